Source: an optimization exercise on an open RTL-to-GDS flow (aim: small area). Production flows keep margins and buffers that such runs may drop.
At most, simulation tests tie the RTL to the original design; equivalence was not proved.
Runs are listed by start time; runs that overlapped did not see each other's results, and the first one shown may already differ from the original design.
Not every run is shown, and edits may drop behaviour that the tests do not exercise.
For runs 3, 4 and 10 to 14, only the layout was checked, not whether the RTL still works.
The flow treats the clock pin as an ideal source, which a real chip does not have.
Power figures rest on the tool's default switching activity, not on a simulated workload.

## run.sh

```bash
#!/bin/bash
# synth_recipe.tcl (not shown) runs the flow's synth.tcl, then flattens the netlist and writes it again
# the make line also repeats each setting of config.mk as NAME=value (left out here)
make -C /OpenROAD-flow-scripts/flow DESIGN_CONFIG=/design/flow/config.mk WORK_HOME=/design/flow/orfs CLKGATE_MAP_FILE= SYNTH_SCRIPT=/design/flow/synth_recipe.tcl finish
```

## config.mk

```make
export PLATFORM = sky130hd
export DESIGN_NAME = CPU
export DESIGN_NICKNAME = CPU
export VERILOG_FILES = /design/flow/design.v
export SDC_FILE = /design/flow/constraint.sdc
export NUM_CORES = 8
export LEC_CHECK = 0
export CAP_MARGIN = 20
export CORE_MARGIN = 2
export CORE_UTILIZATION = 30
export SLEW_MARGIN = 20
```

## constraint.sdc

```tcl
create_clock -name core_clock -period 10.0 [get_ports {clk}]
set_input_delay 2.0000 -clock core_clock [delete_from_list [all_inputs] [get_ports {clk}]]
set_output_delay 2.0000 -clock core_clock [all_outputs]
set_load 0.01 [all_outputs]
```

## design.v

```verilog
module CPU
  ( input             clk
  , input             rst
  , output reg [15:0] addr
  , input      [ 7:0] data_in
  , output reg [ 7:0] data_out
  , output reg        rd_enable
  , output reg        wr_enable
  , input      [7:0]  int_pending
  , output reg [7:0]  int_clear
  );
  reg[15:0] state;
  reg zf;
  reg nf;
  reg hf;
  reg cf;
  reg[15:0] pc;
  reg[15:0] sp;
  reg[7:0] b;
  reg[7:0] c;
  reg[7:0] d;
  reg[7:0] e;
  reg[7:0] h;
  reg[7:0] l;
  reg[7:0] a;
  reg ime;
  reg halted;
  reg [4:0] int_state;
  reg[7:0] alu_lhs;
  reg[7:0] alu_rhs;
  reg[3:0] alu_op;
  reg[7:0] z;
  reg[7:0] w;
  reg[7:0] tmp;
  wire[2:0] state_10_8;
  wire[1:0] state_12_11;
  wire[2:0] state_13_11;
  wire[1:0] state_13_12;
  wire      state_12;
  assign state_10_8  = state[10:8];
  assign state_12_11 = state[12:11];
  assign state_13_11 = state[13:11];
  assign state_13_12 = state[13:12];
  assign state_12    = state[12];
  wire [15:0] addr_p1;
  wire [15:0] addr_m1;
  assign addr_p1 = addr + 16'h0001;
  assign addr_m1 = addr + 16'hffff;
  wire[4:0] half_add;
  wire[4:0] full_add;
  wire[4:0] half_adc;
  wire[4:0] full_adc;
  wire[4:0] half_sub;
  wire[4:0] full_sub;
  wire[4:0] half_sbc;
  wire[4:0] full_sbc;
  wire      alu_zf;
  wire      alu_nf;
  wire      alu_hf;
  wire      alu_cf;
  wire[7:0] alu_r;
  assign half_add = alu_lhs[3:0] + alu_rhs[3:0];
  assign full_add = alu_lhs[7:4] + alu_rhs[7:4] + {3'b000, half_add[4]};
  assign half_adc = alu_lhs[3:0] + alu_rhs[3:0] + {3'b000, cf};
  assign full_adc = alu_lhs[7:4] + alu_rhs[7:4] + {3'b000, half_adc[4]};
  assign half_sub = alu_lhs[3:0] - alu_rhs[3:0];
  assign full_sub = alu_lhs[7:4] - alu_rhs[7:4] - {3'b000, half_sub[4]};
  assign half_sbc = alu_lhs[3:0] - alu_rhs[3:0] - {3'b000, cf};
  assign full_sbc = alu_lhs[7:4] - alu_rhs[7:4] - {3'b000, half_sbc[4]};
  assign alu_zf = !(|alu_r);
  assign alu_nf = 4'b0010 == alu_op || 4'b0011 == alu_op || 4'b0111 == alu_op;
  assign alu_hf =
      4'b0000 == alu_op ? half_add[4] :
      4'b0001 == alu_op ? half_adc[4] :
      4'b0010 == alu_op ? half_sub[4] :
      4'b0011 == alu_op ? half_sbc[4] :
      4'b0100 == alu_op ? 1'b1 :
      4'b0101 == alu_op ? 1'b0 :
      4'b0110 == alu_op ? 1'b0 :
      4'b0111 == alu_op ? half_sub[4] :
      4'b1000 == alu_op ? 1'b0 :
      4'b1001 == alu_op ? 1'b0 :
      4'b1010 == alu_op ? 1'b0 :
      4'b1011 == alu_op ? 1'b0 :
      4'b1100 == alu_op ? 1'b0 :
      4'b1101 == alu_op ? 1'b0 :
      4'b1110 == alu_op ? 1'b0 :
                          1'b0;
  assign alu_cf =
      4'b0000 == alu_op ? full_add[4] :
      4'b0001 == alu_op ? full_adc[4] :
      4'b0010 == alu_op ? full_sub[4] :
      4'b0011 == alu_op ? full_sbc[4] :
      4'b0100 == alu_op ? 1'b0 :
      4'b0101 == alu_op ? 1'b0 :
      4'b0110 == alu_op ? 1'b0 :
      4'b0111 == alu_op ? full_sub[4] :
      4'b1000 == alu_op ? alu_lhs[7] :
      4'b1001 == alu_op ? alu_lhs[0] :
      4'b1010 == alu_op ? alu_lhs[7] :
      4'b1011 == alu_op ? alu_lhs[0] :
      4'b1100 == alu_op ? alu_lhs[7] :
      4'b1101 == alu_op ? alu_lhs[0] :
      4'b1110 == alu_op ? 1'b0 :
                          alu_lhs[0];
  assign alu_r =
      4'b0000 == alu_op ? { full_add[3:0], half_add[3:0] } :
      4'b0001 == alu_op ? { full_adc[3:0], half_adc[3:0] } :
      4'b0010 == alu_op ? { full_sub[3:0], half_sub[3:0] } :
      4'b0011 == alu_op ? { full_sbc[3:0], half_sbc[3:0] } :
      4'b0100 == alu_op ? alu_lhs & alu_rhs :
      4'b0101 == alu_op ? alu_lhs ^ alu_rhs :
      4'b0110 == alu_op ? alu_lhs | alu_rhs :
      4'b0111 == alu_op ? { full_sub[3:0], half_sub[3:0] } :
      4'b1000 == alu_op ? { alu_lhs[6:0], alu_lhs[7] } :
      4'b1001 == alu_op ? { alu_lhs[0], alu_lhs[7:1] } :
      4'b1010 == alu_op ? { alu_lhs[6:0], cf } :
      4'b1011 == alu_op ? { cf, alu_lhs[7:1] } :
      4'b1100 == alu_op ? { alu_lhs[6:0], 1'b0 } :
      4'b1101 == alu_op ? { alu_lhs[7], alu_lhs[7:1] } :
      4'b1110 == alu_op ? { alu_lhs[3:0], alu_lhs[7:4]} :
                          { 1'b0, alu_lhs[7:1] };
  always @(posedge clk) begin
    if (rst) begin
      state     <= 16'h0000;
      zf        <= 1'b0;
      nf        <= 1'b0;
      hf        <= 1'b0;
      cf        <= 1'b0;
      pc        <= 16'h0000;
      sp        <= 16'h0000;
      b         <= 8'h00;
      c         <= 8'h00;
      d         <= 8'h00;
      e         <= 8'h00;
      h         <= 8'h00;
      l         <= 8'h00;
      a         <= 8'h00;
      ime       <= 1'b0;
      halted    <= 1'b0;
      int_clear <= 1'b0;
      int_state <= 1'b0;
      rd_enable <= 1'b0;
      wr_enable <= 1'b0;
    end else begin
      if (halted && |int_pending) begin
        halted <= 1'b0;
      end
      if (int_state || (int_pending && state[7:0] == 8'h00 && ime)) begin
        casez (int_state)
          5'h00: begin
            int_state <= 5'h01;
            ime <= 1'b0;
          end
          5'h01: begin
            int_state <= 5'h02;
          end
          5'h02: begin
            int_state <= 5'h03;
          end
          5'h03: begin
            int_state <= 5'h04;
          end
          5'h04: begin
            int_state <= 5'h05;
          end
          5'h05: begin
            int_state <= 5'h06;
          end
          5'h06: begin
            int_state <= 5'h07;
            sp <= sp + 16'hffff;
          end
          5'h07: begin
            int_state <= 5'h08;
          end
          5'h08: begin
            int_state <= 5'h09;
          end
          5'h09: begin
            int_state <= 5'h0a;
          end
          5'h0a: begin
            int_state <= 5'h0b;
          end
          5'h0b: begin
            int_state <= 5'h0c;
          end
          5'h0c: begin
            int_state <= 5'h0d;
            addr <= sp;
          end
          5'h0d: begin
            int_state <= 5'h0e;
            data_out <= pc[15:8];
            wr_enable <= 1'b1;
          end
          5'h0e: begin
            int_state <= 5'h0f;
            wr_enable <= 1'b0;
            sp <= sp + 16'hffff;
            pc <= { 8'h00, pc[7:0] };
          end
          5'h0f: begin
            int_state <= 5'h10;
          end
          5'h10: begin
            int_state <= 5'h11;
            addr <= sp;
          end
          5'h11: begin
            int_state <= 5'h12;
            data_out <= pc[7:0];
            wr_enable <= 1'b1;
          end
          5'h12: begin
            int_state <= 5'h13;
            wr_enable <= 1'b0;
            if (int_pending & 8'b00000001) begin
              pc <= { pc[15:8], 8'h40 };
              int_clear <= 8'b00000001;
            end else if (int_pending & 8'b00000010) begin
              pc <= { pc[15:8], 8'h48 };
              int_clear <= 8'b00000010;
            end else if (int_pending & 8'b00000100) begin
              pc <= { pc[15:8], 8'h50 };
              int_clear <= 8'b00000100;
            end else if (int_pending & 8'b00001000) begin
              pc <= { pc[15:8], 8'h58 };
              int_clear <= 8'b00001000;
            end else if (int_pending & 8'b00010000) begin
              pc <= { pc[15:8], 8'h60 };
              int_clear <= 8'b00010000;
            end
          end
          5'h13: begin
            int_clear <= 8'h00;
            int_state <= 5'h00;
          end
        endcase
      end else if (!halted) begin
        casez (state)
          16'b????????00000000: begin
            addr <= pc;
            rd_enable <= 1'b1;
            state <= 16'h0001;
          end
          16'b????????00000001: begin
            state <= {data_in, 8'h02};
            rd_enable <= 1'b0;
          end
          16'b00??000100000010: begin
            state <= {state[15:8], 8'h3};
            pc <= pc + 16'd1;
          end
          16'b00??000100000011: begin
            state <= {state[15:8], 8'h4};
          end
          16'b00??000100000100: begin
            state <= {state[15:8], 8'h5};
            addr <= pc;
            rd_enable <= 1'b1;
          end
          16'b00??000100000101: begin
            state <= {state[15:8], 8'h6};
          end
          16'b00??000100000110: begin
            state <= {state[15:8], 8'h7};
          end
          16'b00??000100000111: begin
            state <= {state[15:8], 8'h8};
            rd_enable <= 1'b0;
            pc <= pc + 16'd1;
            casez (state_13_12)
              2'b00: c <= data_in;
              2'b01: e <= data_in;
              2'b10: l <= data_in;
              2'b11: sp <= {sp[15:8], data_in};
            endcase
          end
          16'b00??000100001000: begin
            addr <= pc;
            rd_enable <= 1'b1;
            state <= {state[15:8], 8'h9};
          end
          16'b00??000100001001: begin
            state <= {state[15:8], 8'ha};
          end
          16'b00??000100001010: begin
            state <= {state[15:8], 8'hb};
          end
          16'b00??000100001011: begin
            state <= {state[15:8], 8'h0};
            rd_enable <= 1'b0;
            pc <= pc + 16'd1;
            casez (state_13_12)
              2'b00: b <= data_in;
              2'b01: d <= data_in;
              2'b10: h <= data_in;
              2'b11: sp <= {data_in, sp[7:0]};
            endcase
          end
          16'b001?001000000010: begin
            state <= {state[15:8], 8'h3};
            pc <= pc + 16'd1;
          end
          16'b001?001000000011: begin
            state <= {state[15:8], 8'h4};
          end
          16'b001?001000000100: begin
            state <= {state[15:8], 8'h5};
            addr <= {h, l};
            data_out <= a;
            wr_enable <= 1'b1;
          end
          16'b001?001000000101: begin
            state <= {state[15:8], 8'h6};
            wr_enable <= 1'b0;
          end
          16'b001?001000000110: begin
            state <= {state[15:8], 8'h7};
            addr <= {h, l};
          end
          16'b001?001000000111: begin
            state <= {state[15:8], 8'h0};
            casez (state_12)
              1'b0: begin
                h <= addr_p1[15:8];
                l <= addr_p1[7:0];
              end
              1'b1: begin
                h <= addr_m1[15:8];
                l <= addr_m1[7:0];
              end
            endcase
          end
          16'b001?101000000010: begin
            state <= {state[15:8], 8'h3};
            pc <= pc + 16'd1;
          end
          16'b001?101000000011: begin
            state <= {state[15:8], 8'h4};
          end
          16'b001?101000000100: begin
            state <= {state[15:8], 8'h5};
            addr <= {h, l};
            rd_enable <= 1'b1;
          end
          16'b001?101000000101: begin
            state <= {state[15:8], 8'h6};
            a <= data_in;
            rd_enable <= 1'b0;
          end
          16'b001?101000000110: begin
            state <= {state[15:8], 8'h7};
            addr <= {h, l};
          end
          16'b001?101000000111: begin
            state <= {state[15:8], 8'h0};
            casez (state_12)
              1'b0: begin
                h <= addr_p1[15:8];
                l <= addr_p1[7:0];
              end
              1'b1: begin
                h <= addr_m1[15:8];
                l <= addr_m1[7:0];
              end
            endcase
          end
          16'b10???11000000010: begin
            state <= {state[15:8], 8'h3};
            pc <= pc + 16'd1;
          end
          16'b10??????00000010: begin
            state <= {state[15:8], 8'h3};
            pc <= pc + 16'd1;
            alu_lhs <= a;
            casez (state_10_8)
              3'b000: alu_rhs <= b;
              3'b001: alu_rhs <= c;
              3'b010: alu_rhs <= d;
              3'b011: alu_rhs <= e;
              3'b100: alu_rhs <= h;
              3'b101: alu_rhs <= l;
              3'b111: alu_rhs <= a;
            endcase
            alu_op <= {1'b0, state[13:11]};
          end
          16'b10???11000000011: begin
            state <= {state[15:8], 8'h4};
          end
          16'b10111???00000011: begin
            state <= {state[15:8], 8'h0};
            zf <= alu_zf;
            nf <= alu_nf;
            hf <= alu_hf;
            cf <= alu_cf;
          end
          16'b10??????00000011: begin
            state <= {state[15:8], 8'h0};
            a <= alu_r;
            zf <= alu_zf;
            nf <= alu_nf;
            hf <= alu_hf;
            cf <= alu_cf;
          end
          16'b10???11000000100: begin
            state <= {state[15:8], 8'h5};
            addr <= {h, l};
            rd_enable <= 1'b1;
          end
          16'b10???11000000101: begin
            state <= {state[15:8], 8'h6};
            alu_rhs <= data_in;
            rd_enable <= 1'b0;
          end
          16'b10???11000000110: begin
            state <= {state[15:8], 8'h7};
            alu_lhs <= a;
            alu_op <= state[13:11];
          end
          16'b1011111000000111: begin
            state <= {state[15:8], 8'h0};
            zf <= alu_zf;
            nf <= alu_nf;
            hf <= alu_hf;
            cf <= alu_cf;
          end
          16'b10???11000000111: begin
            state <= {state[15:8], 8'h0};
            a <= alu_r;
            zf <= alu_zf;
            nf <= alu_nf;
            hf <= alu_hf;
            cf <= alu_cf;
          end
          16'b001?001000000010: begin
            state <= {state[15:8], 8'h03};
            pc <= pc + 16'd1;
          end
          16'b001?001000000011: begin
            state <= {state[15:8], 8'h04};
          end
          16'b001?001000000100: begin
            state <= {state[15:8], 8'h05};
            addr <= {h, l};
            wr_enable <= 1'b1;
            data_out <= a;
          end
          16'b001?001000000101: begin
            state <= {state[15:8], 8'h06};
            wr_enable <= 1'b0;
          end
          16'b001?001000000110: begin
            state <= {state[15:8], 8'h07};
            addr <= {h, l};
          end
          16'b001?001000000111: begin
            state <= {state[15:8], 8'h00};
            h <= addr_p1[15:8];
            l <= addr_p1[7:0];
          end
          16'b1100101100000010: begin
            state <= {state[15:8], 8'h03};
            pc <= pc + 16'd1;
          end
          16'b1100101100000011: begin
            state <= {state[15:8], 8'h04};
          end
          16'b1100101100000100: begin
            state <= {state[15:8], 8'h05};
            addr <= pc;
            rd_enable <= 1'b1;
          end
          16'b1100101100000101: begin
            rd_enable <= 1'b0;
            state <= {data_in, 8'h86};
          end
          16'b00???11010000110: begin
            state <= {state[15:8], 8'h87};
            pc <= pc + 16'd1;
          end
          16'b00???11010000111: begin
            state <= {state[15:8], 8'h88};
          end
          16'b00???11010001000: begin
            state <= {state[15:8], 8'h89};
            addr <= {h, l};
            rd_enable <= 1'b1;
          end
          16'b00???11010001001: begin
            state <= {state[15:8], 8'h8a};
            rd_enable <= 1'b0;
            alu_lhs <= data_in;
          end
          16'b00???11010001010: begin
            state <= {state[15:8], 8'h8b};
            alu_rhs <= a;
            alu_op <= {1'b1, state[13:11]};
          end
          16'b00???11010001011: begin
            state <= {state[15:8], 8'h8c};
            z <= alu_r;
            zf <= alu_zf;
            nf <= alu_nf;
            hf <= alu_nf;
            cf <= alu_cf;
          end
          16'b00???11010001100: begin
            state <= {state[15:8], 8'h8d};
            addr <= {h, l};
            data_out <= z;
            wr_enable <= 1'b1;
          end
          16'b00???11010001101: begin
            state <= {state[15:8], 8'h8e};
            wr_enable <= 1'b0;
          end
          16'b00???11010001110: begin
            state <= {state[15:8], 8'h8f};
          end
          16'b00???11010001111: begin
            state <= {state[15:8], 8'h00};
          end
          16'b00??????10000110: begin
            state <= {state[15:8], 8'h87};
            pc <= pc + 16'd1;
            casez (state_10_8)
              3'b000: alu_lhs <= b;
              3'b001: alu_lhs <= c;
              3'b010: alu_lhs <= d;
              3'b011: alu_lhs <= e;
              3'b100: alu_lhs <= h;
              3'b101: alu_lhs <= l;
              3'b111: alu_lhs <= a;
            endcase
            alu_rhs <= 8'h00;
            alu_op <= {1'b1, state[13:11]};
          end
          16'b00??????10000111: begin
            state <= {state[15:8], 8'h00};
            casez (state_10_8)
              3'b000: b <= alu_r;
              3'b001: c <= alu_r;
              3'b010: d <= alu_r;
              3'b011: e <= alu_r;
              3'b100: h <= alu_r;
              3'b101: l <= alu_r;
              3'b111: a <= alu_r;
            endcase
            zf <= alu_zf;
            nf <= alu_nf;
            hf <= alu_hf;
            cf <= alu_cf;
          end
          16'b01???11010000110: begin
            state <= {state[15:8], 8'h87};
            pc <= pc + 16'd1;
          end
          16'b01???11010000111: begin
            state <= {state[15:8], 8'h88};
          end
          16'b01???11010001000: begin
            state <= {state[15:8], 8'h89};
            addr <= {h, l};
            rd_enable <= 1'b1;
          end
          16'b01???11010001001: begin
            state <= {state[15:8], 8'h8a};
            tmp <= data_in;
            rd_enable <= 1'b0;
          end
          16'b01???11010001010: begin
            state <= {state[15:8], 8'h8b};
          end
          16'b01???11010001011: begin
            state <= {state[15:8], 8'h00};
            zf <= (tmp & (8'd1 << state[13:11])) == 8'd0;
            nf <= 1'b0;
            hf <= 1'b1;
          end
          16'b01??????10000110: begin
            state <= {state[15:8], 8'h87};
            pc <= pc + 16'd1;
          end
          16'b01??????10000111: begin
            state <= {state[15:8], 8'h00};
            casez (state_10_8)
              3'b000: zf <= (b & (8'd1 << state[13:11])) == 8'd0;
              3'b001: zf <= (c & (8'd1 << state[13:11])) == 8'd0;
              3'b010: zf <= (d & (8'd1 << state[13:11])) == 8'd0;
              3'b011: zf <= (e & (8'd1 << state[13:11])) == 8'd0;
              3'b100: zf <= (h & (8'd1 << state[13:11])) == 8'd0;
              3'b101: zf <= (l & (8'd1 << state[13:11])) == 8'd0;
              3'b111: zf <= (a & (8'd1 << state[13:11])) == 8'd0;
            endcase
            nf <= 1'b0;
            hf <= 1'b1;
          end
          16'b10???11010000110: begin
            state <= {state[15:8], 8'h87};
            pc <= pc + 16'd1;
          end
          16'b10???11010000111: begin
            state <= {state[15:8], 8'h88};
          end
          16'b10???11010001000: begin
            state <= {state[15:8], 8'h89};
            addr <= {h, l};
            rd_enable <= 1'b1;
          end
          16'b10???11010001001: begin
            state <= {state[15:8], 8'h8a};
            tmp <= data_in;
            rd_enable <= 1'b0;
          end
          16'b10???11010001010: begin
            state <= {state[15:8], 8'h8b};
            tmp <= tmp & ~(8'd1 << state[13:11]);
          end
          16'b10???11010001011: begin
            state <= {state[15:8], 8'h8c};
          end
          16'b10???11010001100: begin
            state <= {state[15:8], 8'h8d};
            addr <= {h, l};
            wr_enable <= 1'b1;
            data_out <= tmp;
          end
          16'b10???11010001101: begin
            state <= {state[15:8], 8'h8e};
            wr_enable <= 1'b0;
          end
          16'b10???11010001110: begin
            state <= {state[15:8], 8'h8f};
          end
          16'b10???11010001111: begin
            state <= {state[15:8], 8'h00};
          end
          16'b10??????10000110: begin
            state <= {state[15:8], 8'h87};
            pc <= pc + 16'd1;
          end
          16'b10??????10000111: begin
            state <= {state[15:8], 8'h00};
            casez (state_10_8)
              3'b000: b <= b & ~(8'd1 << state[13:11]);
              3'b001: c <= c & ~(8'd1 << state[13:11]);
              3'b010: d <= d & ~(8'd1 << state[13:11]);
              3'b011: e <= e & ~(8'd1 << state[13:11]);
              3'b100: h <= h & ~(8'd1 << state[13:11]);
              3'b101: l <= l & ~(8'd1 << state[13:11]);
              3'b111: a <= a & ~(8'd1 << state[13:11]);
            endcase
          end
          16'b11???11010000110: begin
            state <= {state[15:8], 8'h87};
            pc <= pc + 16'd1;
          end
          16'b11???11010000111: begin
            state <= {state[15:8], 8'h88};
          end
          16'b11???11010001000: begin
            state <= {state[15:8], 8'h89};
            addr <= {h, l};
            rd_enable <= 1'b1;
          end
          16'b11???11010001001: begin
            state <= {state[15:8], 8'h8a};
            tmp <= data_in;
            rd_enable <= 1'b0;
          end
          16'b11???11010001010: begin
            state <= {state[15:8], 8'h8b};
            tmp <= tmp | (8'd1 << state[13:11]);
          end
          16'b11???11010001011: begin
            state <= {state[15:8], 8'h8c};
          end
          16'b11???11010001100: begin
            state <= {state[15:8], 8'h8d};
            addr <= {h, l};
            wr_enable <= 1'b1;
            data_out <= tmp;
          end
          16'b11???11010001101: begin
            state <= {state[15:8], 8'h8e};
            wr_enable <= 1'b0;
          end
          16'b11???11010001110: begin
            state <= {state[15:8], 8'h8f};
          end
          16'b11???11010001111: begin
            state <= {state[15:8], 8'h00};
          end
          16'b11??????10000110: begin
            state <= {state[15:8], 8'h87};
            pc <= pc + 16'd1;
          end
          16'b11??????10000111: begin
            state <= {state[15:8], 8'h00};
            casez (state_10_8)
              3'b000: b <= b | (8'd1 << state[13:11]);
              3'b001: c <= c | (8'd1 << state[13:11]);
              3'b010: d <= d | (8'd1 << state[13:11]);
              3'b011: e <= e | (8'd1 << state[13:11]);
              3'b100: h <= h | (8'd1 << state[13:11]);
              3'b101: l <= l | (8'd1 << state[13:11]);
              3'b111: a <= a | (8'd1 << state[13:11]);
            endcase
          end
          16'b0000011100000010: begin
            state <= {state[15:8], 8'h03};
            pc <= pc + 16'd1;
            alu_lhs <= a;
            alu_rhs <= 1'b0;
            alu_op <= 4'b1000;
          end
          16'b0000011100000011: begin
            state <= {state[15:8], 8'h00};
            a <= alu_r;
            zf <= 1'b0;
            nf <= 1'b0;
            hf <= 1'b0;
            cf <= alu_cf;
          end
          16'b0001011100000010: begin
            state <= {state[15:8], 8'h03};
            pc <= pc + 16'd1;
            alu_lhs <= a;
            alu_rhs <= 1'b0;
            alu_op <= 4'b1010;
          end
          16'b0001011100000011: begin
            state <= {state[15:8], 8'h00};
            a <= alu_r;
            zf <= 1'b0;
            nf <= 1'b0;
            hf <= 1'b0;
            cf <= alu_cf;
          end
          16'b0000111100000010: begin
            state <= {state[15:8], 8'h03};
            pc <= pc + 16'd1;
            alu_lhs <= a;
            alu_rhs <= 1'b0;
            alu_op <= 4'b1001;
          end
          16'b0000111100000011: begin
            state <= {state[15:8], 8'h00};
            a <= alu_r;
            zf <= 1'b0;
            nf <= 1'b0;
            hf <= 1'b0;
            cf <= alu_cf;
          end
          16'b0001111100000010: begin
            state <= {state[15:8], 8'h03};
            pc <= pc + 16'd1;
            alu_lhs <= a;
            alu_rhs <= 1'b0;
            alu_op <= 4'b1011;
          end
          16'b0001111100000011: begin
            state <= {state[15:8], 8'h00};
            a <= alu_r;
            zf <= 1'b0;
            nf <= 1'b0;
            hf <= 1'b0;
            cf <= alu_cf;
          end
          16'b001??00000000010: begin
            state <= {state[15:8], 8'h03};
            pc <= pc + 16'd1;
          end
          16'b001??00000000011: begin
            state <= {state[15:8], 8'h04};
          end
          16'b001??00000000100: begin
            state <= {state[15:8], 8'h05};
            addr <= pc;
            rd_enable <= 1'b1;
          end
          16'b001??00000000101: begin
            state <= {state[15:8], 8'h06};
            pc <= pc + 16'd1;
            tmp <= data_in;
            rd_enable <= 1'b0;
          end
          16'b001??00000000110: begin
            state <= {state[15:8], 8'h07};
          end
          16'b001??00000000111: begin
            casez (state_12_11)
              2'b00: begin
                state <= {state[15:8], zf ? 8'h00 : 8'h08};
              end
              2'b01: begin
                state <= {state[15:8], zf ? 8'h08 : 8'h00};
              end
              2'b10: begin
                state <= {state[15:8], cf ? 8'h00 : 8'h08};
              end
              2'b11: begin
                state <= {state[15:8], cf ? 8'h08 : 8'h00};
              end
            endcase
          end
          16'b001??00000001000: begin
            state <= {state[15:8], 8'h09};
          end
          16'b001??00000001001: begin
            state <= {state[15:8], 8'h0a};
          end
          16'b001??00000001010: begin
            state <= {state[15:8], 8'h0b};
          end
          16'b001??00000001011: begin
            state <= {state[15:8], 8'h00};
            if (tmp[7])
              pc <= pc + {8'hff, tmp};
            else
              pc <= pc + {8'h00, tmp};
          end
          16'b0001100000000010: begin
            state <= {state[15:8], 8'h03};
            pc <= pc + 16'd1;
          end
          16'b0001100000000011: begin
            state <= {state[15:8], 8'h04};
          end
          16'b0001100000000100: begin
            state <= {state[15:8], 8'h05};
            addr <= pc;
            rd_enable <= 1'b1;
          end
          16'b0001100000000101: begin
            state <= {state[15:8], 8'h06};
            pc <= pc + 16'd1;
            tmp <= data_in;
            rd_enable <= 1'b0;
          end
          16'b0001100000000110: begin
            state <= {state[15:8], 8'h07};
          end
          16'b0001100000000111: begin
            state <= {state[15:8], 8'h08};
          end
          16'b0001100000001000: begin
            state <= {state[15:8], 8'h09};
          end
          16'b0001100000001001: begin
            state <= {state[15:8], 8'h0a};
          end
          16'b0001100000001010: begin
            state <= {state[15:8], 8'h0b};
          end
          16'b0001100000001011: begin
            state <= {state[15:8], 8'h00};
            if (tmp[7])
              pc <= pc + {8'hff, tmp};
            else
              pc <= pc + {8'h00, tmp};
          end
          16'b0011011000000010: begin
            state <= {state[15:8], 8'h03};
            pc <= pc + 16'd1;
          end
          16'b0011011000000011: begin
            state <= {state[15:8], 8'h04};
          end
          16'b0011011000000100: begin
            state <= {state[15:8], 8'h05};
            addr <= pc;
          end
          16'b0011011000000101: begin
            state <= {state[15:8], 8'h06};
          end
          16'b0011011000000110: begin
            state <= {state[15:8], 8'h07};
            rd_enable <= 1'b1;
          end
          16'b0011011000000111: begin
            state <= {state[15:8], 8'h08};
            pc <= pc + 16'd1;
            tmp <= data_in;
            rd_enable <= 1'b0;
          end
          16'b0011011000001000: begin
            state <= {state[15:8], 8'h09};
            addr <= {h, l};
            data_out <= tmp;
            wr_enable <= 1'b1;
          end
          16'b0011011000001001: begin
            state <= {state[15:8], 8'h0a};
            wr_enable <= 1'b0;
          end
          16'b0011011000001010: begin
            state <= {state[15:8], 8'h0b};
          end
          16'b0011011000001011: begin
            state <= {state[15:8], 8'h00};
          end
          16'b00???11000000010: begin
            state <= {state[15:8], 8'h03};
            pc <= pc + 16'd1;
          end
          16'b00???11000000011: begin
            state <= {state[15:8], 8'h04};
          end
          16'b00???11000000100: begin
            state <= {state[15:8], 8'h05};
            addr <= pc;
            rd_enable <= 1'b1;
          end
          16'b00???11000000101: begin
            casez (state_13_11)
              3'b000: b <= data_in;
              3'b001: c <= data_in;
              3'b010: d <= data_in;
              3'b011: e <= data_in;
              3'b100: h <= data_in;
              3'b101: l <= data_in;
              3'b111: a <= data_in;
            endcase
            rd_enable <= 1'b0;
            state <= {state[15:8], 8'h06};
          end
          16'b00???11000000110: begin
            state <= {state[15:8], 8'h07};
          end
          16'b00???11000000111: begin
            state <= {state[15:8], 8'h00};
            pc <= pc + 16'd1;
          end
          16'b1110001000000010: begin
            pc <= pc + 16'd1;
            state <= {state[15:8], 8'h03};
          end
          16'b1110001000000011: begin
            state <= {state[15:8], 8'h04};
          end
          16'b1110001000000100: begin
            state <= {state[15:8], 8'h05};
            addr <= {8'hff, c};
            data_out <= a;
            wr_enable <= 1'b1;
          end
          16'b1110001000000101: begin
            state <= {state[15:8], 8'h06};
            wr_enable <= 1'b0;
          end
          16'b1110001000000110: begin
            state <= {state[15:8], 8'h07};
          end
          16'b1110001000000111: begin
            state <= {state[15:8], 8'h00};
          end
          16'b1111001000000010: begin
            state <= {state[15:8], 8'h03};
            pc <= pc + 16'd1;
          end
          16'b1111001000000011: begin
            state <= {state[15:8], 8'h04};
          end
          16'b1111001000000100: begin
            state <= {state[15:8], 8'h05};
            addr <= {8'hff, c};
            rd_enable <= 1'b1;
          end
          16'b1111001000000101: begin
            state <= {state[15:8], 8'h06};
            a <= data_in;
            rd_enable <= 1'b0;
          end
          16'b1111001000000110: begin
            state <= {state[15:8], 8'h07};
          end
          16'b1111001000000111: begin
            state <= {state[15:8], 8'h00};
          end
          16'b0011010?00000010: begin
            state <= {state[15:8], 8'h03};
            pc <= pc + 16'd1;
          end
          16'b0011010?00000011: begin
            state <= {state[15:8], 8'h04};
          end
          16'b0011010?00000100: begin
            state <= {state[15:8], 8'h05};
            addr <= {h, l};
            rd_enable <= 1'b1;
          end
          16'b0011010?00000101: begin
            state <= {state[15:8], 8'h06};
            alu_lhs <= data_in;
            rd_enable <= 1'b0;
          end
          16'b0011010?00000110: begin
            state <= {state[15:8], 8'h07};
            alu_rhs <= 8'h01;
            alu_op <= state[8] ? 4'b0010 : 4'b0000;
          end
          16'b0011010?00000111: begin
            state <= {state[15:8], 8'h08};
            z <= alu_r;
            zf <= alu_zf;
            nf <= alu_nf;
            hf <= alu_hf;
          end
          16'b0011010?00001000: begin
            state <= {state[15:8], 8'h09};
            addr <= {h, l};
            data_out <= z;
            wr_enable <= 1'b1;
          end
          16'b0011010?00001001: begin
            state <= {state[15:8], 8'h0a};
            wr_enable <= 1'b0;
          end
          16'b0011010?00001010: begin
            state <= {state[15:8], 8'h0b};
          end
          16'b0011010?00001011: begin
            state <= {state[15:8], 8'h00};
          end
          16'b00???10?00000010: begin
            pc <= pc + 16'd1;
            state <= {state[15:8], 8'h03};
            alu_op <= state[8] ? 4'b0010 : 4'b0000;
            casez (state_13_11)
              3'b000: alu_lhs <= b;
              3'b001: alu_lhs <= c;
              3'b010: alu_lhs <= d;
              3'b011: alu_lhs <= e;
              3'b100: alu_lhs <= h;
              3'b101: alu_lhs <= l;
              3'b111: alu_lhs <= a;
            endcase
            alu_rhs <= 8'h01;
          end
          16'b00???10?00000011: begin
            state <= {state[15:8], 8'h00};
            casez (state_13_11)
              3'b000: b <= alu_r;
              3'b001: c <= alu_r;
              3'b010: d <= alu_r;
              3'b011: e <= alu_r;
              3'b100: h <= alu_r;
              3'b101: l <= alu_r;
              3'b111: a <= alu_r;
            endcase
            zf <= alu_zf;
            nf <= alu_nf;
            hf <= alu_hf;
          end
          16'b0111011000000010: begin
            state <= {state[15:8], 8'h03};
            pc <= pc + 16'd1;
          end
          16'b0111011000000011: begin
            state <= {state[15:8], 8'h00};
            halted <= 1'b1;
          end
          16'b01110???00000010: begin
            state <= {state[15:8], 8'h03};
            pc <= pc + 16'd1;
          end
          16'b01110???00000011: begin
            state <= {state[15:8], 8'h04};
          end
          16'b01110???00000100: begin
            state <= {state[15:8], 8'h05};
            addr <= {h, l};
            casez (state_10_8)
              3'b000: data_out <= b;
              3'b001: data_out <= c;
              3'b010: data_out <= d;
              3'b011: data_out <= e;
              3'b100: data_out <= h;
              3'b101: data_out <= l;
              3'b111: data_out <= a;
            endcase
            wr_enable <= 1'b1;
          end
          16'b01110???00000101: begin
            state <= {state[15:8], 8'h06};
            wr_enable <= 1'b0;
          end
          16'b01110???00000110: begin
            state <= {state[15:8], 8'h07};
          end
          16'b01110???00000111: begin
            state <= {state[15:8], 8'h00};
          end
          16'b01???11000000010: begin
            state <= {state[15:8], 8'h03};
            pc <= pc + 16'd1;
          end
          16'b01???11000000011: begin
            state <= {state[15:8], 8'h04};
          end
          16'b01???11000000100: begin
            state <= {state[15:8], 8'h05};
            addr <= {h, l};
            rd_enable <= 1'b1;
          end
          16'b01???11000000101: begin
            state <= {state[15:8], 8'h06};
            rd_enable <= 1'b0;
            casez (state_13_11)
              3'b000: b <= data_in;
              3'b001: c <= data_in;
              3'b010: d <= data_in;
              3'b011: e <= data_in;
              3'b100: h <= data_in;
              3'b101: l <= data_in;
              3'b111: a <= data_in;
            endcase
          end
          16'b01???11000000110: begin
            state <= {state[15:8], 8'h07};
          end
          16'b01???11000000111: begin
            state <= {state[15:8], 8'h00};
          end
          16'b01??????00000010: begin
            state <= {state[15:8], 8'h03};
            pc <= pc + 16'd1;
            casez (state_10_8)
              3'b000: tmp <= b;
              3'b001: tmp <= c;
              3'b010: tmp <= d;
              3'b011: tmp <= e;
              3'b100: tmp <= h;
              3'b101: tmp <= l;
              3'b111: tmp <= a;
            endcase
          end
          16'b01??????00000011: begin
            state <= {state[15:8], 8'h00};
            casez (state_13_11)
              3'b000: b <= tmp;
              3'b001: c <= tmp;
              3'b010: d <= tmp;
              3'b011: e <= tmp;
              3'b100: h <= tmp;
              3'b101: l <= tmp;
              3'b111: a <= tmp;
            endcase
          end
          16'b1110000000000010: begin
            state <= {state[15:8], 8'h03};
            pc <= pc + 16'd1;
          end
          16'b1110000000000011: begin
            state <= {state[15:8], 8'h04};
          end
          16'b1110000000000100: begin
            state <= {state[15:8], 8'h05};
            addr <= pc;
            rd_enable <= 1'b1;
          end
          16'b1110000000000101: begin
            state <= {state[15:8], 8'h06};
            z <= data_in;
            rd_enable <= 1'b0;
          end
          16'b1110000000000110: begin
            state <= {state[15:8], 8'h07};
          end
          16'b1110000000000111: begin
            state <= {state[15:8], 8'h08};
            pc <= pc + 16'd1;
          end
          16'b1110000000001000: begin
            state <= {state[15:8], 8'h09};
            addr <= {8'hff, z};
            data_out <= a;
            wr_enable <= 1'b1;
          end
          16'b1110000000001001: begin
            state <= {state[15:8], 8'h0a};
            wr_enable <= 1'b0;
          end
          16'b1110000000001010: begin
            state <= {state[15:8], 8'h0b};
          end
          16'b1110000000001011: begin
            state <= {state[15:8], 8'h00};
          end
          16'b000?101000000010: begin
            state <= {state[15:8], 8'h03};
            pc <= pc + 16'd1;
          end
          16'b000?101000000011: begin
            state <= {state[15:8], 8'h04};
          end
          16'b000?101000000100: begin
            state <= {state[15:8], 8'h05};
            casez (state_12)
              1'b0: addr <= {b, c};
              1'b1: addr <= {d, e};
            endcase
            rd_enable <= 1'b1;
          end
          16'b000?101000000101: begin
            state <= {state[15:8], 8'h06};
            a <= data_in;
            rd_enable <= 1'b0;
          end
          16'b000?101000000110: begin
            state <= {state[15:8], 8'h07};
          end
          16'b000?101000000111: begin
            state <= {state[15:8], 8'h00};
          end
          16'b1100110100000010: begin
            state <= {state[15:8], 8'h03};
            pc <= pc + 16'd1;
          end
          16'b1100110100000011: begin
            state <= {state[15:8], 8'h04};
          end
          16'b1100110100000100: begin
            state <= {state[15:8], 8'h05};
            addr <= pc;
            rd_enable <= 1'b1;
          end
          16'b1100110100000101: begin
            state <= {state[15:8], 8'h06};
            z <= data_in;
            rd_enable <= 1'b0;
          end
          16'b1100110100000110: begin
            state <= {state[15:8], 8'h07};
          end
          16'b1100110100000111: begin
            state <= {state[15:8], 8'h08};
            pc <= pc + 16'd1;
          end
          16'b1100110100001000: begin
            state <= {state[15:8], 8'h09};
            addr <= pc;
            rd_enable <= 1'b1;
          end
          16'b1100110100001001: begin
            state <= {state[15:8], 8'h0a};
            w <= data_in;
            rd_enable <= 1'b0;
          end
          16'b1100110100001010: begin
            state <= {state[15:8], 8'h0b};
          end
          16'b1100110100001011: begin
            state <= {state[15:8], 8'h0c};
            pc <= pc + 16'd1;
          end
          16'b110??10000000010: begin
            state <= {state[15:8], 8'h03};
            pc <= pc + 16'd1;
          end
          16'b110??10000000011: begin
            state <= {state[15:8], 8'h04};
          end
          16'b110??10000000100: begin
            state <= {state[15:8], 8'h05};
            addr <= pc;
            rd_enable <= 1'b1;
          end
          16'b110??10000000101: begin
            state <= {state[15:8], 8'h06};
            z <= data_in;
            rd_enable <= 1'b0;
          end
          16'b110??10000000110: begin
            state <= {state[15:8], 8'h07};
          end
          16'b110??10000000111: begin
            state <= {state[15:8], 8'h08};
            pc <= pc + 16'd1;
          end
          16'b110??10000001000: begin
            state <= {state[15:8], 8'h09};
            addr <= pc;
            rd_enable <= 1'b1;
          end
          16'b110??10000001001: begin
            state <= {state[15:8], 8'h0a};
            w <= data_in;
            rd_enable <= 1'b0;
          end
          16'b110??10000001010: begin
            state <= {state[15:8], 8'h0b};
          end
          16'b110??10000001011: begin
            state <= {state[15:8], 8'h0c};
            pc <= pc + 16'd1;
            casez (state_12_11)
              2'b00: begin
                state <= {8'b11001101, zf ? 8'h00 : 8'h0c};
              end
              2'b01: begin
                state <= {8'b11001101, zf ? 8'h0c : 8'h00};
              end
              2'b10: begin
                state <= {8'b11001101, cf ? 8'h00 : 8'h0c};
              end
              2'b11: begin
                state <= {8'b11001101, cf ? 8'h0c : 8'h00};
              end
            endcase
          end
          16'b1100110100001100: begin
            state <= {state[15:8], 8'h0d};
          end
          16'b1100110100001101: begin
            state <= {state[15:8], 8'h0e};
          end
          16'b1100110100001110: begin
            state <= {state[15:8], 8'h0f};
            sp <= sp + 16'hffff;
          end
          16'b1100110100001111: begin
            state <= {state[15:8], 8'h10};
          end
          16'b1100110100010000: begin
            state <= {state[15:8], 8'h11};
            addr <= sp;
            data_out <= pc[15:8];
            wr_enable <= 1'b1;
          end
          16'b1100110100010001: begin
            state <= {state[15:8], 8'h12};
            wr_enable <= 1'b0;
          end
          16'b1100110100010010: begin
            state <= {state[15:8], 8'h13};
            sp <= sp + 16'hffff;
          end
          16'b1100110100010011: begin
            state <= {state[15:8], 8'h14};
            pc <= {w, pc[7:0]};
          end
          16'b1100110100010100: begin
            state <= {state[15:8], 8'h15};
            addr <= sp;
            data_out <= pc[7:0];
            wr_enable <= 1'b1;
          end
          16'b1100110100010101: begin
            state <= {state[15:8], 8'h16};
            wr_enable <= 1'b0;
          end
          16'b1100110100010110: begin
            state <= {state[15:8], 8'h17};
          end
          16'b1100110100010111: begin
            state <= {state[15:8], 8'h00};
            pc <= {pc[15:8], z};
          end
          16'b11??010100000010: begin
            state <= {state[15:8], 8'h03};
            pc <= pc + 16'd1;
          end
          16'b11??010100000011: begin
            state <= {state[15:8], 8'h04};
          end
          16'b11??010100000100: begin
            state <= {state[15:8], 8'h05};
          end
          16'b11??010100000101: begin
            state <= {state[15:8], 8'h06};
          end
          16'b11??010100000110: begin
            state <= {state[15:8], 8'h07};
            sp <= sp + 16'hffff;
          end
          16'b11??010100000111: begin
            state <= {state[15:8], 8'h08};
          end
          16'b11??010100001000: begin
            state <= {state[15:8], 8'h09};
            addr <= sp;
            casez (state_13_12)
              2'b00: data_out <= b;
              2'b01: data_out <= d;
              2'b10: data_out <= h;
              2'b11: data_out <= a;
            endcase
            wr_enable <= 1'b1;
          end
          16'b11??010100001001: begin
            state <= {state[15:8], 8'h0a};
            wr_enable <= 1'b0;
          end
          16'b11??010100001010: begin
            state <= {state[15:8], 8'h0b};
            sp <= sp + 16'hffff;
          end
          16'b11??010100001011: begin
            state <= {state[15:8], 8'h0c};
          end
          16'b11??010100001100: begin
            state <= {state[15:8], 8'h0d};
            addr <= sp;
            casez (state_13_12)
              2'b00: data_out <= c;
              2'b01: data_out <= e;
              2'b10: data_out <= l;
              2'b11: data_out <= { zf, nf, hf, cf, 4'h0 };
            endcase
            wr_enable <= 1'b1;
          end
          16'b11??010100001101: begin
            state <= {state[15:8], 8'h0e};
            wr_enable <= 1'b0;
          end
          16'b11??010100001110: begin
            state <= {state[15:8], 8'h0f};
          end
          16'b11??010100001111: begin
            state <= {state[15:8], 8'h00};
          end
          16'b11??000100000010: begin
            state <= {state[15:8], 8'h03};
            pc <= pc + 16'd1;
          end
          16'b11??000100000011: begin
            state <= {state[15:8], 8'h04};
          end
          16'b11??000100000100: begin
            state <= {state[15:8], 8'h05};
            addr <= sp;
            rd_enable <= 1'b1;
          end
          16'b11??000100000101: begin
            state <= {state[15:8], 8'h06};
            rd_enable <= 1'b0;
            casez (state_13_12)
              2'b00: c <= data_in;
              2'b01: e <= data_in;
              2'b10: l <= data_in;
              2'b11: begin
                zf <= data_in[7];
                nf <= data_in[6];
                hf <= data_in[5];
                cf <= data_in[4];
              end
            endcase
          end
          16'b11??000100000110: begin
            state <= {state[15:8], 8'h07};
            sp <= sp + 1'b1;
          end
          16'b11??000100000111: begin
            state <= {state[15:8], 8'h08};
          end
          16'b11??000100001000: begin
            state <= {state[15:8], 8'h09};
            addr <= sp;
            rd_enable <= 1'b1;
          end
          16'b11??000100001001: begin
            state <= {state[15:8], 8'h0a};
            rd_enable <= 1'b0;
            casez (state_13_12)
              2'b00: b <= data_in;
              2'b01: d <= data_in;
              2'b10: h <= data_in;
              2'b11: a <= data_in;
            endcase
          end
          16'b11??000100001010: begin
            state <= {state[15:8], 8'h0b};
            sp <= sp + 1'b1;
          end
          16'b11??000100001011: begin
            state <= {state[15:8], 8'h00};
          end
          16'b00???01100000010: begin
            state <= {state[15:8], 8'h03};
            pc <= pc + 16'd1;
          end
          16'b00???01100000011: begin
            state <= {state[15:8], 8'h04};
          end
          16'b00???01100000100: begin
            state <= {state[15:8], 8'h05};
          end
          16'b00???01100000101: begin
            state <= {state[15:8], 8'h06};
            casez (state_13_12)
              2'b00: addr <= {b, c};
              2'b01: addr <= {d, e};
              2'b10: addr <= {h, l};
              2'b11: addr <= sp;
            endcase
          end
          16'b00???01100000110: begin
            state <= {state[15:8], 8'h07};
            if (state[11]) begin
              casez (state_13_12)
                2'b00: begin
                  b <= addr_m1[15:8];
                  c <= addr_m1[7:0];
                end
                2'b01: begin
                  d <= addr_m1[15:8];
                  e <= addr_m1[7:0];
                end
                2'b10: begin
                  h <= addr_m1[15:8];
                  l <= addr_m1[7:0];
                end
                2'b11: sp <= addr_m1;
              endcase
            end else begin
              casez (state_13_12)
                2'b00: begin
                  b <= addr_p1[15:8];
                  c <= addr_p1[7:0];
                end
                2'b01: begin
                  d <= addr_p1[15:8];
                  e <= addr_p1[7:0];
                end
                2'b10: begin
                  h <= addr_p1[15:8];
                  l <= addr_p1[7:0];
                end
                2'b11: sp <= addr_p1;
              endcase
            end
          end
          16'b00???01100000111: begin
            state <= {state[15:8], 8'h00};
          end
          16'b110??00000000010: begin
            state <= {state[15:8], 8'h03};
            pc <= pc + 16'd1;
          end
          16'b110??00000000011: begin
            state <= {state[15:8], 8'h04};
          end
          16'b110??00000000100: begin
            state <= {state[15:8], 8'h05};
          end
          16'b110??00000000101: begin
            state <= {state[15:8], 8'h06};
          end
          16'b110??00000000110: begin
            state <= {state[15:8], 8'h07};
          end
          16'b110??00000000111: begin
            casez (state_12_11)
              2'b00: begin
                state <= {8'b11001001, zf ? 8'h00 : 8'h04};
              end
              2'b01: begin
                state <= {8'b11001001, zf ? 8'h04 : 8'h00};
              end
              2'b10: begin
                state <= {8'b11001001, cf ? 8'h00 : 8'h04};
              end
              2'b11: begin
                state <= {8'b11001001, cf ? 8'h04 : 8'h00};
              end
            endcase
          end
          16'b110?100100000010: begin
            state <= {state[15:8], 8'h03};
            pc <= pc + 16'd1;
          end
          16'b110?100100000011: begin
            state <= {state[15:8], 8'h04};
          end
          16'b110?100100000100: begin
            state <= {state[15:8], 8'h05};
            addr <= sp;
            rd_enable <= 1'b1;
          end
          16'b110?100100000101: begin
            state <= {state[15:8], 8'h06};
            z <= data_in;
            rd_enable <= 1'b0;
          end
          16'b110?100100000110: begin
            state <= {state[15:8], 8'h07};
            sp <= sp + 16'h0001;
          end
          16'b110?100100000111: begin
            state <= {state[15:8], 8'h08};
            ime <= state[12] ? 1'b1 : ime;
          end
          16'b110?100100001000: begin
            state <= {state[15:8], 8'h09};
            addr <= sp;
            rd_enable <= 1'b1;
          end
          16'b110?100100001001: begin
            state <= {state[15:8], 8'h0a};
            w <= data_in;
            rd_enable <= 1'b0;
          end
          16'b110?100100001010: begin
            state <= {state[15:8], 8'h0b};
            sp <= sp + 16'h0001;
          end
          16'b110?100100001011: begin
            state <= {state[15:8], 8'h0c};
          end
          16'b110?100100001100: begin
            state <= {state[15:8], 8'h0d};
          end
          16'b110?100100001101: begin
            state <= {state[15:8], 8'h0e};
          end
          16'b110?100100001110: begin
            state <= {state[15:8], 8'h0f};
            pc <= {w, z};
          end
          16'b110?100100001111: begin
            state <= {state[15:8], 8'h00};
          end
          16'b11???11000000010: begin
            state <= {state[15:8], 8'h03};
            pc <= pc + 16'd1;
          end
          16'b11???11000000011: begin
            state <= {state[15:8], 8'h04};
          end
          16'b11???11000000100: begin
            state <= {state[15:8], 8'h05};
            addr <= pc;
            rd_enable <= 1'b1;
          end
          16'b11???11000000101: begin
            state <= {state[15:8], 8'h06};
            alu_rhs <= data_in;
            rd_enable <= 1'b0;
            alu_lhs <= a;
            alu_op <= state[13:11];
          end
          16'b1111111000000110: begin
            state <= {state[15:8], 8'h07};
            zf <= alu_zf;
            nf <= alu_nf;
            hf <= alu_hf;
            cf <= alu_cf;
          end
          16'b11???11000000110: begin
            state <= {state[15:8], 8'h07};
            a <= alu_r;
            zf <= alu_zf;
            nf <= alu_nf;
            hf <= alu_hf;
            cf <= alu_cf;
          end
          16'b11???11000000111: begin
            state <= {state[15:8], 8'h00};
            pc <= pc + 16'd1;
          end
          16'b1110101000000010: begin
            state <= {state[15:8], 8'h03};
            pc <= pc + 16'd1;
          end
          16'b1110101000000011: begin
            state <= {state[15:8], 8'h04};
          end
          16'b1110101000000100: begin
            state <= {state[15:8], 8'h05};
            addr <= pc;
            rd_enable <= 1'b1;
          end
          16'b1110101000000101: begin
            state <= {state[15:8], 8'h06};
            z <= data_in;
            rd_enable <= 1'b0;
          end
          16'b1110101000000110: begin
            state <= {state[15:8], 8'h07};
          end
          16'b1110101000000111: begin
            state <= {state[15:8], 8'h08};
            pc <= pc + 16'd1;
          end
          16'b1110101000001000: begin
            state <= {state[15:8], 8'h09};
            addr <= pc;
            rd_enable <= 1'b1;
          end
          16'b1110101000001001: begin
            state <= {state[15:8], 8'h0a};
            w <= data_in;
            rd_enable <= 1'b0;
          end
          16'b1110101000001010: begin
            state <= {state[15:8], 8'h0b};
          end
          16'b1110101000001011: begin
            state <= {state[15:8], 8'h0c};
            pc <= pc + 16'd1;
          end
          16'b1110101000001100: begin
            state <= {state[15:8], 8'h0d};
            addr <= {w, z};
            wr_enable <= 1'b1;
            data_out <= a;
          end
          16'b1110101000001101: begin
            state <= {state[15:8], 8'h0e};
            wr_enable <= 1'b0;
          end
          16'b1110101000001110: begin
            state <= {state[15:8], 8'h0f};
          end
          16'b1110101000001111: begin
            state <= {state[15:8], 8'h00};
          end
          16'b1111000000000010: begin
            state <= {state[15:8], 8'h03};
            pc <= pc + 16'd1;
          end
          16'b1111000000000011: begin
            state <= {state[15:8], 8'h04};
          end
          16'b1111000000000100: begin
            state <= {state[15:8], 8'h05};
            addr <= pc;
            rd_enable <= 1'b1;
          end
          16'b1111000000000101: begin
            state <= {state[15:8], 8'h06};
            z <= data_in;
            rd_enable <= 1'b0;
          end
          16'b1111000000000110: begin
            state <= {state[15:8], 8'h07};
          end
          16'b1111000000000111: begin
            state <= {state[15:8], 8'h08};
            pc <= pc + 16'd1;
          end
          16'b1111000000001000: begin
            state <= {state[15:8], 8'h09};
            addr <= {8'hff, z};
            rd_enable <= 1'b1;
          end
          16'b1111000000001001: begin
            state <= {state[15:8], 8'h0a};
            a <= data_in;
            rd_enable <= 1'b0;
          end
          16'b1111000000001010: begin
            state <= {state[15:8], 8'h0b};
          end
          16'b1111000000001011: begin
            state <= {state[15:8], 8'h00};
          end
          16'b0000000000000010: begin
            state <= {state[15:8], 8'h03};
            pc <= pc + 16'd1;
          end
          16'b0000000000000011: begin
            state <= {state[15:8], 8'h00};
          end
          16'b1100001100000010: begin
            state <= {state[15:8], 8'h03};
            pc <= pc + 16'd1;
          end
          16'b1100001100000011: begin
            state <= {state[15:8], 8'h04};
          end
          16'b1100001100000100: begin
            state <= {state[15:8], 8'h05};
            addr <= pc;
            rd_enable <= 1'b1;
          end
          16'b1100001100000101: begin
            state <= {state[15:8], 8'h06};
            z <= data_in;
            rd_enable <= 1'b0;
          end
          16'b1100001100000110: begin
            state <= {state[15:8], 8'h07};
            pc <= pc + 16'd1;
          end
          16'b1100001100000111: begin
            state <= {state[15:8], 8'h08};
            addr <= pc;
            rd_enable <= 1'b1;
          end
          16'b1100001100001000: begin
            state <= {state[15:8], 8'h09};
            w <= data_in;
            rd_enable <= 1'b0;
          end
          16'b1100001100001001: begin
            state <= {state[15:8], 8'h0a};
          end
          16'b1100001100001010: begin
            state <= {state[15:8], 8'h0b};
            pc <= pc + 16'd1;
          end
          16'b1100001100001011: begin
            state <= {state[15:8], 8'h0c};
          end
          16'b1100001100001100: begin
            state <= {state[15:8], 8'h0d};
          end
          16'b1100001100001101: begin
            state <= {state[15:8], 8'h0e};
          end
          16'b1100001100001110: begin
            state <= {state[15:8], 8'h0f};
            pc <= {w, z};
          end
          16'b1100001100001111: begin
            state <= {state[15:8], 8'h00};
          end
          16'b110??01000000010: begin
            state <= {state[15:8], 8'h03};
            pc <= pc + 16'd1;
          end
          16'b110??01000000011: begin
            state <= {state[15:8], 8'h04};
          end
          16'b110??01000000100: begin
            state <= {state[15:8], 8'h05};
            addr <= pc;
            rd_enable <= 1'b1;
          end
          16'b110??01000000101: begin
            state <= {state[15:8], 8'h06};
            z <= data_in;
            rd_enable <= 1'b0;
          end
          16'b110??01000000110: begin
            state <= {state[15:8], 8'h07};
            pc <= pc + 16'd1;
          end
          16'b110??01000000111: begin
            state <= {state[15:8], 8'h08};
            addr <= pc;
            rd_enable <= 1'b1;
          end
          16'b110??01000001000: begin
            state <= {state[15:8], 8'h09};
            w <= data_in;
            rd_enable <= 1'b0;
          end
          16'b110??01000001001: begin
            state <= {state[15:8], 8'h0a};
          end
          16'b110??01000001010: begin
            state <= {state[15:8], 8'h0b};
            pc <= pc + 16'd1;
          end
          16'b110??01000001011: begin
            casez (state_12_11)
              2'b00: begin
                state <= {state[15:8], zf ? 8'h00 : 8'h0c};
              end
              2'b01: begin
                state <= {state[15:8], zf ? 8'h0c : 8'h00};
              end
              2'b10: begin
                state <= {state[15:8], cf ? 8'h00 : 8'h0c};
              end
              2'b11: begin
                state <= {state[15:8], cf ? 8'h0c : 8'h00};
              end
            endcase
          end
          16'b110??01000001100: begin
            state <= {state[15:8], 8'h0d};
          end
          16'b110??01000001101: begin
            state <= {state[15:8], 8'h0e};
          end
          16'b110??01000001110: begin
            state <= {state[15:8], 8'h0f};
            pc <= {w, z};
          end
          16'b110??01000001111: begin
            state <= {state[15:8], 8'h00};
          end
          16'b000?001000000010: begin
            state <= {state[15:8], 8'h03};
            pc <= pc + 16'd1;
          end
          16'b000?001000000011: begin
            state <= {state[15:8], 8'h04};
          end
          16'b000?001000000100: begin
            state <= {state[15:8], 8'h05};
            addr <= state[12] ? {d, e} : {b, c};
            data_out <= a;
            wr_enable <= 1'b1;
          end
          16'b000?001000000101: begin
            state <= {state[15:8], 8'h06};
            wr_enable <= 1'b0;
          end
          16'b000?001000000110: begin
            state <= {state[15:8], 8'h07};
          end
          16'b000?001000000111: begin
            state <= {state[15:8], 8'h00};
          end
          16'b1111?01100000010: begin
            state <= {state[15:8], 8'h03};
            pc <= pc + 16'd1;
          end
          16'b1111?01100000011: begin
            state <= {state[15:8], 8'h00};
            ime <= state[11];
          end
          16'b1111101000000010: begin
            state <= {state[15:8], 8'h03};
            pc <= pc + 16'd1;
          end
          16'b1111101000000011: begin
            state <= {state[15:8], 8'h04};
          end
          16'b1111101000000100: begin
            state <= {state[15:8], 8'h05};
            addr <= pc;
            rd_enable <= 1'b1;
          end
          16'b1111101000000101: begin
            state <= {state[15:8], 8'h06};
            z <= data_in;
            rd_enable <= 1'b0;
          end
          16'b1111101000000110: begin
            state <= {state[15:8], 8'h07};
          end
          16'b1111101000000111: begin
            state <= {state[15:8], 8'h08};
            pc <= pc + 16'd1;
          end
          16'b1111101000001000: begin
            state <= {state[15:8], 8'h09};
            addr <= pc;
            rd_enable <= 1'b1;
          end
          16'b1111101000001001: begin
            state <= {state[15:8], 8'h0a};
            w <= data_in;
            rd_enable <= 1'b0;
          end
          16'b1111101000001010: begin
            state <= {state[15:8], 8'h0b};
          end
          16'b1111101000001011: begin
            state <= {state[15:8], 8'h0c};
            pc <= pc + 16'd1;
          end
          16'b1111101000001100: begin
            state <= {state[15:8], 8'h0d};
            addr <= {w, z};
            rd_enable <= 1'b1;
          end
          16'b1111101000001101: begin
            state <= {state[15:8], 8'h0e};
            a <= data_in;
            rd_enable <= 1'b0;
          end
          16'b1111101000001110: begin
            state <= {state[15:8], 8'h0f};
          end
          16'b1111101000001111: begin
            state <= {state[15:8], 8'h00};
          end
          16'b0000100000000010: begin
            state <= {state[15:8], 8'h03};
            pc <= pc + 16'd1;
          end
          16'b0000100000000011: begin
            state <= {state[15:8], 8'h04};
          end
          16'b0000100000000100: begin
            state <= {state[15:8], 8'h05};
            addr <= pc;
            rd_enable <= 1'b1;
          end
          16'b0000100000000101: begin
            state <= {state[15:8], 8'h06};
            z <= data_in;
            rd_enable <= 1'b0;
          end
          16'b0000100000000110: begin
            state <= {state[15:8], 8'h07};
          end
          16'b0000100000000111: begin
            state <= {state[15:8], 8'h08};
            pc <= pc + 16'd1;
          end
          16'b0000100000001000: begin
            state <= {state[15:8], 8'h09};
            addr <= pc;
            rd_enable <= 1'b1;
          end
          16'b0000100000001001: begin
            state <= {state[15:8], 8'h0a};
            w <= data_in;
            rd_enable <= 1'b0;
          end
          16'b0000100000001010: begin
            state <= {state[15:8], 8'h0b};
          end
          16'b0000100000001011: begin
            state <= {state[15:8], 8'h0c};
            pc <= pc + 16'd1;
          end
          16'b0000100000001100: begin
            state <= {state[15:8], 8'h0d};
            addr <= {w, z};
            data_out <= sp[7:0];
            wr_enable <= 1'b1;
          end
          16'b0000100000001101: begin
            state <= {state[15:8], 8'h0e};
            addr <= {w, z};
            wr_enable <= 1'b0;
          end
          16'b0000100000001110: begin
            state <= {state[15:8], 8'h0f};
            w <= addr_p1[15:8];
            z <= addr_p1[7:0];
          end
          16'b0000100000001111: begin
            state <= {state[15:8], 8'h10};
          end
          16'b0000100000010000: begin
            state <= {state[15:8], 8'h11};
            addr <= {w, z};
            data_out <= sp[15:8];
            wr_enable <= 1'b1;
          end
          16'b0000100000010001: begin
            state <= {state[15:8], 8'h12};
            wr_enable <= 1'b0;
          end
          16'b0000100000010010: begin
            state <= {state[15:8], 8'h13};
          end
          16'b0000100000010011: begin
            state <= {state[15:8], 8'h00};
          end
          16'b00??100100000010: begin
            state <= {state[15:8], 8'h03};
            pc <= pc + 16'd1;
            alu_lhs <= l;
          end
          16'b00??100100000011: begin
            state <= {state[15:8], 8'h04};
            casez (state_13_12)
              2'b00: alu_rhs <= c;
              2'b01: alu_rhs <= e;
              2'b10: alu_rhs <= l;
              2'b11: alu_rhs <= sp[7:0];
            endcase
            alu_op <= 4'b0000;
          end
          16'b00??100100000100: begin
            state <= {state[15:8], 8'h05};
            l <= alu_r;
            nf <= alu_nf;
            hf <= alu_hf;
            cf <= alu_cf;
          end
          16'b00??100100000101: begin
            state <= {state[15:8], 8'h06};
            alu_lhs <= h;
          end
          16'b00??100100000110: begin
            state <= {state[15:8], 8'h07};
            casez (state_13_12)
              2'b00: alu_rhs <= b;
              2'b01: alu_rhs <= d;
              2'b10: alu_rhs <= h;
              2'b11: alu_rhs <= sp[15:8];
            endcase
            alu_op <= 4'b0001;
          end
          16'b00??100100000111: begin
            state <= {state[15:8], 8'h00};
            h <= alu_r;
            nf <= alu_nf;
            hf <= alu_hf;
            cf <= alu_cf;
          end
          16'b1110100100000010: begin
            state <= {state[15:8], 8'h03};
          end
          16'b1110100100000011: begin
            state <= {state[15:8], 8'h00};
            pc <= {h, l};
          end
          16'b1111100100000010: begin
            state <= {state[15:8], 8'h03};
            pc <= pc + 16'd1;
          end
          16'b1111100100000011: begin
            state <= {state[15:8], 8'h04};
          end
          16'b1111100100000100: begin
            state <= {state[15:8], 8'h05};
          end
          16'b1111100100000101: begin
            state <= {state[15:8], 8'h06};
          end
          16'b1111100100000110: begin
            state <= {state[15:8], 8'h07};
            sp <= {h, l};
          end
          16'b1111100100000111: begin
            state <= {state[15:8], 8'h00};
          end
          16'b11???11100000010: begin
            state <= {state[15:8], 8'h03};
            pc <= pc + 16'd1;
          end
          16'b11???11100000011: begin
            state <= {state[15:8], 8'h04};
          end
          16'b11???11100000100: begin
            state <= {state[15:8], 8'h05};
          end
          16'b11???11100000101: begin
            state <= {state[15:8], 8'h06};
          end
          16'b11???11100000110: begin
            state <= {state[15:8], 8'h07};
            sp <= sp + 16'hffff;
          end
          16'b11???11100000111: begin
            state <= {state[15:8], 8'h08};
          end
          16'b11???11100001000: begin
            state <= {state[15:8], 8'h09};
            addr <= sp;
            data_out <= pc[15:8];
            wr_enable <= 1'b1;
          end
          16'b11???11100001001: begin
            state <= {state[15:8], 8'h0a};
            wr_enable <= 1'b0;
          end
          16'b11???11100001010: begin
            state <= {state[15:8], 8'h0b};
            sp <= sp + 16'hffff;
          end
          16'b11???11100001011: begin
            state <= {state[15:8], 8'h0c};
            pc <= {8'h00, pc[7:0]};
          end
          16'b11???11100001100: begin
            state <= {state[15:8], 8'h0d};
            addr <= sp;
            data_out <= pc[7:0];
            wr_enable <= 1'b1;
          end
          16'b11???11100001101: begin
            state <= {state[15:8], 8'h0e};
            wr_enable <= 1'b0;
          end
          16'b11???11100001110: begin
            state <= {state[15:8], 8'h0f};
            pc <= {8'h00, 2'b00, state[13:11], 3'b000};
          end
          16'b11???11100001111: begin
            state <= {state[15:8], 8'h00};
          end
          16'b0010111100000010: begin
            state <= {state[15:8], 8'h03};
            pc <= pc + 16'd1;
          end
          16'b0010111100000011: begin
            state <= {state[15:8], 8'h00};
            a <= ~a;
            nf <= 1'b1;
            hf <= 1'b1;
          end
          16'b0011111100000010: begin
            state <= {state[15:8], 8'h03};
            pc <= pc + 16'd1;
          end
          16'b0011111100000011: begin
            state <= {state[15:8], 8'h00};
            nf <= 1'b0;
            hf <= 1'b0;
            cf <= !cf;
          end
          16'b0011011100000010: begin
            state <= {state[15:8], 8'h03};
            pc <= pc + 16'd1;
          end
          16'b0011011100000011: begin
            state <= {state[15:8], 8'h00};
            nf <= 1'b0;
            hf <= 1'b0;
            cf <= 1'b1;
          end
          16'b1110100000000010: begin
            state <= {state[15:8], 8'h03};
            pc <= pc + 16'd1;
          end
          16'b1110100000000011: begin
            state <= {state[15:8], 8'h04};
          end
          16'b1110100000000100: begin
            state <= {state[15:8], 8'h05};
            addr <= pc;
            rd_enable <= 1'b1;
          end
          16'b1110100000000101: begin
            state <= {state[15:8], 8'h06};
            rd_enable <= 1'b0;
            alu_lhs <= sp[7:0];
            alu_rhs <= data_in;
            alu_op <= 4'b0000;
          end
          16'b1110100000000110: begin
            state <= {state[15:8], 8'h07};
            pc <= pc + 16'd1;
          end
          16'b1110100000000111: begin
            state <= {state[15:8], 8'h08};
            sp <= {sp[15:8], alu_r};
            zf <= 1'b0;
            nf <= 1'b0;
            hf <= alu_hf;
            cf <= alu_cf;
          end
          16'b1110100000001000: begin
            state <= {state[15:8], 8'h09};
            alu_lhs <= sp[15:8];
            alu_rhs <= alu_rhs[7] ? 8'hff : 8'h00;
            alu_op <= 4'b0001;
          end
          16'b1110100000001001: begin
            state <= {state[15:8], 8'h0a};
          end
          16'b1110100000001010: begin
            state <= {state[15:8], 8'h0b};
          end
          16'b1110100000001011: begin
            state <= {state[15:8], 8'h0c};
            sp <= {alu_r, sp[7:0]};
          end
          16'b1110100000001100: begin
            state <= {state[15:8], 8'h0d};
          end
          16'b1110100000001101: begin
            state <= {state[15:8], 8'h0e};
          end
          16'b1110100000001110: begin
            state <= {state[15:8], 8'h0f};
          end
          16'b1110100000001111: begin
            state <= {state[15:8], 8'h00};
          end
          16'b1111100000000010: begin
            state <= {state[15:8], 8'h03};
            pc <= pc + 16'd1;
          end
          16'b1111100000000011: begin
            state <= {state[15:8], 8'h04};
          end
          16'b1111100000000100: begin
            state <= {state[15:8], 8'h05};
            addr <= pc;
            rd_enable <= 1'b1;
          end
          16'b1111100000000101: begin
            state <= {state[15:8], 8'h06};
            rd_enable <= 1'b0;
            alu_lhs <= sp[7:0];
            alu_rhs <= data_in;
            alu_op <= 4'b0000;
          end
          16'b1111100000000110: begin
            state <= {state[15:8], 8'h07};
            pc <= pc + 16'd1;
          end
          16'b1111100000000111: begin
            state <= {state[15:8], 8'h08};
            l <= alu_r;
            zf <= 1'b0;
            nf <= 1'b0;
            hf <= alu_hf;
            cf <= alu_cf;
          end
          16'b1111100000001000: begin
            state <= {state[15:8], 8'h09};
            alu_lhs <= sp[15:8];
            alu_rhs <= alu_rhs[7] ? 8'hff : 8'h00;
            alu_op <= 4'b0001;
          end
          16'b1111100000001001: begin
            state <= {state[15:8], 8'h0a};
          end
          16'b1111100000001010: begin
            state <= {state[15:8], 8'h0b};
          end
          16'b1111100000001011: begin
            state <= {state[15:8], 8'h00};
            h <= alu_r;
          end
          16'b0010011100000010: begin
            state <= {state[15:8], 8'h03};
            pc <= pc + 16'd1;
            if (nf) begin
              if (cf && hf) begin
                a <= a + 8'h9a;
              end else if (cf) begin
                a <= a + 8'ha0;
              end else if (hf) begin
                a <= a + 8'hfa;
              end
            end else begin
              if (cf || a > 8'h99) begin
                cf <= 1'b1;
                if (hf || a[3:0] > 4'h9)
                  a <= a + 8'h66;
                else
                  a <= a + 8'h60;
              end else begin
                if (hf || a[3:0] > 8'h09) begin
                  a <= a + 8'h06;
                end
              end
            end
          end
          16'b0010011100000011: begin
            state <= {state[15:8], 8'h00};
            zf <= a == 8'h00;
            hf <= 1'b0;
          end
        endcase
      end
    end
  end
endmodule
```

==> summary.txt, run 1 <==
STA
  – Final Setup Violations: 0
  – Top achievable clock speed: about 160 MHz
  – WHS: just over 0.5 ns
  – Slew Viols, Final: 0
  – Least-Margin Pin Slew: between 1 and 1.5 ns
  – Final worst-path cycle share: 0.641
  – Max_slew headroom: 0.0733
  – Final min period: approximately 6.4 ns
  – RSZ-0062 raised after global routing: false
  – Clock Skew: 0.0341 ns
  – Setup ws final: 3.59 ns
  – Final hold vios: 0
  – Sum Neg Setup Slack: 0 ns

Synth
  – Number of synthesized flops with an enable pin: 68
  – Main synth FF type: dfxtp_1
  – Sequential-to-total area share from yosys stat: 0.131
  – Post-synth ARST share: 0
  – Syn Area/Cell: ~6.6 µm²
  – Mapped cell area: roughly 34000 µm²
  – Syn. warnings: 1
  – Flops & latches, synth: 188
  – Synth Instances: between 5000 and 6000
  – Synth unique cells: between 100 and 150

Placed design
  – Routability cong.: 1.14
  – Placed Area: around 36000 µm²
  – Post-detail-place hpwl: about 200 mm
  – Placed Cells: between 6000 and 7000
  – Pre-CTS setup slack: 3.39 ns
  – I/O Buffers: 48

Routing
  – WL per Instance: 42.8 µm
  – Post-Route WL: about 280 mm
  – DRC marker count from the first detailed-route iteration: between 10000 and 15000
  – Vias per Instance: 7.74
  – Antenna-violating nets left: 0
  – Router iterations before antenna repair: 22
  – DRC violations left: 0
  – Vias: about 50000

Floorplan
  – Num rows: around 120
  – Die ar.: 115000 µm²
  – IO Pins: 52
  – Core area: ~110000 µm²
  – Initial Utilization: 0.301
  – Die height: 340 µm
  – Die X: around 340 µm

Global route
  – M2 GR Usage: 0.615
  – Vias in the first global route: between 40000 and 50000
  – M1 GR Usage: 0.551
  – First-pass GRT wire length: ~380 mm
  – GR peak layer: met2
  – Largest net degree at the start of global routing: between 100 and 150
  – Routing usage on met3: 0.258
  – Gr usage total: 0.462
  – Initial antenna violation count: 38
  – Global route overflow: 0

Outcome
  – Status: timing/DRC/antenna clean

Clocking
  – CTS H-tree depth: 4
  – Clk root buf: clkbuf_16
  – CTS sink cnt: 188
  – Post-cts resize count: 0
  – Worst-case clock buffer depth: 2
  – Clock slew at the register clock pins of the worst setup and hold paths: roughly 0.1 ns
  – CTS Buf Count: 17
  – Post-CTS setup buffers: 0
  – TritonCTS clock tree: yes
  – Worst-Skew Late Latency: just over 0.6 ns
  – Number of hold buffers added after cts: 0

Finish
  – Area grow syn2layout: 9.41%
  – Register Area: ~4500 µm²
  – Fin area: about 37000 µm²
  – Post-Layout Cell Count: approximately 6500
  – Multi-input gate area: 27000 µm²
  – Filler cells: between 10000 and 15000
  – Final Util: 0.330
  – Layout cells sized above 1: 0.109
  – Final nets: ~5000

Flow run
  – Max Cap Viol: 0

Critical path
  – Critical path capture point type: flop
  – Critical-path maximum fanout: 34
  – Setup CP Type: in -> reg
  – CP Launch Type: primary input
  – Critical path arrival: 6.94 ns
  – WP data required: between 10 and 15 ns

Power
  – Post-layout total power: a little over 6 mW
  – Leak Pwr: 12.4 nW
  – VDD IR max: about 0.15 mV
  – Pwr/cell area: around 170 nW/µm²

Min path
  – Worst hold path class: reg -> reg
==> registers in the layout, indices dropped and copies added, names as in the netlist, 4 cells and up <==
signal,count
e,8
l,8
z,8
sp,16
alu_rhs,8
h,8
int_state,5
alu_lhs,8
w,8
int_clear,5
pc,16
d,8
b,8
state,14
tmp,8
c,8
addr,16
a,8
alu_op,4
data_out,8
==> cells by family (layout without fill, tap and decap cells) <==
family,after synthesis,after routing,share of synthesized area
buffers and inverters,612,453,0.0803
muxes,107,107,0.0366
AOI/OAI and AO/OA,2086,2086,0.410
xor gates and xnor gates,123,123,0.0325
other,1,29,0.000111
and+or+nand+nor,1972,1972,0.284
adders and majority gates,65,65,0.0252
DFF,188,188,0.131
==> power breakdown <==
| group | switching (mW) | total, mW | internal (mW) |
|---|---|---|---|
| clock network | 0.450 | 0.808 | 0.358 |
| logic | 2.98 | 4.11 | 1.14 |
| registers | 0.368 | 1.30 | 0.935 |
| total | 3.79 | 6.22 | 2.43 |
==> cells in the mapped netlist (36+ instances only) <==
master | count | area (µm²)
a21oi_1 | 538 | 2690
buf_1 | 55 | 206
clkbuf_1 | 346 | 1300
nand2b_1 | 36 | 225
nand4_1 | 55 | 344
o211ai_1 | 87 | 653
nor3_1 | 159 | 796
a31oi_1 | 101 | 632
nor2_1 | 514 | 1930
nand2_1 | 632 | 2370
a222oi_1 | 40 | 400
a22oi_1 | 88 | 661
inv_1 | 67 | 251
xnor2_1 | 77 | 674
o221ai_1 | 43 | 377
a221oi_1 | 98 | 858
mux2i_1 | 81 | 811
nor4_1 | 45 | 282
nand3_1 | 193 | 966
and3_1 | 39 | 244
or3_1 | 39 | 244
dfxtp_1 | 120 | 2400
o22ai_1 | 92 | 576
edfxtp_1 | 68 | 2040
a211oi_1 | 107 | 803
and2_1 | 38 | 238
buf_2 | 83 | 415
o21ai_0 | 442 | 2210
xor2_1 | 44 | 385
ha_1 | 60 | 751
nor2b_1 | 37 | 231
==> cell type report <==
class                   count  area share
inverters                  71     0.00720
well taps                1500      0.0507
multi-input cells        4356       0.729
diodes                     26     0.00176
flip-flops and latches    188       0.121
repair buffers            350      0.0747
clock inverters            14     0.00460
clock buffers              18      0.0116
==> critical path, cell delays in order <==
cell             delay [ns]
clkdlybuf4s50_1        0.47
nor3_1                 0.35
nand3_1                0.25
a31oi_4                0.20
buf_4                  0.47
nand2b_1               0.11
buf_4                  0.20
or3_1                  0.44
nor4_2                 0.23
nand3_1                0.60
a221o_1                0.83
a2111oi_2              0.50
nand2_1                0.10
a21oi_1                0.15
==> worst paths after layout <==
check / from / end / slack [ns] / cells past startpoint
hold reg to reg: int_clear[1]$_SDFFE_PP0P_ / int_clear[1]$_SDFFE_PP0P_ / 0.51 / 2
setup / recovery: int_pending[0] / b[0]$_SDFFE_PP0P_ / 3.59 / 14
hold / removal: int_clear[1]$_SDFFE_PP0P_ / int_clear[1]$_SDFFE_PP0P_ / 0.51 / 2
setup reg to reg: state[0]$_SDFFE_PP0P_ / tmp[6]$_DFFE_PP_ / 3.90 / 11
==> placed cells by master (no fill, tap or decap), types with 68 or more instances in the layout <==
cell type / netlist / routed
nand2_1: 632 / 631
a21oi_1: 538 / 533
nor2_1: 514 / 503
o21ai_0: 442 / 441
buf_4: 29 / 301
nand3_1: 193 / 192
nor3_1: 159 / 147
dfxtp_1: 120 / 110
a211oi_1: 107 / 102
a31oi_1: 101 / 101
a221oi_1: 98 / 98
o22ai_1: 92 / 92
a22oi_1: 88 / 88
o211ai_1: 87 / 87
mux2i_1: 81 / 81
xnor2_1: 77 / 77
edfxtp_1: 68 / 68
==> layer usage <==
metal  share of wire  routed length (µm)
met5          0.0016                 451
met4           0.098               27400
met3            0.18               49300
met2            0.37              103000
met1            0.35               98700
==> run 2, diff against run 1 <==
==> design.v (replaced) <==
module CPU
  ( input             clk
  , input             rst
  , output reg [15:0] addr
  , input      [ 7:0] data_in
  , output reg [ 7:0] data_out
  , output reg        rd_enable
  , output reg        wr_enable
  , input      [7:0]  int_pending
  , output reg [7:0]  int_clear
  );
  reg [7:0]  op;       
  reg [4:0]  st;       
  reg        cb;       
  reg        intr;     
  reg        halted;
  reg        ime;
  reg [7:0]  a, b, c, d, e, h, l, w, z;
  reg [15:0] sp, pc;
  reg        zf, nf, hf, cf;
  reg [4:0]  ipq;      
  wire [1:0] p  = op[5:4];
  wire [2:0] oy = op[5:3];
  wire [2:0] oz = op[2:0];
  wire       oq = op[3];
  wire       x0 = op[7:6] == 2'd0;
  wire       x1 = op[7:6] == 2'd1;
  wire       x2 = op[7:6] == 2'd2;
  wire       x3 = op[7:6] == 2'd3;
  wire       y6 = oy == 3'd6;
  wire       z6 = oz == 3'd6;
  wire cond = (op[4] ? cf : zf) == op[3];
  wire i_ld16    = x0 & oz == 3'd1 & !oq;
  wire i_addhl   = x0 & oz == 3'd1 & oq;
  wire i_ldrra   = x0 & oz == 3'd2 & !oq & !op[5];
  wire i_ldia    = x0 & oz == 3'd2 & !oq & op[5];
  wire i_ldarr   = x0 & oz == 3'd2 & oq & !op[5];
  wire i_ldai    = x0 & oz == 3'd2 & oq & op[5];
  wire i_incdec16= x0 & oz == 3'd3;
  wire i_incdec8 = x0 & oz[2:1] == 2'd2 & !y6;
  wire i_incdechl= x0 & oz[2:1] == 2'd2 & y6;
  wire i_ld8i    = x0 & oz == 3'd6 & !y6;
  wire i_ldhli   = op == 8'h36;
  wire i_rota    = x0 & oz == 3'd7 & !op[5];
  wire i_daa     = op == 8'h27;
  wire i_cpl     = op == 8'h2f;
  wire i_scf     = op == 8'h37;
  wire i_ccf     = op == 8'h3f;
  wire i_ldnsp   = op == 8'h08;
  wire i_jr      = op == 8'h18;
  wire i_jrcc    = x0 & oz == 3'd0 & op[5];
  wire i_halt    = op == 8'h76;
  wire i_ldrr    = x1 & !y6 & !z6;
  wire i_ldrhl   = x1 & z6 & !y6;
  wire i_ldhlr   = x1 & y6 & !z6;
  wire i_alur    = x2 & !z6;
  wire i_aluhl   = x2 & z6;
  wire i_retcc   = x3 & oz == 3'd0 & !op[5];
  wire i_ldhw    = op == 8'he0;
  wire i_addsp   = op == 8'he8;
  wire i_ldhr    = op == 8'hf0;
  wire i_ldhlsp  = op == 8'hf8;
  wire i_pop     = x3 & oz == 3'd1 & !oq;
  wire i_ret     = x3 & oz == 3'd1 & oq & !op[5];
  wire i_jphl    = op == 8'he9;
  wire i_ldsphl  = op == 8'hf9;
  wire i_jpcc    = x3 & oz == 3'd2 & !op[5];
  wire i_ldca    = op == 8'he2;
  wire i_ldnna   = op == 8'hea;
  wire i_ldac    = op == 8'hf2;
  wire i_ldann   = op == 8'hfa;
  wire i_jp      = op == 8'hc3;
  wire i_cbp     = op == 8'hcb;
  wire i_diei    = x3 & op[5:4] == 2'd3 & oz == 3'd3;
  wire i_callcc  = x3 & oz == 3'd4 & !op[5];
  wire i_push    = x3 & oz == 3'd5 & !oq;
  wire i_call    = op == 8'hcd;
  wire i_alun    = x3 & oz == 3'd6;
  wire i_rst     = x3 & oz == 3'd7;
  wire i_bad     = op == 8'h10 | op == 8'hd3 | op == 8'hdb | op == 8'hdd |
                   op == 8'he3 | op == 8'he4 | op == 8'heb | op == 8'hec |
                   op == 8'hed | op == 8'hf4 | op == 8'hfc | op == 8'hfd;
  localparam AB_BC = 4'd0, AB_DE = 4'd1, AB_HL = 4'd2, AB_SP = 4'd3,
             AB_PC = 4'd4, AB_WZ = 4'd5, AB_FFC = 4'd6, AB_FFZ = 4'd7,
             AB_VEC = 4'd8;
  localparam RB_F = 4'd8, RB_PCH = 4'd9, RB_PCL = 4'd10, RB_SPH = 4'd11,
             RB_SPL = 4'd12, RB_Z = 4'd13, RB_NONE = 4'd15;
  localparam X_0 = 3'd0, X_A = 3'd1, X_L = 3'd2, X_H = 3'd3, X_FF = 3'd4,
             X_M = 3'd5, X_NM = 3'd6;
  localparam R_SUM = 3'd0, R_AND = 3'd1, R_XOR = 3'd2, R_OR = 3'd3,
             R_SH = 3'd4;
  localparam D_SPH = 4'd8, D_SPL = 4'd9, D_W = 4'd10, D_Z = 4'd11,
             D_NONE = 4'd6;
  reg        c_rd, c_wr;
  reg [3:0]  c_ab;
  reg [3:0]  c_rb;
  reg [2:0]  c_x;
  reg        c_inv, c_cin, c_sub, c_daa;
  reg [2:0]  c_res;
  reg [3:0]  c_dst;
  reg        c_pc;             
  reg        c_w16;            
  reg [2:0]  c_pair;           
  reg        c_kff, c_kz, c_cin16;
  reg        c_fz, c_fn, c_fh, c_fc;
  reg        d_fz, d_fn, d_fh, d_fc;
  reg        c_end, c_jmp4, c_hold, c_morph, c_cbset, c_opld;
  reg        c_halt, c_imew, d_ime;
  wire [7:0] res;
  wire       zres, c4, c8, shc, c4w, c8w;
  wire       daa_lo, daa_hi;
  wire a_arith = !oy[2] | (oy == 3'd7);
  wire a_sub   = (oy[2:1] == 2'd1) | (oy == 3'd7);
  wire a_cin   = a_sub ^ (oy[0] & !oy[2] & cf);
  always @* begin
    c_rd = 1'b0; c_wr = 1'b0;
    c_ab = AB_PC;
    c_rb = RB_NONE;
    c_x = X_0; c_inv = 1'b0; c_cin = 1'b0; c_sub = 1'b0; c_daa = 1'b0;
    c_res = R_OR;
    c_dst = D_NONE;
    c_pc = 1'b0; c_w16 = 1'b0; c_pair = 3'd0;
    c_kff = 1'b0; c_kz = 1'b0; c_cin16 = 1'b0;
    c_fz = 1'b0; c_fn = 1'b0; c_fh = 1'b0; c_fc = 1'b0;
    d_fz = 1'b0; d_fn = 1'b0; d_fh = 1'b0; d_fc = 1'b0;
    c_end = 1'b0; c_jmp4 = 1'b0; c_hold = 1'b0; c_morph = 1'b0;
    c_cbset = 1'b0; c_opld = 1'b0;
    c_halt = 1'b0; c_imew = 1'b0; d_ime = 1'b0;
    if (intr) begin
      case (st)
        5'd6: begin
          c_ab = AB_SP; c_kff = 1'b1; c_w16 = 1'b1; c_pair = 3'd3;
        end
        5'd14: begin
          c_wr = 1'b1; c_ab = AB_SP; c_rb = RB_PCH;
          c_kff = 1'b1; c_w16 = 1'b1; c_pair = 3'd3;
        end
        5'd18: begin
          c_wr = 1'b1; c_ab = AB_SP; c_rb = RB_PCL;
        end
        5'd19: begin
          c_ab = AB_VEC; c_pc = 1'b1; c_end = 1'b1;
        end
        default: ;
      endcase
    end else if (st == 5'd1) begin
      c_rd = 1'b1; c_ab = AB_PC; c_opld = 1'b1;
    end else if (st != 5'd0 && !cb) begin
      if (st == 5'd2) begin
        if (i_bad) c_hold = 1'b1;
        else if (!i_jphl) begin c_ab = AB_PC; c_cin16 = 1'b1; c_pc = 1'b1; end
      end
      if (i_ld16) begin
        if (st >= 5'd5 && st <= 5'd7 || st >= 5'd9 && st <= 5'd11) begin
          c_rd = 1'b1; c_rb = 4'd6;
        end
        if (st == 5'd7 || st == 5'd11) begin
          c_cin16 = 1'b1; c_pc = 1'b1;
          if (p == 2'd3) c_dst = st[3] ? D_SPH : D_SPL;
          else c_dst = {1'b0, p, !st[3]};
        end
        if (st == 5'd11) c_end = 1'b1;
      end
      if (i_addhl) begin
        if (st == 5'd4 || st == 5'd7) begin
          c_x = st[0] ? X_H : X_L;
          c_res = R_SUM;
          c_cin = st[0] & cf;
          if (p == 2'd3) c_rb = st[0] ? RB_SPH : RB_SPL;
          else c_rb = {1'b0, p, !st[0]};
          c_dst = st[0] ? 4'd4 : 4'd5;
          c_fn = 1'b1; c_fh = 1'b1; c_fc = 1'b1;
          d_fn = 1'b0; d_fh = c4; d_fc = c8;
        end
        if (st == 5'd7) c_end = 1'b1;
      end
      if (i_ldrra) begin
        if (st == 5'd5) begin
          c_wr = 1'b1; c_ab = op[4] ? AB_DE : AB_BC; c_rb = 4'd7;
        end
        if (st == 5'd7) c_end = 1'b1;
      end
      if (i_ldia) begin
        if (st == 5'd5) begin
          c_wr = 1'b1; c_ab = AB_HL; c_rb = 4'd7;
        end
        if (st == 5'd7) begin
          c_ab = AB_HL; c_kff = op[4]; c_cin16 = !op[4];
          c_w16 = 1'b1; c_pair = 3'd2; c_end = 1'b1;
        end
      end
      if (i_ldarr) begin
        if (st == 5'd5) begin
          c_rd = 1'b1; c_ab = op[4] ? AB_DE : AB_BC; c_rb = 4'd6;
          c_dst = 4'd7;
        end
        if (st == 5'd7) c_end = 1'b1;
      end
      if (i_ldai) begin
        if (st == 5'd5) begin
          c_rd = 1'b1; c_ab = AB_HL; c_rb = 4'd6; c_dst = 4'd7;
        end
        if (st == 5'd7) begin
          c_ab = AB_HL; c_kff = op[4]; c_cin16 = !op[4];
          c_w16 = 1'b1; c_pair = 3'd2; c_end = 1'b1;
        end
      end
      if (i_incdec16) begin
        if (st == 5'd6) begin
          c_ab = {2'b00, p}; c_kff = oq; c_cin16 = !oq;
          c_w16 = 1'b1; c_pair = {1'b0, p};
        end
        if (st == 5'd7) c_end = 1'b1;
      end
      if (i_incdec8) begin
        if (st == 5'd3) begin
          c_x = op[0] ? X_FF : X_0; c_rb = {1'b0, oy}; c_res = R_SUM;
          c_cin = !op[0]; c_sub = op[0]; c_dst = {1'b0, oy};
          c_fz = 1'b1; c_fn = 1'b1; c_fh = 1'b1;
          d_fz = zres; d_fn = op[0]; d_fh = c4 ^ op[0];
          c_end = 1'b1;
        end
      end
      if (i_incdechl) begin
        if (st == 5'd5) begin
          c_rd = 1'b1; c_ab = AB_HL; c_rb = 4'd6;
          c_x = op[0] ? X_FF : X_0; c_res = R_SUM;
          c_cin = !op[0]; c_sub = op[0]; c_dst = D_Z;
          c_fz = 1'b1; c_fn = 1'b1; c_fh = 1'b1;
          d_fz = zres; d_fn = op[0]; d_fh = c4 ^ op[0];
        end
        if (st == 5'd9) begin
          c_wr = 1'b1; c_ab = AB_HL; c_rb = RB_Z;
        end
        if (st == 5'd11) c_end = 1'b1;
      end
      if (i_ld8i) begin
        if (st == 5'd5) begin
          c_rd = 1'b1; c_ab = AB_PC; c_rb = 4'd6; c_dst = {1'b0, oy};
        end
        if (st == 5'd7) begin
          c_cin16 = 1'b1; c_pc = 1'b1; c_end = 1'b1;
        end
      end
      if (i_ldhli) begin
        if (st == 5'd7) begin
          c_rd = 1'b1; c_ab = AB_PC; c_rb = 4'd6; c_dst = D_Z;
          c_cin16 = 1'b1; c_pc = 1'b1;
        end
        if (st == 5'd9) begin
          c_wr = 1'b1; c_ab = AB_HL; c_rb = RB_Z;
        end
        if (st == 5'd11) c_end = 1'b1;
      end
      if (i_rota) begin
        if (st == 5'd3) begin
          c_rb = 4'd7; c_res = R_SH; c_dst = 4'd7;
          c_fz = 1'b1; c_fn = 1'b1; c_fh = 1'b1; c_fc = 1'b1;
          d_fz = 1'b0; d_fn = 1'b0; d_fh = 1'b0; d_fc = shc;
          c_end = 1'b1;
        end
      end
      if (i_daa) begin
        if (st == 5'd3) begin
          c_x = X_A; c_daa = 1'b1; c_res = R_SUM; c_dst = 4'd7;
          c_fz = 1'b1; c_fh = 1'b1; c_fc = 1'b1;
          d_fz = zres; d_fh = 1'b0; d_fc = daa_hi;
          c_end = 1'b1;
        end
      end
      if (i_cpl) begin
        if (st == 5'd3) begin
          c_x = X_A; c_inv = 1'b1; c_res = R_XOR; c_dst = 4'd7;
          c_fn = 1'b1; c_fh = 1'b1; d_fn = 1'b1; d_fh = 1'b1;
          c_end = 1'b1;
        end
      end
      if (i_scf | i_ccf) begin
        if (st == 5'd3) begin
          c_fn = 1'b1; c_fh = 1'b1; c_fc = 1'b1;
          d_fn = 1'b0; d_fh = 1'b0; d_fc = i_scf | !cf;
          c_end = 1'b1;
        end
      end
      if (op == 8'h00) begin
        if (st == 5'd3) c_end = 1'b1;
      end
      if (i_ldnsp) begin
        if (st == 5'd5 || st == 5'd9) begin
          c_rd = 1'b1; c_ab = AB_PC; c_rb = 4'd6;
          c_dst = st[3] ? D_W : D_Z;
        end
        if (st == 5'd7 || st == 5'd11) begin
          c_cin16 = 1'b1; c_pc = 1'b1;
        end
        if (st == 5'd13) begin
          c_wr = 1'b1; c_ab = AB_WZ; c_rb = RB_SPL;
        end
        if (st == 5'd14) begin
          c_ab = AB_WZ; c_cin16 = 1'b1; c_w16 = 1'b1; c_pair = 3'd4;
        end
        if (st == 5'd17) begin
          c_wr = 1'b1; c_ab = AB_WZ; c_rb = RB_SPH;
        end
        if (st == 5'd19) c_end = 1'b1;
      end
      if (i_jr | i_jrcc) begin
        if (st == 5'd5) begin
          c_rd = 1'b1; c_ab = AB_PC; c_rb = 4'd6; c_dst = D_Z;
          c_cin16 = 1'b1; c_pc = 1'b1;
        end
        if (st == 5'd7 && i_jrcc && !cond) c_end = 1'b1;
        if (st == 5'd11) begin
          c_ab = AB_PC; c_kz = 1'b1; c_pc = 1'b1; c_end = 1'b1;
        end
      end
      if (i_halt) begin
        if (st == 5'd3) begin
          c_halt = 1'b1; c_end = 1'b1;
        end
      end
      if (i_ldrr) begin
        if (st == 5'd3) begin
          c_rb = {1'b0, oz}; c_dst = {1'b0, oy}; c_end = 1'b1;
        end
      end
      if (i_ldrhl) begin
        if (st == 5'd5) begin
          c_rd = 1'b1; c_ab = AB_HL; c_rb = 4'd6; c_dst = {1'b0, oy};
        end
        if (st == 5'd7) c_end = 1'b1;
      end
      if (i_ldhlr) begin
        if (st == 5'd5) begin
          c_wr = 1'b1; c_ab = AB_HL; c_rb = {1'b0, oz};
        end
        if (st == 5'd7) c_end = 1'b1;
      end
      if ((i_alur && st == 5'd3) || ((i_aluhl || i_alun) && st == 5'd5)) begin
        c_x = X_A;
        c_rb = {1'b0, oz};
        if (i_alun) c_rb = 4'd6;
        if (!i_alur) begin c_rd = 1'b1; c_ab = i_alun ? AB_PC : AB_HL; end
        c_inv = a_sub; c_sub = a_sub; c_cin = a_cin;
        c_res = a_arith ? R_SUM : (oy == 3'd4 ? R_AND : (oy == 3'd5 ? R_XOR : R_OR));
        if (oy != 3'd7) c_dst = 4'd7;
        c_fz = 1'b1; c_fn = 1'b1; c_fh = 1'b1; c_fc = 1'b1;
        d_fz = zres; d_fn = a_sub;
        d_fh = a_arith ? (c4 ^ a_sub) : (oy == 3'd4);
        d_fc = a_arith & (c8 ^ a_sub);
      end
      if (i_alur && st == 5'd3) c_end = 1'b1;
      if (i_aluhl && st == 5'd7) c_end = 1'b1;
      if (i_alun && st == 5'd7) begin
        c_cin16 = 1'b1; c_pc = 1'b1; c_end = 1'b1;
      end
      if (i_retcc) begin
        if (st == 5'd7) begin
          if (cond) begin c_morph = 1'b1; c_jmp4 = 1'b1; end
          else c_end = 1'b1;
        end
      end
      if (i_pop) begin
        if (st == 5'd5 || st == 5'd9) begin
          c_rd = 1'b1; c_ab = AB_SP; c_rb = 4'd6;
          if (p == 2'd3) begin
            if (st[3]) c_dst = 4'd7;
            else begin
              c_fz = 1'b1; c_fn = 1'b1; c_fh = 1'b1; c_fc = 1'b1;
              d_fz = data_in[7]; d_fn = data_in[6];
              d_fh = data_in[5]; d_fc = data_in[4];
            end
          end else c_dst = {1'b0, p, !st[3]};
        end
        if (st == 5'd6 || st == 5'd10) begin
          c_ab = AB_SP; c_cin16 = 1'b1; c_w16 = 1'b1; c_pair = 3'd3;
        end
        if (st == 5'd11) c_end = 1'b1;
      end
      if (i_ret) begin
        if (st == 5'd5 || st == 5'd9) begin
          c_rd = 1'b1; c_ab = AB_SP; c_rb = 4'd6;
          c_dst = st[3] ? D_W : D_Z;
        end
        if (st == 5'd6 || st == 5'd10) begin
          c_ab = AB_SP; c_cin16 = 1'b1; c_w16 = 1'b1; c_pair = 3'd3;
        end
        if (st == 5'd7 && op[4]) begin c_imew = 1'b1; d_ime = 1'b1; end
        if (st == 5'd14) begin c_ab = AB_WZ; c_pc = 1'b1; end
        if (st == 5'd15) c_end = 1'b1;
      end
      if (i_jp | i_jpcc) begin
        if (st == 5'd5 || st == 5'd8) begin
          c_rd = 1'b1; c_ab = AB_PC; c_rb = 4'd6;
          c_dst = st[3] ? D_W : D_Z;
        end
        if (st == 5'd6 || st == 5'd10) begin
          c_cin16 = 1'b1; c_pc = 1'b1;
        end
        if (st == 5'd11 && i_jpcc && !cond) c_end = 1'b1;
        if (st == 5'd14) begin c_ab = AB_WZ; c_pc = 1'b1; end
        if (st == 5'd15) c_end = 1'b1;
      end
      if (i_call | i_callcc) begin
        if (st == 5'd5 || st == 5'd9) begin
          c_rd = 1'b1; c_ab = AB_PC; c_rb = 4'd6;
          c_dst = st[3] ? D_W : D_Z;
        end
        if (st == 5'd7 || st == 5'd11) begin
          c_cin16 = 1'b1; c_pc = 1'b1;
        end
        if (st == 5'd11 && i_callcc && !cond) c_end = 1'b1;
        if (st == 5'd14 || st == 5'd18) begin
          c_ab = AB_SP; c_kff = 1'b1; c_w16 = 1'b1; c_pair = 3'd3;
        end
        if (st == 5'd17) begin c_wr = 1'b1; c_ab = AB_SP; c_rb = RB_PCH; end
        if (st == 5'd21) begin c_wr = 1'b1; c_ab = AB_SP; c_rb = RB_PCL; end
        if (st == 5'd23) begin c_ab = AB_WZ; c_pc = 1'b1; c_end = 1'b1; end
      end
      if (i_push) begin
        if (st == 5'd6 || st == 5'd10) begin
          c_ab = AB_SP; c_kff = 1'b1; c_w16 = 1'b1; c_pair = 3'd3;
        end
        if (st == 5'd9 || st == 5'd13) begin
          c_wr = 1'b1; c_ab = AB_SP;
          if (p == 2'd3) c_rb = st[2] ? RB_F : 4'd7;
          else c_rb = {1'b0, p, st[2]};
        end
        if (st == 5'd15) c_end = 1'b1;
      end
      if (i_rst) begin
        if (st == 5'd6 || st == 5'd10) begin
          c_ab = AB_SP; c_kff = 1'b1; c_w16 = 1'b1; c_pair = 3'd3;
        end
        if (st == 5'd9) begin c_wr = 1'b1; c_ab = AB_SP; c_rb = RB_PCH; end
        if (st == 5'd13) begin c_wr = 1'b1; c_ab = AB_SP; c_rb = RB_PCL; end
        if (st == 5'd14) begin c_ab = AB_VEC; c_pc = 1'b1; end
        if (st == 5'd15) c_end = 1'b1;
      end
      if (i_ldhw | i_ldhr | i_ldnna | i_ldann) begin
        if (st == 5'd5 || (st == 5'd9 && (i_ldnna || i_ldann))) begin
          c_rd = 1'b1; c_ab = AB_PC; c_rb = 4'd6;
          c_dst = st[3] ? D_W : D_Z;
        end
        if (st == 5'd7 || (st == 5'd11 && (i_ldnna || i_ldann))) begin
          c_cin16 = 1'b1; c_pc = 1'b1;
        end
        if (i_ldhw && st == 5'd9) begin c_wr = 1'b1; c_ab = AB_FFZ; c_rb = 4'd7; end
        if (i_ldhr && st == 5'd9) begin c_rd = 1'b1; c_ab = AB_FFZ; c_rb = 4'd6; c_dst = 4'd7; end
        if (i_ldnna && st == 5'd13) begin c_wr = 1'b1; c_ab = AB_WZ; c_rb = 4'd7; end
        if (i_ldann && st == 5'd13) begin c_rd = 1'b1; c_ab = AB_WZ; c_rb = 4'd6; c_dst = 4'd7; end
        if ((i_ldhw || i_ldhr) && st == 5'd11) c_end = 1'b1;
        if ((i_ldnna || i_ldann) && st == 5'd15) c_end = 1'b1;
      end
      if (i_ldca) begin
        if (st == 5'd5) begin c_wr = 1'b1; c_ab = AB_FFC; c_rb = 4'd7; end
        if (st == 5'd7) c_end = 1'b1;
      end
      if (i_ldac) begin
        if (st == 5'd5) begin c_rd = 1'b1; c_ab = AB_FFC; c_rb = 4'd6; c_dst = 4'd7; end
        if (st == 5'd7) c_end = 1'b1;
      end
      if (i_addsp | i_ldhlsp) begin
        if (st == 5'd5) begin c_rd = 1'b1; c_ab = AB_PC; c_rb = 4'd6; c_dst = D_Z; end
        if (st == 5'd6) begin c_cin16 = 1'b1; c_pc = 1'b1; end
        if (st == 5'd7) begin
          c_ab = AB_SP; c_kz = 1'b1; c_w16 = 1'b1;
          c_pair = i_addsp ? 3'd3 : 3'd2;
          c_fz = 1'b1; c_fn = 1'b1; c_fh = 1'b1; c_fc = 1'b1;
          d_fz = 1'b0; d_fn = 1'b0; d_fh = c4w; d_fc = c8w;
        end
        if (i_ldhlsp && st == 5'd11) c_end = 1'b1;
        if (i_addsp && st == 5'd15) c_end = 1'b1;
      end
      if (i_jphl) begin
        if (st == 5'd3) begin c_ab = AB_HL; c_pc = 1'b1; c_end = 1'b1; end
      end
      if (i_ldsphl) begin
        if (st == 5'd6) begin c_ab = AB_HL; c_w16 = 1'b1; c_pair = 3'd3; end
        if (st == 5'd7) c_end = 1'b1;
      end
      if (i_diei) begin
        if (st == 5'd3) begin c_imew = 1'b1; d_ime = op[3]; c_end = 1'b1; end
      end
      if (i_cbp) begin
        if (st == 5'd5) begin
          c_rd = 1'b1; c_ab = AB_PC; c_opld = 1'b1; c_cbset = 1'b1;
        end
      end
    end else if (cb) begin
      if (st == 5'd6) begin c_cin16 = 1'b1; c_pc = 1'b1; end
      if ((!z6 && st == 5'd7) || (z6 && st == 5'd9)) begin
        c_rb = {1'b0, oz};
        if (z6) begin c_rd = 1'b1; c_ab = AB_HL; end
        case (op[7:6])
          2'd0: begin
            c_res = R_SH; c_dst = z6 ? D_Z : {1'b0, oz};
            c_fz = 1'b1; c_fn = 1'b1; c_fh = 1'b1; c_fc = 1'b1;
            d_fz = zres; d_fn = 1'b0; d_fh = 1'b0; d_fc = shc;
          end
          2'd1: begin
            c_x = X_M; c_res = R_AND;
            c_fz = 1'b1; c_fn = 1'b1; c_fh = 1'b1;
            d_fz = zres; d_fn = 1'b0; d_fh = 1'b1;
          end
          2'd2: begin
            c_x = X_NM; c_res = R_AND; c_dst = z6 ? D_Z : {1'b0, oz};
          end
          2'd3: begin
            c_x = X_M; c_res = R_OR; c_dst = z6 ? D_Z : {1'b0, oz};
          end
        endcase
      end
      if (z6 && !x1 && st == 5'd13) begin
        c_wr = 1'b1; c_ab = AB_HL; c_rb = RB_Z;
      end
      if (!z6 && st == 5'd7) c_end = 1'b1;
      if (z6 && x1 && st == 5'd11) c_end = 1'b1;
      if (z6 && !x1 && st == 5'd15) c_end = 1'b1;
    end
  end
  reg  [15:0] abus;
  wire        any_int = |ipq;
  wire [2:0]  iidx = ipq[0] ? 3'd0 : ipq[1] ? 3'd1 : ipq[2] ? 3'd2 :
                     ipq[3] ? 3'd3 : 3'd4;
  wire [7:0]  vec = intr ? (any_int ? {2'b01, iidx, 3'b000} : pc[7:0])
                         : {2'b00, oy, 3'b000};
  always @* begin
    case (c_ab)
      AB_BC:  abus = {b, c};
      AB_DE:  abus = {d, e};
      AB_HL:  abus = {h, l};
      AB_SP:  abus = sp;
      AB_PC:  abus = pc;
      AB_WZ:  abus = {w, z};
      AB_FFC: abus = {8'hff, c};
      AB_FFZ: abus = {8'hff, z};
      default: abus = {8'h00, vec};
    endcase
  end
  reg [7:0] rbus;
  always @* begin
    case (c_rb)
      4'd0: rbus = b;
      4'd1: rbus = c;
      4'd2: rbus = d;
      4'd3: rbus = e;
      4'd4: rbus = h;
      4'd5: rbus = l;
      4'd6: rbus = data_in;
      4'd7: rbus = a;
      RB_F:   rbus = {zf, nf, hf, cf, 4'h0};
      RB_PCH: rbus = pc[15:8];
      RB_PCL: rbus = pc[7:0];
      RB_SPH: rbus = sp[15:8];
      RB_SPL: rbus = sp[7:0];
      RB_Z:   rbus = z;
      default: rbus = 8'h00;
    endcase
  end
  wire [7:0] mask = 8'd1 << oy;
  reg  [7:0] xop;
  always @* begin
    case (c_x)
      X_A:  xop = a;
      X_L:  xop = l;
      X_H:  xop = h;
      X_FF: xop = 8'hff;
      X_M:  xop = mask;
      X_NM: xop = ~mask;
      default: xop = 8'h00;
    endcase
  end
  assign daa_lo = nf ? hf : (hf | (a[3:0] > 4'h9));
  assign daa_hi = nf ? cf : (cf | (a > 8'h99));
  wire [7:0] daa_k = nf ? {daa_lo | daa_hi, daa_lo & !daa_hi, daa_lo ^ daa_hi, daa_lo, daa_lo, 1'b0, daa_lo, 1'b0}
                        : {1'b0, daa_hi, daa_hi, 1'b0, 1'b0, daa_lo, daa_lo, 1'b0};
  wire [7:0] yop = (rbus | (c_daa ? daa_k : 8'h00)) ^ {8{c_inv}};
  wire [8:0] carry;
  wire [7:0] sum;
  assign carry[0] = c_cin;
  genvar gi;
  generate
    for (gi = 0; gi < 8; gi = gi + 1) begin : g_add8
      assign sum[gi] = xop[gi] ^ yop[gi] ^ carry[gi];
      assign carry[gi+1] = (xop[gi] & yop[gi]) | (carry[gi] & (xop[gi] ^ yop[gi]));
    end
  endgenerate
  assign c4 = carry[4];
  assign c8 = carry[8];
  reg [7:0] shr;
  reg       shc_r;
  always @* begin
    case (oy)
      3'd0: begin shr = {rbus[6:0], rbus[7]}; shc_r = rbus[7]; end
      3'd1: begin shr = {rbus[0], rbus[7:1]}; shc_r = rbus[0]; end
      3'd2: begin shr = {rbus[6:0], cf};      shc_r = rbus[7]; end
      3'd3: begin shr = {cf, rbus[7:1]};      shc_r = rbus[0]; end
      3'd4: begin shr = {rbus[6:0], 1'b0};    shc_r = rbus[7]; end
      3'd5: begin shr = {rbus[7], rbus[7:1]}; shc_r = rbus[0]; end
      3'd6: begin shr = {rbus[3:0], rbus[7:4]}; shc_r = 1'b0; end
      default: begin shr = {1'b0, rbus[7:1]}; shc_r = rbus[0]; end
    endcase
  end
  assign shc = shc_r;
  reg [7:0] res_r;
  always @* begin
    case (c_res)
      R_SUM: res_r = sum;
      R_AND: res_r = xop & yop;
      R_XOR: res_r = xop ^ yop;
      R_SH:  res_r = shr;
      default: res_r = xop | yop;
    endcase
  end
  assign res = res_r;
  assign zres = ~|res;
  wire [7:0]  k = c_kz ? z : (c_kff ? 8'hff : 8'h00);
  wire [16:0] cw;
  wire [15:0] u16;
  wire [15:0] k16 = {{8{k[7]}}, k};
  assign cw[0] = c_cin16;
  generate
    for (gi = 0; gi < 16; gi = gi + 1) begin : g_add16
      assign u16[gi] = abus[gi] ^ k16[gi] ^ cw[gi];
      assign cw[gi+1] = (abus[gi] & k16[gi]) | (cw[gi] & (abus[gi] ^ k16[gi]));
    end
  endgenerate
  assign c4w = cw[4];
  assign c8w = cw[8];
  wire [15:0] wb = c_w16 ? u16 : {res, res};
  always @* begin
    addr      = abus;
    data_out  = rbus;
    rd_enable = c_rd;
    wr_enable = c_wr;
    int_clear = 8'h00;
    if (intr && st == 5'd19 && any_int) int_clear[iidx] = 1'b1;
  end
  wire int_go = !intr && st == 5'd0 && ime && (|int_pending);
  always @(posedge clk) begin
    ipq <= int_pending[4:0];
    if (rst) begin
      st <= 5'd0;
      cb <= 1'b0;
      intr <= 1'b0;
      halted <= 1'b0;
      ime <= 1'b0;
    end else begin
      if (halted && (|int_pending)) halted <= 1'b0;
      if (c_halt) halted <= 1'b1;
      if (int_go) ime <= 1'b0;
      else if (c_imew) ime <= d_ime;
      if (st == 5'd0) begin
        if (int_go) begin
          intr <= 1'b1;
          st <= 5'd1;
        end else if (!halted) begin
          st <= 5'd1;
        end
      end else if (c_end) begin
        st <= 5'd0;
        cb <= 1'b0;
        intr <= 1'b0;
      end else if (c_jmp4) begin
        st <= 5'd4;
      end else if (!c_hold) begin
        st <= st + 5'd1;
      end
      if (c_cbset) cb <= 1'b1;
    end
  end
  always @(posedge clk) begin
    if (c_opld) op <= data_in;
    else if (c_morph) op <= (op | 8'h09) & 8'hef;
  end
  wire we_b   = c_dst == 4'd0 || (c_w16 && c_pair == 3'd0);
  wire we_c   = c_dst == 4'd1 || (c_w16 && c_pair == 3'd0);
  wire we_d   = c_dst == 4'd2 || (c_w16 && c_pair == 3'd1);
  wire we_e   = c_dst == 4'd3 || (c_w16 && c_pair == 3'd1);
  wire we_h   = c_dst == 4'd4 || (c_w16 && c_pair == 3'd2);
  wire we_l   = c_dst == 4'd5 || (c_w16 && c_pair == 3'd2);
  wire we_a   = c_dst == 4'd7;
  wire we_sph = c_dst == D_SPH || (c_w16 && c_pair == 3'd3);
  wire we_spl = c_dst == D_SPL || (c_w16 && c_pair == 3'd3);
  wire we_w   = c_dst == D_W   || (c_w16 && c_pair == 3'd4);
  wire we_z   = c_dst == D_Z   || (c_w16 && c_pair == 3'd4);
  always @(posedge clk) begin
    if (rst) begin
      a <= 8'h00; b <= 8'h00; c <= 8'h00; d <= 8'h00;
      e <= 8'h00; h <= 8'h00; l <= 8'h00;
      sp <= 16'h0000; pc <= 16'h0000;
      zf <= 1'b0; nf <= 1'b0; hf <= 1'b0; cf <= 1'b0;
    end else begin
      if (we_a) a <= res;
      if (we_b) b <= wb[15:8];
      if (we_c) c <= wb[7:0];
      if (we_d) d <= wb[15:8];
      if (we_e) e <= wb[7:0];
      if (we_h) h <= wb[15:8];
      if (we_l) l <= wb[7:0];
      if (we_sph) sp[15:8] <= wb[15:8];
      if (we_spl) sp[7:0] <= wb[7:0];
      if (c_pc) pc <= u16;
      if (c_fz) zf <= d_fz;
      if (c_fn) nf <= d_fn;
      if (c_fh) hf <= d_fh;
      if (c_fc) cf <= d_fc;
    end
  end
  always @(posedge clk) begin
    if (we_w) w <= wb[15:8];
    if (we_z) z <= wb[7:0];
  end
endmodule
==> run 2 against run 1 <==
Compared with the run above: die area is 62% lower; final cell count decreased by 64%; core utilization up 3.4 points; clock skew is 0.020 ns lower; maximum frequency decreased by 34%; wire length fell by 74%; worst hold slack worse by 0.028 ns; global-route usage shrank 15 points; synthesized cell count decreased by 67%; count of clock-buffer cells in the layout unchanged; total power shrank 62%; largest cell class unchanged.
==> summary.txt, run 2 <==
Synth
  – Syn. warnings: 1 (unchanged)
  – Number of synthesized flops with an enable pin: 24 (-65%)
  – Post-synth ARST share: 0 (unchanged)
  – Flops & latches, synth: 130 (-31%)
  – Synth Instances: 1708 (-67%)
  – Sequential-to-total area share from yosys stat: 0.222 (+0.0907)
  – Post-synthesis mux area share: 0.0814 (+0.0448)
  – Syn Area/Cell: 7.49 µm² (+14%)
  – Compound-gate portion of the synthesized area: 0.280 (-0.130)
  – Largest family of logic cells by synthesized area: simple AND/OR/NAND/NOR gates
  – Synth unique cells: 106 (-20%)
  – Top-count cell post-synth: nor2_1
  – Main synth FF type: dfxtp_1
  – Synth Area in Simple Gates: 0.282 (-0.00170)
  – Commonest cells in the netlist: nor2_1, nand2_1, dfxtp_1
  – Synth Area in XOR/XNOR: 0.00890 (-0.0236)
  – Synth Area in Adders: 0.0614 (+0.0362)
  – Yosys top cell area share: 0.166 (+0.0862)
  – Leading area contributor after synthesis: dfxtp_1
  – Top cells by area, synth: dfxtp_1, mux2i_1, edfxtp_1
  – Mapped cell area: 12800 µm² (-62%)

Routing
  – Post-Route WL: 71.2 mm (-74%)
  – Wl on met1: 28.2 mm (-71%)
  – Met3 wire length: 7.30 mm (-85%)
  – DRC marker count from the first detailed-route iteration: 2216 (-81%)
  – WL per Instance: 30.2 µm (-29%)
  – Vias per Instance: 6.53 (-16%)
  – DRC violations left: 0 (unchanged)
  – Wire length on met2: 31.1 mm (-70%)
  – Antenna-violating nets left: 0 (unchanged)
  – Top Layer Used: met5
  – Vias: 15400 (-70%)
  – Router iterations before antenna repair: 7 (-68%)

Placed design
  – Placed Area: 14600 µm² (-60%)
  – Routability cong.: 1.03 (-9.6%)
  – Post-detail-place hpwl: 55.0 mm (-72%)
  – I/O Buffers: 51 (+6.3%)
  – Pre-CTS setup slack: 0.262 ns (-3.13 ns)

STA
  – Max_slew headroom: 0.330 (+0.257)
  – Final Setup Violations: 0 (unchanged)
  – Final hold vios: 0 (unchanged)
  – Setup ws final: 0.362 ns (-3.23 ns)
  – Sum Neg Setup Slack: 0 ns (unchanged)
  – Least-Margin Pin Slew: 1.00 ns (-0.379 ns)
  – Final worst-path cycle share: 0.964 (+0.323)
  – Final min period: 9.64 ns (+3.23 ns)
  – RSZ-0062 raised after global routing: true
  – Top achievable clock speed: 104 MHz (-34%)
  – Slew Viols, Final: 0 (unchanged)
  – Clock Skew: 0.0144 ns (-0.0197 ns)

Outcome
  – Status: timing/DRC/antenna clean

Global route
  – Initial antenna violation count: 3 (-92%)
  – Gr usage total: 0.317 (-0.145)
  – Vias in the first global route: 14700 (-67%)
  – Global route overflow: 0 (unchanged)
  – First-pass GRT wire length: 103 mm (-73%)
  – Largest net degree at the start of global routing: 72 (-32%)

Critical path
  – Worst path top cell family by delay: adder cells
  – Crit path from: st[0]$_SDFFE_PP0P_
  – CP Launch Type: flop
  – WP data required: 10.20 ns (-0.33 ns)
  – Max stage delay on crit path: 0.47 ns (-0.36 ns)
  – Critical path arrival: 9.84 ns (+2.90 ns)
  – Crit path top cell by count: fa_1
  – Critical-path maximum fanout: 13 (-62%)
  – Setup CP Type: reg -> reg
  – Worst r2r src: st[0]$_SDFFE_PP0P_
  – Critical path capture point type: flop
  – WP buf/inv: 9 (+6)
  – Slowest-stage cell, CP: fa_1

Power
  – VDD IR max: 0.186 mV (+26%)
  – Post-layout total power: 2.35 mW (-62%)
  – Leak Pwr: 5.80 nW (-53%)
  – Pwr/cell area: 153 nW/µm² (-8.8%)

Min path
  – Hold Crit Start: cb$_SDFFE_PP0P_
  – Worst hold path class: reg -> reg

Finish
  – Layout cells sized above 1: 0.135 (+0.0266)
  – Commonest non-fill, non-tap cell in the layout: nor2_1
  – Final Util: 0.364 (+0.0344)
  – Most frequent cells in the layout: nor2_1, nand2_1, buf_4, dfxtp_1, a21oi_1
  – Final nets: 1870 (-63%)
  – Regs by FF count: pc: 16 flops, sp: 16 flops
  – Fin area: 15300 µm² (-59%)
  – Area grow syn2layout: 19.6%

Clocking
  – TritonCTS clock tree: yes
  – Clock slew at the register clock pins of the worst setup and hold paths: 0.07 ns (-0.03 ns)
  – CTS Buf Count: 17 (unchanged)
  – Clk root buf: clkbuf_16
  – Worst-Skew Late Latency: 0.46 ns (-0.15 ns)
  – CTS H-tree depth: 4 (unchanged)
  – Worst-case clock buffer depth: 2 (unchanged)
  – CTS sink cnt: 130 (-31%)

Floorplan
  – IO Pins: 52 (unchanged)
  – Num rows: 75 (-39%)
  – Die ar.: 44300 µm² (-62%)
  – Core area: 42000 µm² (-63%)
  – Die height: 211 µm (-38%)
  – Die X: 211 µm (-38%)
  – Initial Utilization: 0.304 (+0.00308)

Flow run
  – Max Cap Viol: 0 (unchanged)
run 2: cell count changes in the layout (fill, tap and decap cells not counted), sizes merged, moves of 67 or more:
cell | before | now
o22ai | 93 | 23
nor3 | 170 | 49
nor2 | 518 | 194
a21oi | 540 | 100
nand3 | 194 | 62
a221oi | 102 | 13
o211ai | 89 | 12
o21ai | 464 | 103
nand2 | 637 | 174
a31oi | 102 | 23
buf | 303 | 146
xnor2 | 78 | 11
run 2: cell families (layout without fill, tap and decap cells):
group | count (synthesis) | count (layout)
AND/OR/NAND/NOR | 702 | 702
XOR/XNOR | 13 | 13
buffers and inverters | 199 | 307
other | 0 | 2
multiplexers | 100 | 100
adder cells (fa/ha/maj) | 49 | 49
AO/OA/AOI/OAI | 515 | 515
flip-flops | 130 | 130
run 2: layout make-up:
type                            count  area, µm²
Fill cell                        4465      26700
Multi-Input combinational cell   1379       9250
Sequential cell                   130       2840
Timing Repair Buffer              197       1640
Tap cell                          539        674
Clock buffer                       18        429
Inverter                           78        293
Clock inverter                     14        178
Antenna cell                        2       5.00
run 2: repair_timing:
| action | CTS | global route |
|---|---|---|
| setup endpoints to repair | 0 | 10 |
| hold buffers | 0 | 0 |
| buffers inserted | 0 | 3 |
| resized for setup | 0 | 16 |
run 2: worst paths after layout:
path | endpoint | slack, ns | cells after the start
min reg2reg | cb$_SDFFE_PP0P_ | 0.48 | 2
max reg2reg | w[7]$_DFFE_PP_ | 0.36 | 40
max | w[7]$_DFFE_PP_ | 0.36 | 40
min | cb$_SDFFE_PP0P_ | 0.48 | 2
run 2: tightest hold or removal path, stage by stage, from the launching register on:
cell and delay (ns):
dfxtp_1 0.32, nand2_1 0.06, o31ai_1 0.06
run 2: power by group:
group / total, mW / internal [mW] / switching (mW) / leakage, nW
clock network: 0.660 / 0.395 / 0.265 / 0.296
logic: 1.08 / 0.356 / 0.728 / 4.42
registers: 0.605 / 0.571 / 0.0346 / 1.08
total: 2.35 / 1.32 / 1.03 / 5.80
run 2: routing by layer:
metal	vias up	global-route usage
met3	250	0.0703
met5	-	0
met2	1110	0.493
met1	7416	0.407
met4	2	0.174
li1	6617	-
run 2: stage by stage:
stage / hold WS, ns / cells
final: 0.478 / 2357
after global routing: 0.508 / 2355
after CTS: 0.480 / 2352
after detailed placement: 0.467 / 2320
after global placement: 0.458 / 2320
after floorplan: 0.444 / 1708
==> run 3, diff against run 2 <==
==> design.v (replaced) <==
module CPU
  ( input             clk
  , input             rst
  , output     [15:0] addr
  , input      [ 7:0] data_in
  , output     [ 7:0] data_out
  , output            rd_enable
  , output            wr_enable
  , input      [7:0]  int_pending
  , output     [7:0]  int_clear
  );
  reg [7:0]  op;       
  reg [4:0]  st;       
  reg        cb;       
  reg        intr;     
  reg        halted;
  reg        ime;
  reg [7:0]  a, b, c, d, e, h, l, w, z;
  reg [15:0] sp, pc;
  reg        zf, nf, hf, cf;
  reg [4:0]  ipq;      
  wire [1:0] p  = op[5:4];
  wire [2:0] oy = op[5:3];
  wire [2:0] oz = op[2:0];
  wire       oq = op[3];
  wire       x0 = op[7:6] == 2'd0;
  wire       x1 = op[7:6] == 2'd1;
  wire       x2 = op[7:6] == 2'd2;
  wire       x3 = op[7:6] == 2'd3;
  wire       y6 = oy == 3'd6;
  wire       z6 = oz == 3'd6;
  wire cond = (op[4] ? cf : zf) == op[3];
  wire s1  = st == 5'd1;
  wire s2  = st == 5'd2;
  wire s3  = st == 5'd3;
  wire s4  = st == 5'd4;
  wire s5  = st == 5'd5;
  wire s6  = st == 5'd6;
  wire s7  = st == 5'd7;
  wire s8  = st == 5'd8;
  wire s9  = st == 5'd9;
  wire s10 = st == 5'd10;
  wire s11 = st == 5'd11;
  wire s13 = st == 5'd13;
  wire s14 = st == 5'd14;
  wire s15 = st == 5'd15;
  wire s17 = st == 5'd17;
  wire s18 = st == 5'd18;
  wire s19 = st == 5'd19;
  wire s21 = st == 5'd21;
  wire s23 = st == 5'd23;
  wire ex = !intr & !cb;
  wire cx = cb;
  wire i_nop     = ex & op == 8'h00;
  wire i_ld16    = ex & x0 & oz == 3'd1 & !oq;
  wire i_addhl   = ex & x0 & oz == 3'd1 & oq;
  wire i_ldrra   = ex & x0 & oz == 3'd2 & !oq & !op[5];
  wire i_ldia    = ex & x0 & oz == 3'd2 & !oq & op[5];
  wire i_ldarr   = ex & x0 & oz == 3'd2 & oq & !op[5];
  wire i_ldai    = ex & x0 & oz == 3'd2 & oq & op[5];
  wire i_incdec16= ex & x0 & oz == 3'd3;
  wire i_incdec8 = ex & x0 & oz[2:1] == 2'd2 & !y6;
  wire i_incdechl= ex & x0 & oz[2:1] == 2'd2 & y6;
  wire i_ld8i    = ex & x0 & oz == 3'd6 & !y6;
  wire i_ldhli   = ex & op == 8'h36;
  wire i_rota    = ex & x0 & oz == 3'd7 & !op[5];
  wire i_daa     = ex & op == 8'h27;
  wire i_cpl     = ex & op == 8'h2f;
  wire i_scf     = ex & op == 8'h37;
  wire i_ccf     = ex & op == 8'h3f;
  wire i_ldnsp   = ex & op == 8'h08;
  wire i_jr      = ex & op == 8'h18;
  wire i_jrcc    = ex & x0 & oz == 3'd0 & op[5];
  wire i_halt    = ex & op == 8'h76;
  wire i_ldrr    = ex & x1 & !y6 & !z6;
  wire i_ldrhl   = ex & x1 & z6 & !y6;
  wire i_ldhlr   = ex & x1 & y6 & !z6;
  wire i_alur    = ex & x2 & !z6;
  wire i_aluhl   = ex & x2 & z6;
  wire i_retcc   = ex & x3 & oz == 3'd0 & !op[5];
  wire i_ldhw    = ex & op == 8'he0;
  wire i_addsp   = ex & op == 8'he8;
  wire i_ldhr    = ex & op == 8'hf0;
  wire i_ldhlsp  = ex & op == 8'hf8;
  wire i_pop     = ex & x3 & oz == 3'd1 & !oq;
  wire i_ret     = ex & x3 & oz == 3'd1 & oq & !op[5];
  wire i_jphl    = ex & op == 8'he9;
  wire i_ldsphl  = ex & op == 8'hf9;
  wire i_jpcc    = ex & x3 & oz == 3'd2 & !op[5];
  wire i_ldca    = ex & op == 8'he2;
  wire i_ldnna   = ex & op == 8'hea;
  wire i_ldac    = ex & op == 8'hf2;
  wire i_ldann   = ex & op == 8'hfa;
  wire i_jp      = ex & op == 8'hc3;
  wire i_cbp     = ex & op == 8'hcb;
  wire i_diei    = ex & x3 & op[5:4] == 2'd3 & oz == 3'd3;
  wire i_callcc  = ex & x3 & oz == 3'd4 & !op[5];
  wire i_push    = ex & x3 & oz == 3'd5 & !oq;
  wire i_call    = ex & op == 8'hcd;
  wire i_alun    = ex & x3 & oz == 3'd6;
  wire i_rst     = ex & x3 & oz == 3'd7;
  wire i_bad     = ex & (op == 8'h10 | op == 8'hd3 | op == 8'hdb | op == 8'hdd |
                   op == 8'he3 | op == 8'he4 | op == 8'heb | op == 8'hec |
                   op == 8'hed | op == 8'hf4 | op == 8'hfc | op == 8'hfd);
  wire k_rot  = cx & x0;
  wire k_bit  = cx & x1;
  wire k_res  = cx & x2;
  wire k_set  = cx & x3;
  wire k_reg  = cx & !z6 & s7;           
  wire k_rhl  = cx & z6 & s9;            
  wire k_whl  = cx & z6 & !x1 & s13;     
  wire g_jp   = i_jp | i_jpcc;
  wire g_call = i_call | i_callcc;
  wire g_jr   = i_jr | i_jrcc;
  wire g_imm8 = i_ld8i | g_jr | i_alun | i_ldhw | i_ldhr | i_addsp |
                i_ldhlsp | i_cbp;
  wire g_imm16 = g_jp | g_call | i_ldnna | i_ldann | i_ldnsp;
  wire alu8   = (i_alur & s3) | ((i_aluhl | i_alun) & s5);
  wire incdec = (i_incdec8 & s3) | (i_incdechl & s5);
  wire fetch = !intr & s1;
  wire rd_c =
      fetch |
      (s5 & (i_ld16 | i_ldarr | i_ldai | i_incdechl | i_ldrhl | i_aluhl |
             i_pop | i_ret | i_ldac | g_imm8 | g_imm16)) |
      ((s6 | s7 | s10 | s11) & i_ld16) |
      (s7 & i_ldhli) |
      (s8 & g_jp) |
      (s9 & (i_ld16 | i_ldnsp | i_pop | i_ret | g_call | i_ldnna | i_ldann |
             i_ldhr)) |
      (s13 & i_ldann) |
      k_rhl;
  wire wr_c =
      (s5 & (i_ldrra | i_ldia | i_ldhlr | i_ldca)) |
      (s9 & (i_incdechl | i_ldhli | i_push | i_rst | i_ldhw)) |
      (s13 & (i_push | i_rst | i_ldnna | i_ldnsp)) |
      (s17 & (g_call | i_ldnsp)) |
      (s21 & g_call) |
      k_whl |
      (intr & (s14 | s18));
  wire sp_dec = ((s6 | s10) & (i_push | i_rst)) |
                ((s14 | s18) & g_call) |
                (intr & (s6 | s14));
  wire sp_inc = (s6 | s10) & (i_pop | i_ret);
  wire hl_step = s7 & (i_ldia | i_ldai);       
  wire rr_step = s6 & i_incdec16;              
  wire sp_rel  = s7 & (i_addsp | i_ldhlsp);    
  wire wz_inc  = s14 & i_ldnsp;
  wire pc_rel  = s11 & g_jr;                   
  wire pc_wz   = (s14 & (g_jp | i_ret)) | (s23 & g_call);
  wire pc_hl   = s3 & i_jphl;
  wire pc_vec  = (s14 & i_rst) | (intr & s19);
  wire sp_hl   = s6 & i_ldsphl;
  wire ab_sp  = ((rd_c | wr_c) & (((s5 | s9) & (i_pop | i_ret)) |
                                  ((s9 | s13) & (i_push | i_rst)) |
                                  ((s17 | s21) & g_call) | intr)) |
                sp_dec | sp_inc | sp_rel;
  wire ab_hl  = (s5 & (i_ldai | i_incdechl | i_ldrhl | i_aluhl | i_ldia |
                       i_ldhlr)) |
                (s9 & (i_incdechl | i_ldhli)) |
                k_rhl | k_whl | hl_step | pc_hl | sp_hl |
                (rr_step & p == 2'd2);
  wire ab_bc  = (s5 & (i_ldrra | i_ldarr) & !op[4]) | (rr_step & p == 2'd0);
  wire ab_de  = (s5 & (i_ldrra | i_ldarr) & op[4]) | (rr_step & p == 2'd1);
  wire ab_rsp = rr_step & p == 2'd3;
  wire ab_wz  = (s13 & (i_ldnna | i_ldann | i_ldnsp)) | wz_inc |
                (s17 & i_ldnsp) | pc_wz;
  wire ab_ffc = s5 & (i_ldca | i_ldac);
  wire ab_ffz = s9 & (i_ldhw | i_ldhr);
  wire ab_vec = pc_vec;
  wire ab_pc  = !(ab_sp | ab_rsp | ab_hl | ab_bc | ab_de | ab_wz | ab_ffc |
                  ab_ffz | ab_vec);
  wire k_ff  = sp_dec | (hl_step & op[4]) | (rr_step & op[3]);
  wire k_z   = sp_rel | pc_rel;
  wire pc_inc = rd_c & ab_pc & !(i_ld16 & (s5 | s6 | s9 | s10));
  wire cin16 = pc_inc | sp_inc | (hl_step & !op[4]) | (rr_step & !op[3]) |
               wz_inc;
  wire w16    = sp_dec | sp_inc | hl_step | rr_step | sp_rel | wz_inc | sp_hl;
  wire w16_hl = hl_step | (rr_step & p == 2'd2) | (sp_rel & i_ldhlsp);
  wire w16_bc = rr_step & p == 2'd0;
  wire w16_de = rr_step & p == 2'd1;
  wire w16_sp = sp_dec | sp_inc | (rr_step & p == 2'd3) | (sp_rel & i_addsp) |
                sp_hl;
  wire w16_wz = wz_inc;
  wire we_pc  = pc_inc | pc_rel | pc_wz | pc_hl | pc_vec;
  wire rs_oz  = (s3 & (i_ldrr | i_alur)) | (s5 & i_ldhlr) | k_reg;
  wire rs_oy  = s3 & i_incdec8;
  wire rs_a   = (s5 & (i_ldrra | i_ldia | i_ldca)) | (s9 & i_ldhw) |
                (s13 & i_ldnna) | (s3 & i_rota);
  wire rs_phi = (s7 & i_addhl) | (s9 & i_push);    
  wire rs_plo = (s4 & i_addhl) | (s13 & i_push);   
  wire [2:0] rs_idx = rs_oz ? oz : rs_oy ? oy : rs_a ? 3'd7 :
                      {p, rs_plo};
  wire rs_en  = rs_oz | rs_oy | rs_a | ((rs_phi | rs_plo) & p != 2'd3);
  wire rs_p3  = (rs_phi | rs_plo) & p == 2'd3;
  wire rb_b = rs_en & rs_idx == 3'd0;
  wire rb_c = rs_en & rs_idx == 3'd1;
  wire rb_d = rs_en & rs_idx == 3'd2;
  wire rb_e = rs_en & rs_idx == 3'd3;
  wire rb_h = rs_en & rs_idx == 3'd4;
  wire rb_l = rs_en & rs_idx == 3'd5;
  wire rb_a = (rs_en & rs_idx == 3'd7) | (rs_p3 & rs_phi & i_push);
  wire rb_f   = rs_p3 & rs_plo & i_push;
  wire rb_sph = (rs_p3 & rs_phi & i_addhl) | (s17 & i_ldnsp);
  wire rb_spl = (rs_p3 & rs_plo & i_addhl) | (s13 & i_ldnsp);
  wire rb_pch = (s17 & g_call) | (s9 & i_rst) | (intr & s14);
  wire rb_pcl = (s21 & g_call) | (s13 & i_rst) | (intr & s18);
  wire rb_z   = (s9 & (i_incdechl | i_ldhli)) | k_whl;
  wire rb_din = rd_c;
  wire [7:0] rbus =
      ({8{rb_b}} & b) | ({8{rb_c}} & c) | ({8{rb_d}} & d) | ({8{rb_e}} & e) |
      ({8{rb_h}} & h) | ({8{rb_l}} & l) | ({8{rb_a}} & a) |
      ({8{rb_f}} & {zf, nf, hf, cf, 4'h0}) |
      ({8{rb_sph}} & sp[15:8]) | ({8{rb_spl}} & sp[7:0]) |
      ({8{rb_pch}} & pc[15:8]) | ({8{rb_pcl}} & pc[7:0]) |
      ({8{rb_z}} & z) | ({8{rb_din}} & data_in);
  wire        any_int = |ipq;
  wire [2:0]  iidx = ipq[0] ? 3'd0 : ipq[1] ? 3'd1 : ipq[2] ? 3'd2 :
                     ipq[3] ? 3'd3 : 3'd4;
  wire [7:0]  vec = intr ? (any_int ? {2'b01, iidx, 3'b000} : pc[7:0])
                         : {2'b00, oy, 3'b000};
  wire [15:0] abus =
      ({16{ab_pc}} & pc) | ({16{ab_sp | ab_rsp}} & sp) |
      ({16{ab_hl}} & {h, l}) | ({16{ab_bc}} & {b, c}) |
      ({16{ab_de}} & {d, e}) | ({16{ab_wz}} & {w, z}) |
      ({16{ab_ffc}} & {8'hff, c}) | ({16{ab_ffz}} & {8'hff, z}) |
      ({16{ab_vec}} & {8'h00, vec});
  wire [7:0]  kk = ({8{k_z}} & z) | {8{k_ff}};
  wire [16:0] cw;
  wire [15:0] u16;
  wire [15:0] k16 = {{8{kk[7]}}, kk};
  assign cw[0] = cin16;
  genvar gi;
  generate
    for (gi = 0; gi < 16; gi = gi + 1) begin : g_add16
      assign u16[gi] = abus[gi] ^ k16[gi] ^ cw[gi];
      assign cw[gi+1] = (abus[gi] & k16[gi]) | (abus[gi] & cw[gi]) |
                        (k16[gi] & cw[gi]);
    end
  endgenerate
  wire c4w = cw[4];
  wire c8w = cw[8];
  wire a_arith = !oy[2] | (oy == 3'd7);
  wire a_sub   = (oy[2:1] == 2'd1) | (oy == 3'd7);
  wire a_cin   = a_sub ^ (oy[0] & !oy[2] & cf);
  wire x_a  = alu8 | (s3 & (i_daa | i_cpl));
  wire x_l  = s4 & i_addhl;
  wire x_h  = s7 & i_addhl;
  wire x_ff = incdec & op[0];
  wire x_m  = (k_rhl | k_reg) & (k_bit | k_set);
  wire x_nm = (k_rhl | k_reg) & k_res;
  wire [7:0] mask = 8'd1 << oy;
  wire [7:0] xop = ({8{x_a}} & a) | ({8{x_l}} & l) | ({8{x_h}} & h) |
                   ({8{x_m}} & mask) | ({8{x_nm}} & ~mask) | {8{x_ff}};
  wire daa_lo = nf ? hf : (hf | (a[3:0] > 4'h9));
  wire daa_hi = nf ? cf : (cf | (a > 8'h99));
  wire [7:0] daa_k = nf ? {daa_lo | daa_hi, daa_lo & !daa_hi, daa_lo ^ daa_hi,
                           daa_lo, daa_lo, 1'b0, daa_lo, 1'b0}
                        : {1'b0, daa_hi, daa_hi, 1'b0, 1'b0, daa_lo, daa_lo, 1'b0};
  wire daa_s = s3 & i_daa;
  wire r_sum = (alu8 & a_arith) | incdec | x_l | x_h | daa_s;
  wire r_and = (alu8 & oy == 3'd4) | x_nm | ((k_rhl | k_reg) & k_bit);
  wire r_xor = (alu8 & oy == 3'd5) | (s3 & i_cpl);
  wire r_sh  = (s3 & i_rota) | ((k_rhl | k_reg) & k_rot);
  wire c_inv = (alu8 & a_sub) | (s3 & i_cpl);
  wire c_sub = (alu8 & a_sub) | (incdec & op[0]);
  wire c_cin = (alu8 & a_cin) | (incdec & !op[0]) | (x_h & cf);
  wire [7:0] yop = (rbus | ({8{daa_s}} & daa_k)) ^ {8{c_inv}};
  wire [8:0] carry;
  wire [7:0] sum;
  assign carry[0] = c_cin;
  generate
    for (gi = 0; gi < 8; gi = gi + 1) begin : g_add8
      assign sum[gi] = xop[gi] ^ yop[gi] ^ carry[gi];
      assign carry[gi+1] = (xop[gi] & yop[gi]) | (xop[gi] & carry[gi]) |
                           (yop[gi] & carry[gi]);
    end
  endgenerate
  wire c4 = carry[4];
  wire c8 = carry[8];
  reg [7:0] shr;
  reg       shc;
  always @* begin
    case (oy)
      3'd0: begin shr = {rbus[6:0], rbus[7]}; shc = rbus[7]; end
      3'd1: begin shr = {rbus[0], rbus[7:1]}; shc = rbus[0]; end
      3'd2: begin shr = {rbus[6:0], cf};      shc = rbus[7]; end
      3'd3: begin shr = {cf, rbus[7:1]};      shc = rbus[0]; end
      3'd4: begin shr = {rbus[6:0], 1'b0};    shc = rbus[7]; end
      3'd5: begin shr = {rbus[7], rbus[7:1]}; shc = rbus[0]; end
      3'd6: begin shr = {rbus[3:0], rbus[7:4]}; shc = 1'b0; end
      default: begin shr = {1'b0, rbus[7:1]}; shc = rbus[0]; end
    endcase
  end
  wire r_or = !(r_sum | r_and | r_xor | r_sh);
  wire [7:0] res = ({8{r_sum}} & sum) | ({8{r_and}} & (xop & yop)) |
                   ({8{r_xor}} & (xop ^ yop)) | ({8{r_or}} & (xop | yop)) |
                   ({8{r_sh}} & shr);
  wire zres = ~|res;
  wire pop_af = s5 & i_pop & p == 2'd3;
  wire f_alu  = alu8 | incdec | x_l | x_h;         
  wire f_shift = r_sh;
  wire f_bit  = (k_rhl | k_reg) & k_bit;
  wire f_scf  = s3 & (i_scf | i_ccf);
  wire f_cpl  = s3 & i_cpl;
  wire we_zf = alu8 | incdec | f_shift | f_bit | daa_s | pop_af | sp_rel;
  wire we_nf = alu8 | incdec | x_l | x_h | f_shift | f_bit | f_scf | f_cpl |
               pop_af | sp_rel;
  wire we_hf = we_nf | daa_s;
  wire we_cf = alu8 | x_l | x_h | f_shift | daa_s | f_scf | pop_af | sp_rel;
  wire d_zf = (zres & !(s3 & i_rota) & !sp_rel & !pop_af) | (pop_af & data_in[7]);
  wire d_nf = c_sub | f_cpl | (pop_af & data_in[6]);
  wire d_hf = (f_alu & (alu8 & !a_arith ? oy == 3'd4 : c4 ^ c_sub)) |
              f_bit | f_cpl | (pop_af & data_in[5]) | (sp_rel & c4w);
  wire d_cf = (((alu8 & a_arith) | x_l | x_h) & (c8 ^ c_sub)) |
              (f_shift & shc) | (daa_s & daa_hi) |
              (f_scf & (i_scf | !cf)) | (pop_af & data_in[4]) |
              (sp_rel & c8w);
  wire wd_oy = (s5 & (i_ld8i | i_ldrhl)) | (s3 & (i_ldrr | i_incdec8));
  wire wd_oz = k_reg & !k_bit;
  wire wd_a  = (alu8 & oy != 3'd7) | (s3 & (i_daa | i_cpl | i_rota)) |
               (s5 & (i_ldarr | i_ldai | i_ldac)) | (s9 & i_ldhr) |
               (s13 & i_ldann);
  wire wd_plo = (s7 & i_ld16) | (s5 & i_pop);      
  wire wd_phi = (s11 & i_ld16) | (s9 & i_pop);     
  wire [2:0] wd_idx = wd_oy ? oy : wd_oz ? oz : wd_a ? 3'd7 : {p, wd_plo};
  wire wd_en = wd_oy | wd_oz | wd_a | ((wd_plo | wd_phi) & p != 2'd3);
  wire wd_p3 = (wd_plo | wd_phi) & p == 2'd3;
  wire we_b = (wd_en & wd_idx == 3'd0) | w16_bc;
  wire we_c = (wd_en & wd_idx == 3'd1) | w16_bc;
  wire we_d = (wd_en & wd_idx == 3'd2) | w16_de;
  wire we_e = (wd_en & wd_idx == 3'd3) | w16_de;
  wire we_h = (wd_en & wd_idx == 3'd4) | w16_hl | x_h;
  wire we_l = (wd_en & wd_idx == 3'd5) | w16_hl | x_l;
  wire we_a = (wd_en & wd_idx == 3'd7) | (wd_p3 & wd_phi & i_pop);
  wire we_sph = (wd_p3 & wd_phi & i_ld16) | w16_sp;
  wire we_spl = (wd_p3 & wd_plo & i_ld16) | w16_sp;
  wire we_z = (s5 & (g_jr | g_jp | g_call | i_ldhw | i_ldhr | i_ldnna |
                     i_ldann | i_ldnsp | i_addsp | i_ldhlsp | i_ret |
                     i_incdechl)) |
              (s7 & i_ldhli) | (k_rhl & !k_bit) | w16_wz;
  wire we_w = (s9 & (g_call | i_ldnna | i_ldann | i_ldnsp | i_ret)) |
              (s8 & g_jp) | w16_wz;
  wire [15:0] wb = w16 ? u16 : {res, res};
  assign addr      = abus;
  assign data_out  = rbus;
  assign rd_enable = rd_c;
  assign wr_enable = wr_c;
  wire   iclr = intr & s19 & any_int;
  assign int_clear = {3'b000, iclr & iidx == 3'd4, iclr & iidx == 3'd3,
                      iclr & iidx == 3'd2, iclr & iidx == 3'd1,
                      iclr & iidx == 3'd0};
  wire int_go = !intr && st == 5'd0 && ime && (|int_pending);
  wire c_end =
      (s3 & (i_nop | i_incdec8 | i_rota | i_daa | i_cpl | i_scf | i_ccf |
             i_ldrr | i_halt | i_alur | i_jphl | i_diei)) |
      (s7 & (i_ldrra | i_ldia | i_ldarr | i_ldai | i_incdec16 | i_addhl |
             i_ld8i | i_ldrhl | i_ldhlr | i_aluhl | i_ldca | i_ldac | i_alun |
             i_ldsphl | ((i_jrcc | i_retcc) & !cond))) |
      (s11 & (i_ld16 | i_incdechl | i_ldhli | g_jr | i_pop | i_ldhw | i_ldhr |
              i_ldhlsp | ((i_jpcc | i_callcc) & !cond))) |
      (s15 & (i_push | i_rst | i_ret | g_jp | i_ldnna | i_ldann | i_addsp)) |
      (s19 & (i_ldnsp | intr)) |
      (s23 & g_call) |
      (cx & ((!z6 & s7) | (z6 & x1 & s11) | (z6 & !x1 & s15)));
  wire c_jmp4 = s7 & i_retcc & cond;
  wire c_hold = s2 & i_bad;
  wire c_opld = fetch | (s5 & i_cbp);
  always @(posedge clk) begin
    ipq <= int_pending[4:0];
    if (rst) begin
      st <= 5'd0;
      cb <= 1'b0;
      intr <= 1'b0;
      halted <= 1'b0;
      ime <= 1'b0;
    end else begin
      if (halted && (|int_pending)) halted <= 1'b0;
      if (s3 & i_halt) halted <= 1'b1;
      if (int_go) ime <= 1'b0;
      else if (s3 & i_diei) ime <= op[3];
      else if (s7 & i_ret & op[4]) ime <= 1'b1;
      if (st == 5'd0) begin
        if (int_go) begin
          intr <= 1'b1;
          st <= 5'd1;
        end else if (!halted) begin
          st <= 5'd1;
        end
      end else if (c_end) begin
        st <= 5'd0;
        cb <= 1'b0;
        intr <= 1'b0;
      end else if (c_jmp4) begin
        st <= 5'd4;
      end else if (!c_hold) begin
        st <= st + 5'd1;
      end
      if (s5 & i_cbp) cb <= 1'b1;
    end
  end
  always @(posedge clk) begin
    if (c_opld) op <= data_in;
    else if (c_jmp4) op <= (op | 8'h09) & 8'hef;
  end
  always @(posedge clk) begin
    if (rst) begin
      a <= 8'h00; b <= 8'h00; c <= 8'h00; d <= 8'h00;
      e <= 8'h00; h <= 8'h00; l <= 8'h00;
      sp <= 16'h0000; pc <= 16'h0000;
      zf <= 1'b0; nf <= 1'b0; hf <= 1'b0; cf <= 1'b0;
    end else begin
      if (we_a) a <= res;
      if (we_b) b <= wb[15:8];
      if (we_c) c <= wb[7:0];
      if (we_d) d <= wb[15:8];
      if (we_e) e <= wb[7:0];
      if (we_h) h <= wb[15:8];
      if (we_l) l <= wb[7:0];
      if (we_sph) sp[15:8] <= wb[15:8];
      if (we_spl) sp[7:0] <= wb[7:0];
      if (we_pc) pc <= u16;
      if (we_zf) zf <= d_zf;
      if (we_nf) nf <= d_nf;
      if (we_hf) hf <= d_hf;
      if (we_cf) cf <= d_cf;
    end
  end
  always @(posedge clk) begin
    if (we_w) w <= wb[15:8];
    if (we_z) z <= wb[7:0];
  end
endmodule
==> run 3 against run 2 <==
Compared with the run above: synthesized cell count decreased by 17%; final cell count fell by 12%; total power shrank 32%; wire length fell by 22%; sequential share of layout area up 2.1 points; synthesized area is 15% lower; global-route usage shrank 2.7 points; clock power decreased by 3.8%; critical path type unchanged; largest cell class unchanged.
==> summary.txt, run 3 <==
Critical path
  – Max stage delay on crit path: 0.64 ns (+0.17 ns)
  – Critical-path maximum fanout: 5 (-8)
  – WP data required: 10.29 ns (+0.09 ns)
  – Crit path top cell by count: fa_2
  – Slowest-stage cell, CP: a2111oi_0
  – CP Launch Type: flop
  – Critical path arrival: 9.95 ns (+0.11 ns)
  – Critical path capture point type: flop
  – Setup CP Type: reg -> reg

Outcome
  – Status: timing/DRC/antenna clean

Routing
  – DRC violations left: 0 (unchanged)
  – Antenna-violating nets left: 0 (unchanged)
  – DRC marker count from the first detailed-route iteration: 1545 (-30%)
  – Post-Route WL: 55.4 mm (-22%)
  – Router iterations before antenna repair: 18 (+11)
  – Vias: 12800 (-17%)
  – WL per Instance: 26.8 µm (-11%)
  – Vias per Instance: 6.19 (-5.2%)

Synth
  – Flops & latches, synth: 130 (unchanged)
  – Number of synthesized flops with an enable pin: 24 (unchanged)
  – Main synth FF type: dfxtp_1
  – Yosys top cell area share: 0.195 (+0.0294)
  – Syn. warnings: 1 (unchanged)
  – Syn Area/Cell: 7.70 µm² (+2.7%)
  – Post-synth ARST share: 0 (unchanged)
  – Sequential-to-total area share from yosys stat: 0.262 (+0.0394)
  – Top-count cell post-synth: nand2_1
  – Commonest cells in the netlist: nand2_1, nor2_1, dfxtp_1
  – Mapped cell area: 10900 µm² (-15%)
  – Synth unique cells: 99 (-6.6%)
  – Leading area contributor after synthesis: dfxtp_1
  – Top cells by area, synth: dfxtp_1, edfxtp_1, nand2_1
  – Synth Instances: 1412 (-17%)

STA
  – Sum Neg Setup Slack: 0 ns (unchanged)
  – Clock Skew: 0.0124 ns (-0.00194 ns)
  – Slew Viols, Final: 0 (unchanged)
  – Final min period: 9.66 ns (+0.0182 ns)
  – WHS: 0.484 ns (+0.00556 ns)
  – Least-Margin Pin Slew: 1.12 ns (+0.117 ns)
  – Max_slew headroom: 0.250 (-0.0804)
  – Final worst-path cycle share: 0.966 (+0.00182)
  – Top achievable clock speed: 104 MHz (-0.19%)
  – Final hold vios: 0 (unchanged)
  – Final Setup Violations: 0 (unchanged)

Global route
  – First-pass GRT wire length: 81.4 mm (-21%)
  – Largest net degree at the start of global routing: 55 (-24%)
  – Vias in the first global route: 12200 (-17%)
  – Global route overflow: 0 (unchanged)
  – Gr usage total: 0.290 (-0.0269)
  – Initial antenna violation count: 0 (-3)

Floorplan
  – IO Pins: 52 (unchanged)
  – Initial Utilization: 0.305 (+0.000375)
  – Core area: 35700 µm² (-15%)
  – Die ar.: 37800 µm² (-15%)
  – Die height: 194 µm (-7.7%)
  – Num rows: 69 (-8.0%)
  – Die X: 194 µm (-7.7%)

Clocking
  – Worst-Skew Late Latency: 0.45 ns (about the same)
  – CTS Buf Count: 17 (unchanged)
  – Number of hold buffers added after cts: 0 (unchanged)
  – Clock slew at the register clock pins of the worst setup and hold paths: 0.06 ns (about the same)
  – TritonCTS clock tree: yes
  – CTS sink cnt: 130 (unchanged)
  – Clk root buf: clkbuf_16
  – CTS H-tree depth: 4 (unchanged)
  – Worst-case clock buffer depth: 2 (unchanged)

Power
  – Post-layout total power: 1.60 mW (-32%)
  – Leak Pwr: 5.25 nW (-9.4%)
  – Pwr/cell area: 116 nW/µm² (-24%)
  – VDD IR max: 0.121 mV (-35%)

Finish
  – Post-Layout Cell Count: 2068 (-12%)
  – Final nets: 1658 (-11%)
  – Most frequent cells in the layout: buf_4, nand2_1, nor2_1, dfxtp_1, a21oi_1
  – Final Util: 0.386 (+0.0222)
  – Layout cells sized above 1: 0.192 (+0.0562)
  – Commonest non-fill, non-tap cell in the layout: buf_4
  – Area grow syn2layout: 26.7%
  – Diode count: 0 (-2)
  – Regs by FF count: pc: 16 flops, sp: 16 flops

Placed design
  – Post-detail-place hpwl: 44.0 mm (-20%)
  – I/O Buffers: 48 (-5.9%)
  – Placed Cells: 2029 (-13%)
  – Routability cong.: 1.03 (+0.19%)

Flow run
  – Max Cap Viol: 0 (unchanged)

Min path
  – Worst hold path class: reg -> reg
==> run 3: changes by cell type after synthesis, sizes merged, moves of 17 or more <==
| cell | before | now |
|---|---|---|
| a211oi | 44 | 25 |
| o21ai | 103 | 81 |
| a22oi | 33 | 16 |
| clkbuf | 80 | 62 |
| mux2i | 88 | 45 |
| o21a | 23 | 5 |
| nor2 | 194 | 133 |
| a221o | 6 | 33 |
| nand4 | 44 | 14 |
==> run 3: final cells by class <==
type                            count  area, µm²
Tap cell                          461        577
Timing Repair Buffer              257       2040
Inverter                           73        274
Sequential cell                   130       2840
Fill cell                        3727      21900
Clock inverter                     13        126
Clock buffer                       19        454
Multi-Input combinational cell   1115       7460
==> run 3: path summary, 6_finish.rpt <==
check	from	end	slack (ns)	cells past startpoint
worst max-delay path	op[4]$_SDFFCE_PP0P_	h[7]$_SDFFE_PP0P_	0.34	34
worst min-delay path	c[2]$_SDFFE_PP0P_	c[2]$_SDFFE_PP0P_	0.48	2
worst max register to register	op[4]$_SDFFCE_PP0P_	h[7]$_SDFFE_PP0P_	0.34	34
worst min register to register	c[2]$_SDFFE_PP0P_	c[2]$_SDFFE_PP0P_	0.48	2
==> run 3: per-stage QoR <==
step,cell area [µm²],setup WS (ns)
floorplan,10900,0.0586
global route,13800,-0.0246
global placement,13100,-0.229
finish,13800,0.344
detailed placement,13100,-0.332
CTS,13700,0.0541
==> run 3: kinds of logic (layout without fill, tap and decap cells) <==
group / Yosys count / after routing / synth area share
buf+inv: 169 / 362 / 0.0633
fa+ha+maj: 46 / 46 / 0.0688
xor+xnor: 14 / 14 / 0.0113
simple gates: 583 / 583 / 0.270
flops: 130 / 130 / 0.262
other cells: 1 / 3 / 0.000345
mux: 49 / 49 / 0.0466
compound gates: 420 / 420 / 0.278
==> run 3: routing by layer <==
layer,share of wire,vias to the layer above,track usage
li1,-,5652,-
met1,0.41,6293,0.373
met2,0.45,698,0.464
met3,0.074,165,0.0368
met4,0.067,0,0.179
met5,0,-,0
==> run 3: worst max-delay path: cells and delay by family (launching register included) <==
family / cells / cell delay, ns
adder cells (fa/ha/maj): 15 / 5.61
AO/OA/AOI/OAI: 5 / 1.16
buffers and inverters: 8 / 1.08
AND/OR/NAND/NOR: 3 / 0.59
flip-flops: 1 / 0.46
XOR/XNOR: 2 / 0.33
multiplexers: 1 / 0.22
==> run 3: timing repair <==
item | 4_1_cts | 5_1_grt
endpoints found under the setup margin | 12 | 12
setup buffers | 3 | 3
pin swaps | 4 | 7
endpoints found under the hold margin | 0 | 0
gates resized for setup | 13 | 9
==> run 3: power by group <==
| part | internal [mW] | switching (mW) |
|---|---|---|
| combinational | 0.151 | 0.247 |
| sequential | 0.549 | 0.0184 |
| clock | 0.360 | 0.275 |
| total | 1.06 | 0.540 |
==> run 4, diff against run 3 <==
--- a/design.v
+++ b/design.v
@@ -169,11 +169,12 @@
   wire ab_vec = pc_vec;
   wire ab_pc  = !(ab_sp | ab_rsp | ab_hl | ab_bc | ab_de | ab_wz | ab_ffc |
                   ab_ffz | ab_vec);
-  wire k_ff  = sp_dec | (hl_step & op[4]) | (rr_step & op[3]);
+  wire u_pass = pc_wz | pc_hl | pc_vec | sp_hl;
+  wire u_dec  = sp_dec | (hl_step & op[4]) | (rr_step & op[3]);
+  wire k_ff  = u_dec | u_pass;
   wire k_z   = sp_rel | pc_rel;
   wire pc_inc = rd_c & ab_pc & !(i_ld16 & (s5 | s6 | s9 | s10));
-  wire cin16 = pc_inc | sp_inc | (hl_step & !op[4]) | (rr_step & !op[3]) |
-               wz_inc;
+  wire cin16 = !(u_dec | k_z);
   wire w16    = sp_dec | sp_inc | hl_step | rr_step | sp_rel | wz_inc | sp_hl;
   wire w16_hl = hl_step | (rr_step & p == 2'd2) | (sp_rel & i_ldhlsp);
   wire w16_bc = rr_step & p == 2'd0;
@@ -225,18 +226,32 @@
       ({16{ab_ffc}} & {8'hff, c}) | ({16{ab_ffz}} & {8'hff, z}) |
       ({16{ab_vec}} & {8'h00, vec});
   wire [7:0]  kk = ({8{k_z}} & z) | {8{k_ff}};
-  wire [16:0] cw;
+  wire [8:0]  cw;
   wire [15:0] u16;
-  wire [15:0] k16 = {{8{kk[7]}}, kk};
   assign cw[0] = cin16;
   genvar gi;
   generate
-    for (gi = 0; gi < 16; gi = gi + 1) begin : g_add16
-      assign u16[gi] = abus[gi] ^ k16[gi] ^ cw[gi];
-      assign cw[gi+1] = (abus[gi] & k16[gi]) | (abus[gi] & cw[gi]) |
-                        (k16[gi] & cw[gi]);
+    for (gi = 0; gi < 8; gi = gi + 1) begin : g_add16
+      assign u16[gi] = abus[gi] ^ kk[gi] ^ cw[gi];
+      assign cw[gi+1] = (abus[gi] & kk[gi]) | (abus[gi] & cw[gi]) |
+                        (kk[gi] & cw[gi]);
     end
   endgenerate
+  wire [7:0] ah = abus[15:8];
+  wire [8:0] ic, dc;
+  assign ic[0] = 1'b1;
+  assign dc[0] = 1'b1;
+  wire [7:0] ah_inc, ah_dec;
+  generate
+    for (gi = 0; gi < 8; gi = gi + 1) begin : g_incdec
+      assign ah_inc[gi] = ah[gi] ^ ic[gi];
+      assign ic[gi+1] = ah[gi] & ic[gi];
+      assign ah_dec[gi] = ah[gi] ^ dc[gi];
+      assign dc[gi+1] = !ah[gi] & dc[gi];
+    end
+  endgenerate
+  wire hi_chg = kk[7] ^ cw[8];
+  assign u16[15:8] = !hi_chg ? ah : (cw[8] ? ah_inc : ah_dec);
   wire c4w = cw[4];
   wire c8w = cw[8];
   wire a_arith = !oy[2] | (oy == 3'd7);
==> run 4 against run 3 <==
Compared with the run above: still clean; register-to-register slack gained 0.46 ns; worst hold slack gained 0.010 ns; wire length grew 13%; sequential power grew 3%; non-clock buffer count shrank 133; critical path type unchanged; highest routed layer unchanged.
==> summary.txt, run 4 <==
Outcome
  – Status: timing/DRC/antenna clean

Synth
  – Synth Instances: 1523 (+7.9%)
  – Sequential-to-total area share from yosys stat: 0.237 (-0.0249)
  – Number of synthesized flops with an enable pin: 24 (unchanged)
  – Top cells by area, synth: dfxtp_1, edfxtp_1, nand2_1
  – Commonest cells in the netlist: nand2_1, nor2_1, dfxtp_1
  – Flops & latches, synth: 130 (unchanged)
  – Post-synth ARST share: 0 (unchanged)
  – Largest family of logic cells by synthesized area: compound AO/OA/AOI/OAI gates
  – Synth Area in Adders: 0.0506 (-0.0182)
  – Synth unique cells: 114 (+15%)
  – Yosys top cell area share: 0.177 (-0.0186)
  – Syn Area/Cell: 7.89 µm² (+2.5%)
  – Compound-gate portion of the synthesized area: 0.302 (+0.0236)
  – Synth Area in XOR/XNOR: 0.0168 (+0.00549)
  – Leading area contributor after synthesis: dfxtp_1
  – Post-synthesis mux area share: 0.0488 (+0.00223)
  – Top-count cell post-synth: nand2_1
  – Main synth FF type: dfxtp_1
  – Syn. warnings: 1 (unchanged)
  – Mapped cell area: 12000 µm² (+11%)
  – Synth Area in Simple Gates: 0.277 (+0.00680)

Critical path
  – Crit path cell chain: or4_4, o21ai_0, a22o_1, o41ai_4, nor2_1, a32oi_1, nand4_2, xor2_1, fa_1, fa_1, fa_1, fa_1, fa_1, fa_1, inv_1, fa_1, fa_1, a21oi_1, a221oi_1, o21ai_0, a211oi_1, a211oi_4, a21oi_2, a211oi_1
  – WP buf/inv: 1 (-7)
  – Slowest-stage cell, CP: o41ai_4
  – Critical-path maximum fanout: 25 (+20)
  – CP Launch Type: flop
  – WP data required: 10.36 ns (+0.07 ns)
  – Max stage delay on crit path: 0.89 ns (+0.25 ns)
  – Setup CP Type: reg -> reg
  – Critical path arrival: 9.55 ns (-0.40 ns)
  – CP Depth: 24 (-29%)
  – R2r setup slk: 0.81 ns (+0.46 ns)
  – Worst path top cell family by delay: compound AO/OA/AOI/OAI gates
  – Crit path top cell by count: fa_1
  – Critical path capture point type: flop
  – Worst R2R Path Depth: 24 (-29%)
  – Worst r2r src: intr$_SDFFE_PP0P_
  – Crit path from: intr$_SDFFE_PP0P_

Finish
  – Final nets: 1614 (-2.7%)
  – Diode count: 0 (unchanged)
  – Filler cells: 4230 (+13%)
  – Post-Layout Cell Count: 2095 (+1.3%)
  – Fin area: 13900 µm² (+0.55%)
  – Final Util: 0.349 (-0.0369)
  – Register Area: 2840 µm² (unchanged)
  – Most frequent cells in the layout: nand2_1, nor2_1, dfxtp_1, buf_4, a21oi_1
  – Regs by FF count: pc: 16 flops, sp: 16 flops
  – Commonest non-fill, non-tap cell in the layout: nand2_1
  – Layout cells sized above 1: 0.119 (-0.0726)
  – Area grow syn2layout: 15.3%
  – Multi-input gate area: 8390 µm² (+13%)

STA
  – WHS: 0.494 ns (+0.0102 ns)
  – Final worst-path cycle share: 0.919 (-0.0465)
  – Max_slew headroom: 0.198 (-0.0521)
  – Final Setup Violations: 0 (unchanged)
  – Setup ws final: 0.809 ns (+0.465 ns)
  – Top achievable clock speed: 109 MHz (+5.1%)
  – Clock Skew: 0.0179 ns (+0.00547 ns)
  – Least-Margin Pin Slew: 1.19 ns (+0.0757 ns)
  – Final min period: 9.19 ns (-0.465 ns)
  – Final hold vios: 0 (unchanged)
  – RSZ-0062 raised after global routing: false
  – Sum Neg Setup Slack: 0 ns (unchanged)
  – Slew Viols, Final: 0 (unchanged)

Min path
  – Hold Crit Start: halted$_SDFFE_PP0P_
  – Worst hold path class: reg -> reg
  – Hold path depth: 2 (unchanged)

Routing
  – DRC violations left: 0 (unchanged)
  – Vias per Instance: 6.52 (+5.3%)
  – Router iterations before antenna repair: 8 (-10)
  – DRC marker count from the first detailed-route iteration: 2006 (+30%)
  – Post-Route WL: 62.4 mm (+13%)
  – WL per Instance: 29.8 µm (+11%)
  – Vias: 13700 (+6.7%)
  – Antenna-violating nets left: 0 (unchanged)

Placed design
  – Post-detail-place hpwl: 48.6 mm (+10%)
  – Routability cong.: 1.06 (+3.6%)
  – Placed Cells: 2063 (+1.7%)
  – I/O Buffers: 48 (unchanged)
  – Pre-CTS setup slack: 0.970 ns (+1.30 ns)
  – Placed Area: 13200 µm² (+1.4%)

Global route
  – Gr usage total: 0.298 (+0.00795)
  – Initial antenna violation count: 2 (+2)
  – Global route overflow: 0 (unchanged)
  – First-pass GRT wire length: 90.7 mm (+11%)
  – Largest net degree at the start of global routing: 80 (+45%)
  – Vias in the first global route: 12900 (+5.7%)

Floorplan
  – Core area: 39600 µm² (+11%)
  – Num rows: 73 (+5.8%)
  – IO Pins: 52 (unchanged)
  – Initial Utilization: 0.303 (-0.00180)
  – Die X: 204 µm (+5.0%)
  – Die ar.: 41700 µm² (+10%)
  – Die height: 204 µm (+5.0%)

Clocking
  – Post-CTS setup buffers: 0 (-3)
  – CTS H-tree depth: 4 (unchanged)
  – CTS sink cnt: 130 (unchanged)
  – TritonCTS clock tree: yes
  – Worst-Skew Late Latency: 0.45 ns (about the same)
  – Clock slew at the register clock pins of the worst setup and hold paths: 0.07 ns (about the same)
  – Clk root buf: clkbuf_16
  – CTS Buf Count: 17 (unchanged)
  – Worst-case clock buffer depth: 2 (unchanged)
  – Number of hold buffers added after cts: 0 (unchanged)
  – Post-cts resize count: 0 (-13)

Flow run
  – Max Cap Viol: 0 (unchanged)

Power
  – VDD IR max: 0.115 mV (-5.3%)
  – Post-layout total power: 1.69 mW (+5.3%)
  – Leak Pwr: 5.03 nW (-4.3%)
  – Pwr/cell area: 122 nW/µm² (+4.7%)
## run 4: logic make-up after synthesis
logic type               Yosys count
buffers and inverters            185
XOR/XNOR                          23
AND/OR/NAND/NOR                  611
adder cells (fa/ha/maj)           39
other                              1
AO/OA/AOI/OAI                    476
flip-flops                       130
multiplexers                      58
## run 4: where the power goes
group          switching (mW)  total (mW)  internal (mW)  leakage (nW)
clock                   0.293       0.694          0.401         0.305
combinational           0.267       0.406          0.139          3.64
sequential             0.0357       0.586          0.550          1.08
## run 4: cell type report
type	instances	share of cell area
Tap cell	525	0.0474
Inverter	74	0.0201
Clock buffer	17	0.0307
Multi-Input combinational cell	1210	0.606
Timing Repair Buffer	124	0.0764
Clock inverter	15	0.0143
Sequential cell	130	0.205
## run 4: routing by layer
layer  vias to the layer above  part of all wire  GRT usage
met4                         0             0.071      0.188
li1                       5893                 -          -
met2                       979              0.42      0.445
met3                       233              0.10     0.0574
met1                      6558              0.40      0.393
met5                         -                 0          0
## run 4: final timing paths
path                              end
setup reg to reg    e[7]$_SDFFE_PP0P_
hold reg to reg   halted$_SDFFE_PP0P_
hold / removal    halted$_SDFFE_PP0P_
setup / recovery    e[7]$_SDFFE_PP0P_
## run 4: worst reg2reg max path, stage by stage, from the launching register on
cell	delay, ns
dfxtp_1	0.87
or4_4	0.47
o21ai_0	0.27
a22o_1	0.43
o41ai_4	0.89
nor2_1	0.17
a32oi_1	0.23
nand4_2	0.31
xor2_1	0.30
fa_1	0.45
fa_1	0.46
fa_1	0.47
fa_1	0.54
fa_1	0.49
fa_1	0.42
inv_1	0.09
fa_1	0.20
fa_1	0.38
a21oi_1	0.14
a221oi_1	0.06
o21ai_0	0.25
a211oi_1	0.17
a211oi_4	0.61
a21oi_2	0.20
a211oi_1	0.23
==> run 5, diff against run 4 <==
--- a/design.v
+++ b/design.v
@@ -265,7 +265,7 @@
   wire x_nm = (k_rhl | k_reg) & k_res;
   wire [7:0] mask = 8'd1 << oy;
   wire [7:0] xop = ({8{x_a}} & a) | ({8{x_l}} & l) | ({8{x_h}} & h) |
-                   ({8{x_m}} & mask) | ({8{x_nm}} & ~mask) | {8{x_ff}};
+                   (mask & {8{x_m}}) | (~mask & {8{x_nm}}) | {8{x_ff}};
   wire daa_lo = nf ? hf : (hf | (a[3:0] > 4'h9));
   wire daa_hi = nf ? cf : (cf | (a > 8'h99));
   wire [7:0] daa_k = nf ? {daa_lo | daa_hi, daa_lo & !daa_hi, daa_lo ^ daa_hi,
@@ -292,24 +292,19 @@
   endgenerate
   wire c4 = carry[4];
   wire c8 = carry[8];
-  reg [7:0] shr;
-  reg       shc;
-  always @* begin
-    case (oy)
-      3'd0: begin shr = {rbus[6:0], rbus[7]}; shc = rbus[7]; end
-      3'd1: begin shr = {rbus[0], rbus[7:1]}; shc = rbus[0]; end
-      3'd2: begin shr = {rbus[6:0], cf};      shc = rbus[7]; end
-      3'd3: begin shr = {cf, rbus[7:1]};      shc = rbus[0]; end
-      3'd4: begin shr = {rbus[6:0], 1'b0};    shc = rbus[7]; end
-      3'd5: begin shr = {rbus[7], rbus[7:1]}; shc = rbus[0]; end
-      3'd6: begin shr = {rbus[3:0], rbus[7:4]}; shc = 1'b0; end
-      default: begin shr = {1'b0, rbus[7:1]}; shc = rbus[0]; end
-    endcase
-  end
+  wire lin   = (oy == 3'd0 & rbus[7]) | (oy == 3'd2 & cf);
+  wire rin   = (oy == 3'd1 & rbus[0]) | (oy == 3'd3 & cf) |
+               (oy == 3'd5 & rbus[7]);
+  wire sh_sw = r_sh & oy == 3'd6;
+  wire sh_l  = r_sh & !oy[0] & !sh_sw;
+  wire sh_r  = r_sh & oy[0];
+  wire shc   = oy[0] ? rbus[0] : (rbus[7] & !sh_sw);
   wire r_or = !(r_sum | r_and | r_xor | r_sh);
-  wire [7:0] res = ({8{r_sum}} & sum) | ({8{r_and}} & (xop & yop)) |
-                   ({8{r_xor}} & (xop ^ yop)) | ({8{r_or}} & (xop | yop)) |
-                   ({8{r_sh}} & shr);
+  wire [7:0] res = ({8{r_sum}} & sum) | ({8{r_and | r_or}} & (xop & yop)) |
+                   ({8{r_xor | r_or}} & (xop ^ yop)) |
+                   ({8{sh_l}} & {rbus[6:0], lin}) |
+                   ({8{sh_r}} & {rin, rbus[7:1]}) |
+                   ({8{sh_sw}} & {rbus[3:0], rbus[7:4]});
   wire zres = ~|res;
   wire pop_af = s5 & i_pop & p == 2'd3;
   wire f_alu  = alu8 | incdec | x_l | x_h;         
==> flow/run.sh (new file) <==
#!/bin/bash
# Own layout flow: the standard ORFS flow, except that synthesis maps the
# logic with an area-oriented ABC script (flow/abc_area.script) instead of
# ORFS's delay-oriented one. Registers are mapped before ABC runs, so they
# come out exactly as in the standard synthesis.
set -euo pipefail
W=$(pwd)
F=$W/flow
# Synthesis script: synth_recipe.tcl with yosys's abc command wrapped so that
# it uses our ABC script.
{
  echo "proc abc {args} {"
  echo "  set i [lsearch -exact \$args -script]"
  echo "  if {\$i >= 0} { lset args [expr {\$i + 1}] $F/abc_area.script }"
  echo "  yosys abc {*}\$args"
  echo "}"
  cat "$W/synth_recipe.tcl"
} > "$W/own_synth.tcl"
sed "s|SYNTH_SCRIPT=[^ ]*|SYNTH_SCRIPT=$W/own_synth.tcl|" "$W/standard.sh" > "$W/own_standard.sh"
grep -q "SYNTH_SCRIPT=$W/own_synth.tcl" "$W/own_standard.sh"
bash "$W/own_standard.sh" finish > "$W/own_flow.log" 2>&1
==> flow/abc_area.script (new file) <==
&get -n
&st
&dch -f
&nf -R 1000
&st
&dch -f
&nf -R 1000
&put
topo
stime -c
==> standard.sh (new file) <==
#!/bin/bash
# synth_recipe.tcl (not shown) runs the flow's synth.tcl, then flattens the netlist and writes it again
# the make line also repeats each setting of config.mk as NAME=value (left out here)
make -C /OpenROAD-flow-scripts/flow DESIGN_CONFIG=/design/flow/config.mk WORK_HOME=/design/flow/orfs CLKGATE_MAP_FILE= SYNTH_SCRIPT=/design/flow/synth_recipe.tcl "${@:-finish}"
removed: run.sh
==> run 5 against run 4 <==
Compared with the run above: largest cell class unchanged; clock skew fell by 0.0059 ns; combinational power fell by 28%; core utilization up 1.8 points; clock power is 8.8% lower; register-to-register slack got worse by 0.40 ns; maximum frequency shrank 4.2%; die area is 23% lower; critical endpoint is now z[7]$_DFFE_PP_; global-route usage decreased by 0.96 points; total power decreased by 11%; still clean on timing, DRC and antenna; sequential cell count did not move.
==> summary.txt, run 5 <==
Global route
  – Routing usage on met3: 0.0521 (-0.00529)
  – First-pass GRT wire length: 68.6 mm (-24%)
  – M1 GR Usage: 0.373 (-0.0200)
  – Largest net degree at the start of global routing: 53 (-34%)
  – M2 GR Usage: 0.455 (+0.0103)
  – Vias in the first global route: 10700 (-17%)
  – GR peak layer: met2
  – Global route overflow: 0 (unchanged)
  – Gr usage total: 0.288 (-0.00958)
  – Initial antenna violation count: 0 (-2)

Finish
  – Regs by FF count: pc: 16 flops, sp: 16 flops
  – Most frequent cells in the layout: nor2_1, nand2_1, dfxtp_1, a211oi_1, a21oi_1
  – Final Util: 0.367 (+0.0179)
  – Final nets: 1374 (-15%)
  – Area grow syn2layout: 21.2%
  – Diode count: 0 (unchanged)
  – Commonest non-fill, non-tap cell in the layout: nor2_1
  – Layout cells sized above 1: 0.0658 (-0.0533)
  – Multi-input gate area: 6180 µm² (-26%)
  – Post-Layout Cell Count: 1734 (-17%)
  – Register Area: 2840 µm² (unchanged)
  – Filler cells: 3234 (-24%)

Routing
  – DRC marker count from the first detailed-route iteration: 2128 (+6.1%)
  – DRC violations left: 0 (unchanged)
  – Vias per Instance: 6.40 (-1.9%)
  – Router iterations before antenna repair: 7 (-1)
  – Antenna-violating nets left: 0 (unchanged)
  – WL per Instance: 26.6 µm (-11%)
  – Vias: 11100 (-19%)
  – Post-Route WL: 46.2 mm (-26%)

Critical path
  – CP Launch Type: flop
  – Slowest-stage cell, CP: edfxtp_1
  – Critical path capture point type: flop
  – Crit path top cell by count: fa_1
  – WP data required: 10.16 ns (-0.20 ns)
  – Max stage delay on crit path: 0.57 ns (-0.32 ns)
  – Critical path arrival: 9.76 ns (+0.21 ns)
  – R2r setup slk: 0.41 ns (-0.40 ns)
  – Setup CP Type: reg -> reg
  – Critical-path maximum fanout: 9 (-64%)

Synth
  – Mapped cell area: 9220 µm² (-23%)
  – Post-synthesis mux area share: 0.00217 (-0.0467)
  – Sequential-to-total area share from yosys stat: 0.308 (+0.0716)
  – Commonest cells in the netlist: nor2_1, nand2_1, dfxtp_1
  – Number of synthesized flops with an enable pin: 24 (unchanged)
  – Synth Instances: 1210 (-21%)
  – Largest family of logic cells by synthesized area: compound AO/OA/AOI/OAI gates
  – Syn. warnings: 1 (unchanged)
  – Synth Area in Simple Gates: 0.290 (+0.0130)
  – Syn Area/Cell: 7.62 µm² (-3.4%)
  – Top cells by area, synth: dfxtp_1, edfxtp_1, nor2_1
  – Leading area contributor after synthesis: dfxtp_1
  – Top-count cell post-synth: nor2_1
  – Synth Area in Adders: 0.0551 (+0.00445)
  – Flops & latches, synth: 130 (unchanged)
  – Main synth FF type: dfxtp_1
  – Yosys top cell area share: 0.230 (+0.0534)
  – Post-synth ARST share: 0 (unchanged)
  – Synth unique cells: 59 (-48%)
  – Compound-gate portion of the synthesized area: 0.295 (-0.00670)
  – Synth Area in XOR/XNOR: 0.0209 (+0.00412)

Placed design
  – Pre-CTS setup slack: 0.550 ns (-0.420 ns)
  – Routability cong.: 1.00 (-6.1%)
  – Post-detail-place hpwl: 35.3 mm (-27%)
  – I/O Buffers: 48 (unchanged)
  – Placed Cells: 1702 (-17%)

Power
  – VDD IR max: 0.0856 mV (-25%)
  – Leak Pwr: 3.79 nW (-25%)
  – Pwr/cell area: 135 nW/µm² (+11%)

STA
  – Final hold vios: 0 (unchanged)
  – Final min period: 9.59 ns (+0.402 ns)
  – Least-Margin Pin Slew: 1.10 ns (-0.0927 ns)
  – Top achievable clock speed: 104 MHz (-4.2%)
  – Slew Viols, Final: 0 (unchanged)
  – Final worst-path cycle share: 0.959 (+0.0402)
  – Max_slew headroom: 0.259 (+0.0607)
  – Setup ws final: 0.407 ns (-0.402 ns)
  – RSZ-0062 raised after global routing: false
  – Final Setup Violations: 0 (unchanged)
  – Clock Skew: 0.0120 ns (-0.00588 ns)
  – Sum Neg Setup Slack: 0 ns (unchanged)

Clocking
  – Post-cts resize count: 0 (unchanged)
  – Worst-Skew Late Latency: 0.44 ns (about the same)
  – Post-CTS setup buffers: 0 (unchanged)
  – Number of hold buffers added after cts: 0 (unchanged)
  – CTS H-tree depth: 4 (unchanged)
  – CTS sink cnt: 130 (unchanged)
  – CTS Buf Count: 17 (unchanged)
  – TritonCTS clock tree: yes
  – Clk root buf: clkbuf_16
  – Worst-case clock buffer depth: 2 (unchanged)
  – Clock slew at the register clock pins of the worst setup and hold paths: 0.07 ns (about the same)

Floorplan
  – Initial Utilization: 0.303 (about the same)
  – IO Pins: 52 (unchanged)
  – Num rows: 64 (-12%)
  – Die height: 179 µm (-12%)
  – Core area: 30400 µm² (-23%)
  – Die X: 179 µm (-12%)
  – Die ar.: 32200 µm² (-23%)

Flow run
  – Max Cap Viol: 0 (unchanged)

Min path
  – Worst hold path class: reg -> reg

Outcome
  – Status: timing/DRC/antenna clean
[run 5: changes by cell type in the layout (fill, tap and decap cells not counted), moves of 17 or more]
cell,delta
a211oi_1,+44
a222oi_1,+18
and2_0,+17
buf_4,-25
clkinv_1,+63
inv_1,-70
mux2i_1,-51
nor2_1,+46
nor3_1,+24
o211ai_1,-21
[run 5: report_power, final]
group	switching, mW	internal (mW)
Sequential	0.0282	0.552
Clock	0.296	0.337
Combinational	0.194	0.0988
[run 5: layout make-up]
class / count / area share
tap: 396 / 0.0443
multi-input combinational: 1015 / 0.553
inverter: 64 / 0.0215
sequential: 130 / 0.254
clock buffer: 18 / 0.0393
timing repair buffer: 97 / 0.0757
clock inverter: 14 / 0.0121
[run 5: cell families after synthesis]
family          after synthesis
compound gates              379
flops                       130
xor+xnor                     22
mux                           2
simple gates                578
buf+inv                      67
other cells                   1
fa+ha+maj                    31
[run 5: path summary, 6_finish.rpt]
kind	from	cells past startpoint	endpoint
max reg2reg	op[0]$_SDFFCE_PP1P_	33	z[7]$_DFFE_PP_
min reg2reg	halted$_SDFFE_PP0P_	2	halted$_SDFFE_PP0P_
min	halted$_SDFFE_PP0P_	2	halted$_SDFFE_PP0P_
max	op[0]$_SDFFCE_PP1P_	33	z[7]$_DFFE_PP_
[run 5: metal layers]
metal | part of all wire | up-vias
li1 | - | 4894
met1 | 0.39 | 5237
met2 | 0.45 | 783
met3 | 0.10 | 181
met4 | 0.062 | 0
met5 | 0 | -
[run 5: stage by stage]
stage | total power [mW] | cell area, µm² | hold WS (ns)
6_report | 1.51 | 11200 | 0.479
5_1_grt | 1.55 | 11200 | 0.515
4_1_cts | 1.50 | 11100 | 0.488
3_5_place_dp | 0.871 | 10600 | 0.477
3_3_place_gp | 0.873 | 10600 | 0.465
2_1_floorplan | 0.740 | 9230 | 0.442
[run 5: critical path: cells and delay by family, from the launching register on]
kind	cells	cell delay, ns
DFF	1	0.57
xor gates and xnor gates	1	0.15
AOI/OAI and AO/OA	8	1.70
and+or+nand+nor	10	2.80
buffers and inverters	6	0.82
adders and majority gates	8	3.25
==> run 6, diff against run 5 <==
==> run.sh (new file) <==
#!/bin/bash
# synth_recipe.tcl (not shown) runs the flow's synth.tcl, then flattens the netlist and writes it again
# the make line also repeats each setting of config.mk as NAME=value (left out here)
make -C /OpenROAD-flow-scripts/flow DESIGN_CONFIG=/design/flow/config.mk WORK_HOME=/design/flow/orfs CLKGATE_MAP_FILE= SYNTH_SCRIPT=/design/flow/synth_recipe.tcl finish
removed: flow/run.sh
removed: flow/abc_area.script
removed: standard.sh
==> run 6 against run 5 <==
Compared with the run above: synthesized cell count grew 25%; highest routed layer unchanged; sequential cell count is the same; clock skew grew 0.0073 ns; sequential power grew 1%; non-clock buffer count grew 20; worst hold slack gained 0.012 ns; still clean; clock power is essentially flat.
==> summary.txt, run 6 <==
Routing
  – DRC violations left: 0 (unchanged)
  – WL per Instance: 29.4 µm (+10%)
  – Router iterations before antenna repair: 6 (-1)
  – Vias: 13600 (+22%)
  – DRC marker count from the first detailed-route iteration: 2101 (-1.3%)
  – Antenna-violating nets left: 0 (unchanged)
  – Post-Route WL: 61.0 mm (+32%)
  – Vias per Instance: 6.55 (+2.3%)

Critical path
  – Slowest-stage cell, CP: edfxtp_1
  – WP data required: 10.19 ns (+0.03 ns)
  – Setup CP Type: reg -> reg
  – Crit path cell chain: and4bb_2, and4_1, nor2_1, a31o_1, a222oi_1, a21o_1, o211ai_1, xor2_1, inv_1, fa_1, inv_1, fa_1, fa_1, fa_1, fa_1, fa_1, fa_1, a222oi_1, o21ai_0, o21ai_0, o311ai_1, nor3_2, inv_1
  – WP buf/inv: 3 (-3)
  – R2r setup slk: 0.39 ns (-0.02 ns)
  – CP Launch Type: flop
  – Critical path capture point type: flop
  – Critical path arrival: 9.80 ns (+0.04 ns)
  – Crit path top cell by count: fa_1
  – Worst path top cell family by delay: adder cells
  – Max stage delay on crit path: 0.95 ns (+0.38 ns)
  – Critical-path maximum fanout: 26 (+17)

Clocking
  – CTS H-tree depth: 4 (unchanged)
  – CTS Buf Count: 17 (unchanged)
  – Clk root buf: clkbuf_16
  – Post-CTS setup buffers: 0 (unchanged)
  – Worst-Skew Late Latency: 0.45 ns (about the same)
  – Clock slew at the register clock pins of the worst setup and hold paths: 0.08 ns (about the same)
  – CTS sink cnt: 130 (unchanged)
  – Number of hold buffers added after cts: 0 (unchanged)
  – TritonCTS clock tree: yes
  – Worst-case clock buffer depth: 2 (unchanged)
  – Post-cts resize count: 0 (unchanged)

Finish
  – Filler cells: 4044 (+25%)
  – Regs by FF count: pc: 16 flops, sp: 16 flops
  – Layout cells sized above 1: 0.0977 (+0.0320)
  – Final nets: 1591 (+16%)
  – Area grow syn2layout: 14.4%
  – Most frequent cells in the layout: nor2_1, nand2_1, dfxtp_1, o21ai_0, a21oi_1
  – Commonest non-fill, non-tap cell in the layout: nor2_1
  – Fin area: 13500 µm² (+20%)
  – Final Util: 0.348 (-0.0191)

STA
  – Top achievable clock speed: 104 MHz (-0.18%)
  – RSZ-0062 raised after global routing: false
  – Final worst-path cycle share: 0.961 (+0.00174)
  – Clock Skew: 0.0193 ns (+0.00730 ns)
  – Least-Margin Pin Slew: 1.21 ns (+0.108 ns)
  – Final hold vios: 0 (unchanged)
  – Final min period: 9.61 ns (+0.0174 ns)
  – Final Setup Violations: 0 (unchanged)
  – Max_slew headroom: 0.192 (-0.0663)
  – Sum Neg Setup Slack: 0 ns (unchanged)
  – Slew Viols, Final: 0 (unchanged)

Synth
  – Flops & latches, synth: 130 (unchanged)
  – Number of synthesized flops with an enable pin: 24 (unchanged)
  – Sequential-to-total area share from yosys stat: 0.242 (-0.0665)
  – Syn Area/Cell: 7.75 µm² (+1.7%)
  – Synth unique cells: 105 (+78%)
  – Synth Instances: 1517 (+25%)
  – Leading area contributor after synthesis: dfxtp_1
  – Syn. warnings: 1 (unchanged)
  – Post-synth ARST share: 0 (unchanged)
  – Top cells by area, synth: dfxtp_1, edfxtp_1, nor2_1
  – Main synth FF type: dfxtp_1
  – Top-count cell post-synth: nor2_1
  – Commonest cells in the netlist: nor2_1, nand2_1, dfxtp_1
  – Yosys top cell area share: 0.180 (-0.0496)
  – Mapped cell area: 11800 µm² (+28%)

Global route
  – Global route overflow: 0 (unchanged)
  – First-pass GRT wire length: 87.8 mm (+28%)
  – Initial antenna violation count: 1 (+1)
  – Largest net degree at the start of global routing: 62 (+17%)
  – Gr usage total: 0.291 (+0.00278)
  – Vias in the first global route: 12500 (+17%)

Floorplan
  – Num rows: 72 (+13%)
  – Die height: 202 µm (+13%)
  – IO Pins: 52 (unchanged)
  – Core area: 38600 µm² (+27%)
  – Die ar.: 40800 µm² (+27%)
  – Die X: 202 µm (+13%)
  – Initial Utilization: 0.304 (+0.00120)

Placed design
  – Routability cong.: 1.06 (+6.0%)
  – I/O Buffers: 48 (unchanged)
  – Placed Area: 12900 µm² (+22%)
  – Post-detail-place hpwl: 47.0 mm (+33%)

Power
  – Clk pwr share: 0.396 (-0.024)
  – Sw frac: 0.368 (+0.0240)
  – Pwr/cell area: 119 nW/µm² (-12%)
  – Flop pwr share: 0.366 (-0.019)
  – VDD IR max: 0.118 mV (+38%)
  – Post-layout total power: 1.60 mW (+6.5%)
  – Leak Pwr: 4.95 nW (+31%)
  – Switching power: 0.591 mW (+14%)
  – Total internal power: 1.01 mW (+2.6%)
  – Gate power share: 0.238 (+0.043)

Min path
  – Worst hold path class: reg -> reg

Outcome
  – Status: timing/DRC/antenna clean

Flow run
  – Max Cap Viol: 0 (unchanged)
==> run 6: changes by cell type after synthesis, sizes merged, moves of 39 or more <==
| cell | before | now |
|---|---|---|
| a211oi | 90 | 37 |
| buf | 3 | 51 |
| clkbuf | 0 | 62 |
| clkinv | 64 | 4 |
| inv | 0 | 53 |
| mux2i | 2 | 56 |
| nor2 | 188 | 149 |
| o21ai | 48 | 103 |
==> run 6: cells by family (layout without fill, tap and decap cells) <==
| logic type | count (synthesis) | count (layout) | share of synthesized area |
|---|---|---|---|
| DFF | 130 | 130 | 0.242 |
| AOI/OAI and AO/OA | 509 | 509 | 0.312 |
| buffers and inverters | 170 | 206 | 0.0652 |
| adders and majority gates | 31 | 31 | 0.0432 |
| other | 1 | 4 | 0.000319 |
| xor gates and xnor gates | 20 | 20 | 0.0149 |
| muxes | 58 | 58 | 0.0499 |
| and+or+nand+nor | 598 | 598 | 0.273 |
==> run 6: power groups by stage <==
stage,Sequential (mW),Combinational [mW],Clock [mW]
CTS,0.585,0.370,0.641
detailed placement,0.597,0.368,0
global placement,0.596,0.369,0
finish,0.587,0.381,0.634
global route,0.588,0.399,0.659
floorplan,0.570,0.241,0
==> run 6: worst min-delay path, stage by stage (launching register included) <==
cell     delay [ns]
dfxtp_1        0.32
nand3_1        0.06
o31ai_1        0.06
==> run 6: final cells by class <==
class                           instances  area, µm²  area share
Sequential cell                       130       2840       0.211
Timing Repair Buffer                  117        996      0.0740
Clock buffer                           19        443      0.0329
Inverter                               57        214      0.0159
Tap cell                              518        648      0.0482
Antenna cell                            1       2.50    0.000186
Clock inverter                         13        115     0.00855
Multi-Input combinational cell       1219       8200       0.609
==> run 6: per-stage QoR <==
stage          instances  worst slack (ns)  hold slack [ns]
5_1_grt             2073            0.0805            0.508
3_3_place_gp        2041             0.526            0.472
6_report            2074             0.389            0.491
2_1_floorplan       1519              1.93            0.442
3_5_place_dp        2041             0.551            0.480
4_1_cts             2073             0.504            0.489
==> run 6: path summary, 6_finish.rpt <==
path | cells after the start | endpoint | startpoint
worst max-delay path | 23 | w[6]$_DFFE_PP_ | op[0]$_SDFFCE_PP1P_
worst min register to register | 2 | sp[7]$_SDFFE_PP0P_ | sp[7]$_SDFFE_PP0P_
worst max register to register | 23 | w[6]$_DFFE_PP_ | op[0]$_SDFFCE_PP1P_
worst min-delay path | 2 | sp[7]$_SDFFE_PP0P_ | sp[7]$_SDFFE_PP0P_
==> run 6: metal layers <==
layer	GRT usage	part of all wire
met3	0.0603	0.098
met1	0.378	0.40
met2	0.440	0.43
met4	0.183	0.069
met5	0	0
==> run 7, diff against run 6 <==
==> flow/run.sh (new file) <==
#!/bin/bash
# Own layout flow: the standard ORFS flow with two changes.
#  - Synthesis maps the logic with an area-oriented ABC script
#    (flow/abc_area.script) instead of ORFS's delay-oriented one. Registers
#    are mapped before ABC runs, so they come out as in the standard synthesis.
#  - Clock tree synthesis uses clkbuf_8 buffers and no dummy loads.
# Each tool writes its log under orfs/logs; make's own output goes to
# own_flow.log in the work folder.
set -euo pipefail
W=$(pwd)
F=$W/flow
{
  echo "proc abc {args} {"
  echo "  set i [lsearch -exact \$args -script]"
  echo "  if {\$i >= 0} { lset args [expr {\$i + 1}] $F/abc_area.script }"
  echo "  yosys abc {*}\$args"
  echo "}"
  cat "$W/synth_recipe.tcl"
} > "$W/own_synth.tcl"
sed "s|SYNTH_SCRIPT=[^ ]*|SYNTH_SCRIPT=$W/own_synth.tcl|" "$W/standard.sh" > "$W/own_standard.sh"
grep -q "SYNTH_SCRIPT=$W/own_synth.tcl" "$W/own_standard.sh"
export CTS_ARGS="-sink_clustering_enable -repair_clock_nets -dont_use_dummy_load -buf_list sky130_fd_sc_hd__clkbuf_8"
bash "$W/own_standard.sh" finish > "$W/own_flow.log" 2>&1
==> flow/abc_area.script (new file) <==
&get -n
&st
&dch -f
&nf -R 1000
&st
&dch -f
&nf -R 1000
&put
topo
stime -c
==> standard.sh (new file) <==
#!/bin/bash
# synth_recipe.tcl (not shown) runs the flow's synth.tcl, then flattens the netlist and writes it again
# the make line also repeats each setting of config.mk as NAME=value (left out here)
make -C /OpenROAD-flow-scripts/flow DESIGN_CONFIG=/design/flow/config.mk WORK_HOME=/design/flow/orfs CLKGATE_MAP_FILE= SYNTH_SCRIPT=/design/flow/synth_recipe.tcl "${@:-finish}"
--- a/config.mk
+++ b/config.mk
@@ -7,5 +7,5 @@
 export LEC_CHECK = 0
 export CAP_MARGIN = 20
 export CORE_MARGIN = 2
-export CORE_UTILIZATION = 30
+export CORE_UTILIZATION = 45
 export SLEW_MARGIN = 20
removed: run.sh
==> run 7 against run 6 <==
Compared with the run above: still clean; die area down 47%; maximum frequency up 1.2%; sequential share of layout area up 5.4 points; global-route usage up 12 points; register-to-register slack better by 0.11 ns; clock skew up 0.026 ns; synthesized area down 22%; largest cell class unchanged.
==> summary.txt, run 7 <==
Routing
  – DRC violations left: 0 (unchanged)
  – Antenna-violating nets left: 0 (unchanged)
  – DRC marker count from the first detailed-route iteration: 1903 (-9.4%)
  – Vias: 11200 (-17%)
  – Router iterations before antenna repair: 8 (+2)
  – Post-Route WL: 44.6 mm (-27%)
  – WL per Instance: 27.9 µm (-5.1%)
  – Vias per Instance: 7.01 (+7.0%)

STA
  – Least-Margin Pin Slew: 1.10 ns (-0.113 ns)
  – Clock Skew: 0.0449 ns (+0.0256 ns)
  – Top achievable clock speed: 105 MHz (+1.2%)
  – Final Setup Violations: 0 (unchanged)
  – Final worst-path cycle share: 0.950 (-0.0109)
  – Max_slew headroom: 0.270 (+0.0775)
  – Setup ws final: 0.498 ns (+0.109 ns)
  – Sum Neg Setup Slack: 0 ns (unchanged)
  – Final min period: 9.50 ns (-0.109 ns)
  – Slew Viols, Final: 0 (unchanged)
  – RSZ-0062 raised after global routing: false
  – WHS: 0.507 ns (+0.0160 ns)
  – Final hold vios: 0 (unchanged)

Global route
  – Initial antenna violation count: 0 (-1)
  – Largest net degree at the start of global routing: 102 (+65%)
  – Gr usage total: 0.406 (+0.115)
  – M1 GR Usage: 0.544 (+0.166)
  – Routing usage on met3: 0.0882 (+0.0279)
  – Global route overflow: 0 (unchanged)
  – Vias in the first global route: 10300 (-18%)
  – GR peak layer: met2
  – M2 GR Usage: 0.610 (+0.170)
  – First-pass GRT wire length: 66.3 mm (-24%)

Critical path
  – Max stage delay on crit path: 0.55 ns (-0.40 ns)
  – Crit path top cell by count: fa_1
  – Slowest-stage cell, CP: a221oi_1
  – CP Launch Type: flop
  – Critical path arrival: 9.69 ns (-0.11 ns)
  – WP data required: 10.19 ns (about the same)
  – Critical path capture point type: flop
  – Setup CP Type: reg -> reg
  – Critical-path maximum fanout: 23 (-12%)

Floorplan
  – Initial Utilization: 0.457 (+0.153)
  – Die X: 147 µm (-27%)
  – IO Pins: 52 (unchanged)
  – Num rows: 52 (-28%)
  – Core area: 20200 µm² (-48%)
  – Die ar.: 21700 µm² (-47%)
  – Die height: 147 µm (-27%)

Finish
  – Layout cells sized above 1: 0.0586 (-0.0391)
  – Commonest non-fill, non-tap cell in the layout: nor2_1
  – Post-Layout Cell Count: 1601 (-23%)
  – Fin area: 10700 µm² (-20%)
  – Most frequent cells in the layout: nor2_1, nand2_1, dfxtp_1, a211oi_1, a21oi_1
  – Regs by FF count: pc: 16 flops, sp: 16 flops
  – Area grow syn2layout: 16.2%
  – Diode count: 0 (-1)
  – Final nets: 1382 (-13%)
  – Final Util: 0.531 (+0.183)

Synth
  – Main synth FF type: dfxtp_1
  – Mapped cell area: 9220 µm² (-22%)
  – Sequential-to-total area share from yosys stat: 0.308 (+0.0665)
  – Flops & latches, synth: 130 (unchanged)
  – Top-count cell post-synth: nor2_1
  – Syn. warnings: 1 (unchanged)
  – Yosys top cell area share: 0.230 (+0.0496)
  – Commonest cells in the netlist: nor2_1, nand2_1, dfxtp_1
  – Top cells by area, synth: dfxtp_1, edfxtp_1, nor2_1
  – Synth Instances: 1210 (-20%)
  – Number of synthesized flops with an enable pin: 24 (unchanged)
  – Syn Area/Cell: 7.62 µm² (-1.7%)
  – Leading area contributor after synthesis: dfxtp_1
  – Post-synth ARST share: 0 (unchanged)
  – Synth unique cells: 59 (-44%)

Power
  – Switching power: 0.424 mW (-28%)
  – Leak Pwr: 3.67 nW (-26%)
  – Total internal power: 0.804 mW (-21%)
  – Pwr/cell area: 115 nW/µm² (-3.8%)
  – Gate power share: 0.241 (+0.003)
  – Post-layout total power: 1.23 mW (-23%)
  – Clk pwr share: 0.288 (-0.108)
  – Sw frac: 0.345 (-0.0230)
  – Flop pwr share: 0.470 (+0.104)
  – VDD IR max: 0.0862 mV (-27%)

Min path
  – Worst hold path class: reg -> reg

Flow run
  – Max Cap Viol: 0 (unchanged)

Clocking
  – CTS H-tree depth: 4 (unchanged)
  – Post-cts resize count: 0 (unchanged)
  – Clk root buf: clkbuf_8
  – Number of hold buffers added after cts: 0 (unchanged)
  – Clock slew at the register clock pins of the worst setup and hold paths: 0.08 ns (about the same)
  – TritonCTS clock tree: yes
  – Post-CTS setup buffers: 0 (unchanged)
  – CTS sink cnt: 130 (unchanged)
  – CTS Buf Count: 17 (unchanged)
  – Worst-Skew Late Latency: 0.47 ns (+0.02 ns)
  – Worst-case clock buffer depth: 2 (unchanged)

Placed design
  – Placed Cells: 1579 (-23%)
  – Pre-CTS setup slack: 0.651 ns (+0.100 ns)
  – Placed Area: 10400 µm² (-19%)
  – I/O Buffers: 48 (unchanged)
  – Routability cong.: 1.02 (-3.8%)
  – Post-detail-place hpwl: 34.1 mm (-27%)

Outcome
  – Status: timing/DRC/antenna clean
==> run 7: critical path: cells and delay by family, from the launching register on <==
family / cells / cell delay [ns]
simple gates: 11 / 2.73
flops: 1 / 0.34
xor+xnor: 1 / 0.10
compound gates: 7 / 1.94
buf+inv: 7 / 1.04
fa+ha+maj: 8 / 3.11
==> run 7: final timing paths <==
| path | cells after the start | slack, ns | endpoint | startpoint |
|---|---|---|---|---|
| max | 34 | 0.50 | z[7]$_DFFE_PP_ | op[5]$_DFFE_PN_ |
| max reg2reg | 34 | 0.50 | z[7]$_DFFE_PP_ | op[5]$_DFFE_PN_ |
| min | 2 | 0.51 | halted$_SDFFE_PP0P_ | halted$_SDFFE_PP0P_ |
| min reg2reg | 2 | 0.51 | halted$_SDFFE_PP0P_ | halted$_SDFFE_PP0P_ |
==> run 7: kinds of logic (layout without fill, tap and decap cells) <==
group | after synthesis | in the layout | share of synthesized area
AOI/OAI and AO/OA | 379 | 379 | 0.295
xor gates and xnor gates | 22 | 22 | 0.0209
other | 1 | 3 | 0.000407
and+or+nand+nor | 578 | 578 | 0.290
muxes | 2 | 2 | 0.00217
adders and majority gates | 31 | 31 | 0.0551
DFF | 130 | 130 | 0.308
buffers and inverters | 67 | 186 | 0.0285
==> run 7: area by class of cell <==
type	instances	area (µm²)
clock buffer	17	234
sequential	130	2840
inverter	64	240
fill	2002	9450
tap	270	338
multi-input combinational	1015	6150
timing repair buffer	105	910
==> run 7: power groups by stage <==
stage	combinational, mW	sequential (mW)	clock (mW)
floorplan	0.158	0.581	0
global placement	0.282	0.589	0
detailed placement	0.280	0.589	0
CTS	0.282	0.577	0.352
global route	0.314	0.578	0.373
finish	0.296	0.577	0.354
==> run 7: per-layer routing <==
layer	up-vias	wire length [µm]	share of wire
li1	4888	-	-
met1	5218	17200	0.39
met2	909	18800	0.42
met3	201	5510	0.12
met4	0	3110	0.070
met5	-	0	0
==> run 8, diff against run 7 <==
--- a/config.mk
+++ b/config.mk
@@ -7,5 +7,5 @@
 export LEC_CHECK = 0
 export CAP_MARGIN = 20
 export CORE_MARGIN = 2
-export CORE_UTILIZATION = 45
+export CORE_UTILIZATION = 30
 export SLEW_MARGIN = 20
==> run 8 against run 7 <==
Compared with the run above: final area is 1.1% higher; die area is 49% higher; first-iteration DRC count is 0.68% lower; still clean; largest cell class unchanged; setup slack worse by 0.043 ns; clock power hardly changed.
==> summary.txt, run 8 <==
STA
  – Least-Margin Pin Slew: 1.13 ns (+0.0314 ns)
  – Top achievable clock speed: 105 MHz (-0.45%)
  – Clock Skew: 0.0342 ns (-0.0107 ns)
  – Setup ws final: 0.456 ns (-0.0429 ns)
  – Final hold vios: 0 (unchanged)
  – Slew Viols, Final: 0 (unchanged)
  – Final Setup Violations: 0 (unchanged)
  – RSZ-0062 raised after global routing: false
  – Final worst-path cycle share: 0.954 (+0.00429)
  – Max_slew headroom: 0.241 (-0.0288)
  – Final min period: 9.54 ns (+0.0429 ns)
  – Sum Neg Setup Slack: 0 ns (unchanged)

Floorplan
  – Core area: 30400 µm² (+51%)
  – IO Pins: 52 (unchanged)
  – Die ar.: 32200 µm² (+49%)
  – Die height: 179 µm (+22%)
  – Die X: 179 µm (+22%)
  – Initial Utilization: 0.303 (-0.154)
  – Num rows: 64 (+23%)

Critical path
  – Slowest-stage cell, CP: edfxtp_1
  – Critical path capture point type: flop
  – Critical path arrival: 9.72 ns (+0.03 ns)
  – Crit path top cell by count: fa_1
  – WP data required: 10.18 ns (about the same)
  – Worst path top cell family by delay: adder cells
  – WP buf/inv: 5 (-2)
  – Setup CP Type: reg -> reg
  – CP Launch Type: flop
  – Max stage delay on crit path: 0.59 ns (+0.04 ns)
  – Critical-path maximum fanout: 12 (-48%)

Synth
  – Synth Area in XOR/XNOR: 0.0209 (unchanged)
  – Largest family of logic cells by synthesized area: compound AO/OA/AOI/OAI gates
  – Top cells by area, synth: dfxtp_1, edfxtp_1, nor2_1
  – Synth Instances: 1210 (unchanged)
  – Post-synth ARST share: 0 (unchanged)
  – Commonest cells in the netlist: nor2_1, nand2_1, dfxtp_1
  – Yosys top cell area share: 0.230 (unchanged)
  – Mapped cell area: 9220 µm² (unchanged)
  – Top-count cell post-synth: nor2_1
  – Flops & latches, synth: 130 (unchanged)
  – Leading area contributor after synthesis: dfxtp_1
  – Synth Area in Adders: 0.0551 (unchanged)
  – Synth Area in Simple Gates: 0.290 (unchanged)
  – Syn. warnings: 1 (unchanged)
  – Compound-gate portion of the synthesized area: 0.295 (unchanged)
  – Synth unique cells: 59 (unchanged)
  – Post-synthesis mux area share: 0.00217 (unchanged)
  – Sequential-to-total area share from yosys stat: 0.308 (unchanged)
  – Number of synthesized flops with an enable pin: 24 (unchanged)
  – Main synth FF type: dfxtp_1
  – Syn Area/Cell: 7.62 µm² (unchanged)

Clocking
  – CTS H-tree depth: 4 (unchanged)
  – Clock slew at the register clock pins of the worst setup and hold paths: 0.08 ns (about the same)
  – Worst-Skew Late Latency: 0.47 ns (about the same)
  – Number of hold buffers added after cts: 0 (unchanged)
  – Worst-case clock buffer depth: 2 (unchanged)
  – Clk root buf: clkbuf_8
  – TritonCTS clock tree: yes
  – CTS Buf Count: 17 (unchanged)
  – CTS sink cnt: 130 (unchanged)

Placed design
  – Routability cong.: 1.00 (-1.9%)
  – Post-detail-place hpwl: 35.3 mm (+3.5%)
  – I/O Buffers: 48 (unchanged)
  – Placed Cells: 1702 (+7.8%)
  – Pre-CTS setup slack: 0.550 ns (-0.101 ns)

Finish
  – Diode count: 0 (unchanged)
  – Commonest non-fill, non-tap cell in the layout: nor2_1
  – Final nets: 1374 (-0.58%)
  – Regs by FF count: pc: 16 flops, sp: 16 flops
  – Most frequent cells in the layout: nor2_1, nand2_1, dfxtp_1, a211oi_1, a21oi_1
  – Post-Layout Cell Count: 1719 (+7.4%)
  – Area grow syn2layout: 17.5%
  – Layout cells sized above 1: 0.0544 (-0.00418)

Power
  – VDD IR max: 0.0851 mV (-1.3%)
  – Post-layout total power: 1.22 mW (-0.25%)
  – Leak Pwr: 3.63 nW (-1.2%)
  – Pwr/cell area: 113 nW/µm² (-1.3%)

Routing
  – Vias: 11100 (-0.62%)
  – Antenna-violating nets left: 0 (unchanged)
  – WL per Instance: 26.9 µm (-3.6%)
  – DRC marker count from the first detailed-route iteration: 1890 (-0.68%)
  – DRC violations left: 0 (unchanged)
  – Post-Route WL: 46.2 mm (+3.5%)
  – Vias per Instance: 6.48 (-7.4%)
  – Router iterations before antenna repair: 10 (+2)

Min path
  – Worst hold path class: reg -> reg

Global route
  – Vias in the first global route: 10600 (+2.9%)
  – First-pass GRT wire length: 68.4 mm (+3.2%)
  – Largest net degree at the start of global routing: 53 (-48%)
  – Gr usage total: 0.287 (-0.119)
  – Global route overflow: 0 (unchanged)
  – Initial antenna violation count: 0 (unchanged)

Outcome
  – Status: timing/DRC/antenna clean

Flow run
  – Max Cap Viol: 0 (unchanged)
## run 8: final cells by class
class                      instances  area [µm²]
clock buffer                      17         234
fill                            3271       19600
inverter                          64         240
multi-input combinational       1015        6180
sequential                       130        2840
tap                              396         495
timing repair buffer              97         846
## run 8: final timing paths
path	from	endpoint	slack, ns	depth (start not counted)
min reg2reg	halted$_SDFFE_PP0P_	halted$_SDFFE_PP0P_	0.48	2
max reg2reg	op[4]$_SDFFCE_PP0P_	z[7]$_DFFE_PP_	0.46	32
min	halted$_SDFFE_PP0P_	halted$_SDFFE_PP0P_	0.48	2
max	op[4]$_SDFFCE_PP0P_	z[7]$_DFFE_PP_	0.46	32
## run 8: timing repair
item,in CTS,in global routing
setup endpoints to repair,0,10
resized for setup,0,4
setup buffers,0,0
## run 8: stage by stage
step,cell area [µm²],utilization,hold slack (ns)
6_report,10800,0.356,0.480
5_1_grt,10800,0.356,0.516
4_1_cts,10800,0.355,0.490
3_5_place_dp,10600,0.347,0.477
3_3_place_gp,10600,0.347,0.465
2_1_floorplan,9230,-,0.442
## run 8: worst min-delay path: cells and delay by family, from the launching register on
| kind | cells | cell delay [ns] |
|---|---|---|
| simple gates | 1 | 0.06 |
| compound gates | 1 | 0.06 |
| flops | 1 | 0.32 |
## run 8: kinds of logic after synthesis
| family | count (synthesis) |
|---|---|
| fa+ha+maj | 31 |
| compound gates | 379 |
| flops | 130 |
| simple gates | 578 |
| buf+inv | 67 |
| xor+xnor | 22 |
| mux | 2 |
| other cells | 1 |
## run 8: power breakdown
| group | internal [mW] | switching [mW] | leakage (nW) |
|---|---|---|---|
| Combinational | 0.0987 | 0.194 | 2.42 |
| Clock | 0.150 | 0.203 | 0.122 |
| Sequential | 0.551 | 0.0281 | 1.08 |
| Total | 0.800 | 0.424 | 3.63 |
## run 8: layer usage
layer,global-route usage,share of wire
met2,0.456,0.45
met5,0,0
met1,0.372,0.40
met4,0.151,0.059
met3,0.0523,0.099
==> run 9, diff against run 8 <==
--- a/config.mk
+++ b/config.mk
@@ -8,4 +8,5 @@
 export CAP_MARGIN = 20
 export CORE_MARGIN = 2
 export CORE_UTILIZATION = 30
+export GPL_TIMING_DRIVEN = 0
 export SLEW_MARGIN = 20
==> run 9 against run 8 <==
Compared with the run above: global-route usage decreased by 1.9 points; die area unchanged; combinational power increased by 2%; still clean; first-iteration DRC count decreased by 17%; final area increased by 0.47%; sequential cell count unchanged; largest cell class unchanged; highest routed layer unchanged.
==> summary.txt, run 9 <==
Outcome
  – Status: timing/DRC/antenna clean

Synth
  – Commonest cells in the netlist: nor2_1, nand2_1, dfxtp_1
  – Top-count cell post-synth: nor2_1
  – Synth unique cells: 59 (unchanged)
  – Yosys top cell area share: 0.230 (unchanged)
  – Sequential-to-total area share from yosys stat: 0.308 (unchanged)
  – Post-synth ARST share: 0 (unchanged)
  – Flops & latches, synth: 130 (unchanged)
  – Leading area contributor after synthesis: dfxtp_1
  – Number of synthesized flops with an enable pin: 24 (unchanged)
  – Main synth FF type: dfxtp_1
  – Syn Area/Cell: 7.62 µm² (unchanged)
  – Top cells by area, synth: dfxtp_1, edfxtp_1, nor2_1
  – Synth Instances: 1210 (unchanged)
  – Syn. warnings: 1 (unchanged)
  – Mapped cell area: 9220 µm² (unchanged)

Critical path
  – Critical path capture point type: flop
  – Setup CP Type: reg -> reg
  – Worst R2R Path Depth: 30 (-6.3%)
  – Crit path top cell by count: fa_1
  – R2r setup slk: 0.31 ns (-0.15 ns)
  – Max stage delay on crit path: 0.56 ns (-0.03 ns)
  – CP Launch Type: flop
  – Critical path arrival: 9.88 ns (+0.16 ns)
  – Critical-path maximum fanout: 17 (+5)
  – Worst r2r src: cb$_SDFFE_PP0P_
  – WP data required: 10.19 ns (about the same)
  – Slowest-stage cell, CP: fa_1
  – R2r endpoint: w[3]$_DFFE_PP_

Finish
  – Filler cells: 3266 (-0.15%)
  – Post-Layout Cell Count: 1705 (-0.81%)
  – Layout cells sized above 1: 0.0626 (+0.00822)
  – Most frequent cells in the layout: nor2_1, nand2_1, dfxtp_1, a211oi_1
  – Final nets: 1360 (-1.0%)
  – Commonest non-fill, non-tap cell in the layout: nor2_1
  – Regs by FF count: pc: 16 flops, sp: 16 flops
  – Diode count: 0 (unchanged)
  – Area grow syn2layout: 18.0%

Global route
  – Routing usage on met3: 0.0460 (-0.00633)
  – First-pass GRT wire length: 64.2 mm (-6.1%)
  – GR peak layer: met2
  – Initial antenna violation count: 0 (unchanged)
  – Global route overflow: 0 (unchanged)
  – M2 GR Usage: 0.414 (-0.0413)
  – Gr usage total: 0.268 (-0.0191)
  – Vias in the first global route: 10100 (-4.7%)
  – Largest net degree at the start of global routing: 53 (unchanged)
  – M1 GR Usage: 0.353 (-0.0186)

Routing
  – Post-Route WL: 43.4 mm (-6.2%)
  – WL per Instance: 25.4 µm (-5.4%)
  – Router iterations before antenna repair: 14 (+4)
  – Antenna-violating nets left: 0 (unchanged)
  – Vias: 10900 (-2.0%)
  – DRC marker count from the first detailed-route iteration: 1576 (-17%)
  – Vias per Instance: 6.41 (-1.2%)
  – DRC violations left: 0 (unchanged)

STA
  – Final min period: 9.69 ns (+0.145 ns)
  – Least-Margin Pin Slew: 1.10 ns (-0.0232 ns)
  – Setup ws final: 0.310 ns (-0.145 ns)
  – Max_slew headroom: 0.257 (+0.0156)
  – Final hold vios: 0 (unchanged)
  – Top achievable clock speed: 103 MHz (-1.5%)
  – Final Setup Violations: 0 (unchanged)
  – Slew Viols, Final: 0 (unchanged)
  – Clock Skew: 0.0390 ns (+0.00484 ns)
  – Final worst-path cycle share: 0.969 (+0.0145)

Min path
  – Hold EP: halted$_SDFFE_PP0P_
  – Worst hold path class: reg -> reg
  – Hold path depth: 2 (unchanged)
  – Hold Crit Start: halted$_SDFFE_PP0P_

Power
  – Gate power share: 0.247 (+0.008)
  – Flop pwr share: 0.472 (about the same)
  – Leak Pwr: 3.60 nW (-0.66%)
  – Clk pwr share: 0.281 (-0.007)
  – VDD IR max: 0.0731 mV (-14%)
  – Switching power: 0.410 mW (-3.4%)
  – Post-layout total power: 1.22 mW (-0.70%)
  – Total internal power: 0.806 mW (+0.73%)
  – Sw frac: 0.337 (-0.00942)
  – Pwr/cell area: 112 nW/µm² (-1.2%)

Clocking
  – TritonCTS clock tree: yes
  – Worst-case clock buffer depth: 2 (unchanged)
  – CTS Buf Count: 17 (unchanged)
  – CTS H-tree depth: 4 (unchanged)
  – CTS sink cnt: 130 (unchanged)
  – Clk root buf: clkbuf_8
  – Worst-Skew Late Latency: 0.47 ns (about the same)
  – Clock slew at the register clock pins of the worst setup and hold paths: 0.07 ns (about the same)

Placed design
  – Post-detail-place hpwl: 32.5 mm (-8.1%)
  – Pre-CTS setup slack: -1.53 ns (-2.08 ns)
  – Routability cong.: 0.995 (-0.50%)
  – Placed Cells: 1667 (-2.1%)
  – I/O Buffers: 48 (unchanged)

Floorplan
  – Die ar.: 32200 µm² (unchanged)
  – Num rows: 64 (unchanged)
  – IO Pins: 52 (unchanged)
  – Die height: 179 µm (unchanged)
  – Die X: 179 µm (unchanged)
  – Core area: 30400 µm² (unchanged)
  – Initial Utilization: 0.303 (unchanged)

Flow run
  – Max Cap Viol: 0 (unchanged)
run 9: cell counts after synthesis:
No cell type changed its count.
run 9: worst max path at each step:
| stage | from | slack [ns] | depth (start not counted) | to |
|---|---|---|---|---|
| 2_1_floorplan | intr$_SDFFE_PP0P_ | 0.70 | 30 | w[7]$_DFFE_PP_ |
| 3_3_place_gp | intr$_SDFFE_PP0P_ | -2.33 | 30 | h[7]$_SDFFE_PP0P_ |
| 3_5_place_dp | intr$_SDFFE_PP0P_ | -1.53 | 30 | w[7]$_DFFE_PP_ |
| 4_1_cts | intr$_SDFFE_PP0P_ | 0.06 | 29 | w[3]$_DFFE_PP_ |
| 5_1_grt | cb$_SDFFE_PP0P_ | -0.04 | 29 | w[3]$_DFFE_PP_ |
| 6_report | cb$_SDFFE_PP0P_ | 0.31 | 30 | w[3]$_DFFE_PP_ |
run 9: through the flow:
step	hold slack [ns]	setup TNS, ns	instance area (µm²)	util
global route	0.500	-0.0364	10900	0.358
CTS	0.478	0	10700	0.353
floorplan	0.442	0	9230	-
finish	0.470	0	10900	0.358
global placement	0.465	-118.94	10200	0.335
detailed placement	0.470	-54.97	10400	0.341
run 9: cells by family after synthesis:
kind of cell / count (synthesis) / share of synthesized area
adder cells (fa/ha/maj): 31 / 0.0551
multiplexers: 2 / 0.00217
XOR/XNOR: 22 / 0.0209
flip-flops: 130 / 0.308
AO/OA/AOI/OAI: 379 / 0.295
AND/OR/NAND/NOR: 578 / 0.290
buffers and inverters: 67 / 0.0285
other: 1 / 0.000407
run 9: routing by layer:
metal,vias to the layer above,part of all wire,routed length [µm]
met5,-,0,0
met4,0,0.068,2950
met3,160,0.11,4640
li1,4835,-,-
met2,759,0.43,18800
met1,5172,0.39,16900
run 9: critical path: cells and delay by family, from the launching register on:
family,cells,cell delay [ns]
xor gates and xnor gates,1,0.33
buffers and inverters,3,0.43
DFF,1,0.49
and+or+nand+nor,10,2.58
adders and majority gates,8,3.79
AOI/OAI and AO/OA,8,1.78
run 9: timing repair:
action                                  CTS  global route
pin swaps                                 1             2
hold buffers                              0             0
gates resized for setup                  12            11
setup buffers                            10            11
endpoints found under the setup margin   61            47
run 9: cell type report:
| class | instances | area [µm²] | area share |
|---|---|---|---|
| multi-input combinational | 1015 | 6280 | 0.577 |
| inverter | 64 | 240 | 0.0221 |
| timing repair buffer | 80 | 763 | 0.0701 |
| tap | 396 | 495 | 0.0455 |
| sequential | 130 | 2850 | 0.261 |
| buffer | 3 | 22.5 | 0.00207 |
| clock buffer | 17 | 234 | 0.0215 |
run 9: power groups by stage:
stage	sequential (mW)	clock [mW]	combinational, mW
final	0.574	0.342	0.300
after global routing	0.575	0.368	0.322
after CTS	0.575	0.344	0.282
after detailed placement	0.596	0	0.262
after global placement	0.597	0	0.260
after floorplan	0.581	0	0.158
==> run 10, diff against run 9 <==
--- a/design.v
+++ b/design.v
@@ -150,31 +150,20 @@
   wire pc_hl   = s3 & i_jphl;
   wire pc_vec  = (s14 & i_rst) | (intr & s19);
   wire sp_hl   = s6 & i_ldsphl;
-  wire ab_sp  = ((rd_c | wr_c) & (((s5 | s9) & (i_pop | i_ret)) |
-                                  ((s9 | s13) & (i_push | i_rst)) |
-                                  ((s17 | s21) & g_call) | intr)) |
-                sp_dec | sp_inc | sp_rel;
-  wire ab_hl  = (s5 & (i_ldai | i_incdechl | i_ldrhl | i_aluhl | i_ldia |
-                       i_ldhlr)) |
-                (s9 & (i_incdechl | i_ldhli)) |
-                k_rhl | k_whl | hl_step | pc_hl | sp_hl |
-                (rr_step & p == 2'd2);
-  wire ab_bc  = (s5 & (i_ldrra | i_ldarr) & !op[4]) | (rr_step & p == 2'd0);
-  wire ab_de  = (s5 & (i_ldrra | i_ldarr) & op[4]) | (rr_step & p == 2'd1);
-  wire ab_rsp = rr_step & p == 2'd3;
-  wire ab_wz  = (s13 & (i_ldnna | i_ldann | i_ldnsp)) | wz_inc |
-                (s17 & i_ldnsp) | pc_wz;
-  wire ab_ffc = s5 & (i_ldca | i_ldac);
-  wire ab_ffz = s9 & (i_ldhw | i_ldhr);
-  wire ab_vec = pc_vec;
-  wire ab_pc  = !(ab_sp | ab_rsp | ab_hl | ab_bc | ab_de | ab_wz | ab_ffc |
-                  ab_ffz | ab_vec);
-  wire u_pass = pc_wz | pc_hl | pc_vec | sp_hl;
-  wire u_dec  = sp_dec | (hl_step & op[4]) | (rr_step & op[3]);
-  wire k_ff  = u_dec | u_pass;
-  wire k_z   = sp_rel | pc_rel;
+  wire [4:0] st_n = st + 5'd1;
+  wire n_pc, n_sp, n_hl, n_bc, n_de, n_wz, n_ffc, n_ffz, n_vec, n_kff, n_kz, n_cin;
+  CPU_absel u_absel(.op(op), .st(st_n), .cb(cb), .intr(intr),
+    .ab_pc(n_pc), .ab_sp(n_sp), .ab_hl(n_hl), .ab_bc(n_bc), .ab_de(n_de),
+    .ab_wz(n_wz), .ab_ffc(n_ffc), .ab_ffz(n_ffz), .ab_vec(n_vec),
+    .k_ff(n_kff), .k_z(n_kz), .cin16(n_cin));
+  reg ab_pc, ab_sp, ab_hl, ab_bc, ab_de, ab_wz, ab_ffc, ab_ffz, ab_vec;
+  reg k_ff, k_z, cin16;
+  always @(posedge clk) begin
+    ab_pc <= n_pc; ab_sp <= n_sp; ab_hl <= n_hl; ab_bc <= n_bc; ab_de <= n_de;
+    ab_wz <= n_wz; ab_ffc <= n_ffc; ab_ffz <= n_ffz; ab_vec <= n_vec;
+    k_ff <= n_kff; k_z <= n_kz; cin16 <= n_cin;
+  end
   wire pc_inc = rd_c & ab_pc & !(i_ld16 & (s5 | s6 | s9 | s10));
-  wire cin16 = !(u_dec | k_z);
   wire w16    = sp_dec | sp_inc | hl_step | rr_step | sp_rel | wz_inc | sp_hl;
   wire w16_hl = hl_step | (rr_step & p == 2'd2) | (sp_rel & i_ldhlsp);
   wire w16_bc = rr_step & p == 2'd0;
@@ -220,7 +209,7 @@
   wire [7:0]  vec = intr ? (any_int ? {2'b01, iidx, 3'b000} : pc[7:0])
                          : {2'b00, oy, 3'b000};
   wire [15:0] abus =
-      ({16{ab_pc}} & pc) | ({16{ab_sp | ab_rsp}} & sp) |
+      ({16{ab_pc}} & pc) | ({16{ab_sp}} & sp) |
       ({16{ab_hl}} & {h, l}) | ({16{ab_bc}} & {b, c}) |
       ({16{ab_de}} & {d, e}) | ({16{ab_wz}} & {w, z}) |
       ({16{ab_ffc}} & {8'hff, c}) | ({16{ab_ffz}} & {8'hff, z}) |
@@ -256,7 +245,6 @@
   wire c8w = cw[8];
   wire a_arith = !oy[2] | (oy == 3'd7);
   wire a_sub   = (oy[2:1] == 2'd1) | (oy == 3'd7);
-  wire a_cin   = a_sub ^ (oy[0] & !oy[2] & cf);
   wire x_a  = alu8 | (s3 & (i_daa | i_cpl));
   wire x_l  = s4 & i_addhl;
   wire x_h  = s7 & i_addhl;
@@ -278,7 +266,11 @@
   wire r_sh  = (s3 & i_rota) | ((k_rhl | k_reg) & k_rot);
   wire c_inv = (alu8 & a_sub) | (s3 & i_cpl);
   wire c_sub = (alu8 & a_sub) | (incdec & op[0]);
-  wire c_cin = (alu8 & a_cin) | (incdec & !op[0]) | (x_h & cf);
+  wire adc_sbc = alu8 & oy[0] & !oy[2];
+  wire cin_one = (alu8 & a_sub & !adc_sbc) | (incdec & !op[0]);
+  wire cin_cf  = (adc_sbc & !a_sub) | x_h;
+  wire cin_ncf = adc_sbc & a_sub;
+  wire c_cin = cin_one | (cin_cf & cf) | (cin_ncf & !cf);
   wire [7:0] yop = (rbus | ({8{daa_s}} & daa_k)) ^ {8{c_inv}};
   wire [8:0] carry;
   wire [7:0] sum;
@@ -317,13 +309,19 @@
                pop_af | sp_rel;
   wire we_hf = we_nf | daa_s;
   wire we_cf = alu8 | x_l | x_h | f_shift | daa_s | f_scf | pop_af | sp_rel;
-  wire d_zf = (zres & !(s3 & i_rota) & !sp_rel & !pop_af) | (pop_af & data_in[7]);
+  wire z_keep = !(s3 & i_rota) & !sp_rel & !pop_af;
+  wire h_alu  = f_alu & !(alu8 & !a_arith);
+  wire h_one  = (f_alu & alu8 & !a_arith & oy == 3'd4) | f_bit | f_cpl;
+  wire c_alu  = (alu8 & a_arith) | x_l | x_h;
+  wire c_set  = f_scf & i_scf;
+  wire c_inv_f = f_scf & !i_scf;
+  wire d_zf = (zres & z_keep) | (pop_af & data_in[7]);
   wire d_nf = c_sub | f_cpl | (pop_af & data_in[6]);
-  wire d_hf = (f_alu & (alu8 & !a_arith ? oy == 3'd4 : c4 ^ c_sub)) |
-              f_bit | f_cpl | (pop_af & data_in[5]) | (sp_rel & c4w);
-  wire d_cf = (((alu8 & a_arith) | x_l | x_h) & (c8 ^ c_sub)) |
+  wire d_hf = (h_alu & (c4 ^ c_sub)) | h_one | (pop_af & data_in[5]) |
+              (sp_rel & c4w);
+  wire d_cf = (c_alu & (c8 ^ c_sub)) |
               (f_shift & shc) | (daa_s & daa_hi) |
-              (f_scf & (i_scf | !cf)) | (pop_af & data_in[4]) |
+              c_set | (c_inv_f & !cf) | (pop_af & data_in[4]) |
               (sp_rel & c8w);
   wire wd_oy = (s5 & (i_ld8i | i_ldrhl)) | (s3 & (i_ldrr | i_incdec8));
   wire wd_oz = k_reg & !k_bit;
@@ -375,6 +373,10 @@
   wire c_jmp4 = s7 & i_retcc & cond;
   wire c_hold = s2 & i_bad;
   wire c_opld = fetch | (s5 & i_cbp);
+  wire c_cbset = s5 & i_cbp;
+  wire c_halt  = s3 & i_halt;
+  wire c_di_ei = s3 & i_diei;
+  wire c_reti  = s7 & i_ret & op[4];
   always @(posedge clk) begin
     ipq <= int_pending[4:0];
     if (rst) begin
@@ -385,10 +387,10 @@
       ime <= 1'b0;
     end else begin
       if (halted && (|int_pending)) halted <= 1'b0;
-      if (s3 & i_halt) halted <= 1'b1;
+      if (c_halt) halted <= 1'b1;
       if (int_go) ime <= 1'b0;
-      else if (s3 & i_diei) ime <= op[3];
-      else if (s7 & i_ret & op[4]) ime <= 1'b1;
+      else if (c_di_ei) ime <= op[3];
+      else if (c_reti) ime <= 1'b1;
       if (st == 5'd0) begin
         if (int_go) begin
           intr <= 1'b1;
@@ -405,7 +407,7 @@
       end else if (!c_hold) begin
         st <= st + 5'd1;
       end
-      if (s5 & i_cbp) cb <= 1'b1;
+      if (c_cbset) cb <= 1'b1;
     end
   end
   always @(posedge clk) begin
@@ -440,3 +442,145 @@
     if (we_z) z <= wb[7:0];
   end
 endmodule
+module CPU_absel
+  ( input  [7:0] op
+  , input  [4:0] st
+  , input        cb
+  , input        intr
+  , output       ab_pc, ab_sp, ab_hl, ab_bc, ab_de, ab_wz, ab_ffc, ab_ffz,
+                 ab_vec
+  , output       k_ff, k_z, cin16
+  );
+  wire [1:0] p  = op[5:4];
+  wire [2:0] oy = op[5:3];
+  wire [2:0] oz = op[2:0];
+  wire       oq = op[3];
+  wire       x0 = op[7:6] == 2'd0;
+  wire       x1 = op[7:6] == 2'd1;
+  wire       x2 = op[7:6] == 2'd2;
+  wire       x3 = op[7:6] == 2'd3;
+  wire       y6 = oy == 3'd6;
+  wire       z6 = oz == 3'd6;
+  wire s1  = st == 5'd1;
+  wire s2  = st == 5'd2;
+  wire s3  = st == 5'd3;
+  wire s4  = st == 5'd4;
+  wire s5  = st == 5'd5;
+  wire s6  = st == 5'd6;
+  wire s7  = st == 5'd7;
+  wire s8  = st == 5'd8;
+  wire s9  = st == 5'd9;
+  wire s10 = st == 5'd10;
+  wire s11 = st == 5'd11;
+  wire s13 = st == 5'd13;
+  wire s14 = st == 5'd14;
+  wire s15 = st == 5'd15;
+  wire s17 = st == 5'd17;
+  wire s18 = st == 5'd18;
+  wire s19 = st == 5'd19;
+  wire s21 = st == 5'd21;
+  wire s23 = st == 5'd23;
+  wire ex = !intr & !cb;
+  wire cx = cb;
+  wire i_nop     = ex & op == 8'h00;
+  wire i_ld16    = ex & x0 & oz == 3'd1 & !oq;
+  wire i_addhl   = ex & x0 & oz == 3'd1 & oq;
+  wire i_ldrra   = ex & x0 & oz == 3'd2 & !oq & !op[5];
+  wire i_ldia    = ex & x0 & oz == 3'd2 & !oq & op[5];
+  wire i_ldarr   = ex & x0 & oz == 3'd2 & oq & !op[5];
+  wire i_ldai    = ex & x0 & oz == 3'd2 & oq & op[5];
+  wire i_incdec16= ex & x0 & oz == 3'd3;
+  wire i_incdec8 = ex & x0 & oz[2:1] == 2'd2 & !y6;
+  wire i_incdechl= ex & x0 & oz[2:1] == 2'd2 & y6;
+  wire i_ld8i    = ex & x0 & oz == 3'd6 & !y6;
+  wire i_ldhli   = ex & op == 8'h36;
+  wire i_rota    = ex & x0 & oz == 3'd7 & !op[5];
+  wire i_daa     = ex & op == 8'h27;
+  wire i_cpl     = ex & op == 8'h2f;
+  wire i_scf     = ex & op == 8'h37;
+  wire i_ccf     = ex & op == 8'h3f;
+  wire i_ldnsp   = ex & op == 8'h08;
+  wire i_jr      = ex & op == 8'h18;
+  wire i_jrcc    = ex & x0 & oz == 3'd0 & op[5];
+  wire i_halt    = ex & op == 8'h76;
+  wire i_ldrr    = ex & x1 & !y6 & !z6;
+  wire i_ldrhl   = ex & x1 & z6 & !y6;
+  wire i_ldhlr   = ex & x1 & y6 & !z6;
+  wire i_alur    = ex & x2 & !z6;
+  wire i_aluhl   = ex & x2 & z6;
+  wire i_retcc   = ex & x3 & oz == 3'd0 & !op[5];
+  wire i_ldhw    = ex & op == 8'he0;
+  wire i_addsp   = ex & op == 8'he8;
+  wire i_ldhr    = ex & op == 8'hf0;
+  wire i_ldhlsp  = ex & op == 8'hf8;
+  wire i_pop     = ex & x3 & oz == 3'd1 & !oq;
+  wire i_ret     = ex & x3 & oz == 3'd1 & oq & !op[5];
+  wire i_jphl    = ex & op == 8'he9;
+  wire i_ldsphl  = ex & op == 8'hf9;
+  wire i_jpcc    = ex & x3 & oz == 3'd2 & !op[5];
+  wire i_ldca    = ex & op == 8'he2;
+  wire i_ldnna   = ex & op == 8'hea;
+  wire i_ldac    = ex & op == 8'hf2;
+  wire i_ldann   = ex & op == 8'hfa;
+  wire i_jp      = ex & op == 8'hc3;
+  wire i_cbp     = ex & op == 8'hcb;
+  wire i_diei    = ex & x3 & op[5:4] == 2'd3 & oz == 3'd3;
+  wire i_callcc  = ex & x3 & oz == 3'd4 & !op[5];
+  wire i_push    = ex & x3 & oz == 3'd5 & !oq;
+  wire i_call    = ex & op == 8'hcd;
+  wire i_alun    = ex & x3 & oz == 3'd6;
+  wire i_rst     = ex & x3 & oz == 3'd7;
+  wire i_bad     = ex & (op == 8'h10 | op == 8'hd3 | op == 8'hdb | op == 8'hdd |
+                   op == 8'he3 | op == 8'he4 | op == 8'heb | op == 8'hec |
+                   op == 8'hed | op == 8'hf4 | op == 8'hfc | op == 8'hfd);
+  wire k_rot  = cx & x0;
+  wire k_bit  = cx & x1;
+  wire k_res  = cx & x2;
+  wire k_set  = cx & x3;
+  wire k_reg  = cx & !z6 & s7;           
+  wire k_rhl  = cx & z6 & s9;            
+  wire k_whl  = cx & z6 & !x1 & s13;     
+  wire g_jp   = i_jp | i_jpcc;
+  wire g_call = i_call | i_callcc;
+  wire g_jr   = i_jr | i_jrcc;
+  wire g_imm8 = i_ld8i | g_jr | i_alun | i_ldhw | i_ldhr | i_addsp |
+                i_ldhlsp | i_cbp;
+  wire g_imm16 = g_jp | g_call | i_ldnna | i_ldann | i_ldnsp;
+  wire alu8   = (i_alur & s3) | ((i_aluhl | i_alun) & s5);
+  wire incdec = (i_incdec8 & s3) | (i_incdechl & s5);
+  wire sp_dec = ((s6 | s10) & (i_push | i_rst)) |
+                ((s14 | s18) & g_call) |
+                (intr & (s6 | s14));
+  wire sp_inc = (s6 | s10) & (i_pop | i_ret);
+  wire hl_step = s7 & (i_ldia | i_ldai);       
+  wire rr_step = s6 & i_incdec16;              
+  wire sp_rel  = s7 & (i_addsp | i_ldhlsp);    
+  wire wz_inc  = s14 & i_ldnsp;
+  wire pc_rel  = s11 & g_jr;                   
+  wire pc_wz   = (s14 & (g_jp | i_ret)) | (s23 & g_call);
+  wire pc_hl   = s3 & i_jphl;
+  wire pc_vec  = (s14 & i_rst) | (intr & s19);
+  wire sp_hl   = s6 & i_ldsphl;
+  assign ab_sp = ((s5 | s9) & (i_pop | i_ret)) | ((s9 | s13) & (i_push | i_rst)) |
+                ((s17 | s21) & g_call) | (intr & (s14 | s18)) |
+                sp_dec | sp_inc | sp_rel | (rr_step & p == 2'd3);
+  assign ab_hl = (s5 & (i_ldai | i_incdechl | i_ldrhl | i_aluhl | i_ldia |
+                       i_ldhlr)) |
+                (s9 & (i_incdechl | i_ldhli)) |
+                k_rhl | k_whl | hl_step | pc_hl | sp_hl |
+                (rr_step & p == 2'd2);
+  assign ab_bc = (s5 & (i_ldrra | i_ldarr) & !op[4]) | (rr_step & p == 2'd0);
+  assign ab_de = (s5 & (i_ldrra | i_ldarr) & op[4]) | (rr_step & p == 2'd1);
+  assign ab_wz = (s13 & (i_ldnna | i_ldann | i_ldnsp)) | wz_inc |
+                (s17 & i_ldnsp) | pc_wz;
+  assign ab_ffc = s5 & (i_ldca | i_ldac);
+  assign ab_ffz = s9 & (i_ldhw | i_ldhr);
+  assign ab_pc = !(ab_sp | ab_hl | ab_bc | ab_de | ab_wz | ab_ffc |
+                  ab_ffz | ab_vec);
+  wire u_pass = pc_wz | pc_hl | pc_vec | sp_hl;
+  wire u_dec  = sp_dec | (hl_step & op[4]) | (rr_step & op[3]);
+  assign k_ff = u_dec | u_pass;
+  assign k_z = sp_rel | pc_rel;
+  assign cin16 = !(u_dec | k_z);
+  assign ab_vec = pc_vec;
+endmodule
--- a/config.mk
+++ b/config.mk
@@ -8,5 +8,4 @@
 export CAP_MARGIN = 20
 export CORE_MARGIN = 2
 export CORE_UTILIZATION = 30
-export GPL_TIMING_DRIVEN = 0
 export SLEW_MARGIN = 20
==> run 10 against run 9 <==
Compared with the run above: final cell count rose by 3.4%; critical path type unchanged; still clean on timing, DRC and antenna; first-iteration DRC count rose by 17%; count of clock-buffer cells in the layout did not move; combinational power fell by 26%; worst hold slack improved by 0.054 ns; largest power group unchanged; wire length rose by 9.4%; sequential cell count rose by 12; total power fell by 1.8%; critical path depth fell by 1; register-to-register slack improved by 0.39 ns; critical endpoint is now z[7]$_DFFE_PP_; maximum frequency rose by 4.2%.
==> summary.txt, run 10 <==
Outcome
  – Status: timing/DRC/antenna clean

Floorplan
  – IO Pins: 52 (unchanged)
  – Die height: 183 µm (+1.9%)
  – Num rows: 65 (+1.6%)
  – Core area: 31600 µm² (+3.7%)
  – Die ar.: 33400 µm² (+3.9%)
  – Initial Utilization: 0.304 (+0.000919)
  – Die X: 183 µm (+1.9%)

Clocking
  – Clk root buf: clkbuf_8
  – Clock slew at the register clock pins of the worst setup and hold paths: 0.07 ns (about the same)
  – CTS Buf Count: 17 (unchanged)
  – Post-cts resize count: 0 (-12)
  – Worst-Skew Late Latency: 0.48 ns (about the same)
  – Worst-case clock buffer depth: 2 (unchanged)
  – Post-CTS setup buffers: 0 (-10)
  – CTS sink cnt: 142 (+9.2%)
  – Number of hold buffers added after cts: 0 (unchanged)
  – TritonCTS clock tree: yes
  – CTS H-tree depth: 4 (unchanged)

Power
  – Sw frac: 0.324 (-0.0133)
  – VDD IR max: 0.0919 mV (+26%)
  – Gate power share: 0.186 (-0.061)
  – Leak Pwr: 3.72 nW (+3.1%)
  – Total internal power: 0.807 mW (+0.13%)
  – Flop pwr share: 0.515 (+0.043)
  – Switching power: 0.387 mW (-5.7%)
  – Clk pwr share: 0.300 (+0.019)
  – Pwr/cell area: 107 nW/µm² (-4.0%)

STA
  – Clock Skew: 0.0372 ns (-0.00182 ns)
  – Slew Viols, Final: 0 (unchanged)
  – Final worst-path cycle share: 0.930 (-0.0393)
  – Sum Neg Setup Slack: 0 ns (unchanged)
  – Least-Margin Pin Slew: 1.08 ns (-0.0197 ns)
  – Final hold vios: 0 (unchanged)
  – Max_slew headroom: 0.273 (+0.0160)
  – Final min period: 9.30 ns (-0.393 ns)
  – RSZ-0062 raised after global routing: false
  – Final Setup Violations: 0 (unchanged)
  – Top achievable clock speed: 108 MHz (+4.2%)

Synth
  – Syn Area/Cell: 7.63 µm² (about the same)
  – Largest family of logic cells by synthesized area: compound AO/OA/AOI/OAI gates
  – Flops & latches, synth: 142 (+9.2%)
  – Top cells by area, synth: dfxtp_1, nor2_1, edfxtp_1
  – Commonest cells in the netlist: nor2_1, nand2_1, dfxtp_1
  – Synth Area in Adders: 0.0509 (-0.00421)
  – Synth Area in XOR/XNOR: 0.0219 (+0.00102)
  – Post-synthesis mux area share: 0.0115 (+0.00931)
  – Yosys top cell area share: 0.246 (+0.0162)
  – Compound-gate portion of the synthesized area: 0.285 (-0.00995)
  – Post-synth ARST share: 0 (unchanged)
  – Mapped cell area: 9590 µm² (+4.0%)
  – Synth Instances: 1258 (+4.0%)
  – Number of synthesized flops with an enable pin: 24 (unchanged)
  – Syn. warnings: 1 (unchanged)
  – Synth Area in Simple Gates: 0.278 (-0.0113)
  – Sequential-to-total area share from yosys stat: 0.321 (+0.0131)
  – Synth unique cells: 56 (-5.1%)
  – Top-count cell post-synth: nor2_1
  – Main synth FF type: dfxtp_1
  – Leading area contributor after synthesis: dfxtp_1

Critical path
  – Max stage delay on crit path: 0.69 ns (+0.13 ns)
  – Crit path top cell by count: fa_1
  – WP data required: 10.20 ns (about the same)
  – Setup CP Type: reg -> reg
  – Critical-path maximum fanout: 11 (-6)
  – Slowest-stage cell, CP: nor3_1
  – Critical path arrival: 9.49 ns (-0.39 ns)
  – CP Launch Type: flop
  – Critical path capture point type: flop

Finish
  – Final nets: 1408 (+3.5%)
  – Filler cells: 3379 (+3.5%)
  – Most frequent cells in the layout: nor2_1, nand2_1, dfxtp_1, a21oi_1, a211oi_1
  – Post-Layout Cell Count: 1763 (+3.4%)
  – Commonest non-fill, non-tap cell in the layout: nor2_1
  – Regs by FF count: pc: 16 flops, sp: 16 flops
  – Layout cells sized above 1: 0.0442 (-0.0185)
  – Area grow syn2layout: 16.0%

Global route
  – Initial antenna violation count: 1 (+1)
  – Global route overflow: 0 (unchanged)
  – Largest net degree at the start of global routing: 85 (+60%)
  – Vias in the first global route: 10700 (+5.6%)
  – First-pass GRT wire length: 70.6 mm (+9.9%)
  – Gr usage total: 0.282 (+0.0137)

Routing
  – Vias: 11400 (+4.7%)
  – DRC violations left: 0 (unchanged)
  – Vias per Instance: 6.49 (+1.2%)
  – Router iterations before antenna repair: 8 (-6)
  – Post-Route WL: 47.4 mm (+9.4%)
  – WL per Instance: 26.9 µm (+5.8%)
  – Antenna-violating nets left: 0 (unchanged)
  – DRC marker count from the first detailed-route iteration: 1851 (+17%)

Placed design
  – Placed Cells: 1743 (+4.6%)
  – Post-detail-place hpwl: 36.2 mm (+11%)
  – Routability cong.: 1.04 (+4.4%)
  – I/O Buffers: 48 (unchanged)

Min path
  – Worst hold path class: reg -> reg

Flow run
  – Max Cap Viol: 0 (unchanged)
==> run 10: area by class of cell <==
cell class	count	area, µm²	area share
Timing Repair Buffer	84	748	0.0672
Antenna cell	3	7.51	0.000674
Multi-Input combinational cell	1043	6290	0.565
Inverter	72	270	0.0243
Sequential cell	142	3080	0.277
Clock buffer	17	234	0.0210
Tap cell	402	503	0.0452
==> run 10: power by group through the flow <==
stage	Sequential, mW	Combinational [mW]	Clock [mW]
CTS	0.613	0.214	0.363
floorplan	0.617	0.119	0
global placement	0.626	0.215	0
detailed placement	0.626	0.213	0
finish	0.614	0.222	0.358
global route	0.615	0.235	0.383
==> run 10: path summary, 6_finish.rpt <==
kind | from | end | slack [ns] | cells past startpoint
worst max register to register | op[0]$_SDFFCE_PP1P_ | z[7]$_DFFE_PP_ | 0.70 | 29
worst min register to register | halted$_SDFFE_PP0P_ | halted$_SDFFE_PP0P_ | 0.52 | 2
worst min-delay path | halted$_SDFFE_PP0P_ | halted$_SDFFE_PP0P_ | 0.52 | 2
worst max-delay path | op[0]$_SDFFCE_PP1P_ | z[7]$_DFFE_PP_ | 0.70 | 29
==> run 10: stage by stage <==
| stage | worst slack (ns) | hold WS [ns] | util | cell area, µm² | total power [mW] |
|---|---|---|---|---|---|
| detailed placement | 1.09 | 0.506 | 0.345 | 10900 | 0.838 |
| finish | 0.703 | 0.524 | 0.353 | 11100 | 1.19 |
| global route | 0.384 | 0.527 | 0.353 | 11100 | 1.23 |
| floorplan | 2.32 | 0.447 | - | 9600 | 0.736 |
| global placement | 1.15 | 0.486 | 0.344 | 10900 | 0.840 |
| CTS | 1.04 | 0.518 | 0.353 | 11100 | 1.19 |
==> run 10: cell families after synthesis <==
logic type,Yosys count
AO/OA/AOI/OAI,388
multiplexers,11
AND/OR/NAND/NOR,587
adder cells (fa/ha/maj),30
other,1
XOR/XNOR,24
flip-flops,142
buffers and inverters,75
==> run 10: critical path: cells and delay by family, from the launching register on <==
kind / cells / cell delay (ns)
simple gates: 8 / 2.44
compound gates: 8 / 2.40
fa+ha+maj: 7 / 2.35
buf+inv: 5 / 0.78
flops: 1 / 0.68
xor+xnor: 1 / 0.38
==> run 10: layer usage <==
metal | vias up | global-route usage | wire (µm)
li1 | 4980 | - | -
met3 | 139 | 0.0544 | 5040
met4 | 0 | 0.116 | 1900
met2 | 816 | 0.439 | 20900
met1 | 5500 | 0.383 | 19500
met5 | - | 0 | 0
==> run 11, diff against run 10 <==
--- a/design.v
+++ b/design.v
@@ -18,7 +18,7 @@
   reg [7:0]  a, b, c, d, e, h, l, w, z;
   reg [15:0] sp, pc;
   reg        zf, nf, hf, cf;
-  reg [4:0]  ipq;      
+  reg [2:0]  iq;       
   wire [1:0] p  = op[5:4];
   wire [2:0] oy = op[5:3];
   wire [2:0] oz = op[2:0];
@@ -150,20 +150,31 @@
   wire pc_hl   = s3 & i_jphl;
   wire pc_vec  = (s14 & i_rst) | (intr & s19);
   wire sp_hl   = s6 & i_ldsphl;
-  wire [4:0] st_n = st + 5'd1;
-  wire n_pc, n_sp, n_hl, n_bc, n_de, n_wz, n_ffc, n_ffz, n_vec, n_kff, n_kz, n_cin;
-  CPU_absel u_absel(.op(op), .st(st_n), .cb(cb), .intr(intr),
-    .ab_pc(n_pc), .ab_sp(n_sp), .ab_hl(n_hl), .ab_bc(n_bc), .ab_de(n_de),
-    .ab_wz(n_wz), .ab_ffc(n_ffc), .ab_ffz(n_ffz), .ab_vec(n_vec),
-    .k_ff(n_kff), .k_z(n_kz), .cin16(n_cin));
-  reg ab_pc, ab_sp, ab_hl, ab_bc, ab_de, ab_wz, ab_ffc, ab_ffz, ab_vec;
-  reg k_ff, k_z, cin16;
-  always @(posedge clk) begin
-    ab_pc <= n_pc; ab_sp <= n_sp; ab_hl <= n_hl; ab_bc <= n_bc; ab_de <= n_de;
-    ab_wz <= n_wz; ab_ffc <= n_ffc; ab_ffz <= n_ffz; ab_vec <= n_vec;
-    k_ff <= n_kff; k_z <= n_kz; cin16 <= n_cin;
-  end
+  wire ab_sp  = ((rd_c | wr_c) & (((s5 | s9) & (i_pop | i_ret)) |
+                                  ((s9 | s13) & (i_push | i_rst)) |
+                                  ((s17 | s21) & g_call) | intr)) |
+                sp_dec | sp_inc | sp_rel;
+  wire ab_hl  = (s5 & (i_ldai | i_incdechl | i_ldrhl | i_aluhl | i_ldia |
+                       i_ldhlr)) |
+                (s9 & (i_incdechl | i_ldhli)) |
+                k_rhl | k_whl | hl_step | pc_hl | sp_hl |
+                (rr_step & p == 2'd2);
+  wire ab_bc  = (s5 & (i_ldrra | i_ldarr) & !op[4]) | (rr_step & p == 2'd0);
+  wire ab_de  = (s5 & (i_ldrra | i_ldarr) & op[4]) | (rr_step & p == 2'd1);
+  wire ab_rsp = rr_step & p == 2'd3;
+  wire ab_wz  = (s13 & (i_ldnna | i_ldann | i_ldnsp)) | wz_inc |
+                (s17 & i_ldnsp) | pc_wz;
+  wire ab_ffc = s5 & (i_ldca | i_ldac);
+  wire ab_ffz = s9 & (i_ldhw | i_ldhr);
+  wire ab_vec = pc_vec;
+  wire ab_pc  = !(ab_sp | ab_rsp | ab_hl | ab_bc | ab_de | ab_wz | ab_ffc |
+                  ab_ffz | ab_vec);
+  wire u_pass = pc_wz | pc_hl | pc_vec | sp_hl;
+  wire u_dec  = sp_dec | (hl_step & op[4]) | (rr_step & op[3]);
+  wire k_ff  = u_dec | u_pass;
+  wire k_z   = sp_rel | pc_rel;
   wire pc_inc = rd_c & ab_pc & !(i_ld16 & (s5 | s6 | s9 | s10));
+  wire cin16 = !(u_dec | k_z);
   wire w16    = sp_dec | sp_inc | hl_step | rr_step | sp_rel | wz_inc | sp_hl;
   wire w16_hl = hl_step | (rr_step & p == 2'd2) | (sp_rel & i_ldhlsp);
   wire w16_bc = rr_step & p == 2'd0;
@@ -203,13 +214,12 @@
       ({8{rb_sph}} & sp[15:8]) | ({8{rb_spl}} & sp[7:0]) |
       ({8{rb_pch}} & pc[15:8]) | ({8{rb_pcl}} & pc[7:0]) |
       ({8{rb_z}} & z) | ({8{rb_din}} & data_in);
-  wire        any_int = |ipq;
-  wire [2:0]  iidx = ipq[0] ? 3'd0 : ipq[1] ? 3'd1 : ipq[2] ? 3'd2 :
-                     ipq[3] ? 3'd3 : 3'd4;
+  wire        any_int = !(iq[2] & iq[1]);
+  wire [2:0]  iidx = iq;
   wire [7:0]  vec = intr ? (any_int ? {2'b01, iidx, 3'b000} : pc[7:0])
                          : {2'b00, oy, 3'b000};
   wire [15:0] abus =
-      ({16{ab_pc}} & pc) | ({16{ab_sp}} & sp) |
+      ({16{ab_pc}} & pc) | ({16{ab_sp | ab_rsp}} & sp) |
       ({16{ab_hl}} & {h, l}) | ({16{ab_bc}} & {b, c}) |
       ({16{ab_de}} & {d, e}) | ({16{ab_wz}} & {w, z}) |
       ({16{ab_ffc}} & {8'hff, c}) | ({16{ab_ffz}} & {8'hff, z}) |
@@ -342,12 +352,8 @@
   wire we_a = (wd_en & wd_idx == 3'd7) | (wd_p3 & wd_phi & i_pop);
   wire we_sph = (wd_p3 & wd_phi & i_ld16) | w16_sp;
   wire we_spl = (wd_p3 & wd_plo & i_ld16) | w16_sp;
-  wire we_z = (s5 & (g_jr | g_jp | g_call | i_ldhw | i_ldhr | i_ldnna |
-                     i_ldann | i_ldnsp | i_addsp | i_ldhlsp | i_ret |
-                     i_incdechl)) |
-              (s7 & i_ldhli) | (k_rhl & !k_bit) | w16_wz;
-  wire we_w = (s9 & (g_call | i_ldnna | i_ldann | i_ldnsp | i_ret)) |
-              (s8 & g_jp) | w16_wz;
+  wire we_z = (rd_c & (st[2] | cb)) | w16_wz;
+  wire we_w = (rd_c & st[3] & !st[2]) | w16_wz;
   wire [15:0] wb = w16 ? u16 : {res, res};
   assign addr      = abus;
   assign data_out  = rbus;
@@ -378,7 +384,8 @@
   wire c_di_ei = s3 & i_diei;
   wire c_reti  = s7 & i_ret & op[4];
   always @(posedge clk) begin
-    ipq <= int_pending[4:0];
+    iq <= int_pending[0] ? 3'd0 : int_pending[1] ? 3'd1 : int_pending[2] ? 3'd2 :
+          int_pending[3] ? 3'd3 : int_pending[4] ? 3'd4 : 3'd7;
     if (rst) begin
       st <= 5'd0;
       cb <= 1'b0;
@@ -442,145 +449,3 @@
     if (we_z) z <= wb[7:0];
   end
 endmodule
-module CPU_absel
-  ( input  [7:0] op
-  , input  [4:0] st
-  , input        cb
-  , input        intr
-  , output       ab_pc, ab_sp, ab_hl, ab_bc, ab_de, ab_wz, ab_ffc, ab_ffz,
-                 ab_vec
-  , output       k_ff, k_z, cin16
-  );
-  wire [1:0] p  = op[5:4];
-  wire [2:0] oy = op[5:3];
-  wire [2:0] oz = op[2:0];
-  wire       oq = op[3];
-  wire       x0 = op[7:6] == 2'd0;
-  wire       x1 = op[7:6] == 2'd1;
-  wire       x2 = op[7:6] == 2'd2;
-  wire       x3 = op[7:6] == 2'd3;
-  wire       y6 = oy == 3'd6;
-  wire       z6 = oz == 3'd6;
-  wire s1  = st == 5'd1;
-  wire s2  = st == 5'd2;
-  wire s3  = st == 5'd3;
-  wire s4  = st == 5'd4;
-  wire s5  = st == 5'd5;
-  wire s6  = st == 5'd6;
-  wire s7  = st == 5'd7;
-  wire s8  = st == 5'd8;
-  wire s9  = st == 5'd9;
-  wire s10 = st == 5'd10;
-  wire s11 = st == 5'd11;
-  wire s13 = st == 5'd13;
-  wire s14 = st == 5'd14;
-  wire s15 = st == 5'd15;
-  wire s17 = st == 5'd17;
-  wire s18 = st == 5'd18;
-  wire s19 = st == 5'd19;
-  wire s21 = st == 5'd21;
-  wire s23 = st == 5'd23;
-  wire ex = !intr & !cb;
-  wire cx = cb;
-  wire i_nop     = ex & op == 8'h00;
-  wire i_ld16    = ex & x0 & oz == 3'd1 & !oq;
-  wire i_addhl   = ex & x0 & oz == 3'd1 & oq;
-  wire i_ldrra   = ex & x0 & oz == 3'd2 & !oq & !op[5];
-  wire i_ldia    = ex & x0 & oz == 3'd2 & !oq & op[5];
-  wire i_ldarr   = ex & x0 & oz == 3'd2 & oq & !op[5];
-  wire i_ldai    = ex & x0 & oz == 3'd2 & oq & op[5];
-  wire i_incdec16= ex & x0 & oz == 3'd3;
-  wire i_incdec8 = ex & x0 & oz[2:1] == 2'd2 & !y6;
-  wire i_incdechl= ex & x0 & oz[2:1] == 2'd2 & y6;
-  wire i_ld8i    = ex & x0 & oz == 3'd6 & !y6;
-  wire i_ldhli   = ex & op == 8'h36;
-  wire i_rota    = ex & x0 & oz == 3'd7 & !op[5];
-  wire i_daa     = ex & op == 8'h27;
-  wire i_cpl     = ex & op == 8'h2f;
-  wire i_scf     = ex & op == 8'h37;
-  wire i_ccf     = ex & op == 8'h3f;
-  wire i_ldnsp   = ex & op == 8'h08;
-  wire i_jr      = ex & op == 8'h18;
-  wire i_jrcc    = ex & x0 & oz == 3'd0 & op[5];
-  wire i_halt    = ex & op == 8'h76;
-  wire i_ldrr    = ex & x1 & !y6 & !z6;
-  wire i_ldrhl   = ex & x1 & z6 & !y6;
-  wire i_ldhlr   = ex & x1 & y6 & !z6;
-  wire i_alur    = ex & x2 & !z6;
-  wire i_aluhl   = ex & x2 & z6;
-  wire i_retcc   = ex & x3 & oz == 3'd0 & !op[5];
-  wire i_ldhw    = ex & op == 8'he0;
-  wire i_addsp   = ex & op == 8'he8;
-  wire i_ldhr    = ex & op == 8'hf0;
-  wire i_ldhlsp  = ex & op == 8'hf8;
-  wire i_pop     = ex & x3 & oz == 3'd1 & !oq;
-  wire i_ret     = ex & x3 & oz == 3'd1 & oq & !op[5];
-  wire i_jphl    = ex & op == 8'he9;
-  wire i_ldsphl  = ex & op == 8'hf9;
-  wire i_jpcc    = ex & x3 & oz == 3'd2 & !op[5];
-  wire i_ldca    = ex & op == 8'he2;
-  wire i_ldnna   = ex & op == 8'hea;
-  wire i_ldac    = ex & op == 8'hf2;
-  wire i_ldann   = ex & op == 8'hfa;
-  wire i_jp      = ex & op == 8'hc3;
-  wire i_cbp     = ex & op == 8'hcb;
-  wire i_diei    = ex & x3 & op[5:4] == 2'd3 & oz == 3'd3;
-  wire i_callcc  = ex & x3 & oz == 3'd4 & !op[5];
-  wire i_push    = ex & x3 & oz == 3'd5 & !oq;
-  wire i_call    = ex & op == 8'hcd;
-  wire i_alun    = ex & x3 & oz == 3'd6;
-  wire i_rst     = ex & x3 & oz == 3'd7;
-  wire i_bad     = ex & (op == 8'h10 | op == 8'hd3 | op == 8'hdb | op == 8'hdd |
-                   op == 8'he3 | op == 8'he4 | op == 8'heb | op == 8'hec |
-                   op == 8'hed | op == 8'hf4 | op == 8'hfc | op == 8'hfd);
-  wire k_rot  = cx & x0;
-  wire k_bit  = cx & x1;
-  wire k_res  = cx & x2;
-  wire k_set  = cx & x3;
-  wire k_reg  = cx & !z6 & s7;           
-  wire k_rhl  = cx & z6 & s9;            
-  wire k_whl  = cx & z6 & !x1 & s13;     
-  wire g_jp   = i_jp | i_jpcc;
-  wire g_call = i_call | i_callcc;
-  wire g_jr   = i_jr | i_jrcc;
-  wire g_imm8 = i_ld8i | g_jr | i_alun | i_ldhw | i_ldhr | i_addsp |
-                i_ldhlsp | i_cbp;
-  wire g_imm16 = g_jp | g_call | i_ldnna | i_ldann | i_ldnsp;
-  wire alu8   = (i_alur & s3) | ((i_aluhl | i_alun) & s5);
-  wire incdec = (i_incdec8 & s3) | (i_incdechl & s5);
-  wire sp_dec = ((s6 | s10) & (i_push | i_rst)) |
-                ((s14 | s18) & g_call) |
-                (intr & (s6 | s14));
-  wire sp_inc = (s6 | s10) & (i_pop | i_ret);
-  wire hl_step = s7 & (i_ldia | i_ldai);       
-  wire rr_step = s6 & i_incdec16;              
-  wire sp_rel  = s7 & (i_addsp | i_ldhlsp);    
-  wire wz_inc  = s14 & i_ldnsp;
-  wire pc_rel  = s11 & g_jr;                   
-  wire pc_wz   = (s14 & (g_jp | i_ret)) | (s23 & g_call);
-  wire pc_hl   = s3 & i_jphl;
-  wire pc_vec  = (s14 & i_rst) | (intr & s19);
-  wire sp_hl   = s6 & i_ldsphl;
-  assign ab_sp = ((s5 | s9) & (i_pop | i_ret)) | ((s9 | s13) & (i_push | i_rst)) |
-                ((s17 | s21) & g_call) | (intr & (s14 | s18)) |
-                sp_dec | sp_inc | sp_rel | (rr_step & p == 2'd3);
-  assign ab_hl = (s5 & (i_ldai | i_incdechl | i_ldrhl | i_aluhl | i_ldia |
-                       i_ldhlr)) |
-                (s9 & (i_incdechl | i_ldhli)) |
-                k_rhl | k_whl | hl_step | pc_hl | sp_hl |
-                (rr_step & p == 2'd2);
-  assign ab_bc = (s5 & (i_ldrra | i_ldarr) & !op[4]) | (rr_step & p == 2'd0);
-  assign ab_de = (s5 & (i_ldrra | i_ldarr) & op[4]) | (rr_step & p == 2'd1);
-  assign ab_wz = (s13 & (i_ldnna | i_ldann | i_ldnsp)) | wz_inc |
-                (s17 & i_ldnsp) | pc_wz;
-  assign ab_ffc = s5 & (i_ldca | i_ldac);
-  assign ab_ffz = s9 & (i_ldhw | i_ldhr);
-  assign ab_pc = !(ab_sp | ab_hl | ab_bc | ab_de | ab_wz | ab_ffc |
-                  ab_ffz | ab_vec);
-  wire u_pass = pc_wz | pc_hl | pc_vec | sp_hl;
-  wire u_dec  = sp_dec | (hl_step & op[4]) | (rr_step & op[3]);
-  assign k_ff = u_dec | u_pass;
-  assign k_z = sp_rel | pc_rel;
-  assign cin16 = !(u_dec | k_z);
-  assign ab_vec = pc_vec;
-endmodule
==> flow/run.sh (replaced) <==
#!/bin/bash
# Own layout flow: the standard ORFS flow with these changes.
#  - Synthesis maps the logic with an area-oriented ABC script
#    (flow/abc_area.script) instead of ORFS's delay-oriented one. Registers
#    are mapped before ABC runs, so they come out as in the standard synthesis.
#  - Clock tree synthesis uses clkbuf_8 buffers and no dummy loads.
#  - EXTRA_MAKE_ARGS (set below) passes further ORFS variables.
# Each tool writes its log under orfs/logs; make's own output goes to
# own_flow.log in the work folder.
set -euo pipefail
W=$(pwd)
F=$W/flow
{
  echo "proc abc {args} {"
  echo "  set i [lsearch -exact \$args -script]"
  echo "  if {\$i >= 0} { lset args [expr {\$i + 1}] $F/abc_area.script }"
  echo "  yosys abc {*}\$args"
  echo "}"
  cat "$W/synth_recipe.tcl"
} > "$W/own_synth.tcl"
EXTRA_MAKE_ARGS="RECOVER_POWER=100 MATCH_CELL_FOOTPRINT=0"
sed "s|SYNTH_SCRIPT=[^ ]*|SYNTH_SCRIPT=$W/own_synth.tcl $EXTRA_MAKE_ARGS|" "$W/standard.sh" > "$W/own_standard.sh"
grep -q "SYNTH_SCRIPT=$W/own_synth.tcl" "$W/own_standard.sh"
export CTS_ARGS="-sink_clustering_enable -repair_clock_nets -dont_use_dummy_load -buf_list sky130_fd_sc_hd__clkbuf_8"

bash "$W/own_standard.sh" finish > "$W/own_flow.log" 2>&1
==> run 11 against run 10 <==
Compared with the run above: sequential share of layout area down 1.7 points; combinational power up 23%; core utilization up 0.23 points; critical path depth down 2; non-clock buffer count up 20; final area down 3.2%; sequential cell count down 14; die area down 4.1%; via count down 2.4%; sequential power down 7.5%.
==> summary.txt, run 11 <==
Min path
  – Hold Crit Start: halted$_SDFFE_PP0P_
  – Worst hold path class: reg -> reg
  – Hold path depth: 2 (unchanged)
  – Hold EP: halted$_SDFFE_PP0P_

Power
  – Total internal power: 0.779 mW (-3.4%)
  – Flop pwr share: 0.477 (-0.038)
  – Clk pwr share: 0.294 (-0.006)
  – Switching power: 0.411 mW (+6.3%)
  – VDD IR max: 0.0840 mV (-8.6%)
  – Post-layout total power: 1.19 mW (-0.29%)
  – Pwr/cell area: 110 nW/µm² (+3.0%)
  – Sw frac: 0.345 (+0.0213)
  – Gate power share: 0.229 (+0.043)
  – Leak Pwr: 3.92 nW (+5.4%)

STA
  – Final worst-path cycle share: 0.946 (+0.0162)
  – Max_slew headroom: 0.202 (-0.0708)
  – Final hold vios: 0 (unchanged)
  – Slew Viols, Final: 0 (unchanged)
  – RSZ-0062 raised after global routing: false
  – Top achievable clock speed: 106 MHz (-1.7%)
  – Setup ws final: 0.541 ns (-0.162 ns)
  – Clock Skew: 0.0364 ns (-0.000831 ns)
  – Sum Neg Setup Slack: 0 ns (unchanged)
  – Least-Margin Pin Slew: 1.19 ns (+0.108 ns)
  – Final min period: 9.46 ns (+0.162 ns)
  – Final Setup Violations: 0 (unchanged)

Synth
  – Commonest cells in the netlist: nor2_1, nand2_1, dfxtp_1
  – Synth unique cells: 61 (+8.9%)
  – Top-count cell post-synth: nor2_1
  – Synth Instances: 1222 (-2.9%)
  – Syn Area/Cell: 7.52 µm² (-1.3%)
  – Number of synthesized flops with an enable pin: 24 (unchanged)
  – Post-synth ARST share: 0 (unchanged)
  – Syn. warnings: 1 (unchanged)
  – Sequential-to-total area share from yosys stat: 0.305 (-0.0165)
  – Main synth FF type: dfxtp_1
  – Mapped cell area: 9200 µm² (-4.2%)
  – Leading area contributor after synthesis: dfxtp_1
  – Flops & latches, synth: 128 (-9.9%)
  – Top cells by area, synth: dfxtp_1, nor2_1, edfxtp_1
  – Yosys top cell area share: 0.226 (-0.0198)

Global route
  – Initial antenna violation count: 0 (-1)
  – Largest net degree at the start of global routing: 55 (-35%)
  – Vias in the first global route: 10500 (-1.7%)
  – Global route overflow: 0 (unchanged)
  – Gr usage total: 0.282 (about the same)
  – First-pass GRT wire length: 66.9 mm (-5.3%)

Clocking
  – Clk root buf: clkbuf_8
  – Post-cts resize count: 0 (unchanged)
  – CTS sink cnt: 128 (-9.9%)
  – Worst-Skew Late Latency: 0.47 ns (about the same)
  – Number of hold buffers added after cts: 0 (unchanged)
  – Clock slew at the register clock pins of the worst setup and hold paths: 0.07 ns (about the same)
  – CTS H-tree depth: 4 (unchanged)
  – Post-CTS setup buffers: 0 (unchanged)
  – Worst-case clock buffer depth: 2 (unchanged)
  – CTS Buf Count: 17 (unchanged)
  – TritonCTS clock tree: yes

Routing
  – Vias per Instance: 6.42 (-1.0%)
  – DRC marker count from the first detailed-route iteration: 1615 (-13%)
  – Wire length on met2: 19.5 mm (-6.6%)
  – DRC violations left: 0 (unchanged)
  – Met3 wire length: 4.96 mm (-1.7%)
  – Antenna-violating nets left: 0 (unchanged)
  – Vias: 11200 (-2.4%)
  – Top Layer Used: met4
  – WL per Instance: 26.0 µm (-3.4%)
  – Router iterations before antenna repair: 9 (+1)
  – Wl on met1: 17.6 mm (-10%)
  – Post-Route WL: 45.1 mm (-4.8%)

Floorplan
  – IO Pins: 52 (unchanged)
  – Die height: 179 µm (-2.1%)
  – Die ar.: 32100 µm² (-4.1%)
  – Core area: 30300 µm² (-3.8%)
  – Die X: 179 µm (-2.1%)
  – Num rows: 64 (-1.5%)
  – Initial Utilization: 0.303 (-0.00107)

Finish
  – Fin area: 10800 µm² (-3.2%)
  – Layout cells sized above 1: 0.0477 (+0.00351)
  – Filler cells: 3182 (-5.8%)
  – Commonest non-fill, non-tap cell in the layout: nor2_1
  – Multi-input gate area: 6200 µm² (-1.3%)
  – Regs by FF count: pc: 16 flops, sp: 16 flops
  – Most frequent cells in the layout: nor2_1, nand2_1, dfxtp_1, nor3_1, a21oi_1
  – Diode count: 0 (-3)
  – Final nets: 1393 (-1.1%)
  – Register Area: 2800 µm² (-9.1%)
  – Final Util: 0.355 (+0.00227)
  – Area grow syn2layout: 17.2%

Critical path
  – WP data required: 10.20 ns (about the same)
  – Worst path top cell family by delay: adder cells
  – CP Launch Type: flop
  – Crit path top cell by count: fa_1
  – Max stage delay on crit path: 0.58 ns (-0.11 ns)
  – Worst R2R Path Depth: 27 (-6.9%)
  – Slowest-stage cell, CP: clkbuf_1
  – R2r setup slk: 0.54 ns (-0.16 ns)
  – Setup CP Type: reg -> reg
  – Critical path capture point type: flop
  – Critical-path maximum fanout: 12 (+1)
  – WP buf/inv: 6 (+1)
  – Worst r2r src: op[5]$_DFFE_PN_
  – R2r endpoint: w[5]$_DFFE_PP_
  – Critical path arrival: 9.66 ns (+0.17 ns)

Placed design
  – I/O Buffers: 48 (unchanged)
  – Placed Area: 10600 µm² (-2.8%)
  – Post-detail-place hpwl: 34.7 mm (-4.1%)
  – Pre-CTS setup slack: 1.01 ns (-0.0876 ns)
  – Routability cong.: 1.02 (-2.1%)

Flow run
  – Max Cap Viol: 0 (unchanged)

Outcome
  – Status: timing/DRC/antenna clean
## run 11: cell types whose count changed after synthesis, sizes merged, moves of 16 or more
cell,change
a221o,+16
nor2b,+17
nor3,+39
clkinv,-22
a211oi,-26
a21oi,-22
a22oi,-21
## run 11: worst max path at each step
stage | from | endpoint | slack, ns | depth (start not counted)
floorplan | intr$_SDFFE_PP0P_ | w[2]$_DFFE_PP_ | 0.92 | 27
global placement | cb$_SDFFE_PP0P_ | h[6]$_SDFFE_PP0P_ | 1.05 | 29
detailed placement | op[4]$_SDFFCE_PP0P_ | h[6]$_SDFFE_PP0P_ | 1.01 | 27
CTS | op[4]$_SDFFCE_PP0P_ | b[6]$_SDFFE_PP0P_ | 0.99 | 27
global route | op[5]$_DFFE_PN_ | w[3]$_DFFE_PP_ | 0.20 | 30
finish | op[5]$_DFFE_PN_ | w[5]$_DFFE_PP_ | 0.54 | 27
## run 11: kinds of logic (layout without fill, tap and decap cells)
| kind of cell | Yosys count | in the layout | share of synthesized area |
|---|---|---|---|
| buf+inv | 53 | 171 | 0.0229 |
| flops | 128 | 128 | 0.305 |
| xor+xnor | 23 | 23 | 0.0219 |
| fa+ha+maj | 31 | 31 | 0.0552 |
| compound gates | 337 | 337 | 0.264 |
| mux | 7 | 7 | 0.00776 |
| simple gates | 642 | 642 | 0.323 |
| other cells | 1 | 3 | 0.000408 |
## run 11: final cells by class
| type | count | share of cell area |
|---|---|---|
| Sequential cell | 128 | 0.260 |
| Multi-Input combinational cell | 1043 | 0.576 |
| Timing Repair Buffer | 104 | 0.0792 |
| Tap cell | 396 | 0.0460 |
| Inverter | 50 | 0.0174 |
| Clock buffer | 17 | 0.0217 |
## run 11: stage by stage
step                      hold slack (ns)  cells
after CTS                           0.509   1738
after floorplan                     0.464   1224
after detailed placement            0.495   1721
final                               0.506   1738
after global routing                0.531   1738
after global placement              0.489   1720
## run 11: layer usage
layer,global-route usage,up-vias
li1,-,4874
met1,0.363,5267
met2,0.436,833
met3,0.0602,185
met4,0.159,0
met5,0,-
## run 11: worst reg2reg max path: stages, from the launching register on
cell and delay (ns):
edfxtp_1 0.53, clkbuf_1 0.58, nor2_1 0.29, nand2_1 0.43, nor3_1 0.18, a31oi_1 0.33
nand4_1 0.14, o31ai_1 0.24, nand3_1 0.15, clkbuf_1 0.42, a221o_1 0.56, nor4_1 0.35
clkbuf_1 0.24, xnor2_1 0.16, fa_1 0.45, fa_1 0.48, fa_1 0.47, fa_1 0.52
fa_1 0.49, fa_1 0.48, a222oi_1 0.30, o21ai_0 0.14, a211oi_1 0.24, clkbuf_1 0.35
nor2_1 0.12, a21oi_1 0.14, clkbuf_1 0.31, clkinv_1 0.12
## run 11: power groups by stage
stage	Combinational, mW	Clock, mW	Sequential [mW]
CTS	0.273	0.347	0.567
global placement	0.274	0	0.578
finish	0.272	0.350	0.568
floorplan	0.145	0	0.572
global route	0.290	0.368	0.570
detailed placement	0.271	0	0.578
==> run 12, diff against run 11 <==
--- a/flow/run.sh
+++ b/flow/run.sh
@@ -18,9 +18,9 @@
   echo "}"
   cat "$W/synth_recipe.tcl"
 } > "$W/own_synth.tcl"
-EXTRA_MAKE_ARGS="RECOVER_POWER=100 MATCH_CELL_FOOTPRINT=0"
+EXTRA_MAKE_ARGS=""
 sed "s|SYNTH_SCRIPT=[^ ]*|SYNTH_SCRIPT=$W/own_synth.tcl $EXTRA_MAKE_ARGS|" "$W/standard.sh" > "$W/own_standard.sh"
 grep -q "SYNTH_SCRIPT=$W/own_synth.tcl" "$W/own_standard.sh"
 export CTS_ARGS="-sink_clustering_enable -repair_clock_nets -dont_use_dummy_load -buf_list sky130_fd_sc_hd__clkbuf_8"
-
+export BUFFER_PORTS_ARGS="-buffer_cell sky130_fd_sc_hd__buf_1"
 bash "$W/own_standard.sh" finish > "$W/own_flow.log" 2>&1
==> run 12 against run 11 <==
Compared with the run above: still clean on timing, DRC and antenna; global-route usage is essentially flat; sequential share of layout area is 0.52 points higher; wire length is 0.26% lower; final area decreased by 2.0%.
==> summary.txt, run 12 <==
Finish
  – Area grow syn2layout: 14.9%
  – Diode count: 0 (unchanged)
  – Regs by FF count: pc: 16 flops, sp: 16 flops
  – Final nets: 1398 (+0.36%)
  – Layout cells sized above 1: 0.0601 (+0.0124)
  – Most frequent cells in the layout: nor2_1, nand2_1, dfxtp_1, nor3_1, buf_4
  – Final Util: 0.348 (-0.00693)
  – Post-Layout Cell Count: 1743 (+0.29%)
  – Commonest non-fill, non-tap cell in the layout: nor2_1

Routing
  – Vias: 11000 (-1.5%)
  – WL per Instance: 25.8 µm (-0.55%)
  – Router iterations before antenna repair: 8 (-1)
  – Vias per Instance: 6.31 (-1.8%)
  – Post-Route WL: 45.0 mm (-0.26%)
  – Antenna-violating nets left: 0 (unchanged)
  – DRC marker count from the first detailed-route iteration: 1641 (+1.6%)
  – DRC violations left: 0 (unchanged)

Global route
  – Global route overflow: 0 (unchanged)
  – Initial antenna violation count: 0 (unchanged)
  – First-pass GRT wire length: 66.6 mm (-0.35%)
  – Vias in the first global route: 10400 (-1.3%)
  – Largest net degree at the start of global routing: 53 (-3.6%)
  – Gr usage total: 0.282 (about the same)

Power
  – VDD IR max: 0.0752 mV (-11%)
  – Leak Pwr: 3.79 nW (-3.3%)
  – Gate power share: 0.225 (-0.004)
  – Post-layout total power: 1.17 mW (-1.3%)
  – Switching power: 0.404 mW (-1.7%)
  – Pwr/cell area: 111 nW/µm² (+0.66%)
  – Total internal power: 0.770 mW (-1.1%)
  – Flop pwr share: 0.483 (+0.006)
  – Clk pwr share: 0.291 (-0.003)
  – Sw frac: 0.344 (-0.00126)

Floorplan
  – Initial Utilization: 0.303 (unchanged)
  – Die ar.: 32100 µm² (unchanged)
  – Die X: 179 µm (unchanged)
  – IO Pins: 52 (unchanged)
  – Die height: 179 µm (unchanged)
  – Num rows: 64 (unchanged)
  – Core area: 30300 µm² (unchanged)

Critical path
  – Worst path top cell family by delay: adder cells
  – Critical path arrival: 9.74 ns (+0.08 ns)
  – CP Launch Type: flop
  – Slowest-stage cell, CP: a2111oi_1
  – WP buf/inv: 1 (-5)
  – Crit path cell chain: buf_4, and3b_1, nor2_1, a2111oi_1, o21ai_1, or4_1, nor3_1, o21bai_1, nand2_1, and3_1, fa_1, fa_1, fa_1, fa_1, fa_1, fa_1, fa_1, fa_1, xnor2_1, nor3_1, xnor2_1, o21ai_0, nor2b_1, nor3_1
  – Max stage delay on crit path: 0.87 ns (+0.29 ns)
  – Critical-path maximum fanout: 15 (+3)
  – WP data required: 10.37 ns (+0.17 ns)
  – Crit path top cell by count: fa_1
  – Critical path capture point type: flop
  – R2r setup slk: 0.63 ns (+0.09 ns)
  – Setup CP Type: reg -> reg

Synth
  – Syn Area/Cell: 7.52 µm² (unchanged)
  – Main synth FF type: dfxtp_1
  – Post-synth ARST share: 0 (unchanged)
  – Yosys top cell area share: 0.226 (unchanged)
  – Commonest cells in the netlist: nor2_1, nand2_1, dfxtp_1
  – Sequential-to-total area share from yosys stat: 0.305 (unchanged)
  – Syn. warnings: 1 (unchanged)
  – Leading area contributor after synthesis: dfxtp_1
  – Flops & latches, synth: 128 (unchanged)
  – Top-count cell post-synth: nor2_1
  – Top cells by area, synth: dfxtp_1, nor2_1, edfxtp_1
  – Synth unique cells: 61 (unchanged)
  – Synth Instances: 1222 (unchanged)
  – Number of synthesized flops with an enable pin: 24 (unchanged)
  – Mapped cell area: 9200 µm² (unchanged)

Outcome
  – Status: timing/DRC/antenna clean

STA
  – Least-Margin Pin Slew: 1.07 ns (-0.125 ns)
  – Final hold vios: 0 (unchanged)
  – Final min period: 9.37 ns (-0.0930 ns)
  – Final Setup Violations: 0 (unchanged)
  – Clock Skew: 0.0411 ns (+0.00468 ns)
  – Max_slew headroom: 0.281 (+0.0793)
  – Sum Neg Setup Slack: 0 ns (unchanged)
  – Slew Viols, Final: 0 (unchanged)
  – Top achievable clock speed: 107 MHz (+0.99%)
  – Final worst-path cycle share: 0.937 (-0.00930)
  – RSZ-0062 raised after global routing: false

Clocking
  – CTS H-tree depth: 4 (unchanged)
  – Clock slew at the register clock pins of the worst setup and hold paths: 0.08 ns (about the same)
  – Worst-case clock buffer depth: 2 (unchanged)
  – Post-CTS setup buffers: 0 (unchanged)
  – CTS Buf Count: 17 (unchanged)
  – Post-cts resize count: 0 (unchanged)
  – Worst-Skew Late Latency: 0.46 ns (about the same)
  – CTS sink cnt: 128 (unchanged)
  – Number of hold buffers added after cts: 0 (unchanged)
  – TritonCTS clock tree: yes
  – Clk root buf: clkbuf_8

Placed design
  – I/O Buffers: 48 (unchanged)
  – Placed Cells: 1726 (+0.29%)
  – Routability cong.: 1.03 (+1.6%)
  – Post-detail-place hpwl: 35.0 mm (+0.91%)

Min path
  – Worst hold path class: reg -> reg

Flow run
  – Max Cap Viol: 0 (unchanged)
[run 12: cell counts after synthesis]
No cell type changed its count.
[run 12: worst reg2reg max path, delay by kind of cell, from the launching register on]
family	cells	cell delay [ns]
AO/OA/AOI/OAI	4	1.94
XOR/XNOR	2	0.41
buffers and inverters	1	0.25
adder cells (fa/ha/maj)	8	3.72
flip-flops	1	0.49
AND/OR/NAND/NOR	9	2.48
[run 12: metrics by stage]
stage | setup slack, ns | hold WS, ns | instance area [µm²]
after CTS | 0.830 | 0.506 | 10600
final | 0.634 | 0.512 | 10600
after global placement | 0.733 | 0.493 | 10300
after floorplan | 0.916 | 0.464 | 9200
after detailed placement | 0.895 | 0.493 | 10300
after global routing | 0.223 | 0.528 | 10600
[run 12: area by class of cell]
cell class / count / area [µm²]
clock buffers: 17 / 234
inverters: 50 / 188
fillers: 3253 / 19800
multi-input cells: 1043 / 6200
flip-flops and latches: 128 / 2800
repair buffers: 109 / 642
well taps: 396 / 495
[run 12: path summary, 6_finish.rpt]
path,startpoint,endpoint,cells past startpoint
setup / recovery,op[0]$_SDFFCE_PP1P_,sp[14]$_SDFFE_PP0P_,24
hold / removal,c[6]$_SDFFE_PP0P_,c[6]$_SDFFE_PP0P_,2
setup reg to reg,op[0]$_SDFFCE_PP1P_,sp[14]$_SDFFE_PP0P_,24
hold reg to reg,c[6]$_SDFFE_PP0P_,c[6]$_SDFFE_PP0P_,2
[run 12: per-layer routing]
layer,global-route usage,up-vias,part of all wire
li1,-,4878,-
met1,0.363,5205,0.40
met2,0.448,744,0.44
met3,0.0520,164,0.098
met4,0.144,0,0.061
met5,0,-,0
[run 12: cells by family (layout without fill, tap and decap cells)]
family | count (synthesis) | after routing | share of synthesized area
other cells | 1 | 3 | 0.000408
compound gates | 337 | 337 | 0.264
flops | 128 | 128 | 0.305
simple gates | 642 | 642 | 0.323
xor+xnor | 23 | 23 | 0.0219
fa+ha+maj | 31 | 31 | 0.0552
buf+inv | 53 | 176 | 0.0229
mux | 7 | 7 | 0.00776
[run 12: power groups by stage]
| stage | registers (mW) | logic, mW | clock network [mW] |
|---|---|---|---|
| 2_1_floorplan | 0.572 | 0.145 | 0 |
| 3_3_place_gp | 0.578 | 0.259 | 0 |
| 3_5_place_dp | 0.577 | 0.256 | 0 |
| 4_1_cts | 0.566 | 0.258 | 0.346 |
| 5_1_grt | 0.568 | 0.283 | 0.365 |
| 6_report | 0.568 | 0.265 | 0.342 |
==> run 13, diff against run 12 <==
--- a/design.v
+++ b/design.v
@@ -18,6 +18,7 @@
   reg [7:0]  a, b, c, d, e, h, l, w, z;
   reg [15:0] sp, pc;
   reg        zf, nf, hf, cf;
+  reg        c16;      
   reg [2:0]  iq;       
   wire [1:0] p  = op[5:4];
   wire [2:0] oy = op[5:3];
@@ -30,6 +31,7 @@
   wire       y6 = oy == 3'd6;
   wire       z6 = oz == 3'd6;
   wire cond = (op[4] ? cf : zf) == op[3];
+  wire s0  = st == 5'd0;
   wire s1  = st == 5'd1;
   wire s2  = st == 5'd2;
   wire s3  = st == 5'd3;
@@ -44,10 +46,12 @@
   wire s13 = st == 5'd13;
   wire s14 = st == 5'd14;
   wire s15 = st == 5'd15;
+  wire s16 = st == 5'd16;
   wire s17 = st == 5'd17;
   wire s18 = st == 5'd18;
   wire s19 = st == 5'd19;
   wire s21 = st == 5'd21;
+  wire s22 = st == 5'd22;
   wire s23 = st == 5'd23;
   wire ex = !intr & !cb;
   wire cx = cb;
@@ -137,52 +141,51 @@
       (s21 & g_call) |
       k_whl |
       (intr & (s14 | s18));
-  wire sp_dec = ((s6 | s10) & (i_push | i_rst)) |
-                ((s14 | s18) & g_call) |
-                (intr & (s6 | s14));
-  wire sp_inc = (s6 | s10) & (i_pop | i_ret);
-  wire hl_step = s7 & (i_ldia | i_ldai);       
-  wire rr_step = s6 & i_incdec16;              
-  wire sp_rel  = s7 & (i_addsp | i_ldhlsp);    
-  wire wz_inc  = s14 & i_ldnsp;
-  wire pc_rel  = s11 & g_jr;                   
-  wire pc_wz   = (s14 & (g_jp | i_ret)) | (s23 & g_call);
-  wire pc_hl   = s3 & i_jphl;
-  wire pc_vec  = (s14 & i_rst) | (intr & s19);
-  wire sp_hl   = s6 & i_ldsphl;
-  wire ab_sp  = ((rd_c | wr_c) & (((s5 | s9) & (i_pop | i_ret)) |
-                                  ((s9 | s13) & (i_push | i_rst)) |
-                                  ((s17 | s21) & g_call) | intr)) |
-                sp_dec | sp_inc | sp_rel;
+  wire g_imm8n = g_imm8 & !i_cbp;
+  wire pc_lo = fetch | (s6 & (g_imm8n | g_imm16)) | (s10 & (g_imm16 | i_ldhli)) |
+               ((s7 | s11) & i_ld16) | (s5 & i_cbp);
+  wire pc_hi = s0 | (s2 & !i_jphl & !intr) | (s7 & (g_imm8n | g_imm16)) |
+               (s11 & (g_imm16 | i_ldhli)) | (s8 & i_ld16) | (cx & s6);
+  wire sp_dlo = ((s6 | s10) & (i_push | i_rst)) | ((s14 | s18) & g_call) |
+                (intr & (s6 | s15));
+  wire sp_dhi = ((s7 | s11) & (i_push | i_rst)) | ((s15 | s19) & g_call) |
+                (intr & (s7 | s16));
+  wire sp_ilo = (s6 | s10) & (i_pop | i_ret);
+  wire sp_ihi = (s7 | s11) & (i_pop | i_ret);
+  wire rr_lo = s6 & i_incdec16;
+  wire rr_hi = s7 & i_incdec16;
+  wire hl_lo = s6 & (i_ldia | i_ldai);
+  wire hl_hi = s7 & (i_ldia | i_ldai);
+  wire wz_lo = s14 & i_ldnsp;
+  wire wz_hi = s15 & i_ldnsp;
+  wire pr_lo = s10 & g_jr;
+  wire pr_hi = s11 & g_jr;
+  wire sp_rel = s8 & (i_addsp | i_ldhlsp);
+  wire sr_hi  = s9 & (i_addsp | i_ldhlsp);
+  wire pcl_z = (s14 & (g_jp | i_ret)) | (s22 & g_call);
+  wire pch_w = (s15 & (g_jp | i_ret)) | (s23 & g_call);
+  wire pcl_l = s2 & i_jphl;
+  wire pch_h = s3 & i_jphl;
+  wire pcl_v = (s14 & i_rst) | (intr & s19 & any_int);
+  wire pch_0 = (s15 & i_rst) | (intr & s17);
+  wire spl_l = s6 & i_ldsphl;
+  wire sph_h = s7 & i_ldsphl;
+  wire lo_step = pc_lo | sp_dlo | sp_ilo | rr_lo | hl_lo | wz_lo | pr_lo | sp_rel;
+  wire hi_step = pc_hi | sp_dhi | sp_ihi | rr_hi | hl_hi | wz_hi | pr_hi | sr_hi;
+  wire dec_lo  = sp_dlo | (rr_lo & oq) | (hl_lo & op[4]);
+  wire dec_hi  = sp_dhi | (rr_hi & oq) | (hl_hi & op[4]);
+  wire inc_lo  = pc_lo | sp_ilo | (rr_lo & !oq) | (hl_lo & !op[4]) | wz_lo;
+  wire ab_sp  = ((s5 | s9) & (i_pop | i_ret)) | ((s9 | s13) & (i_push | i_rst)) |
+                ((s17 | s21) & g_call) | intr;
   wire ab_hl  = (s5 & (i_ldai | i_incdechl | i_ldrhl | i_aluhl | i_ldia |
                        i_ldhlr)) |
-                (s9 & (i_incdechl | i_ldhli)) |
-                k_rhl | k_whl | hl_step | pc_hl | sp_hl |
-                (rr_step & p == 2'd2);
-  wire ab_bc  = (s5 & (i_ldrra | i_ldarr) & !op[4]) | (rr_step & p == 2'd0);
-  wire ab_de  = (s5 & (i_ldrra | i_ldarr) & op[4]) | (rr_step & p == 2'd1);
-  wire ab_rsp = rr_step & p == 2'd3;
-  wire ab_wz  = (s13 & (i_ldnna | i_ldann | i_ldnsp)) | wz_inc |
-                (s17 & i_ldnsp) | pc_wz;
+                (s9 & (i_incdechl | i_ldhli)) | k_rhl | k_whl;
+  wire ab_bc  = s5 & (i_ldrra | i_ldarr) & !op[4];
+  wire ab_de  = s5 & (i_ldrra | i_ldarr) & op[4];
+  wire ab_wz  = (s13 & (i_ldnna | i_ldann | i_ldnsp)) | (s17 & i_ldnsp);
   wire ab_ffc = s5 & (i_ldca | i_ldac);
   wire ab_ffz = s9 & (i_ldhw | i_ldhr);
-  wire ab_vec = pc_vec;
-  wire ab_pc  = !(ab_sp | ab_rsp | ab_hl | ab_bc | ab_de | ab_wz | ab_ffc |
-                  ab_ffz | ab_vec);
-  wire u_pass = pc_wz | pc_hl | pc_vec | sp_hl;
-  wire u_dec  = sp_dec | (hl_step & op[4]) | (rr_step & op[3]);
-  wire k_ff  = u_dec | u_pass;
-  wire k_z   = sp_rel | pc_rel;
-  wire pc_inc = rd_c & ab_pc & !(i_ld16 & (s5 | s6 | s9 | s10));
-  wire cin16 = !(u_dec | k_z);
-  wire w16    = sp_dec | sp_inc | hl_step | rr_step | sp_rel | wz_inc | sp_hl;
-  wire w16_hl = hl_step | (rr_step & p == 2'd2) | (sp_rel & i_ldhlsp);
-  wire w16_bc = rr_step & p == 2'd0;
-  wire w16_de = rr_step & p == 2'd1;
-  wire w16_sp = sp_dec | sp_inc | (rr_step & p == 2'd3) | (sp_rel & i_addsp) |
-                sp_hl;
-  wire w16_wz = wz_inc;
-  wire we_pc  = pc_inc | pc_rel | pc_wz | pc_hl | pc_vec;
+  wire ab_pc  = !(ab_sp | ab_hl | ab_bc | ab_de | ab_wz | ab_ffc | ab_ffz);
   wire rs_oz  = (s3 & (i_ldrr | i_alur)) | (s5 & i_ldhlr) | k_reg;
   wire rs_oy  = s3 & i_incdec8;
   wire rs_a   = (s5 & (i_ldrra | i_ldia | i_ldca)) | (s9 & i_ldhw) |
@@ -193,98 +196,78 @@
                       {p, rs_plo};
   wire rs_en  = rs_oz | rs_oy | rs_a | ((rs_phi | rs_plo) & p != 2'd3);
   wire rs_p3  = (rs_phi | rs_plo) & p == 2'd3;
-  wire rb_b = rs_en & rs_idx == 3'd0;
-  wire rb_c = rs_en & rs_idx == 3'd1;
-  wire rb_d = rs_en & rs_idx == 3'd2;
-  wire rb_e = rs_en & rs_idx == 3'd3;
-  wire rb_h = rs_en & rs_idx == 3'd4;
-  wire rb_l = rs_en & rs_idx == 3'd5;
+  wire rb_b = (rs_en & rs_idx == 3'd0) | (rr_hi & p == 2'd0);
+  wire rb_c = (rs_en & rs_idx == 3'd1) | (rr_lo & p == 2'd0);
+  wire rb_d = (rs_en & rs_idx == 3'd2) | (rr_hi & p == 2'd1);
+  wire rb_e = (rs_en & rs_idx == 3'd3) | (rr_lo & p == 2'd1);
+  wire rb_h = (rs_en & rs_idx == 3'd4) | (rr_hi & p == 2'd2) | hl_hi | pch_h |
+              sph_h;
+  wire rb_l = (rs_en & rs_idx == 3'd5) | (rr_lo & p == 2'd2) | hl_lo | pcl_l |
+              spl_l;
   wire rb_a = (rs_en & rs_idx == 3'd7) | (rs_p3 & rs_phi & i_push);
   wire rb_f   = rs_p3 & rs_plo & i_push;
-  wire rb_sph = (rs_p3 & rs_phi & i_addhl) | (s17 & i_ldnsp);
-  wire rb_spl = (rs_p3 & rs_plo & i_addhl) | (s13 & i_ldnsp);
-  wire rb_pch = (s17 & g_call) | (s9 & i_rst) | (intr & s14);
-  wire rb_pcl = (s21 & g_call) | (s13 & i_rst) | (intr & s18);
-  wire rb_z   = (s9 & (i_incdechl | i_ldhli)) | k_whl;
-  wire rb_din = rd_c;
+  wire rb_sph = (rs_p3 & rs_phi & i_addhl) | (s17 & i_ldnsp) | sp_dhi | sp_ihi |
+                sr_hi | (rr_hi & p == 2'd3);
+  wire rb_spl = (rs_p3 & rs_plo & i_addhl) | (s13 & i_ldnsp) | sp_dlo | sp_ilo |
+                sp_rel | (rr_lo & p == 2'd3);
+  wire rb_pch = (s17 & g_call) | (s9 & i_rst) | (intr & s14) | pc_hi | pr_hi;
+  wire rb_pcl = (s21 & g_call) | (s13 & i_rst) | (intr & s18) | pc_lo | pr_lo;
+  wire rb_z   = (s9 & (i_incdechl | i_ldhli)) | k_whl | wz_lo | pcl_z;
+  wire rb_w   = wz_hi | pch_w;
+  wire rb_v   = pcl_v;
+  wire rb_din = rd_c & !pc_lo;
   wire [7:0] rbus =
       ({8{rb_b}} & b) | ({8{rb_c}} & c) | ({8{rb_d}} & d) | ({8{rb_e}} & e) |
       ({8{rb_h}} & h) | ({8{rb_l}} & l) | ({8{rb_a}} & a) |
       ({8{rb_f}} & {zf, nf, hf, cf, 4'h0}) |
       ({8{rb_sph}} & sp[15:8]) | ({8{rb_spl}} & sp[7:0]) |
       ({8{rb_pch}} & pc[15:8]) | ({8{rb_pcl}} & pc[7:0]) |
-      ({8{rb_z}} & z) | ({8{rb_din}} & data_in);
+      ({8{rb_z}} & z) | ({8{rb_w}} & w) | ({8{rb_v}} & vec) |
+      ({8{rb_din}} & data_in);
   wire        any_int = !(iq[2] & iq[1]);
   wire [2:0]  iidx = iq;
-  wire [7:0]  vec = intr ? (any_int ? {2'b01, iidx, 3'b000} : pc[7:0])
-                         : {2'b00, oy, 3'b000};
+  wire [7:0]  vec = {1'b0, intr, intr ? iidx : oy, 3'b000};
   wire [15:0] abus =
-      ({16{ab_pc}} & pc) | ({16{ab_sp | ab_rsp}} & sp) |
+      ({16{ab_pc}} & pc) | ({16{ab_sp}} & sp) |
       ({16{ab_hl}} & {h, l}) | ({16{ab_bc}} & {b, c}) |
       ({16{ab_de}} & {d, e}) | ({16{ab_wz}} & {w, z}) |
-      ({16{ab_ffc}} & {8'hff, c}) | ({16{ab_ffz}} & {8'hff, z}) |
-      ({16{ab_vec}} & {8'h00, vec});
-  wire [7:0]  kk = ({8{k_z}} & z) | {8{k_ff}};
-  wire [8:0]  cw;
-  wire [15:0] u16;
-  assign cw[0] = cin16;
-  genvar gi;
-  generate
-    for (gi = 0; gi < 8; gi = gi + 1) begin : g_add16
-      assign u16[gi] = abus[gi] ^ kk[gi] ^ cw[gi];
-      assign cw[gi+1] = (abus[gi] & kk[gi]) | (abus[gi] & cw[gi]) |
-                        (kk[gi] & cw[gi]);
-    end
-  endgenerate
-  wire [7:0] ah = abus[15:8];
-  wire [8:0] ic, dc;
-  assign ic[0] = 1'b1;
-  assign dc[0] = 1'b1;
-  wire [7:0] ah_inc, ah_dec;
-  generate
-    for (gi = 0; gi < 8; gi = gi + 1) begin : g_incdec
-      assign ah_inc[gi] = ah[gi] ^ ic[gi];
-      assign ic[gi+1] = ah[gi] & ic[gi];
-      assign ah_dec[gi] = ah[gi] ^ dc[gi];
-      assign dc[gi+1] = !ah[gi] & dc[gi];
-    end
-  endgenerate
-  wire hi_chg = kk[7] ^ cw[8];
-  assign u16[15:8] = !hi_chg ? ah : (cw[8] ? ah_inc : ah_dec);
-  wire c4w = cw[4];
-  wire c8w = cw[8];
+      ({16{ab_ffc}} & {8'hff, c}) | ({16{ab_ffz}} & {8'hff, z});
   wire a_arith = !oy[2] | (oy == 3'd7);
   wire a_sub   = (oy[2:1] == 2'd1) | (oy == 3'd7);
   wire x_a  = alu8 | (s3 & (i_daa | i_cpl));
   wire x_l  = s4 & i_addhl;
   wire x_h  = s7 & i_addhl;
-  wire x_ff = incdec & op[0];
+  wire x_ff = (incdec & op[0]) | dec_lo | dec_hi;
+  wire x_z  = pr_lo | sp_rel;
+  wire x_sx = (pr_hi | sr_hi) & z[7];
   wire x_m  = (k_rhl | k_reg) & (k_bit | k_set);
   wire x_nm = (k_rhl | k_reg) & k_res;
   wire [7:0] mask = 8'd1 << oy;
   wire [7:0] xop = ({8{x_a}} & a) | ({8{x_l}} & l) | ({8{x_h}} & h) |
-                   (mask & {8{x_m}}) | (~mask & {8{x_nm}}) | {8{x_ff}};
+                   (mask & {8{x_m}}) | (~mask & {8{x_nm}}) | ({8{x_z}} & z) |
+                   {8{x_ff | x_sx}};
   wire daa_lo = nf ? hf : (hf | (a[3:0] > 4'h9));
   wire daa_hi = nf ? cf : (cf | (a > 8'h99));
   wire [7:0] daa_k = nf ? {daa_lo | daa_hi, daa_lo & !daa_hi, daa_lo ^ daa_hi,
                            daa_lo, daa_lo, 1'b0, daa_lo, 1'b0}
                         : {1'b0, daa_hi, daa_hi, 1'b0, 1'b0, daa_lo, daa_lo, 1'b0};
   wire daa_s = s3 & i_daa;
-  wire r_sum = (alu8 & a_arith) | incdec | x_l | x_h | daa_s;
+  wire r_sum = (alu8 & a_arith) | incdec | x_l | x_h | daa_s | lo_step | hi_step;
   wire r_and = (alu8 & oy == 3'd4) | x_nm | ((k_rhl | k_reg) & k_bit);
   wire r_xor = (alu8 & oy == 3'd5) | (s3 & i_cpl);
   wire r_sh  = (s3 & i_rota) | ((k_rhl | k_reg) & k_rot);
   wire c_inv = (alu8 & a_sub) | (s3 & i_cpl);
   wire c_sub = (alu8 & a_sub) | (incdec & op[0]);
   wire adc_sbc = alu8 & oy[0] & !oy[2];
-  wire cin_one = (alu8 & a_sub & !adc_sbc) | (incdec & !op[0]);
+  wire cin_one = (alu8 & a_sub & !adc_sbc) | (incdec & !op[0]) | inc_lo;
   wire cin_cf  = (adc_sbc & !a_sub) | x_h;
   wire cin_ncf = adc_sbc & a_sub;
-  wire c_cin = cin_one | (cin_cf & cf) | (cin_ncf & !cf);
+  wire c_cin = cin_one | (cin_cf & cf) | (cin_ncf & !cf) | (hi_step & c16);
   wire [7:0] yop = (rbus | ({8{daa_s}} & daa_k)) ^ {8{c_inv}};
   wire [8:0] carry;
   wire [7:0] sum;
   assign carry[0] = c_cin;
+  genvar gi;
   generate
     for (gi = 0; gi < 8; gi = gi + 1) begin : g_add8
       assign sum[gi] = xop[gi] ^ yop[gi] ^ carry[gi];
@@ -328,33 +311,38 @@
   wire d_zf = (zres & z_keep) | (pop_af & data_in[7]);
   wire d_nf = c_sub | f_cpl | (pop_af & data_in[6]);
   wire d_hf = (h_alu & (c4 ^ c_sub)) | h_one | (pop_af & data_in[5]) |
-              (sp_rel & c4w);
+              (sp_rel & c4);
   wire d_cf = (c_alu & (c8 ^ c_sub)) |
               (f_shift & shc) | (daa_s & daa_hi) |
               c_set | (c_inv_f & !cf) | (pop_af & data_in[4]) |
-              (sp_rel & c8w);
+              (sp_rel & c8);
   wire wd_oy = (s5 & (i_ld8i | i_ldrhl)) | (s3 & (i_ldrr | i_incdec8));
   wire wd_oz = k_reg & !k_bit;
   wire wd_a  = (alu8 & oy != 3'd7) | (s3 & (i_daa | i_cpl | i_rota)) |
                (s5 & (i_ldarr | i_ldai | i_ldac)) | (s9 & i_ldhr) |
                (s13 & i_ldann);
-  wire wd_plo = (s7 & i_ld16) | (s5 & i_pop);      
-  wire wd_phi = (s11 & i_ld16) | (s9 & i_pop);     
+  wire wd_plo = (s5 & (i_ld16 | i_pop));           
+  wire wd_phi = (s9 & (i_ld16 | i_pop));           
   wire [2:0] wd_idx = wd_oy ? oy : wd_oz ? oz : wd_a ? 3'd7 : {p, wd_plo};
   wire wd_en = wd_oy | wd_oz | wd_a | ((wd_plo | wd_phi) & p != 2'd3);
   wire wd_p3 = (wd_plo | wd_phi) & p == 2'd3;
-  wire we_b = (wd_en & wd_idx == 3'd0) | w16_bc;
-  wire we_c = (wd_en & wd_idx == 3'd1) | w16_bc;
-  wire we_d = (wd_en & wd_idx == 3'd2) | w16_de;
-  wire we_e = (wd_en & wd_idx == 3'd3) | w16_de;
-  wire we_h = (wd_en & wd_idx == 3'd4) | w16_hl | x_h;
-  wire we_l = (wd_en & wd_idx == 3'd5) | w16_hl | x_l;
+  wire we_b = (wd_en & wd_idx == 3'd0) | (rr_hi & p == 2'd0);
+  wire we_c = (wd_en & wd_idx == 3'd1) | (rr_lo & p == 2'd0);
+  wire we_d = (wd_en & wd_idx == 3'd2) | (rr_hi & p == 2'd1);
+  wire we_e = (wd_en & wd_idx == 3'd3) | (rr_lo & p == 2'd1);
+  wire we_h = (wd_en & wd_idx == 3'd4) | x_h | (rr_hi & p == 2'd2) | hl_hi |
+              (sr_hi & i_ldhlsp);
+  wire we_l = (wd_en & wd_idx == 3'd5) | x_l | (rr_lo & p == 2'd2) | hl_lo |
+              (sp_rel & i_ldhlsp);
   wire we_a = (wd_en & wd_idx == 3'd7) | (wd_p3 & wd_phi & i_pop);
-  wire we_sph = (wd_p3 & wd_phi & i_ld16) | w16_sp;
-  wire we_spl = (wd_p3 & wd_plo & i_ld16) | w16_sp;
-  wire we_z = (rd_c & (st[2] | cb)) | w16_wz;
-  wire we_w = (rd_c & st[3] & !st[2]) | w16_wz;
-  wire [15:0] wb = w16 ? u16 : {res, res};
+  wire we_sph = (wd_p3 & wd_phi & i_ld16) | sp_dhi | sp_ihi | (rr_hi & p == 2'd3) |
+                (sr_hi & i_addsp) | sph_h;
+  wire we_spl = (wd_p3 & wd_plo & i_ld16) | sp_dlo | sp_ilo | (rr_lo & p == 2'd3) |
+                (sp_rel & i_addsp) | spl_l;
+  wire we_pcl = pc_lo | pr_lo | pcl_z | pcl_l | pcl_v;
+  wire we_pch = pc_hi | pr_hi | pch_w | pch_h | pch_0;
+  wire we_z = (rd_c & !pc_lo & (st[2] | cb)) | wz_lo;
+  wire we_w = (rd_c & !pc_lo & st[3] & !st[2]) | wz_hi;
   assign addr      = abus;
   assign data_out  = rbus;
   assign rd_enable = rd_c;
@@ -429,15 +417,16 @@
       zf <= 1'b0; nf <= 1'b0; hf <= 1'b0; cf <= 1'b0;
     end else begin
       if (we_a) a <= res;
-      if (we_b) b <= wb[15:8];
-      if (we_c) c <= wb[7:0];
-      if (we_d) d <= wb[15:8];
-      if (we_e) e <= wb[7:0];
-      if (we_h) h <= wb[15:8];
-      if (we_l) l <= wb[7:0];
-      if (we_sph) sp[15:8] <= wb[15:8];
-      if (we_spl) sp[7:0] <= wb[7:0];
-      if (we_pc) pc <= u16;
+      if (we_b) b <= res;
+      if (we_c) c <= res;
+      if (we_d) d <= res;
+      if (we_e) e <= res;
+      if (we_h) h <= res;
+      if (we_l) l <= res;
+      if (we_sph) sp[15:8] <= res;
+      if (we_spl) sp[7:0] <= res;
+      if (we_pch) pc[15:8] <= res;
+      if (we_pcl) pc[7:0] <= res;
       if (we_zf) zf <= d_zf;
       if (we_nf) nf <= d_nf;
       if (we_hf) hf <= d_hf;
@@ -445,7 +434,8 @@
     end
   end
   always @(posedge clk) begin
-    if (we_w) w <= wb[15:8];
-    if (we_z) z <= wb[7:0];
+    if (we_w) w <= res;
+    if (we_z) z <= res;
+    c16 <= lo_step & c8 & !rst;
   end
 endmodule
==> run 13 against run 12 <==
Compared with the run above: still clean; synthesized area fell by 1.8%; register-to-register slack got worse by 0.11 ns; setup slack got worse by 0.11 ns; combinational power rose by 65%; final cell count barely moved; sequential power rose by 3.7%; total power rose by 17%; non-clock buffer count fell by 7; via count rose by 2.7%; maximum frequency fell by 1.2%; die area fell by 1.8%.
==> summary.txt, run 13 <==
Clocking
  – Post-CTS setup buffers: 0 (unchanged)
  – CTS H-tree depth: 4 (unchanged)
  – TritonCTS clock tree: yes
  – CTS Buf Count: 17 (unchanged)
  – Number of hold buffers added after cts: 0 (unchanged)
  – Clock slew at the register clock pins of the worst setup and hold paths: 0.08 ns (about the same)
  – CTS sink cnt: 129 (+0.78%)
  – Worst-Skew Late Latency: 0.46 ns (about the same)
  – Worst-case clock buffer depth: 2 (unchanged)
  – Post-cts resize count: 0 (unchanged)
  – Clk root buf: clkbuf_8

Finish
  – Layout cells sized above 1: 0.0555 (-0.00466)
  – Area grow syn2layout: 14.5%
  – Commonest non-fill, non-tap cell in the layout: nor2_1
  – Regs by FF count: pc: 16 flops, sp: 16 flops
  – Post-Layout Cell Count: 1742 (-0.057%)
  – Diode count: 0 (unchanged)
  – Most frequent cells in the layout: nor2_1, nand2_1, nor3_1, dfxtp_1, nand3_1
  – Final nets: 1395 (-0.21%)

Global route
  – Global route overflow: 0 (unchanged)
  – Largest net degree at the start of global routing: 73 (+38%)
  – Gr usage total: 0.303 (+0.0216)
  – Vias in the first global route: 10800 (+3.9%)
  – Initial antenna violation count: 1 (+1)
  – First-pass GRT wire length: 70.9 mm (+6.4%)

Routing
  – Router iterations before antenna repair: 10 (+2)
  – Post-Route WL: 47.7 mm (+6.0%)
  – Antenna-violating nets left: 0 (unchanged)
  – DRC violations left: 0 (unchanged)
  – WL per Instance: 27.4 µm (+6.0%)
  – Vias: 11300 (+2.7%)
  – Vias per Instance: 6.48 (+2.8%)
  – DRC marker count from the first detailed-route iteration: 1964 (+20%)

Critical path
  – R2r endpoint: zf$_SDFFE_PP0P_
  – Critical path arrival: 9.82 ns (+0.08 ns)
  – CP Launch Type: flop
  – Critical-path maximum fanout: 13 (-2)
  – R2r setup slk: 0.52 ns (-0.11 ns)
  – Crit path top cell by count: fa_1
  – Slowest-stage cell, CP: nor3_1
  – WP data required: 10.34 ns (-0.03 ns)
  – Worst R2R Path Depth: 30 (+25%)
  – Max stage delay on crit path: 0.60 ns (-0.27 ns)
  – Worst r2r src: op[6]$_DFFE_PN_
  – Setup CP Type: reg -> reg
  – Critical path capture point type: flop
  – Crit path from: op[6]$_DFFE_PN_

STA
  – Final min period: 9.48 ns (+0.111 ns)
  – Final Setup Violations: 0 (unchanged)
  – Max_slew headroom: 0.171 (-0.110)
  – Top achievable clock speed: 106 MHz (-1.2%)
  – Final worst-path cycle share: 0.948 (+0.0111)
  – Final hold vios: 0 (unchanged)
  – Least-Margin Pin Slew: 1.24 ns (+0.177 ns)
  – Setup ws final: 0.524 ns (-0.111 ns)
  – RSZ-0062 raised after global routing: false
  – Sum Neg Setup Slack: 0 ns (unchanged)
  – Clock Skew: 0.0400 ns (-0.00101 ns)
  – Slew Viols, Final: 0 (unchanged)

Synth
  – Leading area contributor after synthesis: dfxtp_1
  – Main synth FF type: dfxtp_1
  – Commonest cells in the netlist: nor2_1, nand2_1, nor3_1
  – Synth unique cells: 60 (-1.6%)
  – Syn. warnings: 1 (unchanged)
  – Sequential-to-total area share from yosys stat: 0.313 (+0.00788)
  – Top-count cell post-synth: nor2_1
  – Flops & latches, synth: 129 (+0.78%)
  – Number of synthesized flops with an enable pin: 24 (unchanged)
  – Syn Area/Cell: 7.32 µm² (-2.8%)
  – Post-synth ARST share: 0 (unchanged)
  – Yosys top cell area share: 0.233 (+0.00642)
  – Mapped cell area: 9030 µm² (-1.8%)
  – Top cells by area, synth: dfxtp_1, nor2_1, edfxtp_1
  – Synth Instances: 1234 (+0.98%)

Floorplan
  – Initial Utilization: 0.305 (+0.00161)
  – IO Pins: 52 (unchanged)
  – Die height: 177 µm (-0.89%)
  – Die X: 177 µm (-0.89%)
  – Die ar.: 31500 µm² (-1.8%)
  – Num rows: 63 (-1.6%)
  – Core area: 29600 µm² (-2.3%)

Power
  – Post-layout total power: 1.37 mW (+17%)
  – Leak Pwr: 3.79 nW (about the same)
  – Pwr/cell area: 132 nW/µm² (+19%)
  – VDD IR max: 0.0673 mV (-10%)

Min path
  – Worst hold path class: reg -> reg
  – Hold path depth: 2 (unchanged)
  – Hold Crit Start: st[1]$_SDFFE_PP0P_
  – Hold EP: st[1]$_SDFFE_PP0P_

Placed design
  – I/O Buffers: 48 (unchanged)
  – Placed Cells: 1725 (-0.058%)
  – Routability cong.: 1.03 (-0.61%)
  – Pre-CTS setup slack: 0.727 ns (-0.167 ns)
  – Post-detail-place hpwl: 36.5 mm (+4.4%)

Outcome
  – Status: timing/DRC/antenna clean

Flow run
  – Max Cap Viol: 0 (unchanged)
## run 13: cell types whose count changed in the layout (fill, tap and decap cells not counted), sizes merged, moves of 8 or more
| cell | previous run | this run |
|---|---|---|
| a22oi | 13 | 41 |
| nor2 | 213 | 272 |
| nor2b | 36 | 23 |
| o21ai | 52 | 32 |
| a211oi | 50 | 18 |
| fa | 16 | 8 |
| nand3 | 49 | 58 |
| nor3 | 87 | 115 |
| clkinv | 50 | 26 |
## run 13: cell families (layout without fill, tap and decap cells)
kind of cell	after synthesis	count (layout)	share of synthesized area
AND/OR/NAND/NOR	739	739	0.374
buffers and inverters	29	145	0.0133
XOR/XNOR	13	13	0.0126
multiplexers	6	6	0.00665
other	1	3	0.000415
AO/OA/AOI/OAI	294	294	0.241
flip-flops	129	129	0.313
adder cells (fa/ha/maj)	23	23	0.0385
## run 13: area by class of cell
cell class              count  area [µm²]
fillers                  3279       19300
multi-input cells        1078        6110
flip-flops and latches    129        2820
repair buffers            102         589
well taps                 390         488
clock buffers              17         234
inverters                  26        97.6
## run 13: through the flow
stage	instance area, µm²	utilization	hold slack, ns
after detailed placement	10100	0.341	0.502
after global routing	10300	0.349	0.544
final	10300	0.349	0.516
after CTS	10300	0.349	0.512
after floorplan	9030	-	0.444
after global placement	10100	0.341	0.469
## run 13: layer usage
layer | global-route usage | vias to the layer above | share of wire
met3 | 0.0604 | 183 | 0.10
met2 | 0.472 | 789 | 0.44
met4 | 0.161 | 2 | 0.060
met1 | 0.395 | 5383 | 0.40
li1 | - | 4936 | -
met5 | 0 | - | 0.00027
## run 13: power breakdown
part	internal, mW	leakage [nW]	switching (mW)
registers	0.558	1.07	0.0308
clock network	0.149	0.122	0.195
logic	0.124	2.60	0.312
## run 13: worst max path at each step
stage	endpoint	slack [ns]
after floorplan	w[7]$_DFFE_PP_	0.63
after global placement	zf$_SDFFE_PP0P_	0.67
after detailed placement	zf$_SDFFE_PP0P_	0.73
after CTS	zf$_SDFFE_PP0P_	0.69
after global routing	zf$_SDFFE_PP0P_	0.08
final	zf$_SDFFE_PP0P_	0.52
## run 13: worst max-delay path, delay by kind of cell, from the launching register on
family | cells | cell delay, ns
DFF | 1 | 0.58
AOI/OAI and AO/OA | 7 | 1.48
adders and majority gates | 8 | 3.53
buffers and inverters | 4 | 0.49
xor gates and xnor gates | 1 | 0.14
and+or+nand+nor | 10 | 3.13
==> run 14, diff against run 13 <==
--- a/flow/run.sh
+++ b/flow/run.sh
@@ -22,5 +22,5 @@
 sed "s|SYNTH_SCRIPT=[^ ]*|SYNTH_SCRIPT=$W/own_synth.tcl $EXTRA_MAKE_ARGS|" "$W/standard.sh" > "$W/own_standard.sh"
 grep -q "SYNTH_SCRIPT=$W/own_synth.tcl" "$W/own_standard.sh"
 export CTS_ARGS="-sink_clustering_enable -repair_clock_nets -dont_use_dummy_load -buf_list sky130_fd_sc_hd__clkbuf_8"
-export BUFFER_PORTS_ARGS="-buffer_cell sky130_fd_sc_hd__buf_1"
+
 bash "$W/own_standard.sh" finish > "$W/own_flow.log" 2>&1
==> run 14 against run 13 <==
Compared with the run above: die area stayed put; synthesized area stayed put; sequential share of layout area is 0.68 points lower; core utilization is 0.89 points higher; critical path type unchanged.
==> summary.txt, run 14 <==
Synth
  – Post-synth ARST share: 0 (unchanged)
  – Top-count cell post-synth: nor2_1
  – Syn Area/Cell: 7.32 µm² (unchanged)
  – Yosys top cell area share: 0.233 (unchanged)
  – Number of synthesized flops with an enable pin: 24 (unchanged)
  – Synth Instances: 1234 (unchanged)
  – Flops & latches, synth: 129 (unchanged)
  – Syn. warnings: 1 (unchanged)
  – Sequential-to-total area share from yosys stat: 0.313 (unchanged)
  – Commonest cells in the netlist: nor2_1, nand2_1, nor3_1
  – Leading area contributor after synthesis: dfxtp_1
  – Synth unique cells: 60 (unchanged)
  – Main synth FF type: dfxtp_1
  – Mapped cell area: 9030 µm² (unchanged)
  – Top cells by area, synth: dfxtp_1, nor2_1, edfxtp_1

Routing
  – Post-Route WL: 47.1 mm (-1.3%)
  – Antenna-violating nets left: 0 (unchanged)
  – Router iterations before antenna repair: 9 (-1)
  – DRC violations left: 0 (unchanged)
  – Vias per Instance: 6.54 (+0.81%)
  – DRC marker count from the first detailed-route iteration: 2231 (+14%)
  – Vias: 11400 (+0.64%)
  – WL per Instance: 27.1 µm (-1.1%)

Global route
  – Largest net degree at the start of global routing: 67 (-8.2%)
  – Gr usage total: 0.299 (-0.00393)
  – Global route overflow: 0 (unchanged)
  – Initial antenna violation count: 2 (+1)
  – Vias in the first global route: 10700 (-0.71%)
  – First-pass GRT wire length: 70.1 mm (-1.1%)

Finish
  – Final Util: 0.358 (+0.00891)
  – Final nets: 1391 (-0.29%)
  – Layout cells sized above 1: 0.0527 (-0.00280)
  – Most frequent cells in the layout: nor2_1, nand2_1, nor3_1, dfxtp_1, nand3_1
  – Filler cells: 3189 (-2.7%)
  – Area grow syn2layout: 17.5%
  – Post-Layout Cell Count: 1739 (-0.17%)
  – Commonest non-fill, non-tap cell in the layout: nor2_1
  – Regs by FF count: pc: 16 flops, sp: 16 flops

Placed design
  – I/O Buffers: 48 (unchanged)
  – Post-detail-place hpwl: 36.1 mm (-1.2%)
  – Placed Cells: 1721 (-0.23%)
  – Routability cong.: 1.06 (+2.7%)

Min path
  – Worst hold path class: reg -> reg
  – Hold path depth: 2 (unchanged)

Clocking
  – Clock slew at the register clock pins of the worst setup and hold paths: 0.07 ns (about the same)
  – Worst-case clock buffer depth: 2 (unchanged)
  – Clk root buf: clkbuf_8
  – CTS Buf Count: 17 (unchanged)
  – CTS sink cnt: 129 (unchanged)
  – Worst-Skew Late Latency: 0.46 ns (about the same)
  – Number of hold buffers added after cts: 0 (unchanged)
  – Post-cts resize count: 0 (unchanged)
  – CTS H-tree depth: 4 (unchanged)
  – TritonCTS clock tree: yes
  – Post-CTS setup buffers: 0 (unchanged)

Floorplan
  – Die ar.: 31500 µm² (unchanged)
  – IO Pins: 52 (unchanged)
  – Num rows: 63 (unchanged)
  – Die X: 177 µm (unchanged)
  – Core area: 29600 µm² (unchanged)
  – Initial Utilization: 0.305 (unchanged)
  – Die height: 177 µm (unchanged)

Power
  – Leak Pwr: 3.89 nW (+2.6%)
  – VDD IR max: 0.0751 mV (+12%)
  – Post-layout total power: 1.39 mW (+1.4%)
  – Pwr/cell area: 131 nW/µm² (-1.2%)

Critical path
  – Worst R2R Path Depth: 29 (-3.3%)
  – CP Launch Type: flop
  – Slowest-stage cell, CP: o21ai_0
  – Critical-path maximum fanout: 13 (unchanged)
  – Critical path arrival: 9.74 ns (-0.08 ns)
  – WP data required: 10.33 ns (about the same)
  – Setup CP Type: reg -> reg
  – Max stage delay on crit path: 0.61 ns (about the same)
  – Crit path top cell by count: fa_1
  – Critical path capture point type: flop

STA
  – Clock Skew: 0.0365 ns (-0.00350 ns)
  – RSZ-0062 raised after global routing: false
  – Final min period: 9.41 ns (-0.0660 ns)
  – Sum Neg Setup Slack: 0 ns (unchanged)
  – Slew Viols, Final: 0 (unchanged)
  – Final Setup Violations: 0 (unchanged)
  – Least-Margin Pin Slew: 1.06 ns (-0.187 ns)
  – Max_slew headroom: 0.295 (+0.125)
  – Final hold vios: 0 (unchanged)
  – Top achievable clock speed: 106 MHz (+0.70%)
  – Final worst-path cycle share: 0.941 (-0.00660)

Flow run
  – Max Cap Viol: 0 (unchanged)

Outcome
  – Status: timing/DRC/antenna clean
[run 14: path summary, 6_finish.rpt]
check	from	end	slack (ns)
max	op[6]$_DFFE_PN_	zf$_SDFFE_PP0P_	0.59
min reg2reg	halted$_SDFFE_PP0P_	halted$_SDFFE_PP0P_	0.51
min	halted$_SDFFE_PP0P_	halted$_SDFFE_PP0P_	0.51
max reg2reg	op[6]$_DFFE_PN_	zf$_SDFFE_PP0P_	0.59
[run 14: per-layer routing]
metal / wire (µm) / part of all wire / GRT usage / vias up
met3: 5140 / 0.11 / 0.0576 / 200
met4: 3100 / 0.066 / 0.163 / 0
met1: 18400 / 0.39 / 0.387 / 5343
met2: 20500 / 0.44 / 0.468 / 894
met5: 0 / 0 / 0 / -
li1: - / - / - / 4928
[run 14: metrics by stage]
step           hold WS, ns  area, µm²  setup WS [ns]
6_report             0.514      10600          0.590
5_1_grt              0.542      10600         0.0552
4_1_cts              0.502      10600          0.744
3_5_place_dp         0.486      10400          0.802
3_3_place_gp         0.472      10400          0.873
2_1_floorplan        0.444       9030          0.629
[run 14: critical path, delay by kind of cell, from the launching register on]
family | cells | cell delay (ns)
AOI/OAI and AO/OA | 8 | 2.00
xor gates and xnor gates | 1 | 0.15
adders and majority gates | 8 | 3.52
buffers and inverters | 4 | 0.67
DFF | 1 | 0.58
and+or+nand+nor | 8 | 2.36
[run 14: area by class of cell]
class / count / area (µm²) / share of cell area
multi-input cells: 1078 / 6100 / 0.576
inverters: 26 / 97.6 / 0.00920
clock buffers: 17 / 234 / 0.0221
well taps: 390 / 488 / 0.0460
flip-flops and latches: 129 / 2820 / 0.266
repair buffers: 98 / 853 / 0.0805
diodes: 1 / 2.50 / 0.000236
[run 14: power by group]
group	total, mW	internal [mW]	switching [mW]
registers	0.587	0.558	0.0290
clock network	0.339	0.149	0.189
logic	0.462	0.151	0.311
total	1.39	0.859	0.529
[run 14: logic make-up (layout without fill, tap and decap cells)]
logic type	after synthesis	in the layout	synth area share
other	1	4	0.000415
DFF	129	129	0.313
and+or+nand+nor	739	739	0.374
AOI/OAI and AO/OA	294	294	0.241
xor gates and xnor gates	13	13	0.0126
muxes	6	6	0.00665
adders and majority gates	23	23	0.0385
buffers and inverters	29	141	0.0133
==> run 15, diff against run 14 <==
--- a/design.v
+++ b/design.v
@@ -175,35 +175,40 @@
   wire dec_lo  = sp_dlo | (rr_lo & oq) | (hl_lo & op[4]);
   wire dec_hi  = sp_dhi | (rr_hi & oq) | (hl_hi & op[4]);
   wire inc_lo  = pc_lo | sp_ilo | (rr_lo & !oq) | (hl_lo & !op[4]) | wz_lo;
-  wire ab_sp  = ((s5 | s9) & (i_pop | i_ret)) | ((s9 | s13) & (i_push | i_rst)) |
-                ((s17 | s21) & g_call) | intr;
-  wire ab_hl  = (s5 & (i_ldai | i_incdechl | i_ldrhl | i_aluhl | i_ldia |
-                       i_ldhlr)) |
-                (s9 & (i_incdechl | i_ldhli)) | k_rhl | k_whl;
-  wire ab_bc  = s5 & (i_ldrra | i_ldarr) & !op[4];
-  wire ab_de  = s5 & (i_ldrra | i_ldarr) & op[4];
-  wire ab_wz  = (s13 & (i_ldnna | i_ldann | i_ldnsp)) | (s17 & i_ldnsp);
-  wire ab_ffc = s5 & (i_ldca | i_ldac);
-  wire ab_ffz = s9 & (i_ldhw | i_ldhr);
-  wire ab_pc  = !(ab_sp | ab_hl | ab_bc | ab_de | ab_wz | ab_ffc | ab_ffz);
+  wire ns1    = !s1;
+  wire ab_sp  = (ns1 & (i_pop | i_ret | i_push | i_rst)) | (g_call & st[4]) | intr;
+  wire ab_hl  = (ns1 & (i_ldai | i_ldia | i_incdechl | i_ldrhl | i_aluhl |
+                        i_ldhlr)) | (i_ldhli & st[3]) | (cx & z6);
+  wire ab_wz  = ((i_ldnna | i_ldann | i_ldnsp) & st[3] & st[2]) |
+                (i_ldnsp & st[4]) | (ns1 & (i_ldrra | i_ldarr));
+  wire ab_ffz = ((i_ldhw | i_ldhr) & st[3]) | (ns1 & (i_ldca | i_ldac));
+  wire ab_pc  = !(ab_sp | ab_hl | ab_wz | ab_ffz);
+  wire g_rra = i_ldrra | i_ldarr;
+  wire cp_z  = s3 & (g_rra | i_ldca | i_ldac);
+  wire cp_w  = s4 & g_rra;
+  wire ah_clo = s3 & i_addhl;
+  wire ah_chi = s6 & i_addhl;
+  wire ah_lo  = s4 & i_addhl;
+  wire ah_hi  = s7 & i_addhl;
   wire rs_oz  = (s3 & (i_ldrr | i_alur)) | (s5 & i_ldhlr) | k_reg;
   wire rs_oy  = s3 & i_incdec8;
   wire rs_a   = (s5 & (i_ldrra | i_ldia | i_ldca)) | (s9 & i_ldhw) |
                 (s13 & i_ldnna) | (s3 & i_rota);
-  wire rs_phi = (s7 & i_addhl) | (s9 & i_push);    
-  wire rs_plo = (s4 & i_addhl) | (s13 & i_push);   
+  wire rs_phi = ah_chi | (s9 & i_push);            
+  wire rs_plo = ah_clo | (s13 & i_push);           
   wire [2:0] rs_idx = rs_oz ? oz : rs_oy ? oy : rs_a ? 3'd7 :
                       {p, rs_plo};
   wire rs_en  = rs_oz | rs_oy | rs_a | ((rs_phi | rs_plo) & p != 2'd3);
   wire rs_p3  = (rs_phi | rs_plo) & p == 2'd3;
-  wire rb_b = (rs_en & rs_idx == 3'd0) | (rr_hi & p == 2'd0);
-  wire rb_c = (rs_en & rs_idx == 3'd1) | (rr_lo & p == 2'd0);
-  wire rb_d = (rs_en & rs_idx == 3'd2) | (rr_hi & p == 2'd1);
-  wire rb_e = (rs_en & rs_idx == 3'd3) | (rr_lo & p == 2'd1);
+  wire rb_b = (rs_en & rs_idx == 3'd0) | (rr_hi & p == 2'd0) | (cp_w & !op[4]);
+  wire rb_c = (rs_en & rs_idx == 3'd1) | (rr_lo & p == 2'd0) |
+              (cp_z & (!op[4] | !g_rra));
+  wire rb_d = (rs_en & rs_idx == 3'd2) | (rr_hi & p == 2'd1) | (cp_w & op[4]);
+  wire rb_e = (rs_en & rs_idx == 3'd3) | (rr_lo & p == 2'd1) | (cp_z & op[4] & g_rra);
   wire rb_h = (rs_en & rs_idx == 3'd4) | (rr_hi & p == 2'd2) | hl_hi | pch_h |
-              sph_h;
+              sph_h | ah_hi;
   wire rb_l = (rs_en & rs_idx == 3'd5) | (rr_lo & p == 2'd2) | hl_lo | pcl_l |
-              spl_l;
+              spl_l | ah_lo;
   wire rb_a = (rs_en & rs_idx == 3'd7) | (rs_p3 & rs_phi & i_push);
   wire rb_f   = rs_p3 & rs_plo & i_push;
   wire rb_sph = (rs_p3 & rs_phi & i_addhl) | (s17 & i_ldnsp) | sp_dhi | sp_ihi |
@@ -229,21 +234,18 @@
   wire [7:0]  vec = {1'b0, intr, intr ? iidx : oy, 3'b000};
   wire [15:0] abus =
       ({16{ab_pc}} & pc) | ({16{ab_sp}} & sp) |
-      ({16{ab_hl}} & {h, l}) | ({16{ab_bc}} & {b, c}) |
-      ({16{ab_de}} & {d, e}) | ({16{ab_wz}} & {w, z}) |
-      ({16{ab_ffc}} & {8'hff, c}) | ({16{ab_ffz}} & {8'hff, z});
+      ({16{ab_hl}} & {h, l}) | ({16{ab_wz}} & {w, z}) |
+      ({16{ab_ffz}} & {8'hff, z});
   wire a_arith = !oy[2] | (oy == 3'd7);
   wire a_sub   = (oy[2:1] == 2'd1) | (oy == 3'd7);
   wire x_a  = alu8 | (s3 & (i_daa | i_cpl));
-  wire x_l  = s4 & i_addhl;
-  wire x_h  = s7 & i_addhl;
   wire x_ff = (incdec & op[0]) | dec_lo | dec_hi;
-  wire x_z  = pr_lo | sp_rel;
+  wire x_z  = pr_lo | sp_rel | ah_lo | ah_hi;
   wire x_sx = (pr_hi | sr_hi) & z[7];
   wire x_m  = (k_rhl | k_reg) & (k_bit | k_set);
   wire x_nm = (k_rhl | k_reg) & k_res;
   wire [7:0] mask = 8'd1 << oy;
-  wire [7:0] xop = ({8{x_a}} & a) | ({8{x_l}} & l) | ({8{x_h}} & h) |
+  wire [7:0] xop = ({8{x_a}} & a) |
                    (mask & {8{x_m}}) | (~mask & {8{x_nm}}) | ({8{x_z}} & z) |
                    {8{x_ff | x_sx}};
   wire daa_lo = nf ? hf : (hf | (a[3:0] > 4'h9));
@@ -252,7 +254,7 @@
                            daa_lo, daa_lo, 1'b0, daa_lo, 1'b0}
                         : {1'b0, daa_hi, daa_hi, 1'b0, 1'b0, daa_lo, daa_lo, 1'b0};
   wire daa_s = s3 & i_daa;
-  wire r_sum = (alu8 & a_arith) | incdec | x_l | x_h | daa_s | lo_step | hi_step;
+  wire r_sum = (alu8 & a_arith) | incdec | ah_lo | ah_hi | daa_s | lo_step | hi_step;
   wire r_and = (alu8 & oy == 3'd4) | x_nm | ((k_rhl | k_reg) & k_bit);
   wire r_xor = (alu8 & oy == 3'd5) | (s3 & i_cpl);
   wire r_sh  = (s3 & i_rota) | ((k_rhl | k_reg) & k_rot);
@@ -260,7 +262,7 @@
   wire c_sub = (alu8 & a_sub) | (incdec & op[0]);
   wire adc_sbc = alu8 & oy[0] & !oy[2];
   wire cin_one = (alu8 & a_sub & !adc_sbc) | (incdec & !op[0]) | inc_lo;
-  wire cin_cf  = (adc_sbc & !a_sub) | x_h;
+  wire cin_cf  = (adc_sbc & !a_sub) | ah_hi;
   wire cin_ncf = adc_sbc & a_sub;
   wire c_cin = cin_one | (cin_cf & cf) | (cin_ncf & !cf) | (hi_step & c16);
   wire [7:0] yop = (rbus | ({8{daa_s}} & daa_k)) ^ {8{c_inv}};
@@ -292,20 +294,20 @@
                    ({8{sh_sw}} & {rbus[3:0], rbus[7:4]});
   wire zres = ~|res;
   wire pop_af = s5 & i_pop & p == 2'd3;
-  wire f_alu  = alu8 | incdec | x_l | x_h;         
+  wire f_alu  = alu8 | incdec | ah_lo | ah_hi;         
   wire f_shift = r_sh;
   wire f_bit  = (k_rhl | k_reg) & k_bit;
   wire f_scf  = s3 & (i_scf | i_ccf);
   wire f_cpl  = s3 & i_cpl;
   wire we_zf = alu8 | incdec | f_shift | f_bit | daa_s | pop_af | sp_rel;
-  wire we_nf = alu8 | incdec | x_l | x_h | f_shift | f_bit | f_scf | f_cpl |
+  wire we_nf = alu8 | incdec | ah_lo | ah_hi | f_shift | f_bit | f_scf | f_cpl |
                pop_af | sp_rel;
   wire we_hf = we_nf | daa_s;
-  wire we_cf = alu8 | x_l | x_h | f_shift | daa_s | f_scf | pop_af | sp_rel;
+  wire we_cf = alu8 | ah_lo | ah_hi | f_shift | daa_s | f_scf | pop_af | sp_rel;
   wire z_keep = !(s3 & i_rota) & !sp_rel & !pop_af;
   wire h_alu  = f_alu & !(alu8 & !a_arith);
   wire h_one  = (f_alu & alu8 & !a_arith & oy == 3'd4) | f_bit | f_cpl;
-  wire c_alu  = (alu8 & a_arith) | x_l | x_h;
+  wire c_alu  = (alu8 & a_arith) | ah_lo | ah_hi;
   wire c_set  = f_scf & i_scf;
   wire c_inv_f = f_scf & !i_scf;
   wire d_zf = (zres & z_keep) | (pop_af & data_in[7]);
@@ -330,9 +332,9 @@
   wire we_c = (wd_en & wd_idx == 3'd1) | (rr_lo & p == 2'd0);
   wire we_d = (wd_en & wd_idx == 3'd2) | (rr_hi & p == 2'd1);
   wire we_e = (wd_en & wd_idx == 3'd3) | (rr_lo & p == 2'd1);
-  wire we_h = (wd_en & wd_idx == 3'd4) | x_h | (rr_hi & p == 2'd2) | hl_hi |
+  wire we_h = (wd_en & wd_idx == 3'd4) | ah_hi | (rr_hi & p == 2'd2) | hl_hi |
               (sr_hi & i_ldhlsp);
-  wire we_l = (wd_en & wd_idx == 3'd5) | x_l | (rr_lo & p == 2'd2) | hl_lo |
+  wire we_l = (wd_en & wd_idx == 3'd5) | ah_lo | (rr_lo & p == 2'd2) | hl_lo |
               (sp_rel & i_ldhlsp);
   wire we_a = (wd_en & wd_idx == 3'd7) | (wd_p3 & wd_phi & i_pop);
   wire we_sph = (wd_p3 & wd_phi & i_ld16) | sp_dhi | sp_ihi | (rr_hi & p == 2'd3) |
@@ -341,8 +343,8 @@
                 (sp_rel & i_addsp) | spl_l;
   wire we_pcl = pc_lo | pr_lo | pcl_z | pcl_l | pcl_v;
   wire we_pch = pc_hi | pr_hi | pch_w | pch_h | pch_0;
-  wire we_z = (rd_c & !pc_lo & (st[2] | cb)) | wz_lo;
-  wire we_w = (rd_c & !pc_lo & st[3] & !st[2]) | wz_hi;
+  wire we_z = (rd_c & !pc_lo & (st[2] | cb)) | wz_lo | cp_z | ah_clo | ah_chi;
+  wire we_w = (rd_c & !pc_lo & st[3] & !st[2]) | wz_hi | cp_w;
   assign addr      = abus;
   assign data_out  = rbus;
   assign rd_enable = rd_c;
@@ -409,29 +411,23 @@
     if (c_opld) op <= data_in;
     else if (c_jmp4) op <= (op | 8'h09) & 8'hef;
   end
+  wire [7:0] resr = res & {8{!rst}};
   always @(posedge clk) begin
-    if (rst) begin
-      a <= 8'h00; b <= 8'h00; c <= 8'h00; d <= 8'h00;
-      e <= 8'h00; h <= 8'h00; l <= 8'h00;
-      sp <= 16'h0000; pc <= 16'h0000;
-      zf <= 1'b0; nf <= 1'b0; hf <= 1'b0; cf <= 1'b0;
-    end else begin
-      if (we_a) a <= res;
-      if (we_b) b <= res;
-      if (we_c) c <= res;
-      if (we_d) d <= res;
-      if (we_e) e <= res;
-      if (we_h) h <= res;
-      if (we_l) l <= res;
-      if (we_sph) sp[15:8] <= res;
-      if (we_spl) sp[7:0] <= res;
-      if (we_pch) pc[15:8] <= res;
-      if (we_pcl) pc[7:0] <= res;
-      if (we_zf) zf <= d_zf;
-      if (we_nf) nf <= d_nf;
-      if (we_hf) hf <= d_hf;
-      if (we_cf) cf <= d_cf;
-    end
+    if (we_a | rst) a <= resr;
+    if (we_b | rst) b <= resr;
+    if (we_c | rst) c <= resr;
+    if (we_d | rst) d <= resr;
+    if (we_e | rst) e <= resr;
+    if (we_h | rst) h <= resr;
+    if (we_l | rst) l <= resr;
+    if (we_sph | rst) sp[15:8] <= resr;
+    if (we_spl | rst) sp[7:0] <= resr;
+    if (we_pch | rst) pc[15:8] <= resr;
+    if (we_pcl | rst) pc[7:0] <= resr;
+    if (we_zf | rst) zf <= d_zf & !rst;
+    if (we_nf | rst) nf <= d_nf & !rst;
+    if (we_hf | rst) hf <= d_hf & !rst;
+    if (we_cf | rst) cf <= d_cf & !rst;
   end
   always @(posedge clk) begin
     if (we_w) w <= res;
==> flow/run.sh (replaced) <==
#!/bin/bash
# Own layout flow: the standard ORFS flow with these changes.
#  - Synthesis maps the logic with several area-oriented ABC scripts
#    (flow/abc_*.script, some with ABC's SAT-based &deepsyn resynthesis)
#    instead of ORFS's delay-oriented one, and keeps the smallest mapping
#    (flow/abc_pick.tcl). Adders are left to ABC too (no full-adder cell
#    extraction). Registers are mapped before ABC runs, so they come out as
#    in the standard synthesis.
#  - Port buffers are buf_1 cells.
#  - Clock tree synthesis uses clkbuf_8 buffers and no dummy loads; then
#    each leaf clock buffer is shrunk to clkbuf_2 or clkbuf_4 where the
#    clock pins it drives keep a slew under 100 ps (flow/shrink_clk.tcl).
#  - After global routing, cells off the critical paths are downsized
#    (ORFS's RECOVER_POWER).
# Each tool writes its log under orfs/logs; make's own output goes to
# own_flow.log in the work folder.
set -euo pipefail
W=$(pwd)
export OWN_FLOW_DIR=$W/flow
cat "$W/flow/abc_pick.tcl" "$W/synth_recipe.tcl" > "$W/own_synth.tcl"
sed "s|SYNTH_SCRIPT=[^ ]*|SYNTH_SCRIPT=$W/own_synth.tcl ADDER_MAP_FILE= RECOVER_POWER=100|" "$W/standard.sh" > "$W/own_standard.sh"
grep -q "SYNTH_SCRIPT=$W/own_synth.tcl" "$W/own_standard.sh"
export CTS_ARGS="-sink_clustering_enable -repair_clock_nets -dont_use_dummy_load -buf_list sky130_fd_sc_hd__clkbuf_8"
export POST_CTS_TCL="$W/flow/shrink_clk.tcl"
export BUFFER_PORTS_ARGS="-buffer_cell sky130_fd_sc_hd__buf_1"
bash "$W/own_standard.sh" finish > "$W/own_flow.log" 2>&1
==> flow/abc_1.script (new file) <==
&get -n
&st
&dch -f
&nf -R 1000
&st
&deepsyn -I 1 -T 90 -S 2
&dch -f
&nf -R 1000
&st
&dch -f
&nf -R 1000
&put
topo
stime -c
==> flow/abc_2.script (new file) <==
&get -n
&st
&dch -f
&nf -R 1000
&st
&deepsyn -I 1 -T 90 -S 3
&dch -f
&nf -R 1000
&st
&dch -f
&nf -R 1000
&put
topo
stime -c
==> flow/abc_3.script (new file) <==
&get -n
&st
&dch -f
&nf -R 1000
&st
&deepsyn -I 1 -T 90 -S 5
&dch -f
&nf -R 1000
&st
&dch -f
&nf -R 1000
&put
topo
stime -c
==> flow/abc_4.script (new file) <==
&get -n
&st
&dch -f
&nf -R 1000
&st
&deepsyn -I 1 -T 90 -S 7
&dch -f
&nf -R 1000
&st
&dch -f
&nf -R 1000
&put
topo
stime -c
==> flow/abc_5.script (new file) <==
&get -n
&st
&dch -f
&nf -R 1000
&st
&deepsyn -I 1 -T 90 -S 8
&dch -f
&nf -R 1000
&st
&dch -f
&nf -R 1000
&put
topo
stime -c
==> flow/abc_6.script (new file) <==
&get -n
&st
&dch -f
&nf -R 1000
&st
&dch -f
&nf -R 1000
&st
&dch -f
&nf -R 1000
&put
topo
stime -c
==> flow/abc_7.script (new file) <==
&get -n
&st
&dch -f
&nf -R 1000
&st
&syn2
&dch -f
&nf -R 1000
&st
&dch -f
&nf -R 1000
&st
&syn2
&dch -f
&nf -R 1000
&st
&dch -f
&nf -R 1000
&put
topo
stime -c
==> flow/abc_pick.tcl (new file) <==
# Sourced before synth_recipe.tcl. Wraps yosys's abc command: the logic is
# mapped with each of the area-oriented ABC scripts flow/abc_<n>.script, and
# the mapping with the smallest cell area is kept. Registers are mapped
# before abc runs, so they are the same whichever mapping is kept.
proc abc {args} {
  set scripts [lsort [glob $::env(OWN_FLOW_DIR)/abc_*.script]]
  set i [lsearch -exact $args -script]
  set j [lsearch -exact $args -liberty]
  set lib [lindex $args [expr {$j + 1}]]
  yosys design -save own_pre_abc
  set best_area ""
  set best ""
  foreach sc $scripts {
    yosys design -load own_pre_abc
    set a $args
    lset a [expr {$i + 1}] $sc
    yosys abc {*}$a
    set f $::env(OWN_FLOW_DIR)/../own_abc_area.txt
    yosys tee -q -o $f stat -liberty $lib
    set fh [open $f r]
    set txt [read $fh]
    close $fh
    regexp {Chip area for module '[^']*': ([0-9.]+)} $txt -> area
    puts "own flow: ABC script [file tail $sc] gives cell area $area"
    if {$best_area eq "" || $area < $best_area} {
      set best_area $area
      set best $sc
      yosys design -save own_best_abc
    }
  }
  yosys design -load own_best_abc
  puts "own flow: kept ABC script [file tail $best], cell area $best_area"
}
==> flow/shrink_clk.tcl (new file) <==
proc own_clk_pin_slew {net} {
  set worst 0.0
  foreach pin [get_pins -of_objects $net -filter "direction==input"] {
    set s [get_property $pin slew_max]
    if {$s > $worst} { set worst $s }
  }
  return $worst
}

proc own_shrink_clock_buffers {limit cells} {
  estimate_parasitics -placement
  set changed 0
  foreach inst [get_cells clkbuf_*] {
    set name [get_full_name $inst]
    set out [get_nets -of_objects [get_pins $name/X]]
    # leaf buffers only: all loads are register clock pins
    set leaf 1
    foreach pin [get_pins -of_objects $out -filter "direction==input"] {
      if {[get_property $pin is_clock] == 0 && ![string match */CLK [get_full_name $pin]]} { set leaf 0 }
    }
    if {!$leaf} { continue }
    set orig [get_property $inst ref_name]
    foreach cell $cells {
      if {$cell eq $orig} { break }
      replace_cell $name $cell
      estimate_parasitics -placement
      if {[own_clk_pin_slew $out] <= $limit} {
        incr changed
        break
      }
      replace_cell $name $orig
      estimate_parasitics -placement
    }
  }
  puts "own flow: resized $changed leaf clock buffers"
}

own_shrink_clock_buffers 0.100 {sky130_fd_sc_hd__clkbuf_2 sky130_fd_sc_hd__clkbuf_4}
--- a/config.mk
+++ b/config.mk
@@ -8,4 +8,6 @@
 export CAP_MARGIN = 20
 export CORE_MARGIN = 2
 export CORE_UTILIZATION = 30
+export GPL_TIMING_DRIVEN = 0
+export PLACE_DENSITY = 0.75
 export SLEW_MARGIN = 20
removed: flow/abc_area.script
==> run 15 against run 14 <==
Compared with the run above: largest cell class unchanged; the layout now fails its checks (capacitance limit, slew limit); critical path depth rose by 2; global-route usage fell by 4.7 points; sequential cell count did not move; final area fell by 15%; synthesized cell count fell by 28%; register-to-register slack got worse by 0.09 ns; clock skew rose by 0.029 ns; sequential power rose by 33%; core utilization fell by 2.1 points; worst hold slack got worse by 0.026 ns; maximum frequency fell by 0.91%; final cell count fell by 24%.
==> summary.txt, run 15 <==
Min path
  – Hold path depth: 2 (unchanged)
  – Worst hold path class: reg -> reg
  – Hold EP: halted$_SDFFE_PP0P_
  – Hold Crit Start: halted$_SDFFE_PP0P_

Synth
  – Commonest cells in the netlist: nand2_1, edfxtp_1, nor2_1
  – Yosys top cell area share: 0.429 (+0.196)
  – Synth Instances: 893 (-28%)
  – Leading area contributor after synthesis: edfxtp_1
  – Synth unique cells: 56 (-6.7%)
  – Sequential-to-total area share from yosys stat: 0.461 (+0.148)
  – Post-synth ARST share: 0 (unchanged)
  – Top-count cell post-synth: nand2_1
  – Syn Area/Cell: 9.10 µm² (+24%)
  – Syn. warnings: 1 (unchanged)
  – Number of synthesized flops with an enable pin: 116 (+380%)
  – Flops & latches, synth: 129 (unchanged)
  – Top cells by area, synth: edfxtp_1, nand2_1, nor2_1
  – Main synth FF type: edfxtp_1
  – Mapped cell area: 8130 µm² (-10%)

Global route
  – Gr usage total: 0.252 (-0.0468)
  – First-pass GRT wire length: 53.3 mm (-24%)
  – Initial antenna violation count: 1 (-1)
  – Largest net degree at the start of global routing: 30 (-55%)
  – Global route overflow: 0 (unchanged)
  – Vias in the first global route: 8303 (-22%)

Placed design
  – Placed Area: 8880 µm² (-14%)
  – Placed Cells: 1296 (-25%)
  – Routability cong.: 1.07 (+1.1%)
  – Post-detail-place hpwl: 26.7 mm (-26%)
  – I/O Buffers: 48 (unchanged)

Routing
  – DRC marker count from the first detailed-route iteration: 1689 (-24%)
  – Router iterations before antenna repair: 7 (-2)
  – Wire length on met2: 16.2 mm (-21%)
  – Met3 wire length: 5.16 mm (+0.31%)
  – Post-Route WL: 36.7 mm (-22%)
  – Top Layer Used: met4
  – Wl on met1: 13.0 mm (-29%)
  – Vias per Instance: 6.75 (+3.3%)
  – DRC violations left: 0 (unchanged)
  – WL per Instance: 27.8 µm (+2.7%)
  – Vias: 8908 (-22%)
  – Antenna-violating nets left: 0 (unchanged)

Critical path
  – Crit path from: op[0]$_SDFFCE_PP1P_
  – Setup CP Type: reg -> reg
  – CP Depth: 31 (+6.9%)
  – R2r endpoint: zf$_DFFE_PP_
  – Worst r2r src: op[0]$_SDFFCE_PP1P_
  – WP buf/inv: 2 (-2)
  – CP Launch Type: flop
  – Critical-path maximum fanout: 26 (+13)
  – Critical path arrival: 9.69 ns (-0.05 ns)
  – Worst R2R Path Depth: 31 (+6.9%)
  – WP data required: 10.20 ns (-0.13 ns)
  – Max stage delay on crit path: 1.05 ns (+0.44 ns)
  – Worst path top cell family by delay: simple AND/OR/NAND/NOR gates
  – Slowest-stage cell, CP: edfxtp_1
  – Critical path capture point type: flop
  – Crit path top cell by count: nand2_1
  – R2r setup slk: 0.50 ns (-0.09 ns)

Clocking
  – TritonCTS clock tree: yes
  – Clock slew at the register clock pins of the worst setup and hold paths: 0.11 ns (+0.04 ns)
  – Worst-Skew Late Latency: 0.43 ns (-0.03 ns)
  – CTS sink cnt: 129 (unchanged)

Finish
  – Commonest non-fill, non-tap cell in the layout: nand2_1
  – Filler cells: 2764 (-13%)
  – Most frequent cells in the layout: nand2_1, edfxtp_1, nor2_1, o21ai_0, buf_1
  – Final nets: 996 (-28%)
  – Post-Layout Cell Count: 1319 (-24%)
  – Area grow syn2layout: 11.2%
  – Fin area: 9030 µm² (-15%)
  – Regs by FF count: pc: 16 flops, sp: 16 flops
  – Layout cells sized above 1: 0.0369 (-0.0158)

Floorplan
  – Num rows: 60 (-4.8%)
  – Die X: 169 µm (-5.0%)
  – Die height: 169 µm (-5.0%)
  – IO Pins: 52 (unchanged)
  – Die ar.: 28400 µm² (-9.8%)
  – Initial Utilization: 0.303 (-0.00141)
  – Core area: 26800 µm² (-9.6%)

STA
  – Final worst-path cycle share: 0.950 (+0.00863)
  – Final min period: 9.50 ns (+0.0863 ns)
  – Max_slew headroom: -0.346 (-0.641)
  – Final hold vios: 0 (unchanged)
  – Clock Skew: 0.0654 ns (+0.0289 ns)
  – Top achievable clock speed: 105 MHz (-0.91%)
  – Least-Margin Pin Slew: 2.00 ns (+0.945 ns)
  – Slew Viols, Final: 50 (+50)
  – Final Setup Violations: 0 (unchanged)
  – RSZ-0062 raised after global routing: false

Power
  – Flop pwr share: 0.526 (+0.103)
  – Total internal power: 0.932 mW (+8.5%)
  – Gate power share: 0.295 (-0.038)
  – Switching power: 0.547 mW (+3.4%)
  – Post-layout total power: 1.48 mW (+6.6%)
  – Clk pwr share: 0.179 (-0.065)
  – Pwr/cell area: 164 nW/µm² (+25%)
  – Sw frac: 0.370 (-0.0113)
  – Leak Pwr: 2.91 nW (-25%)
  – VDD IR max: 0.123 mV (+64%)

Outcome
  – Status: finished with violations
  – Violated checks: capacitance limit, slew limit

Flow run
  – Max Cap Viol: 4 (+4)
-- run 15: cells by family after synthesis --
logic type	count (synthesis)	synth area share
simple gates	444	0.257
compound gates	272	0.242
flops	129	0.461
buf+inv	23	0.0120
xor+xnor	14	0.0151
mux	8	0.0100
fa+ha+maj	2	0.00246
other cells	1	0.000462
-- run 15: area by class of cell --
type | count | area (µm²) | area share
Tap cell | 341 | 427 | 0.0472
Multi-Input combinational cell | 743 | 4320 | 0.479
Timing Repair Buffer | 64 | 278 | 0.0307
Sequential cell | 129 | 3740 | 0.414
Antenna cell | 2 | 5.00 | 0.000554
Clock buffer | 17 | 160 | 0.0177
Inverter | 20 | 75.1 | 0.00831
Buffer | 3 | 22.5 | 0.00249
-- run 15: tightest hold or removal path, delay by kind of cell, from the launching register on --
family             cells  cell delay, ns
and+or+nand+nor        1            0.07
AOI/OAI and AO/OA      1            0.06
DFF                    1            0.32
-- run 15: power by group through the flow --
stage	Clock, mW	Sequential (mW)	Combinational, mW
floorplan	0	0.758	0.248
global placement	0	0.783	0.399
detailed placement	0	0.786	0.411
global route	0.290	0.782	0.457
finish	0.265	0.778	0.436
-- run 15: per-stage QoR --
stage	setup WS (ns)	hold slack [ns]	utilization	setup TNS, ns
floorplan	2.52	0.442	-	0
global placement	-0.460	0.458	0.326	-1.88
detailed placement	-0.188	0.486	0.331	-0.188
global route	0.0850	0.508	0.337	0
finish	0.503	0.488	0.337	0
-- run 15: worst max path at each step --
stage	to	slack, ns
finish	zf$_DFFE_PP_	0.50
global route	zf$_DFFE_PP_	0.08
detailed placement	zf$_DFFE_PP_	-0.19
global placement	zf$_DFFE_PP_	-0.46
floorplan	zf$_DFFE_PP_	2.52
-- run 15: per-layer routing --
metal | vias to the layer above | global-route usage
met4 | 0 | 0.148
met3 | 192 | 0.0659
met1 | 4168 | 0.315
met5 | - | 0
met2 | 840 | 0.395
li1 | 3708 | -

## what the ideal ports hide
Ports are ideal in the flow. The routed layouts listed here were re-timed in OpenROAD. Step 1 sets driving cells, clkbuf_16 on the clock port and buf_2 on the other inputs (assumed; they add their load-dependent delay and slew). Step 2 times the ports against the registers' clock, not the clock port: input delays grow and output delays shrink by t, the midpoint of the rising clock arrivals with the driver on. Slacks: ideal ports / drivers / drivers and shift; pairs: ideal ports / drivers.
| run | t, ns | setup slack, ns | worst setup path after step 2 | worst slew at a driven data input, ns | cell pins on the clock port's net |
|---|---|---|---|---|---|
| run 1 | 0.661 | 3.592 / 3.635 / 2.974 | input to register | 0.03 | 1 |
| run 2 | 0.508 | 0.362 / 0.362 / 0.362 | register to register | 0.04 | 1 |
| run 3 | 0.489 | 0.344 / 0.344 / 0.344 | register to register | 0.04 | 1 |
| run 4 | 0.489 | 0.809 / 0.809 / 0.809 | register to register | 0.04 | 1 |
| run 5 | 0.481 | 0.407 / 0.407 / 0.407 | register to register | 0.05 | 1 |
| run 6 | 0.502 | 0.389 / 0.389 / 0.389 | register to register | 0.05 | 1 |
| run 7 | 0.492 | 0.498 / 0.498 / 0.498 | register to register | 0.04 | 1 |
| run 8 | 0.495 | 0.456 / 0.456 / 0.456 | register to register | 0.05 | 1 |
| run 9 | 0.490 | 0.310 / 0.310 / 0.310 | register to register | 0.05 | 1 |
| run 10 | 0.506 | 0.703 / 0.703 / 0.703 | register to register | 0.04 | 1 |
| run 11 | 0.499 | 0.541 / 0.541 / 0.541 | register to register | 0.04 | 1 |
| run 12 | 0.479 | 0.634 / 0.634 / 0.634 | register to register | 0.05 | 1 |
| run 13 | 0.484 | 0.524 / 0.524 / 0.524 | register to register | 0.04 | 1 |
| run 14 | 0.483 | 0.590 / 0.590 / 0.590 | register to register | 0.04 | 1 |
| run 15 | 0.440 | 0.503 / 0.503 / 0.503 | register to register | 0.03 | 1 |
The setup slack of run 1, which loses most, moves by +0.043 ns with the drivers and by -0.618 ns with both steps.
